What follows belongs to an exercise in optimizing a design on an open flow for a short achievable clock period and few clock cycles per item; a production flow would make more cautious choices. RTL that was checked went through simulation tests only; none was proved equivalent to the original. Order is by start time. A run may have started before the one above it ended, and the first run may already hold edits. Some runs may be left out. An edit can pass the tests and still lose a function that they never use. Only the layout flow was run in runs 2 to 16, 18 to 24, 27, 30, 37 to 42, 57, 63, 64, 75, 77, 78 and 80 to 82; the RTL was not checked for function there. No activity file was given, so power comes from the tool's default toggle rates.

==> flow/design.v <==
module cpu(clk, rst, imem_addr, imem_rdata, dmem_addr, dmem_rdata, dmem_we, dmem_wdata);
  input clk;
  input rst;
  output [9:0] imem_addr;
  input [31:0] imem_rdata;
  output [9:0] dmem_addr;
  input [31:0] dmem_rdata;
  output dmem_we;
  output [31:0] dmem_wdata;
  parameter nop = 32'd0, lw = 6'd35, sw = 6'd43, RInstruction = 6'd0, beq = 6'd4, bne = 6'd5, j = 6'd2,
            addi = 6'd8, andi = 6'd12, ori = 6'd13;
  reg [9:0] PC, IFID_PC, IDEX_PC;
  reg [31:0] RegisterFile [1:31];
  reg [31:0] IFID_Instruction,
             IDEX_Instruction, IDEX_Rs, IDEX_Rt, IDEX_Constant,
             EXMEM_Instruction, EXMEM_ALUout, EXMEM_Rt,
             MEMWB_Instruction, MEMWB_Value, MEMWB_ALUout;
  function [4:0] dest;
    input [31:0] i;
    begin
      dest = 5'd0;
      if(i[31:26] == RInstruction) begin
        case(i[5:0])
          6'd00, 6'd02, 6'd32, 6'd34, 6'd36, 6'd37, 6'd39: dest = i[15:11];
          default: dest = 5'd0;
        endcase
      end else if(i[31:26] == lw | i[31:26] == addi | i[31:26] == andi | i[31:26] == ori)
        dest = i[20:16];
    end
  endfunction
  wire [4:0] EXMEM_Dest = dest(EXMEM_Instruction);
  wire [4:0] MEMWB_Dest = dest(MEMWB_Instruction);
  wire [31:0] MEMWB_Result = (MEMWB_Instruction[31:26] == lw) ? MEMWB_Value : MEMWB_ALUout;
  wire [4:0] IFID_RsNum = IFID_Instruction[25:21], IFID_RtNum = IFID_Instruction[20:16];
  wire [31:0] ID_Rs = IFID_RsNum == 0 ? 32'd0
                    : MEMWB_Dest == IFID_RsNum ? MEMWB_Result : RegisterFile[IFID_RsNum];
  wire [31:0] ID_Rt = IFID_RtNum == 0 ? 32'd0
                    : MEMWB_Dest == IFID_RtNum ? MEMWB_Result : RegisterFile[IFID_RtNum];
  wire Stall = (IDEX_Instruction[31:26] == lw)
             & (IDEX_Instruction[20:16] == IFID_RsNum | IDEX_Instruction[20:16] == IFID_RtNum);
  wire [4:0] IDEX_RsNum = IDEX_Instruction[25:21], IDEX_RtNum = IDEX_Instruction[20:16];
  wire [31:0] EX_Rs = (EXMEM_Dest != 0 & EXMEM_Dest == IDEX_RsNum) ? EXMEM_ALUout
                    : (MEMWB_Dest != 0 & MEMWB_Dest == IDEX_RsNum) ? MEMWB_Result : IDEX_Rs;
  wire [31:0] EX_Rt = (EXMEM_Dest != 0 & EXMEM_Dest == IDEX_RtNum) ? EXMEM_ALUout
                    : (MEMWB_Dest != 0 & MEMWB_Dest == IDEX_RtNum) ? MEMWB_Result : IDEX_Rt;
  reg [31:0] ALUout;
  always @ * begin
    ALUout = 32'd0;
    if(IDEX_Instruction[31:26] == lw | IDEX_Instruction[31:26] == sw)
      ALUout = EX_Rs + (IDEX_Constant >> 2);
    else if(IDEX_Instruction[31:26] == RInstruction) begin
      case(IDEX_Instruction[5:0])
        6'd00: ALUout = EX_Rt << IDEX_Instruction[10:6];
        6'd02: ALUout = EX_Rt >> IDEX_Instruction[10:6];
        6'd32: ALUout = EX_Rs + EX_Rt;
        6'd34: ALUout = EX_Rs - EX_Rt;
        6'd36: ALUout = EX_Rs & EX_Rt;
        6'd37: ALUout = EX_Rs | EX_Rt;
        6'd39: ALUout = ~(EX_Rs | EX_Rt);
        default: ALUout = 32'd0;
      endcase
    end else if(IDEX_Instruction[31:26] == addi) ALUout = EX_Rs + IDEX_Constant;
    else if(IDEX_Instruction[31:26] == andi) ALUout = EX_Rs & IDEX_Constant;
    else if(IDEX_Instruction[31:26] == ori) ALUout = EX_Rs | IDEX_Constant;
  end
  wire Taken = (IDEX_Instruction[31:26] == beq & EX_Rs == EX_Rt)
             | (IDEX_Instruction[31:26] == bne & EX_Rs != EX_Rt);
  wire Jump = IDEX_Instruction[31:26] == j;
  wire [9:0] Target = Jump ? IDEX_Instruction[9:0] : IDEX_PC + 10'd1 + IDEX_Constant[9:0];
  assign imem_addr = PC;
  assign dmem_addr = EXMEM_ALUout[9:0];
  assign dmem_we = EXMEM_Instruction[31:26] == sw;
  assign dmem_wdata = EXMEM_Rt;
  always @(posedge clk) begin
    if(rst) begin
      PC <= 10'd0;
      IFID_Instruction <= nop;
      IDEX_Instruction <= nop;
      EXMEM_Instruction <= nop;
      MEMWB_Instruction <= nop;
    end else begin
      if(Taken | Jump) begin
        PC <= Target;
        IFID_Instruction <= nop;
        IDEX_Instruction <= nop;
      end else if(Stall) begin
        IDEX_Instruction <= nop;
      end else begin
        PC <= PC + 10'd1;
        IFID_PC <= PC;
        IFID_Instruction <= imem_rdata;
        IDEX_Instruction <= IFID_Instruction;
      end
      EXMEM_Instruction <= IDEX_Instruction;
      MEMWB_Instruction <= EXMEM_Instruction;
    end
    IDEX_PC <= IFID_PC;
    IDEX_Rs <= ID_Rs;
    IDEX_Rt <= ID_Rt;
    IDEX_Constant <= { { 16 { IFID_Instruction[15] } }, IFID_Instruction[15:0]};
    EXMEM_ALUout <= ALUout;
    EXMEM_Rt <= EX_Rt;
    MEMWB_ALUout <= EXMEM_ALUout;
    MEMWB_Value <= dmem_rdata;
    if(MEMWB_Dest != 0) RegisterFile[MEMWB_Dest] <= MEMWB_Result;
  end
endmodule
==> flow/run.sh <==
#!/bin/bash
# synth_recipe.tcl (not shown) runs the flow's synth.tcl, then flattens the netlist and writes it again
# the make line also repeats each setting of config.mk as NAME=value (left out here)
make -C /OpenROAD-flow-scripts/flow DESIGN_CONFIG=/design/flow/config.mk WORK_HOME=/design/flow/orfs CLKGATE_MAP_FILE= SYNTH_SCRIPT=/design/flow/synth_recipe.tcl finish
==> flow/config.mk <==
export PLATFORM = sky130hd
export DESIGN_NAME = cpu
export DESIGN_NICKNAME = cpu
export VERILOG_FILES = /design/flow/design.v
export SDC_FILE = /design/flow/constraint.sdc
export NUM_CORES = 8
export LEC_CHECK = 0
export CAP_MARGIN = 20
export CORE_MARGIN = 2
export CORE_UTILIZATION = 40
export SLEW_MARGIN = 20
==> flow/constraint.sdc <==
create_clock -name core_clock -period 7.5 [get_ports {clk}]
set_input_delay 1.5000 -clock core_clock [delete_from_list [all_inputs] [get_ports {clk}]]
set_output_delay 1.5000 -clock core_clock [all_outputs]
set_load 0.01 [all_outputs]
==> reports/metrics.cfg, run 1 <==
[drt]
firstDrtPassIters = 8
avgViaCountPerCell = 6.46
postRouteAntennaNets = 0
drt-total-wl_mm = 258
drc = 0
wl_per_cell_um = 32.9
drt_iter0_drc = 6681
vias = 50800

[synth]
ys_warn_count = 1
synthArstFlopShare_pct = 0
ys_ff_latch = 1338
yosysUniqueCellTypes = 100
synthCells = 5346
synth_top_flop_cell = edfxtp_1
syn_area_per_cell_um2 = 13.3
synth_edf_count = 1002
yosysSeqAreaShare_pct = 51.6
synth_area_mm2 = 0.0713

[critical_path]
cp.required_ps = 8140
arrival_ps = 7870
r2r-start = MEMWB_Instruction[28]
critPathKind = flop to flop
r2r.worst_path.cells = 24
rrSetupSlack_ps = 270
cp-end-kind = flop
path_max_fanout = 15
reg2reg_to = EXMEM_ALUout[19]
start_kind = flop

[floorplanning]
initial_core_util_pct = 40.4
die_w_um = 426
die-area_mm2 = 0.182
io_pins = 119
die_h_um = 426
coreArea_mm2 = 0.177
rows = 154

[run]
maxCapViolCount = 0

[timing]
max_freq_mhz = 138
finClkSkew_ps = 35.0
final-hold-violation-count = 0
hold_ws_ps = 339
finalSetupViolCount = 0
worst_pin_slew_ps = 1140
setup_tns_ps = 0
slew_viol_final = 0
finalCriticalPeriod_ps = 7230
slew_headroom_pct = 23.5
rsz0062_at_grt = false
fin_crit_sh_pct = 96.4

[min_path]
hold_end = IDEX_PC[5]
min_path_type = flop to flop
worstHoldStart = IFID_PC[5]
hold_depth = 0

[place]
finalWeightedCongestion = 1.04
hpwlAfterDp_mm = 170
portBuffers = 118

[global_route]
grt_max_degree = 98
antenna_found_initial = 7
grt_pass1_wl_mm = 365
grt_pass1_vias = 49300
grt_usage_pct = 28.0
grt_overflow = 0

[clocking]
clock_tree.buffer_depth = 3
worstSkewPairLatency_ps = 800
cts_max_level = 4
holdBufCountCts = 0
cts_inserted_buffers = 145
clock_sinks = 1338
cts_tree = done
root_buffer = clkbuf_16
clk_pin_slew_ps = 60

[cells_and_area]
area_growth_pct = 13.1
layout.nets = 5662
drive_gt1_share_pct = 22.5

[outcome]
status = no timing/DRC/antenna violations

[power_and_ir_drop]
leakagePower_uw = 0.0273
ir_worst_vdd_mv = 0.227
power_density_mw_per_mm2 = 271

through the flow:
step | cells | util (%) | area, um^2 | total power (uW) | setup WS, ps
6_report | 7858 | 45.6 | 80700 | 21900 | 267
5_1_grt | 7855 | 45.6 | 80600 | 22500 | 25.9
4_1_cts | 7855 | 45.6 | 80600 | 21800 | 166
3_5_place_dp | 7591 | 42.9 | 75900 | 14700 | 219
3_3_place_gp | 7588 | 42.9 | 75800 | 14700 | 297
2_1_floorplan | 5346 | - | 71300 | 12400 | 1020
placed cells by master, fill, tap and decap left out, types with 89 or more instances in the layout:
master           instances
nand3_1                 89
mux2i_1                267
buf_4                  184
clkdlybuf4s50_1        117
nor2_1                 335
a21oi_1                377
edfxtp_1              1002
mux4_2                 499
o21ai_0                159
nand2_1                213
dfxtp_1                320
ha_1                   193
mux2_2                 171
clkbuf_16              148
inv_1                  139
critical path, stage by stage (launching register included):
cell and delay [ps]:
dfxtp_1 320, or4_4 540, nor4_4 330, nand3_1 220
and4_1 280, a211o_1 310, a211oi_2 320, o2111ai_4 150
buf_4 250, mux2_2 290, mux2_2 370, ha_1 390
a21o_1 200, a21o_1 200, a21oi_1 290, a21oi_1 180
a221oi_1 370, o21ai_0 290, a21o_1 260, a21oi_1 280
o21ai_0 130, o21bai_1 230, nand3_1 130, o41ai_2 520
o2111ai_1 200
report_power, final:
part | internal [uW] | switching, uW | leakage (uW)
logic | 1960 | 3770 | 0.0130
registers | 8670 | 287 | 0.0120
clock network | 4110 | 3090 | 0.00230
total | 14700 | 7140 | 0.0273
kinds of logic (layout without fill, tap and decap cells):
kind of cell               count (synthesis)  count (layout)  synth area share, %
adders and majority gates                198             198                 3.53
and+or+nand+nor                         1067            1067                 7.27
xor gates and xnor gates                  94              94                 1.15
buffers and inverters                    552             721                 3.05
DFF                                     1338            1338                 51.6
muxes                                    941             941                 22.3
AOI/OAI and AO/OA                       1156            1156                 11.1
other                                      0               3                    0
worst max-delay path by stage:
stage	startpoint	end	slack, ps	cells past startpoint
2_1_floorplan	MEMWB_Instruction[28]	EXMEM_ALUout[31]	1020	25
3_3_place_gp	MEMWB_Instruction[28]	EXMEM_ALUout[28]	300	27
3_5_place_dp	MEMWB_Instruction[28]	EXMEM_ALUout[28]	220	27
4_1_cts	MEMWB_Instruction[28]	EXMEM_ALUout[28]	170	27
5_1_grt	MEMWB_Instruction[28]	EXMEM_ALUout[30]	30	25
6_report	MEMWB_Instruction[28]	EXMEM_ALUout[19]	270	24
sequential cells by signal (all words and copies together), names as in the netlist:
name / flops
EXMEM_ALUout: 32
EXMEM_Instruction: 22
EXMEM_Rt: 32
IDEX_Constant: 16
IDEX_Instruction: 32
IDEX_PC: 10
IDEX_Rs: 32
IDEX_Rt: 32
IFID_Instruction: 32
IFID_PC: 10
MEMWB_ALUout: 32
MEMWB_Instruction: 22
MEMWB_Value: 32
PC: 10
RegisterFile: 992
cell usage after synthesis, types with 23 or more instances:
cell type / n / area (um^2)
a211oi_1: 65 / 488
a21o_1: 44 / 330
a21oi_1: 377 / 1890
a221o_1: 23 / 230
a221oi_1: 85 / 744
a31oi_1: 39 / 244
and2_1: 48 / 300
buf_1: 103 / 387
clkbuf_1: 272 / 1020
dfxtp_1: 336 / 6730
edfxtp_1: 1002 / 30100
ha_1: 193 / 2410
inv_1: 139 / 522
mux2_2: 171 / 1930
mux2i_1: 267 / 2670
mux4_2: 499 / 11200
nand2_1: 216 / 811
nand2b_1: 39 / 244
nand3_1: 89 / 445
nor2_1: 368 / 1380
nor2b_1: 83 / 519
nor3_1: 90 / 450
o21ai_0: 161 / 806
o21bai_1: 25 / 188
o221ai_1: 57 / 499
o22ai_1: 50 / 313
or3_1: 24 / 150
xnor2_1: 55 / 482
xor2_1: 39 / 342
metal layers:
metal	share of wire, %	global-route usage, %	vias up
li1	-	-	21200
met1	39	37.6	26100
met2	46	43.6	2885
met3	9.6	5.83	608
met4	5.2	12.6	4
met5	0.010	0	-
area by class of cell:
cell class                      instances  area, um^2
Timing Repair Buffer                  314        2800
Multi-Input combinational cell       3456       32800
Tap cell                             2340        2930
Fill cell                           15700       96000
Antenna cell                            3        7.51
Clock buffer                          208        4060
Inverter                              143         537
Sequential cell                      1338       36900
Clock inverter                         56         686
what timing repair did:
action,4_1_cts,5_1_grt
resized for setup,0,6
setup buffers,0,0
setup endpoints to repair,0,6
Testbench counts, summed over its fixed seeds: cycles 63,139, instructions 44,290.
==> inputs of run 2 (changes only) <==
==> flow/design.v (replaced) <==
module cpu(clk, rst, imem_addr, imem_rdata, dmem_addr, dmem_rdata, dmem_we, dmem_wdata);
  input clk;
  input rst;
  output [9:0] imem_addr;
  input [31:0] imem_rdata;
  output [9:0] dmem_addr;
  input [31:0] dmem_rdata;
  output dmem_we;
  output [31:0] dmem_wdata;
  reg [9:0] PC;
  wire [31:0] fI = imem_rdata;
  wire fJ = fI[31:26] == 6'd2;
  wire fBr = fI[31:27] == 5'b00010;
  wire fPT = fBr & fI[15];
  wire [9:0] fPC1 = PC + 10'd1;
  wire [9:0] fBT = fPC1 + fI[9:0];
  wire [9:0] fNext = fJ ? fI[9:0] : fPT ? fBT : fPC1;
  wire [9:0] fAlt = fPT ? fPC1 : fBT;
  reg [31:0] dI;
  reg dV, dPT;
  reg [9:0] dAlt;
  reg [31:0] RF [1:31];
  reg [31:0] wRes;
  reg [4:0] wDest;
  wire [5:0] dOp = dI[31:26], dFn = dI[5:0];
  wire [4:0] dRs = dI[25:21], dRt = dI[20:16], dRd = dI[15:11];
  wire dR = dOp == 6'd0;
  wire dSLL = dR & dFn == 6'd0, dSRL = dR & dFn == 6'd2, dADD = dR & dFn == 6'd32,
       dSUB = dR & dFn == 6'd34, dAND = dR & dFn == 6'd36, dOR = dR & dFn == 6'd37,
       dNOR = dR & dFn == 6'd39;
  wire dADDI = dOp == 6'd8, dANDI = dOp == 6'd12, dORI = dOp == 6'd13,
       dLW = dOp == 6'd35, dSW = dOp == 6'd43, dBEQ = dOp == 6'd4, dBNE = dOp == 6'd5;
  wire dRW = dSLL | dSRL | dADD | dSUB | dAND | dOR | dNOR;
  wire dIW = dADDI | dANDI | dORI | dLW;
  wire [4:0] dDest = dRW ? dRd : dIW ? dRt : 5'd0;
  wire dImm = dADDI | dANDI | dORI;
  wire [31:0] dSimm = {{16{dI[15]}}, dI[15:0]};
  wire [31:0] dRsV = dRs == 5'd0 ? 32'd0 : wDest == dRs ? wRes : RF[dRs];
  wire [31:0] dRtV = dRt == 5'd0 ? 32'd0 : wDest == dRt ? wRes : RF[dRt];
  reg [4:0] eDest;
  reg eWe, eBeq, eBne, ePT;
  reg [9:0] eAlt, eAddr;
  reg [31:0] eA, eB, eO2;
  reg eFA, eFB, eF2, eSub;
  reg [4:0] eSh;
  reg sAdd, sAnd, sOr, sNor, sSll, sSrl, sLw;
  wire dStall = dV & (dLW | dSW) & eDest != 5'd0 & eDest == dRs;
  wire [31:0] A = eFA ? wRes : eA;
  wire [31:0] B = eFB ? wRes : eB;
  wire [31:0] O2 = eF2 ? wRes ^ {32{eSub}} : eO2;
  wire [31:0] sum = A + O2 + {31'd0, eSub};
  wire [31:0] res = ({32{sAdd}} & sum) | ({32{sAnd}} & (A & O2)) | ({32{sOr}} & (A | O2))
                  | ({32{sNor}} & ~(A | O2)) | ({32{sSll}} & (B << eSh))
                  | ({32{sSrl}} & (B >> eSh)) | ({32{sLw}} & dmem_rdata);
  wire eEq = A == B;
  wire eMis = (eBeq & (eEq ^ ePT)) | (eBne & (eEq ~^ ePT));
  assign imem_addr = PC;
  assign dmem_addr = eAddr;
  assign dmem_we = eWe;
  assign dmem_wdata = B;
  wire dGo = dV & ~dStall & ~eMis;
  always @(posedge clk) begin
    if(rst) begin
      PC <= 10'd0;
      dV <= 1'b0;
      eDest <= 5'd0;
      eWe <= 1'b0;
      eBeq <= 1'b0;
      eBne <= 1'b0;
      wDest <= 5'd0;
    end else begin
      if(eMis) begin
        PC <= eAlt;
        dV <= 1'b0;
      end else if(~dStall) begin
        PC <= fNext;
        dV <= 1'b1;
      end
      eDest <= dGo ? dDest : 5'd0;
      eWe <= dGo & dSW;
      eBeq <= dGo & dBEQ;
      eBne <= dGo & dBNE;
      wDest <= eDest;
    end
    if(~dStall) begin
      dI <= fI;
      dPT <= fPT;
      dAlt <= fAlt;
    end
    ePT <= dPT;
    eAlt <= dAlt;
    eAddr <= dRsV[9:0] + dI[11:2];
    eA <= dRsV;
    eB <= dRtV;
    eO2 <= dImm ? dSimm : dSUB ? ~dRtV : dRtV;
    eFA <= eDest != 5'd0 & eDest == dRs;
    eFB <= eDest != 5'd0 & eDest == dRt;
    eF2 <= ~dImm & eDest != 5'd0 & eDest == dRt;
    eSub <= dSUB;
    eSh <= dI[10:6];
    sAdd <= dADD | dSUB | dADDI;
    sAnd <= dAND | dANDI;
    sOr <= dOR | dORI;
    sNor <= dNOR;
    sSll <= dSLL;
    sSrl <= dSRL;
    sLw <= dLW;
    wRes <= res;
    if(wDest != 5'd0) RF[wDest] <= wRes;
  end
endmodule
--- a/flow/config.mk
+++ b/flow/config.mk
@@ -5,7 +5,9 @@
 export SDC_FILE = /design/flow/constraint.sdc
 export NUM_CORES = 8
 export LEC_CHECK = 0
+export ABC_CLOCK_PERIOD_IN_PS = 3000
 export CAP_MARGIN = 20
 export CORE_MARGIN = 2
 export CORE_UTILIZATION = 40
+export SETUP_SLACK_MARGIN = 4.5
 export SLEW_MARGIN = 20
==> run 2 against run 1 <==
Effect of this change: via count is 16% lower; flip-flop and latch count is 104 lower; clock-buffer cell count is 46 lower; synthesized cell count is 21% lower; final area is 4.1% lower; global-route usage is 0.62 points lower; synthesized area is 11% lower; register-to-register slack better by 3700 ps; sequential power is 13% lower; cell count is 15% lower; still clean; highest routed layer unchanged; wire length is 12% lower.
==> reports/metrics.cfg, run 2 <==
[outcome]
status = no timing/DRC/antenna violations

[drt]
drt-total-wl_mm = 227  ; -12%
drc = 0  ; unchanged
drt_iter0_drc = 6144  ; -8.0%
met2WireLength_mm = 105  ; -11%
wl_per_cell_um = 34.0  ; +3.2%
vias = 42800  ; -16%
met1Wirelength_mm = 88.0  ; -14%
avgViaCountPerCell = 6.42  ; -0.64%

[global_route]
grt-busiest-layer = met2
grt_use_met3_pct = 5.69  ; -0.14 points
grt_max_degree = 79  ; -19%
grt_util_met2_pct = 42.8  ; -0.82 points

[synth]
synth_compound_area_share_pct = 7.36  ; -3.8 points
synth_commonest_cells = 1035 x edfxtp_1, 574 x mux4_2, 331 x nor2_1, 266 x mux2i_1, 223 x a21oi_1
synthCells = 4226  ; -21%
post-synth-top-area-cell = edfxtp_1
synth.most_common_cell = edfxtp_1
synth_top_family_by_area = multiplexers
synth_fa_ha_area_share_pct = 1.76  ; -1.8 points
synthArstFlopShare_pct = 0  ; unchanged
synth_edf_count = 1035  ; +3.3%

[timing]
final-hold-violation-count = 0  ; unchanged
fin_ws_ps = 3940  ; +3670 ps
max_freq_mhz = 281  ; +100%
finClkSkew_ps = 30.2  ; -4.81 ps
finalCriticalPeriod_ps = 3560  ; -3670 ps

[cells_and_area]
layout.nets = 4644  ; -18%
largest-register = RF
area_growth_pct = 21.9
utilization_pct = 49.0  ; +3.3 points
largest_reg_flops = 992  ; unchanged

[floorplanning]
coreArea_mm2 = 0.158  ; -11%
die_w_um = 402  ; -5.7%

[power_and_ir_drop]
powerComb_uw = 2970  ; -48%
switchingPower_uw = 4680  ; -35%
power.group.top = registers
power_density_mw_per_mm2 = 223  ; -18%

[clocking]
clock_sinks = 1234  ; -7.8%
clk_pin_slew_ps = 60  ; about the same
cts_max_level = 4  ; unchanged

[place]
portBuffers = 118  ; unchanged
hpwlAfterDp_mm = 127  ; -25%
finalWeightedCongestion = 0.936  ; -9.7%

[critical_path]
arrival_ps = 2060  ; -5810 ps
critPathSlowestCell = dfxtp_4
cp.required_ps = 6000  ; -2140 ps
cp-end-kind = output port

[run]
maxCapViolCount = 0  ; unchanged

[run 2: stage by stage]
step | std cells | power, uW | area (um^2)
finish | 6673 | 17200 | 77300
global placement | 6193 | 10200 | 67300
global route | 6673 | 17700 | 77300
CTS | 6603 | 16900 | 75500
detailed placement | 6193 | 10200 | 67300
floorplan | 4226 | 9350 | 64100
[run 2: path summary, 6_finish.rpt]
| path | depth (start not counted) | slack [ps] | to |
|---|---|---|---|
| worst max-delay path | 5 | 3940 | dmem_wdata[25] |
| worst min-delay path | 0 | 340 | eAlt[5] |
| worst max register to register | 20 | 3940 | eAddr[8] |
| worst min register to register | 0 | 340 | eAlt[5] |
[run 2: cell type report]
class                      count  area, um^2
tap                         2072        2590
fill                       13200       80500
inverter                     128         499
antenna                        1        2.50
timing repair buffer         461        5680
clock buffer                 162        3470
sequential                  1234       35200
timing repair inverter         3        22.5
multi-input combinational   2531       29100
clock inverter                81         798
[run 2: repair_timing]
| action | 4_1_cts | 5_1_grt |
|---|---|---|
| pin swaps | 65 | 110 |
| endpoints found under the hold margin | 0 | 0 |
| gates cloned | 27 | 10 |
| setup buffers | 140 | 59 |
| endpoints found under the setup margin | 254 | 148 |
| resized for setup | 583 | 247 |
==> inputs of run 3 (changes only) <==
==> flow/config.mk (replaced) <==
export PLATFORM = sky130hd
export DESIGN_NAME = cpu
export DESIGN_NICKNAME = cpu
export VERILOG_FILES = /design/flow/design.v
export SDC_FILE = /design/flow/constraint.sdc
export NUM_CORES = 8
export LEC_CHECK = 0
export ABC_CLOCK_PERIOD_IN_PS = 2000
export CAP_MARGIN = 20
export CORE_MARGIN = 2
export CORE_UTILIZATION = 40
export SETUP_SLACK_MARGIN = 5
export SLEW_MARGIN = 20
==> run 3 against run 2 <==
Effect of this change: still clean on timing, DRC and antenna; sequential share of layout area down 2.8 points; total power is 5.4% higher; final area up 6.8%; first-iteration DRC count up 6.2%; non-clock buffer count up 250; clock skew increased by 1.9 ps; setup slack worse by 82 ps; combinational power increased by 13%; sequential power about the same; critical endpoint is now eAddr[9].
==> reports/metrics.cfg, run 3 <==
[outcome]
status = no timing/DRC/antenna violations

[timing]
finClkSkew_ps = 32.0  ; +1.85 ps
fin_ws_ps = 3850  ; -81.8 ps
max_freq_mhz = 274  ; -2.2%
finalCriticalPeriod_ps = 3650  ; +81.8 ps
final-hold-violation-count = 0  ; unchanged

[min_path]
hold_end = eAlt[3]
hold_depth = 0  ; unchanged

[synth]
synthArstFlopShare_pct = 0  ; unchanged
synth_edf_count = 1035  ; unchanged
synthCells = 4226  ; unchanged
synth_commonest_cells = 1035 x edfxtp_1, 574 x mux4_2, 331 x nor2_1, 266 x mux2i_1, 223 x a21oi_1
synth_fa_ha_area_share_pct = 1.76  ; unchanged
synth-xor-area-share_pct = 2.49
synth.most_common_cell = edfxtp_1
post-synth-top-area-cell = edfxtp_1
ys_top_cells_by_area = edfxtp_1 49%, mux4_2 20%, dfxtp_1 6.3%
synth_compound_area_share_pct = 7.36  ; unchanged

[critical_path]
r2r.worst_path.cells = 15  ; -25%
critPathSlowestCell = xnor2_2
worstSetupEndpoint = eAddr[9]
reg2reg_to = eAddr[9]
path_depth = 15  ; +10
arrival_ps = 4310  ; +2250 ps
cp-end-kind = flop

[power_and_ir_drop]
power.group.top = registers
ir_worst_vdd_mv = 0.222
powerComb_uw = 3350  ; +13%
switchingPower_uw = 4920  ; +5.1%
power_density_mw_per_mm2 = 220  ; -1.3%

[run]
maxCapViolCount = 0  ; unchanged

[drt]
drt_iter0_drc = 6522  ; +6.2%
met1Wirelength_mm = 88.7  ; +0.88%
met2WireLength_mm = 113  ; +7.9%
vias = 45000  ; +5.0%
avgViaCountPerCell = 6.48  ; +0.95%
drt-total-wl_mm = 248  ; +9.3%

[place]
finalWeightedCongestion = 0.940  ; +0.42%
portBuffers = 118  ; unchanged

[cells_and_area]
largest-register = RF
area_growth_pct = 30.1
utilization_pct = 52.3  ; +3.3 points
layout.nets = 4902  ; +5.6%
largest_reg_flops = 992  ; unchanged

[clocking]
clk_pin_slew_ps = 60  ; about the same
cts_resized = 1007  ; +73%
cts_max_level = 4  ; unchanged

[floorplanning]
die_w_um = 402  ; unchanged
coreArea_mm2 = 0.158  ; unchanged

[run 3: changes by cell type in the layout (fill, tap and decap cells not counted), moves of 30 or more]
| cell | delta |
|---|---|
| dfxtp_4 | +30 |
| a211oi_1 | -61 |
| buf_4 | +95 |
| buf_6 | +71 |
| buf_16 | +56 |
| buf_12 | +40 |
| a211oi_2 | +40 |
[run 3: per-layer routing]
metal / vias to the layer above / global-route usage [%]
met5: - / 0
met4: 6 / 15.9
met3: 721 / 7.59
met2: 3176 / 46.8
met1: 23100 / 39.1
li1: 18000 / -
[run 3: final cells by class]
type / instances / area (um^2)
antenna: 10 / 25.0
clock buffer: 188 / 3810
clock inverter: 63 / 831
fill: 12500 / 75300
inverter: 128 / 497
multi-input combinational: 2536 / 30200
sequential: 1234 / 35300
tap: 2072 / 2590
timing repair buffer: 711 / 9350
[run 3: through the flow]
stage | total power, uW | cell area [um^2] | instances | hold slack (ps)
5_1_grt | 18600 | 82500 | 6937 | 346
2_1_floorplan | 9390 | 64600 | 4226 | 323
4_1_cts | 17900 | 80400 | 6812 | 343
3_3_place_gp | 10200 | 67500 | 6169 | 324
3_5_place_dp | 10200 | 67500 | 6169 | 328
6_report | 18100 | 82500 | 6942 | 340
==> inputs of run 4 (changes only) <==
==> flow/design.v (replaced) <==
module cpu(clk, rst, imem_addr, imem_rdata, dmem_addr, dmem_rdata, dmem_we, dmem_wdata);
  input clk;
  input rst;
  output [9:0] imem_addr;
  input [31:0] imem_rdata;
  output [9:0] dmem_addr;
  input [31:0] dmem_rdata;
  output dmem_we;
  output [31:0] dmem_wdata;
  reg [31:0] RF [1:31];
  reg [31:0] wRes, w2Res;      
  reg [4:0] wDest;             
  reg [9:0] PC;
  wire [31:0] fI = imem_rdata;
  wire fJ = fI[31:26] == 6'd2;
  wire fBr = fI[31:27] == 5'b00010;
  wire fPT = fBr & fI[15];
  wire [9:0] fPC1 = PC + 10'd1;
  wire [10:0] fBTx = {PC, 1'b1} + {fI[9:0], 1'b1};
  wire [9:0] fBT = fBTx[10:1];
  wire [9:0] fNext = fJ ? fI[9:0] : fPT ? fBT : fPC1;
  wire [9:0] fAlt = fPT ? fPC1 : fBT;
  wire [4:0] fRs = fI[25:21], fRt = fI[20:16];
  wire [31:0] fRsV = fRs == 5'd0 ? 32'd0 : RF[fRs];
  wire [31:0] fRtV = fRt == 5'd0 ? 32'd0 : RF[fRt];
  reg [31:0] dI, dA, dB;
  reg dV, dPT, dA2, dA3, dB2, dB3;
  reg [9:0] dAlt;
  wire [5:0] dOp = dI[31:26], dFn = dI[5:0];
  wire [4:0] dRs = dI[25:21], dRt = dI[20:16], dRd = dI[15:11];
  wire dR = dOp == 6'd0;
  wire dSLL = dR & dFn == 6'd0, dSRL = dR & dFn == 6'd2, dADD = dR & dFn == 6'd32,
       dSUB = dR & dFn == 6'd34, dAND = dR & dFn == 6'd36, dOR = dR & dFn == 6'd37,
       dNOR = dR & dFn == 6'd39;
  wire dADDI = dOp == 6'd8, dANDI = dOp == 6'd12, dORI = dOp == 6'd13,
       dLW = dOp == 6'd35, dSW = dOp == 6'd43, dBEQ = dOp == 6'd4, dBNE = dOp == 6'd5;
  wire dRW = dSLL | dSRL | dADD | dSUB | dAND | dOR | dNOR;
  wire dIW = dADDI | dANDI | dORI | dLW;
  wire [4:0] dDest = dRW ? dRd : dIW ? dRt : 5'd0;
  wire dImm = dADDI | dANDI | dORI;
  wire [31:0] dSimm = {{16{dI[15]}}, dI[15:0]};
  wire [31:0] dAv = dA2 ? wRes : dA3 ? w2Res : dA;
  wire [31:0] dBv = dB2 ? wRes : dB3 ? w2Res : dB;
  wire [9:0] dAddr = dAv[9:0] + dI[11:2];
  reg [4:0] eDest;
  reg eSW, eBeq, eBne, ePT;
  reg [9:0] eAlt, eAddr, mAddr;
  reg [31:0] eA, eB, eO2;
  reg eFA, eFB, eF2, eSub;
  reg [4:0] eSh;
  reg sAdd, sAnd, sOr, sNor, sSll, sSrl, sLw;
  reg sWe;
  reg [31:0] sData;
  wire dStall = dV & (((dLW | dSW) & eDest != 5'd0 & eDest == dRs) | (dLW & eSW));
  wire [31:0] A = eFA ? wRes : eA;
  wire [31:0] B = eFB ? wRes : eB;
  wire [31:0] O2 = eF2 ? wRes ^ {32{eSub}} : eO2;
  wire [32:0] sumx = {A, 1'b1} + {O2, eSub};
  wire [31:0] sum = sumx[32:1];
  wire [31:0] res = ({32{sAdd}} & sum) | ({32{sAnd}} & (A & O2)) | ({32{sOr}} & (A | O2))
                  | ({32{sNor}} & ~(A | O2)) | ({32{sSll}} & (B << eSh))
                  | ({32{sSrl}} & (B >> eSh)) | ({32{sLw}} & dmem_rdata);
  wire eqAB = eA == eB, eqRB = wRes == eB, eqAR = eA == wRes;
  wire eEq = eFA ? (eFB | eqRB) : (eFB ? eqAR : eqAB);
  wire eMis = (eBeq & (eEq ^ ePT)) | (eBne & (eEq ~^ ePT));
  assign imem_addr = PC;
  assign dmem_addr = mAddr;
  assign dmem_we = sWe;
  assign dmem_wdata = sData;
  wire dGo = dV & ~dStall & ~eMis;
  always @(posedge clk) begin
    if(rst) begin
      PC <= 10'd0;
      dV <= 1'b0;
      eDest <= 5'd0;
      eSW <= 1'b0;
      eBeq <= 1'b0;
      eBne <= 1'b0;
      wDest <= 5'd0;
      sWe <= 1'b0;
    end else begin
      if(eMis) begin
        PC <= eAlt;
        dV <= 1'b0;
      end else if(~dStall) begin
        PC <= fNext;
        dV <= 1'b1;
      end
      eDest <= dGo ? dDest : 5'd0;
      eSW <= dGo & dSW;
      eBeq <= dGo & dBEQ;
      eBne <= dGo & dBNE;
      wDest <= eDest;
      sWe <= eSW;
    end
    if(~dStall) begin
      dI <= fI;
      dPT <= fPT;
      dAlt <= fAlt;
      dA <= fRsV;
      dB <= fRtV;
      dA2 <= eDest != 5'd0 & eDest == fRs;
      dB2 <= eDest != 5'd0 & eDest == fRt;
      dA3 <= wDest != 5'd0 & wDest == fRs;
      dB3 <= wDest != 5'd0 & wDest == fRt;
    end else begin
      dA <= dAv;
      dB <= dBv;
      dA2 <= eDest != 5'd0 & eDest == dRs;
      dB2 <= eDest != 5'd0 & eDest == dRt;
      dA3 <= 1'b0;
      dB3 <= 1'b0;
    end
    ePT <= dPT;
    eAlt <= dAlt;
    eAddr <= dAddr;
    mAddr <= eSW ? eAddr : dAddr;
    eA <= dAv;
    eB <= dBv;
    eO2 <= dImm ? dSimm : dSUB ? ~dBv : dBv;
    eFA <= eDest != 5'd0 & eDest == dRs;
    eFB <= eDest != 5'd0 & eDest == dRt;
    eF2 <= ~dImm & eDest != 5'd0 & eDest == dRt;
    eSub <= dSUB;
    eSh <= dI[10:6];
    sAdd <= dADD | dSUB | dADDI;
    sAnd <= dAND | dANDI;
    sOr <= dOR | dORI;
    sNor <= dNOR;
    sSll <= dSLL;
    sSrl <= dSRL;
    sLw <= dLW;
    sData <= B;
    wRes <= res;
    w2Res <= wRes;
    if(wDest != 5'd0) RF[wDest] <= wRes;
  end
endmodule
==> flow/config.mk (replaced) <==
export PLATFORM = sky130hd
export DESIGN_NAME = cpu
export DESIGN_NICKNAME = cpu
export VERILOG_FILES = /design/flow/design.v
export SDC_FILE = /design/flow/constraint.sdc
export NUM_CORES = 8
export LEC_CHECK = 0
export ABC_CLOCK_PERIOD_IN_PS = 2500
export CAP_MARGIN = 20
export CORE_MARGIN = 2
export CORE_UTILIZATION = 40
export SETUP_SLACK_MARGIN = 4.8
export SLEW_MARGIN = 20
==> run 4 against run 3 <==
Effect of this change: maximum frequency increased by 12%; sequential share of layout area increased by 3.0 points; non-clock buffer count decreased by 181; via count increased by 1.5%; still clean on timing, DRC and antenna; synthesized cell count increased by 5.7%; critical path depth decreased by 5.
==> reports/metrics.cfg, run 4 <==
[drt]
avgViaCountPerCell = 6.41  ; -1.1%
vias = 45600  ; +1.5%
met1Wirelength_mm = 90.4  ; +1.9%
drt-total-wl_mm = 256  ; +3.5%
met2WireLength_mm = 122  ; +7.6%

[power_and_ir_drop]
powerComb_uw = 3260  ; -3%
power.total_uw = 19100  ; +5.0%
switchingPower_uw = 5090  ; +3.6%
ir_worst_vdd_mv = 0.193  ; -13%
power_density_mw_per_mm2 = 230  ; +4.6%
power.group.top = registers

[global_route]
grt_use_met3_pct = 6.49  ; -1.1 points
grt_util_met2_pct = 46.4  ; -0.34 points
use_met1_pct = 35.6  ; -3.5 points
grt-busiest-layer = met2

[synth]
synth-simple-area-share_pct = 4.43
synth.most_common_cell = edfxtp_1
synth_edf_count = 1035  ; unchanged
synthCells = 4468  ; +5.7%
ys_top_cells_by_area = edfxtp_1 46%, mux4_2 20%, dfxtp_1 9.8%
synthArstFlopShare_pct = 0  ; unchanged
synth_compound_area_share_pct = 5.74  ; -1.6 points
post-synth-top-area-cell = edfxtp_1
synth-xor-area-share_pct = 2.64  ; +0.16 points

[cells_and_area]
multiInputGateArea_mm2 = 0.0302  ; about the same
layout.nets = 4950  ; +0.98%
area_growth_pct = 22.7
largest-register = RF
largest_reg_flops = 992  ; unchanged
fill_cells = 13900  ; +11%

[critical_path]
cp-end-kind = flop
worstSetupEndpoint = PC[9]
arrival_ps = 3960  ; -350 ps
reg2reg_to = PC[9]
r2r.worst_path.cells = 10  ; -5

[clocking]
cts_resized = 705  ; -30%
cts_max_level = 4  ; unchanged
clk_pin_slew_ps = 60  ; about the same

[floorplanning]
coreArea_mm2 = 0.167  ; +6.1%

[timing]
max_freq_mhz = 307  ; +12%
finalCriticalPeriod_ps = 3260  ; -390 ps
fin_ws_ps = 4240  ; +390 ps
finClkSkew_ps = 39.9  ; +7.85 ps
final-hold-violation-count = 0  ; unchanged

[run]
maxCapViolCount = 0  ; unchanged

[min_path]
hold_end = eAlt[0]

[outcome]
status = no timing/DRC/antenna violations

[place]
dp_cells = 6531  ; +5.9%
finalWeightedCongestion = 0.980  ; +4.3%

-- run 4: logic make-up (layout without fill, tap and decap cells) --
| logic type | Yosys count | after routing |
|---|---|---|
| AO/OA/AOI/OAI | 633 | 633 |
| AND/OR/NAND/NOR | 678 | 681 |
| XOR/XNOR | 201 | 201 |
| other | 0 | 2 |
| buffers and inverters | 485 | 933 |
| flip-flops | 1367 | 1367 |
| multiplexers | 1017 | 1017 |
| adder cells (fa/ha/maj) | 87 | 87 |
-- run 4: metrics by stage --
stage | util, % | hold WS [ps]
global route | 49.5 | 345
finish | 49.5 | 339
global placement | 42.6 | 325
detailed placement | 42.6 | 327
floorplan | - | 323
CTS | 48.2 | 340
-- run 4: critical path: stages, from the launching register on --
cell	delay [ps]
dfxtp_4	380
buf_12	160
buf_12	160
mux2_4	350
xnor2_2	140
nand4_1	310
nor4_4	460
a32o_2	350
a21boi_4	370
or2_4	280
mux2i_1	200
-- run 4: layout make-up --
cell class / count / share of cell area, %
diodes: 2 / 0.00604
clock buffers: 213 / 5.07
clock inverters: 55 / 0.646
inverters: 134 / 0.661
multi-input cells: 2619 / 36.4
flip-flops and latches: 1367 / 45.8
well taps: 2204 / 3.33
repair buffers: 530 / 8.12
repair inverters: 1 / 0.0106
==> inputs of run 5 (changes only) <==
==> flow/config.mk (replaced) <==
export PLATFORM = sky130hd
export DESIGN_NAME = cpu
export DESIGN_NICKNAME = cpu
export VERILOG_FILES = /design/flow/design.v
export SDC_FILE = /design/flow/constraint.sdc
export NUM_CORES = 8
export LEC_CHECK = 0
export ABC_CLOCK_PERIOD_IN_PS = 3000
export CAP_MARGIN = 20
export CORE_MARGIN = 2
export CORE_UTILIZATION = 40
export SETUP_SLACK_MARGIN = 4.5
export SLEW_MARGIN = 20
==> run 5 against run 4 <==
Effect of this change: wire length decreased by 7.3%; utilization decreased by 1.8 points; via count decreased by 3.3%; still clean on timing, DRC and antenna; clock-buffer cell count decreased by 20; flip-flop and latch count unchanged.
==> reports/metrics.cfg, run 5 <==
[clocking]
cts_resized = 401  ; -43%
cts_max_level = 4  ; unchanged
cts_tree = done
clk_pin_slew_ps = 60  ; about the same

[cells_and_area]
largest_reg_flops = 992  ; unchanged
design.seq.count = 1367  ; unchanged
clkbuf_count = 193  ; -9.4%
area_share_nonclk_buffers_pct = 5.59  ; -2.5 points
seq_share_pct = 47.4  ; +1.6 points
clock_cell_area_share_pct = 6.08  ; +0.36 points
area_growth_pct = 18.4
largest-register = RF
multi_input_area_share_pct = 36.8  ; +0.43 points
fill_cells = 14200  ; +1.9%
multiInputGateArea_mm2 = 0.0294  ; -2.4%
num-nonclk-inverters = 134  ; -0.74%
insertedDiodeCount = 4  ; +2
utilization_pct = 47.7  ; -1.8 points
n_all_buffers = 385  ; -27%
multi_input_gates = 2617  ; -0.076%
layout.nets = 4802  ; -3.0%

[timing]
hold_ws_ps = 340  ; +0.653 ps
finalCriticalPeriod_ps = 3210  ; -44.3 ps
final-hold-violation-count = 0  ; unchanged
finClkSkew_ps = 32.6  ; -7.28 ps
max_freq_mhz = 311  ; +1.4%
fin_ws_ps = 4290  ; +44.3 ps

[power_and_ir_drop]
power_density_mw_per_mm2 = 235  ; +2.1%
power.total_uw = 18800  ; -1.6%
power.group.top = registers
switchingPower_uw = 4930  ; -3.2%
powerComb_uw = 2850  ; -13%

[run]
maxCapViolCount = 0  ; unchanged

[synth]
synth_edf_count = 1035  ; unchanged
synthCells = 4468  ; unchanged
synth-xor-area-share_pct = 2.64  ; unchanged
synth.most_common_cell = edfxtp_1
synth_compound_area_share_pct = 5.74  ; unchanged
post-synth-top-area-cell = edfxtp_1

[drt]
avgViaCountPerCell = 6.32  ; -1.3%
drt-total-wl_mm = 238  ; -7.3%

[critical_path]
r2r.worst_path.cells = 11  ; +1
arrival_ps = 3920  ; -40 ps
worstSetupEndpoint = eBeq

[floorplanning]
taps = 2204  ; unchanged
coreArea_mm2 = 0.167  ; unchanged

[place]
finalWeightedCongestion = 1.01  ; +2.7%
dp_cells = 6548  ; +0.26%

[outcome]
status = no timing/DRC/antenna violations

-- run 5: cell counts after synthesis --
No cell type changed its count.
-- run 5: critical path: stages (launching register included) --
cell and delay [ps]:
dfxtp_4 360, buf_12 150, buf_8 130, buf_16 140, mux2_4 340, xnor2_2 160
nand4_1 270, nor4_4 380, a32o_2 360, a21oi_4 80, or4_4 490, nor4b_4 260
-- run 5: per-layer routing --
| metal | share of wire [%] | wire length, um | global-route usage (%) | up-vias |
|---|---|---|---|---|
| li1 | - | - | - | 18000 |
| met1 | 37 | 87400 | 33.9 | 22900 |
| met2 | 48 | 115000 | 44.5 | 2541 |
| met3 | 9.0 | 21400 | 5.11 | 645 |
| met4 | 6.0 | 14200 | 14.2 | 2 |
| met5 | 0.0093 | 22 | 0 | - |
-- run 5: worst min-delay path by stage --
stage                       start  endpoint  slack, ps  cells past startpoint
final                     dAlt[5]   eAlt[5]        340                      0
after global routing      dAlt[5]   eAlt[5]        350                      0
after CTS                 dAlt[5]   eAlt[5]        340                      0
after detailed placement  dAlt[7]   eAlt[7]        330                      0
after global placement    dAlt[9]   eAlt[9]        330                      0
after floorplan           dAlt[0]   eAlt[0]        320                      0
==> inputs of run 6 (changes only) <==
--- a/flow/design.v
+++ b/flow/design.v
@@ -10,6 +10,7 @@
   reg [31:0] RF [1:31];
   reg [31:0] wRes, w2Res;      
   reg [4:0] wDest;             
+  reg [31:0] rfData;           
   reg [9:0] PC;
   wire [31:0] fI = imem_rdata;
   wire fJ = fI[31:26] == 6'd2;
@@ -43,7 +44,9 @@
   wire [31:0] dBv = dB2 ? wRes : dB3 ? w2Res : dB;
   wire [9:0] dAddr = dAv[9:0] + dI[11:2];
   reg [4:0] eDest;
-  reg eSW, eBeq, eBne, ePT;
+  reg eSW, eBeq, eBne, ePT, eK;
+  wire [4:0] eDestV = eK ? 5'd0 : eDest;
+  wire eSWV = eSW & ~eK;
   reg [9:0] eAlt, eAddr, mAddr;
   reg [31:0] eA, eB, eO2;
   reg eFA, eFB, eF2, eSub;
@@ -51,7 +54,7 @@
   reg sAdd, sAnd, sOr, sNor, sSll, sSrl, sLw;
   reg sWe;
   reg [31:0] sData;
-  wire dStall = dV & (((dLW | dSW) & eDest != 5'd0 & eDest == dRs) | (dLW & eSW));
+  wire dStall = dV & (((dLW | dSW) & eDestV != 5'd0 & eDestV == dRs) | (dLW & eSWV));
   wire [31:0] A = eFA ? wRes : eA;
   wire [31:0] B = eFB ? wRes : eB;
   wire [31:0] O2 = eF2 ? wRes ^ {32{eSub}} : eO2;
@@ -62,12 +65,12 @@
                   | ({32{sSrl}} & (B >> eSh)) | ({32{sLw}} & dmem_rdata);
   wire eqAB = eA == eB, eqRB = wRes == eB, eqAR = eA == wRes;
   wire eEq = eFA ? (eFB | eqRB) : (eFB ? eqAR : eqAB);
-  wire eMis = (eBeq & (eEq ^ ePT)) | (eBne & (eEq ~^ ePT));
+  wire eMis = ~eK & ((eBeq & (eEq ^ ePT)) | (eBne & (eEq ~^ ePT)));
   assign imem_addr = PC;
   assign dmem_addr = mAddr;
   assign dmem_we = sWe;
   assign dmem_wdata = sData;
-  wire dGo = dV & ~dStall & ~eMis;
+  wire dGo = dV & ~dStall;
   always @(posedge clk) begin
     if(rst) begin
       PC <= 10'd0;
@@ -76,6 +79,7 @@
       eSW <= 1'b0;
       eBeq <= 1'b0;
       eBne <= 1'b0;
+      eK <= 1'b0;
       wDest <= 5'd0;
       sWe <= 1'b0;
     end else begin
@@ -90,8 +94,9 @@
       eSW <= dGo & dSW;
       eBeq <= dGo & dBEQ;
       eBne <= dGo & dBNE;
-      wDest <= eDest;
-      sWe <= eSW;
+      eK <= eMis;
+      wDest <= eDestV;
+      sWe <= eSWV;
     end
     if(~dStall) begin
       dI <= fI;
@@ -99,28 +104,28 @@
       dAlt <= fAlt;
       dA <= fRsV;
       dB <= fRtV;
-      dA2 <= eDest != 5'd0 & eDest == fRs;
-      dB2 <= eDest != 5'd0 & eDest == fRt;
+      dA2 <= eDestV != 5'd0 & eDestV == fRs;
+      dB2 <= eDestV != 5'd0 & eDestV == fRt;
       dA3 <= wDest != 5'd0 & wDest == fRs;
       dB3 <= wDest != 5'd0 & wDest == fRt;
     end else begin
       dA <= dAv;
       dB <= dBv;
-      dA2 <= eDest != 5'd0 & eDest == dRs;
-      dB2 <= eDest != 5'd0 & eDest == dRt;
+      dA2 <= eDestV != 5'd0 & eDestV == dRs;
+      dB2 <= eDestV != 5'd0 & eDestV == dRt;
       dA3 <= 1'b0;
       dB3 <= 1'b0;
     end
     ePT <= dPT;
     eAlt <= dAlt;
     eAddr <= dAddr;
-    mAddr <= eSW ? eAddr : dAddr;
+    mAddr <= eSWV ? eAddr : dAddr;
     eA <= dAv;
     eB <= dBv;
     eO2 <= dImm ? dSimm : dSUB ? ~dBv : dBv;
-    eFA <= eDest != 5'd0 & eDest == dRs;
-    eFB <= eDest != 5'd0 & eDest == dRt;
-    eF2 <= ~dImm & eDest != 5'd0 & eDest == dRt;
+    eFA <= eDestV != 5'd0 & eDestV == dRs;
+    eFB <= eDestV != 5'd0 & eDestV == dRt;
+    eF2 <= ~dImm & eDestV != 5'd0 & eDestV == dRt;
     eSub <= dSUB;
     eSh <= dI[10:6];
     sAdd <= dADD | dSUB | dADDI;
@@ -132,7 +137,8 @@
     sLw <= dLW;
     sData <= B;
     wRes <= res;
-    w2Res <= wRes;
-    if(wDest != 5'd0) RF[wDest] <= wRes;
+    rfData <= eDestV != 5'd0 ? res : 32'd0;
+    w2Res <= rfData;
+    if(wDest != 5'd0) RF[wDest] <= rfData;
   end
 endmodule
==> run 6 against run 5 <==
Effect of this change: worst hold slack hardly changed; setup slack worse by 150 ps; total power is 3.9% lower; largest cell class unchanged; sequential share of layout area is 0.64 points lower; maximum frequency is 4.5% lower; synthesized cell count is 14% higher; still clean.
==> reports/metrics.cfg, run 6 <==
[cells_and_area]
area_growth_pct = 18.5
largest-register = RF
layout.nets = 5381  ; +12%
multiInputGateArea_mm2 = 0.0311  ; +5.8%
fill_cells = 15000  ; +5.8%
largest_reg_flops = 992  ; unchanged

[critical_path]
cpPeakStageDelay_ps = 470  ; -20 ps
crit_family = compound AO/OA/AOI/OAI gates
worstSetupEndpoint = wRes[20]
r2r.worst_path.cells = 13  ; +2
critPathSlowestCell = a221o_1
cp.buffers_inverters = 3  ; unchanged
crit_chain = buf_12 -> buf_16 -> mux2i_4 -> inv_2 -> ha_4 -> nand2_1 -> o211ai_1 -> a221o_1 -> or2_4 -> a31o_2 -> a21oi_4 -> nor3b_1 -> or3_4
arrival_ps = 4040  ; +120 ps

[clocking]
cts_tree = done
cts_resized = 485  ; +21%
holdBufCountCts = 0
post-cts-setup-buffers = 67
cts_max_level = 4  ; unchanged
clk_pin_slew_ps = 60  ; about the same

[timing]
finalCriticalPeriod_ps = 3360  ; +151 ps
finClkSkew_ps = 31.3  ; -1.29 ps
slew_viol_final = 0
final-hold-violation-count = 0  ; unchanged
fin_crit_sh_pct = 44.8
hold_ws_ps = 340  ; -0.249 ps
max_freq_mhz = 297  ; -4.5%

[drt]
avgViaCountPerCell = 6.31  ; -0.28%
drt-total-wl_mm = 251  ; +5.5%

[min_path]
hold_end = eAlt[6]
hold_depth = 0  ; unchanged
worstHoldStart = dAlt[6]

[global_route]
antenna_found_initial = 17
grt_max_degree = 78

[power_and_ir_drop]
power_density_mw_per_mm2 = 219  ; -6.8%
power.total_uw = 18000  ; -3.9%

[synth]
synth_compound_area_share_pct = 9.20  ; +3.5 points
yosysUniqueCellTypes = 83
synth-xor-area-share_pct = 2.38  ; -0.26 points
synthCells = 5104  ; +14%
synth_edf_count = 1035  ; unchanged
synth.most_common_cell = edfxtp_1
post-synth-top-area-cell = edfxtp_1

[place]
portBuffers = 118
dp_cells = 7245  ; +11%
finalWeightedCongestion = 0.969  ; -3.8%

[outcome]
status = no timing/DRC/antenna violations

[run]
maxCapViolCount = 0  ; unchanged

[floorplanning]
die_w_um = 421

## run 6: through the flow
step                      utilization (%)  setup slack (ps)
final                                47.6              4140
after global routing                 47.6              4080
after CTS                            46.7              4140
after detailed placement             42.3              2290
after global placement               42.3              2370
after floorplan                         -              4100
## run 6: layer usage
| metal | global-route usage, % | routed length [um] |
|---|---|---|
| met4 | 11.5 | 12400 |
| met5 | 0 | 36 |
| met3 | 5.26 | 24200 |
| met1 | 36.6 | 96300 |
| met2 | 44.0 | 118000 |
## run 6: layout make-up
| class | count | share of cell area [%] |
|---|---|---|
| multi-input combinational | 3164 | 37.8 |
| timing repair buffer | 384 | 5.55 |
| inverter | 132 | 0.633 |
| sequential | 1400 | 46.7 |
| tap | 2325 | 3.53 |
| antenna | 3 | 0.00911 |
| clock buffer | 196 | 4.90 |
| clock inverter | 75 | 0.879 |
## run 6: power breakdown
group | internal (uW) | total [uW] | leakage (uW) | switching, uW
Combinational | 929 | 2220 | 0.0134 | 1290
Sequential | 8370 | 8530 | 0.0130 | 158
Clock | 4070 | 7270 | 0.00233 | 3200
Total | 13400 | 18000 | 0.0287 | 4650
==> inputs of run 7 (changes only) <==
==> flow/config.mk (replaced) <==
export PLATFORM = sky130hd
export DESIGN_NAME = cpu
export DESIGN_NICKNAME = cpu
export VERILOG_FILES = /design/flow/design.v
export SDC_FILE = /design/flow/constraint.sdc
export NUM_CORES = 8
export LEC_CHECK = 0
export ABC_CLOCK_PERIOD_IN_PS = 2800
export CAP_MARGIN = 20
export CORE_MARGIN = 2
export CORE_UTILIZATION = 55
export SETUP_SLACK_MARGIN = 4.7
export SLEW_MARGIN = 20
==> run 7 against run 6 <==
Effect of this change: still clean; critical path depth is the same; cell count shrank 7.1%; highest routed layer unchanged; maximum frequency shrank 2.2%; clock skew is essentially flat; critical path type unchanged.
==> reports/metrics.cfg, run 7 <==
[global_route]
antenna_found_initial = 14  ; -3
grt_util_met2_pct = 61.4  ; +17 points
grt_max_degree = 74  ; -5.1%
use_met1_pct = 51.0  ; +14 points

[timing]
finClkSkew_ps = 30.9  ; -0.418 ps
slew_viol_final = 0  ; unchanged
max_freq_mhz = 291  ; -2.2%
finalCriticalPeriod_ps = 3440  ; +74.3 ps
fin_crit_sh_pct = 45.8  ; +0.99 points

[floorplanning]
die_w_um = 360  ; -15%

[power_and_ir_drop]
switchingPower_uw = 4690  ; +0.90%
pg_clk_uw = 7630  ; +5.0%
combPwrFrac_pct = 12.7  ; +0.4 points
swShare_pct = 25.4  ; -0.43 points
power.group.top = registers
power_density_mw_per_mm2 = 222  ; +1.3%
p_int_uw = 13800  ; +3.2%
powerComb_uw = 2340  ; +5%

[synth]
yosysUniqueCellTypes = 83  ; unchanged
synth_edf_count = 1035  ; unchanged
synth.most_common_cell = edfxtp_1

[cells_and_area]
seq_share_pct = 46.2  ; -0.58 points
layout.nets = 5507  ; +2.3%
n_all_buffers = 503  ; +31%
largest_reg_flops = 992  ; unchanged
area_growth_pct = 20.1
multiInputGateArea_mm2 = 0.0314  ; +0.90%
multi_input_area_share_pct = 37.6  ; -0.14 points
clkbuf_count = 212  ; +8.2%
top_area_cell_class = sequential cells
num-nonclk-inverters = 134  ; +1.5%
multi_input_gates = 3164  ; unchanged
design.seq.count = 1400  ; unchanged

[run]
maxCapViolCount = 0  ; unchanged

[critical_path]
r2r.worst_path.cells = 13  ; unchanged
critPathSlowestCell = a221o_1
crit_chain = buf_6 -> mux2i_4 -> inv_2 -> ha_4 -> a21oi_2 -> o211ai_1 -> a221o_1 -> o2111ai_2 -> nand3b_1 -> buf_6 -> a221oi_4 -> nor3b_2 -> or3_1
crit_family = compound AO/OA/AOI/OAI gates
cpPeakStageDelay_ps = 460  ; about the same

[min_path]
hold_end = ePT

[drt]
met1Wirelength_mm = 94.3  ; -2.1%
met2WireLength_mm = 119  ; +1.2%
top_layer = met5

[clocking]
cts_tree = done
clk_pin_slew_ps = 60  ; about the same
holdBufCountCts = 0  ; unchanged

[place]
finalWeightedCongestion = 0.999  ; +3.0%
portBuffers = 118  ; unchanged

[outcome]
status = no timing/DRC/antenna violations

## run 7: per-stage QoR
stage          instances  power, uW  hold slack, ps  util [%]  worst slack [ps]
6_report            7132      18500             325      66.5              4060
5_1_grt             7131      19000             326      66.5              4060
4_1_cts             7046      18300             319      65.1              4170
3_5_place_dp        6587      10500             329      58.0              2830
3_3_place_gp        6586      10500             324      57.9              2850
2_1_floorplan       5104       9910             323         -              4100
## run 7: what timing repair did
action	in CTS	in global routing
cloned	33	11
endpoints found under the setup margin	266	175
setup buffers	147	73
pin swaps	67	72
resized for setup	661	209
## run 7: logic make-up (layout without fill, tap and decap cells)
| family | after synthesis | after routing | share of synthesized area [%] |
|---|---|---|---|
| DFF | 1400 | 1400 | 55.2 |
| muxes | 1022 | 1022 | 22.7 |
| AOI/OAI and AO/OA | 989 | 989 | 9.20 |
| and+or+nand+nor | 874 | 877 | 5.73 |
| buffers and inverters | 543 | 916 | 3.22 |
| xor gates and xnor gates | 189 | 189 | 2.38 |
| adders and majority gates | 87 | 87 | 1.60 |
| other | 0 | 2 | 0 |
==> run 8: too many edits to list; what changed since run 7 <==
flow/design.v: 144 -> 253 lines; modules unchanged: 0
  cpu: edited, 144 -> 253 lines, not shown
==> flow/config.mk (replaced) <==
export PLATFORM = sky130hd
export DESIGN_NAME = cpu
export DESIGN_NICKNAME = cpu
export VERILOG_FILES = /design/flow/design.v
export SDC_FILE = /design/flow/constraint.sdc
export NUM_CORES = 8
export LEC_CHECK = 0
export ABC_CLOCK_PERIOD_IN_PS = 3000
export CAP_MARGIN = 20
export CORE_MARGIN = 2
export CORE_UTILIZATION = 40
export SETUP_SLACK_MARGIN = 4.5
export SLEW_MARGIN = 20
==> run 8 against run 7 <==
Effect of this change: setup slack worse by 130 ps; utilization fell by 18 points; global-route usage fell by 8.9 points; combinational power rose to 6.2 times the previous value; critical path depth increased by 2; maximum frequency decreased by 3.7%; synthesized area is 90% higher; die area increased to 2.6 times the previous value; largest cell class unchanged.
==> reports/metrics.cfg, run 8 <==
[outcome]
status = no timing/DRC/antenna violations

[timing]
finalCriticalPeriod_ps = 3570  ; +133 ps
fin_crit_sh_pct = 47.6  ; +1.8 points
slew_viol_final = 0  ; unchanged
finClkSkew_ps = 100  ; +69.2 ps
hold_ws_ps = 269  ; -55.4 ps
max_freq_mhz = 280  ; -3.7%

[global_route]
grt_util_met2_pct = 44.3  ; -17 points

[place]
dp_cells = 14100  ; +110%
finalWeightedCongestion = 0.919  ; -7.9%

[cells_and_area]
fin_cells = 15100  ; +110%
utilization_pct = 48.4  ; -18 points
area_growth_pct = 20.6
layout.nets = 10600  ; +93%

[power_and_ir_drop]
combPwrFrac_pct = 31.2  ; +19 points
power_density_mw_per_mm2 = 291  ; +32%
swShare_pct = 33.2  ; +7.9 points
p_int_uw = 31000  ; +120%
power.total_uw = 46500  ; +150%

[synth]
synth_edf_count = 1936  ; +87%
yosysUniqueCellTypes = 82  ; -1.2%
synth-xor-area-share_pct = 1.58  ; -0.80 points

[clocking]
post-cts-setup-buffers = 226  ; +54%
cts_tree = done
cts_resized = 870  ; +32%
clk_pin_slew_ps = 60  ; about the same
holdBufCountCts = 0  ; unchanged

[drt]
met1Wirelength_mm = 190  ; +100%
top_layer = met5
met2WireLength_mm = 226  ; +90%

[critical_path]
r2r.worst_path.cells = 15  ; +2
cpPeakStageDelay_ps = 420  ; -40 ps
crit_chain = buf_12 -> buf_12 -> buf_8 -> mux2i_4 -> a211oi_2 -> a21oi_2 -> xor2_2 -> nand4_1 -> o41ai_2 -> nand4_1 -> buf_6 -> o2111ai_4 -> nand4_4 -> buf_12 -> mux2_4
critPathSlowestCell = o41ai_2

## run 8: cell types whose count changed after synthesis, moves of 305 or more
cell      before   now
clkbuf_1     251   578
nand2_1      223  1372
edfxtp_1    1035  1936
dfxtp_1      365   670
nand3_1       52   501
mux4_2       433   952
## run 8: cell families (layout without fill, tap and decap cells)
logic type,Yosys count,in the layout
xor gates and xnor gates,239,239
adders and majority gates,91,91
buffers and inverters,1023,1540
AOI/OAI and AO/OA,1631,1631
muxes,1865,1868
DFF,2606,2606
and+or+nand+nor,2748,2751
other,0,17
## run 8: power groups by stage
stage / Clock, uW / Sequential [uW] / Combinational [uW]
finish: 14600 / 17400 / 14500
global route: 15200 / 17400 / 14900
CTS: 14600 / 17400 / 13400
detailed placement: 0 / 17700 / 12300
global placement: 0 / 17700 / 12200
floorplan: 0 / 16900 / 8720
## run 8: layout make-up
type                    instances  area (um^2)  area share, %
diodes                         17         42.5         0.0267
clock buffers                 398         8240           5.17
clock inverters               133         1350          0.847
inverters                     174          769          0.483
multi-input cells            6580        61000           38.2
flip-flops and latches       2606        71700           45.0
well taps                    4366         5460           3.43
repair buffers                829        10900           6.83
repair inverters                6         53.8         0.0337
==> inputs of run 9 (changes only) <==
==> flow/config.mk (replaced) <==
export PLATFORM = sky130hd
export DESIGN_NAME = cpu
export DESIGN_NICKNAME = cpu
export VERILOG_FILES = /design/flow/design.v
export SDC_FILE = /design/flow/constraint.sdc
export NUM_CORES = 8
export LEC_CHECK = 0
export ABC_CLOCK_PERIOD_IN_PS = 2500
export CAP_MARGIN = 20
export CORE_MARGIN = 2
export CORE_UTILIZATION = 40
export SETUP_SLACK_MARGIN = 4.7
export SLEW_MARGIN = 20
==> run 9 against run 8 <==
Effect of this change: combinational power about the same; wire length increased by 0.51%; flip-flop and latch count unchanged; total power decreased by 0.27%; sequential power about the same; synthesized cell count is the same; worst hold slack better by 29 ps; highest routed layer unchanged.
==> reports/metrics.cfg, run 9 <==
[timing]
max_freq_mhz = 274  ; -2.4%
fin_crit_sh_pct = 48.7  ; +1.2 points
finClkSkew_ps = 87.2  ; -12.9 ps
final-hold-violation-count = 0
slew_viol_final = 0  ; unchanged
finalCriticalPeriod_ps = 3660  ; +86.3 ps

[global_route]
grt_usage_pct = 30.1
grt_overflow = 0

[clocking]
cts_max_level = 5
clk_pin_slew_ps = 60  ; about the same
cts_tree = done
holdBufCountCts = 0  ; unchanged

[cells_and_area]
clkbuf_count = 400  ; +0.50%
final_common_cell = edfxtp_1
top_area_cell_class = sequential cells
num-nonclk-inverters = 181  ; +0.56%
seq_share_pct = 44.5  ; -0.48 points
insertedDiodeCount = 23  ; +6
clock_cell_area_share_pct = 5.78  ; -0.23 points
area_share_nonclk_buffers_pct = 7.40  ; +0.57 points
multi_input_gates = 6594  ; +0.21%
multi_input_area_share_pct = 38.4  ; +0.14 points
n_all_buffers = 907  ; +9.4%
largest-register = RF
design.seq.count = 2606  ; unchanged
multiInputGateArea_mm2 = 0.0619  ; +1.5%
area_growth_pct = 21.9
layout.nets = 10700  ; +0.86%

[critical_path]
critPathSlowestCell = a2111o_1
crit_chain = buf_12 -> buf_6 -> mux2i_2 -> a211o_1 -> a2111o_1 -> nor4_2 -> a21oi_2 -> o41ai_4 -> nand4_1 -> buf_4 -> o2111ai_4 -> nand4_4 -> buf_12 -> buf_16 -> mux2_4
cp.required_ps = 8300
cpPeakStageDelay_ps = 470  ; +50 ps
r2r.worst_path.cells = 15  ; unchanged

[synth]
synth_edf_count = 1936  ; unchanged
yosysUniqueCellTypes = 82  ; unchanged
synth_area_mm2 = 0.132

[power_and_ir_drop]
powerComb_uw = 14800  ; about the same
power.group.top = registers
swShare_pct = 33.4  ; +0.13 points
power_density_mw_per_mm2 = 287  ; -1.4%
seq_cell_power_uw = 17300  ; about the same
p_int_uw = 30900  ; -0.47%
pg_clk_uw = 14300  ; about the same

[outcome]
status = no timing/DRC/antenna violations

[place]
finalWeightedCongestion = 0.929  ; +1.1%

[min_path]
hold_depth = 0

[drt]
firstDrtPassIters = 13
drc = 0
drt-total-wl_mm = 529

## run 9: metrics by stage
step / util (%) / hold slack (ps) / std cells / total power [uW]
2_1_floorplan: - / 310 / 10200 / 25700
3_3_place_gp: 42.1 / 311 / 14100 / 29900
6_report: 48.9 / 298 / 15200 / 46300
5_1_grt: 48.9 / 311 / 15200 / 47400
4_1_cts: 47.5 / 303 / 15000 / 45400
3_5_place_dp: 42.1 / 312 / 14100 / 29900
## run 9: logic make-up (layout without fill, tap and decap cells)
family	after synthesis	count (layout)	share of synthesized area [%]
xor gates and xnor gates	239	239	1.58
adders and majority gates	91	91	0.878
AOI/OAI and AO/OA	1631	1633	8.08
muxes	1865	1868	23.4
and+or+nand+nor	2748	2763	8.97
other	0	23	0
buffers and inverters	1023	1611	3.01
DFF	2606	2606	54.1
## run 9: what timing repair did
action / CTS / global route
endpoints found under the setup margin: 1762 / 930
pin swaps: 157 / 272
gates resized for setup: 1109 / 565
endpoints found under the hold margin: 0 / 0
cloned: 91 / 31
buffers inserted: 290 / 185
## run 9: metal layers
metal	wire (um)	GRT usage, %
met5	410	0
met4	38900	18.7
met3	72900	8.18
met2	227000	44.4
met1	190000	39.5
==> inputs of run 10 (changes only) <==
==> flow/design.v: back to that of run 6 <==
==> flow/config.mk (replaced) <==
export PLATFORM = sky130hd
export DESIGN_NAME = cpu
export DESIGN_NICKNAME = cpu
export VERILOG_FILES = /design/flow/design.v
export SDC_FILE = /design/flow/constraint.sdc
export NUM_CORES = 8
export LEC_CHECK = 0
export ABC_CLOCK_PERIOD_IN_PS = 1600
export CAP_MARGIN = 20
export CORE_MARGIN = 2
export CORE_UTILIZATION = 40
export SETUP_SLACK_MARGIN = 4.5
export SLEW_MARGIN = 20
==> run 10 against run 9 <==
Effect of this change: via count fell by 52%; clock-buffer cell count fell by 204; sequential power fell by 51%; synthesized cell count fell by 50%; die area fell by 47%; combinational power fell by 85%; register-to-register slack improved by 290 ps; clock power fell by 49%; final area fell by 49%; first-iteration DRC count fell by 58%; highest routed layer unchanged.
==> reports/metrics.cfg, run 10 <==
[clocking]
clk_pin_slew_ps = 60  ; about the same
cts_max_level = 4  ; -1
post-cts-setup-buffers = 67  ; -77%
cts_tree = done
holdBufCountCts = 0  ; unchanged
worstSkewPairLatency_ps = 820

[synth]
synth_top_family_by_area = multiplexers
synth_compound_area_share_pct = 9.20  ; +1.1 points
synth_commonest_cells = 1035 x edfxtp_1, 499 x mux2i_1, 433 x mux4_2, 374 x nor2_1, 365 x dfxtp_1
synth_area_mm2 = 0.0695  ; -47%
synth_fa_ha_area_share_pct = 1.60  ; +0.72 points
yosysUniqueCellTypes = 83  ; +1.2%
muxShareOfSynthArea_pct = 22.7  ; -0.72 points
synth_edf_count = 1035  ; -47%
synth-xor-area-share_pct = 2.38  ; +0.80 points

[cells_and_area]
multiInputGateArea_mm2 = 0.0311  ; -50%
fin_cells = 7679  ; -49%
area_growth_pct = 18.5
layout.nets = 5381  ; -50%
utilization_pct = 47.6  ; -1.3 points
final_common_cell = edfxtp_1

[timing]
fin_crit_sh_pct = 44.8  ; -3.9 points
finClkSkew_ps = 31.3  ; -56.0 ps
hold_ws_ps = 340  ; +41.3 ps
rsz0062_at_grt = true
finalCriticalPeriod_ps = 3360  ; -293 ps
final-hold-violation-count = 0  ; unchanged
slew_viol_final = 0  ; unchanged

[critical_path]
crit_chain = buf_12 -> buf_16 -> mux2i_4 -> inv_2 -> ha_4 -> nand2_1 -> o211ai_1 -> a221o_1 -> or2_4 -> a31o_2 -> a21oi_4 -> nor3b_1 -> or3_4
arrival_ps = 4040
crit_family = compound AO/OA/AOI/OAI gates
cp.required_ps = 8180  ; -120 ps
critPathSlowestCell = a221o_1
cpPeakStageDelay_ps = 470  ; about the same

[drt]
firstDrtPassIters = 6  ; -7
postRouteAntennaNets = 0
drt-total-wl_mm = 251  ; -53%
wl_per_cell_um = 32.7
drc = 0  ; unchanged

[outcome]
status = no timing/DRC/antenna violations

[power_and_ir_drop]
swShare_pct = 25.8  ; -7.6 points
p_int_uw = 13400  ; -57%
ir_worst_vdd_mv = 0.250

[global_route]
grt_usage_pct = 27.4  ; -2.7 points
grt_overflow = 0  ; unchanged
grt_pass1_wl_mm = 352

[place]
dp_cells = 7245  ; -48%
finalWeightedCongestion = 0.969  ; +4.3%

[run]
maxCapViolCount = 0

run 10: cell type report:
type	count	area share, %
Sequential cell	1400	46.7
Multi-Input combinational cell	3164	37.8
Timing Repair Buffer	384	5.55
Clock buffer	196	4.90
Tap cell	2325	3.53
Clock inverter	75	0.879
Inverter	132	0.633
Antenna cell	3	0.00911
run 10: metal layers:
| layer | part of all wire, % | track usage, % |
|---|---|---|
| met5 | 0.014 | 0 |
| met2 | 47 | 44.0 |
| met3 | 9.7 | 5.26 |
| met1 | 38 | 36.6 |
| met4 | 4.9 | 11.5 |
run 10: power groups by stage:
stage / Clock, uW / Sequential (uW) / Combinational, uW
after floorplan: 0 / 8620 / 1260
after global placement: 0 / 8690 / 1840
after detailed placement: 0 / 8690 / 1830
after CTS: 7350 / 8530 / 2030
after global routing: 7650 / 8540 / 2320
final: 7270 / 8530 / 2220
run 10: worst paths after layout:
kind | from | end | slack, ps
max reg2reg | eFA | wRes[20] | 4140
min reg2reg | dAlt[6] | eAlt[6] | 340
min | dAlt[6] | eAlt[6] | 340
max | eFA | wRes[20] | 4140
==> inputs of run 11 (changes only) <==
--- a/flow/config.mk
+++ b/flow/config.mk
@@ -5,7 +5,7 @@
 export SDC_FILE = /design/flow/constraint.sdc
 export NUM_CORES = 8
 export LEC_CHECK = 0
-export ABC_CLOCK_PERIOD_IN_PS = 1600
+export ABC_CLOCK_PERIOD_IN_PS = 800
 export CAP_MARGIN = 20
 export CORE_MARGIN = 2
 export CORE_UTILIZATION = 40
==> run 11 against run 10 <==
Effect of this change: synthesized cell count unchanged; critical path type unchanged; cell count unchanged; clock-buffer cell count stayed put; critical endpoint unchanged; setup slack unchanged; combinational power about the same; critical path depth unchanged; via count stayed put; still clean; maximum frequency stayed put; final area unchanged.
==> reports/metrics.cfg, run 11 <==
[place]
dp_cells = 7245  ; unchanged
finalWeightedCongestion = 0.969  ; unchanged

[drt]
wl_per_cell_um = 32.7  ; unchanged
drc = 0  ; unchanged
met1Wirelength_mm = 96.3  ; unchanged
met2WireLength_mm = 118  ; unchanged
postRouteAntennaNets = 0  ; unchanged
top_layer = met5
firstDrtPassIters = 6  ; unchanged
wl_met3_mm = 24.2  ; unchanged

[critical_path]
reg2reg_to = wRes[20]
startpoint = eFA
crit_chain = buf_12 -> buf_16 -> mux2i_4 -> inv_2 -> ha_4 -> nand2_1 -> o211ai_1 -> a221o_1 -> or2_4 -> a31o_2 -> a21oi_4 -> nor3b_1 -> or3_4
cpPeakStageDelay_ps = 470  ; about the same
cp.required_ps = 8180  ; about the same

[run]
maxCapViolCount = 0  ; unchanged

[power_and_ir_drop]
powerComb_uw = 2220  ; about the same
seq_cell_power_uw = 8530  ; about the same
p_int_uw = 13400  ; unchanged
power.group.top = registers
pg_clk_uw = 7270  ; about the same
swShare_pct = 25.8  ; unchanged

[synth]
yosysUniqueCellTypes = 83  ; unchanged
synth_area_mm2 = 0.0695  ; unchanged

[outcome]
status = no timing/DRC/antenna violations

[cells_and_area]
multiInputGateArea_mm2 = 0.0311  ; unchanged
fin_cells = 7679  ; unchanged
utilization_pct = 47.6  ; unchanged

[timing]
slew_viol_final = 0  ; unchanged
fin_crit_sh_pct = 44.8  ; unchanged

[global_route]
grt-busiest-layer = met2
use_met1_pct = 36.6  ; unchanged
grt_usage_pct = 27.4  ; unchanged

[clocking]
post-cts-setup-buffers = 67  ; unchanged

==> run 11: cell counts after synthesis <==
Identical to the previous run, type by type.
==> run 11: worst min path at each step <==
stage            start      end  slack [ps]  cells past startpoint
2_1_floorplan  dAlt[0]  eAlt[0]         320                      0
3_3_place_gp   dAlt[5]  eAlt[5]         320                      0
3_5_place_dp   dAlt[1]  eAlt[1]         330                      0
4_1_cts        dAlt[1]  eAlt[1]         340                      0
5_1_grt        dAlt[1]  eAlt[1]         350                      0
6_report       dAlt[6]  eAlt[6]         340                      0
==> run 11: area by class of cell <==
| class | instances | share of cell area [%] |
|---|---|---|
| flip-flops and latches | 1400 | 46.7 |
| multi-input cells | 3164 | 37.8 |
| repair buffers | 384 | 5.55 |
| clock buffers | 196 | 4.90 |
| well taps | 2325 | 3.53 |
| clock inverters | 75 | 0.879 |
| inverters | 132 | 0.633 |
| diodes | 3 | 0.00911 |
==> run 11: cells by family (layout without fill, tap and decap cells) <==
group	count (synthesis)	in the layout	synth area share, %
multiplexers	1022	1022	22.7
adder cells (fa/ha/maj)	87	87	1.60
other	0	3	0
flip-flops	1400	1400	55.2
buffers and inverters	543	787	3.22
AND/OR/NAND/NOR	874	877	5.73
AO/OA/AOI/OAI	989	989	9.20
XOR/XNOR	189	189	2.38
==> inputs of run 12 (changes only) <==
==> flow/design.v (replaced) <==
module cpu(clk, rst, imem_addr, imem_rdata, dmem_addr, dmem_rdata, dmem_we, dmem_wdata);
  input clk;
  input rst;
  output [9:0] imem_addr;
  input [31:0] imem_rdata;
  output [9:0] dmem_addr;
  input [31:0] dmem_rdata;
  output dmem_we;
  output [31:0] dmem_wdata;
  reg [31:0] RF [1:31];
  reg [31:0] wRes, w2Res;      
  reg [4:0] wDest;             
  reg [4:0] eDest;
  reg eSW, eK;
  wire [4:0] eDestV = eK ? 5'd0 : eDest;
  wire eSWV = eSW & ~eK;
  reg [127:0] BHT;             
  reg uV, uInv;
  reg [5:0] uIdx;
  reg [9:0] PC;
  wire [31:0] fI = imem_rdata;
  wire fJ = fI[31:26] == 6'd2;
  wire fBr = fI[31:27] == 5'b00010;
  wire fInv = BHT[{PC[5:0], 1'b1}];
  wire fPT = fBr & (fI[15] ^ fInv);
  wire [9:0] fPC1 = PC + 10'd1;
  wire [10:0] fBTx = {PC, 1'b1} + {fI[9:0], 1'b1};
  wire [9:0] fBT = fBTx[10:1];
  wire [9:0] fNext = fJ ? fI[9:0] : fPT ? fBT : fPC1;
  wire [9:0] fAlt = fPT ? fPC1 : fBT;
  wire [4:0] fRs = fI[25:21], fRt = fI[20:16];
  wire [31:0] fA0 = fRs[2:0] == 3'd0 ? 32'd0 : RF[{2'd0, fRs[2:0]}];
  wire [31:0] fA1 = RF[{2'd1, fRs[2:0]}], fA2 = RF[{2'd2, fRs[2:0]}], fA3 = RF[{2'd3, fRs[2:0]}];
  wire [31:0] fB0 = fRt[2:0] == 3'd0 ? 32'd0 : RF[{2'd0, fRt[2:0]}];
  wire [31:0] fB1 = RF[{2'd1, fRt[2:0]}], fB2 = RF[{2'd2, fRt[2:0]}], fB3 = RF[{2'd3, fRt[2:0]}];
  reg [31:0] dI;
  reg [31:0] dA0, dA1, dA2v, dA3v, dB0, dB1, dB2v, dB3v;
  reg dV, dPT, dA2, dA3, dB2, dB3;
  reg [9:0] dAlt;
  reg [5:0] dIdx;
  wire [5:0] dOp = dI[31:26], dFn = dI[5:0];
  wire [4:0] dRs = dI[25:21], dRt = dI[20:16], dRd = dI[15:11];
  wire dR = dOp == 6'd0;
  wire dSLL = dR & dFn == 6'd0, dSRL = dR & dFn == 6'd2, dADD = dR & dFn == 6'd32,
       dSUB = dR & dFn == 6'd34, dAND = dR & dFn == 6'd36, dOR = dR & dFn == 6'd37,
       dNOR = dR & dFn == 6'd39;
  wire dADDI = dOp == 6'd8, dANDI = dOp == 6'd12, dORI = dOp == 6'd13,
       dLW = dOp == 6'd35, dSW = dOp == 6'd43, dBEQ = dOp == 6'd4, dBNE = dOp == 6'd5;
  wire dRW = dSLL | dSRL | dADD | dSUB | dAND | dOR | dNOR;
  wire dIW = dADDI | dANDI | dORI | dLW;
  wire [4:0] dDest = dRW ? dRd : dIW ? dRt : 5'd0;
  wire dImm = dADDI | dANDI | dORI;
  wire [31:0] dSimm = {{16{dI[15]}}, dI[15:0]};
  wire [31:0] dA = dRs[4:3] == 2'd0 ? dA0 : dRs[4:3] == 2'd1 ? dA1 : dRs[4:3] == 2'd2 ? dA2v : dA3v;
  wire [31:0] dB = dRt[4:3] == 2'd0 ? dB0 : dRt[4:3] == 2'd1 ? dB1 : dRt[4:3] == 2'd2 ? dB2v : dB3v;
  wire [31:0] dAv = dA2 ? wRes : dA3 ? w2Res : dA;
  wire [31:0] dBv = dB2 ? wRes : dB3 ? w2Res : dB;
  wire [9:0] dAddr = dAv[9:0] + dI[11:2];
  wire dMA = eDestV != 5'd0 & eDestV == dRs;
  wire dMB = eDestV != 5'd0 & eDestV == dRt;
  wire dStall = dV & (((dLW | dSW) & dMA) | (dLW & eSWV));
  wire dGo = dV & ~dStall;
  reg eBeq, eBne, ePT, eSt;
  reg [5:0] eIdx;
  reg [9:0] eAlt, eAddr, mAddr;
  reg [31:0] eA, eB, eO2;      
  reg eSub;
  reg [4:0] eSh;
  reg sAdd, sAnd, sOr, sNor, sSll, sSrl, sLw;
  reg sWe;
  reg [31:0] sData;
  wire [32:0] sumx = {eA, 1'b1} + {eO2, eSub};
  wire [31:0] sum = sumx[32:1];
  wire [31:0] res = ({32{sAdd}} & sum) | ({32{sAnd}} & (eA & eO2)) | ({32{sOr}} & (eA | eO2))
                  | ({32{sNor}} & ~(eA | eO2)) | ({32{sSll}} & (eB << eSh))
                  | ({32{sSrl}} & (eB >> eSh)) | ({32{sLw}} & dmem_rdata);
  wire eEq = eA == eB;
  wire eBr = ~eK & (eBeq | eBne);
  wire eTaken = eBeq ? eEq : ~eEq;
  wire eMis = eBr & (eTaken ^ ePT);
  wire [31:0] nA = dMA ? res : dAv;
  wire [31:0] nB = dMB ? res : dBv;
  assign imem_addr = PC;
  assign dmem_addr = mAddr;
  assign dmem_we = sWe;
  assign dmem_wdata = sData;
  always @(posedge clk) begin
    if(rst) begin
      PC <= 10'd0;
      dV <= 1'b0;
      BHT <= 128'd0;
      uV <= 1'b0;
      eDest <= 5'd0;
      eSW <= 1'b0;
      eBeq <= 1'b0;
      eBne <= 1'b0;
      eK <= 1'b0;
      wDest <= 5'd0;
      sWe <= 1'b0;
    end else begin
      if(eMis) begin
        PC <= eAlt;
        dV <= 1'b0;
      end else if(~dStall) begin
        PC <= fNext;
        dV <= 1'b1;
      end
      if(uV) begin
        if(uInv) begin
          if(BHT[{uIdx, 1'b1}] == 1'b0 | BHT[{uIdx, 1'b0}] == 1'b0)
            {BHT[{uIdx, 1'b1}], BHT[{uIdx, 1'b0}]} <= {BHT[{uIdx, 1'b1}], BHT[{uIdx, 1'b0}]} + 2'd1;
        end else begin
          if(BHT[{uIdx, 1'b1}] == 1'b1 | BHT[{uIdx, 1'b0}] == 1'b1)
            {BHT[{uIdx, 1'b1}], BHT[{uIdx, 1'b0}]} <= {BHT[{uIdx, 1'b1}], BHT[{uIdx, 1'b0}]} - 2'd1;
        end
      end
      uV <= eBr;
      eDest <= dGo ? dDest : 5'd0;
      eSW <= dGo & dSW;
      eBeq <= dGo & dBEQ;
      eBne <= dGo & dBNE;
      eK <= eMis;
      wDest <= eDestV;
      sWe <= eSWV;
    end
    uIdx <= eIdx;
    uInv <= eTaken ^ eSt;
    if(~dStall) begin
      dI <= fI;
      dPT <= fPT;
      dAlt <= fAlt;
      dIdx <= PC[5:0];
      dA0 <= fA0; dA1 <= fA1; dA2v <= fA2; dA3v <= fA3;
      dB0 <= fB0; dB1 <= fB1; dB2v <= fB2; dB3v <= fB3;
      dA2 <= eDestV != 5'd0 & eDestV == fRs;
      dB2 <= eDestV != 5'd0 & eDestV == fRt;
      dA3 <= wDest != 5'd0 & wDest == fRs;
      dB3 <= wDest != 5'd0 & wDest == fRt;
    end else begin
      dA0 <= dAv; dA1 <= dAv; dA2v <= dAv; dA3v <= dAv;
      dB0 <= dBv; dB1 <= dBv; dB2v <= dBv; dB3v <= dBv;
      dA2 <= dMA;
      dB2 <= dMB;
      dA3 <= 1'b0;
      dB3 <= 1'b0;
    end
    ePT <= dPT;
    eSt <= dI[15];
    eIdx <= dIdx;
    eAlt <= dAlt;
    eAddr <= dAddr;
    mAddr <= eSWV ? eAddr : dAddr;
    eA <= nA;
    eB <= nB;
    eO2 <= dImm ? dSimm : nB ^ {32{dSUB}};
    eSub <= dSUB;
    eSh <= dI[10:6];
    sAdd <= dADD | dSUB | dADDI;
    sAnd <= dAND | dANDI;
    sOr <= dOR | dORI;
    sNor <= dNOR;
    sSll <= dSLL;
    sSrl <= dSRL;
    sLw <= dLW;
    sData <= eB;
    wRes <= res;
    w2Res <= wRes;
    if(wDest != 5'd0) RF[wDest] <= wRes;
  end
endmodule
--- a/flow/config.mk
+++ b/flow/config.mk
@@ -5,7 +5,6 @@
 export SDC_FILE = /design/flow/constraint.sdc
 export NUM_CORES = 8
 export LEC_CHECK = 0
-export ABC_CLOCK_PERIOD_IN_PS = 800
 export CAP_MARGIN = 20
 export CORE_MARGIN = 2
 export CORE_UTILIZATION = 40
==> run 12 against run 11 <==
Effect of this change: clock-buffer cell count up 44; largest power group unchanged; sequential power up 14%; final area up 3.2%; first-iteration DRC count down 7.2%; global-route usage down 1.5 points; setup slack worse by 10 ps; critical path type unchanged; total power up 14%; utilization down 0.35 points; synthesized area up 4.0%; register-to-register slack about the same.
==> reports/metrics.cfg, run 12 <==
[min_path]
hold_end = eAlt[7]
hold_depth = 0  ; unchanged
worstHoldStart = dAlt[7]

[power_and_ir_drop]
pg_clk_uw = 7900  ; +8.7%
powerComb_uw = 2850  ; +28%
power.group.top = registers
seq_cell_power_uw = 9710  ; +14%
swShare_pct = 26.2  ; +0.36 points
p_int_uw = 15100  ; +13%

[cells_and_area]
multiInputGateArea_mm2 = 0.0305  ; -2.0%
utilization_pct = 47.2  ; -0.35 points
final_cell_mix = 1035 x edfxtp_1, 559 x mux4_2, 431 x dfxtp_1
fin_cells = 7639  ; -0.52%

[critical_path]
cpPeakStageDelay_ps = 490  ; +20 ps
critPathSlowestCell = mux4_2
r2r.worst_path.cells = 18
cp.required_ps = 8190  ; about the same
r2r-start = dI[24]
startpoint = dI[24]
reg2reg_to = mAddr[8]

[synth]
synth_top_family_by_area = multiplexers
yosysUniqueCellTypes = 91  ; +9.6%
muxShareOfSynthArea_pct = 24.3  ; +1.6 points
synth_compound_area_share_pct = 7.87  ; -1.3 points
yosysSeqAreaShare_pct = 57.4
synth_fa_ha_area_share_pct = 1.52  ; -0.079 points
synth-simple-area-share_pct = 4.57  ; -1.2 points
synth_area_mm2 = 0.0723  ; +4.0%
ys_top_cells_by_area = edfxtp_1 43%, mux4_2 17%, dfxtp_1 14%
synth-xor-area-share_pct = 1.47  ; -0.92 points
synth.most_common_cell = edfxtp_1

[timing]
slew_viol_final = 0  ; unchanged
finalCriticalPeriod_ps = 3370
fin_crit_sh_pct = 45.0  ; +0.14 points
finalSetupViolCount = 0

[global_route]
grt_max_degree = 122
grt_usage_pct = 26.0  ; -1.5 points
grt_overflow = 0

[place]
dp_cells = 7150  ; -1.3%
finalWeightedCongestion = 1.03  ; +6.0%

[run]
maxCapViolCount = 0  ; unchanged

[drt]
wl_per_cell_um = 32.2  ; -1.5%
firstDrtPassIters = 6  ; unchanged
drc = 0  ; unchanged

[floorplanning]
die_w_um = 429
io_pins = 119

[clocking]
post-cts-setup-buffers = 106  ; +58%
holdBufCountCts = 0

[outcome]
status = no timing/DRC/antenna violations

==> run 12: cell count changes after synthesis, sizes merged, moves of 31 or more <==
cell / previous run / this run
xnor2: 163 / 63
o21ai: 184 / 94
buf: 160 / 128
o221ai: 89 / 5
nor2: 374 / 305
xor2: 26 / 58
mux4: 433 / 566
mux2i: 499 / 434
a22o: 31 / 0
dfxtp: 365 / 522
nand2: 223 / 129
and2: 30 / 66
mux2: 90 / 40
a21oi: 306 / 437
==> run 12: critical path: cells and delay by family, from the launching register on <==
kind / cells / cell delay (ps)
buffers and inverters: 3 / 300
adders and majority gates: 2 / 370
xor gates and xnor gates: 1 / 80
DFF: 1 / 400
AOI/OAI and AO/OA: 6 / 970
and+or+nand+nor: 3 / 220
muxes: 3 / 890
==> run 12: cell type report <==
class                           instances  area share (%)
Sequential cell                      1557            49.0
Multi-Input combinational cell       2865            35.8
Clock buffer                          240            5.46
Timing Repair Buffer                  402            4.91
Tap cell                             2370            3.49
Inverter                              135           0.650
Clock inverter                         64           0.613
Timing Repair inverter                  2          0.0162
Antenna cell                            4          0.0118
==> run 12: routing by layer <==
layer / global-route usage, % / wire [um]
met3: 4.31 / 20200
met4: 11.9 / 12900
met1: 35.2 / 98900
met2: 41.0 / 114000
met5: 0 / 46
==> inputs of run 13 (changes only) <==
--- a/flow/design.v
+++ b/flow/design.v
@@ -24,8 +24,8 @@
   wire fInv = BHT[{PC[5:0], 1'b1}];
   wire fPT = fBr & (fI[15] ^ fInv);
   wire [9:0] fPC1 = PC + 10'd1;
-  wire [10:0] fBTx = {PC, 1'b1} + {fI[9:0], 1'b1};
-  wire [9:0] fBT = fBTx[10:1];
+  wire [9:0] fBT;
+  add10c u_fbt(.a(PC), .b(fI[9:0]), .ci(1'b1), .s(fBT));
   wire [9:0] fNext = fJ ? fI[9:0] : fPT ? fBT : fPC1;
   wire [9:0] fAlt = fPT ? fPC1 : fBT;
   wire [4:0] fRs = fI[25:21], fRt = fI[20:16];
@@ -55,7 +55,8 @@
   wire [31:0] dB = dRt[4:3] == 2'd0 ? dB0 : dRt[4:3] == 2'd1 ? dB1 : dRt[4:3] == 2'd2 ? dB2v : dB3v;
   wire [31:0] dAv = dA2 ? wRes : dA3 ? w2Res : dA;
   wire [31:0] dBv = dB2 ? wRes : dB3 ? w2Res : dB;
-  wire [9:0] dAddr = dAv[9:0] + dI[11:2];
+  wire [9:0] dAddr;
+  add10c u_addr(.a(dAv[9:0]), .b(dI[11:2]), .ci(1'b0), .s(dAddr));
   wire dMA = eDestV != 5'd0 & eDestV == dRs;
   wire dMB = eDestV != 5'd0 & eDestV == dRt;
   wire dStall = dV & (((dLW | dSW) & dMA) | (dLW & eSWV));
@@ -168,3 +169,10 @@
     if(wDest != 5'd0) RF[wDest] <= wRes;
   end
 endmodule
+module add10c(a, b, ci, s);
+  input [9:0] a, b;
+  input ci;
+  output [9:0] s;
+  wire [10:0] x = {a, 1'b1} + {b, ci};
+  assign s = x[10:1];
+endmodule
--- a/flow/config.mk
+++ b/flow/config.mk
@@ -10,3 +10,4 @@
 export CORE_UTILIZATION = 40
 export SETUP_SLACK_MARGIN = 4.5
 export SLEW_MARGIN = 20
+export SYNTH_HIERARCHICAL = 1
==> run 13 against run 12 <==
Effect of this change: cell count grew 2.4%; total power rose by 2.6%; clock skew increased by 4.8 ps; wire length up 2.0%; via count increased by 2.0%; highest routed layer unchanged; sequential power is 0.4% higher; largest cell class unchanged; largest power group unchanged; critical path type unchanged; synthesized cell count grew 3.1%; clock-buffer cell count grew 4; global-route usage grew 0.38 points; clock power rose by 3.4%.
==> reports/metrics.cfg, run 13 <==
[outcome]
status = no timing/DRC/antenna violations

[timing]
finalCriticalPeriod_ps = 3150  ; -227 ps
fin_crit_sh_pct = 41.9  ; -3.0 points
slew_viol_final = 0  ; unchanged
finalSetupViolCount = 0  ; unchanged

[synth]
synth_area_mm2 = 0.0731  ; +1.1%
synth.most_common_cell = edfxtp_1
ys_top_cells_by_area = edfxtp_1 43%, mux4_2 17%, dfxtp_1 14%
yosysUniqueCellTypes = 95  ; +4.4%

[min_path]
worstHoldStart = dAlt[6]
hold_end = eAlt[6]
hold_depth = 0  ; unchanged

[place]
finalWeightedCongestion = 1.01  ; -1.9%
dp_cells = 7287  ; +1.9%

[critical_path]
cp.required_ps = 8260  ; +70 ps
r2r.worst_path.cells = 13  ; -5
crit_family = compound AO/OA/AOI/OAI gates
critPathSlowestCell = or4b_4
reg2reg_to = eA[30]
startpoint = eA[1]

[global_route]
grt_use_met3_pct = 5.04  ; +0.73 points
grt_overflow = 0  ; unchanged
use_met1_pct = 34.5  ; -0.69 points
grt_util_met2_pct = 42.7  ; +1.7 points

[floorplanning]
die_w_um = 431  ; +0.52%

[cells_and_area]
fin_cells = 7820  ; +2.4%
final_cell_mix = 1035 x edfxtp_1, 547 x mux4_2, 428 x mux2i_1
utilization_pct = 48.0  ; +0.74 points
multiInputGateArea_mm2 = 0.0315  ; +3.3%

[run]
maxCapViolCount = 0  ; unchanged

[drt]
top_layer = met5
drc = 0  ; unchanged
met2WireLength_mm = 119  ; +4.9%
wl_per_cell_um = 32.0  ; -0.40%

[run 13: cell count changes in the layout (fill, tap and decap cells not counted), moves of 18 or more]
cell,before,now
and2_1,65,11
o21ai_1,32,14
buf_4,212,232
o21ai_0,51,75
and3_1,21,63
nand2_1,123,166
nor2_1,263,311
[run 13: cell families (layout without fill, tap and decap cells)]
kind of cell             after synthesis  in the layout  synth area share, %
AO/OA/AOI/OAI                        942            942                 7.95
AND/OR/NAND/NOR                      782            782                 4.92
flip-flops                          1557           1557                 56.8
other                                  2              8               0.0103
multiplexers                        1055           1055                 24.1
adder cells (fa/ha/maj)               86             86                 1.50
buffers and inverters                524            888                 3.10
XOR/XNOR                             132            132                 1.58
[run 13: final cells by class]
cell class / count / area share (%)
clock buffer: 244 / 5.43
tap: 2370 / 3.41
inverter: 136 / 0.645
timing repair buffer: 447 / 5.45
clock inverter: 61 / 0.770
antenna: 4 / 0.0115
sequential: 1557 / 48.0
multi-input combinational: 3001 / 36.3
[run 13: metrics by stage]
step	cell area, um^2	setup WS, ps
finish	86900	4350
global route	86900	4240
CTS	85000	4330
detailed placement	76800	3300
global placement	76800	3190
floorplan	73300	4230
[run 13: power by group]
group	switching, uW	internal, uW
Combinational	1710	1380
Sequential	331	9420
Clock	3530	4640
Total	5570	15400
==> inputs of run 14 (changes only) <==
--- a/flow/design.v
+++ b/flow/design.v
@@ -36,6 +36,8 @@
   reg [31:0] dI;
   reg [31:0] dA0, dA1, dA2v, dA3v, dB0, dB1, dB2v, dB3v;
   reg dV, dPT, dA2, dA3, dB2, dB3;
+  reg [3:0] gA, gB;            
+  reg dStall;                  
   reg [9:0] dAlt;
   reg [5:0] dIdx;
   wire [5:0] dOp = dI[31:26], dFn = dI[5:0];
@@ -51,16 +53,17 @@
   wire [4:0] dDest = dRW ? dRd : dIW ? dRt : 5'd0;
   wire dImm = dADDI | dANDI | dORI;
   wire [31:0] dSimm = {{16{dI[15]}}, dI[15:0]};
-  wire [31:0] dA = dRs[4:3] == 2'd0 ? dA0 : dRs[4:3] == 2'd1 ? dA1 : dRs[4:3] == 2'd2 ? dA2v : dA3v;
-  wire [31:0] dB = dRt[4:3] == 2'd0 ? dB0 : dRt[4:3] == 2'd1 ? dB1 : dRt[4:3] == 2'd2 ? dB2v : dB3v;
+  wire [31:0] dA = ({32{gA[0]}} & dA0) | ({32{gA[1]}} & dA1) | ({32{gA[2]}} & dA2v) | ({32{gA[3]}} & dA3v);
+  wire [31:0] dB = ({32{gB[0]}} & dB0) | ({32{gB[1]}} & dB1) | ({32{gB[2]}} & dB2v) | ({32{gB[3]}} & dB3v);
   wire [31:0] dAv = dA2 ? wRes : dA3 ? w2Res : dA;
   wire [31:0] dBv = dB2 ? wRes : dB3 ? w2Res : dB;
   wire [9:0] dAddr;
   add10c u_addr(.a(dAv[9:0]), .b(dI[11:2]), .ci(1'b0), .s(dAddr));
   wire dMA = eDestV != 5'd0 & eDestV == dRs;
   wire dMB = eDestV != 5'd0 & eDestV == dRt;
-  wire dStall = dV & (((dLW | dSW) & dMA) | (dLW & eSWV));
   wire dGo = dV & ~dStall;
+  wire fLW = fI[31:26] == 6'd35, fMem = fLW | fI[31:26] == 6'd43;
+  wire fStall = (fMem & dGo & dDest != 5'd0 & dDest == fRs) | (fLW & dGo & dSW);
   reg eBeq, eBne, ePT, eSt;
   reg [5:0] eIdx;
   reg [9:0] eAlt, eAddr, mAddr;
@@ -96,6 +99,7 @@
       eBeq <= 1'b0;
       eBne <= 1'b0;
       eK <= 1'b0;
+      dStall <= 1'b0;
       wDest <= 5'd0;
       sWe <= 1'b0;
     end else begin
@@ -121,6 +125,7 @@
       eBeq <= dGo & dBEQ;
       eBne <= dGo & dBNE;
       eK <= eMis;
+      dStall <= ~eMis & ~dStall & fStall;
       wDest <= eDestV;
       sWe <= eSWV;
     end
@@ -131,6 +136,8 @@
       dPT <= fPT;
       dAlt <= fAlt;
       dIdx <= PC[5:0];
+      gA <= 4'd1 << fI[25:24];
+      gB <= 4'd1 << fI[20:19];
       dA0 <= fA0; dA1 <= fA1; dA2v <= fA2; dA3v <= fA3;
       dB0 <= fB0; dB1 <= fB1; dB2v <= fB2; dB3v <= fB3;
       dA2 <= eDestV != 5'd0 & eDestV == fRs;
==> run 14 against run 13 <==
Effect of this change: clock skew is 0.78 ps higher; critical endpoint is now eO2[27]; maximum frequency grew 3.4%; wire length about the same; critical path depth down 5.
==> reports/metrics.cfg, run 14 <==
[outcome]
status = no timing/DRC/antenna violations

[synth]
ys_top_cells_by_area = edfxtp_1 43%, mux4_2 16%, dfxtp_1 14%
muxShareOfSynthArea_pct = 22.0  ; -2.1 points
synth_fa_ha_area_share_pct = 1.50  ; -0.0054 points
synth-simple-area-share_pct = 4.66  ; -0.26 points
synth_area_mm2 = 0.0734  ; +0.36%
post-synth-top-area-cell = edfxtp_1
yosysUniqueCellTypes = 91  ; -4.2%
synth-xor-area-share_pct = 1.56  ; -0.018 points
synth.most_common_cell = edfxtp_1
synth_top_family_by_area = multiplexers

[cells_and_area]
fin_cells = 7819  ; -0.013%
final_cell_mix = 1043 x edfxtp_1, 524 x mux4_2, 435 x dfxtp_1
fin_area_mm2 = 0.0858  ; -1.3%
utilization_pct = 47.0  ; -1.0 points

[critical_path]
r2r.worst_path.cells = 8  ; -5
startpoint = eB[10]
reg2reg_to = eO2[27]
cp.required_ps = 8160  ; -100 ps

[timing]
slew_viol_final = 0  ; unchanged
fin_ws_ps = 4460  ; +103 ps
finalCriticalPeriod_ps = 3040  ; -103 ps
finalSetupViolCount = 0  ; unchanged

[global_route]
grt_util_met2_pct = 41.8  ; -0.85 points
grt_pass1_vias = 48300
grt_use_met3_pct = 5.52  ; +0.49 points
use_met1_pct = 34.8  ; +0.23 points

[place]
dpl_cell_area_mm2 = 0.0772  ; +0.49%
finalWeightedCongestion = 0.962  ; -4.5%
pre_cts_ws_ps = 3330  ; +25.4 ps
dp_cells = 7356  ; +0.95%

[power_and_ir_drop]
combPwrFrac_pct = 13.0  ; -1.7 points
pg_clk_uw = 8200  ; about the same
powerComb_uw = 2670  ; -13%
pwr-share-clk_pct = 39.8  ; +0.9 points
power.group.top = registers
switchingPower_uw = 5270  ; -5.3%
p_int_uw = 15300  ; -0.60%
seqPwrFrac_pct = 47.3  ; +0.9 points
swShare_pct = 25.6  ; -0.94 points
seq_cell_power_uw = 9740  ; about the same

[drt]
wl_per_cell_um = 32.1  ; about the same
met1Wirelength_mm = 98.3
drt-total-wl_mm = 251
drc = 0  ; unchanged
top_layer = met5
met2WireLength_mm = 118  ; -1.1%

[run]
maxCapViolCount = 0  ; unchanged

[clocking]
clock_tree.buffer_depth = 3

[run 14: cell types whose count changed after synthesis, moves of 56 or more]
cell      delta
a21oi_1    -187
a21boi_0   +189
and3_1      -56
a22oi_1    +130
mux2i_1     -75
a311oi_1    +63
[run 14: worst min-delay path by stage]
stage | startpoint | endpoint | slack, ps | cells past startpoint
after floorplan | dAlt[0] | eAlt[0] | 320 | 0
after global placement | dAlt[5] | eAlt[5] | 320 | 0
after detailed placement | dAlt[1] | eAlt[1] | 330 | 0
after CTS | dAlt[4] | eAlt[4] | 340 | 0
after global routing | dAlt[4] | eAlt[4] | 340 | 0
final | dAlt[4] | eAlt[4] | 340 | 0
[run 14: final cells by class]
cell class	count	area, um^2
clock inverters	64	622
well taps	2385	2980
multi-input cells	3033	30900
repair buffers	396	4020
diodes	1	2.50
inverters	133	556
clock buffers	241	4780
fillers	15800	96900
flip-flops and latches	1566	42000
[run 14: worst max-delay path, cell delays in order (launching register included)]
cell and delay (ps):
dfxtp_1 520, mux4_2 560, mux2i_2 280, nor2_1 90
a21oi_1 360, o221ai_1 310, o41a_1 510, xnor2_1 170
a21oi_1 80
==> inputs of run 15 (changes only) <==
--- a/flow/design.v
+++ b/flow/design.v
@@ -29,17 +29,17 @@
   wire [9:0] fNext = fJ ? fI[9:0] : fPT ? fBT : fPC1;
   wire [9:0] fAlt = fPT ? fPC1 : fBT;
   wire [4:0] fRs = fI[25:21], fRt = fI[20:16];
-  wire [31:0] fA0 = fRs[2:0] == 3'd0 ? 32'd0 : RF[{2'd0, fRs[2:0]}];
-  wire [31:0] fA1 = RF[{2'd1, fRs[2:0]}], fA2 = RF[{2'd2, fRs[2:0]}], fA3 = RF[{2'd3, fRs[2:0]}];
-  wire [31:0] fB0 = fRt[2:0] == 3'd0 ? 32'd0 : RF[{2'd0, fRt[2:0]}];
-  wire [31:0] fB1 = RF[{2'd1, fRt[2:0]}], fB2 = RF[{2'd2, fRt[2:0]}], fB3 = RF[{2'd3, fRt[2:0]}];
+  wire [9:0] fA0 = fRs[2] ? (fRs[1] ? (fRs[0] ? RF[7][9:0] : RF[6][9:0]) : (fRs[0] ? RF[5][9:0] : RF[4][9:0]))
+                          : (fRs[1] ? (fRs[0] ? RF[3][9:0] : RF[2][9:0]) : RF[1][9:0]);
+  wire [9:0] fA1 = RF[{2'd1, fRs[2:0]}][9:0], fA2 = RF[{2'd2, fRs[2:0]}][9:0],
+             fA3 = RF[{2'd3, fRs[2:0]}][9:0];
   reg [31:0] dI;
-  reg [31:0] dA0, dA1, dA2v, dA3v, dB0, dB1, dB2v, dB3v;
-  reg dV, dPT, dA2, dA3, dB2, dB3;
-  reg [3:0] gA, gB;            
-  reg dStall;                  
+  reg [9:0] dG0, dG1, dG2, dG3;
+  reg [3:0] gA;                
+  reg dV, dPT, dA2, dA3;       
   reg [9:0] dAlt;
   reg [5:0] dIdx;
+  reg dStall;                  
   wire [5:0] dOp = dI[31:26], dFn = dI[5:0];
   wire [4:0] dRs = dI[25:21], dRt = dI[20:16], dRd = dI[15:11];
   wire dR = dOp == 6'd0;
@@ -53,12 +53,18 @@
   wire [4:0] dDest = dRW ? dRd : dIW ? dRt : 5'd0;
   wire dImm = dADDI | dANDI | dORI;
   wire [31:0] dSimm = {{16{dI[15]}}, dI[15:0]};
-  wire [31:0] dA = ({32{gA[0]}} & dA0) | ({32{gA[1]}} & dA1) | ({32{gA[2]}} & dA2v) | ({32{gA[3]}} & dA3v);
-  wire [31:0] dB = ({32{gB[0]}} & dB0) | ({32{gB[1]}} & dB1) | ({32{gB[2]}} & dB2v) | ({32{gB[3]}} & dB3v);
-  wire [31:0] dAv = dA2 ? wRes : dA3 ? w2Res : dA;
-  wire [31:0] dBv = dB2 ? wRes : dB3 ? w2Res : dB;
-  wire [9:0] dAddr;
-  add10c u_addr(.a(dAv[9:0]), .b(dI[11:2]), .ci(1'b0), .s(dAddr));
+  wire [9:0] dAlo = ({10{gA[0]}} & dG0) | ({10{gA[1]}} & dG1) | ({10{gA[2]}} & dG2) | ({10{gA[3]}} & dG3);
+  wire dWA = wDest != 5'd0 & wDest == dRs;
+  wire dWB = wDest != 5'd0 & wDest == dRt;
+  wire [21:0] dAhi = dWA ? wRes[31:10] : dRs == 5'd0 ? 22'd0 : RF[dRs][31:10];
+  wire [31:0] dAv = {dAhi, dA2 ? wRes[9:0] : dA3 ? w2Res[9:0] : dAlo};
+  wire [31:0] dBv = dWB ? wRes : dRt == 5'd0 ? 32'd0 : RF[dRt];
+  wire [9:0] dOff = dI[11:2];
+  wire [9:0] aW, aW2, aR;
+  add10c u_aw(.a(wRes[9:0]), .b(dOff), .ci(1'b0), .s(aW));
+  add10c u_aw2(.a(w2Res[9:0]), .b(dOff), .ci(1'b0), .s(aW2));
+  add10c u_ar(.a(dAlo), .b(dOff), .ci(1'b0), .s(aR));
+  wire [9:0] dAddr = dA2 ? aW : dA3 ? aW2 : aR;
   wire dMA = eDestV != 5'd0 & eDestV == dRs;
   wire dMB = eDestV != 5'd0 & eDestV == dRt;
   wire dGo = dV & ~dStall;
@@ -73,7 +79,7 @@
   reg sAdd, sAnd, sOr, sNor, sSll, sSrl, sLw;
   reg sWe;
   reg [31:0] sData;
-  wire [32:0] sumx = {eA, 1'b1} + {eO2, eSub};
+  wire [32:0] sumx = {eA, 1'b1} + {eO2 ^ {32{eSub}}, eSub};
   wire [31:0] sum = sumx[32:1];
   wire [31:0] res = ({32{sAdd}} & sum) | ({32{sAnd}} & (eA & eO2)) | ({32{sOr}} & (eA | eO2))
                   | ({32{sNor}} & ~(eA | eO2)) | ({32{sSll}} & (eB << eSh))
@@ -82,8 +88,6 @@
   wire eBr = ~eK & (eBeq | eBne);
   wire eTaken = eBeq ? eEq : ~eEq;
   wire eMis = eBr & (eTaken ^ ePT);
-  wire [31:0] nA = dMA ? res : dAv;
-  wire [31:0] nB = dMB ? res : dBv;
   assign imem_addr = PC;
   assign dmem_addr = mAddr;
   assign dmem_we = sWe;
@@ -136,21 +140,14 @@
       dPT <= fPT;
       dAlt <= fAlt;
       dIdx <= PC[5:0];
-      gA <= 4'd1 << fI[25:24];
-      gB <= 4'd1 << fI[20:19];
-      dA0 <= fA0; dA1 <= fA1; dA2v <= fA2; dA3v <= fA3;
-      dB0 <= fB0; dB1 <= fB1; dB2v <= fB2; dB3v <= fB3;
+      gA <= fRs == 5'd0 ? 4'd0 : 4'd1 << fRs[4:3];
+      dG0 <= fA0; dG1 <= fA1; dG2 <= fA2; dG3 <= fA3;
       dA2 <= eDestV != 5'd0 & eDestV == fRs;
-      dB2 <= eDestV != 5'd0 & eDestV == fRt;
       dA3 <= wDest != 5'd0 & wDest == fRs;
-      dB3 <= wDest != 5'd0 & wDest == fRt;
     end else begin
-      dA0 <= dAv; dA1 <= dAv; dA2v <= dAv; dA3v <= dAv;
-      dB0 <= dBv; dB1 <= dBv; dB2v <= dBv; dB3v <= dBv;
+      dG0 <= dAv[9:0]; dG1 <= dAv[9:0]; dG2 <= dAv[9:0]; dG3 <= dAv[9:0];
       dA2 <= dMA;
-      dB2 <= dMB;
       dA3 <= 1'b0;
-      dB3 <= 1'b0;
     end
     ePT <= dPT;
     eSt <= dI[15];
@@ -158,9 +155,9 @@
     eAlt <= dAlt;
     eAddr <= dAddr;
     mAddr <= eSWV ? eAddr : dAddr;
-    eA <= nA;
-    eB <= nB;
-    eO2 <= dImm ? dSimm : nB ^ {32{dSUB}};
+    eA <= dMA ? res : dAv;
+    eB <= dMB ? res : dBv;
+    eO2 <= dMB & ~dImm ? res : dImm ? dSimm : dBv;
     eSub <= dSUB;
     eSh <= dI[10:6];
     sAdd <= dADD | dSUB | dADDI;
==> run 15 against run 14 <==
Effect of this change: still clean; utilization increased by 0.90 points; die area decreased by 7.0%; sequential power decreased by about 10%; critical endpoint is now eO2[14].
==> reports/metrics.cfg, run 15 <==
[outcome]
status = no timing/DRC/antenna violations

[synth]
synth-simple-area-share_pct = 5.36  ; +0.70 points
synth.most_common_cell = edfxtp_1
synth_fa_ha_area_share_pct = 1.51  ; +0.015 points
post-synth-top-area-cell = edfxtp_1
yosysUniqueCellTypes = 84  ; -7.7%
ys_top_cells_by_area = edfxtp_1 47%, mux4_2 18%, dfxtp_1 8.6%
muxShareOfSynthArea_pct = 23.4  ; +1.4 points
synth-xor-area-share_pct = 2.02  ; +0.45 points
synth_area_mm2 = 0.0682  ; -7.1%
synth_top_family_by_area = multiplexers

[cells_and_area]
seq_share_pct = 47.1  ; -1.8 points
clock_cell_area_share_pct = 5.94  ; -0.36 points
fin_cells = 7182  ; -8.1%
insertedDiodeCount = 0  ; -1
top_area_cell_class = sequential cells
seq_area_mm2 = 0.0382  ; -9.1%
area_share_nonclk_buffers_pct = 5.61  ; +0.93 points
num-nonclk-inverters = 77  ; -42%
n_all_buffers = 415  ; +4.8%
clkbuf_count = 189  ; -22%
design.seq.count = 1364  ; -13%
multi_input_area_share_pct = 37.5  ; +1.6 points
fill_cells = 14400  ; -8.8%
utilization_pct = 47.9  ; +0.90 points

[timing]
finalSetupViolCount = 0  ; unchanged
slew_viol_final = 0  ; unchanged
fin_ws_ps = 4210  ; -248 ps

[drt]
met1Wirelength_mm = 95.2  ; -3.1%
top_layer = met5
drc = 0  ; unchanged
wl_per_cell_um = 34.5  ; +7.4%
drt-total-wl_mm = 247  ; -1.3%

[power_and_ir_drop]
combPwrFrac_pct = 14.9  ; +1.9 points
pwr-share-clk_pct = 38.9  ; -0.9 points
swShare_pct = 26.5  ; +0.97 points
seqPwrFrac_pct = 46.2  ; -1.1 points

[critical_path]
crit_family = compound AO/OA/AOI/OAI gates
cpPeakStageDelay_ps = 520  ; -40 ps
cp.required_ps = 8200  ; +40 ps
cp.buffers_inverters = 3  ; +3

[place]
dp_cells = 6732  ; -8.5%
pre_cts_ws_ps = 3200  ; -124 ps
finalWeightedCongestion = 0.972  ; +1.0%
dpl_cell_area_mm2 = 0.0721  ; -6.6%

[global_route]
grt_pass1_vias = 45200  ; -6.4%
grt_util_met2_pct = 42.8  ; +0.95 points
use_met1_pct = 37.6  ; +2.9 points

[floorplanning]
taps = 2218  ; -7.0%

## run 15: cell types whose count changed in the layout (fill, tap and decap cells not counted), moves of 46 or more
cell / before / now
mux2i_1: 362 / 222
a211oi_1: 77 / 29
a21boi_0: 192 / 0
a21oi_1: 230 / 184
nor2_1: 308 / 204
a311oi_1: 60 / 2
o22ai_1: 72 / 8
mux2_2: 36 / 96
dfxtp_1: 435 / 226
## run 15: power by group through the flow
stage	Sequential, uW	Combinational, uW	Clock, uW
6_report	8730	2820	7360
5_1_grt	8740	2960	7710
4_1_cts	8710	2650	7420
3_5_place_dp	8900	2290	0
3_3_place_gp	8900	2300	0
2_1_floorplan	8670	1620	0
## run 15: modules after synthesis (local to each module, per instance)
| module | cells inside | flip-flops and latches | cell area, um^2 | copies in the design |
|---|---|---|---|---|
| cpu | 4370 | 1364 | 66400 | 1 |
| add10c | 61 | 0 | 440 | 4 |
## run 15: worst paths after layout
check	start	to	slack [ps]	depth (start not counted)
worst max-delay path	flop	eO2[14]	4210	9
worst min-delay path	dAlt[3]	eAlt[3]	340	0
worst max register to register	flop	eO2[14]	4210	9
worst min register to register	dAlt[3]	eAlt[3]	340	0
==> inputs of run 16 (changes only) <==
--- a/flow/design.v
+++ b/flow/design.v
@@ -73,15 +73,15 @@
   reg eBeq, eBne, ePT, eSt;
   reg [5:0] eIdx;
   reg [9:0] eAlt, eAddr, mAddr;
-  reg [31:0] eA, eB, eO2;      
-  reg eSub;
+  reg [31:0] eA, eB, eO2, eO2n;  
   reg [4:0] eSh;
-  reg sAdd, sAnd, sOr, sNor, sSll, sSrl, sLw;
+  reg sAdd, sSub, sAnd, sOr, sNor, sSll, sSrl, sLw;
   reg sWe;
   reg [31:0] sData;
-  wire [32:0] sumx = {eA, 1'b1} + {eO2 ^ {32{eSub}}, eSub};
-  wire [31:0] sum = sumx[32:1];
-  wire [31:0] res = ({32{sAdd}} & sum) | ({32{sAnd}} & (eA & eO2)) | ({32{sOr}} & (eA | eO2))
+  wire [31:0] sum = eA + eO2;
+  wire [32:0] difx = {eA, 1'b1} + {eO2n, 1'b1};
+  wire [31:0] dif = difx[32:1];
+  wire [31:0] res = ({32{sAdd}} & sum) | ({32{sSub}} & dif) | ({32{sAnd}} & (eA & eO2)) | ({32{sOr}} & (eA | eO2))
                   | ({32{sNor}} & ~(eA | eO2)) | ({32{sSll}} & (eB << eSh))
                   | ({32{sSrl}} & (eB >> eSh)) | ({32{sLw}} & dmem_rdata);
   wire eEq = eA == eB;
@@ -158,9 +158,10 @@
     eA <= dMA ? res : dAv;
     eB <= dMB ? res : dBv;
     eO2 <= dMB & ~dImm ? res : dImm ? dSimm : dBv;
-    eSub <= dSUB;
+    eO2n <= ~(dMB ? res : dBv);
     eSh <= dI[10:6];
-    sAdd <= dADD | dSUB | dADDI;
+    sAdd <= dADD | dADDI;
+    sSub <= dSUB;
     sAnd <= dAND | dANDI;
     sOr <= dOR | dORI;
     sNor <= dNOR;
==> run 16 against run 15 <==
Effect of this change: die area is 4.4% higher; global-route usage is 2.0 points lower; still clean; largest cell class unchanged; non-clock buffer count is 43 lower; critical endpoint is now eO2[28].
==> reports/metrics.cfg, run 16 <==
[cells_and_area]
final_common_cell = edfxtp_1
utilization_pct = 47.3  ; -0.54 points
fin_cells = 7454  ; +3.8%
insertedDiodeCount = 0  ; unchanged
layout.nets = 5201

[power_and_ir_drop]
combPwrFrac_pct = 16.1  ; +1.2 points
seqPwrFrac_pct = 44.9  ; -1.3 points
power.total_uw = 19700
pwr-share-clk_pct = 39.0  ; about the same
seq_cell_power_uw = 8830  ; +1%
leakagePower_uw = 0.0291
swShare_pct = 26.3  ; -0.22 points
pg_clk_uw = 7690  ; +4.5%
powerComb_uw = 3180  ; +13%

[place]
dp_cells = 7048  ; +4.7%
finalWeightedCongestion = 0.983  ; +1.1%
pre_cts_ws_ps = 3430  ; +229 ps

[critical_path]
critPathKind = flop to flop
r2r-start = eA[0]
rrSetupSlack_ps = 4370  ; +170 ps
path_max_fanout = 4
cp.buffers_inverters = 4  ; +1
cpPeakStageDelay_ps = 390  ; -130 ps
startpoint = eA[0]
cp.required_ps = 8120  ; -80 ps
crit_family = compound AO/OA/AOI/OAI gates

[drt]
drc = 0  ; unchanged
met1Wirelength_mm = 93.2  ; -2.1%
top_layer = met4
wl_per_cell_um = 31.8  ; -7.6%
drt-total-wl_mm = 237  ; -4.1%
postRouteAntennaNets = 0

[global_route]
grt_util_met2_pct = 41.8  ; -0.98 points
grt_pass1_vias = 45900  ; +1.6%
use_met1_pct = 34.6  ; -3.0 points

[clocking]
holdBufCountCts = 0

[timing]
slew_viol_final = 0  ; unchanged
final-hold-violation-count = 0
fin_ws_ps = 4370  ; +165 ps
setup_tns_ps = 0
finalSetupViolCount = 0  ; unchanged

[synth]
synth.most_common_cell = edfxtp_1
ys_top_cells_by_area = edfxtp_1 45%, mux4_2 20%, dfxtp_1 9.1%
synth_area_mm2 = 0.0712  ; +4.5%
yosysTopAreaCellShare_pct = 45.2
post-synth-top-area-cell = edfxtp_1

[floorplanning]
die_h_um = 426

[outcome]
status = no timing/DRC/antenna violations

[min_path]
worstHoldStart = dAlt[7]

## run 16: kinds of logic (layout without fill, tap and decap cells)
kind of cell,Yosys count,after routing,synth area share (%)
AOI/OAI and AO/OA,846,846,8.03
xor gates and xnor gates,135,135,1.66
adders and majority gates,139,139,2.51
buffers and inverters,529,822,3.23
DFF,1396,1396,54.3
muxes,968,968,25.1
other,2,40,0.0105
and+or+nand+nor,768,768,5.20
## run 16: final cells by class
type,count,area [um^2]
inverters,182,701
clock inverters,63,806
repair buffers,372,3910
fillers,15100,93000
clock buffers,205,4240
multi-input cells,2896,32100
flip-flops and latches,1396,38800
well taps,2340,2930
## run 16: Yosys stat by module, one instance, submodules excluded
| module | cells | times used | area (um^2) |
|---|---|---|---|
| add10c | 61 | 4 | 440 |
| cpu | 4539 | 1 | 69400 |
## run 16: worst paths after layout
path | endpoint | cells after the start
worst min register to register | eAlt[7] | 0
worst max register to register | eO2[28] | 14
worst min-delay path | eAlt[7] | 0
worst max-delay path | eO2[28] | 14
## run 16: stage by stage
stage                     hold WS [ps]  area (um^2)
after global routing               355        83500
after global placement             324        75200
final                              342        83500
after detailed placement           331        75200
after floorplan                    323        71500
after CTS                          343        82100
==> inputs of run 17 (changes only) <==
==> flow/design.v (replaced) <==
module cpu(clk, rst, imem_addr, imem_rdata, dmem_addr, dmem_rdata, dmem_we, dmem_wdata);
  input clk;
  input rst;
  output [9:0] imem_addr;
  input [31:0] imem_rdata;
  output [9:0] dmem_addr;
  input [31:0] dmem_rdata;
  output dmem_we;
  output [31:0] dmem_wdata;
  reg [31:0] RF [1:31];
  reg [31:0] wRes, w2Res;      
  reg [4:0] wDest;             
  reg [4:0] eDest;
  reg eSW, eK;
  wire [4:0] eDestV = eK ? 5'd0 : eDest;
  wire eSWV = eSW & ~eK;
  reg [63:0] bhtH, bhtL;
  integer k;
  reg uV, uInv;
  reg [5:0] uIdx;
  reg [9:0] PC;
  wire [31:0] fI = imem_rdata;
  wire fJ = fI[31:26] == 6'd2;
  wire fBr = fI[31:27] == 5'b00010;
  wire fInv = bhtH[PC[5:0]];
  wire fPT = fBr & (fI[15] ^ fInv);
  wire [9:0] fPC1 = PC + 10'd1;
  wire [9:0] fBT;
  add10c u_fbt(.a(PC), .b(fI[9:0]), .ci(1'b1), .s(fBT));
  wire [9:0] fNext = fJ ? fI[9:0] : fPT ? fBT : fPC1;
  wire [9:0] fAlt = fPT ? fPC1 : fBT;
  wire [4:0] fRs = fI[25:21], fRt = fI[20:16];
  wire [31:0] fA0 = fRs[2:0] == 3'd0 ? 32'd0 : RF[{2'd0, fRs[2:0]}];
  wire [31:0] fA1 = RF[{2'd1, fRs[2:0]}], fA2 = RF[{2'd2, fRs[2:0]}], fA3 = RF[{2'd3, fRs[2:0]}];
  wire [31:0] fB0 = fRt[2:0] == 3'd0 ? 32'd0 : RF[{2'd0, fRt[2:0]}];
  wire [31:0] fB1 = RF[{2'd1, fRt[2:0]}], fB2 = RF[{2'd2, fRt[2:0]}], fB3 = RF[{2'd3, fRt[2:0]}];
  reg [31:0] dI;
  reg [31:0] dA0, dA1, dA2v, dA3v, dB0, dB1, dB2v, dB3v;
  reg dV, dPT, dA2, dA3, dB2, dB3;
  reg [3:0] gA, gB;            
  reg dStall;                  
  reg [9:0] dAlt;
  reg [5:0] dIdx;
  wire [5:0] dOp = dI[31:26], dFn = dI[5:0];
  wire [4:0] dRs = dI[25:21], dRt = dI[20:16], dRd = dI[15:11];
  wire dR = dOp == 6'd0;
  wire dSLL = dR & dFn == 6'd0, dSRL = dR & dFn == 6'd2, dADD = dR & dFn == 6'd32,
       dSUB = dR & dFn == 6'd34, dAND = dR & dFn == 6'd36, dOR = dR & dFn == 6'd37,
       dNOR = dR & dFn == 6'd39;
  wire dADDI = dOp == 6'd8, dANDI = dOp == 6'd12, dORI = dOp == 6'd13,
       dLW = dOp == 6'd35, dSW = dOp == 6'd43, dBEQ = dOp == 6'd4, dBNE = dOp == 6'd5;
  wire dRW = dSLL | dSRL | dADD | dSUB | dAND | dOR | dNOR;
  wire dIW = dADDI | dANDI | dORI | dLW;
  wire [4:0] dDest = dRW ? dRd : dIW ? dRt : 5'd0;
  wire dImm = dADDI | dANDI | dORI;
  wire [31:0] dSimm = {{16{dI[15]}}, dI[15:0]};
  wire [31:0] dA = ({32{gA[0]}} & dA0) | ({32{gA[1]}} & dA1) | ({32{gA[2]}} & dA2v) | ({32{gA[3]}} & dA3v);
  wire [31:0] dB = ({32{gB[0]}} & dB0) | ({32{gB[1]}} & dB1) | ({32{gB[2]}} & dB2v) | ({32{gB[3]}} & dB3v);
  wire [31:0] dAv = dA2 ? wRes : dA3 ? w2Res : dA;
  wire [31:0] dBv = dB2 ? wRes : dB3 ? w2Res : dB;
  wire [9:0] dAddr;
  add10c u_addr(.a(dAv[9:0]), .b(dI[11:2]), .ci(1'b0), .s(dAddr));
  wire dMA = eDestV != 5'd0 & eDestV == dRs;
  wire dMB = eDestV != 5'd0 & eDestV == dRt;
  wire dGo = dV & ~dStall;
  wire fLW = fI[31:26] == 6'd35, fMem = fLW | fI[31:26] == 6'd43;
  wire fStall = (fMem & dGo & dDest != 5'd0 & dDest == fRs) | (fLW & dGo & dSW);
  reg eBeq, eBne, ePT, eSt;
  reg [5:0] eIdx;
  reg [9:0] eAlt, eAddr, mAddr;
  reg [31:0] eA, eB, eO2;      
  reg eSub;
  reg [4:0] eSh;
  reg sAdd, sAnd, sOr, sNor, sSll, sSrl, sLw;
  reg sWe;
  reg [31:0] sData;
  wire [32:0] sumx = {eA, 1'b1} + {eO2, eSub};
  wire [31:0] sum = sumx[32:1];
  wire [31:0] res = ({32{sAdd}} & sum) | ({32{sAnd}} & (eA & eO2)) | ({32{sOr}} & (eA | eO2))
                  | ({32{sNor}} & ~(eA | eO2)) | ({32{sSll}} & (eB << eSh))
                  | ({32{sSrl}} & (eB >> eSh)) | ({32{sLw}} & dmem_rdata);
  wire eEq = eA == eB;
  wire eBr = ~eK & (eBeq | eBne);
  wire eTaken = eBeq ? eEq : ~eEq;
  wire eMis = eBr & (eTaken ^ ePT);
  wire [31:0] nA = dMA ? res : dAv;
  wire [31:0] nB = dMB ? res : dBv;
  assign imem_addr = PC;
  assign dmem_addr = mAddr;
  assign dmem_we = sWe;
  assign dmem_wdata = sData;
  always @(posedge clk) begin
    if(rst) begin
      PC <= 10'd0;
      dV <= 1'b0;
      bhtH <= 64'd0;
      bhtL <= 64'd0;
      uV <= 1'b0;
      eDest <= 5'd0;
      eSW <= 1'b0;
      eBeq <= 1'b0;
      eBne <= 1'b0;
      eK <= 1'b0;
      dStall <= 1'b0;
      wDest <= 5'd0;
      sWe <= 1'b0;
    end else begin
      if(eMis) begin
        PC <= eAlt;
        dV <= 1'b0;
      end else if(~dStall) begin
        PC <= fNext;
        dV <= 1'b1;
      end
      for(k = 0; k < 64; k = k + 1)
        if(uV & uIdx == k) begin
          bhtH[k] <= uInv ? bhtH[k] | bhtL[k] : bhtH[k] & bhtL[k];
          bhtL[k] <= uInv ? ~bhtL[k] | bhtH[k] : ~bhtL[k] & bhtH[k];
        end
      uV <= eBr;
      eDest <= dGo ? dDest : 5'd0;
      eSW <= dGo & dSW;
      eBeq <= dGo & dBEQ;
      eBne <= dGo & dBNE;
      eK <= eMis;
      dStall <= ~eMis & ~dStall & fStall;
      wDest <= eDestV;
      sWe <= eSWV;
    end
    uIdx <= eIdx;
    uInv <= eTaken ^ eSt;
    if(~dStall) begin
      dI <= fI;
      dPT <= fPT;
      dAlt <= fAlt;
      dIdx <= PC[5:0];
      gA <= 4'd1 << fI[25:24];
      gB <= 4'd1 << fI[20:19];
      dA0 <= fA0; dA1 <= fA1; dA2v <= fA2; dA3v <= fA3;
      dB0 <= fB0; dB1 <= fB1; dB2v <= fB2; dB3v <= fB3;
      dA2 <= eDestV != 5'd0 & eDestV == fRs;
      dB2 <= eDestV != 5'd0 & eDestV == fRt;
      dA3 <= wDest != 5'd0 & wDest == fRs;
      dB3 <= wDest != 5'd0 & wDest == fRt;
    end else begin
      dA0 <= dAv; dA1 <= dAv; dA2v <= dAv; dA3v <= dAv;
      dB0 <= dBv; dB1 <= dBv; dB2v <= dBv; dB3v <= dBv;
      dA2 <= dMA;
      dB2 <= dMB;
      dA3 <= 1'b0;
      dB3 <= 1'b0;
    end
    ePT <= dPT;
    eSt <= dI[15];
    eIdx <= dIdx;
    eAlt <= dAlt;
    eAddr <= dAddr;
    mAddr <= eSWV ? eAddr : dAddr;
    eA <= nA;
    eB <= nB;
    eO2 <= dImm ? dSimm : nB ^ {32{dSUB}};
    eSub <= dSUB;
    eSh <= dI[10:6];
    sAdd <= dADD | dSUB | dADDI;
    sAnd <= dAND | dANDI;
    sOr <= dOR | dORI;
    sNor <= dNOR;
    sSll <= dSLL;
    sSrl <= dSRL;
    sLw <= dLW;
    sData <= eB;
    wRes <= res;
    w2Res <= wRes;
    if(wDest != 5'd0) RF[wDest] <= wRes;
  end
endmodule
module add10c(a, b, ci, s);
  input [9:0] a, b;
  input ci;
  output [9:0] s;
  wire [10:0] x = {a, 1'b1} + {b, ci};
  assign s = x[10:1];
endmodule
==> run 17 against run 16 <==
Effect of this change: still clean on timing, DRC and antenna; utilization fell by 0.51 points; critical path type unchanged; flip-flop and latch count rose by 319; combinational power fell by 14%; final area rose by 12%; wire length rose by 12%; clock power rose by 23%; sequential share of layout area rose by 1.7 points; synthesized area rose by 13%; critical path depth fell by 6; highest routed layer is now met5; die area rose by 12%.
==> reports/metrics.cfg, run 17 <==
[timing]
finalSetupViolCount = 0  ; unchanged
setup_tns_ps = 0  ; unchanged
final-hold-violation-count = 0  ; unchanged
hold_ws_ps = 327  ; -15.1 ps
fin_ws_ps = 4450  ; +75.3 ps

[cells_and_area]
drive_gt1_share_pct = 24.6
layout.nets = 6190  ; +19%
fin_area_mm2 = 0.0934  ; +12%
fill_cells = 17400  ; +15%
final_common_cell = edfxtp_1
utilization_pct = 46.8  ; -0.51 points
fin_cells = 8861  ; +19%

[min_path]
hold_depth = 0  ; unchanged
worstHoldStart = eIdx[1]
hold_end = uIdx[1]

[drt]
drc = 0  ; unchanged
postRouteAntennaNets = 0  ; unchanged
drt-total-wl_mm = 266  ; +12%
wl_per_cell_um = 30.0  ; -5.7%

[synth]
ys_top_cells_by_area = edfxtp_1 39%, dfxtp_1 17%, mux4_2 15%
muxShareOfSynthArea_pct = 20.5  ; -4.6 points
synth_area_mm2 = 0.0802  ; +13%
synth_top_family_by_area = multiplexers
yosysTopAreaCellShare_pct = 39.3  ; -5.9 points
synthArstFlopShare_pct = 0
synth.most_common_cell = edfxtp_1
synth-simple-area-share_pct = 6.05  ; +0.85 points
post-synth-top-area-cell = edfxtp_1

[critical_path]
r2r-start = sAdd
path_max_fanout = 33  ; +29
startpoint = sAdd
crit_family = buffers and inverters
worstSetupEndpoint = eB[23]
cpPeakStageDelay_ps = 660  ; +270 ps
path_depth = 8  ; -6
rrSetupSlack_ps = 4450  ; +80 ps
reg2reg_to = eB[23]
critPathKind = flop to flop
cp.required_ps = 8190  ; +70 ps
r2r.worst_path.cells = 8  ; -6

[power_and_ir_drop]
leakagePower_uw = 0.0330  ; +13%

[place]
dpl_cell_area_mm2 = 0.0843  ; +12%
finalWeightedCongestion = 0.971  ; -1.2%
dp_cells = 8373  ; +19%
pre_cts_ws_ps = 3350  ; -82.9 ps

[outcome]
status = no timing/DRC/antenna violations

[clocking]
cts_tree = done

[floorplanning]
die_h_um = 452  ; +6.1%

[global_route]
grt_overflow = 0

run 17: cell types whose count changed in the layout (fill, tap and decap cells not counted), moves of 78 or more:
cell      change
dfxtp_1     +343
a21boi_0    +187
nor2_1      +175
a21oi_1     +140
mux2i_1     +130
a311oi_1    +108
mux4_2       -98
a22oi_1      +95
nand2_1      +78
run 17: what timing repair did:
action,CTS,global route
hold buffers,0,0
setup buffers,70,54
pin swaps,28,39
cloned,9,7
setup endpoints to repair,356,149
gates resized for setup,301,145
run 17: layout make-up:
type	instances	area, um^2	share of cell area [%]
repair inverters	1	8.76	0.00938
diodes	8	20.0	0.0214
inverters	140	568	0.608
well taps	2656	3320	3.56
multi-input cells	3629	34400	36.8
clock buffers	260	5250	5.63
repair buffers	372	3770	4.04
clock inverters	80	1080	1.16
flip-flops and latches	1715	45000	48.2
run 17: metal layers:
layer,global-route usage [%],part of all wire (%),vias up
met5,0,0.0083,-
met4,10.3,4.2,4
met3,4.77,9.5,564
met2,39.9,46,2942
met1,34.2,40,28500
li1,-,-,23500
run 17: where the power goes:
group	internal [uW]	switching, uW
logic	1190	1560
clock network	5500	3950
registers	10300	291
total	17000	5810
run 17: Yosys stat by module, one instance, submodules excluded:
module  cells  copies in the design
add10c     61                     2
cpu      5800                     1
Testbench counts for the RTL of run 17, summed over its fixed seeds: cycles 47,280, instructions 44,290.
==> inputs of run 18 (changes only) <==
--- a/flow/design.v
+++ b/flow/design.v
@@ -30,17 +30,17 @@
   wire [9:0] fNext = fJ ? fI[9:0] : fPT ? fBT : fPC1;
   wire [9:0] fAlt = fPT ? fPC1 : fBT;
   wire [4:0] fRs = fI[25:21], fRt = fI[20:16];
-  wire [31:0] fA0 = fRs[2:0] == 3'd0 ? 32'd0 : RF[{2'd0, fRs[2:0]}];
-  wire [31:0] fA1 = RF[{2'd1, fRs[2:0]}], fA2 = RF[{2'd2, fRs[2:0]}], fA3 = RF[{2'd3, fRs[2:0]}];
-  wire [31:0] fB0 = fRt[2:0] == 3'd0 ? 32'd0 : RF[{2'd0, fRt[2:0]}];
-  wire [31:0] fB1 = RF[{2'd1, fRt[2:0]}], fB2 = RF[{2'd2, fRt[2:0]}], fB3 = RF[{2'd3, fRt[2:0]}];
+  wire [9:0] fA0 = fRs[2] ? (fRs[1] ? (fRs[0] ? RF[7][9:0] : RF[6][9:0]) : (fRs[0] ? RF[5][9:0] : RF[4][9:0]))
+                          : (fRs[1] ? (fRs[0] ? RF[3][9:0] : RF[2][9:0]) : RF[1][9:0]);
+  wire [9:0] fA1 = RF[{2'd1, fRs[2:0]}][9:0], fA2 = RF[{2'd2, fRs[2:0]}][9:0],
+             fA3 = RF[{2'd3, fRs[2:0]}][9:0];
   reg [31:0] dI;
-  reg [31:0] dA0, dA1, dA2v, dA3v, dB0, dB1, dB2v, dB3v;
-  reg dV, dPT, dA2, dA3, dB2, dB3;
-  reg [3:0] gA, gB;            
-  reg dStall;                  
+  reg [9:0] dG0, dG1, dG2, dG3;
+  reg [3:0] gA;                
+  reg dV, dPT, dA2, dA3;       
   reg [9:0] dAlt;
   reg [5:0] dIdx;
+  reg dStall;                  
   wire [5:0] dOp = dI[31:26], dFn = dI[5:0];
   wire [4:0] dRs = dI[25:21], dRt = dI[20:16], dRd = dI[15:11];
   wire dR = dOp == 6'd0;
@@ -54,12 +54,18 @@
   wire [4:0] dDest = dRW ? dRd : dIW ? dRt : 5'd0;
   wire dImm = dADDI | dANDI | dORI;
   wire [31:0] dSimm = {{16{dI[15]}}, dI[15:0]};
-  wire [31:0] dA = ({32{gA[0]}} & dA0) | ({32{gA[1]}} & dA1) | ({32{gA[2]}} & dA2v) | ({32{gA[3]}} & dA3v);
-  wire [31:0] dB = ({32{gB[0]}} & dB0) | ({32{gB[1]}} & dB1) | ({32{gB[2]}} & dB2v) | ({32{gB[3]}} & dB3v);
-  wire [31:0] dAv = dA2 ? wRes : dA3 ? w2Res : dA;
-  wire [31:0] dBv = dB2 ? wRes : dB3 ? w2Res : dB;
-  wire [9:0] dAddr;
-  add10c u_addr(.a(dAv[9:0]), .b(dI[11:2]), .ci(1'b0), .s(dAddr));
+  wire [9:0] dAlo = ({10{gA[0]}} & dG0) | ({10{gA[1]}} & dG1) | ({10{gA[2]}} & dG2) | ({10{gA[3]}} & dG3);
+  wire dWA = wDest != 5'd0 & wDest == dRs;
+  wire dWB = wDest != 5'd0 & wDest == dRt;
+  wire [21:0] dAhi = dWA ? wRes[31:10] : dRs == 5'd0 ? 22'd0 : RF[dRs][31:10];
+  wire [31:0] dAv = {dAhi, dA2 ? wRes[9:0] : dA3 ? w2Res[9:0] : dAlo};
+  wire [31:0] dBv = dWB ? wRes : dRt == 5'd0 ? 32'd0 : RF[dRt];
+  wire [9:0] dOff = dI[11:2];
+  wire [9:0] aW, aW2, aR;
+  add10c u_aw(.a(wRes[9:0]), .b(dOff), .ci(1'b0), .s(aW));
+  add10c u_aw2(.a(w2Res[9:0]), .b(dOff), .ci(1'b0), .s(aW2));
+  add10c u_ar(.a(dAlo), .b(dOff), .ci(1'b0), .s(aR));
+  wire [9:0] dAddr = dA2 ? aW : dA3 ? aW2 : aR;
   wire dMA = eDestV != 5'd0 & eDestV == dRs;
   wire dMB = eDestV != 5'd0 & eDestV == dRt;
   wire dGo = dV & ~dStall;
@@ -68,23 +74,28 @@
   reg eBeq, eBne, ePT, eSt;
   reg [5:0] eIdx;
   reg [9:0] eAlt, eAddr, mAddr;
-  reg [31:0] eA, eB, eO2;      
-  reg eSub;
+  reg [31:0] eA, eB, eO2, eO2n;  
   reg [4:0] eSh;
-  reg sAdd, sAnd, sOr, sNor, sSll, sSrl, sLw;
+  reg sAdd, sSub, sAnd, sOr, sNor, sSll, sSrl, sLw;
   reg sWe;
   reg [31:0] sData;
-  wire [32:0] sumx = {eA, 1'b1} + {eO2, eSub};
-  wire [31:0] sum = sumx[32:1];
-  wire [31:0] res = ({32{sAdd}} & sum) | ({32{sAnd}} & (eA & eO2)) | ({32{sOr}} & (eA | eO2))
+  wire [31:0] sum = eA + eO2;
+  wire [32:0] difx = {eA, 1'b1} + {eO2n, 1'b1};
+  wire [31:0] dif = difx[32:1];
+  wire [31:0] oth = ({32{sAnd}} & (eA & eO2)) | ({32{sOr}} & (eA | eO2))
                   | ({32{sNor}} & ~(eA | eO2)) | ({32{sSll}} & (eB << eSh))
                   | ({32{sSrl}} & (eB >> eSh)) | ({32{sLw}} & dmem_rdata);
+  wire [31:0] res = sAdd ? sum : sSub ? dif : oth;
+  wire fwAs = dMA & sAdd, fwAd = dMA & sSub, fwAo = dMA & ~sAdd & ~sSub;
+  wire fwBs = dMB & sAdd, fwBd = dMB & sSub, fwBo = dMB & ~sAdd & ~sSub;
+  wire [31:0] nA = ({32{fwAs}} & sum) | ({32{fwAd}} & dif) | ({32{fwAo}} & oth) | ({32{~dMA}} & dAv);
+  wire [31:0] nB = ({32{fwBs}} & sum) | ({32{fwBd}} & dif) | ({32{fwBo}} & oth) | ({32{~dMB}} & dBv);
+  wire [31:0] nO2 = ({32{fwBs & ~dImm}} & sum) | ({32{fwBd & ~dImm}} & dif) | ({32{fwBo & ~dImm}} & oth)
+                  | ({32{~dMB | dImm}} & (dImm ? dSimm : dBv));
   wire eEq = eA == eB;
   wire eBr = ~eK & (eBeq | eBne);
   wire eTaken = eBeq ? eEq : ~eEq;
   wire eMis = eBr & (eTaken ^ ePT);
-  wire [31:0] nA = dMA ? res : dAv;
-  wire [31:0] nB = dMB ? res : dBv;
   assign imem_addr = PC;
   assign dmem_addr = mAddr;
   assign dmem_we = sWe;
@@ -134,21 +145,14 @@
       dPT <= fPT;
       dAlt <= fAlt;
       dIdx <= PC[5:0];
-      gA <= 4'd1 << fI[25:24];
-      gB <= 4'd1 << fI[20:19];
-      dA0 <= fA0; dA1 <= fA1; dA2v <= fA2; dA3v <= fA3;
-      dB0 <= fB0; dB1 <= fB1; dB2v <= fB2; dB3v <= fB3;
+      gA <= fRs == 5'd0 ? 4'd0 : 4'd1 << fRs[4:3];
+      dG0 <= fA0; dG1 <= fA1; dG2 <= fA2; dG3 <= fA3;
       dA2 <= eDestV != 5'd0 & eDestV == fRs;
-      dB2 <= eDestV != 5'd0 & eDestV == fRt;
       dA3 <= wDest != 5'd0 & wDest == fRs;
-      dB3 <= wDest != 5'd0 & wDest == fRt;
     end else begin
-      dA0 <= dAv; dA1 <= dAv; dA2v <= dAv; dA3v <= dAv;
-      dB0 <= dBv; dB1 <= dBv; dB2v <= dBv; dB3v <= dBv;
+      dG0 <= dAv[9:0]; dG1 <= dAv[9:0]; dG2 <= dAv[9:0]; dG3 <= dAv[9:0];
       dA2 <= dMA;
-      dB2 <= dMB;
       dA3 <= 1'b0;
-      dB3 <= 1'b0;
     end
     ePT <= dPT;
     eSt <= dI[15];
@@ -158,10 +162,11 @@
     mAddr <= eSWV ? eAddr : dAddr;
     eA <= nA;
     eB <= nB;
-    eO2 <= dImm ? dSimm : nB ^ {32{dSUB}};
-    eSub <= dSUB;
+    eO2 <= nO2;
+    eO2n <= ~nB;
     eSh <= dI[10:6];
-    sAdd <= dADD | dSUB | dADDI;
+    sAdd <= dADD | dADDI;
+    sSub <= dSUB;
     sAnd <= dAND | dANDI;
     sOr <= dOR | dORI;
     sNor <= dNOR;
==> flow/flow/run.sh (new file) <==
#!/bin/bash
# The standard layout (standard.sh), except that Yosys's adders are left to
# ABC instead of being mapped to the library's full/half-adder cells.
set -o pipefail
export ADDER_MAP_FILE=
bash standard.sh 2>&1 | tee standard.log
==> flow/standard.sh (new file) <==
#!/bin/bash
# synth_recipe.tcl (not shown) runs the flow's synth.tcl, then flattens the netlist and writes it again
# the make line also repeats each setting of config.mk as NAME=value (left out here)
make -C /OpenROAD-flow-scripts/flow DESIGN_CONFIG=/design/flow/config.mk WORK_HOME=/design/flow/orfs CLKGATE_MAP_FILE= SYNTH_SCRIPT=/design/flow/synth_recipe.tcl "${@:-finish}"
removed: flow/run.sh
==> run 18 against run 17 <==
Effect of this change: die area is 3.4% lower; synthesized cell count fell by 6.0%; critical path type unchanged; still clean; clock-buffer cell count fell by 39; critical endpoint is now dAlt[8]; worst hold slack worse by 1.4 ps; global-route usage is essentially flat; total power down 6.7%; combinational power up 18%; wire length is 3.6% lower; via count shrank 3.4%.
==> reports/metrics.cfg, run 18 <==
[place]
finalWeightedCongestion = 0.948  ; -2.3%
dp_cells = 7923  ; -5.4%
dpl_cell_area_mm2 = 0.0814  ; -3.4%

[synth]
synth_area_mm2 = 0.0774  ; -3.4%
synth_top_family_by_area = multiplexers
synth-simple-area-share_pct = 6.33  ; +0.28 points
ys_top_cells_by_area = edfxtp_1 42%, mux4_2 20%, dfxtp_1 12%
yosysTopAreaCellShare_pct = 41.8  ; +2.5 points

[floorplanning]
die_h_um = 444  ; -1.7%
taps = 2526  ; -4.9%

[cells_and_area]
multi_input_gates = 3521  ; -3.0%
seq_area_mm2 = 0.0419  ; -6.9%
design.seq.count = 1545  ; -9.9%
final_common_cell = edfxtp_1
layout.nets = 5881  ; -5.0%
multi_input_area_share_pct = 38.4  ; +1.6 points
num-nonclk-inverters = 102  ; -28%
clkbuf_count = 221  ; -15%
insertedDiodeCount = 2  ; -6
fin_area_mm2 = 0.0922  ; -1.2%
fin_cells = 8480  ; -4.3%
multiInputGateArea_mm2 = 0.0354  ; +3.1%
n_all_buffers = 483  ; +30%
top_area_cell_class = sequential cells
seq_share_pct = 45.4  ; -2.7 points
fill_cells = 16300  ; -6.2%

[outcome]
status = no timing/DRC/antenna violations

[critical_path]
reg2reg_to = dAlt[8]
critPathKind = flop to flop
cp.required_ps = 8050  ; -140 ps
crit_family = multiplexers
r2r-start = PC[0]
r2r.worst_path.cells = 10  ; +2
rrSetupSlack_ps = 4050  ; -400 ps
path_max_fanout = 11  ; -67%
cpPeakStageDelay_ps = 550  ; -110 ps

[global_route]
grt_use_met3_pct = 4.74  ; -0.026 points
grt-busiest-layer = met2

[drt]
met2WireLength_mm = 124  ; +0.19%
drt-total-wl_mm = 256  ; -3.6%
postRouteAntennaNets = 0  ; unchanged
wl_met3_mm = 23.6  ; -6.3%
met1Wirelength_mm = 97.9  ; -7.6%
top_layer = met5

[min_path]
hold_end = uIdx[2]
hold_depth = 0  ; unchanged
worstHoldStart = eIdx[2]

[timing]
setup_tns_ps = 0  ; unchanged

[clocking]
cts_tree = done

[run 18: worst max-delay path by stage]
stage,start,to,depth (start not counted)
2_1_floorplan,imem_rdata[27],dAlt[1],5
3_3_place_gp,flop,eO2[30],9
3_5_place_dp,flop,eO2[30],9
4_1_cts,PC[0],PC[3],12
5_1_grt,PC[0],PC[8],12
6_report,PC[0],dAlt[8],10
[run 18: Yosys stat by module (local to each module, per instance)]
module / times used / cells / flops+latches / cell area, um^2
add10c: 4 / 51 / 0 / 385
cpu: 1 / 5363 / 1545 / 75900
[run 18: where the power goes]
group	leakage, uW	internal, uW	switching (uW)	total (uW)
registers	0.0140	9340	472	9810
clock network	0.00261	4650	3530	8180
logic	0.0144	1530	1720	3250
total	0.0310	15500	5720	21200
[run 18: stage by stage]
stage                     worst slack [ps]  util, %
final                                 4050     47.9
after detailed placement              3140     42.3
after global routing                  3990     47.9
after floorplan                       4280        -
after global placement                3150     42.3
after CTS                             4120     46.9
[run 18: timing repair]
action | 4_1_cts | 5_1_grt
resized for setup | 414 | 213
pin swaps | 37 | 68
cloned | 35 | 13
hold endpoints to repair | 0 | 0
setup endpoints to repair | 322 | 220
setup buffers | 115 | 91
==> inputs of run 19 (changes only) <==
--- a/flow/design.v
+++ b/flow/design.v
@@ -30,17 +30,17 @@
   wire [9:0] fNext = fJ ? fI[9:0] : fPT ? fBT : fPC1;
   wire [9:0] fAlt = fPT ? fPC1 : fBT;
   wire [4:0] fRs = fI[25:21], fRt = fI[20:16];
-  wire [9:0] fA0 = fRs[2] ? (fRs[1] ? (fRs[0] ? RF[7][9:0] : RF[6][9:0]) : (fRs[0] ? RF[5][9:0] : RF[4][9:0]))
-                          : (fRs[1] ? (fRs[0] ? RF[3][9:0] : RF[2][9:0]) : RF[1][9:0]);
-  wire [9:0] fA1 = RF[{2'd1, fRs[2:0]}][9:0], fA2 = RF[{2'd2, fRs[2:0]}][9:0],
-             fA3 = RF[{2'd3, fRs[2:0]}][9:0];
+  wire [31:0] fA0 = fRs[2:0] == 3'd0 ? 32'd0 : RF[{2'd0, fRs[2:0]}];
+  wire [31:0] fA1 = RF[{2'd1, fRs[2:0]}], fA2 = RF[{2'd2, fRs[2:0]}], fA3 = RF[{2'd3, fRs[2:0]}];
+  wire [31:0] fB0 = fRt[2:0] == 3'd0 ? 32'd0 : RF[{2'd0, fRt[2:0]}];
+  wire [31:0] fB1 = RF[{2'd1, fRt[2:0]}], fB2 = RF[{2'd2, fRt[2:0]}], fB3 = RF[{2'd3, fRt[2:0]}];
   reg [31:0] dI;
-  reg [9:0] dG0, dG1, dG2, dG3;
-  reg [3:0] gA;                
-  reg dV, dPT, dA2, dA3;       
+  reg [31:0] dA0, dA1, dA2v, dA3v, dB0, dB1, dB2v, dB3v;
+  reg dV, dPT, dA2, dA3, dB2, dB3;
+  reg [3:0] gA, gB;            
+  reg dStall;                  
   reg [9:0] dAlt;
   reg [5:0] dIdx;
-  reg dStall;                  
   wire [5:0] dOp = dI[31:26], dFn = dI[5:0];
   wire [4:0] dRs = dI[25:21], dRt = dI[20:16], dRd = dI[15:11];
   wire dR = dOp == 6'd0;
@@ -54,18 +54,12 @@
   wire [4:0] dDest = dRW ? dRd : dIW ? dRt : 5'd0;
   wire dImm = dADDI | dANDI | dORI;
   wire [31:0] dSimm = {{16{dI[15]}}, dI[15:0]};
-  wire [9:0] dAlo = ({10{gA[0]}} & dG0) | ({10{gA[1]}} & dG1) | ({10{gA[2]}} & dG2) | ({10{gA[3]}} & dG3);
-  wire dWA = wDest != 5'd0 & wDest == dRs;
-  wire dWB = wDest != 5'd0 & wDest == dRt;
-  wire [21:0] dAhi = dWA ? wRes[31:10] : dRs == 5'd0 ? 22'd0 : RF[dRs][31:10];
-  wire [31:0] dAv = {dAhi, dA2 ? wRes[9:0] : dA3 ? w2Res[9:0] : dAlo};
-  wire [31:0] dBv = dWB ? wRes : dRt == 5'd0 ? 32'd0 : RF[dRt];
-  wire [9:0] dOff = dI[11:2];
-  wire [9:0] aW, aW2, aR;
-  add10c u_aw(.a(wRes[9:0]), .b(dOff), .ci(1'b0), .s(aW));
-  add10c u_aw2(.a(w2Res[9:0]), .b(dOff), .ci(1'b0), .s(aW2));
-  add10c u_ar(.a(dAlo), .b(dOff), .ci(1'b0), .s(aR));
-  wire [9:0] dAddr = dA2 ? aW : dA3 ? aW2 : aR;
+  wire [31:0] dA = ({32{gA[0]}} & dA0) | ({32{gA[1]}} & dA1) | ({32{gA[2]}} & dA2v) | ({32{gA[3]}} & dA3v);
+  wire [31:0] dB = ({32{gB[0]}} & dB0) | ({32{gB[1]}} & dB1) | ({32{gB[2]}} & dB2v) | ({32{gB[3]}} & dB3v);
+  wire [31:0] dAv = dA2 ? wRes : dA3 ? w2Res : dA;
+  wire [31:0] dBv = dB2 ? wRes : dB3 ? w2Res : dB;
+  wire [9:0] dAddr;
+  add10c u_addr(.a(dAv[9:0]), .b(dI[11:2]), .ci(1'b0), .s(dAddr));
   wire dMA = eDestV != 5'd0 & eDestV == dRs;
   wire dMB = eDestV != 5'd0 & eDestV == dRt;
   wire dGo = dV & ~dStall;
@@ -82,20 +76,15 @@
   wire [31:0] sum = eA + eO2;
   wire [32:0] difx = {eA, 1'b1} + {eO2n, 1'b1};
   wire [31:0] dif = difx[32:1];
-  wire [31:0] oth = ({32{sAnd}} & (eA & eO2)) | ({32{sOr}} & (eA | eO2))
+  wire [31:0] res = ({32{sAdd}} & sum) | ({32{sSub}} & dif) | ({32{sAnd}} & (eA & eO2)) | ({32{sOr}} & (eA | eO2))
                   | ({32{sNor}} & ~(eA | eO2)) | ({32{sSll}} & (eB << eSh))
                   | ({32{sSrl}} & (eB >> eSh)) | ({32{sLw}} & dmem_rdata);
-  wire [31:0] res = sAdd ? sum : sSub ? dif : oth;
-  wire fwAs = dMA & sAdd, fwAd = dMA & sSub, fwAo = dMA & ~sAdd & ~sSub;
-  wire fwBs = dMB & sAdd, fwBd = dMB & sSub, fwBo = dMB & ~sAdd & ~sSub;
-  wire [31:0] nA = ({32{fwAs}} & sum) | ({32{fwAd}} & dif) | ({32{fwAo}} & oth) | ({32{~dMA}} & dAv);
-  wire [31:0] nB = ({32{fwBs}} & sum) | ({32{fwBd}} & dif) | ({32{fwBo}} & oth) | ({32{~dMB}} & dBv);
-  wire [31:0] nO2 = ({32{fwBs & ~dImm}} & sum) | ({32{fwBd & ~dImm}} & dif) | ({32{fwBo & ~dImm}} & oth)
-                  | ({32{~dMB | dImm}} & (dImm ? dSimm : dBv));
   wire eEq = eA == eB;
   wire eBr = ~eK & (eBeq | eBne);
   wire eTaken = eBeq ? eEq : ~eEq;
   wire eMis = eBr & (eTaken ^ ePT);
+  wire [31:0] nA = dMA ? res : dAv;
+  wire [31:0] nB = dMB ? res : dBv;
   assign imem_addr = PC;
   assign dmem_addr = mAddr;
   assign dmem_we = sWe;
@@ -145,14 +134,21 @@
       dPT <= fPT;
       dAlt <= fAlt;
       dIdx <= PC[5:0];
-      gA <= fRs == 5'd0 ? 4'd0 : 4'd1 << fRs[4:3];
-      dG0 <= fA0; dG1 <= fA1; dG2 <= fA2; dG3 <= fA3;
+      gA <= 4'd1 << fI[25:24];
+      gB <= 4'd1 << fI[20:19];
+      dA0 <= fA0; dA1 <= fA1; dA2v <= fA2; dA3v <= fA3;
+      dB0 <= fB0; dB1 <= fB1; dB2v <= fB2; dB3v <= fB3;
       dA2 <= eDestV != 5'd0 & eDestV == fRs;
+      dB2 <= eDestV != 5'd0 & eDestV == fRt;
       dA3 <= wDest != 5'd0 & wDest == fRs;
+      dB3 <= wDest != 5'd0 & wDest == fRt;
     end else begin
-      dG0 <= dAv[9:0]; dG1 <= dAv[9:0]; dG2 <= dAv[9:0]; dG3 <= dAv[9:0];
+      dA0 <= dAv; dA1 <= dAv; dA2v <= dAv; dA3v <= dAv;
+      dB0 <= dBv; dB1 <= dBv; dB2v <= dBv; dB3v <= dBv;
       dA2 <= dMA;
+      dB2 <= dMB;
       dA3 <= 1'b0;
+      dB3 <= 1'b0;
     end
     ePT <= dPT;
     eSt <= dI[15];
@@ -162,7 +158,7 @@
     mAddr <= eSWV ? eAddr : dAddr;
     eA <= nA;
     eB <= nB;
-    eO2 <= nO2;
+    eO2 <= dImm ? dSimm : nB;
     eO2n <= ~nB;
     eSh <= dI[10:6];
     sAdd <= dADD | dADDI;
==> run 19 against run 18 <==
Effect of this change: still clean; utilization down 0.47 points; final area grew 5.1%; clock skew increased by 13 ps; register-to-register slack hardly changed; wire length is 7.4% higher; critical path type unchanged; highest routed layer unchanged.
==> reports/metrics.cfg, run 19 <==
[power_and_ir_drop]
powerComb_uw = 3210  ; -1%
switchingPower_uw = 6160  ; +7.7%
leakagePower_uw = 0.0340
combPwrFrac_pct = 13.8  ; -1.5 points
seqPwrFrac_pct = 46.7  ; +0.5 points
power.group.top = registers
pg_clk_uw = 9230  ; +13%
p_int_uw = 17200  ; +11%
pwr-share-clk_pct = 39.6  ; +1.1 points
seq_cell_power_uw = 10900  ; +11%

[cells_and_area]
fill_cells = 17700  ; +8.8%
final_common_cell = edfxtp_1
largest_reg_flops = 992
fin_cells = 9307  ; +9.8%
layout.nets = 6523  ; +11%
fin_area_mm2 = 0.0969  ; +5.1%

[clocking]
cts_resized = 379  ; -8.5%
cts_tree = done
post-cts-setup-buffers = 84  ; -27%

[synth]
synth_area_mm2 = 0.0819  ; +5.8%
yosysTopAreaCellShare_pct = 38.4  ; -3.3 points
ys_top_cells_by_area = edfxtp_1 38%, dfxtp_1 17%, mux4_2 14%
syn_area_per_cell_um2 = 13.0
yosysSeqAreaShare_pct = 55.5

[critical_path]
r2r.worst_path.cells = 9  ; -1
cp.required_ps = 8080  ; +30 ps
crit_family = multiplexers
critPathKind = flop to flop
path_depth = 9  ; -1
reg2reg_to = dAlt[5]
startpoint = PC[0]
cpPeakStageDelay_ps = 530  ; -20 ps
path_max_fanout = 6  ; -5
worstSetupEndpoint = dAlt[5]
r2r-start = PC[0]

[min_path]
hold_depth = 0  ; unchanged
hold_end = uIdx[4]
worstHoldStart = eIdx[4]

[floorplanning]
die_h_um = 457  ; +2.8%
die_w_um = 457

[global_route]
grt-busiest-layer = met2
grt_use_met3_pct = 4.77  ; +0.027 points

[place]
finalWeightedCongestion = 0.999  ; +5.4%
dp_cells = 8738  ; +10%
dpl_cell_area_mm2 = 0.0860  ; +5.7%

[drt]
postRouteAntennaNets = 0  ; unchanged
drt-total-wl_mm = 275  ; +7.4%

[outcome]
status = no timing/DRC/antenna violations

[timing]
fin_ws_ps = 4070  ; +12.9 ps

## run 19: changes by cell type after synthesis, sizes merged, moves of 90 or more
| cell | change |
|---|---|
| a22oi | +106 |
| dfxtp | +230 |
| a311oi | +90 |
| mux2i | +192 |
| mux4 | -164 |
| a21boi | +192 |
## run 19: layout make-up
| type | instances | area (um^2) | area share, % |
|---|---|---|---|
| Sequential cell | 1747 | 45700 | 47.1 |
| Inverter | 125 | 529 | 0.546 |
| Clock inverter | 73 | 836 | 0.863 |
| Multi-Input combinational cell | 3932 | 36300 | 37.5 |
| Clock buffer | 267 | 5250 | 5.42 |
| Timing Repair Buffer | 469 | 4930 | 5.09 |
| Tap cell | 2688 | 3360 | 3.47 |
| Antenna cell | 6 | 15.0 | 0.0155 |
## run 19: cells by family after synthesis
| logic type | share of synthesized area, % |
|---|---|
| AND/OR/NAND/NOR | 6.53 |
| buffers and inverters | 2.94 |
| adder cells (fa/ha/maj) | 0.631 |
| XOR/XNOR | 2.42 |
| AO/OA/AOI/OAI | 12.8 |
| flip-flops | 55.5 |
| multiplexers | 19.2 |
| other | 0.00917 |
## run 19: metal layers
layer	wire length, um	part of all wire, %
met3	25200	9.1
met2	129000	47
met5	41	0.015
met1	108000	39
met4	12900	4.7
==> inputs of run 20 (changes only) <==
--- a/flow/design.v
+++ b/flow/design.v
@@ -34,6 +34,19 @@
   wire [31:0] fA1 = RF[{2'd1, fRs[2:0]}], fA2 = RF[{2'd2, fRs[2:0]}], fA3 = RF[{2'd3, fRs[2:0]}];
   wire [31:0] fB0 = fRt[2:0] == 3'd0 ? 32'd0 : RF[{2'd0, fRt[2:0]}];
   wire [31:0] fB1 = RF[{2'd1, fRt[2:0]}], fB2 = RF[{2'd2, fRt[2:0]}], fB3 = RF[{2'd3, fRt[2:0]}];
+  reg [7:0] cV;
+  reg [6:0] cTag [0:7];
+  reg [31:0] cIns [0:7];
+  reg fill;                    
+  reg kV;
+  reg [31:0] kI;
+  reg [9:0] kAlt1;             
+  wire [4:0] kRs = kI[25:21], kRt = kI[20:16];
+  wire [31:0] kA0 = kRs[2:0] == 3'd0 ? 32'd0 : RF[{2'd0, kRs[2:0]}];
+  wire [31:0] kA1 = RF[{2'd1, kRs[2:0]}], kA2 = RF[{2'd2, kRs[2:0]}], kA3 = RF[{2'd3, kRs[2:0]}];
+  wire [31:0] kB0 = kRt[2:0] == 3'd0 ? 32'd0 : RF[{2'd0, kRt[2:0]}];
+  wire [31:0] kB1 = RF[{2'd1, kRt[2:0]}], kB2 = RF[{2'd2, kRt[2:0]}], kB3 = RF[{2'd3, kRt[2:0]}];
+  wire fCtl = fJ | fBr;
   reg [31:0] dI;
   reg [31:0] dA0, dA1, dA2v, dA3v, dB0, dB1, dB2v, dB3v;
   reg dV, dPT, dA2, dA3, dB2, dB3;
@@ -102,16 +115,20 @@
       eBne <= 1'b0;
       eK <= 1'b0;
       dStall <= 1'b0;
+      cV <= 8'd0;
+      fill <= 1'b0;
       wDest <= 5'd0;
       sWe <= 1'b0;
     end else begin
       if(eMis) begin
-        PC <= eAlt;
-        dV <= 1'b0;
+        PC <= kV ? kAlt1 : eAlt;
+        dV <= kV;
       end else if(~dStall) begin
         PC <= fNext;
         dV <= 1'b1;
       end
+      fill <= eMis & ~kV;
+      if(fill & ~fCtl) cV[PC[2:0]] <= 1'b1;
       for(k = 0; k < 64; k = k + 1)
         if(uV & uIdx == k) begin
           bhtH[k] <= uInv ? bhtH[k] | bhtL[k] : bhtH[k] & bhtL[k];
@@ -129,7 +146,25 @@
     end
     uIdx <= eIdx;
     uInv <= eTaken ^ eSt;
-    if(~dStall) begin
+    if(fill & ~fCtl) begin
+      cTag[PC[2:0]] <= PC[9:3];
+      cIns[PC[2:0]] <= fI;
+    end
+    kV <= cV[dAlt[2:0]] & cTag[dAlt[2:0]] == dAlt[9:3];
+    kI <= cIns[dAlt[2:0]];
+    kAlt1 <= dAlt + 10'd1;
+    if(eMis) begin
+      dI <= kI;
+      dPT <= 1'b0;
+      gA <= kRs == 5'd0 ? 4'd0 : 4'd1 << kRs[4:3];
+      gB <= kRt == 5'd0 ? 4'd0 : 4'd1 << kRt[4:3];
+      dA0 <= kA0; dA1 <= kA1; dA2v <= kA2; dA3v <= kA3;
+      dB0 <= kB0; dB1 <= kB1; dB2v <= kB2; dB3v <= kB3;
+      dA2 <= 1'b0;
+      dB2 <= 1'b0;
+      dA3 <= wDest != 5'd0 & wDest == kRs;
+      dB3 <= wDest != 5'd0 & wDest == kRt;
+    end else if(~dStall) begin
       dI <= fI;
       dPT <= fPT;
       dAlt <= fAlt;
==> run 20 against run 19 <==
Effect of this change: still clean; clock power up 28%; first-iteration DRC count up 46%; register-to-register slack got worse by 40 ps; non-clock buffer count is 220 higher; clock-buffer cell count increased by 28; utilization rose by 0.26 points; clock skew is 49 ps higher; die area rose by 37%; setup slack got worse by 41 ps; critical path depth unchanged; highest routed layer unchanged.
==> reports/metrics.cfg, run 20 <==
[outcome]
status = no timing/DRC/antenna violations

[place]
finalWeightedCongestion = 0.950  ; -4.9%
dpl_cell_area_mm2 = 0.118  ; +37%
dp_cells = 11900  ; +37%

[min_path]
hold_end = uIdx[4]
hold_depth = 0  ; unchanged
worstHoldStart = eIdx[4]

[synth]
muxShareOfSynthArea_pct = 27.8  ; +8.6 points
synth_fa_ha_area_share_pct = 0.209  ; -0.42 points
synth_compound_area_share_pct = 11.0  ; -1.8 points
yosysSeqAreaShare_pct = 49.7  ; -5.8 points
yosysTopAreaCellShare_pct = 36.3  ; -2.1 points
synth_top_family_by_area = multiplexers
synth-simple-area-share_pct = 6.24  ; -0.29 points
synth_area_mm2 = 0.112  ; +37%
syn_area_per_cell_um2 = 13.0  ; about the same
synth-xor-area-share_pct = 2.04  ; -0.38 points

[clocking]
cts_max_level = 4
cts_inserted_buffers = 229
clock_sinks = 2114
cts_tree = done
post-cts-setup-buffers = 190  ; +130%
cts_resized = 759  ; +100%

[critical_path]
cp.required_ps = 8300  ; +220 ps
startpoint = PC[0]
r2r-start = PC[0]
path_max_fanout = 6  ; unchanged
cpPeakStageDelay_ps = 530  ; about the same
path_depth = 9  ; unchanged
critPathKind = flop to flop
rrSetupSlack_ps = 4030

[timing]
final-hold-violation-count = 0
fin_ws_ps = 4030  ; -40.9 ps
slew_headroom_pct = 13.1
finClkSkew_ps = 99.0
finalSetupViolCount = 0

[cells_and_area]
layout.nets = 8879  ; +36%
multiInputGateArea_mm2 = 0.0563  ; +55%
final_common_cell = edfxtp_1
fin_cells = 12700  ; +37%
fill_cells = 23900  ; +35%
largest_reg_flops = 992  ; unchanged
seq_area_mm2 = 0.0563  ; +23%
fin_area_mm2 = 0.133  ; +38%

[floorplanning]
die_w_um = 534  ; +17%
die_h_um = 534  ; +17%

[drt]
postRouteAntennaNets = 0  ; unchanged
drt-total-wl_mm = 409  ; +49%

[power_and_ir_drop]
leakagePower_uw = 0.0465  ; +37%

[run 20: changes by cell type after synthesis, moves of 140 or more]
cell	before	now
a21oi_1	398	884
a21boi_0	196	2
nand2_1	336	561
clkbuf_1	348	546
mux2i_1	333	555
mux2_2	42	182
mux4_2	525	1032
nor2_1	483	647
edfxtp_1	1049	1360
[run 20: layer usage]
layer | wire length (um) | global-route usage (%) | vias up
met4 | 24900 | 14.2 | 12
li1 | - | - | 34600
met5 | 76 | 0 | -
met1 | 154000 | 36.7 | 42600
met2 | 184000 | 42.3 | 5460
met3 | 46400 | 5.55 | 1100
[run 20: final cells by class]
cell class                      instances  share of cell area (%)
Clock inverter                        129                    1.15
Multi-Input combinational cell       5663                    42.3
Sequential cell                      2114                    42.2
Antenna cell                            7                  0.0131
Inverter                              116                   0.372
Clock buffer                          295                    4.68
Timing Repair Buffer                  689                    5.82
Tap cell                             3724                    3.50
[run 20: power by group]
part / total (uW) / leakage, uW / internal [uW] / switching (uW)
clock network: 11800 / 0.00378 / 6960 / 4870
registers: 13500 / 0.0189 / 12800 / 702
logic: 8440 / 0.0238 / 3890 / 4560
[run 20: modules after synthesis, one instance, submodules excluded]
module  times used  cells  flip-flops and latches  area, um^2
cpu              1   8534                    2114      112000
add10c           2     51                       0         385
## Run 21: large edit since run 20, in outline
flow/design.v: 219 -> 276 lines; modules unchanged: 1
  cpu: edited, 212 -> 269 lines, shown in part
==> module cpu, changes in run 21, first 10 of 343 lines <==
@@ -10,76 +10,114 @@
   reg [31:0] RF [1:31];
   reg [31:0] wRes, w2Res;      
   reg [4:0] wDest;             
+  function [16:0] dec;
+    input [31:0] i;
+    reg r, sll, srl, add, sub, an, o, nr, addi, andi, ori, lw, sw, beq, bne, rw, iw;
+    begin
+      r = i[31:26] == 6'd0;
+      sll = r & i[5:0] == 6'd0;  srl = r & i[5:0] == 6'd2;  add = r & i[5:0] == 6'd32;
==> flow/flow/run.sh (replaced) <==
#!/bin/bash
# The standard layout (standard.sh) with these changes:
# - synthesis leaves Yosys's adders to ABC instead of mapping them to the
#   library's full/half-adder cells, and ABC maps for delay with its classic
#   mapper (flow/abc.script) instead of ORFS's speed script;
set -o pipefail
export ADDER_MAP_FILE=
export MY_ABC_SCRIPT=$PWD/flow/abc.script
# The standard flow's synthesis script with the ABC script replaced
{ head -n 1 synth_recipe.tcl
  cat <<'EOT'
proc abc {args} {
  set i [lsearch -exact $args -script]
  if {$i >= 0} { set args [lreplace $args $i [expr {$i + 1}] -script $::env(MY_ABC_SCRIPT)] }
  yosys abc {*}$args
}
EOT
  tail -n +2 synth_recipe.tcl; } > flow_synth.tcl
bash standard.sh SYNTH_SCRIPT=$PWD/flow_synth.tcl SETUP_SLACK_MARGIN=5 finish 2>&1 | tee standard.log
==> flow/flow/abc.script (new file) <==
strash
map -D 300
buffer -c
topo
stime -c
upsize -c
dnsize -c
--- a/flow/config.mk
+++ b/flow/config.mk
@@ -8,6 +8,6 @@
 export CAP_MARGIN = 20
 export CORE_MARGIN = 2
 export CORE_UTILIZATION = 40
-export SETUP_SLACK_MARGIN = 4.5
+export SETUP_SLACK_MARGIN = 5
 export SLEW_MARGIN = 20
 export SYNTH_HIERARCHICAL = 1
==> run 21 against run 20 <==
Effect of this change: synthesized area grew 25%; critical path depth decreased by 2; wire length increased by 87%; critical path type unchanged; combinational power grew to 3.5 times the previous value; total power rose by 78%; setup slack worse by 27 ps; still clean; maximum frequency down 0.79%; largest power group is now combinational logic; non-clock buffer count grew 778.
==> reports/metrics.cfg, run 21 <==
[drt]
top_layer = met5
postRouteAntennaNets = 0  ; unchanged
wl_met3_mm = 133  ; +190%
drt-total-wl_mm = 767  ; +87%
met2WireLength_mm = 291  ; +58%
drc = 0
firstDrtPassIters = 14

[clocking]
post-cts-setup-buffers = 476  ; +150%
clock_sinks = 2424  ; +15%
cts_max_level = 5  ; +1
cts_tree = done
cts_inserted_buffers = 280  ; +22%

[power_and_ir_drop]
p_int_uw = 33900  ; +43%
combPwrFrac_pct = 48.9  ; +24 points
power_density_mw_per_mm2 = 322
swShare_pct = 43.7  ; +14 points
seqPwrFrac_pct = 27.4  ; -13 points
leakagePower_uw = 0.0742  ; +60%
pwr-share-clk_pct = 23.7  ; -11 points

[timing]
final-hold-violation-count = 0  ; unchanged
finClkSkew_ps = 100  ; +1.19 ps
finalSetupViolCount = 0  ; unchanged

[cells_and_area]
fin_area_mm2 = 0.187  ; +40%
multiInputGateArea_mm2 = 0.0762  ; +35%
fin_cells = 23000  ; +81%
final_common_cell = nand2_1
seq_area_mm2 = 0.0658  ; +17%
layout.nets = 18200  ; +100%

[global_route]
grt-busiest-layer = met2
use_met1_pct = 47.3  ; +11 points
grt_use_met3_pct = 16.7  ; +11 points

[place]
dp_cells = 21300  ; +78%
finalWeightedCongestion = 1.04  ; +9.8%
dpl_cell_area_mm2 = 0.145  ; +23%

[synth]
yosysSeqAreaShare_pct = 46.6  ; -3.2 points
synth_area_mm2 = 0.140  ; +25%
yosysTopAreaCellShare_pct = 36.0  ; -0.30 points
synth-simple-area-share_pct = 19.0  ; +13 points
muxShareOfSynthArea_pct = 8.85  ; -19 points
synth_top_family_by_area = simple AND/OR/NAND/NOR gates
synth-xor-area-share_pct = 1.30  ; -0.74 points
syn_area_per_cell_um2 = 8.05  ; -38%

[critical_path]
path_max_fanout = 22  ; +16
cp.required_ps = 8410  ; +110 ps
critPathKind = flop to flop

[floorplanning]
die_h_um = 596  ; +12%
die_w_um = 596  ; +12%
initial_core_util_pct = 40.2

[outcome]
status = no timing/DRC/antenna violations

==> run 21: cells by family after synthesis <==
family	count (synthesis)
simple gates	6661
compound gates	4710
flops	2424
buf+inv	2147
mux	1240
xor+xnor	195
fa+ha+maj	59
other cells	2
==> run 21: critical path: stages (launching register included) <==
cell and delay [ps]:
dfxtp_2 890, buf_6 580, nand2_1 150, a41oi_2 860, mux2i_1 430, o21ai_0 280
nand2_1 80, nand2_1 50
==> run 21: layout make-up <==
class	instances	area share (%)
Antenna cell	62	0.0832
Clock buffer	385	4.24
Clock inverter	131	0.710
Inverter	959	2.10
Multi-Input combinational cell	12900	40.8
Sequential cell	2424	35.2
Tap cell	4599	3.08
Timing Repair Buffer	1467	12.9
Timing Repair inverter	77	0.800
==> run 21: power groups by stage <==
stage               clock (uW)  sequential (uW)  combinational (uW)
detailed placement           0            16600               14100
CTS                      14100            16300               23900
global route             14600            16500               29100
floorplan                    0            16000                9080
global placement             0            16600               14100
finish                   14300            16500               29400
==> run 21: path summary, 6_finish.rpt <==
check	startpoint	end	slack (ps)	cells past startpoint
min reg2reg	eIdx[2]	uIdx[2]	330	0
min	eIdx[2]	uIdx[2]	330	0
max reg2reg	xgB[3]	eO2[30]	4000	7
max	xgB[3]	eO2[30]	4000	7
==> inputs of run 22 (changes only) <==
--- a/flow/design.v
+++ b/flow/design.v
@@ -7,7 +7,7 @@
   input [31:0] dmem_rdata;
   output dmem_we;
   output [31:0] dmem_wdata;
-  reg [31:0] RF [1:31];
+  reg [1023:32] RF;            
   reg [31:0] wRes, w2Res;      
   reg [4:0] wDest;             
   function [16:0] dec;
@@ -50,24 +50,25 @@
   wire [9:0] fNext = fInv ? fNext1 : fNext0;
   wire [9:0] fAlt = fInv ^ fI[15] ? fPC1 : fBT;
   wire [4:0] fRs = fI[25:21], fRt = fI[20:16];
-  wire [9:0] fA0 = fRs[2] ? (fRs[1] ? (fRs[0] ? RF[7][9:0] : RF[6][9:0]) : (fRs[0] ? RF[5][9:0] : RF[4][9:0]))
-                          : (fRs[1] ? (fRs[0] ? RF[3][9:0] : RF[2][9:0]) : RF[1][9:0]);
-  wire [9:0] fA1 = RF[{2'd1, fRs[2:0]}][9:0], fA2 = RF[{2'd2, fRs[2:0]}][9:0],
-             fA3 = RF[{2'd3, fRs[2:0]}][9:0];
+  wire [9:0] fA0 = fRs[2] ? (fRs[1] ? (fRs[0] ? RF[32*(7) +: 10] : RF[32*(6) +: 10]) : (fRs[0] ? RF[32*(5) +: 10] : RF[32*(4) +: 10]))
+                          : (fRs[1] ? (fRs[0] ? RF[32*(3) +: 10] : RF[32*(2) +: 10]) : RF[32*(1) +: 10]);
+  wire [9:0] fA1 = RF[32*({2'd1, fRs[2:0]}) +: 10], fA2 = RF[32*({2'd2, fRs[2:0]}) +: 10],
+             fA3 = RF[32*({2'd3, fRs[2:0]}) +: 10];
   reg [7:0] cV;
-  reg [6:0] cTag [0:7];
-  reg [31:0] cIns1 [0:7];
-  reg [31:0] cIns2 [0:7];
+  reg [8*92-1:0] cE;
   reg fill1, fill2;            
   reg fOK;                     
   reg [31:0] fT1;
   reg [9:0] fTA;
   wire [2:0] cI = dAlt[2:0];
-  wire [31:0] cN1 = cIns1[cI];
+  wire [91:0] cR = cE[92*cI +: 92];
+  wire [31:0] cN1 = cR[84:53];
   wire [4:0] cRs = cN1[25:21], cRt = cN1[20:16];
   reg xV;
   reg [31:0] xI, x2I;          
-  reg [9:0] xAlt2;             
+  reg [9:0] xAd1;              
+  reg x2PT;
+  reg [9:0] x2Alt, x2Nxt;
   reg [31:0] xA0, xA1, xA2v, xA3v, xB0, xB1, xB2v, xB3v;
   reg [3:0] xgA, xgB;
   reg xA2, xA3, xB2, xB3;
@@ -81,10 +82,10 @@
   wire [9:0] xAddr;
   add10c u_xaddr(.a(xAv[9:0]), .b(xI[11:2]), .ci(1'b0), .s(xAddr));
   wire [4:0] yRs = x2I[25:21];
-  wire [9:0] yA0 = yRs[2] ? (yRs[1] ? (yRs[0] ? RF[7][9:0] : RF[6][9:0]) : (yRs[0] ? RF[5][9:0] : RF[4][9:0]))
-                          : (yRs[1] ? (yRs[0] ? RF[3][9:0] : RF[2][9:0]) : RF[1][9:0]);
-  wire [9:0] yA1 = RF[{2'd1, yRs[2:0]}][9:0], yA2 = RF[{2'd2, yRs[2:0]}][9:0],
-             yA3 = RF[{2'd3, yRs[2:0]}][9:0];
+  wire [9:0] yA0 = yRs[2] ? (yRs[1] ? (yRs[0] ? RF[32*(7) +: 10] : RF[32*(6) +: 10]) : (yRs[0] ? RF[32*(5) +: 10] : RF[32*(4) +: 10]))
+                          : (yRs[1] ? (yRs[0] ? RF[32*(3) +: 10] : RF[32*(2) +: 10]) : RF[32*(1) +: 10]);
+  wire [9:0] yA1 = RF[32*({2'd1, yRs[2:0]}) +: 10], yA2 = RF[32*({2'd2, yRs[2:0]}) +: 10],
+             yA3 = RF[32*({2'd3, yRs[2:0]}) +: 10];
   wire [16:0] yC = dec(x2I);
   wire yStall = ((yC[3] | yC[2]) & xDest != 5'd0 & xDest == yRs) | (yC[3] & xC[2]);
   reg [31:0] dI;
@@ -102,9 +103,9 @@
   wire [9:0] dAlo = ({10{gA[0]}} & dG0) | ({10{gA[1]}} & dG1) | ({10{gA[2]}} & dG2) | ({10{gA[3]}} & dG3);
   wire dWA = wDest != 5'd0 & wDest == dRs;
   wire dWB = wDest != 5'd0 & wDest == dRt;
-  wire [21:0] dAhi = dWA ? wRes[31:10] : dRs == 5'd0 ? 22'd0 : RF[dRs][31:10];
+  wire [21:0] dAhi = dWA ? wRes[31:10] : dRs == 5'd0 ? 22'd0 : RF[32*(dRs)+10 +: 22];
   wire [31:0] dAv = {dAhi, dA2 ? wRes[9:0] : dA3 ? w2Res[9:0] : dAlo};
-  wire [31:0] dBv = dWB ? wRes : dRt == 5'd0 ? 32'd0 : RF[dRt];
+  wire [31:0] dBv = dWB ? wRes : dRt == 5'd0 ? 32'd0 : RF[32*(dRt) +: 32];
   wire [9:0] dOff = dI[11:2];
   wire [9:0] aW, aW2, aR;
   add10c u_aw(.a(wRes[9:0]), .b(dOff), .ci(1'b0), .s(aW));
@@ -161,7 +162,7 @@
       sWe <= 1'b0;
     end else begin
       if(eMis) begin
-        PC <= xV ? xAlt2 : eAlt;
+        PC <= xV ? x2Nxt : eAlt;
         dV <= xV;
       end else if(~dStall) begin
         PC <= fNext;
@@ -169,7 +170,7 @@
       end
       fill1 <= eMis & ~xV;
       fill2 <= fill1 & ~fCtl;
-      if(fill2 & ~fCtl) cV[fTA[2:0]] <= 1'b1;
+      if(fill2) cV[fTA[2:0]] <= 1'b1;
       for(k = 0; k < 16; k = k + 1)
         if(uV & uIdx == k) begin
           bhtH[k] <= uInv ? bhtH[k] | bhtL[k] : bhtH[k] & bhtL[k];
@@ -198,28 +199,32 @@
       fT1 <= fI;
       fTA <= PC;
     end
-    if(fill2 & ~fCtl) begin
-      cTag[fTA[2:0]] <= fTA[9:3];
-      cIns1[fTA[2:0]] <= fT1;
-      cIns2[fTA[2:0]] <= fI;
-    end
-    xV <= cV[cI] & cTag[cI] == dAlt[9:3];
+    if(fill2) begin
+      for(k = 0; k < 8; k = k + 1)
+        if(fTA[2:0] == k) cE[92*k +: 92] <= {fTA[9:3], fT1, fI, fPT, fAlt, fNext};
+    end
+    xV <= cV[cI] & cR[91:85] == dAlt[9:3];
     xI <= cN1;
-    x2I <= cIns2[cI];
-    xAlt2 <= dAlt + 10'd2;
+    x2I <= cR[52:21];
+    xAd1 <= dAlt + 10'd1;
+    x2PT <= cR[20];
+    x2Alt <= cR[19:10];
+    x2Nxt <= cR[9:0];
     xgA <= cRs == 5'd0 ? 4'd0 : 4'd1 << cRs[4:3];
     xgB <= cRt == 5'd0 ? 4'd0 : 4'd1 << cRt[4:3];
-    xA0 <= cRs[2:0] == 3'd0 ? 32'd0 : RF[{2'd0, cRs[2:0]}];
-    xA1 <= RF[{2'd1, cRs[2:0]}]; xA2v <= RF[{2'd2, cRs[2:0]}]; xA3v <= RF[{2'd3, cRs[2:0]}];
-    xB0 <= cRt[2:0] == 3'd0 ? 32'd0 : RF[{2'd0, cRt[2:0]}];
-    xB1 <= RF[{2'd1, cRt[2:0]}]; xB2v <= RF[{2'd2, cRt[2:0]}]; xB3v <= RF[{2'd3, cRt[2:0]}];
+    xA0 <= cRs[2:0] == 3'd0 ? 32'd0 : RF[32*({2'd0, cRs[2:0]}) +: 32];
+    xA1 <= RF[32*({2'd1, cRs[2:0]}) +: 32]; xA2v <= RF[32*({2'd2, cRs[2:0]}) +: 32]; xA3v <= RF[32*({2'd3, cRs[2:0]}) +: 32];
+    xB0 <= cRt[2:0] == 3'd0 ? 32'd0 : RF[32*({2'd0, cRt[2:0]}) +: 32];
+    xB1 <= RF[32*({2'd1, cRt[2:0]}) +: 32]; xB2v <= RF[32*({2'd2, cRt[2:0]}) +: 32]; xB3v <= RF[32*({2'd3, cRt[2:0]}) +: 32];
     xA2 <= eDestV != 5'd0 & eDestV == cRs;
     xB2 <= eDestV != 5'd0 & eDestV == cRt;
     xA3 <= wDest != 5'd0 & wDest == cRs;
     xB3 <= wDest != 5'd0 & wDest == cRt;
     if(eMis) begin
       dI <= x2I;
-      dPT <= 1'b0;
+      dPT <= x2PT;
+      dAlt <= x2Alt;
+      dIdx <= xAd1[3:0];
       gA <= yRs == 5'd0 ? 4'd0 : 4'd1 << yRs[4:3];
       dG0 <= yA0; dG1 <= yA1; dG2 <= yA2; dG3 <= yA3;
       dA2 <= 1'b0;
@@ -264,7 +269,8 @@
     sData <= eB;
     wRes <= res;
     w2Res <= wRes;
-    if(wDest != 5'd0) RF[wDest] <= wRes;
+    for(k = 1; k < 32; k = k + 1)
+      if(wDest == k) RF[32*k +: 32] <= wRes;
   end
 endmodule
 module add10c(a, b, ci, s);
==> run 22 against run 21 <==
Effect of this change: the run now fails in global routing (5_1_grt); synthesized cell count up 23%; synthesized area up 12%.
==> reports/metrics.cfg, run 22 <==
[outcome]
status = stopped before the end
haltStage = global routing (5_1_grt)
tool.error = [ERROR GRT-0232] Routing congestion too high. Check the congestion heatmap in the GUI.

[global_route]
grt_use_met3_pct = 38.0
grt_overflow = 2
use_met1_pct = 55.0
grt_max_degree = 92
grt_usage_pct = 51.9
grt_util_met2_pct = 63.8
grt-busiest-layer = met2

[synth]
ys_ff_latch = 2563
yosysUniqueCellTypes = 73
synth_edf_count = 1821
yosysSeqAreaShare_pct = 44.2  ; -2.3 points
synthArstFlopShare_pct = 0
ys_warn_count = 7
ys_top_cells_by_area = edfxtp_1 35%, nand2_1 12%, a21oi_1 9.9%
yosysTopAreaCellShare_pct = 34.8  ; -1.2 points
synth_top_flop_cell = edfxtp_1
syn_area_per_cell_um2 = 7.31  ; -9.2%
synthCells = 21500
post-synth-top-area-cell = edfxtp_1
synth.most_common_cell = nand2_1
synth_area_mm2 = 0.157  ; +12%
synth_commonest_cells = 5069 x nand2_1, 3119 x a21oi_1, 2904 x o21ai_0, 2566 x nor2_1, 1821 x edfxtp_1

[clocking]
clock_sinks = 2563  ; +5.7%
cts_inserted_buffers = 300  ; +7.1%
cts_max_level = 5  ; unchanged
clock_tree.buffer_depth = 4
root_buffer = clkbuf_16

[place]
pre_cts_ws_ps = 1900
dpl_cell_area_mm2 = 0.163  ; +12%
portBuffers = 118
hpwlAfterDp_mm = 447
finalWeightedCongestion = 1.05  ; +1.0%

[floorplanning]
io_pins = 119
die_w_um = 631  ; +5.8%
die_h_um = 631  ; +5.8%
rows = 230
initial_core_util_pct = 40.1  ; -0.071 points

## run 22: power groups by stage
stage	sequential (uW)	combinational, uW	clock (uW)
2_1_floorplan	17000	13500	0
3_3_place_gp	17500	21700	0
3_5_place_dp	17500	21700	0
4_1_cts	17200	38300	15400
## run 22: logic make-up after synthesis
kind of cell	synth area share, %
AOI/OAI and AO/OA	22.9
xor gates and xnor gates	1.09
adders and majority gates	0.376
buffers and inverters	7.14
DFF	44.2
muxes	1.92
other	0.00478
and+or+nand+nor	22.4
## run 22: worst min-delay path by stage
| stage | startpoint | end | slack, ps | cells after the start |
|---|---|---|---|---|
| 4_1_cts | eIdx[2] | uIdx[2] | 330 | 0 |
| 3_5_place_dp | eIdx[0] | uIdx[0] | 310 | 0 |
| 3_3_place_gp | eIdx[1] | uIdx[1] | 310 | 0 |
| 2_1_floorplan | eIdx[0] | uIdx[0] | 310 | 0 |
## run 22: timing repair
action	CTS
buffers inserted	849
pin swaps	654
hold buffers	0
gates cloned	434
resized for setup	4211
endpoints found under the setup margin	2404
## run 22: through the flow
step           utilization [%]  instances
2_1_floorplan                -      21500
3_3_place_gp              41.5      25600
3_5_place_dp              41.5      25600
4_1_cts                   52.5      27500
--- run 23: outline of the changes from run 22 ---
flow/design.v: 282 -> 219 lines; modules unchanged: 1
  cpu: edited, 275 -> 212 lines, not shown
==> run 23 against run 22 <==
Effect of this change: now clean on timing, DRC and antenna; synthesized area decreased by 25%; synthesized cell count decreased by 24%.
==> reports/metrics.cfg, run 23 <==
[synth]
synth_area_mm2 = 0.118  ; -25%
ys_top_cells_by_area = edfxtp_1 34%, nand2_1 18%, dfxtp_1 11%
synth-xor-area-share_pct = 1.35  ; +0.26 points
syn_area_per_cell_um2 = 7.26  ; -0.62%
muxShareOfSynthArea_pct = 0.618  ; -1.3 points
synth_edf_count = 1358  ; -25%
ys_ff_latch = 2009  ; -22%
ys_warn_count = 7  ; unchanged
yosysSeqAreaShare_pct = 45.5  ; +1.2 points
yosysUniqueCellTypes = 80  ; +9.6%
synth_commonest_cells = 5545 x nand2_1, 2420 x a21oi_1, 2082 x o21ai_0, 1358 x edfxtp_1, 910 x clkbuf_1
synth_fa_ha_area_share_pct = 0.495  ; +0.12 points
post-synth-top-area-cell = edfxtp_1
yosysTopAreaCellShare_pct = 34.5  ; -0.34 points
synth-simple-area-share_pct = 23.3  ; +0.90 points
synthArstFlopShare_pct = 0  ; unchanged
synth_top_family_by_area = simple AND/OR/NAND/NOR gates
synthCells = 16300  ; -24%
synth_top_flop_cell = edfxtp_1
synth.most_common_cell = nand2_1

[critical_path]
startpoint = eB[20]
r2r-start = eB[20]

[timing]
setup_tns_ps = 0
max_freq_mhz = 320

[global_route]
grt_util_met2_pct = 52.2
grt_usage_pct = 36.2
grt-busiest-layer = met2
use_met1_pct = 47.2
grt_use_met3_pct = 9.18
grt_max_degree = 219

[clocking]
clock_sinks = 2009  ; -22%
root_buffer = clkbuf_16
cts_resized = 1919  ; -54%
clock_tree.buffer_depth = 4  ; unchanged
holdBufCountCts = 0  ; unchanged
clk_pin_slew_ps = 60
cts_max_level = 4  ; -1
post-cts-setup-buffers = 316  ; -63%

[outcome]
status = no timing/DRC/antenna violations

[place]
portBuffers = 118  ; unchanged
hpwlAfterDp_mm = 296  ; -34%
finalWeightedCongestion = 0.990  ; -6.1%

[power_and_ir_drop]
power_density_mw_per_mm2 = 237

[floorplanning]
die_w_um = 548  ; -13%
initial_core_util_pct = 40.3  ; +0.15 points
die_h_um = 548  ; -13%
io_pins = 119  ; unchanged

[drt]
top_layer = met5
vias = 125000

[run 23: kinds of logic (layout without fill, tap and decap cells)]
kind of cell / count (synthesis) / after routing
XOR/XNOR: 165 / 165
buffers and inverters: 1992 / 2225
AO/OA/AOI/OAI: 5056 / 5056
adder cells (fa/ha/maj): 56 / 56
AND/OR/NAND/NOR: 6948 / 6951
flip-flops: 2009 / 2009
multiplexers: 72 / 72
other: 2 / 21
[run 23: worst paths after layout]
kind,slack (ps),depth (start not counted),end
worst max-delay path,4380,14,dI[0]
worst min-delay path,330,0,uIdx[2]
worst max register to register,4380,14,dI[0]
worst min register to register,330,0,uIdx[2]
[run 23: area by class of cell]
type | instances | area [um^2]
diodes | 13 | 32.5
repair buffers | 944 | 12900
flip-flops and latches | 2009 | 54200
clock inverters | 106 | 1030
well taps | 3919 | 4900
inverters | 836 | 3480
clock buffers | 322 | 6570
fillers | 27700 | 147000
multi-input cells | 12300 | 63600
repair inverters | 17 | 262
[run 23: metrics by stage]
stage          instances  area, um^2  total power, uW  worst slack, ps
3_5_place_dp       19500      123000            21300             2670
3_3_place_gp       19500      123000            21300             2720
6_report           20500      147000            34800             4380
5_1_grt            20500      147000            35700             4380
2_1_floorplan      16300      121000            18400             3630
4_1_cts            20300      142000            33700             4400
==> inputs of run 24 (changes only) <==
--- a/flow/design.v
+++ b/flow/design.v
@@ -7,7 +7,7 @@
   input [31:0] dmem_rdata;
   output dmem_we;
   output [31:0] dmem_wdata;
-  reg [31:0] RF [1:31];
+  reg [1023:32] RF;            
   reg [31:0] wRes, w2Res;      
   reg [4:0] wDest;             
   reg [4:0] eDest;
@@ -32,26 +32,26 @@
   wire [9:0] fNext = fInv ? fNext1 : fNext0;
   wire [9:0] fAlt = fInv ^ fI[15] ? fPC1 : fBT;
   wire [4:0] fRs = fI[25:21], fRt = fI[20:16];
-  wire [31:0] fA0 = fRs[2:0] == 3'd0 ? 32'd0 : RF[{2'd0, fRs[2:0]}];
-  wire [31:0] fA1 = RF[{2'd1, fRs[2:0]}], fA2 = RF[{2'd2, fRs[2:0]}], fA3 = RF[{2'd3, fRs[2:0]}];
-  wire [31:0] fB0 = fRt[2:0] == 3'd0 ? 32'd0 : RF[{2'd0, fRt[2:0]}];
-  wire [31:0] fB1 = RF[{2'd1, fRt[2:0]}], fB2 = RF[{2'd2, fRt[2:0]}], fB3 = RF[{2'd3, fRt[2:0]}];
+  wire [9:0] fA0 = fRs[2] ? (fRs[1] ? (fRs[0] ? RF[32*(7) +: 10] : RF[32*(6) +: 10]) : (fRs[0] ? RF[32*(5) +: 10] : RF[32*(4) +: 10]))
+                          : (fRs[1] ? (fRs[0] ? RF[32*(3) +: 10] : RF[32*(2) +: 10]) : RF[32*(1) +: 10]);
+  wire [9:0] fA1 = RF[32*({2'd1, fRs[2:0]}) +: 10], fA2 = RF[32*({2'd2, fRs[2:0]}) +: 10],
+             fA3 = RF[32*({2'd3, fRs[2:0]}) +: 10];
   reg [7:0] cV;
   reg [8*39-1:0] cE;
   reg fill;                    
   reg kV;
   reg [31:0] kI;
   reg [9:0] kAlt1;             
-  wire [4:0] kRs = kI[25:21], kRt = kI[20:16];
-  wire [31:0] kA0 = kRs[2:0] == 3'd0 ? 32'd0 : RF[{2'd0, kRs[2:0]}];
-  wire [31:0] kA1 = RF[{2'd1, kRs[2:0]}], kA2 = RF[{2'd2, kRs[2:0]}], kA3 = RF[{2'd3, kRs[2:0]}];
-  wire [31:0] kB0 = kRt[2:0] == 3'd0 ? 32'd0 : RF[{2'd0, kRt[2:0]}];
-  wire [31:0] kB1 = RF[{2'd1, kRt[2:0]}], kB2 = RF[{2'd2, kRt[2:0]}], kB3 = RF[{2'd3, kRt[2:0]}];
+  wire [4:0] kRs = kI[25:21];
+  wire [9:0] kA0 = kRs[2] ? (kRs[1] ? (kRs[0] ? RF[32*(7) +: 10] : RF[32*(6) +: 10]) : (kRs[0] ? RF[32*(5) +: 10] : RF[32*(4) +: 10]))
+                          : (kRs[1] ? (kRs[0] ? RF[32*(3) +: 10] : RF[32*(2) +: 10]) : RF[32*(1) +: 10]);
+  wire [9:0] kA1 = RF[32*({2'd1, kRs[2:0]}) +: 10], kA2 = RF[32*({2'd2, kRs[2:0]}) +: 10],
+             kA3 = RF[32*({2'd3, kRs[2:0]}) +: 10];
   wire fCtl = fJ | fBr;
   reg [31:0] dI;
-  reg [31:0] dA0, dA1, dA2v, dA3v, dB0, dB1, dB2v, dB3v;
-  reg dV, dPT, dA2, dA3, dB2, dB3;
-  reg [3:0] gA, gB;            
+  reg [9:0] dG0, dG1, dG2, dG3;
+  reg dV, dPT, dA2, dA3;       
+  reg [3:0] gA;                
   reg dStall;                  
   reg [9:0] dAlt;
   reg [3:0] dIdx;
@@ -69,12 +69,18 @@
   wire [4:0] dDest = dRW ? dRd : dIW ? dRt : 5'd0;
   wire dImm = dADDI | dANDI | dORI;
   wire [31:0] dSimm = {{16{dI[15]}}, dI[15:0]};
-  wire [31:0] dA = ({32{gA[0]}} & dA0) | ({32{gA[1]}} & dA1) | ({32{gA[2]}} & dA2v) | ({32{gA[3]}} & dA3v);
-  wire [31:0] dB = ({32{gB[0]}} & dB0) | ({32{gB[1]}} & dB1) | ({32{gB[2]}} & dB2v) | ({32{gB[3]}} & dB3v);
-  wire [31:0] dAv = dA2 ? wRes : dA3 ? w2Res : dA;
-  wire [31:0] dBv = dB2 ? wRes : dB3 ? w2Res : dB;
-  wire [9:0] dAddr;
-  add10c u_addr(.a(dAv[9:0]), .b(dI[11:2]), .ci(1'b0), .s(dAddr));
+  wire [9:0] dAlo = ({10{gA[0]}} & dG0) | ({10{gA[1]}} & dG1) | ({10{gA[2]}} & dG2) | ({10{gA[3]}} & dG3);
+  wire dWA = wDest != 5'd0 & wDest == dRs;
+  wire dWB = wDest != 5'd0 & wDest == dRt;
+  wire [21:0] dAhi = dWA ? wRes[31:10] : dRs == 5'd0 ? 22'd0 : RF[32*(dRs)+10 +: 22];
+  wire [31:0] dAv = {dAhi, dA2 ? wRes[9:0] : dA3 ? w2Res[9:0] : dAlo};
+  wire [31:0] dBv = dWB ? wRes : dRt == 5'd0 ? 32'd0 : RF[32*(dRt) +: 32];
+  wire [9:0] dOff = dI[11:2];
+  wire [9:0] aW, aW2, aR;
+  add10c u_aw(.a(wRes[9:0]), .b(dOff), .ci(1'b0), .s(aW));
+  add10c u_aw2(.a(w2Res[9:0]), .b(dOff), .ci(1'b0), .s(aW2));
+  add10c u_ar(.a(dAlo), .b(dOff), .ci(1'b0), .s(aR));
+  wire [9:0] dAddr = dA2 ? aW : dA3 ? aW2 : aR;
   wire dMA = eDestV != 5'd0 & eDestV == dRs;
   wire dMB = eDestV != 5'd0 & eDestV == dRt;
   wire dGo = dV & ~dStall;
@@ -157,33 +163,22 @@
       dI <= kI;
       dPT <= 1'b0;
       gA <= kRs == 5'd0 ? 4'd0 : 4'd1 << kRs[4:3];
-      gB <= kRt == 5'd0 ? 4'd0 : 4'd1 << kRt[4:3];
-      dA0 <= kA0; dA1 <= kA1; dA2v <= kA2; dA3v <= kA3;
-      dB0 <= kB0; dB1 <= kB1; dB2v <= kB2; dB3v <= kB3;
+      dG0 <= kA0; dG1 <= kA1; dG2 <= kA2; dG3 <= kA3;
       dA2 <= 1'b0;
-      dB2 <= 1'b0;
       dA3 <= wDest != 5'd0 & wDest == kRs;
-      dB3 <= wDest != 5'd0 & wDest == kRt;
     end else if(~dStall) begin
       dI <= fI;
       dPT <= fPT;
       dAlt <= fAlt;
       dIdx <= PC[3:0];
-      gA <= 4'd1 << fI[25:24];
-      gB <= 4'd1 << fI[20:19];
-      dA0 <= fA0; dA1 <= fA1; dA2v <= fA2; dA3v <= fA3;
-      dB0 <= fB0; dB1 <= fB1; dB2v <= fB2; dB3v <= fB3;
+      gA <= fRs == 5'd0 ? 4'd0 : 4'd1 << fRs[4:3];
+      dG0 <= fA0; dG1 <= fA1; dG2 <= fA2; dG3 <= fA3;
       dA2 <= eDestV != 5'd0 & eDestV == fRs;
-      dB2 <= eDestV != 5'd0 & eDestV == fRt;
       dA3 <= wDest != 5'd0 & wDest == fRs;
-      dB3 <= wDest != 5'd0 & wDest == fRt;
     end else begin
-      dA0 <= dAv; dA1 <= dAv; dA2v <= dAv; dA3v <= dAv;
-      dB0 <= dBv; dB1 <= dBv; dB2v <= dBv; dB3v <= dBv;
+      dG0 <= dAv[9:0]; dG1 <= dAv[9:0]; dG2 <= dAv[9:0]; dG3 <= dAv[9:0];
       dA2 <= dMA;
-      dB2 <= dMB;
       dA3 <= 1'b0;
-      dB3 <= 1'b0;
     end
     ePT <= dPT;
     eSt <= dI[15];
@@ -207,7 +202,8 @@
     sData <= eB;
     wRes <= res;
     w2Res <= wRes;
-    if(wDest != 5'd0) RF[wDest] <= wRes;
+    for(k = 1; k < 32; k = k + 1)
+      if(wDest == k) RF[32*k +: 32] <= wRes;
   end
 endmodule
 module add10c(a, b, ci, s);
==> run 24 against run 23 <==
Effect of this change: register-to-register slack worse by 480 ps; total power fell by 12%; die area is 16% lower; non-clock buffer count is 209 higher; still clean; worst hold slack barely moved; clock power decreased by 14%; cell count is 19% lower; global-route usage up 1.8 points; critical path depth is 3 higher; critical path type unchanged; largest power group unchanged; utilization rose by 3.0 points; sequential share of layout area increased by 0.57 points.
==> reports/metrics.cfg, run 24 <==
[synth]
synthCells = 12500  ; -23%
synthArstFlopShare_pct = 0  ; unchanged
yosysTopAreaCellShare_pct = 40.8  ; +6.4 points
synth.most_common_cell = nand2_1
yosysUniqueCellTypes = 75  ; -6.3%
synth_area_mm2 = 0.0995  ; -16%
synth_top_flop_cell = edfxtp_1
post-synth-top-area-cell = edfxtp_1
synth-xor-area-share_pct = 1.64  ; +0.29 points
muxShareOfSynthArea_pct = 1.31  ; +0.69 points
synth_edf_count = 1354  ; -0.29%
synth_fa_ha_area_share_pct = 0.588  ; +0.094 points

[timing]
setup_tns_ps = 0  ; unchanged
fin_ws_ps = 3890  ; -484 ps

[global_route]
grt_util_met2_pct = 54.2  ; +2.0 points
use_met1_pct = 48.5  ; +1.3 points
grt_usage_pct = 38.0  ; +1.8 points
grt_use_met3_pct = 13.7  ; +4.6 points

[outcome]
status = no timing/DRC/antenna violations

[clocking]
clock_tree.buffer_depth = 3  ; -1
root_buffer = clkbuf_16
clock_sinks = 1765  ; -12%
cts_max_level = 4  ; unchanged

[critical_path]
r2r.worst_path.cells = 17  ; +3

[place]
portBuffers = 118  ; unchanged
finalWeightedCongestion = 1.02  ; +3.1%
dpl_cell_area_mm2 = 0.104  ; -15%
pre_cts_ws_ps = 2340  ; -330 ps
dp_cells = 15300  ; -21%

[min_path]
hold_depth = 0  ; unchanged

[floorplanning]
die_w_um = 503  ; -8.2%
die_h_um = 503  ; -8.2%
io_pins = 119  ; unchanged

[power_and_ir_drop]
power_density_mw_per_mm2 = 233  ; -1.5%

run 24: changes by cell type after synthesis, moves of 49 or more:
cell / change
nor2_1: +1034
buf_1: -49
clkbuf_1: -374
nand4_1: +74
inv_1: -127
mux2i_1: +56
o21ai_0: -298
nand2_1: -3464
dfxtp_1: -240
a21oi_1: -428
a22oi_1: -53
o21ai_1: -159
buf_2: +132
run 24: Yosys stat by module, one instance, submodules excluded:
module	cells	cell area [um^2]	flip-flops and latches
cpu	12000	96600	1765
add10c	136	727	0
run 24: what timing repair did:
item | CTS | global route
setup buffers | 533 | 115
pin swaps | 608 | 394
gates resized for setup | 2672 | 640
hold buffers | 0 | 0
gates cloned | 190 | 39
endpoints found under the hold margin | 0 | 0
endpoints found under the setup margin | 1411 | 725
run 24: cell type report:
type                       count  area [um^2]
fill                       21700       116000
multi-input combinational   9193        51600
sequential                  1765        49200
timing repair buffer        1153        16500
clock buffer                 281         5640
tap                         3330         4170
inverter                     687         2940
clock inverter                88          988
timing repair inverter        28          355
antenna                       30         75.1
run 24: final timing paths:
path | start | end | slack, ps
max | dI[17] | eO2[13] | 3890
min reg2reg | eIdx[3] | uIdx[3] | 330
min | eIdx[3] | uIdx[3] | 330
max reg2reg | dI[17] | eO2[13] | 3890
==> inputs of run 25 (changes only) <==
==> flow/design.v: back to that of run 17 <==
==> run 25 against run 24 <==
Effect of this change: largest power group unchanged; non-clock buffer count shrank 423; clock power shrank 6.1%; global-route usage shrank 9.2 points; still clean on timing, DRC and antenna; flip-flop and latch count shrank 50; first-iteration DRC count shrank 54%; maximum frequency grew 22%; sequential power shrank 8%; die area shrank 14%; synthesized area shrank 14%.
==> reports/metrics.cfg, run 25 <==
[clocking]
cts_resized = 1484  ; -44%
clock_sinks = 1715  ; -2.8%
post-cts-setup-buffers = 294  ; -45%
clock_tree.buffer_depth = 3  ; unchanged
holdBufCountCts = 0  ; unchanged
root_buffer = clkbuf_16

[critical_path]
r2r-start = PC[0]
startpoint = PC[2]
r2r.worst_path.cells = 17  ; unchanged
cp.buffers_inverters = 2
worstSetupEndpoint = imem_addr[2]
rrSetupSlack_ps = 4570  ; +680 ps
reg2reg_to = PC[5]

[synth]
post-synth-top-area-cell = edfxtp_1
synth_top_flop_cell = edfxtp_1
synth_edf_count = 1049  ; -23%
synth.most_common_cell = nand2_1
synthArstFlopShare_pct = 0  ; unchanged
yosysUniqueCellTypes = 69  ; -8.0%
synth_area_mm2 = 0.0853  ; -14%
synthCells = 10300  ; -18%
yosysTopAreaCellShare_pct = 36.9  ; -3.9 points

[power_and_ir_drop]
power_density_mw_per_mm2 = 221  ; -5.3%

[global_route]
grt_usage_pct = 28.8  ; -9.2 points

[outcome]
status = no timing/DRC/antenna violations

[cells_and_area]
insertedDiodeCount = 4  ; -87%
seq_share_pct = 42.2  ; +4.8 points
num-nonclk-inverters = 847  ; +18%
clkbuf_count = 277  ; -1.4%
multiInputGateArea_mm2 = 0.0405  ; -22%
n_all_buffers = 730  ; -37%
area_share_nonclk_buffers_pct = 7.58  ; -5.0 points
seq_area_mm2 = 0.0452  ; -8.3%
multi_input_gates = 7073  ; -23%
fill_cells = 19200  ; -12%
top_area_cell_class = sequential cells
multi_input_area_share_pct = 37.8  ; -1.4 points

[timing]
setup_tns_ps = 0  ; unchanged
fin_ws_ps = 4530  ; +643 ps

[place]
finalWeightedCongestion = 0.979  ; -4.1%
portBuffers = 118  ; unchanged
dpl_cell_area_mm2 = 0.0898  ; -14%
dp_cells = 12700  ; -17%

[floorplanning]
io_pins = 119  ; unchanged
die_h_um = 466  ; -7.3%
taps = 2821  ; -15%

[min_path]
hold_depth = 0  ; unchanged
worstHoldStart = eIdx[1]
hold_end = uIdx[1]

[run 25: changes by cell type after synthesis, sizes merged, moves of 122 or more]
cell    before   now
buf        341   144
inv        679   827
nand2     2083  2536
edfxtp    1354  1049
nor2      1818   771
nand4      231   109
dfxtp      411   666
mux2i      119   281
a21oi     2004   931
o21ai     1849  1497
[run 25: Yosys stat by module (local to each module, per instance)]
module  flip-flops and latches  cell area (um^2)
cpu                       1715             83900
add10c                       0               727
[run 25: worst register-to-register path, delay by kind of cell (launching register included)]
kind	cells	cell delay (ps)
and+or+nand+nor	3	220
buffers and inverters	4	630
AOI/OAI and AO/OA	10	1620
DFF	1	360
[run 25: logic make-up after synthesis]
kind of cell / count (synthesis) / share of synthesized area [%]
other cells: 2 / 0.00880
compound gates: 2733 / 17.0
fa+ha+maj: 127 / 1.49
flops: 1715 / 52.5
mux: 281 / 3.30
xor+xnor: 94 / 1.00
buf+inv: 1470 / 6.57
simple gates: 3828 / 18.1
[run 25: routing by layer]
| metal | global-route usage, % | wire, um | share of wire, % |
|---|---|---|---|
| met5 | 0 | 64 | 0.019 |
| met4 | 12.9 | 15800 | 4.8 |
| met3 | 5.98 | 33300 | 10 |
| met2 | 45.0 | 148000 | 45 |
| met1 | 38.6 | 133000 | 40 |
Testbench counts for the RTL of run 25, summed over its fixed seeds: cycles 47,280, instructions 44,290.
==> inputs of run 26 (changes only) <==
--- a/flow/design.v
+++ b/flow/design.v
@@ -14,21 +14,23 @@
   reg eSW, eK;
   wire [4:0] eDestV = eK ? 5'd0 : eDest;
   wire eSWV = eSW & ~eK;
-  reg [63:0] bhtH, bhtL;
+  reg [15:0] bhtH, bhtL;
   integer k;
   reg uV, uInv;
-  reg [5:0] uIdx;
+  reg [3:0] uIdx;
   reg [9:0] PC;
   wire [31:0] fI = imem_rdata;
   wire fJ = fI[31:26] == 6'd2;
   wire fBr = fI[31:27] == 5'b00010;
-  wire fInv = bhtH[PC[5:0]];
+  wire fInv = bhtH[PC[3:0]];
   wire fPT = fBr & (fI[15] ^ fInv);
   wire [9:0] fPC1 = PC + 10'd1;
   wire [9:0] fBT;
   add10c u_fbt(.a(PC), .b(fI[9:0]), .ci(1'b1), .s(fBT));
-  wire [9:0] fNext = fJ ? fI[9:0] : fPT ? fBT : fPC1;
-  wire [9:0] fAlt = fPT ? fPC1 : fBT;
+  wire [9:0] fNext0 = fJ ? fI[9:0] : fBr & fI[15] ? fBT : fPC1;
+  wire [9:0] fNext1 = fJ ? fI[9:0] : fBr & ~fI[15] ? fBT : fPC1;
+  wire [9:0] fNext = fInv ? fNext1 : fNext0;
+  wire [9:0] fAlt = fInv ^ fI[15] ? fPC1 : fBT;
   wire [4:0] fRs = fI[25:21], fRt = fI[20:16];
   wire [31:0] fA0 = fRs[2:0] == 3'd0 ? 32'd0 : RF[{2'd0, fRs[2:0]}];
   wire [31:0] fA1 = RF[{2'd1, fRs[2:0]}], fA2 = RF[{2'd2, fRs[2:0]}], fA3 = RF[{2'd3, fRs[2:0]}];
@@ -40,7 +42,7 @@
   reg [3:0] gA, gB;            
   reg dStall;                  
   reg [9:0] dAlt;
-  reg [5:0] dIdx;
+  reg [3:0] dIdx;
   wire [5:0] dOp = dI[31:26], dFn = dI[5:0];
   wire [4:0] dRs = dI[25:21], dRt = dI[20:16], dRd = dI[15:11];
   wire dR = dOp == 6'd0;
@@ -66,7 +68,7 @@
   wire fLW = fI[31:26] == 6'd35, fMem = fLW | fI[31:26] == 6'd43;
   wire fStall = (fMem & dGo & dDest != 5'd0 & dDest == fRs) | (fLW & dGo & dSW);
   reg eBeq, eBne, ePT, eSt;
-  reg [5:0] eIdx;
+  reg [3:0] eIdx;
   reg [9:0] eAlt, eAddr, mAddr;
   reg [31:0] eA, eB, eO2;      
   reg eSub;
@@ -93,8 +95,8 @@
     if(rst) begin
       PC <= 10'd0;
       dV <= 1'b0;
-      bhtH <= 64'd0;
-      bhtL <= 64'd0;
+      bhtH <= 16'd0;
+      bhtL <= 16'd0;
       uV <= 1'b0;
       eDest <= 5'd0;
       eSW <= 1'b0;
@@ -112,7 +114,7 @@
         PC <= fNext;
         dV <= 1'b1;
       end
-      for(k = 0; k < 64; k = k + 1)
+      for(k = 0; k < 16; k = k + 1)
         if(uV & uIdx == k) begin
           bhtH[k] <= uInv ? bhtH[k] | bhtL[k] : bhtH[k] & bhtL[k];
           bhtL[k] <= uInv ? ~bhtL[k] | bhtH[k] : ~bhtL[k] & bhtH[k];
@@ -133,7 +135,7 @@
       dI <= fI;
       dPT <= fPT;
       dAlt <= fAlt;
-      dIdx <= PC[5:0];
+      dIdx <= PC[3:0];
       gA <= 4'd1 << fI[25:24];
       gB <= 4'd1 << fI[20:19];
       dA0 <= fA0; dA1 <= fA1; dA2v <= fA2; dA3v <= fA3;
==> run 26 against run 25 <==
Effect of this change: setup slack better by 31 ps; worst hold slack hardly changed; synthesized cell count is 6.5% lower; flip-flop and latch count is 102 lower; critical path type unchanged.
==> reports/metrics.cfg, run 26 <==
[clocking]
cts_resized = 1452  ; -2.2%
clock_tree.buffer_depth = 3  ; unchanged
root_buffer = clkbuf_16
post-cts-setup-buffers = 239  ; -19%
clock_sinks = 1613  ; -5.9%

[global_route]
grt-busiest-layer = met2
grt_use_met3_pct = 5.78  ; -0.21 points
grt_util_met2_pct = 46.0  ; +1.0 points
grt_usage_pct = 29.3  ; +0.46 points

[synth]
yosysTopAreaCellShare_pct = 39.0  ; +2.1 points
post-synth-top-area-cell = edfxtp_1
synth_top_family_by_area = simple AND/OR/NAND/NOR gates
synth_fa_ha_area_share_pct = 0.506  ; -0.98 points
yosysUniqueCellTypes = 77  ; +12%
synth_compound_area_share_pct = 17.5  ; +0.45 points
synthCells = 9583  ; -6.5%
synth-simple-area-share_pct = 18.0  ; -0.063 points
synth.most_common_cell = nand2_1
synth-xor-area-share_pct = 1.05  ; +0.053 points
synthArstFlopShare_pct = 0  ; unchanged
synth_area_mm2 = 0.0806  ; -5.6%

[critical_path]
r2r.worst_path.cells = 15  ; -2
reg2reg_to = eO2[18]
r2r-start = eA[12]
rrSetupSlack_ps = 4670  ; +100 ps

[floorplanning]
io_pins = 119  ; unchanged
initial_core_util_pct = 40.3
die_h_um = 453  ; -2.8%

[outcome]
status = no timing/DRC/antenna violations

[drt]
met2WireLength_mm = 142  ; -3.7%
drt_iter0_drc = 8387
wl_met3_mm = 30.8  ; -7.5%
top_layer = met5
met1Wirelength_mm = 129  ; -3.7%

[cells_and_area]
utilization_pct = 50.5
drive_gt1_share_pct = 21.1
multiInputGateArea_mm2 = 0.0382  ; -5.7%

[timing]
setup_tns_ps = 0  ; unchanged
fin_ws_ps = 4570  ; +30.9 ps

[min_path]
hold_depth = 0  ; unchanged
worstHoldStart = eIdx[0]
min_path_type = flop to flop
hold_end = uIdx[0]

[place]
dp_cells = 11900  ; -6.1%
dpl_cell_area_mm2 = 0.0852  ; -5.1%
finalWeightedCongestion = 0.962  ; -1.7%
portBuffers = 118  ; unchanged

[power_and_ir_drop]
seqPwrFrac_pct = 45.0
power_density_mw_per_mm2 = 220  ; -0.27%

## run 26: final cells by class
cell class                      count  area share, %
Tap cell                         2656           3.29
Timing Repair inverter              3         0.0260
Sequential cell                  1613           42.7
Multi-Input combinational cell   6634           37.8
Clock inverter                     62          0.602
Antenna cell                       10         0.0248
Clock buffer                      271           5.14
Inverter                          758           3.00
Timing Repair Buffer              676           7.42
## run 26: worst max-delay path: stages (launching register included)
cell and delay (ps):
dfxtp_4 350, buf_12 120, buf_6 110
## run 26: power groups by stage
stage / Clock [uW] / Combinational, uW / Sequential, uW
floorplan: 0 / 1690 / 10000
global placement: 0 / 2480 / 10100
detailed placement: 0 / 2500 / 10100
CTS: 8830 / 3060 / 9990
global route: 9190 / 3710 / 10000
finish: 8740 / 3480 / 10000
## run 26: how the worst max path moves through the flow
stage / start / endpoint / slack [ps]
floorplan: imem_rdata[6] / PC[9] / 4570
global placement: imem_rdata[16] / dB2v[1] / 3270
detailed placement: imem_rdata[16] / dB2v[0] / 3220
CTS: PC[0] / imem_addr[0] / 4510
global route: PC[1] / imem_addr[1] / 4530
finish: PC[0] / imem_addr[0] / 4570
## run 26: per-module statistics from Yosys, one instance, submodules excluded
module / flip-flops and latches / area (um^2)
add10c: 0 / 727
cpu: 1613 / 79200
Testbench counts for the RTL of run 26, summed over its fixed seeds: cycles 47,280, instructions 44,290.
==> inputs of run 27 (changes only) <==
==> flow/design.v: back to that of run 23 <==
--- a/flow/flow/run.sh
+++ b/flow/flow/run.sh
@@ -3,6 +3,7 @@
 # - synthesis leaves Yosys's adders to ABC instead of mapping them to the
 #   library's full/half-adder cells, and ABC maps for delay with its classic
 #   mapper (flow/abc.script) instead of ORFS's speed script;
+# - timing repair aims at a 5 ns setup margin;
 set -o pipefail
 export ADDER_MAP_FILE=
 export MY_ABC_SCRIPT=$PWD/flow/abc.script
@@ -16,4 +17,4 @@
 }
 EOT
   tail -n +2 synth_recipe.tcl; } > flow_synth.tcl
-bash standard.sh SYNTH_SCRIPT=$PWD/flow_synth.tcl SETUP_SLACK_MARGIN=5 finish 2>&1 | tee standard.log
+bash standard.sh SYNTH_SCRIPT=$PWD/flow_synth.tcl SETUP_SLACK_MARGIN=5 PRE_RESIZE_TCL=$PWD/flow/pre_resize.tcl finish 2>&1 | tee standard.log
==> flow/flow/pre_resize.tcl (new file) <==
# Before the first buffering pass (repair_design): keep fanout low, so that
# high-fanout nets get buffer trees rather than long slow wires.
set_max_fanout 16 [current_design]
==> run 27 against run 26 <==
Effect of this change: die area rose by 46%; maximum frequency is 9.2% lower; total power increased by 65%; highest routed layer unchanged.
==> reports/metrics.cfg, run 27 <==
[timing]
fin_ws_ps = 4270  ; -299 ps

[power_and_ir_drop]
pg_clk_uw = 11800  ; +35%
power_density_mw_per_mm2 = 235  ; +6.7%
seqPwrFrac_pct = 34.5  ; -11 points
power.group.top = registers
powerComb_uw = 12300  ; +250%
seq_cell_power_uw = 12700  ; +27%

[critical_path]
r2r-start = eA[2]
reg2reg_to = eO2[22]
worstSetupEndpoint = eO2[22]
crit_family = simple AND/OR/NAND/NOR gates
path_depth = 12  ; +10
r2r.worst_path.cells = 12  ; -3
cp.buffers_inverters = 0  ; -2
cpPeakStageDelay_ps = 430  ; +80 ps
startpoint = eA[2]
crit_chain = xor2_4 -> nand4_1 -> o211ai_4 -> nand4_1 -> o211ai_1 -> nand2_1 -> nand3_2 -> nand3_2 -> nor3_4 -> nand4_4 -> a21oi_2 -> o21ai_1
rrSetupSlack_ps = 4270  ; -400 ps

[synth]
synth-simple-area-share_pct = 23.3  ; +5.2 points
synth-xor-area-share_pct = 1.35  ; +0.30 points
synthCells = 16300  ; +70%
synth_compound_area_share_pct = 22.3  ; +4.8 points
synth_fa_ha_area_share_pct = 0.495  ; -0.011 points
synth_top_family_by_area = simple AND/OR/NAND/NOR gates
post-synth-top-area-cell = edfxtp_1
synth.most_common_cell = nand2_1
yosysTopAreaCellShare_pct = 34.5  ; -4.5 points

[floorplanning]
io_pins = 119  ; unchanged
die_h_um = 548  ; +21%

[cells_and_area]
utilization_pct = 53.2  ; +2.7 points
drive_gt1_share_pct = 21.1  ; +0.023 points

[min_path]
worstHoldStart = eIdx[2]
min_path_type = flop to flop
hold_end = uIdx[2]

[global_route]
grt_util_met2_pct = 53.7  ; +7.7 points
grt_use_met3_pct = 12.5  ; +6.8 points
grt_usage_pct = 38.1  ; +8.8 points
grt-busiest-layer = met2

[clocking]
cts_resized = 1172  ; -19%
root_buffer = clkbuf_16
clock_tree.buffer_depth = 4  ; +1

[drt]
top_layer = met5
met1Wirelength_mm = 219  ; +70%
drt_iter0_drc = 22300  ; +170%
wl_met3_mm = 97.4  ; +220%

[place]
finalWeightedCongestion = 0.990  ; +2.9%
dpl_cell_area_mm2 = 0.131  ; +54%
portBuffers = 118  ; unchanged

[outcome]
status = no timing/DRC/antenna violations

[run 27: cell types whose count changed after synthesis, moves of 34 or more]
cell	change
dfxtp_1	+85
clkbuf_1	+440
xor2_1	+36
o21ai_0	+592
a21oi_1	+1630
inv_1	+47
nand2_1	+3227
nor3_1	+34
nand4_1	+41
o21ai_1	+174
buf_1	+74
mux2i_1	-222
edfxtp_1	+311
[run 27: final cells by class]
type	count	area (um^2)
timing repair buffer	1984	22300
tap	3919	4900
inverter	836	3430
multi-input combinational	12300	63800
fill	27000	138000
clock buffer	322	6430
sequential	2009	54200
clock inverter	101	1190
antenna	60	150
[run 27: Yosys stat by module (local to each module, per instance)]
module / cell area, um^2 / copies in the design / flip-flops and latches
add10c: 727 / 2 / 0
cpu: 117000 / 1 / 2009
[run 27: metrics by stage]
| stage | cells | TNS (ps) |
|---|---|---|
| after floorplan | 16300 | 0 |
| after global placement | 19500 | 0 |
| after detailed placement | 20300 | -327340 |
| after CTS | 20800 | 0 |
| after global routing | 21500 | 0 |
| final | 21500 | 0 |
[run 27: kinds of logic after synthesis]
logic type	after synthesis
AO/OA/AOI/OAI	5056
adder cells (fa/ha/maj)	56
flip-flops	2009
other	2
AND/OR/NAND/NOR	6948
XOR/XNOR	165
buffers and inverters	1992
multiplexers	72
==> inputs of run 28 (changes only) <==
==> flow/design.v: back to that of run 26 <==
==> run 28 against run 27 <==
Effect of this change: die area shrank 32%; combinational power fell by about 70%; via count decreased by 43%; global-route usage shrank 7.1 points; critical path depth is 10 higher; wire length down 45%; register-to-register slack gained 150 ps; cell count down 39%; non-clock buffer count shrank 778; total power fell by 39%; sequential share of layout area increased by 6.0 points; utilization shrank 0.26 points; largest power group unchanged.
==> reports/metrics.cfg, run 28 <==
[outcome]
status = no timing/DRC/antenna violations

[critical_path]
crit_chain = buf_6 -> buf_12 -> buf_12 -> inv_8 -> buf_12 -> clkbuf_16 -> buf_6 -> nand2_4 -> nand2_4 -> a21oi_2 -> nor2_1 -> nor2_2 -> nor2_2 -> nor2_1 -> nor3_2 -> nor2_2 -> o211ai_4 -> buf_12 -> nand2_2 -> a21oi_1 -> o21ai_2 -> nand2_1
r2r.worst_path.cells = 22  ; +10
r2r-start = eSh[0]
cpPeakStageDelay_ps = 320  ; -110 ps
reg2reg_to = eO2[14]

[global_route]
grt_usage_pct = 31.0  ; -7.1 points
grt_use_met3_pct = 6.69  ; -5.9 points
grt-busiest-layer = met2

[synth]
synth.most_common_cell = nand2_1
synth-simple-area-share_pct = 18.0  ; -5.2 points
synthCells = 9583  ; -41%
synth_compound_area_share_pct = 17.5  ; -4.8 points
post-synth-top-area-cell = edfxtp_1
yosysTopAreaCellShare_pct = 39.0  ; +4.5 points
synth_top_family_by_area = simple AND/OR/NAND/NOR gates

[min_path]
hold_end = uIdx[0]
worstHoldStart = eIdx[0]
min_path_type = flop to flop

[clocking]
clk_pin_slew_ps = 70
clock_tree.buffer_depth = 3  ; -1
root_buffer = clkbuf_16

[drt]
wl_met3_mm = 36.2  ; -63%
top_layer = met5

[cells_and_area]
fin_cells = 13200  ; -39%
utilization_pct = 52.9  ; -0.26 points

[floorplanning]
die_h_um = 453  ; -17%
io_pins = 119  ; unchanged

[timing]
fin_ws_ps = 4420  ; +153 ps
finClkSkew_ps = 56.1

[place]
dp_cells = 12400  ; -39%
portBuffers = 118  ; unchanged
finalWeightedCongestion = 0.962  ; -2.8%

[power_and_ir_drop]
power_density_mw_per_mm2 = 213  ; -9.3%

[run 28: cell type report]
cell class,count,area (um^2)
multi-input cells,6631,37900
well taps,2656,3320
repair buffers,1206,12700
flip-flops and latches,1613,43100
diodes,12,30.0
fillers,17700,94200
clock inverters,70,758
clock buffers,262,5170
inverters,758,2930
[run 28: critical path: cells and delay by family (launching register included)]
family,cells,cell delay (ps)
compound gates,4,590
simple gates,10,1010
flops,1,320
buf+inv,8,1000
[run 28: per-stage QoR]
step | cell area, um^2 | setup TNS [ps]
after CTS | 96300 | 0
after global routing | 106000 | 0
after detailed placement | 89700 | -84460
final | 106000 | 0
after global placement | 85100 | 0
after floorplan | 82600 | 0
[run 28: power groups by stage]
stage	Combinational (uW)	Sequential, uW	Clock [uW]
finish	3640	9990	8930
global route	3860	10000	9320
CTS	2760	9930	8980
detailed placement	2730	10100	0
global placement	2480	10100	0
floorplan	1690	10000	0
[run 28: repair_timing]
item                                    in CTS  in global routing
endpoints found under the setup margin    1725               1791
gates cloned                                 1                 20
gates resized for setup                   1099               3087
buffers inserted                            43                366
pin swaps                                   21                412
[run 28: Yosys stat by module (local to each module, per instance)]
module / area (um^2) / flip-flops and latches
add10c: 727 / 0
cpu: 79200 / 1613
Testbench counts for the RTL of run 28, summed over its fixed seeds: cycles 47,280, instructions 44,290.
==> inputs of run 29 (changes only) <==
--- a/flow/flow/run.sh
+++ b/flow/flow/run.sh
@@ -3,7 +3,6 @@
 # - synthesis leaves Yosys's adders to ABC instead of mapping them to the
 #   library's full/half-adder cells, and ABC maps for delay with its classic
 #   mapper (flow/abc.script) instead of ORFS's speed script;
-# - timing repair aims at a 5 ns setup margin;
 set -o pipefail
 export ADDER_MAP_FILE=
 export MY_ABC_SCRIPT=$PWD/flow/abc.script
@@ -17,4 +16,4 @@
 }
 EOT
   tail -n +2 synth_recipe.tcl; } > flow_synth.tcl
-bash standard.sh SYNTH_SCRIPT=$PWD/flow_synth.tcl SETUP_SLACK_MARGIN=5 PRE_RESIZE_TCL=$PWD/flow/pre_resize.tcl finish 2>&1 | tee standard.log
+bash standard.sh SYNTH_SCRIPT=$PWD/flow_synth.tcl SETUP_SLACK_MARGIN=5 finish 2>&1 | tee standard.log
--- a/flow/config.mk
+++ b/flow/config.mk
@@ -7,7 +7,7 @@
 export LEC_CHECK = 0
 export CAP_MARGIN = 20
 export CORE_MARGIN = 2
-export CORE_UTILIZATION = 40
+export CORE_UTILIZATION = 45
 export SETUP_SLACK_MARGIN = 5
 export SLEW_MARGIN = 20
 export SYNTH_HIERARCHICAL = 1
removed: flow/flow/pre_resize.tcl
==> run 29 against run 28 <==
Effect of this change: synthesized area unchanged; via count decreased by 2.9%; wire length decreased by 3.3%; global-route usage rose by 2.7 points; sequential power barely moved; critical endpoint is now eO2[28]; highest routed layer unchanged.
==> reports/metrics.cfg, run 29 <==
[critical_path]
cp-end-kind = flop
cp.buffers_inverters = 3  ; -5
arrival_ps = 3790
crit_family = compound AO/OA/AOI/OAI gates
crit_chain = clkinvlp_4 -> clkbuf_16 -> buf_8 -> nand2_1 -> a21oi_1 -> o21ai_2 -> a21oi_1 -> o21ai_2 -> nand4_4 -> nand2_2 -> a21oi_2 -> o21ai_1 -> nand2_1
r2r.worst_path.cells = 13  ; -41%
path_depth = 13  ; -41%
cpPeakStageDelay_ps = 430  ; +110 ps
cp.required_ps = 8200

[power_and_ir_drop]
seq_cell_power_uw = 10000  ; about the same
powerComb_uw = 3800  ; +4%
seqPwrFrac_pct = 44.3
power.group.top = registers
pg_clk_uw = 8770  ; -2%

[place]
dpl_cell_area_mm2 = 0.0847  ; -5.7%
dp_cells = 11600  ; -6.5%
finalWeightedCongestion = 0.993  ; +3.2%
portBuffers = 118  ; unchanged

[drt]
top_layer = met5
wl_met3_mm = 36.2  ; +0.17%
met2WireLength_mm = 144

[clocking]
clk_pin_slew_ps = 60  ; about the same
post-cts-setup-buffers = 274  ; +540%
cts_resized = 1385  ; +26%
clock_tree.buffer_depth = 3  ; unchanged
root_buffer = clkbuf_16

[cells_and_area]
multiInputGateArea_mm2 = 0.0384  ; +1.3%
area_growth_pct = 26.3
fin_cells = 12500  ; -5.7%
fill_cells = 15300  ; -14%
fin_area_mm2 = 0.102  ; -3.8%
utilization_pct = 57.1  ; +4.2 points
seq_area_mm2 = 0.0431  ; about the same

[floorplanning]
initial_core_util_pct = 45.2
die_h_um = 427  ; -5.7%
io_pins = 119  ; unchanged

[timing]
fin_ws_ps = 4410  ; -13.9 ps
finalSetupViolCount = 0
finClkSkew_ps = 48.3  ; -7.72 ps
setup_tns_ps = 0  ; unchanged

[min_path]
min_path_type = flop to flop

[synth]
synth.most_common_cell = nand2_1
post-synth-top-area-cell = edfxtp_1
yosysTopAreaCellShare_pct = 39.0  ; unchanged

[global_route]
grt_usage_pct = 33.7  ; +2.7 points
grt_pass1_wl_mm = 452
grt_use_met3_pct = 7.53  ; +0.84 points
grt-busiest-layer = met2

[outcome]
status = no timing/DRC/antenna violations

## run 29: cell types whose count changed in the layout (fill, tap and decap cells not counted), sizes merged, moves of 6 or more
cell           before  now
clkdlybuf4s50      89   43
dlymetal6s2s       71    1
diode              12    6
clkbuf            388  284
clkinv             56   44
buf               916  674
bufbuf              0   16
## run 29: cells by family after synthesis
kind of cell / Yosys count / share of synthesized area (%)
AND/OR/NAND/NOR: 3570 / 18.0
XOR/XNOR: 90 / 1.05
flip-flops: 1613 / 53.1
AO/OA/AOI/OAI: 2636 / 17.5
adder cells (fa/ha/maj): 40 / 0.506
buffers and inverters: 1347 / 6.34
multiplexers: 285 / 3.54
other: 2 / 0.00932
## run 29: worst paths after layout
check | from | end | slack [ps]
min | eIdx[0] | uIdx[0] | 330
min reg2reg | eIdx[0] | uIdx[0] | 330
max | eSh[1] | eO2[28] | 4410
max reg2reg | eSh[1] | eO2[28] | 4410
## run 29: final cells by class
class / instances / area share, %
sequential: 1613 / 42.3
multi-input combinational: 6635 / 37.7
timing repair buffer: 756 / 8.32
clock buffer: 268 / 5.12
inverter: 758 / 2.96
tap: 2355 / 2.89
clock inverter: 57 / 0.584
timing repair inverter: 5 / 0.0541
antenna: 6 / 0.0147
==> inputs of run 30 (changes only) <==
--- a/flow/design.v
+++ b/flow/design.v
@@ -18,18 +18,25 @@
   integer k;
   reg uV, uInv;
   reg [3:0] uIdx;
-  reg [9:0] PC;
+  reg [9:0] PC;                 
+  reg [9:0] PCn;                
   wire [31:0] fI = imem_rdata;
   wire fJ = fI[31:26] == 6'd2;
   wire fBr = fI[31:27] == 5'b00010;
-  wire fInv = bhtH[PC[3:0]];
+  wire fInv = bhtH[PCn[3:0]];   
   wire fPT = fBr & (fI[15] ^ fInv);
-  wire [9:0] fPC1 = PC + 10'd1;
-  wire [9:0] fBT;
-  add10c u_fbt(.a(PC), .b(fI[9:0]), .ci(1'b1), .s(fBT));
+  wire [9:0] fPC1 = PCn;
+  wire [9:0] fBT, fBT1, fPC2, fJT1;
+  add10c u_fbt(.a(PCn), .b(fI[9:0]), .ci(1'b0), .s(fBT));
+  add10c u_fbt1(.a(PCn), .b(fI[9:0]), .ci(1'b1), .s(fBT1));
+  add10c u_pc2(.a(PCn), .b(10'd0), .ci(1'b1), .s(fPC2));
+  add10c u_jt1(.a(fI[9:0]), .b(10'd0), .ci(1'b1), .s(fJT1));
   wire [9:0] fNext0 = fJ ? fI[9:0] : fBr & fI[15] ? fBT : fPC1;
   wire [9:0] fNext1 = fJ ? fI[9:0] : fBr & ~fI[15] ? fBT : fPC1;
   wire [9:0] fNext = fInv ? fNext1 : fNext0;
+  wire [9:0] fNextP0 = fJ ? fJT1 : fBr & fI[15] ? fBT1 : fPC2;
+  wire [9:0] fNextP1 = fJ ? fJT1 : fBr & ~fI[15] ? fBT1 : fPC2;
+  wire [9:0] fNextP = fInv ? fNextP1 : fNextP0;
   wire [9:0] fAlt = fInv ^ fI[15] ? fPC1 : fBT;
   wire [4:0] fRs = fI[25:21], fRt = fI[20:16];
   wire [31:0] fA0 = fRs[2:0] == 3'd0 ? 32'd0 : RF[{2'd0, fRs[2:0]}];
@@ -41,7 +48,7 @@
   reg dV, dPT, dA2, dA3, dB2, dB3;
   reg [3:0] gA, gB;            
   reg dStall;                  
-  reg [9:0] dAlt;
+  reg [9:0] dAlt, dAlt1;       
   reg [3:0] dIdx;
   wire [5:0] dOp = dI[31:26], dFn = dI[5:0];
   wire [4:0] dRs = dI[25:21], dRt = dI[20:16], dRd = dI[15:11];
@@ -69,7 +76,7 @@
   wire fStall = (fMem & dGo & dDest != 5'd0 & dDest == fRs) | (fLW & dGo & dSW);
   reg eBeq, eBne, ePT, eSt;
   reg [3:0] eIdx;
-  reg [9:0] eAlt, eAddr, mAddr;
+  reg [9:0] eAlt, eAlt1, eAddr, mAddr;
   reg [31:0] eA, eB, eO2;      
   reg eSub;
   reg [4:0] eSh;
@@ -94,6 +101,7 @@
   always @(posedge clk) begin
     if(rst) begin
       PC <= 10'd0;
+      PCn <= 10'd1;
       dV <= 1'b0;
       bhtH <= 16'd0;
       bhtL <= 16'd0;
@@ -109,9 +117,11 @@
     end else begin
       if(eMis) begin
         PC <= eAlt;
+        PCn <= eAlt1;
         dV <= 1'b0;
       end else if(~dStall) begin
         PC <= fNext;
+        PCn <= fNextP;
         dV <= 1'b1;
       end
       for(k = 0; k < 16; k = k + 1)
@@ -135,7 +145,8 @@
       dI <= fI;
       dPT <= fPT;
       dAlt <= fAlt;
-      dIdx <= PC[3:0];
+      dAlt1 <= fInv ^ fI[15] ? fPC2 : fBT1;
+      dIdx <= PCn[3:0];
       gA <= 4'd1 << fI[25:24];
       gB <= 4'd1 << fI[20:19];
       dA0 <= fA0; dA1 <= fA1; dA2v <= fA2; dA3v <= fA3;
@@ -156,6 +167,7 @@
     eSt <= dI[15];
     eIdx <= dIdx;
     eAlt <= dAlt;
+    eAlt1 <= dAlt1;
     eAddr <= dAddr;
     mAddr <= eSWV ? eAddr : dAddr;
     eA <= nA;
--- a/flow/config.mk
+++ b/flow/config.mk
@@ -7,7 +7,7 @@
 export LEC_CHECK = 0
 export CAP_MARGIN = 20
 export CORE_MARGIN = 2
-export CORE_UTILIZATION = 45
+export CORE_UTILIZATION = 40
 export SETUP_SLACK_MARGIN = 5
 export SLEW_MARGIN = 20
 export SYNTH_HIERARCHICAL = 1
==> run 30 against run 29 <==
Effect of this change: critical path type unchanged; maximum frequency grew 0.31%; synthesized cell count grew 6.6%; non-clock buffer count shrank 54; still clean; largest cell class unchanged.
==> reports/metrics.cfg, run 30 <==
[outcome]
status = no timing/DRC/antenna violations

[drt]
met2WireLength_mm = 151  ; +4.7%
top_layer = met5

[cells_and_area]
clock_cell_area_share_pct = 5.90  ; +0.20 points
num-nonclk-inverters = 853  ; +12%
multiInputGateArea_mm2 = 0.0408  ; +6.3%
area_share_nonclk_buffers_pct = 7.57  ; -0.75 points
top_area_cell_class = sequential cells
fin_area_mm2 = 0.106  ; +3.9%
multi_input_area_share_pct = 38.6  ; +0.86 points
utilization_pct = 50.5  ; -6.7 points
design.seq.count = 1643  ; +1.9%
seq_area_mm2 = 0.0438  ; +1.6%

[synth]
yosysTopAreaCellShare_pct = 37.6  ; -1.4 points
synth.most_common_cell = nand2_1

[place]
dpl_cell_area_mm2 = 0.0894  ; +5.6%
portBuffers = 118  ; unchanged
finalWeightedCongestion = 0.972  ; -2.1%

[critical_path]
cp-end-kind = flop
crit_family = simple AND/OR/NAND/NOR gates
cp.required_ps = 8220  ; +20 ps

[clocking]
root_buffer = clkbuf_16
cts_resized = 1465  ; +5.8%

[floorplanning]
taps = 2805  ; +19%
die_h_um = 463  ; +8.4%
io_pins = 119  ; unchanged
initial_core_util_pct = 40.2  ; -5.0 points

[power_and_ir_drop]
power.group.top = registers
seqPwrFrac_pct = 43.0  ; -1.3 points
powerComb_uw = 4490  ; +18%

[global_route]
grt-busiest-layer = met2
grt_pass1_wl_mm = 488  ; +7.9%

[timing]
fin_ws_ps = 4410  ; +9.43 ps
finalSetupViolCount = 0  ; unchanged

[run 30: changes by cell type in the layout (fill, tap and decap cells not counted), moves of 17 or more]
cell | before | now
nor2_1 | 640 | 706
inv_1 | 695 | 785
conb_1 | 8 | 92
nand2_1 | 2072 | 2265
buf_4 | 355 | 334
a21oi_1 | 557 | 633
nand3_1 | 118 | 142
nand4_1 | 111 | 128
o21ai_0 | 984 | 1062
o21ai_2 | 70 | 51
o21ai_1 | 464 | 481
a21oi_2 | 205 | 174
a21oi_4 | 33 | 15
dfxtp_2 | 69 | 90
[run 30: cells by family after synthesis]
| kind of cell | after synthesis | share of synthesized area (%) |
|---|---|---|
| and+or+nand+nor | 3869 | 18.8 |
| AOI/OAI and AO/OA | 2810 | 18.0 |
| DFF | 1643 | 51.5 |
| buffers and inverters | 1458 | 6.58 |
| muxes | 282 | 3.35 |
| xor gates and xnor gates | 109 | 1.23 |
| adders and majority gates | 43 | 0.513 |
| other | 2 | 0.00890 |
[run 30: path summary, 6_finish.rpt]
path                            startpoint  slack, ps  endpoint  depth (start not counted)
worst max-delay path                eA[14]       4410    eA[16]                         17
worst min-delay path               eIdx[2]        330   uIdx[2]                          0
worst max register to register      eA[14]       4410    eA[16]                         17
worst min register to register     eIdx[2]        330   uIdx[2]                          0
==> inputs of run 31 (changes only) <==
--- a/flow/design.v
+++ b/flow/design.v
@@ -18,25 +18,18 @@
   integer k;
   reg uV, uInv;
   reg [3:0] uIdx;
-  reg [9:0] PC;                 
-  reg [9:0] PCn;                
+  reg [9:0] PC;
   wire [31:0] fI = imem_rdata;
   wire fJ = fI[31:26] == 6'd2;
   wire fBr = fI[31:27] == 5'b00010;
-  wire fInv = bhtH[PCn[3:0]];   
+  wire fInv = bhtH[PC[3:0]];
   wire fPT = fBr & (fI[15] ^ fInv);
-  wire [9:0] fPC1 = PCn;
-  wire [9:0] fBT, fBT1, fPC2, fJT1;
-  add10c u_fbt(.a(PCn), .b(fI[9:0]), .ci(1'b0), .s(fBT));
-  add10c u_fbt1(.a(PCn), .b(fI[9:0]), .ci(1'b1), .s(fBT1));
-  add10c u_pc2(.a(PCn), .b(10'd0), .ci(1'b1), .s(fPC2));
-  add10c u_jt1(.a(fI[9:0]), .b(10'd0), .ci(1'b1), .s(fJT1));
+  wire [9:0] fPC1 = PC + 10'd1;
+  wire [9:0] fBT;
+  add10c u_fbt(.a(PC), .b(fI[9:0]), .ci(1'b1), .s(fBT));
   wire [9:0] fNext0 = fJ ? fI[9:0] : fBr & fI[15] ? fBT : fPC1;
   wire [9:0] fNext1 = fJ ? fI[9:0] : fBr & ~fI[15] ? fBT : fPC1;
   wire [9:0] fNext = fInv ? fNext1 : fNext0;
-  wire [9:0] fNextP0 = fJ ? fJT1 : fBr & fI[15] ? fBT1 : fPC2;
-  wire [9:0] fNextP1 = fJ ? fJT1 : fBr & ~fI[15] ? fBT1 : fPC2;
-  wire [9:0] fNextP = fInv ? fNextP1 : fNextP0;
   wire [9:0] fAlt = fInv ^ fI[15] ? fPC1 : fBT;
   wire [4:0] fRs = fI[25:21], fRt = fI[20:16];
   wire [31:0] fA0 = fRs[2:0] == 3'd0 ? 32'd0 : RF[{2'd0, fRs[2:0]}];
@@ -48,7 +41,7 @@
   reg dV, dPT, dA2, dA3, dB2, dB3;
   reg [3:0] gA, gB;            
   reg dStall;                  
-  reg [9:0] dAlt, dAlt1;       
+  reg [9:0] dAlt;
   reg [3:0] dIdx;
   wire [5:0] dOp = dI[31:26], dFn = dI[5:0];
   wire [4:0] dRs = dI[25:21], dRt = dI[20:16], dRd = dI[15:11];
@@ -76,11 +69,13 @@
   wire fStall = (fMem & dGo & dDest != 5'd0 & dDest == fRs) | (fLW & dGo & dSW);
   reg eBeq, eBne, ePT, eSt;
   reg [3:0] eIdx;
-  reg [9:0] eAlt, eAlt1, eAddr, mAddr;
+  reg [9:0] eAlt, eAddr, mAddr;
   reg [31:0] eA, eB, eO2;      
   reg eSub;
   reg [4:0] eSh;
   reg sAdd, sAnd, sOr, sNor, sSll, sSrl, sLw;
+  reg eZok, eZsh;              
+  reg [31:0] eZm;              
   reg sWe;
   reg [31:0] sData;
   wire [32:0] sumx = {eA, 1'b1} + {eO2, eSub};
@@ -92,6 +87,13 @@
   wire eBr = ~eK & (eBeq | eBne);
   wire eTaken = eBeq ? eEq : ~eEq;
   wire eMis = eBr & (eTaken ^ ePT);
+  wire [31:0] eZv = eZsh ? eB & eZm : ({32{sAnd}} & (eA & eO2)) | ({32{sOr}} & (eA | eO2))
+                                      | ({32{sNor}} & ~(eA | eO2));
+  wire eZ = eZv == 32'd0;
+  wire [4:0] dX = dRs == 5'd0 ? dRt : dRs;
+  wire dEarly = dV & (dBEQ | dBNE) & ((dRs == 5'd0) ^ (dRt == 5'd0)) & eZok & eDestV == dX;
+  wire dTakenE = dBEQ ? eZ : ~eZ;
+  wire dMisE = dEarly & (dTakenE ^ dPT);
   wire [31:0] nA = dMA ? res : dAv;
   wire [31:0] nB = dMB ? res : dBv;
   assign imem_addr = PC;
@@ -101,7 +103,6 @@
   always @(posedge clk) begin
     if(rst) begin
       PC <= 10'd0;
-      PCn <= 10'd1;
       dV <= 1'b0;
       bhtH <= 16'd0;
       bhtL <= 16'd0;
@@ -117,11 +118,12 @@
     end else begin
       if(eMis) begin
         PC <= eAlt;
-        PCn <= eAlt1;
+        dV <= 1'b0;
+      end else if(dMisE) begin
+        PC <= dAlt;
         dV <= 1'b0;
       end else if(~dStall) begin
         PC <= fNext;
-        PCn <= fNextP;
         dV <= 1'b1;
       end
       for(k = 0; k < 16; k = k + 1)
@@ -145,8 +147,7 @@
       dI <= fI;
       dPT <= fPT;
       dAlt <= fAlt;
-      dAlt1 <= fInv ^ fI[15] ? fPC2 : fBT1;
-      dIdx <= PCn[3:0];
+      dIdx <= PC[3:0];
       gA <= 4'd1 << fI[25:24];
       gB <= 4'd1 << fI[20:19];
       dA0 <= fA0; dA1 <= fA1; dA2v <= fA2; dA3v <= fA3;
@@ -163,11 +164,10 @@
       dA3 <= 1'b0;
       dB3 <= 1'b0;
     end
-    ePT <= dPT;
+    ePT <= dPT ^ dMisE;
     eSt <= dI[15];
     eIdx <= dIdx;
     eAlt <= dAlt;
-    eAlt1 <= dAlt1;
     eAddr <= dAddr;
     mAddr <= eSWV ? eAddr : dAddr;
     eA <= nA;
@@ -182,6 +182,9 @@
     sSll <= dSLL;
     sSrl <= dSRL;
     sLw <= dLW;
+    eZok <= dSLL | dSRL | dAND | dANDI | dOR | dORI | dNOR;
+    eZsh <= dSLL | dSRL;
+    eZm <= dSLL ? 32'hffffffff >> dI[10:6] : 32'hffffffff << dI[10:6];
     sData <= eB;
     wRes <= res;
     w2Res <= wRes;
==> run 31 against run 30 <==
Effect of this change: wire length down 6.3%; sequential power about the same; final area shrank 3.3%; first-iteration DRC count decreased by 14%; non-clock buffer count down 36; flip-flop and latch count increased by 4; total power shrank 6.1%; setup slack gained 61 ps; clock power fell by 2.9%; sequential share of layout area rose by 1.4 points; critical path type unchanged; critical endpoint is now eO2[21]; largest power group unchanged; highest routed layer unchanged.
==> reports/metrics.cfg, run 31 <==
[outcome]
status = no timing/DRC/antenna violations

[synth]
synth_top_family_by_area = simple AND/OR/NAND/NOR gates
yosysTopAreaCellShare_pct = 38.1  ; +0.45 points
synth_fa_ha_area_share_pct = 0.429  ; -0.084 points
synth.most_common_cell = nand2_1
synth-simple-area-share_pct = 18.5  ; -0.36 points
synth-xor-area-share_pct = 1.01  ; -0.22 points
synth_compound_area_share_pct = 17.6  ; -0.41 points

[power_and_ir_drop]
powerComb_uw = 3460  ; -23%
seqPwrFrac_pct = 45.1  ; +2.1 points

[floorplanning]
initial_core_util_pct = 40.3  ; about the same
io_pins = 119  ; unchanged
coreArea_mm2 = 0.205
die_h_um = 458  ; -1.1%

[cells_and_area]
utilization_pct = 49.9  ; -0.57 points
fin_area_mm2 = 0.102  ; -3.3%
multiInputGateArea_mm2 = 0.0384  ; -5.9%
seq_area_mm2 = 0.0438  ; about the same

[place]
portBuffers = 118  ; unchanged
dpl_cell_area_mm2 = 0.0869  ; -2.8%
dp_cells = 12300
finalWeightedCongestion = 0.968  ; -0.45%

[critical_path]
critPathSlowestCell = dfxtp_4
r2r-start = eA[3]
path_depth = 18  ; +1
crit_family = compound AO/OA/AOI/OAI gates
rrSetupSlack_ps = 4480  ; +60 ps
cp.required_ps = 8220  ; about the same
crit_top_cell = buf_6
reg2reg_to = eO2[21]
worstSetupEndpoint = eO2[21]
r2r.worst_path.cells = 18  ; +1
startpoint = eA[3]

[drt]
met2WireLength_mm = 146  ; -3.4%
wl_per_cell_um = 25.0
top_layer = met5
met1Wirelength_mm = 133
vias = 75200
firstDrtPassIters = 9
postRouteAntennaNets = 0

[clocking]
root_buffer = clkbuf_16
cts_resized = 1351  ; -7.8%

[timing]
fin_ws_ps = 4480  ; +60.5 ps
finalSetupViolCount = 0  ; unchanged

[min_path]
hold_depth = 0  ; unchanged
worstHoldStart = eIdx[0]

[global_route]
grt-busiest-layer = met2
grt_pass1_wl_mm = 466  ; -4.6%
grt_use_met3_pct = 5.11

-- run 31: cell types whose count changed in the layout (fill, tap and decap cells not counted), sizes merged, moves of 16 or more --
| cell | previous run | this run |
|---|---|---|
| nor2b | 26 | 6 |
| o21ai | 1620 | 1568 |
| nand3 | 190 | 224 |
| xor2 | 56 | 40 |
| nor3b | 20 | 0 |
| nand2 | 2498 | 2383 |
| clkinv | 76 | 50 |
| inv | 843 | 787 |
| nor2 | 812 | 782 |
| buf | 619 | 579 |
| o21a | 34 | 15 |
| conb | 92 | 8 |
| a21boi | 25 | 6 |
-- run 31: layout make-up --
| class | instances | share of cell area [%] |
|---|---|---|
| repair inverters | 3 | 0.0220 |
| clock buffers | 262 | 5.04 |
| inverters | 792 | 3.12 |
| clock inverters | 70 | 0.784 |
| diodes | 4 | 0.00979 |
| well taps | 2688 | 3.29 |
| repair buffers | 666 | 7.37 |
| multi-input cells | 6881 | 37.5 |
| flip-flops and latches | 1647 | 42.8 |
-- run 31: modules after synthesis (local to each module, per instance) --
module	flip-flops and latches	area, um^2	cells	times used
add10c	0	727	136	2
cpu	1647	81100	9654	1
Testbench counts for the RTL of run 31, summed over its fixed seeds: cycles 46,044, instructions 44,290.
==> inputs of run 32 (changes only) <==
--- a/flow/flow/run.sh
+++ b/flow/flow/run.sh
@@ -16,4 +16,4 @@
 }
 EOT
   tail -n +2 synth_recipe.tcl; } > flow_synth.tcl
-bash standard.sh SYNTH_SCRIPT=$PWD/flow_synth.tcl SETUP_SLACK_MARGIN=5 finish 2>&1 | tee standard.log
+bash standard.sh SYNTH_SCRIPT=$PWD/flow_synth.tcl SETUP_SLACK_MARGIN=4.5 finish 2>&1 | tee standard.log
==> run 32 against run 31 <==
Effect of this change: setup slack lost 75 ps; maximum frequency shrank 2.4%; still clean; largest power group unchanged; first-iteration DRC count shrank 0.88%; flip-flop and latch count is the same; utilization shrank 3.2 points; global-route usage shrank 1.5 points; sequential share of layout area grew 2.7 points.
==> reports/metrics.cfg, run 32 <==
[outcome]
status = no timing/DRC/antenna violations

[cells_and_area]
insertedDiodeCount = 9  ; +5
num-nonclk-inverters = 794  ; -0.13%
clkbuf_count = 268  ; +2.3%
design.seq.count = 1647  ; unchanged
multi_input_area_share_pct = 37.2  ; -0.35 points
seq_share_pct = 45.6  ; +2.7 points
seq_area_mm2 = 0.0437  ; -0.35%
n_all_buffers = 428  ; -36%
top_area_cell_class = sequential cells
utilization_pct = 46.7  ; -3.2 points
fin_area_mm2 = 0.0958  ; -6.3%
multiInputGateArea_mm2 = 0.0356  ; -7.2%
multi_input_gates = 6880  ; -0.015%
area_share_nonclk_buffers_pct = 4.44  ; -2.9 points

[critical_path]
cp.required_ps = 8260  ; +40 ps
critPathSlowestCell = dfxtp_1
path_depth = 12  ; -6
crit_family = compound AO/OA/AOI/OAI gates
r2r.worst_path.cells = 12  ; -6

[timing]
fin_ws_ps = 4400  ; -75.3 ps
finalSetupViolCount = 0  ; unchanged

[power_and_ir_drop]
leakagePower_uw = 0.0381
seqPwrFrac_pct = 46.9  ; +1.8 points
switchingPower_uw = 5910

[floorplanning]
taps = 2688  ; unchanged
coreArea_mm2 = 0.205  ; unchanged
io_pins = 119  ; unchanged
initial_core_util_pct = 40.3  ; unchanged
die_h_um = 458  ; unchanged

[drt]
avgViaCountPerCell = 5.72
met1Wirelength_mm = 127  ; -4.7%
wl_per_cell_um = 24.2  ; -3.1%
met2WireLength_mm = 137  ; -5.9%
vias = 73100  ; -2.9%
top_layer = met4
firstDrtPassIters = 6  ; -3

[place]
dpl_cell_area_mm2 = 0.0864  ; -0.63%
portBuffers = 118  ; unchanged
finalWeightedCongestion = 1.04  ; +7.7%

[clocking]
root_buffer = clkbuf_16

[synth]
synthArstFlopShare_pct = 0
yosysTopAreaCellShare_pct = 38.1  ; unchanged
synth.most_common_cell = nand2_1

[global_route]
grt-busiest-layer = met2
grt_pass1_wl_mm = 444  ; -4.6%
grt_use_met3_pct = 5.27  ; +0.16 points

[min_path]
hold_depth = 0  ; unchanged
min_path_type = flop to flop

run 32: logic make-up after synthesis:
kind of cell | Yosys count | share of synthesized area (%)
multiplexers | 286 | 3.47
AO/OA/AOI/OAI | 2719 | 17.6
AND/OR/NAND/NOR | 3738 | 18.5
buffers and inverters | 1408 | 6.46
XOR/XNOR | 91 | 1.01
adder cells (fa/ha/maj) | 35 | 0.429
other | 2 | 0.00910
flip-flops | 1647 | 52.6
run 32: what timing repair did:
action	CTS	global route
gates resized for setup	429	399
setup endpoints to repair	635	475
pin swaps	51	98
buffers inserted	65	73
hold buffers	0	0
gates cloned	4	10
run 32: power groups by stage:
stage | logic [uW] | clock network, uW | registers [uW]
global route | 3020 | 9230 | 10200
floorplan | 1590 | 0 | 10200
finish | 2790 | 8760 | 10200
CTS | 2570 | 8880 | 10200
global placement | 2440 | 0 | 10300
detailed placement | 2450 | 0 | 10300
run 32: worst paths after layout:
| path | end | slack (ps) | start |
|---|---|---|---|
| worst min register to register | uIdx[1] | 330 | eIdx[1] |
| worst min-delay path | uIdx[1] | 330 | eIdx[1] |
| worst max-delay path | eO2[12] | 4400 | eB[4] |
| worst max register to register | eO2[12] | 4400 | eB[4] |
==> inputs of run 33 (changes only) <==
--- a/flow/flow/run.sh
+++ b/flow/flow/run.sh
@@ -16,4 +16,4 @@
 }
 EOT
   tail -n +2 synth_recipe.tcl; } > flow_synth.tcl
-bash standard.sh SYNTH_SCRIPT=$PWD/flow_synth.tcl SETUP_SLACK_MARGIN=4.5 finish 2>&1 | tee standard.log
+bash standard.sh SYNTH_SCRIPT=$PWD/flow_synth.tcl SETUP_SLACK_MARGIN=5 finish 2>&1 | tee standard.log
--- a/flow/config.mk
+++ b/flow/config.mk
@@ -8,6 +8,7 @@
 export CAP_MARGIN = 20
 export CORE_MARGIN = 2
 export CORE_UTILIZATION = 40
+export PLACE_DENSITY = 0.7
 export SETUP_SLACK_MARGIN = 5
 export SLEW_MARGIN = 20
 export SYNTH_HIERARCHICAL = 1
==> run 33 against run 32 <==
Effect of this change: still clean; cell count increased by 2.2%; wire length increased by 5.5%; first-iteration DRC count increased by 22%; die area unchanged.
==> reports/metrics.cfg, run 33 <==
[critical_path]
cp.required_ps = 6000  ; -2260 ps
worstSetupEndpoint = imem_addr[0]
rrSetupSlack_ps = 4590  ; +190 ps
r2r.worst_path.cells = 13  ; +1
path_depth = 2  ; -10
r2r-start = sNor
reg2reg_to = PC[5]
startpoint = PC[0]
critPathSlowestCell = dfxtp_4
crit_family = flip-flops

[global_route]
grt_use_met3_pct = 6.15  ; +0.89 points
grt_pass1_wl_mm = 459  ; +3.3%
grt-busiest-layer = met2

[drt]
top_layer = met5
met1Wirelength_mm = 122  ; -3.7%
drc = 0
wl_per_cell_um = 25.0  ; +3.3%
met2WireLength_mm = 145  ; +5.1%
vias = 77600  ; +6.1%

[timing]
fin_ws_ps = 4570  ; +170 ps
finalSetupViolCount = 0  ; unchanged

[synth]
synth-simple-area-share_pct = 18.5  ; unchanged
synth_fa_ha_area_share_pct = 0.429  ; unchanged
synth-xor-area-share_pct = 1.01  ; unchanged
synth.most_common_cell = nand2_1
yosysTopAreaCellShare_pct = 38.1  ; unchanged
synth_compound_area_share_pct = 17.6  ; unchanged
ys_ff_latch = 1647
synth_top_flop_cell = edfxtp_1
muxShareOfSynthArea_pct = 3.47  ; unchanged
synthArstFlopShare_pct = 0  ; unchanged
synth_top_family_by_area = simple AND/OR/NAND/NOR gates

[place]
portBuffers = 118  ; unchanged
finalWeightedCongestion = 0.969  ; -7.1%
dp_cells = 12300
dpl_cell_area_mm2 = 0.0869  ; +0.58%

[cells_and_area]
fin_area_mm2 = 0.103  ; +7.3%
multiInputGateArea_mm2 = 0.0384  ; +7.9%
utilization_pct = 50.1  ; +3.4 points
seq_area_mm2 = 0.0438  ; +0.29%

[min_path]
hold_depth = 0  ; unchanged
min_path_type = flop to flop
hold_end = uIdx[1]

[floorplanning]
io_pins = 119  ; unchanged
die_h_um = 458  ; unchanged

[power_and_ir_drop]
power_density_mw_per_mm2 = 220

[clocking]
holdBufCountCts = 0  ; unchanged
root_buffer = clkbuf_16

[outcome]
status = no timing/DRC/antenna violations

[run 33: cell count changes in the layout (fill, tap and decap cells not counted), moves of 116 or more]
cell	previous run	this run
nand2_2	52	168
buf_6	42	171
nand2_1	2315	2148
a21oi_2	24	169
o21ai_0	1455	461
a21oi_1	803	648
o21ai_1	80	1033
[run 33: per-module statistics from Yosys, one instance, submodules excluded]
module	flops+latches	area, um^2	copies in the design	cells
cpu	1647	81100	1	9654
add10c	0	727	2	136
[run 33: power breakdown]
part	internal (uW)	total (uW)	switching, uW	leakage, uW
registers	9900	10200	322	0.0147
logic	1340	3530	2190	0.0237
clock network	5080	8840	3770	0.00285
[run 33: cell type report]
| type | instances | area share [%] |
|---|---|---|
| Sequential cell | 1647 | 42.6 |
| Multi-Input combinational cell | 6883 | 37.4 |
| Timing Repair Buffer | 708 | 7.84 |
| Clock buffer | 248 | 4.86 |
| Tap cell | 2688 | 3.27 |
| Inverter | 792 | 3.12 |
| Clock inverter | 75 | 0.802 |
| Timing Repair inverter | 11 | 0.0864 |
| Antenna cell | 7 | 0.0170 |
[run 33: repair_timing]
item                                     CTS  global route
buffers inserted                         265           130
pin swaps                                259           252
cloned                                    34            26
endpoints found under the setup margin  1186           526
gates resized for setup                 1351           557
==> inputs of run 34 (changes only) <==
--- a/flow/config.mk
+++ b/flow/config.mk
@@ -7,8 +7,7 @@
 export LEC_CHECK = 0
 export CAP_MARGIN = 20
 export CORE_MARGIN = 2
-export CORE_UTILIZATION = 40
-export PLACE_DENSITY = 0.7
+export CORE_UTILIZATION = 50
 export SETUP_SLACK_MARGIN = 5
 export SLEW_MARGIN = 20
 export SYNTH_HIERARCHICAL = 1
==> run 34 against run 33 <==
Effect of this change: wire length up 0.88%; clock skew grew 11 ps; sequential power barely moved; still clean; critical endpoint is now eO2[4]; largest power group unchanged; worst hold slack barely moved; highest routed layer unchanged.
==> reports/metrics.cfg, run 34 <==
[outcome]
status = no timing/DRC/antenna violations

[cells_and_area]
fin_area_mm2 = 0.102  ; -0.63%
utilization_pct = 62.1  ; +12 points
seq_area_mm2 = 0.0438  ; about the same
clock_cell_area_share_pct = 5.51  ; -0.16 points
num-nonclk-inverters = 799  ; -0.50%
seq_share_pct = 42.8  ; +0.24 points
n_all_buffers = 735  ; +3.8%
area_share_nonclk_buffers_pct = 7.86  ; +0.022 points
multi_input_area_share_pct = 37.9  ; +0.49 points
design.seq.count = 1647  ; unchanged
insertedDiodeCount = 2  ; -5
multi_input_gates = 6883  ; unchanged
multiInputGateArea_mm2 = 0.0387  ; +0.68%
clkbuf_count = 257  ; +3.6%

[floorplanning]
taps = 2189  ; -19%
die_h_um = 410  ; -10%
io_pins = 119  ; unchanged

[drt]
met1Wirelength_mm = 130  ; +6.3%
wl_per_cell_um = 26.2  ; +4.7%
met2WireLength_mm = 147  ; +1.9%
vias = 76100  ; -1.9%
drc = 0  ; unchanged

[power_and_ir_drop]
leakagePower_uw = 0.0414
power_density_mw_per_mm2 = 219  ; -0.21%
power.total_uw = 22400

[global_route]
grt_pass1_wl_mm = 467  ; +1.7%

[place]
finalWeightedCongestion = 1.01  ; +3.7%
portBuffers = 118  ; unchanged
dpl_cell_area_mm2 = 0.0864  ; -0.52%

[clocking]
root_buffer = clkbuf_16

[critical_path]
crit_family = simple AND/OR/NAND/NOR gates
critPathSlowestCell = nand4_1
cp.required_ps = 8200  ; +2200 ps

[synth]
synth.most_common_cell = nand2_1
post-synth-top-area-cell = edfxtp_1
ys_ff_latch = 1647  ; unchanged
synthArstFlopShare_pct = 0  ; unchanged
synth-xor-area-share_pct = 1.01  ; unchanged
muxShareOfSynthArea_pct = 3.47  ; unchanged
yosysTopAreaCellShare_pct = 38.1  ; unchanged
synth_top_family_by_area = simple AND/OR/NAND/NOR gates
synth_fa_ha_area_share_pct = 0.429  ; unchanged
synth_top_flop_cell = edfxtp_1
synth_compound_area_share_pct = 17.6  ; unchanged
synth-simple-area-share_pct = 18.5  ; unchanged

[timing]
finalSetupViolCount = 0  ; unchanged
fin_crit_sh_pct = 40.2

[min_path]
min_path_type = flop to flop

==> run 34: cell counts after synthesis <==
Identical to the previous run, type by type.
==> run 34: power breakdown <==
part	internal [uW]	switching (uW)	leakage, uW
clock network	4860	3760	0.00277
registers	9900	330	0.0147
logic	1340	2210	0.0239
total	16100	6300	0.0414
==> run 34: metrics by stage <==
stage,setup WS (ps),std cells,hold WS (ps)
2_1_floorplan,4530,9932,310
3_3_place_gp,2970,11800,312
3_5_place_dp,2930,11800,320
4_1_cts,4550,12500,336
5_1_grt,4520,12600,336
6_report,4490,12600,328
==> run 34: timing repair <==
action                                 in CTS  in global routing
gates resized for setup                  1517                435
endpoints found under the hold margin       0                  0
gates cloned                               34                 13
pin swaps                                 304                228
hold buffers                                0                  0
setup buffers                             317                 92
setup endpoints to repair                1194                694
==> run 34: worst paths after layout <==
check | startpoint | to | slack, ps | cells after the start
min | eIdx[1] | uIdx[1] | 330 | 0
max reg2reg | eB[4] | eO2[4] | 4490 | 14
max | eB[4] | eO2[4] | 4490 | 14
min reg2reg | eIdx[1] | uIdx[1] | 330 | 0
==> run 34: routing by layer <==
layer  vias to the layer above  GRT usage, %
li1                      34600             -
met1                     36500          49.8
met4                        14          20.1
met5                         -             0
met2                      4050          58.4
met3                       897          7.04
==> inputs of run 35 (changes only) <==
--- a/flow/flow/run.sh
+++ b/flow/flow/run.sh
@@ -16,4 +16,4 @@
 }
 EOT
   tail -n +2 synth_recipe.tcl; } > flow_synth.tcl
-bash standard.sh SYNTH_SCRIPT=$PWD/flow_synth.tcl SETUP_SLACK_MARGIN=5 finish 2>&1 | tee standard.log
+bash standard.sh SYNTH_SCRIPT=$PWD/flow_synth.tcl SETUP_SLACK_MARGIN=5.5 finish 2>&1 | tee standard.log
--- a/flow/config.mk
+++ b/flow/config.mk
@@ -7,7 +7,7 @@
 export LEC_CHECK = 0
 export CAP_MARGIN = 20
 export CORE_MARGIN = 2
-export CORE_UTILIZATION = 50
+export CORE_UTILIZATION = 40
 export SETUP_SLACK_MARGIN = 5
 export SLEW_MARGIN = 20
 export SYNTH_HIERARCHICAL = 1
==> run 35 against run 34 <==
Effect of this change: critical path type is now flop to output port; clock power up 4.6%; cell count up 6.7%; combinational power up 24%; global-route usage down 3.8 points; synthesized cell count unchanged; via count up 7.5%; non-clock buffer count up 326; flip-flop and latch count unchanged; wire length up 17%.
==> reports/metrics.cfg, run 35 <==
[critical_path]
critPathSlowestCell = dfxtp_4
crit_family = flip-flops
path_depth = 2  ; -12
r2r.worst_path.cells = 14  ; unchanged
cp.required_ps = 6000  ; -2200 ps

[synth]
post-synth-top-area-cell = edfxtp_1
synth.most_common_cell = nand2_1
synth_top_flop_cell = edfxtp_1
synthArstFlopShare_pct = 0  ; unchanged

[drt]
wl_per_cell_um = 28.8  ; +10%
vias = 81800  ; +7.5%
top_layer = met5
drc = 0  ; unchanged
met2WireLength_mm = 168  ; +14%

[power_and_ir_drop]
pwr-share-clk_pct = 38.2  ; -0.3 points
power.group.top = registers
p_int_uw = 16800  ; +4.5%
pg_clk_uw = 9030  ; +4.6%
swShare_pct = 28.9  ; +0.73 points
power_density_mw_per_mm2 = 207  ; -5.8%
leakagePower_uw = 0.0463  ; +12%
combPwrFrac_pct = 18.6  ; +2.7 points
switchingPower_uw = 6830  ; +8.3%
seqPwrFrac_pct = 43.2  ; -2.4 points
seq_cell_power_uw = 10200  ; about the same
powerComb_uw = 4400  ; +24%
power.total_uw = 23600  ; +5.5%

[cells_and_area]
fin_cells = 13400  ; +6.7%
seq_area_mm2 = 0.0439  ; +0.27%
multiInputGateArea_mm2 = 0.0418  ; +8.1%
fin_area_mm2 = 0.114  ; +12%
utilization_pct = 55.8  ; -6.3 points

[timing]
hold_ws_ps = 326  ; -2.74 ps
finalSetupViolCount = 0  ; unchanged

[place]
dpl_cell_area_mm2 = 0.0877  ; +1.5%
portBuffers = 118  ; unchanged
finalWeightedCongestion = 0.981  ; -2.4%
pre_cts_ws_ps = 2980  ; +55.0 ps

[global_route]
grt_pass1_wl_mm = 520  ; +11%
grt-busiest-layer = met2
grt_util_met2_pct = 51.7  ; -6.7 points
use_met1_pct = 43.1  ; -6.7 points
grt_use_met3_pct = 7.41  ; +0.37 points

[clocking]
root_buffer = clkbuf_16
clock_sinks = 1647
holdBufCountCts = 0  ; unchanged

[floorplanning]
io_pins = 119  ; unchanged
die_h_um = 458  ; +12%

[outcome]
status = no timing/DRC/antenna violations

-- run 35: cell counts after synthesis --
No cell type changed its count.
-- run 35: path summary, 6_finish.rpt --
| check | from | end | slack [ps] |
|---|---|---|---|
| hold / removal | eIdx[0] | uIdx[0] | 330 |
| setup reg to reg | sAnd | PC[1] | 4590 |
| hold reg to reg | eIdx[0] | uIdx[0] | 330 |
| setup / recovery | PC[1] | imem_addr[1] | 4560 |
-- run 35: layout make-up --
cell class	instances	share of cell area (%)
diodes	6	0.0131
clock buffers	265	4.63
clock inverters	71	0.536
inverters	792	2.83
multi-input cells	6882	36.6
flip-flops and latches	1647	38.3
well taps	2688	2.94
repair buffers	1061	14.0
repair inverters	13	0.128
-- run 35: cell families (layout without fill, tap and decap cells) --
group	Yosys count	count (layout)	synth area share, %
other cells	2	14	0.00910
buf+inv	1408	2202	6.46
fa+ha+maj	35	35	0.429
xor+xnor	91	93	1.01
simple gates	3738	3741	18.5
compound gates	2719	2719	17.6
flops	1647	1647	52.6
mux	286	286	3.47
-- run 35: repair_timing --
item,in CTS,in global routing
setup buffers,376,188
gates resized for setup,2022,1005
endpoints found under the hold margin,0,0
endpoints found under the setup margin,1462,706
pin swaps,419,442
gates cloned,174,77
==> inputs of run 36 (changes only) <==
--- a/flow/flow/run.sh
+++ b/flow/flow/run.sh
@@ -16,4 +16,4 @@
 }
 EOT
   tail -n +2 synth_recipe.tcl; } > flow_synth.tcl
-bash standard.sh SYNTH_SCRIPT=$PWD/flow_synth.tcl SETUP_SLACK_MARGIN=5.5 finish 2>&1 | tee standard.log
+bash standard.sh SYNTH_SCRIPT=$PWD/flow_synth.tcl SETUP_SLACK_MARGIN=5 finish 2>&1 | tee standard.log
--- a/flow/config.mk
+++ b/flow/config.mk
@@ -7,7 +7,7 @@
 export LEC_CHECK = 0
 export CAP_MARGIN = 20
 export CORE_MARGIN = 2
-export CORE_UTILIZATION = 40
+export CORE_UTILIZATION = 35
 export SETUP_SLACK_MARGIN = 5
 export SLEW_MARGIN = 20
 export SYNTH_HIERARCHICAL = 1
==> run 36 against run 35 <==
Effect of this change: synthesized cell count is the same; synthesized area stayed put; sequential power is essentially flat; still clean; critical path depth stayed put; final area is 9.5% lower; largest power group unchanged; flip-flop and latch count unchanged.
==> reports/metrics.cfg, run 36 <==
[outcome]
status = no timing/DRC/antenna violations

[place]
dpl_cell_area_mm2 = 0.0876  ; -0.15%

[power_and_ir_drop]
pg_clk_uw = 8910  ; -1%
p_int_uw = 16300  ; -3.1%
swShare_pct = 28.1  ; -0.79 points
seqPwrFrac_pct = 45.0  ; +1.8 points
power.total_uw = 22700  ; -4.2%
powerComb_uw = 3550  ; -19%
pwr-share-clk_pct = 39.3  ; +1.1 points
seq_cell_power_uw = 10200  ; about the same
power_density_mw_per_mm2 = 219  ; +5.9%
combPwrFrac_pct = 15.7  ; -2.9 points
leakagePower_uw = 0.0415  ; -10%
switchingPower_uw = 6360  ; -6.8%

[synth]
synthArstFlopShare_pct = 0  ; unchanged
synth-xor-area-share_pct = 1.01  ; unchanged
synth_top_family_by_area = simple AND/OR/NAND/NOR gates
synth.most_common_cell = nand2_1
muxShareOfSynthArea_pct = 3.47  ; unchanged
synth-simple-area-share_pct = 18.5  ; unchanged
post-synth-top-area-cell = edfxtp_1
synth_fa_ha_area_share_pct = 0.429  ; unchanged
synth_compound_area_share_pct = 17.6  ; unchanged
synth_top_flop_cell = edfxtp_1

[drt]
wl_per_cell_um = 24.3  ; -16%
drc = 0  ; unchanged
met2WireLength_mm = 149  ; -11%
top_layer = met5
postRouteAntennaNets = 0

[critical_path]
arrival_ps = 1430
crit_family = flip-flops
cp.required_ps = 6000  ; about the same
cp.buffers_inverters = 2
crit_chain = buf_12 -> buf_6

[global_route]
use_met1_pct = 34.2  ; -8.9 points
grt_util_met2_pct = 41.5  ; -10 points
grt_use_met3_pct = 4.92  ; -2.5 points
grt_pass1_wl_mm = 468  ; -10%

[cells_and_area]
multiInputGateArea_mm2 = 0.0388  ; -7.3%
seq_area_mm2 = 0.0438  ; -0.20%
utilization_pct = 44.1  ; -12 points
fin_area_mm2 = 0.104  ; -9.5%
fin_cells = 13500  ; +0.76%

[timing]
hold_ws_ps = 321  ; -4.40 ps
finalSetupViolCount = 0  ; unchanged

[clocking]
root_buffer = clkbuf_16
holdBufCountCts = 0  ; unchanged

[floorplanning]
io_pins = 119  ; unchanged
die_h_um = 490  ; +6.8%

[run 36: cell counts after synthesis]
Identical to the previous run, type by type.
[run 36: timing repair]
action                      CTS  global route
buffers inserted            252           143
hold endpoints to repair      0             0
pin swaps                   264           319
resized for setup          1364           603
setup endpoints to repair  1128           530
gates cloned                 39            12
[run 36: cell families after synthesis]
family / count (synthesis)
and+or+nand+nor: 3738
AOI/OAI and AO/OA: 2719
DFF: 1647
buffers and inverters: 1408
muxes: 286
xor gates and xnor gates: 91
adders and majority gates: 35
other: 2
[run 36: layout make-up]
cell class / instances / share of cell area (%)
sequential: 1647 / 42.3
inverter: 792 / 3.07
tap: 3150 / 3.81
timing repair inverter: 5 / 0.0471
multi-input combinational: 6883 / 37.5
timing repair buffer: 715 / 7.68
antenna: 7 / 0.0169
clock inverter: 83 / 0.702
clock buffer: 245 / 4.93
[run 36: worst paths after layout]
path / cells after the start / from / slack, ps / endpoint
worst max-delay path: 2 / PC[0] / 4570 / imem_addr[0]
worst min-delay path: 0 / eIdx[0] / 320 / uIdx[0]
worst max register to register: 17 / eO2[13] / 4590 / eO2[16]
worst min register to register: 0 / eIdx[0] / 320 / uIdx[0]
==> inputs of run 37 (changes only) <==
--- a/flow/design.v
+++ b/flow/design.v
@@ -74,8 +74,9 @@
   reg eSub;
   reg [4:0] eSh;
   reg sAdd, sAnd, sOr, sNor, sSll, sSrl, sLw;
-  reg eZok, eZsh;              
+  reg eZok, eZsh, eZeq;        
   reg [31:0] eZm;              
+  reg [31:0] eZn;              
   reg sWe;
   reg [31:0] sData;
   wire [32:0] sumx = {eA, 1'b1} + {eO2, eSub};
@@ -87,8 +88,8 @@
   wire eBr = ~eK & (eBeq | eBne);
   wire eTaken = eBeq ? eEq : ~eEq;
   wire eMis = eBr & (eTaken ^ ePT);
-  wire [31:0] eZv = eZsh ? eB & eZm : ({32{sAnd}} & (eA & eO2)) | ({32{sOr}} & (eA | eO2))
-                                      | ({32{sNor}} & ~(eA | eO2));
+  wire [31:0] eZv = eZsh ? eB & eZm : eZeq ? eA ^ eZn
+                 : ({32{sAnd}} & (eA & eO2)) | ({32{sOr}} & (eA | eO2)) | ({32{sNor}} & ~(eA | eO2));
   wire eZ = eZv == 32'd0;
   wire [4:0] dX = dRs == 5'd0 ? dRt : dRs;
   wire dEarly = dV & (dBEQ | dBNE) & ((dRs == 5'd0) ^ (dRt == 5'd0)) & eZok & eDestV == dX;
@@ -182,8 +183,10 @@
     sSll <= dSLL;
     sSrl <= dSRL;
     sLw <= dLW;
-    eZok <= dSLL | dSRL | dAND | dANDI | dOR | dORI | dNOR;
+    eZok <= dSLL | dSRL | dAND | dANDI | dOR | dORI | dNOR | dADDI | dSUB;
     eZsh <= dSLL | dSRL;
+    eZeq <= dADDI | dSUB;
+    eZn <= dSUB ? nB : 32'd0 - dSimm;
     eZm <= dSLL ? 32'hffffffff >> dI[10:6] : 32'hffffffff << dI[10:6];
     sData <= eB;
     wRes <= res;
==> run 37 against run 36 <==
Effect of this change: combinational power fell by 1%; clock skew up 10 ps; flip-flop and latch count increased by 33; synthesized area rose by 2.8%; critical path depth increased by 15; clock power is 0.4% higher; register-to-register slack worse by 160 ps; critical path type is now flop to flop; highest routed layer unchanged.
==> reports/metrics.cfg, run 37 <==
[outcome]
status = no timing/DRC/antenna violations

[cells_and_area]
utilization_pct = 43.5  ; -0.56 points
multiInputGateArea_mm2 = 0.0394  ; +1.7%
insertedDiodeCount = 4  ; -3
n_all_buffers = 695  ; -2.8%
clock_cell_area_share_pct = 5.64  ; +0.0083 points
multi_input_area_share_pct = 37.6  ; +0.19 points
top_area_cell_class = sequential cells
area_share_nonclk_buffers_pct = 7.34  ; -0.34 points
seq_area_mm2 = 0.0444  ; +1.4%

[drt]
postRouteAntennaNets = 0  ; unchanged
drc = 0  ; unchanged
top_layer = met5
wl_per_cell_um = 24.3  ; about the same

[critical_path]
arrival_ps = 3810  ; +2380 ps
crit_chain = xor2_4 -> buf_6 -> buf_6 -> nand4_1 -> buf_4 -> nor2_4 -> nand2_2 -> nand3b_1 -> nand2_1 -> nand3_2 -> nand4_1 -> nor3_2 -> nand2_2 -> nand2_2 -> a21oi_1 -> o21ai_1 -> o21ai_1
cp.required_ps = 8250  ; +2250 ps
crit_family = simple AND/OR/NAND/NOR gates
startpoint = eA[9]
cp.buffers_inverters = 3  ; +1

[global_route]
grt_pass1_wl_mm = 475  ; +1.6%
use_met1_pct = 33.4  ; -0.77 points
grt_util_met2_pct = 40.8  ; -0.71 points

[power_and_ir_drop]
swShare_pct = 28.6  ; +0.49 points
power_density_mw_per_mm2 = 218  ; -0.23%
leakagePower_uw = 0.0421  ; +1.4%
combPwrFrac_pct = 15.3  ; -0.4 points
switchingPower_uw = 6530  ; +2.7%

[synth]
synth_top_flop_cell = edfxtp_1

[clocking]
holdBufCountCts = 0  ; unchanged

[min_path]
worstHoldStart = eIdx[1]

[place]
dpl_cell_area_mm2 = 0.0898  ; +2.5%

[timing]
hold_ws_ps = 326  ; +4.69 ps

[floorplanning]
taps = 3185  ; +1.1%

-- run 37: cell count changes after synthesis, moves of 9 or more --
cell	change
nor2_1	+79
o22ai_2	+10
inv_2	+11
nand3_1	+20
inv_1	+31
nand2_2	+9
buf_2	+23
nand2_1	+78
nor3b_1	+10
nand3b_1	-11
dfxtp_1	+33
o21ai_1	+40
xor2_1	+22
a21oi_1	+11
-- run 37: modules after synthesis (local to each module, per instance) --
module | times used | area, um^2 | cells inside | flip-flops and latches
cpu | 1 | 83400 | 10000 | 1680
add10c | 2 | 727 | 136 | 0
-- run 37: cells by family after synthesis --
group	count (synthesis)	synth area share [%]
and+or+nand+nor	3911	18.8
AOI/OAI and AO/OA	2778	17.5
DFF	1680	52.0
buffers and inverters	1476	6.71
muxes	286	3.37
xor gates and xnor gates	119	1.31
adders and majority gates	26	0.307
other	2	0.00885
-- run 37: what timing repair did --
action                     in CTS  in global routing
gates cloned                   22                 19
pin swaps                     215                254
gates resized for setup      1237                496
buffers inserted              272                100
setup endpoints to repair    1333                583
-- run 37: final timing paths --
| check | end | depth (start not counted) |
|---|---|---|
| min | uIdx[1] | 0 |
| max | eO2[11] | 17 |
| max reg2reg | eO2[11] | 17 |
| min reg2reg | uIdx[1] | 0 |
==> inputs of run 38 (changes only) <==
--- a/flow/config.mk
+++ b/flow/config.mk
@@ -7,7 +7,8 @@
 export LEC_CHECK = 0
 export CAP_MARGIN = 20
 export CORE_MARGIN = 2
-export CORE_UTILIZATION = 35
+export CORE_UTILIZATION = 40
+export PLACE_DENSITY = 0.7
 export SETUP_SLACK_MARGIN = 5
 export SLEW_MARGIN = 20
 export SYNTH_HIERARCHICAL = 1
==> run 38 against run 37 <==
Effect of this change: largest power group unchanged; clock skew down 20 ps; critical path depth down 1; combinational power up 2%; via count up 1.6%; largest cell class unchanged.
==> reports/metrics.cfg, run 38 <==
[drt]
postRouteAntennaNets = 0  ; unchanged
avgViaCountPerCell = 5.86
drc = 0  ; unchanged
top_layer = met5
wl_per_cell_um = 25.0  ; +2.9%

[place]
dpl_cell_area_mm2 = 0.0892  ; -0.66%
hpwlAfterDp_mm = 196
portBuffers = 118

[critical_path]
cp.buffers_inverters = 3  ; unchanged
critPathSlowestCell = xor3_4
crit_chain = buf_12 -> clkbuf_16 -> o21ai_4 -> nand2_1 -> o21ai_1 -> nand2_1 -> a21oi_2 -> nand4_1 -> nor2_4 -> nand4_1 -> xor3_4 -> buf_12 -> o22ai_4 -> a21oi_2 -> o22ai_1 -> a21oi_1
crit_family = simple AND/OR/NAND/NOR gates
cp.required_ps = 8190  ; -60 ps
arrival_ps = 3870  ; +60 ps
path_depth = 16  ; -1
r2r.worst_path.cells = 16  ; -1

[cells_and_area]
drive_gt1_share_pct = 19.1
n_all_buffers = 685  ; -1.4%
seq_area_mm2 = 0.0444  ; about the same
multiInputGateArea_mm2 = 0.0400  ; +1.4%
clock_cell_area_share_pct = 5.63  ; -0.012 points
insertedDiodeCount = 5  ; +1
area_share_nonclk_buffers_pct = 7.31  ; -0.030 points
top_area_cell_class = sequential cells
multi_input_area_share_pct = 38.1  ; +0.48 points
num-nonclk-inverters = 837

[power_and_ir_drop]
swShare_pct = 28.1  ; -0.42 points
leakagePower_uw = 0.0422  ; +0.16%
combPwrFrac_pct = 15.6  ; +0.3 points
power_density_mw_per_mm2 = 219  ; +0.21%
switchingPower_uw = 6460  ; -1.2%

[floorplanning]
die-area_mm2 = 0.216
taps = 2821  ; -11%

[synth]
ys_warn_count = 7
synth_top_flop_cell = edfxtp_1

[clocking]
cts_max_level = 4
cts_tree = done
clock_sinks = 1680

[min_path]
min_path_type = flop to flop
hold_depth = 0  ; unchanged

[timing]
final-hold-violation-count = 0
fin_crit_sh_pct = 42.3

[global_route]
grt_usage_pct = 29.3
grt_pass1_wl_mm = 477  ; +0.25%
use_met1_pct = 37.7  ; +4.3 points
grt_use_met3_pct = 6.20
grt_util_met2_pct = 45.8  ; +5.0 points

[outcome]
status = no timing/DRC/antenna violations

[run]
maxCapViolCount = 0

[run 38: cell counts after synthesis]
No cell type changed its count.
[run 38: stage by stage]
stage               power (uW)  setup WS (ps)  std cells  hold slack, ps  utilization (%)
CTS                      22500           4330      13400             332             48.0
finish                   22900           4330      13500             331             49.6
global placement         13100           2730      12700             310             42.2
global route             23600           4260      13500             338             49.6
floorplan                12200           4480      10300             310                -
detailed placement       13100           2660      12700             316             42.2
[run 38: logic make-up after synthesis]
group                      Yosys count  synth area share [%]
AOI/OAI and AO/OA                 2778                  17.5
xor gates and xnor gates           119                  1.31
adders and majority gates           26                 0.307
buffers and inverters             1476                  6.71
DFF                               1680                  52.0
muxes                              286                  3.37
other                                2               0.00885
and+or+nand+nor                   3911                  18.8
[run 38: repair_timing]
item                                     CTS  global route
resized for setup                       1254           613
endpoints found under the setup margin  1335           537
hold buffers                               0             0
cloned                                    33            16
buffers inserted                         251           113
pin swaps                                241           246
hold endpoints to repair                   0             0
[run 38: path summary, 6_finish.rpt]
kind,startpoint,endpoint,slack [ps]
max,sOr,PC[9],4330
min,eIdx[0],uIdx[0],330
max reg2reg,sOr,PC[9],4330
min reg2reg,eIdx[0],uIdx[0],330
==> inputs of run 39 (changes only) <==
--- a/flow/config.mk
+++ b/flow/config.mk
@@ -7,8 +7,7 @@
 export LEC_CHECK = 0
 export CAP_MARGIN = 20
 export CORE_MARGIN = 2
-export CORE_UTILIZATION = 40
-export PLACE_DENSITY = 0.7
+export CORE_UTILIZATION = 30
 export SETUP_SLACK_MARGIN = 5
 export SLEW_MARGIN = 20
 export SYNTH_HIERARCHICAL = 1
==> run 39 against run 38 <==
Effect of this change: total power decreased by 0.83%; register-to-register slack improved by 130 ps; synthesized area is the same.
==> reports/metrics.cfg, run 39 <==
[clocking]
cts_tree = done
holdBufCountCts = 0  ; unchanged
cts_max_level = 4  ; unchanged
clock_sinks = 1680  ; unchanged

[min_path]
hold_depth = 0  ; unchanged
min_path_type = flop to flop
hold_end = uIdx[0]
worstHoldStart = eIdx[0]

[cells_and_area]
fin_cells = 14400  ; +7.1%
utilization_pct = 37.5  ; -12 points
area_share_nonclk_buffers_pct = 7.47  ; +0.16 points
multi_input_area_share_pct = 37.5  ; -0.61 points
insertedDiodeCount = 8  ; +3
multiInputGateArea_mm2 = 0.0397  ; -0.75%
drive_gt1_share_pct = 18.8  ; -0.35 points
seq_area_mm2 = 0.0444  ; about the same
top_area_cell_class = sequential cells
n_all_buffers = 725  ; +5.8%
num-nonclk-inverters = 840  ; +0.36%

[power_and_ir_drop]
switchingPower_uw = 6370  ; -1.4%
power.total_uw = 22800  ; -0.83%
swShare_pct = 28.0  ; -0.15 points
leakagePower_uw = 0.0421  ; about the same

[critical_path]
crit_family = compound AO/OA/AOI/OAI gates
critPathSlowestCell = dfxtp_4
cp.required_ps = 8190  ; about the same
cp.buffers_inverters = 3  ; unchanged
r2r.worst_path.cells = 15  ; -1
reg2reg_to = PC[9]
r2r-start = eA[1]
arrival_ps = 3740  ; -130 ps
startpoint = eA[1]

[run]
maxCapViolCount = 0  ; unchanged

[global_route]
grt_pass1_wl_mm = 462  ; -3.0%
grt_usage_pct = 21.4  ; -7.9 points

[timing]
hold_ws_ps = 326  ; -4.51 ps
fin_ws_ps = 4460  ; +132 ps
final-hold-violation-count = 0  ; unchanged

[drt]
postRouteAntennaNets = 0  ; unchanged
avgViaCountPerCell = 5.29  ; -9.7%

[place]
dpl_cell_area_mm2 = 0.0904  ; +1.3%
hpwlAfterDp_mm = 189  ; -3.7%
portBuffers = 118  ; unchanged

[synth]
muxShareOfSynthArea_pct = 3.37  ; unchanged
synth-xor-area-share_pct = 1.31  ; unchanged
synth_top_family_by_area = simple AND/OR/NAND/NOR gates
synth_compound_area_share_pct = 17.5  ; unchanged

[outcome]
status = no timing/DRC/antenna violations

[floorplanning]
taps = 3743  ; +33%

[run 39: cell counts after synthesis]
No cell type changed its count.
[run 39: power by group through the flow]
stage | Combinational [uW] | Clock (uW) | Sequential (uW)
final | 3580 | 8760 | 10400
after global routing | 3810 | 9190 | 10400
after CTS | 3110 | 8850 | 10400
after detailed placement | 2530 | 0 | 10600
after global placement | 2530 | 0 | 10600
after floorplan | 1780 | 0 | 10400
[run 39: metal layers]
metal  global-route usage [%]  part of all wire, %  vias up
li1                         -                    -    35500
met2                     34.7                   46     3790
met5                        0                0.016        -
met1                     27.4                   39    36200
met3                     3.43                  9.0      962
met4                     11.1                  5.8        8
[run 39: what timing repair did]
item,CTS,global route
gates cloned,29,16
pin swaps,223,259
hold endpoints to repair,0,0
buffers inserted,276,134
setup endpoints to repair,1243,802
resized for setup,1273,561
[run 39: worst max-delay path by stage]
stage	to	cells past startpoint	slack [ps]
2_1_floorplan	PC[7]	13	4480
3_3_place_gp	dB0[5]	6	3090
3_5_place_dp	dB0[18]	6	3040
4_1_cts	imem_addr[2]	2	4500
5_1_grt	PC[8]	15	4390
6_report	PC[9]	15	4460
[run 39: Yosys stat by module, one instance, submodules excluded]
module  cells inside  flops+latches
cpu            10000           1680
add10c           136              0
==> inputs of run 40 (changes only) <==
--- a/flow/config.mk
+++ b/flow/config.mk
@@ -7,7 +7,8 @@
 export LEC_CHECK = 0
 export CAP_MARGIN = 20
 export CORE_MARGIN = 2
-export CORE_UTILIZATION = 30
+export CORE_UTILIZATION = 35
+export PLACE_DENSITY = 0.7
 export SETUP_SLACK_MARGIN = 5
 export SLEW_MARGIN = 20
 export SYNTH_HIERARCHICAL = 1
==> run 40 against run 39 <==
Effect of this change: flip-flop and latch count did not move; clock power rose by 1%; critical path depth decreased by 1; maximum frequency fell by 3.3%; worst hold slack gained 0.67 ps; synthesized cell count did not move; wire length shrank 2.0%; first-iteration DRC count increased by 21%; largest cell class unchanged; cell count decreased by 4.1%; total power increased by 0.21%; highest routed layer unchanged; sequential power hardly changed; via count increased by 2.0%.
==> reports/metrics.cfg, run 40 <==
[outcome]
status = no timing/DRC/antenna violations

[synth]
synth-xor-area-share_pct = 1.31  ; unchanged
synth_compound_area_share_pct = 17.5  ; unchanged
synth_top_family_by_area = simple AND/OR/NAND/NOR gates
muxShareOfSynthArea_pct = 3.37  ; unchanged

[critical_path]
r2r-start = sOr
cp.required_ps = 8190  ; about the same
r2r.worst_path.cells = 14  ; -1
reg2reg_to = PC[0]

[cells_and_area]
utilization_pct = 43.6  ; +6.1 points
seq_area_mm2 = 0.0444  ; about the same
layout.nets = 10600
area_share_nonclk_buffers_pct = 7.42  ; -0.049 points
num-nonclk-inverters = 838  ; -0.24%
multiInputGateArea_mm2 = 0.0395  ; -0.42%
largest_reg_flops = 992
top_area_cell_class = sequential cells
drive_gt1_share_pct = 18.5  ; -0.33 points
n_all_buffers = 694  ; -4.3%
insertedDiodeCount = 9  ; +1

[place]
hpwlAfterDp_mm = 185  ; -1.9%
pre_cts_ws_ps = 3070
dp_cells = 13100
dpl_cell_area_mm2 = 0.0896  ; -0.81%

[min_path]
hold_end = uIdx[0]
hold_depth = 0  ; unchanged

[clocking]
clock_sinks = 1680  ; unchanged
clk_pin_slew_ps = 70
cts_max_level = 4  ; unchanged
cts_tree = done
holdBufCountCts = 0  ; unchanged
post-cts-setup-buffers = 267  ; -3.3%
cts_resized = 1244  ; -2.3%

[power_and_ir_drop]
seq_cell_power_uw = 10400  ; about the same
switchingPower_uw = 6350  ; -0.34%
pg_clk_uw = 8880  ; +1%
leakagePower_uw = 0.0422  ; +0.13%
swShare_pct = 27.8  ; -0.15 points
powerComb_uw = 3510  ; -2%
power.group.top = registers
p_int_uw = 16500
power.total_uw = 22800  ; +0.21%

[drt]
avgViaCountPerCell = 5.63  ; +6.4%

[global_route]
grt_pass1_wl_mm = 450  ; -2.5%
grt_usage_pct = 24.2  ; +2.9 points

[timing]
final-hold-violation-count = 0  ; unchanged
fin_ws_ps = 4350  ; -104 ps

[floorplanning]
taps = 3185  ; -15%
die-area_mm2 = 0.246

-- run 40: cell counts after synthesis --
Identical to the previous run, type by type.
-- run 40: routing by layer --
metal / up-vias / global-route usage (%) / wire length [um]
met2: 4862 / 37.8 / 143000
met5: - / 0 / 63
met4: 8 / 14.6 / 22000
met1: 36500 / 31.0 / 121000
met3: 1125 / 4.85 / 36400
li1: 35400 / - / -
-- run 40: worst max path at each step --
stage / start / to / slack (ps)
2_1_floorplan: imem_rdata[3] / PC[7] / 4480
3_3_place_gp: imem_rdata[27] / PC[7] / 3000
3_5_place_dp: imem_rdata[28] / PC[6] / 3070
4_1_cts: sOr / PC[0] / 4490
5_1_grt: sOr / PC[3] / 4250
6_report: sOr / PC[0] / 4350
-- run 40: modules after synthesis, one instance, submodules excluded --
| module | flops+latches | area (um^2) |
|---|---|---|
| cpu | 1680 | 83400 |
| add10c | 0 | 727 |
-- run 40: worst max-delay path, stage by stage, from the launching register on --
cell	delay, ps
dfxtp_4	440
buf_12	190
o21ai_1	130
a31oi_1	170
o21ai_1	210
nand4_1	190
nor4_2	310
nand4_1	170
buf_6	170
xor3_4	390
buf_12	190
o22ai_4	140
a21oi_2	80
o22ai_2	90
a21oi_1	80
==> inputs of run 41 (changes only) <==
--- a/flow/design.v
+++ b/flow/design.v
@@ -74,7 +74,7 @@
   reg eSub;
   reg [4:0] eSh;
   reg sAdd, sAnd, sOr, sNor, sSll, sSrl, sLw;
-  reg eZok, eZsh, eZeq;        
+  reg eZok, eZsh, eZeq, eZsub;  
   reg [31:0] eZm;              
   reg [31:0] eZn;              
   reg sWe;
@@ -88,7 +88,7 @@
   wire eBr = ~eK & (eBeq | eBne);
   wire eTaken = eBeq ? eEq : ~eEq;
   wire eMis = eBr & (eTaken ^ ePT);
-  wire [31:0] eZv = eZsh ? eB & eZm : eZeq ? eA ^ eZn
+  wire [31:0] eZv = eZsh ? eB & eZm : eZeq ? eA ^ (eZsub ? eB : eZn)
                  : ({32{sAnd}} & (eA & eO2)) | ({32{sOr}} & (eA | eO2)) | ({32{sNor}} & ~(eA | eO2));
   wire eZ = eZv == 32'd0;
   wire [4:0] dX = dRs == 5'd0 ? dRt : dRs;
@@ -186,7 +186,8 @@
     eZok <= dSLL | dSRL | dAND | dANDI | dOR | dORI | dNOR | dADDI | dSUB;
     eZsh <= dSLL | dSRL;
     eZeq <= dADDI | dSUB;
-    eZn <= dSUB ? nB : 32'd0 - dSimm;
+    eZsub <= dSUB;
+    eZn <= 32'd0 - dSimm;
     eZm <= dSLL ? 32'hffffffff >> dI[10:6] : 32'hffffffff << dI[10:6];
     sData <= eB;
     wRes <= res;
--- a/flow/config.mk
+++ b/flow/config.mk
@@ -8,7 +8,6 @@
 export CAP_MARGIN = 20
 export CORE_MARGIN = 2
 export CORE_UTILIZATION = 35
-export PLACE_DENSITY = 0.7
 export SETUP_SLACK_MARGIN = 5
 export SLEW_MARGIN = 20
 export SYNTH_HIERARCHICAL = 1
==> run 41 against run 40 <==
Effect of this change: still clean on timing, DRC and antenna; sequential power is essentially flat; first-iteration DRC count shrank 12%; maximum frequency shrank 2.3%; utilization grew 0.46 points; synthesized cell count shrank 1.6%; flip-flop and latch count shrank 15; via count shrank 0.67%; synthesized area shrank 1.1%; cell count shrank 1.2%; critical path depth shrank 1; critical path type unchanged; largest cell class unchanged; largest power group unchanged; highest routed layer unchanged.
==> reports/metrics.cfg, run 41 <==
[outcome]
status = no timing/DRC/antenna violations

[power_and_ir_drop]
seq_cell_power_uw = 10300  ; about the same
swShare_pct = 28.2  ; +0.34 points
leakagePower_uw = 0.0419  ; -0.64%
powerComb_uw = 3580  ; +2%
p_int_uw = 16500  ; +0.54%
power.total_uw = 23000  ; +1.0%
pg_clk_uw = 9120  ; +2.7%
power.group.top = registers

[clocking]
post-cts-setup-buffers = 279  ; +4.5%
clk_pin_slew_ps = 60  ; about the same
holdBufCountCts = 0  ; unchanged
cts_max_level = 4  ; unchanged
cts_tree = done
clock_sinks = 1665  ; -0.89%

[place]
hpwlAfterDp_mm = 198  ; +6.9%
dpl_cell_area_mm2 = 0.0889  ; -0.83%
pre_cts_ws_ps = 2700  ; -366 ps
dp_cells = 12900  ; -1.3%

[min_path]
hold_depth = 0  ; unchanged

[global_route]
grt_usage_pct = 26.4  ; +2.2 points
grt_util_met2_pct = 41.6  ; +3.8 points
use_met1_pct = 35.0  ; +4.0 points
grt_pass1_wl_mm = 479  ; +6.4%

[critical_path]
cp.buffers_inverters = 3  ; unchanged
critPathSlowestCell = nand4_1
r2r-start = eA[2]
r2r.worst_path.cells = 13  ; -1
cpPeakStageDelay_ps = 420  ; -20 ps
cp.required_ps = 8290  ; +100 ps

[synth]
muxShareOfSynthArea_pct = 3.42  ; +0.049 points
synth_compound_area_share_pct = 18.1  ; +0.54 points

[cells_and_area]
drive_gt1_share_pct = 19.2  ; +0.78 points
largest_reg_flops = 992  ; unchanged

## run 41: per-layer routing
metal,vias to the layer above,share of wire (%),wire length (um)
met2,4168,45,153000
met3,868,9.9,33400
met1,37300,40,135000
met5,-,0.013,43
met4,6,5.1,17200
li1,35100,-,-
## run 41: area by class of cell
cell class / count / area [um^2] / area share (%)
sequential: 1665 / 44100 / 42.1
multi-input combinational: 7007 / 39600 / 37.8
timing repair buffer: 696 / 7750 / 7.39
clock buffer: 252 / 5150 / 4.92
tap: 3167 / 3960 / 3.78
inverter: 813 / 3280 / 3.13
clock inverter: 77 / 870 / 0.829
timing repair inverter: 7 / 65.1 / 0.0621
antenna: 2 / 5.00 / 0.00477
## run 41: how the worst max path moves through the flow
| stage | start | endpoint | slack (ps) | depth (start not counted) |
|---|---|---|---|---|
| 6_report | eA[2] | PC[8] | 4280 | 13 |
| 5_1_grt | eZsub | PC[8] | 4150 | 16 |
| 4_1_cts | eZsub | PC[9] | 4280 | 16 |
| 3_5_place_dp | eZsub | PC[8] | 2700 | 15 |
| 3_3_place_gp | eZsub | PC[3] | 2680 | 15 |
| 2_1_floorplan | imem_rdata[3] | PC[7] | 4470 | 13 |
==> inputs of run 42 (changes only) <==
--- a/flow/design.v
+++ b/flow/design.v
@@ -70,18 +70,18 @@
   reg eBeq, eBne, ePT, eSt;
   reg [3:0] eIdx;
   reg [9:0] eAlt, eAddr, mAddr;
-  reg [31:0] eA, eB, eO2;      
-  reg eSub;
+  reg [31:0] eA, eB, eO2, eO2n;  
   reg [4:0] eSh;
-  reg sAdd, sAnd, sOr, sNor, sSll, sSrl, sLw;
+  reg sAdd, sSub, sAnd, sOr, sNor, sSll, sSrl, sLw;
   reg eZok, eZsh, eZeq, eZsub;  
   reg [31:0] eZm;              
   reg [31:0] eZn;              
   reg sWe;
   reg [31:0] sData;
-  wire [32:0] sumx = {eA, 1'b1} + {eO2, eSub};
-  wire [31:0] sum = sumx[32:1];
-  wire [31:0] res = ({32{sAdd}} & sum) | ({32{sAnd}} & (eA & eO2)) | ({32{sOr}} & (eA | eO2))
+  wire [31:0] sum = eA + eO2;
+  wire [32:0] difx = {eA, 1'b1} + {eO2n, 1'b1};
+  wire [31:0] dif = difx[32:1];
+  wire [31:0] res = ({32{sAdd}} & sum) | ({32{sSub}} & dif) | ({32{sAnd}} & (eA & eO2)) | ({32{sOr}} & (eA | eO2))
                   | ({32{sNor}} & ~(eA | eO2)) | ({32{sSll}} & (eB << eSh))
                   | ({32{sSrl}} & (eB >> eSh)) | ({32{sLw}} & dmem_rdata);
   wire eEq = eA == eB;
@@ -173,10 +173,11 @@
     mAddr <= eSWV ? eAddr : dAddr;
     eA <= nA;
     eB <= nB;
-    eO2 <= dImm ? dSimm : nB ^ {32{dSUB}};
-    eSub <= dSUB;
+    eO2 <= dImm ? dSimm : nB;
+    eO2n <= ~nB;
     eSh <= dI[10:6];
-    sAdd <= dADD | dSUB | dADDI;
+    sAdd <= dADD | dADDI;
+    sSub <= dSUB;
     sAnd <= dAND | dANDI;
     sOr <= dOR | dORI;
     sNor <= dNOR;
==> run 42 against run 41 <==
Effect of this change: still clean; via count increased by 4.6%; cell count increased by 4.5%; register-to-register slack got worse by 60 ps; sequential share of layout area decreased by 1.0 points; combinational power increased by 27%; sequential power about the same; setup slack got worse by 56 ps; global-route usage increased by 1.1 points; final area increased by 4.0%; clock power increased by 3.0%; maximum frequency decreased by 1.7%; largest cell class unchanged; highest routed layer unchanged.
==> reports/metrics.cfg, run 42 <==
[clocking]
cts_tree = done
post-cts-setup-buffers = 325  ; +16%
clock_sinks = 1697  ; +1.9%
clk_pin_slew_ps = 60  ; about the same
holdBufCountCts = 0  ; unchanged
cts_max_level = 4  ; unchanged

[cells_and_area]
layout.nets = 10900
final_cell_mix = 2172 x nand2_1, 1096 x o21ai_0, 1047 x edfxtp_1
seq_area_mm2 = 0.0448  ; +1.5%
fin_area_mm2 = 0.109
multiInputGateArea_mm2 = 0.0421  ; +6.1%
largest_reg_flops = 992  ; unchanged
drive_gt1_share_pct = 19.7  ; +0.44 points

[critical_path]
r2r.worst_path.cells = 15  ; +2
r2r-start = eZeq
crit_family = buffers and inverters
cp.required_ps = 8260  ; -30 ps
critPathSlowestCell = dfxtp_4
cp.buffers_inverters = 6  ; +3
cpPeakStageDelay_ps = 380  ; -40 ps

[power_and_ir_drop]
powerComb_uw = 4560  ; +27%
seq_cell_power_uw = 10600  ; about the same
power.total_uw = 24600  ; +6.6%
leakagePower_uw = 0.0436  ; +3.9%
swShare_pct = 29.5  ; +1.3 points
pg_clk_uw = 9390  ; +3.0%
p_int_uw = 17300  ; +4.7%
power.group.top = registers

[drt]
postRouteAntennaNets = 0
top_layer = met5
wl_met3_mm = 35.4  ; +5.7%
met2WireLength_mm = 161  ; +5.0%
met1Wirelength_mm = 143  ; +5.4%

[min_path]
hold_depth = 0  ; unchanged

[outcome]
status = no timing/DRC/antenna violations

[global_route]
grt-busiest-layer = met2
use_met1_pct = 35.4  ; +0.46 points
grt_util_met2_pct = 42.8  ; +1.1 points
grt_usage_pct = 27.5  ; +1.1 points
grt_pass1_wl_mm = 512  ; +6.9%

[place]
pre_cts_ws_ps = 2900  ; +194 ps
hpwlAfterDp_mm = 217  ; +9.9%
dp_cells = 13500  ; +4.3%
dpl_cell_area_mm2 = 0.0918  ; +3.3%

[synth]
synth.most_common_cell = nand2_1
synth_commonest_cells = 2346 x nand2_1, 1566 x o21ai_0, 1047 x edfxtp_1, 961 x nor2_1, 853 x inv_1
yosysUniqueCellTypes = 79

[floorplanning]
die_w_um = 502
io_pins = 119

## run 42: worst max path at each step
stage                   from    end  slack (ps)  cells after the start
3_3_place_gp            sAnd  PC[1]        2890                     14
2_1_floorplan  imem_rdata[3]  PC[7]        4470                     13
4_1_cts               eA[16]  PC[5]        4100                     16
6_report                eZeq  PC[5]        4220                     15
5_1_grt                  sOr  PC[4]        4140                     16
3_5_place_dp            sAnd  PC[6]        2900                     14
## run 42: cell families (layout without fill, tap and decap cells)
| kind of cell | count (synthesis) | in the layout | share of synthesized area, % |
|---|---|---|---|
| buf+inv | 1534 | 1973 | 6.85 |
| flops | 1697 | 1697 | 51.2 |
| simple gates | 3960 | 3962 | 18.7 |
| fa+ha+maj | 30 | 30 | 0.348 |
| mux | 300 | 300 | 3.46 |
| other cells | 2 | 15 | 0.00866 |
| compound gates | 2838 | 2838 | 17.6 |
| xor+xnor | 176 | 177 | 1.84 |
## run 42: final cells by class
cell class,instances,share of cell area (%)
diodes,7,0.0161
clock buffers,279,4.91
clock inverters,70,0.769
inverters,876,3.22
multi-input cells,7315,38.6
flip-flops and latches,1697,41.1
well taps,3312,3.80
repair buffers,743,7.60
repair inverters,5,0.0447
==> inputs of run 43 (changes only) <==
--- a/flow/design.v
+++ b/flow/design.v
@@ -70,26 +70,25 @@
   reg eBeq, eBne, ePT, eSt;
   reg [3:0] eIdx;
   reg [9:0] eAlt, eAddr, mAddr;
-  reg [31:0] eA, eB, eO2, eO2n;  
+  reg [31:0] eA, eB, eO2;      
+  reg eSub;
   reg [4:0] eSh;
-  reg sAdd, sSub, sAnd, sOr, sNor, sSll, sSrl, sLw;
-  reg eZok, eZsh, eZeq, eZsub;  
+  reg sAdd, sAnd, sOr, sNor, sSll, sSrl, sLw;
+  reg eZok, eZsh;              
   reg [31:0] eZm;              
-  reg [31:0] eZn;              
   reg sWe;
   reg [31:0] sData;
-  wire [31:0] sum = eA + eO2;
-  wire [32:0] difx = {eA, 1'b1} + {eO2n, 1'b1};
-  wire [31:0] dif = difx[32:1];
-  wire [31:0] res = ({32{sAdd}} & sum) | ({32{sSub}} & dif) | ({32{sAnd}} & (eA & eO2)) | ({32{sOr}} & (eA | eO2))
+  wire [32:0] sumx = {eA, 1'b1} + {eO2, eSub};
+  wire [31:0] sum = sumx[32:1];
+  wire [31:0] res = ({32{sAdd}} & sum) | ({32{sAnd}} & (eA & eO2)) | ({32{sOr}} & (eA | eO2))
                   | ({32{sNor}} & ~(eA | eO2)) | ({32{sSll}} & (eB << eSh))
                   | ({32{sSrl}} & (eB >> eSh)) | ({32{sLw}} & dmem_rdata);
   wire eEq = eA == eB;
   wire eBr = ~eK & (eBeq | eBne);
   wire eTaken = eBeq ? eEq : ~eEq;
   wire eMis = eBr & (eTaken ^ ePT);
-  wire [31:0] eZv = eZsh ? eB & eZm : eZeq ? eA ^ (eZsub ? eB : eZn)
-                 : ({32{sAnd}} & (eA & eO2)) | ({32{sOr}} & (eA | eO2)) | ({32{sNor}} & ~(eA | eO2));
+  wire [31:0] eZv = eZsh ? eB & eZm : ({32{sAnd}} & (eA & eO2)) | ({32{sOr}} & (eA | eO2))
+                                      | ({32{sNor}} & ~(eA | eO2));
   wire eZ = eZv == 32'd0;
   wire [4:0] dX = dRs == 5'd0 ? dRt : dRs;
   wire dEarly = dV & (dBEQ | dBNE) & ((dRs == 5'd0) ^ (dRt == 5'd0)) & eZok & eDestV == dX;
@@ -173,22 +172,18 @@
     mAddr <= eSWV ? eAddr : dAddr;
     eA <= nA;
     eB <= nB;
-    eO2 <= dImm ? dSimm : nB;
-    eO2n <= ~nB;
+    eO2 <= dImm ? dSimm : nB ^ {32{dSUB}};
+    eSub <= dSUB;
     eSh <= dI[10:6];
-    sAdd <= dADD | dADDI;
-    sSub <= dSUB;
+    sAdd <= dADD | dSUB | dADDI;
     sAnd <= dAND | dANDI;
     sOr <= dOR | dORI;
     sNor <= dNOR;
     sSll <= dSLL;
     sSrl <= dSRL;
     sLw <= dLW;
-    eZok <= dSLL | dSRL | dAND | dANDI | dOR | dORI | dNOR | dADDI | dSUB;
+    eZok <= dSLL | dSRL | dAND | dANDI | dOR | dORI | dNOR;
     eZsh <= dSLL | dSRL;
-    eZeq <= dADDI | dSUB;
-    eZsub <= dSUB;
-    eZn <= 32'd0 - dSimm;
     eZm <= dSLL ? 32'hffffffff >> dI[10:6] : 32'hffffffff << dI[10:6];
     sData <= eB;
     wRes <= res;
--- a/flow/flow/run.sh
+++ b/flow/flow/run.sh
@@ -1,8 +1,8 @@
 #!/bin/bash
 # The standard layout (standard.sh) with these changes:
 # - synthesis leaves Yosys's adders to ABC instead of mapping them to the
-#   library's full/half-adder cells, and ABC maps for delay with its classic
-#   mapper (flow/abc.script) instead of ORFS's speed script;
+#   library's full/half-adder cells, and ABC maps for delay (structural choices, then its classic
+#   mapper; flow/abc.script) instead of ORFS's speed script;
 set -o pipefail
 export ADDER_MAP_FILE=
 export MY_ABC_SCRIPT=$PWD/flow/abc.script
==> flow/flow/abc.script (replaced) <==
strash
dch
map -D 300
buffer -c
topo
stime -c
upsize -c
dnsize -c
==> run 43 against run 42 <==
Effect of this change: non-clock buffer count fell by 173; synthesized area fell by 9.5%; sequential share of layout area rose by 4.5 points; flip-flop and latch count fell by 50; utilization fell by 1.2 points; die area fell by 9.5%; largest power group unchanged.
==> reports/metrics.cfg, run 43 <==
[critical_path]
cpPeakStageDelay_ps = 330  ; -50 ps
startpoint = PC[0]
critPathSlowestCell = dfxtp_2
r2r-start = sOr
cp.required_ps = 6000  ; -2260 ps

[place]
dpl_cell_area_mm2 = 0.0827  ; -9.9%
pre_cts_ws_ps = 3200  ; +305 ps

[floorplanning]
initial_core_util_pct = 35.3
coreArea_mm2 = 0.223
die_h_um = 478
taps = 2975  ; -10%
io_pins = 119  ; unchanged

[power_and_ir_drop]
pg_clk_uw = 8460  ; -9.9%
swShare_pct = 28.8  ; -0.63 points
power.total_uw = 22400  ; -8.6%
powerComb_uw = 3640  ; -20%
leakagePower_uw = 0.0342  ; -22%
ir_worst_vdd_mv = 0.193
power.group.top = registers

[clocking]
holdBufCountCts = 0  ; unchanged
cts_tree = done
clk_pin_slew_ps = 60  ; about the same
clock_sinks = 1647  ; -2.9%

[cells_and_area]
drive_gt1_share_pct = 19.2  ; -0.51 points
layout.nets = 8708  ; -20%
multi_input_gates = 5819  ; -20%
top_area_cell_class = sequential cells
fin_area_mm2 = 0.0959  ; -12%
n_all_buffers = 570  ; -23%
seq_share_pct = 45.6  ; +4.5 points
insertedDiodeCount = 4  ; -3
area_share_nonclk_buffers_pct = 6.98  ; -0.62 points
seq_area_mm2 = 0.0437  ; -2.4%
largest_reg_flops = 992  ; unchanged
final_cell_mix = 1138 x nor2_1, 1047 x edfxtp_1, 892 x nand2_1
clock_cell_area_share_pct = 5.75  ; +0.064 points
design.seq.count = 1647  ; -2.9%
multiInputGateArea_mm2 = 0.0344  ; -18%

[outcome]
status = no timing/DRC/antenna violations

[timing]
final-hold-violation-count = 0

[global_route]
grt_pass1_wl_mm = 491  ; -4.1%
grt_usage_pct = 29.3  ; +1.8 points

[synth]
synthCells = 8484
yosysUniqueCellTypes = 87  ; +10%
synth.most_common_cell = o21ai_0

[drt]
wl_met3_mm = 44.4  ; +26%
top_layer = met5
met1Wirelength_mm = 131  ; -8.2%
met2WireLength_mm = 157  ; -2.4%

run 43: cell count changes after synthesis, sizes merged, moves of 81 or more:
cell	change
o221ai	+369
inv	-448
xor2	-81
a31o	+95
a22oi	+97
o211ai	+154
o22ai	+103
o21ai	-331
mux2i	-294
nand2	-1339
nor2	+295
a21oi	-437
run 43: cell families (layout without fill, tap and decap cells):
logic type                 count (synthesis)  count (layout)  synth area share (%)
buffers and inverters                   1024            1324                  5.06
and+or+nand+nor                         2775            2781                  14.8
AOI/OAI and AO/OA                       2973            2973                  24.0
DFF                                     1647            1647                  55.4
other                                      2               6               0.00957
muxes                                      6               6                0.0765
xor gates and xnor gates                  52              52                 0.598
adders and majority gates                  5               5                0.0638
run 43: layer usage:
layer	track usage [%]	vias to the layer above
li1	-	31500
met4	18.6	6
met1	37.6	36200
met5	0	-
met2	44.9	5718
met3	6.28	1295
run 43: final timing paths:
path | end | slack (ps) | depth (start not counted)
worst max-delay path | imem_addr[0] | 4610 | 2
worst min-delay path | uIdx[1] | 330 | 0
worst max register to register | PC[8] | 4730 | 13
worst min register to register | uIdx[1] | 330 | 0
run 43: modules after synthesis (local to each module, per instance):
module,area [um^2],times used,flip-flops and latches,cells inside
add10c,647,2,0,105
cpu,77200,1,1647,8274
Testbench counts for the RTL of run 43, summed over its fixed seeds: cycles 46,044, instructions 44,290.
==> inputs of run 44 (changes only) <==
--- a/flow/config.mk
+++ b/flow/config.mk
@@ -7,7 +7,7 @@
 export LEC_CHECK = 0
 export CAP_MARGIN = 20
 export CORE_MARGIN = 2
-export CORE_UTILIZATION = 35
+export CORE_UTILIZATION = 40
 export SETUP_SLACK_MARGIN = 5
 export SLEW_MARGIN = 20
 export SYNTH_HIERARCHICAL = 1
==> run 44 against run 43 <==
Effect of this change: clock skew increased by 7.9 ps; sequential share of layout area rose by 0.26 points; sequential power hardly changed; first-iteration DRC count shrank 5.3%; largest power group unchanged; register-to-register slack lost 260 ps; setup slack worse by 280 ps; utilization rose by 5.8 points; global-route usage grew 4.2 points.
==> reports/metrics.cfg, run 44 <==
[critical_path]
rrSetupSlack_ps = 4470  ; -260 ps
cp.required_ps = 8210  ; +2210 ps
r2r.worst_path.cells = 13  ; unchanged
critPathSlowestCell = a21oi_1
cpPeakStageDelay_ps = 970  ; +640 ps
path_depth = 6  ; +4
r2r-start = eSh[0]
reg2reg_to = eO2[1]

[synth]
ys_top_cells_by_area = edfxtp_1 40%, dfxtp_1 15%, o21ai_0 8.0%
yosysUniqueCellTypes = 87  ; unchanged
synth.most_common_cell = o21ai_0
yosysSeqAreaShare_pct = 55.4
synthCells = 8484  ; unchanged

[cells_and_area]
final_cell_mix = 1140 x nor2_1, 1047 x edfxtp_1, 900 x nand2_1
multiInputGateArea_mm2 = 0.0343  ; -0.27%
final_common_cell = nor2_1
largest_reg_flops = 992  ; unchanged
fin_area_mm2 = 0.0954  ; -0.57%
drive_gt1_share_pct = 19.2  ; +0.062 points

[floorplanning]
io_pins = 119  ; unchanged
initial_core_util_pct = 40.2  ; +5.0 points
coreArea_mm2 = 0.195  ; -12%
die_h_um = 447  ; -6.4%

[drt]
top_layer = met5
avgViaCountPerCell = 6.49
met1Wirelength_mm = 129  ; -1.3%
met2WireLength_mm = 151  ; -3.9%
wl_met3_mm = 46.3  ; +4.3%

[outcome]
status = no timing/DRC/antenna violations

[min_path]
hold_depth = 0  ; unchanged
hold_end = uIdx[2]

[global_route]
grt_util_met2_pct = 50.2  ; +5.3 points
grt_pass1_wl_mm = 488  ; -0.68%
grt-busiest-layer = met2
antenna_found_initial = 16
grt_usage_pct = 33.6  ; +4.2 points

[place]
pre_cts_ws_ps = 3210  ; +10.6 ps
dp_cells = 10800
dpl_cell_area_mm2 = 0.0823  ; -0.53%

[clocking]
worstSkewPairLatency_ps = 870
clock_sinks = 1647  ; unchanged
holdBufCountCts = 0  ; unchanged
cts_tree = done
clk_pin_slew_ps = 60  ; about the same

[timing]
finClkSkew_ps = 39.4
setup_tns_ps = 0

[power_and_ir_drop]
ir_worst_vdd_mv = 0.264  ; +37%
leakagePower_uw = 0.0342  ; about the same
power.total_uw = 22700  ; +1.2%

-- run 44: report_power, final --
group	switching [uW]	internal, uW
clock network	3860	4960
logic	2340	1200
registers	391	9960
-- run 44: worst max path at each step --
stage               slack [ps]           end           start
floorplan                 4570         PC[6]  imem_rdata[27]
global placement          3200       dB0[23]  imem_rdata[16]
detailed placement        3210       dB0[23]  imem_rdata[16]
CTS                       4590  imem_addr[0]           PC[0]
global route              4260       eO2[11]  dmem_rdata[11]
finish                    4330       eO2[11]  dmem_rdata[11]
-- run 44: area by class of cell --
type	count	area share (%)
Antenna cell	2	0.00525
Clock inverter	89	0.869
Timing Repair inverter	8	0.0735
Sequential cell	1647	45.8
Tap cell	2624	3.44
Timing Repair Buffer	558	6.67
Inverter	427	1.92
Clock buffer	247	5.26
Multi-Input combinational cell	5817	35.9
-- run 44: cell families after synthesis --
family / count (synthesis) / synth area share (%)
other: 2 / 0.00957
flip-flops: 1647 / 55.4
AO/OA/AOI/OAI: 2973 / 24.0
buffers and inverters: 1024 / 5.06
XOR/XNOR: 52 / 0.598
multiplexers: 6 / 0.0765
AND/OR/NAND/NOR: 2775 / 14.8
adder cells (fa/ha/maj): 5 / 0.0638
==> inputs of run 45 (changes only) <==
--- a/flow/config.mk
+++ b/flow/config.mk
@@ -8,6 +8,7 @@
 export CAP_MARGIN = 20
 export CORE_MARGIN = 2
 export CORE_UTILIZATION = 40
+export PLACE_DENSITY = 0.7
 export SETUP_SLACK_MARGIN = 5
 export SLEW_MARGIN = 20
 export SYNTH_HIERARCHICAL = 1
==> run 45 against run 44 <==
Effect of this change: still clean; sequential power about the same; flip-flop and latch count did not move; synthesized cell count stayed put; highest routed layer unchanged.
==> reports/metrics.cfg, run 45 <==
[place]
dp_cells = 10800  ; -0.15%
pre_cts_ws_ps = 2740  ; -475 ps
dpl_cell_area_mm2 = 0.0821  ; -0.15%

[power_and_ir_drop]
ir_worst_vdd_mv = 0.206  ; -22%
swShare_pct = 28.6  ; -0.36 points
seqPwrFrac_pct = 45.9  ; +0.3 points
pwr-share-clk_pct = 38.2  ; -0.6 points
powerComb_uw = 3570  ; about the same
pg_clk_uw = 8590  ; -2.5%
switchingPower_uw = 6450  ; -2.1%
leakagePower_uw = 0.0339  ; -0.83%
power.group.top = registers
power.total_uw = 22500  ; -0.88%
combPwrFrac_pct = 15.9  ; +0.3 points
p_int_uw = 16100  ; -0.37%

[clocking]
holdBufCountCts = 0  ; unchanged
worstSkewPairLatency_ps = 850  ; -20 ps
cts_tree = done
clk_pin_slew_ps = 70  ; about the same
clock_sinks = 1647  ; unchanged

[global_route]
grt_pass1_vias = 69200
grt_usage_pct = 31.9  ; -1.7 points
grt_pass1_wl_mm = 469  ; -3.8%
antenna_found_initial = 14  ; -2

[min_path]
hold_depth = 0  ; unchanged

[outcome]
status = no timing/DRC/antenna violations

[floorplanning]
coreArea_mm2 = 0.195  ; unchanged
die_h_um = 447  ; unchanged
io_pins = 119  ; unchanged
initial_core_util_pct = 40.2  ; unchanged

[timing]
fin_ws_ps = 4610
slew_headroom_pct = 21.7
setup_tns_ps = 0  ; unchanged

[synth]
synthCells = 8484  ; unchanged
ys_top_cells_by_area = edfxtp_1 40%, dfxtp_1 15%, o21ai_0 8.0%
yosysSeqAreaShare_pct = 55.4  ; unchanged
yosysUniqueCellTypes = 87  ; unchanged
synth.most_common_cell = o21ai_0

[critical_path]
r2r.worst_path.cells = 13  ; unchanged
cp.required_ps = 8200  ; about the same
path_depth = 13  ; +7
critPathSlowestCell = o211ai_1
cpPeakStageDelay_ps = 830  ; -140 ps

[cells_and_area]
drive_gt1_share_pct = 18.5  ; -0.76 points
final_common_cell = nor2_1
final_cell_mix = 1149 x nor2_1, 1047 x edfxtp_1, 915 x nand2_1
largest_reg_flops = 992  ; unchanged
fin_area_mm2 = 0.0949  ; -0.50%

[drt]
avgViaCountPerCell = 6.59  ; +1.6%

==> run 45: cell counts after synthesis <==
Identical to the previous run, type by type.
==> run 45: path summary, 6_finish.rpt <==
kind	to	start	slack (ps)
worst min register to register	uIdx[2]	eIdx[2]	310
worst max register to register	eO2[24]	eSh[0]	4610
worst min-delay path	uIdx[2]	eIdx[2]	310
worst max-delay path	eO2[24]	eSh[0]	4610
==> run 45: logic make-up after synthesis <==
family          synth area share (%)
compound gates                  24.0
xor+xnor                       0.598
fa+ha+maj                     0.0638
buf+inv                         5.06
flops                           55.4
mux                           0.0765
other cells                  0.00957
simple gates                    14.8
==> run 45: cell type report <==
type	count	area, um^2	share of cell area (%)
clock buffers	244	4850	5.11
multi-input cells	5820	34100	36.0
flip-flops and latches	1647	43700	46.1
well taps	2624	3280	3.46
repair buffers	537	6120	6.45
inverters	427	1870	1.98
clock inverters	76	778	0.820
diodes	4	10.0	0.0105
repair inverters	10	114	0.120
==> run 45: layer usage <==
| metal | track usage [%] | wire (um) | up-vias |
|---|---|---|---|
| met5 | 0 | 135 | - |
| met4 | 21.1 | 27400 | 14 |
| met3 | 9.96 | 51900 | 1634 |
| met2 | 47.8 | 145000 | 6327 |
| met1 | 39.5 | 118000 | 35700 |
| li1 | - | - | 31400 |
==> inputs of run 46 (changes only) <==
--- a/flow/design.v
+++ b/flow/design.v
@@ -18,18 +18,25 @@
   integer k;
   reg uV, uInv;
   reg [3:0] uIdx;
-  reg [9:0] PC;
+  reg [9:0] PC;                 
+  reg [9:0] PCn;                
   wire [31:0] fI = imem_rdata;
   wire fJ = fI[31:26] == 6'd2;
   wire fBr = fI[31:27] == 5'b00010;
-  wire fInv = bhtH[PC[3:0]];
+  wire fInv = bhtH[PCn[3:0]];   
   wire fPT = fBr & (fI[15] ^ fInv);
-  wire [9:0] fPC1 = PC + 10'd1;
-  wire [9:0] fBT;
-  add10c u_fbt(.a(PC), .b(fI[9:0]), .ci(1'b1), .s(fBT));
+  wire [9:0] fPC1 = PCn;
+  wire [9:0] fBT, fBT1, fPC2, fJT1;
+  add10c u_fbt(.a(PCn), .b(fI[9:0]), .ci(1'b0), .s(fBT));
+  add10c u_fbt1(.a(PCn), .b(fI[9:0]), .ci(1'b1), .s(fBT1));
+  add10c u_pc2(.a(PCn), .b(10'd0), .ci(1'b1), .s(fPC2));
+  add10c u_jt1(.a(fI[9:0]), .b(10'd0), .ci(1'b1), .s(fJT1));
   wire [9:0] fNext0 = fJ ? fI[9:0] : fBr & fI[15] ? fBT : fPC1;
   wire [9:0] fNext1 = fJ ? fI[9:0] : fBr & ~fI[15] ? fBT : fPC1;
   wire [9:0] fNext = fInv ? fNext1 : fNext0;
+  wire [9:0] fNextP0 = fJ ? fJT1 : fBr & fI[15] ? fBT1 : fPC2;
+  wire [9:0] fNextP1 = fJ ? fJT1 : fBr & ~fI[15] ? fBT1 : fPC2;
+  wire [9:0] fNextP = fInv ? fNextP1 : fNextP0;
   wire [9:0] fAlt = fInv ^ fI[15] ? fPC1 : fBT;
   wire [4:0] fRs = fI[25:21], fRt = fI[20:16];
   wire [31:0] fA0 = fRs[2:0] == 3'd0 ? 32'd0 : RF[{2'd0, fRs[2:0]}];
@@ -41,7 +48,7 @@
   reg dV, dPT, dA2, dA3, dB2, dB3;
   reg [3:0] gA, gB;            
   reg dStall;                  
-  reg [9:0] dAlt;
+  reg [9:0] dAlt, dAlt1;       
   reg [3:0] dIdx;
   wire [5:0] dOp = dI[31:26], dFn = dI[5:0];
   wire [4:0] dRs = dI[25:21], dRt = dI[20:16], dRd = dI[15:11];
@@ -69,7 +76,7 @@
   wire fStall = (fMem & dGo & dDest != 5'd0 & dDest == fRs) | (fLW & dGo & dSW);
   reg eBeq, eBne, ePT, eSt;
   reg [3:0] eIdx;
-  reg [9:0] eAlt, eAddr, mAddr;
+  reg [9:0] eAlt, eAlt1, eAddr, mAddr;
   reg [31:0] eA, eB, eO2;      
   reg eSub;
   reg [4:0] eSh;
@@ -103,6 +110,7 @@
   always @(posedge clk) begin
     if(rst) begin
       PC <= 10'd0;
+      PCn <= 10'd1;
       dV <= 1'b0;
       bhtH <= 16'd0;
       bhtL <= 16'd0;
@@ -118,12 +126,15 @@
     end else begin
       if(eMis) begin
         PC <= eAlt;
+        PCn <= eAlt1;
         dV <= 1'b0;
       end else if(dMisE) begin
         PC <= dAlt;
+        PCn <= dAlt1;
         dV <= 1'b0;
       end else if(~dStall) begin
         PC <= fNext;
+        PCn <= fNextP;
         dV <= 1'b1;
       end
       for(k = 0; k < 16; k = k + 1)
@@ -147,7 +158,8 @@
       dI <= fI;
       dPT <= fPT;
       dAlt <= fAlt;
-      dIdx <= PC[3:0];
+      dAlt1 <= fInv ^ fI[15] ? fPC2 : fBT1;
+      dIdx <= PCn[3:0];
       gA <= 4'd1 << fI[25:24];
       gB <= 4'd1 << fI[20:19];
       dA0 <= fA0; dA1 <= fA1; dA2v <= fA2; dA3v <= fA3;
@@ -168,6 +180,7 @@
     eSt <= dI[15];
     eIdx <= dIdx;
     eAlt <= dAlt;
+    eAlt1 <= dAlt1;
     eAddr <= dAddr;
     mAddr <= eSWV ? eAddr : dAddr;
     eA <= nA;
--- a/flow/config.mk
+++ b/flow/config.mk
@@ -7,8 +7,7 @@
 export LEC_CHECK = 0
 export CAP_MARGIN = 20
 export CORE_MARGIN = 2
-export CORE_UTILIZATION = 40
-export PLACE_DENSITY = 0.7
+export CORE_UTILIZATION = 35
 export SETUP_SLACK_MARGIN = 5
 export SLEW_MARGIN = 20
 export SYNTH_HIERARCHICAL = 1
==> run 46 against run 45 <==
Effect of this change: still clean; register-to-register slack improved by 130 ps; maximum frequency increased by 0.81%; sequential power increased by 5%; worst hold slack improved by 16 ps; flip-flop and latch count increased by 30; synthesized area increased by 3.9%; final area increased by 5.7%; first-iteration DRC count decreased by 0.93%; cell count increased by 8.9%; critical path type is now flop to output port; critical endpoint is now imem_addr[7]; largest cell class unchanged.
==> reports/metrics.cfg, run 46 <==
[outcome]
status = no timing/DRC/antenna violations

[place]
dp_cells = 11700  ; +8.6%
dpl_cell_area_mm2 = 0.0859  ; +4.6%

[timing]
fin_ws_ps = 4630  ; +23.2 ps

[global_route]
antenna_found_initial = 24  ; +10
use_met1_pct = 38.3  ; -1.2 points
grt_util_met2_pct = 43.6  ; -4.2 points
grt_pass1_vias = 72100  ; +4.1%
grt-busiest-layer = met2
grt_use_met3_pct = 7.14  ; -2.8 points

[power_and_ir_drop]
leakagePower_uw = 0.0365  ; +7.6%
power.total_uw = 25000  ; +11%
ir_worst_vdd_mv = 0.275  ; +34%

[cells_and_area]
multiInputGateArea_mm2 = 0.0370  ; +8.2%
seq_area_mm2 = 0.0444  ; +1.5%
largest_reg_flops = 992  ; unchanged

[critical_path]
worstSetupEndpoint = imem_addr[7]
r2r.worst_path.cells = 14  ; +1
rrSetupSlack_ps = 4740  ; +130 ps
reg2reg_to = PC[2]
cpPeakStageDelay_ps = 390  ; -440 ps

[min_path]
hold_depth = 0  ; unchanged
hold_end = uIdx[3]

[clocking]
clk_pin_slew_ps = 70  ; about the same
clock_sinks = 1677  ; +1.8%

[synth]
yosysUniqueCellTypes = 86  ; -1.1%
yosysSeqAreaShare_pct = 54.1  ; -1.2 points
synthCells = 8949  ; +5.5%
synth-simple-area-share_pct = 15.7  ; +0.91 points

[floorplanning]
die_h_um = 487  ; +8.9%
coreArea_mm2 = 0.232  ; +19%

[drt]
avgViaCountPerCell = 6.32  ; -4.1%
top_layer = met5
wl_met3_mm = 48.4  ; -6.8%

-- run 46: cell types whose count changed after synthesis, sizes merged, moves of 26 or more --
cell / delta
a21oi: -26
a31o: +50
a31oi: +31
inv: +42
nand2: +82
nor2: +144
o221ai: +41
xor2: +34
-- run 46: where the power goes --
group | internal [uW] | switching (uW) | leakage (uW) | total (uW)
sequential | 10300 | 475 | 0.0152 | 10800
combinational | 1810 | 3320 | 0.0184 | 5130
clock | 5120 | 3930 | 0.00290 | 9050
-- run 46: cell type report --
cell class / count / area share, %
inverter: 472 / 2.09
antenna: 12 / 0.0299
timing repair buffer: 610 / 6.90
sequential: 1677 / 44.2
clock inverter: 78 / 0.802
timing repair inverter: 15 / 0.148
tap: 3043 / 3.80
multi-input combinational: 6244 / 36.9
clock buffer: 256 / 5.14
-- run 46: timing repair --
item,CTS,global route
gates cloned,39,28
pin swaps,117,205
buffers inserted,176,133
endpoints found under the hold margin,0,0
hold buffers,0,0
resized for setup,965,584
endpoints found under the setup margin,853,563
-- run 46: per-module statistics from Yosys, one instance, submodules excluded --
module / flops+latches / area [um^2] / times used / cells inside
cpu: 1677 / 78300 / 1 / 8424
add10c: 0 / 647 / 5 / 105
Testbench counts for the RTL of run 46, summed over its fixed seeds: cycles 46,044, instructions 44,290.
==> inputs of run 47 (changes only) <==
--- a/flow/config.mk
+++ b/flow/config.mk
@@ -7,7 +7,7 @@
 export LEC_CHECK = 0
 export CAP_MARGIN = 20
 export CORE_MARGIN = 2
-export CORE_UTILIZATION = 35
+export CORE_UTILIZATION = 30
 export SETUP_SLACK_MARGIN = 5
 export SLEW_MARGIN = 20
 export SYNTH_HIERARCHICAL = 1
==> run 47 against run 46 <==
Effect of this change: register-to-register slack lost 40 ps; setup slack gained 38 ps; synthesized area is the same; sequential share of layout area shrank 0.36 points; non-clock buffer count shrank 9; critical path depth is the same; clock skew grew 28 ps; worst hold slack lost 3.0 ps; global-route usage shrank 4.3 points.
==> reports/metrics.cfg, run 47 <==
[outcome]
status = no timing/DRC/antenna violations

[power_and_ir_drop]
pg_clk_uw = 8950  ; -1%
ir_worst_vdd_mv = 0.188  ; -31%
swShare_pct = 30.9  ; -0.075 points
pwr-share-clk_pct = 35.9  ; -0.4 points
seq_cell_power_uw = 10800  ; about the same
p_int_uw = 17300  ; +0.13%
switchingPower_uw = 7710  ; -0.22%
seqPwrFrac_pct = 43.4  ; +0.2 points
power.total_uw = 25000  ; about the same
power.group.top = registers
leakagePower_uw = 0.0365  ; about the same
combPwrFrac_pct = 20.8  ; +0.3 points

[global_route]
grt_util_met2_pct = 37.2  ; -6.4 points
grt_use_met3_pct = 5.49  ; -1.6 points
use_met1_pct = 32.5  ; -5.8 points
grt-busiest-layer = met2
antenna_found_initial = 26  ; +8.3%
grt_pass1_vias = 72500  ; +0.63%

[critical_path]
cpPeakStageDelay_ps = 360  ; -30 ps
path_max_fanout = 2
arrival_ps = 1330
rrSetupSlack_ps = 4700  ; -40 ps
reg2reg_to = eO2[31]
critPathKind = flop to output port

[min_path]
hold_depth = 0  ; unchanged
hold_end = uIdx[2]

[clocking]
holdBufCountCts = 0  ; unchanged
clock_sinks = 1677  ; unchanged

[cells_and_area]
fill_cells = 26400
largest_reg_flops = 992  ; unchanged
final_cell_mix = 1236 x nor2_1, 1057 x edfxtp_1, 960 x nand2_1
multiInputGateArea_mm2 = 0.0370  ; +0.15%
seq_area_mm2 = 0.0444  ; about the same
final_common_cell = nor2_1

[floorplanning]
coreArea_mm2 = 0.271  ; +17%

[drt]
drt_iter0_drc = 12700
top_layer = met5
avgViaCountPerCell = 6.10  ; -3.5%
drt-total-wl_mm = 374
wl_met3_mm = 46.7  ; -3.4%

[synth]
ys_top_cells_by_area = edfxtp_1 39%, dfxtp_1 15%, o21ai_0 7.9%
synthCells = 8949  ; unchanged
syn_area_per_cell_um2 = 9.12
synth-simple-area-share_pct = 15.7  ; unchanged
yosysUniqueCellTypes = 86  ; unchanged

[place]
dpl_cell_area_mm2 = 0.0866  ; +0.82%

[timing]
fin_ws_ps = 4670  ; +38.5 ps
fin_crit_sh_pct = 37.7

[run 47: cell counts after synthesis]
Identical to the previous run, type by type.
[run 47: how the worst max path moves through the flow]
stage	from	to	slack, ps
finish	PC[0]	imem_addr[0]	4670
global route	PC[3]	imem_addr[3]	4650
CTS	PC[3]	imem_addr[3]	4630
detailed placement	dmem_rdata[12]	eA[12]	3150
global placement	dmem_rdata[12]	eA[12]	3110
floorplan	imem_rdata[28]	PC[5]	4550
[run 47: through the flow]
step / std cells / util, %
CTS: 12800 / 36.0
detailed placement: 12200 / 32.0
global placement: 12200 / 32.0
finish: 12900 / 37.4
global route: 12900 / 37.4
floorplan: 9008 / -
[run 47: modules after synthesis, one instance, submodules excluded]
module	flip-flops and latches	cell area, um^2
add10c	0	647
cpu	1677	78300
[run 47: area by class of cell]
class / instances / area share, %
Tap cell: 3570 / 4.42
Clock inverter: 73 / 0.723
Antenna cell: 13 / 0.0322
Clock buffer: 267 / 5.11
Multi-Input combinational cell: 6241 / 36.6
Sequential cell: 1677 / 43.9
Timing Repair inverter: 14 / 0.124
Inverter: 472 / 2.03
Timing Repair Buffer: 601 / 7.08
==> inputs of run 48 (changes only) <==
--- a/flow/config.mk
+++ b/flow/config.mk
@@ -7,7 +7,7 @@
 export LEC_CHECK = 0
 export CAP_MARGIN = 20
 export CORE_MARGIN = 2
-export CORE_UTILIZATION = 30
+export CORE_UTILIZATION = 40
 export SETUP_SLACK_MARGIN = 5
 export SLEW_MARGIN = 20
 export SYNTH_HIERARCHICAL = 1
==> run 48 against run 47 <==
Effect of this change: wire length decreased by 2.3%; final area fell by 0.34%; largest cell class unchanged; combinational power down 1%; still clean on timing, DRC and antenna; critical endpoint is now imem_addr[1]; flip-flop and latch count is the same; first-iteration DRC count decreased by 4.8%; maximum frequency down 0.94%.
==> reports/metrics.cfg, run 48 <==
[outcome]
status = no timing/DRC/antenna violations

[cells_and_area]
clkbuf_count = 259  ; -3.0%
area_share_nonclk_buffers_pct = 7.27  ; +0.19 points
multi_input_gates = 6247  ; +0.096%
multi_input_area_share_pct = 37.0  ; +0.39 points
final_common_cell = nor2_1
design.seq.count = 1677  ; unchanged
num-nonclk-inverters = 481  ; -1.0%
fill_cells = 18200  ; -31%
seq_area_mm2 = 0.0444  ; unchanged
insertedDiodeCount = 11  ; -2
fin_cells = 12100  ; -6.8%
seq_share_pct = 44.0  ; +0.15 points
clock_cell_area_share_pct = 6.26  ; +0.43 points
largest_reg_flops = 992  ; unchanged

[synth]
ys_top_cells_by_area = edfxtp_1 39%, dfxtp_1 15%, o21ai_0 7.9%
synth-simple-area-share_pct = 15.7  ; unchanged
synthCells = 8949  ; unchanged
yosysUniqueCellTypes = 86  ; unchanged

[critical_path]
arrival_ps = 1360  ; +30 ps
path_max_fanout = 2  ; unchanged
startpoint = PC[1]
worstSetupEndpoint = imem_addr[1]
cpPeakStageDelay_ps = 390  ; +30 ps
critPathKind = flop to output port

[floorplanning]
taps = 2672  ; -25%
coreArea_mm2 = 0.203  ; -25%

[drt]
wl_met3_mm = 47.4  ; +1.6%
avgViaCountPerCell = 6.51  ; +6.8%
drt_iter0_drc = 12100  ; -4.8%
top_layer = met5

[power_and_ir_drop]
p_int_uw = 17700  ; +2.4%
swShare_pct = 30.4  ; -0.50 points
ir_worst_vdd_mv = 0.273  ; +45%
seqPwrFrac_pct = 42.5  ; -0.9 points
combPwrFrac_pct = 20.2  ; -0.6 points
pwr-share-clk_pct = 37.3  ; +1.4 points
leakagePower_uw = 0.0368  ; +0.91%

[global_route]
grt_util_met2_pct = 48.8  ; +12 points
use_met1_pct = 43.3  ; +11 points
grt_pass1_vias = 72900  ; +0.50%
grt-busiest-layer = met2
grt_use_met3_pct = 7.74  ; +2.2 points

[place]
dp_cells = 11300  ; -7.4%
dpl_cell_area_mm2 = 0.0855  ; -1.3%

[clocking]
clock_sinks = 1677  ; unchanged
holdBufCountCts = 0  ; unchanged

[min_path]
hold_depth = 0  ; unchanged

[timing]
fin_crit_sh_pct = 38.1  ; +0.36 points

==> run 48: timing repair <==
item	CTS	global route
endpoints found under the setup margin	943	373
pin swaps	153	299
gates resized for setup	972	677
cloned	45	23
buffers inserted	191	126
==> run 48: modules after synthesis (local to each module, per instance) <==
| module | cells | cell area [um^2] | copies in the design | flip-flops and latches |
|---|---|---|---|---|
| add10c | 105 | 647 | 5 | 0 |
| cpu | 8424 | 78300 | 1 | 1677 |
==> run 48: per-stage QoR <==
stage | hold slack (ps) | setup slack, ps | util, % | total power (uW)
finish | 327 | 4640 | 49.8 | 25400
global route | 342 | 4630 | 49.8 | 26100
CTS | 332 | 4610 | 47.8 | 24700
detailed placement | 319 | 3140 | 42.2 | 14900
global placement | 313 | 3140 | 42.2 | 14800
floorplan | 310 | 4550 | - | 13400
==> run 48: power groups by stage <==
stage | clock, uW | combinational (uW) | sequential [uW]
6_report | 9460 | 5130 | 10800
5_1_grt | 9870 | 5420 | 10800
4_1_cts | 9500 | 4450 | 10700
3_5_place_dp | 0 | 3970 | 10900
3_3_place_gp | 0 | 3940 | 10900
2_1_floorplan | 0 | 2670 | 10700
==> inputs of run 49 (changes only) <==
==> flow/design.v: back to that of run 31 <==
--- a/flow/config.mk
+++ b/flow/config.mk
@@ -7,7 +7,8 @@
 export LEC_CHECK = 0
 export CAP_MARGIN = 20
 export CORE_MARGIN = 2
-export CORE_UTILIZATION = 40
+export CORE_UTILIZATION = 35
+export PLACE_DENSITY = 0.7
 export SETUP_SLACK_MARGIN = 5
 export SLEW_MARGIN = 20
 export SYNTH_HIERARCHICAL = 1
==> run 49 against run 48 <==
Effect of this change: die area increased by 9.9%; sequential power is 5% lower; sequential share of layout area up 1.5 points; non-clock buffer count shrank 87; wire length is 5.6% lower; synthesized cell count fell by 5.2%; clock-buffer cell count fell by 8; first-iteration DRC count rose by 8.4%; via count shrank 3.7%; maximum frequency fell by 0.15%; critical path depth stayed put; flip-flop and latch count decreased by 30; critical path type unchanged.
==> reports/metrics.cfg, run 49 <==
[power_and_ir_drop]
power.total_uw = 22900  ; -9.7%
powerComb_uw = 3530  ; -31%
power.group.top = registers
pwr-share-clk_pct = 39.4  ; +2.1 points
combPwrFrac_pct = 15.4  ; -4.8 points
swShare_pct = 28.7  ; -1.7 points
seqPwrFrac_pct = 45.2  ; +2.7 points
seq_cell_power_uw = 10300  ; -5%
leakagePower_uw = 0.0341  ; -7.4%
ir_worst_vdd_mv = 0.279  ; +2.2%

[cells_and_area]
utilization_pct = 43.1  ; -6.7 points
clkbuf_count = 251  ; -3.1%
clock_cell_area_share_pct = 6.26  ; about the same
multi_input_area_share_pct = 35.7  ; -1.3 points
design.seq.count = 1647  ; -1.8%
fill_cells = 20700  ; +14%
num-nonclk-inverters = 439  ; -8.7%
fin_cells = 11700  ; -2.5%
seq_share_pct = 45.6  ; +1.5 points
seq_area_mm2 = 0.0437  ; -1.5%
final_common_cell = nor2_1
insertedDiodeCount = 7  ; -4
multi_input_gates = 5815  ; -6.9%
area_share_nonclk_buffers_pct = 6.50  ; -0.77 points

[critical_path]
arrival_ps = 1360  ; about the same
cpPeakStageDelay_ps = 380  ; about the same
startpoint = PC[9]
path_max_fanout = 3  ; +1
critPathKind = flop to output port
worstSetupEndpoint = imem_addr[9]

[drt]
avgViaCountPerCell = 6.44  ; -1.2%
drt_iter0_drc = 13100  ; +8.4%

[timing]
hold_ws_ps = 323  ; -3.88 ps
slew_headroom_pct = 18.9
fin_crit_sh_pct = 38.1  ; +0.056 points
fin_ws_ps = 4640  ; -4.22 ps
max_freq_mhz = 350

[global_route]
grt_pass1_vias = 70500  ; -3.2%
antenna_found_initial = 8

[clocking]
worstSkewPairLatency_ps = 880
clock_sinks = 1647  ; -1.8%
clock_tree.buffer_depth = 3

[synth]
synthCells = 8484  ; -5.2%
yosysUniqueCellTypes = 87  ; +1.2%
ys_top_cells_by_area = edfxtp_1 40%, dfxtp_1 15%, o21ai_0 8.0%

[floorplanning]
die_h_um = 478

[min_path]
hold_depth = 0  ; unchanged

[place]
dpl_cell_area_mm2 = 0.0825  ; -3.5%

[outcome]
status = no timing/DRC/antenna violations

==> run 49: modules after synthesis (local to each module, per instance) <==
module	times used	flip-flops and latches	cells
cpu	1	1647	8274
add10c	2	0	105
==> run 49: timing repair <==
action | in CTS | in global routing
resized for setup | 886 | 495
cloned | 34 | 14
setup buffers | 176 | 91
pin swaps | 113 | 168
setup endpoints to repair | 655 | 438
hold buffers | 0 | 0
==> run 49: logic make-up (layout without fill, tap and decap cells) <==
family / count (synthesis) / after routing / synth area share, %
muxes: 6 / 6 / 0.0765
and+or+nand+nor: 2775 / 2777 / 14.8
AOI/OAI and AO/OA: 2973 / 2973 / 24.0
xor gates and xnor gates: 52 / 52 / 0.598
adders and majority gates: 5 / 5 / 0.0638
DFF: 1647 / 1647 / 55.4
other: 2 / 9 / 0.00957
buffers and inverters: 1024 / 1304 / 5.06
==> run 49: layer usage <==
layer / up-vias / track usage [%] / share of wire (%)
li1: 31400 / - / -
met1: 36000 / 35.1 / 35
met2: 6556 / 42.2 / 42
met3: 1634 / 9.07 / 15
met4: 20 / 18.7 / 7.8
met5: - / 0 / 0.18
Testbench counts for the RTL of run 49, summed over its fixed seeds: cycles 46,044, instructions 44,290.
==> inputs of run 50 (changes only) <==
==> flow/design.v: back to that of run 46 <==
--- a/flow/config.mk
+++ b/flow/config.mk
@@ -7,7 +7,7 @@
 export LEC_CHECK = 0
 export CAP_MARGIN = 20
 export CORE_MARGIN = 2
-export CORE_UTILIZATION = 35
+export CORE_UTILIZATION = 40
 export PLACE_DENSITY = 0.7
 export SETUP_SLACK_MARGIN = 5
 export SLEW_MARGIN = 20
==> run 50 against run 49 <==
Effect of this change: via count up 5.8%; sequential share of layout area decreased by 0.78 points; clock skew fell by 25 ps; wire length grew 4.1%; final area rose by 3.3%; non-clock buffer count grew 18; largest power group unchanged.
==> reports/metrics.cfg, run 50 <==
[global_route]
use_met1_pct = 40.2  ; +5.2 points
antenna_found_initial = 22  ; +14
grt_pass1_vias = 74800  ; +6.0%
grt_util_met2_pct = 47.1  ; +4.9 points
grt-busiest-layer = met2
grt_use_met3_pct = 9.44  ; +0.38 points

[power_and_ir_drop]
leakagePower_uw = 0.0361  ; +5.8%
ir_worst_vdd_mv = 0.237  ; -15%
power.total_uw = 24600  ; +7.5%

[critical_path]
critPathKind = flop to output port
path_max_fanout = 2  ; -1
worstSetupEndpoint = imem_addr[0]
startpoint = PC[0]
arrival_ps = 1330  ; -30 ps
cpPeakStageDelay_ps = 390  ; about the same

[cells_and_area]
utilization_pct = 48.9  ; +5.8 points
seq_area_mm2 = 0.0444  ; +1.5%
fill_cells = 17900  ; -14%
final_common_cell = nor2_1
fin_cells = 12000  ; +1.9%

[synth]
synth-simple-area-share_pct = 15.7  ; +0.91 points
muxShareOfSynthArea_pct = 0.0368  ; -0.040 points
synth-xor-area-share_pct = 0.822  ; +0.22 points
synthCells = 8949  ; +5.5%
synth_compound_area_share_pct = 23.9  ; -0.087 points
ys_top_cells_by_area = edfxtp_1 39%, dfxtp_1 15%, o21ai_0 7.9%
synth_top_family_by_area = compound AO/OA/AOI/OAI gates
yosysUniqueCellTypes = 86  ; -1.1%

[timing]
hold_ws_ps = 331  ; +7.64 ps
slew_headroom_pct = 22.9  ; +3.9 points
fin_crit_sh_pct = 37.7  ; -0.40 points
max_freq_mhz = 353  ; +1.1%
slew_viol_final = 0
fin_ws_ps = 4670  ; +30.4 ps

[floorplanning]
coreArea_mm2 = 0.203
die_h_um = 456  ; -4.6%

[drt]
wl_met3_mm = 55.0  ; +5.2%
met2WireLength_mm = 149  ; +2.1%
avgViaCountPerCell = 6.68  ; +3.8%
drt_iter0_drc = 14100  ; +7.1%
met1Wirelength_mm = 123  ; +3.2%
top_layer = met5

[clocking]
holdBufCountCts = 0  ; unchanged
clock_sinks = 1677  ; +1.8%
cts_resized = 966  ; +9.0%
worstSkewPairLatency_ps = 860  ; -20 ps
post-cts-setup-buffers = 161  ; -8.5%

[place]
dpl_cell_area_mm2 = 0.0853  ; +3.4%

[outcome]
status = no timing/DRC/antenna violations

## run 50: changes by cell type in the layout (fill, tap and decap cells not counted), sizes merged, moves of 25 or more
cell	before	now
nor2	1257	1402
nand2	1008	1092
conb	2	61
a31o	98	148
inv	426	467
o221ai	376	417
xor2	20	54
a31oi	90	121
a21oi	410	384
o211ai	190	165
o21ai	1312	1337
## run 50: modules after synthesis (local to each module, per instance)
module | cells | cell area, um^2
add10c | 105 | 647
cpu | 8424 | 78300
## run 50: final cells by class
class                   count  area share [%]
clock inverters            83           0.960
diodes                     10          0.0253
well taps                2672            3.37
multi-input cells        6244            37.0
inverters                 472            2.05
flip-flops and latches   1677            44.8
repair buffers            555            6.81
repair inverters           12          0.0998
clock buffers             244            4.92
## run 50: how the worst min path moves through the flow
stage               endpoint  slack, ps  cells after the start
finish               uIdx[3]        330                      0
global route         uIdx[3]        330                      0
CTS                  uIdx[3]        330                      0
detailed placement   uIdx[0]        310                      0
global placement     uIdx[3]        310                      0
floorplan            uIdx[0]        310                      0
## run 50: power breakdown
group / total (uW) / switching [uW] / internal, uW
logic: 4950 / 3200 / 1750
clock network: 8870 / 3900 / 4970
registers: 10800 / 511 / 10300
total: 24600 / 7610 / 17000
Testbench counts for the RTL of run 50, summed over its fixed seeds: cycles 46,044, instructions 44,290.
==> inputs of run 51 (changes only) <==
==> flow/design.v: back to that of run 31 <==
--- a/flow/flow/run.sh
+++ b/flow/flow/run.sh
@@ -16,4 +16,4 @@
 }
 EOT
   tail -n +2 synth_recipe.tcl; } > flow_synth.tcl
-bash standard.sh SYNTH_SCRIPT=$PWD/flow_synth.tcl SETUP_SLACK_MARGIN=5 finish 2>&1 | tee standard.log
+bash standard.sh SYNTH_SCRIPT=$PWD/flow_synth.tcl SETUP_SLACK_MARGIN=5.5 finish 2>&1 | tee standard.log
--- a/flow/config.mk
+++ b/flow/config.mk
@@ -7,8 +7,7 @@
 export LEC_CHECK = 0
 export CAP_MARGIN = 20
 export CORE_MARGIN = 2
-export CORE_UTILIZATION = 40
-export PLACE_DENSITY = 0.7
+export CORE_UTILIZATION = 35
 export SETUP_SLACK_MARGIN = 5
 export SLEW_MARGIN = 20
 export SYNTH_HIERARCHICAL = 1
==> run 51 against run 50 <==
Effect of this change: die area rose by 9.9%; still clean; synthesized area is 3.8% lower; largest power group unchanged; utilization grew 2.2 points; global-route usage is 2.4 points higher; sequential power fell by 4%; critical path depth unchanged; total power fell by 0.48%; highest routed layer unchanged; critical path type unchanged.
==> reports/metrics.cfg, run 51 <==
[clocking]
holdBufCountCts = 0  ; unchanged
worstSkewPairLatency_ps = 930  ; +70 ps
post-cts-setup-buffers = 402  ; +150%
clock_sinks = 1647  ; -1.8%
cts_resized = 1956  ; +100%

[critical_path]
arrival_ps = 1380  ; +50 ps
worstSetupEndpoint = imem_addr[4]
path_max_fanout = 2  ; unchanged
startpoint = PC[4]
path_depth = 1
critPathKind = flop to output port
cpPeakStageDelay_ps = 400  ; about the same

[timing]
fin_crit_sh_pct = 38.4  ; +0.62 points
slew_viol_final = 0  ; unchanged
slew_headroom_pct = 19.6  ; -3.3 points
hold_ws_ps = 326  ; -4.43 ps

[global_route]
grt_use_met3_pct = 12.3  ; +2.8 points
use_met1_pct = 41.1  ; +0.91 points
grt_pass1_vias = 74600  ; -0.22%
grt_util_met2_pct = 50.0  ; +2.9 points
grt-busiest-layer = met2
antenna_found_initial = 44  ; +100%

[floorplanning]
coreArea_mm2 = 0.223  ; +9.9%
rows = 173
die_h_um = 478  ; +4.8%

[drt]
drt_iter0_drc = 17300  ; +23%
wl_met3_mm = 83.6  ; +52%
avgViaCountPerCell = 6.96  ; +4.2%
met1Wirelength_mm = 149  ; +21%
met2WireLength_mm = 181  ; +21%
top_layer = met5

[synth]
synth-simple-area-share_pct = 14.8  ; -0.91 points
ys_top_cells_by_area = edfxtp_1 40%, dfxtp_1 15%, o21ai_0 8.0%
muxShareOfSynthArea_pct = 0.0765  ; +0.040 points
ys_ff_latch = 1647
yosysUniqueCellTypes = 87  ; +1.2%
synth_top_family_by_area = compound AO/OA/AOI/OAI gates
synth-xor-area-share_pct = 0.598  ; -0.22 points
synth_edf_count = 1047
synth_compound_area_share_pct = 24.0  ; +0.087 points

[cells_and_area]
final_common_cell = edfxtp_1
fill_cells = 18800  ; +5.4%
layout.nets = 9347

[place]
dpl_cell_area_mm2 = 0.0829  ; -2.8%

[run]
maxCapViolCount = 0

[min_path]
hold_depth = 0  ; unchanged
worstHoldStart = eIdx[3]

[outcome]
status = no timing/DRC/antenna violations

[power_and_ir_drop]
leakagePower_uw = 0.0413  ; +14%

[run 51: cell count changes in the layout (fill, tap and decap cells not counted), moves of 142 or more]
cell and change:
nor2_1 -304, o21ai_1 +149, nand2_1 -213, o221ai_1 -145, o21ai_0 -393, o21ai_2 +142
[run 51: cell type report]
class | instances | area (um^2) | area share, %
inverter | 427 | 1970 | 1.73
clock inverter | 78 | 785 | 0.690
sequential | 1647 | 43800 | 38.5
timing repair inverter | 56 | 1020 | 0.900
timing repair buffer | 1162 | 17600 | 15.5
clock buffer | 240 | 4900 | 4.31
multi-input combinational | 5817 | 39800 | 35.0
antenna | 50 | 125 | 0.110
tap | 2975 | 3720 | 3.27
[run 51: where the power goes]
| group | switching (uW) | internal (uW) | total, uW |
|---|---|---|---|
| Combinational | 3260 | 2020 | 5270 |
| Sequential | 399 | 9960 | 10400 |
| Clock | 3910 | 4960 | 8870 |
[run 51: stage by stage]
step	setup slack (ps)	cells	util [%]	power, uW
5_1_grt	4580	12400	51.1	24800
3_5_place_dp	3140	11100	37.3	13300
4_1_cts	4620	12000	46.0	23100
3_3_place_gp	3150	11100	37.3	13300
2_1_floorplan	4570	8484	-	12200
6_report	4620	12500	51.1	24500
Testbench counts for the RTL of run 51, summed over its fixed seeds: cycles 46,044, instructions 44,290.
==> inputs of run 52 (changes only) <==
--- a/flow/flow/run.sh
+++ b/flow/flow/run.sh
@@ -16,4 +16,4 @@
 }
 EOT
   tail -n +2 synth_recipe.tcl; } > flow_synth.tcl
-bash standard.sh SYNTH_SCRIPT=$PWD/flow_synth.tcl SETUP_SLACK_MARGIN=5.5 finish 2>&1 | tee standard.log
+bash standard.sh SYNTH_SCRIPT=$PWD/flow_synth.tcl SETUP_SLACK_MARGIN=5 finish 2>&1 | tee standard.log
--- a/flow/config.mk
+++ b/flow/config.mk
@@ -7,7 +7,7 @@
 export LEC_CHECK = 0
 export CAP_MARGIN = 20
 export CORE_MARGIN = 2
-export CORE_UTILIZATION = 35
+export CORE_UTILIZATION = 30
 export SETUP_SLACK_MARGIN = 5
 export SLEW_MARGIN = 20
 export SYNTH_HIERARCHICAL = 1
==> run 52 against run 51 <==
Effect of this change: utilization down 14 points; synthesized cell count unchanged; highest routed layer unchanged; critical endpoint is now imem_addr[8]; flip-flop and latch count unchanged; total power down 6.0%; register-to-register slack better by 100 ps.
==> reports/metrics.cfg, run 52 <==
[place]
dpl_cell_area_mm2 = 0.0832  ; +0.37%
dp_cells = 11600  ; +4.7%

[timing]
slew_viol_final = 0  ; unchanged
fin_ws_ps = 4650  ; +22.4 ps
slew_headroom_pct = 20.1  ; +0.48 points
fin_crit_sh_pct = 38.1  ; -0.30 points
hold_ws_ps = 309  ; -17.0 ps

[drt]
avgViaCountPerCell = 6.04  ; -13%
met2WireLength_mm = 152  ; -16%
met1Wirelength_mm = 132  ; -12%
drt_iter0_drc = 11100  ; -36%
wl_met3_mm = 42.8  ; -49%
top_layer = met5

[critical_path]
arrival_ps = 1350  ; -30 ps
worstSetupEndpoint = imem_addr[8]
path_depth = 1  ; unchanged
cpPeakStageDelay_ps = 390  ; about the same
startpoint = PC[8]
critPathKind = flop to output port

[outcome]
status = no timing/DRC/antenna violations

[global_route]
grt_util_met2_pct = 37.2  ; -13 points
antenna_found_initial = 14  ; -68%
grt_use_met3_pct = 5.58  ; -6.7 points
grt-busiest-layer = met2
use_met1_pct = 31.6  ; -9.6 points

[power_and_ir_drop]
power.total_uw = 23000  ; -6.0%
leakagePower_uw = 0.0342  ; -17%
swShare_pct = 29.0  ; -1.9 points
seqPwrFrac_pct = 45.0  ; +2.7 points
power.group.top = registers
pwr-share-clk_pct = 39.2  ; +3.0 points
pg_clk_uw = 9040  ; +2%
switchingPower_uw = 6680  ; -12%

[min_path]
hold_depth = 0  ; unchanged
worstHoldStart = eIdx[2]

[cells_and_area]
fin_cells = 12300  ; -1.3%
utilization_pct = 37.3  ; -14 points
layout.nets = 8699  ; -6.9%
final_common_cell = nor2_1

[synth]
ys_ff_latch = 1647  ; unchanged
synth_edf_count = 1047  ; unchanged

[clocking]
worstSkewPairLatency_ps = 890  ; -40 ps
holdBufCountCts = 0  ; unchanged
clock_sinks = 1647  ; unchanged
post-cts-setup-buffers = 135  ; -66%

[floorplanning]
coreArea_mm2 = 0.260  ; +17%
die_h_um = 515  ; +7.9%
rows = 187  ; +8.1%

[run]
maxCapViolCount = 0  ; unchanged

[run 52: cell count changes in the layout (fill, tap and decap cells not counted), moves of 110 or more]
cell / delta
o21ai_2: -136
buf_16: -130
o21ai_1: -132
buf_12: -140
nor2_1: +199
nand2_1: +119
buf_6: -110
o21ai_0: +332
[run 52: cell families (layout without fill, tap and decap cells)]
| kind of cell | Yosys count | count (layout) | synth area share, % |
|---|---|---|---|
| simple gates | 2775 | 2779 | 14.8 |
| flops | 1647 | 1647 | 55.4 |
| other cells | 2 | 10 | 0.00957 |
| fa+ha+maj | 5 | 5 | 0.0638 |
| compound gates | 2973 | 2974 | 24.0 |
| xor+xnor | 52 | 52 | 0.598 |
| buf+inv | 1024 | 1324 | 5.06 |
| mux | 6 | 6 | 0.0765 |
[run 52: area by class of cell]
class | count | area (um^2) | area share, %
flip-flops and latches | 1647 | 43700 | 45.1
multi-input cells | 5818 | 34500 | 35.6
clock buffers | 258 | 5110 | 5.27
repair inverters | 12 | 110 | 0.114
well taps | 3496 | 4370 | 4.51
diodes | 8 | 20.0 | 0.0206
clock inverters | 77 | 988 | 1.02
repair buffers | 550 | 6270 | 6.46
inverters | 427 | 1840 | 1.89
==> inputs of run 53 (changes only) <==
==> flow/design.v: back to that of run 46 <==
--- a/flow/config.mk
+++ b/flow/config.mk
@@ -8,6 +8,7 @@
 export CAP_MARGIN = 20
 export CORE_MARGIN = 2
 export CORE_UTILIZATION = 30
+export PLACE_DENSITY = 0.7
 export SETUP_SLACK_MARGIN = 5
 export SLEW_MARGIN = 20
 export SYNTH_HIERARCHICAL = 1
==> run 53 against run 52 <==
Effect of this change: clock power is 3.4% lower; synthesized area is 3.9% higher; sequential power is 4% higher; setup slack worse by 5.2 ps; flip-flop and latch count is 30 higher; worst hold slack better by 17 ps; critical endpoint is now imem_addr[5]; final area is 2.4% higher; utilization is 0.58 points lower; via count is 5.0% higher; non-clock buffer count is 31 lower.
==> reports/metrics.cfg, run 53 <==
[min_path]
hold_depth = 0  ; unchanged
worstHoldStart = eIdx[2]

[critical_path]
cpPeakStageDelay_ps = 370  ; -20 ps
path_depth = 1  ; unchanged
worstSetupEndpoint = imem_addr[5]

[cells_and_area]
clock_cell_area_share_pct = 5.80  ; -0.49 points
clkbuf_count = 266  ; +3.1%
multi_input_gates = 6243  ; +7.3%
final_common_cell = nor2_1
multiInputGateArea_mm2 = 0.0364  ; +5.3%
multi_input_area_share_pct = 36.6  ; +1.0 points
area_share_nonclk_buffers_pct = 6.23  ; -0.23 points
seq_share_pct = 44.7  ; -0.43 points
num-nonclk-inverters = 483  ; +10%
layout.nets = 9166  ; +5.4%
top_area_cell_class = sequential cells
fin_cells = 12800  ; +4.4%
seq_area_mm2 = 0.0444  ; +1.5%
n_all_buffers = 519  ; -5.6%
design.seq.count = 1677  ; +1.8%
insertedDiodeCount = 12  ; +4

[power_and_ir_drop]
switchingPower_uw = 7470  ; +12%
swShare_pct = 30.7  ; +1.8 points
pwr-share-clk_pct = 35.9  ; -3.3 points
pg_clk_uw = 8730  ; -3.4%
leakagePower_uw = 0.0357  ; +4.4%

[outcome]
status = no timing/DRC/antenna violations

[run]
maxCapViolCount = 0  ; unchanged

[global_route]
antenna_found_initial = 12  ; -2
grt-busiest-layer = met2
use_met1_pct = 29.1  ; -2.5 points
grt_use_met3_pct = 6.21  ; +0.64 points
grt_util_met2_pct = 33.5  ; -3.7 points

[drt]
top_layer = met5
wl_met3_mm = 52.4  ; +23%
drt_iter0_drc = 13600  ; +23%
met1Wirelength_mm = 121  ; -8.3%
avgViaCountPerCell = 6.07  ; +0.56%

[floorplanning]
die_h_um = 525  ; +1.9%
rows = 191  ; +2.1%

[place]
dpl_cell_area_mm2 = 0.0865  ; +3.9%
dp_cells = 12200  ; +4.9%
finalWeightedCongestion = 1.05

[synth]
ys_ff_latch = 1677  ; +1.8%
synth_edf_count = 1057  ; +0.96%

[clocking]
clock_sinks = 1677  ; +1.8%
worstSkewPairLatency_ps = 890  ; about the same
holdBufCountCts = 0  ; unchanged

[timing]
slew_viol_final = 0  ; unchanged

## run 53: changes by cell type in the layout (fill, tap and decap cells not counted), sizes merged, moves of 34 or more
| cell | before | now |
|---|---|---|
| nor2 | 1257 | 1402 |
| nand2 | 1011 | 1094 |
| conb | 2 | 61 |
| xor2 | 20 | 54 |
| a31o | 98 | 148 |
| inv | 421 | 459 |
| o221ai | 376 | 417 |
## run 53: logic make-up (layout without fill, tap and decap cells)
group | count (synthesis) | in the layout | synth area share (%)
and+or+nand+nor | 3045 | 3056 | 15.7
AOI/OAI and AO/OA | 3041 | 3041 | 23.9
DFF | 1677 | 1677 | 54.1
buffers and inverters | 1099 | 1335 | 5.27
xor gates and xnor gates | 75 | 75 | 0.822
adders and majority gates | 7 | 7 | 0.0859
muxes | 3 | 3 | 0.0368
other | 2 | 73 | 0.00921
## run 53: what timing repair did
action                     CTS  global route
resized for setup          810           573
gates cloned                40            25
pin swaps                   80           166
buffers inserted           106           123
setup endpoints to repair  986           457
## run 53: stage by stage
step	worst slack [ps]	utilization, %	power, uW	hold WS (ps)
final	4640	36.7	24300	326
after global routing	4620	36.7	24900	331
after CTS	4600	35.4	23600	327
after detailed placement	3190	32.0	14700	315
after global placement	3170	32.0	14700	313
after floorplan	4550	-	13400	310
Testbench counts for the RTL of run 53, summed over its fixed seeds: cycles 46,044, instructions 44,290.
==> inputs of run 54 (changes only) <==
==> flow/design.v: back to that of run 31 <==
--- a/flow/config.mk
+++ b/flow/config.mk
@@ -7,8 +7,7 @@
 export LEC_CHECK = 0
 export CAP_MARGIN = 20
 export CORE_MARGIN = 2
-export CORE_UTILIZATION = 30
-export PLACE_DENSITY = 0.7
+export CORE_UTILIZATION = 45
 export SETUP_SLACK_MARGIN = 5
 export SLEW_MARGIN = 20
 export SYNTH_HIERARCHICAL = 1
==> run 54 against run 53 <==
Effect of this change: global-route usage up 15 points; clock-buffer cell count down 9; maximum frequency down 2.6%; sequential share of layout area up 0.65 points; combinational power down about 20%.
==> reports/metrics.cfg, run 54 <==
[outcome]
status = no timing/DRC/antenna violations

[place]
pre_cts_ws_ps = 3160  ; -27.7 ps
dp_cells = 10500  ; -14%
finalWeightedCongestion = 1.03  ; -2.5%
dpl_cell_area_mm2 = 0.0820  ; -5.2%

[synth]
synth_fa_ha_area_share_pct = 0.0638  ; -0.022 points
synth_top_family_by_area = compound AO/OA/AOI/OAI gates
synth_edf_count = 1047  ; -0.95%
synth_commonest_cells = 1261 x o21ai_0, 1228 x nor2_1, 1047 x edfxtp_1, 994 x nand2_1, 600 x dfxtp_1
synth-simple-area-share_pct = 14.8  ; -0.91 points
synth-xor-area-share_pct = 0.598  ; -0.22 points
muxShareOfSynthArea_pct = 0.0765  ; +0.040 points
ys_ff_latch = 1647  ; -1.8%
synthCells = 8484

[global_route]
use_met1_pct = 48.9  ; +20 points
antenna_found_initial = 12  ; unchanged
grt_use_met3_pct = 9.81  ; +3.6 points

[clocking]
worstSkewPairLatency_ps = 860  ; -30 ps
clock_sinks = 1647  ; -1.8%
post-cts-setup-buffers = 182  ; +72%
cts_resized = 973  ; +20%
holdBufCountCts = 0  ; unchanged

[cells_and_area]
final_common_cell = nor2_1
drive_gt1_share_pct = 20.5
layout.nets = 8780  ; -4.2%
utilization_pct = 55.6  ; +19 points
fin_cells = 11200  ; -13%

[power_and_ir_drop]
swShare_pct = 28.8  ; -2.0 points
power_density_mw_per_mm2 = 238
pwr-share-clk_pct = 38.4  ; +2.5 points
switchingPower_uw = 6620  ; -11%
pg_clk_uw = 8820  ; +1%
seq_cell_power_uw = 10300
power.total_uw = 23000  ; -5.4%

[min_path]
worstHoldStart = eIdx[2]
hold_depth = 0  ; unchanged

[drt]
avgViaCountPerCell = 6.72  ; +11%
drc = 0

[floorplanning]
die_h_um = 422  ; -20%
rows = 153  ; -20%

[critical_path]
crit_family = flip-flops
worstSetupEndpoint = imem_addr[0]
path_depth = 2  ; +1
cpPeakStageDelay_ps = 360  ; about the same

[timing]
slew_viol_final = 0  ; unchanged
hold_ws_ps = 318  ; -8.00 ps
fin_ws_ps = 4570  ; -75.1 ps
slew_headroom_pct = 24.6

[run]
maxCapViolCount = 0  ; unchanged

## run 54: cell count changes in the layout (fill, tap and decap cells not counted), sizes merged, moves of 41 or more
cell / before / now
a31o: 148 / 98
buf: 440 / 546
conb: 61 / 2
nand2: 1094 / 1010
nor2: 1402 / 1257
o221ai: 417 / 376
## run 54: worst register-to-register path, stage by stage (launching register included)
cell	delay [ps]
dfxtp_4	440
inv_16	170
o22ai_1	110
a21oi_2	250
nand4_1	340
o22ai_2	260
nand4_1	210
nand2_4	160
a21oi_4	70
buf_6	130
buf_12	140
o211ai_1	220
a31oi_2	130
## run 54: cell type report
cell class | instances | area [um^2]
Inverter | 427 | 1870
Clock buffer | 257 | 5010
Timing Repair Buffer | 633 | 7340
Timing Repair inverter | 11 | 110
Fill cell | 15100 | 77100
Sequential cell | 1647 | 43700
Tap cell | 2325 | 2910
Multi-Input combinational cell | 5819 | 34800
Antenna cell | 7 | 17.5
Clock inverter | 74 | 774
## run 54: routing by layer
layer  share of wire (%)  up-vias
li1                    -    31700
met1                  37    36400
met2                  43     5811
met3                  13     1359
met4                 7.3       12
met5               0.067        -
Testbench counts for the RTL of run 54, summed over its fixed seeds: cycles 46,044, instructions 44,290.
==> inputs of run 55 (changes only) <==
==> flow/design.v: back to that of run 46 <==
--- a/flow/config.mk
+++ b/flow/config.mk
@@ -7,7 +7,7 @@
 export LEC_CHECK = 0
 export CAP_MARGIN = 20
 export CORE_MARGIN = 2
-export CORE_UTILIZATION = 45
+export CORE_UTILIZATION = 25
 export SETUP_SLACK_MARGIN = 5
 export SLEW_MARGIN = 20
 export SYNTH_HIERARCHICAL = 1
==> run 55 against run 54 <==
Effect of this change: first-iteration DRC count down 2.8%; total power up 8.6%; register-to-register slack worse by 130 ps; non-clock buffer count down 57; die area up 86%; via count up 2.3%; clock skew up 23 ps.
==> reports/metrics.cfg, run 55 <==
[outcome]
status = no timing/DRC/antenna violations

[run]
maxCapViolCount = 0  ; unchanged

[drt]
met2WireLength_mm = 156  ; +2.0%
drc = 0  ; unchanged
wl_met3_mm = 44.5  ; -5.4%
top_layer = met5
avgViaCountPerCell = 5.64  ; -16%
met1Wirelength_mm = 138  ; +6.0%

[floorplanning]
die_w_um = 575
die-area_mm2 = 0.331
rows = 209  ; +37%
die_h_um = 575  ; +36%

[clocking]
worstSkewPairLatency_ps = 880  ; +20 ps
post-cts-setup-buffers = 113  ; -38%
holdBufCountCts = 0  ; unchanged
clock_sinks = 1677  ; +1.8%
clock_tree.buffer_depth = 3

[critical_path]
cpPeakStageDelay_ps = 890  ; +530 ps
start_kind = flop
path_depth = 9  ; +7
worstSetupEndpoint = dA2v[11]
cp-end-kind = flop
crit_family = compound AO/OA/AOI/OAI gates

[cells_and_area]
drive_gt1_share_pct = 20.7  ; +0.22 points
layout.nets = 9226  ; +5.1%
utilization_pct = 31.5  ; -24 points

[timing]
max_freq_mhz = 347
slew_viol_final = 0  ; unchanged
fin_ws_ps = 4620  ; +53.1 ps
hold_ws_ps = 327  ; +8.89 ps
slew_headroom_pct = 20.1  ; -4.4 points

[place]
finalWeightedCongestion = 1.01  ; -1.8%
dp_cells = 13000  ; +24%
pre_cts_ws_ps = 3140  ; -19.2 ps
dpl_cell_area_mm2 = 0.0876  ; +6.8%

[min_path]
worstHoldStart = eIdx[0]

[synth]
post-synth-top-area-cell = edfxtp_1
synth_commonest_cells = 1347 x nor2_1, 1293 x o21ai_0, 1070 x nand2_1, 1057 x edfxtp_1, 620 x dfxtp_1
synth_edf_count = 1057  ; +0.96%
ys_ff_latch = 1677  ; +1.8%
yosysTopAreaCellShare_pct = 38.9
synthArstFlopShare_pct = 0

[global_route]
use_met1_pct = 26.6  ; -22 points
antenna_found_initial = 17  ; +5
grt_util_met2_pct = 30.8
grt_max_degree = 98
grt_use_met3_pct = 4.46  ; -5.4 points

[power_and_ir_drop]
power_density_mw_per_mm2 = 244  ; +2.5%
power.total_uw = 25000  ; +8.6%

-- run 55: cell types whose count changed in the layout (fill, tap and decap cells not counted), moves of 31 or more --
cell and delta:
nor2_2 +40, buf_6 +51, conb_1 +59, dfxtp_1 +31, nor2_1 +97, buf_4 -83, a31o_2 +50, xor2_1 +33
o221ai_1 +45, inv_1 +37, nand2_1 +52, o21ai_0 +38, nand2_2 +45
-- run 55: cells by family after synthesis --
kind of cell	count (synthesis)	synth area share, %
fa+ha+maj	7	0.0859
compound gates	3041	23.9
other cells	2	0.00921
flops	1677	54.1
simple gates	3045	15.7
buf+inv	1099	5.27
xor+xnor	75	0.822
mux	3	0.0368
-- run 55: Yosys stat by module (local to each module, per instance) --
module | cells inside | area (um^2)
add10c | 105 | 647
cpu | 8424 | 78300
-- run 55: where the power goes --
part	internal (uW)	switching [uW]	total [uW]
clock	5110	3990	9100
combinational	1840	3240	5080
sequential	10300	475	10800
-- run 55: layout make-up --
cell class | instances | area, um^2
repair buffers | 576 | 7050
well taps | 4325 | 5410
inverters | 472 | 2060
multi-input cells | 6242 | 37100
clock inverters | 85 | 955
fillers | 33100 | 222000
repair inverters | 11 | 101
flip-flops and latches | 1677 | 44400
diodes | 7 | 17.5
clock buffers | 252 | 5090
Testbench counts for the RTL of run 55, summed over its fixed seeds: cycles 46,044, instructions 44,290.
==> inputs of run 56 (changes only) <==
--- a/flow/flow/run.sh
+++ b/flow/flow/run.sh
@@ -16,4 +16,4 @@
 }
 EOT
   tail -n +2 synth_recipe.tcl; } > flow_synth.tcl
-bash standard.sh SYNTH_SCRIPT=$PWD/flow_synth.tcl SETUP_SLACK_MARGIN=5 finish 2>&1 | tee standard.log
+bash standard.sh SYNTH_SCRIPT=$PWD/flow_synth.tcl SETUP_SLACK_MARGIN=5.5 finish 2>&1 | tee standard.log
--- a/flow/config.mk
+++ b/flow/config.mk
@@ -7,7 +7,7 @@
 export LEC_CHECK = 0
 export CAP_MARGIN = 20
 export CORE_MARGIN = 2
-export CORE_UTILIZATION = 25
+export CORE_UTILIZATION = 35
 export SETUP_SLACK_MARGIN = 5
 export SLEW_MARGIN = 20
 export SYNTH_HIERARCHICAL = 1
==> run 56 against run 55 <==
Effect of this change: total power rose by 11%; clock skew fell by 8.9 ps; final area grew 19%; register-to-register slack better by 160 ps; clock power rose by 6.2%; flip-flop and latch count unchanged; clock-buffer cell count increased by 22; cell count is 3.6% lower; critical endpoint is now imem_addr[7].
==> reports/metrics.cfg, run 56 <==
[synth]
post-synth-top-area-cell = edfxtp_1
yosysTopAreaCellShare_pct = 38.9  ; unchanged
synth_commonest_cells = 1347 x nor2_1, 1293 x o21ai_0, 1070 x nand2_1, 1057 x edfxtp_1, 620 x dfxtp_1
synth_edf_count = 1057  ; unchanged

[timing]
hold_ws_ps = 323  ; -3.61 ps
fin_ws_ps = 4600  ; -17.3 ps
slew_headroom_pct = 29.5  ; +9.4 points
slew_viol_final = 0  ; unchanged
finalCriticalPeriod_ps = 2900

[critical_path]
cp-end-kind = output port
path_depth = 1  ; -8
cpPeakStageDelay_ps = 400  ; -490 ps
start_kind = flop
crit_chain = buf_6
crit_family = flip-flops

[floorplanning]
die_w_um = 487  ; -15%
die-area_mm2 = 0.237  ; -28%
rows = 177  ; -15%

[min_path]
min_path_type = flop to flop
worstHoldStart = eIdx[0]

[drt]
drc = 0  ; unchanged
met1Wirelength_mm = 163  ; +18%
wl_met3_mm = 93.1  ; +110%
met2WireLength_mm = 191  ; +22%

[clocking]
holdBufCountCts = 0  ; unchanged
clock_tree.buffer_depth = 3  ; unchanged
worstSkewPairLatency_ps = 940  ; +60 ps
clk_pin_slew_ps = 60
cts_tree = done
post-cts-setup-buffers = 510  ; +350%
clock_sinks = 1677  ; unchanged

[global_route]
grt_util_met2_pct = 50.9  ; +20 points
grt_use_met3_pct = 16.4  ; +12 points
grt_max_degree = 113  ; +15%
antenna_found_initial = 56  ; +39

[power_and_ir_drop]
power_density_mw_per_mm2 = 227  ; -7.2%
power.total_uw = 27600  ; +11%

[cells_and_area]
drive_gt1_share_pct = 38.7  ; +18 points
fill_cells = 19000  ; -42%
seq_area_mm2 = 0.0445  ; +0.14%
utilization_pct = 52.6  ; +21 points
fin_cells = 13200
multiInputGateArea_mm2 = 0.0448  ; +21%
layout.nets = 9955  ; +7.9%

[place]
pre_cts_ws_ps = 3020  ; -128 ps
dp_cells = 11700  ; -10%
dpl_cell_area_mm2 = 0.0863  ; -1.4%

[run]
maxCapViolCount = 0  ; unchanged

[outcome]
status = no timing/DRC/antenna violations

-- run 56: cell counts after synthesis --
No cell type changed its count.
-- run 56: modules after synthesis (local to each module, per instance) --
| module | copies in the design | cells | area, um^2 |
|---|---|---|---|
| cpu | 1 | 8424 | 78300 |
| add10c | 5 | 105 | 647 |
-- run 56: area by class of cell --
class	instances	share of cell area, %
Sequential cell	1677	36.4
Multi-Input combinational cell	6250	36.8
Clock inverter	71	0.800
Timing Repair inverter	67	1.05
Antenna cell	63	0.129
Tap cell	3043	3.12
Timing Repair Buffer	1239	15.6
Clock buffer	274	4.35
Inverter	472	1.76
-- run 56: power by group --
group / internal [uW] / switching, uW
Combinational: 2730 / 4420
Sequential: 10300 / 523
Clock: 5440 / 4210
-- run 56: logic make-up after synthesis --
group	Yosys count	synth area share, %
simple gates	3045	15.7
compound gates	3041	23.9
flops	1677	54.1
buf+inv	1099	5.27
xor+xnor	75	0.822
fa+ha+maj	7	0.0859
mux	3	0.0368
other cells	2	0.00921
-- run 56: path summary, 6_finish.rpt --
| path | endpoint | slack (ps) |
|---|---|---|
| worst max register to register | PC[4] | 4780 |
| worst max-delay path | imem_addr[7] | 4600 |
| worst min register to register | uIdx[0] | 320 |
| worst min-delay path | uIdx[0] | 320 |
==> inputs of run 57 (changes only) <==
==> flow/design.v: back to that of run 41 <==
--- a/flow/flow/run.sh
+++ b/flow/flow/run.sh
@@ -16,4 +16,4 @@
 }
 EOT
   tail -n +2 synth_recipe.tcl; } > flow_synth.tcl
-bash standard.sh SYNTH_SCRIPT=$PWD/flow_synth.tcl SETUP_SLACK_MARGIN=5.5 finish 2>&1 | tee standard.log
+bash standard.sh SYNTH_SCRIPT=$PWD/flow_synth.tcl SETUP_SLACK_MARGIN=5 finish 2>&1 | tee standard.log
--- a/flow/config.mk
+++ b/flow/config.mk
@@ -7,7 +7,7 @@
 export LEC_CHECK = 0
 export CAP_MARGIN = 20
 export CORE_MARGIN = 2
-export CORE_UTILIZATION = 35
+export CORE_UTILIZATION = 30
 export SETUP_SLACK_MARGIN = 5
 export SLEW_MARGIN = 20
 export SYNTH_HIERARCHICAL = 1
==> run 57 against run 56 <==
Effect of this change: largest cell class is now sequential cells; via count fell by 18%; worst hold slack improved by 1.6 ps; highest routed layer unchanged; still clean; synthesized area fell by 2.9%; critical path type is now flop to flop; combinational power fell by 41%.
==> reports/metrics.cfg, run 57 <==
[synth]
synth_commonest_cells = 1386 x o21ai_0, 1288 x nor2_1, 1047 x edfxtp_1, 1044 x nand2_1, 618 x dfxtp_1
synth_fa_ha_area_share_pct = 0.0126  ; -0.073 points
synth-simple-area-share_pct = 14.2  ; -1.6 points
synth_edf_count = 1047  ; -0.95%
synth_top_family_by_area = compound AO/OA/AOI/OAI gates
yosysTopAreaCellShare_pct = 39.7  ; +0.80 points
synth_compound_area_share_pct = 24.2  ; +0.31 points

[timing]
fin_ws_ps = 4380  ; -220 ps
slew_viol_final = 0  ; unchanged
hold_ws_ps = 325  ; +1.61 ps
slew_headroom_pct = 23.5  ; -6.1 points

[cells_and_area]
multi_input_area_share_pct = 35.5  ; -1.3 points
clkbuf_count = 245  ; -11%
layout.nets = 8973  ; -9.9%
area_share_nonclk_buffers_pct = 7.81  ; -7.8 points
fin_cells = 12600  ; -4.3%
clock_cell_area_share_pct = 5.79  ; +0.64 points
multi_input_gates = 5907  ; -5.5%
drive_gt1_share_pct = 21.5  ; -17 points
seq_area_mm2 = 0.0441  ; -0.85%
fill_cells = 25500  ; +34%
n_all_buffers = 652  ; -47%

[floorplanning]
rows = 188  ; +6.2%

[power_and_ir_drop]
power_density_mw_per_mm2 = 237  ; +4.7%
seqPwrFrac_pct = 44.6  ; +5.4 points
pwr-share-clk_pct = 37.7  ; +2.8 points
combPwrFrac_pct = 17.7  ; -8.2 points
switchingPower_uw = 6930  ; -24%
power.total_uw = 23600  ; -14%

[critical_path]
worstSetupEndpoint = PC[1]
cpPeakStageDelay_ps = 390  ; about the same
rrSetupSlack_ps = 4380  ; -400 ps
start_kind = flop
cp-end-kind = flop

[clocking]
clock_tree.buffer_depth = 3  ; unchanged
clock_sinks = 1665  ; -0.72%
post-cts-setup-buffers = 228  ; -55%
cts_tree = done
clk_pin_slew_ps = 60  ; about the same

[global_route]
grt_use_met3_pct = 7.46  ; -9.0 points
grt_max_degree = 138  ; +22%
grt_util_met2_pct = 39.0  ; -12 points

[min_path]
min_path_type = flop to flop
worstHoldStart = eIdx[3]

[drt]
wl_met3_mm = 50.1  ; -46%
drc = 0  ; unchanged
met1Wirelength_mm = 134  ; -18%

[outcome]
status = no timing/DRC/antenna violations

[place]
pre_cts_ws_ps = 3080  ; +59.5 ps

## run 57: changes by cell type in the layout (fill, tap and decap cells not counted), sizes merged, moves of 35 or more
cell / previous run / this run
diode: 63 / 17
conb: 61 / 2
o211ai: 165 / 120
o21ai: 1337 / 1407
clkbuf: 328 / 260
nor2: 1402 / 1309
a21oi: 384 / 480
nand2: 1099 / 1052
nand3: 250 / 203
buf: 1104 / 558
nand4: 135 / 62
o221ai: 417 / 382
## run 57: kinds of logic after synthesis
logic type	count (synthesis)
compound gates	3079
simple gates	2754
flops	1665
buf+inv	1114
xor+xnor	51
mux	18
other cells	2
fa+ha+maj	1
## run 57: worst max-delay path, delay by kind of cell, from the launching register on
kind	cells	cell delay, ps
flops	1	390
compound gates	6	1100
simple gates	3	680
buf+inv	5	780
## run 57: power by group through the flow
stage / sequential (uW) / combinational [uW] / clock, uW
floorplan: 10500 / 2050 / 0
CTS: 10500 / 3640 / 8930
global route: 10600 / 4410 / 9290
detailed placement: 10700 / 3090 / 0
finish: 10500 / 4190 / 8900
global placement: 10700 / 3050 / 0
## run 57: Yosys stat by module (local to each module, per instance)
module,times used,area (um^2),cells,flops+latches
add10c,2,647,105,0
cpu,1,77900,8474,1665
==> inputs of run 58 (changes only) <==
==> flow/design.v: back to that of run 46 <==
--- a/flow/config.mk
+++ b/flow/config.mk
@@ -7,7 +7,7 @@
 export LEC_CHECK = 0
 export CAP_MARGIN = 20
 export CORE_MARGIN = 2
-export CORE_UTILIZATION = 30
+export CORE_UTILIZATION = 45
 export SETUP_SLACK_MARGIN = 5
 export SLEW_MARGIN = 20
 export SYNTH_HIERARCHICAL = 1
==> run 58 against run 57 <==
Effect of this change: still clean on timing, DRC and antenna; clock skew up 2.2 ps; wire length is 2.4% higher; setup slack improved by 270 ps; total power is 6.9% higher; final area up 1.4%; utilization increased by 18 points; synthesized area grew 3.0%; worst hold slack better by 2.8 ps.
==> reports/metrics.cfg, run 58 <==
[outcome]
status = no timing/DRC/antenna violations

[min_path]
worstHoldStart = eIdx[2]
min_path_type = flop to flop

[timing]
slew_headroom_pct = 19.1  ; -4.3 points
hold_ws_ps = 328  ; +2.75 ps
slew_viol_final = 0  ; unchanged
fin_ws_ps = 4650  ; +269 ps
setup_tns_ps = 0

[cells_and_area]
fin_cells = 11800  ; -6.3%
layout.nets = 9324  ; +3.9%
fill_cells = 15600  ; -39%
final_cell_mix = 1226 x nor2_1, 1057 x edfxtp_1, 937 x nand2_1
drive_gt1_share_pct = 22.0  ; +0.55 points

[global_route]
grt_util_met2_pct = 55.8  ; +17 points
grt_max_degree = 128  ; -7.2%
grt_use_met3_pct = 9.33  ; +1.9 points

[power_and_ir_drop]
combPwrFrac_pct = 20.9  ; +3.2 points
seq_cell_power_uw = 10800  ; about the same
powerComb_uw = 5280  ; +26%
power.total_uw = 25300  ; +6.9%
pg_clk_uw = 9190  ; +3.3%
seqPwrFrac_pct = 42.7  ; -1.9 points
switchingPower_uw = 7820  ; +13%
power.group.top = registers
power_density_mw_per_mm2 = 250  ; +5.4%
pwr-share-clk_pct = 36.4  ; -1.3 points

[place]
pre_cts_ws_ps = 3020  ; -54.3 ps
hpwlAfterDp_mm = 207

[drt]
wl_met3_mm = 50.5  ; +0.91%
met1Wirelength_mm = 143  ; +7.1%
top_layer = met5

[synth]
synth_top_flop_cell = edfxtp_1
synth_edf_count = 1057  ; +0.96%
synth_commonest_cells = 1347 x nor2_1, 1293 x o21ai_0, 1070 x nand2_1, 1057 x edfxtp_1, 620 x dfxtp_1
synth.most_common_cell = nor2_1
yosysTopAreaCellShare_pct = 38.9  ; -0.80 points

[critical_path]
cp-end-kind = output port
rrSetupSlack_ps = 4770  ; +390 ps
start_kind = flop
cp.buffers_inverters = 1  ; -4
reg2reg_to = eO2[31]
cpPeakStageDelay_ps = 390  ; about the same
worstSetupEndpoint = imem_addr[8]
crit_family = flip-flops

[clocking]
post-cts-setup-buffers = 194  ; -15%
cts_tree = done
clock_sinks = 1677  ; +0.72%
cts_resized = 1156
clock_tree.buffer_depth = 3  ; unchanged

==> run 58: cell count changes in the layout (fill, tap and decap cells not counted), moves of 33 or more <==
cell and delta:
o21ai_1 +198, o21ai_2 -47, inv_1 -39, o211ai_1 +44, nand4_1 +72, nand3_1 +35, nand2_2 +33, nor2_1 +63
conb_1 +59, o21ai_0 -209, a21oi_1 -92, o221ai_1 +33
==> run 58: area by class of cell <==
type / instances / area, um^2 / area share (%)
flip-flops and latches: 1677 / 44400 / 44.0
multi-input cells: 6243 / 37500 / 37.1
repair buffers: 672 / 8000 / 7.91
clock buffers: 249 / 5090 / 5.04
well taps: 2370 / 2970 / 2.93
inverters: 472 / 2040 / 2.02
clock inverters: 91 / 965 / 0.954
repair inverters: 12 / 101 / 0.100
diodes: 11 / 27.5 / 0.0272
==> run 58: kinds of logic after synthesis <==
logic type | synth area share (%)
flops | 54.1
simple gates | 15.7
other cells | 0.00921
xor+xnor | 0.822
fa+ha+maj | 0.0859
mux | 0.0368
compound gates | 23.9
buf+inv | 5.27
==> run 58: per-module statistics from Yosys (local to each module, per instance) <==
| module | cells inside | copies in the design |
|---|---|---|
| cpu | 8424 | 1 |
| add10c | 105 | 5 |
Testbench counts for the RTL of run 58, summed over its fixed seeds: cycles 46,044, instructions 44,290.
==> inputs of run 59 (changes only) <==
--- a/flow/config.mk
+++ b/flow/config.mk
@@ -7,7 +7,7 @@
 export LEC_CHECK = 0
 export CAP_MARGIN = 20
 export CORE_MARGIN = 2
-export CORE_UTILIZATION = 45
+export CORE_UTILIZATION = 50
 export SETUP_SLACK_MARGIN = 5
 export SLEW_MARGIN = 20
 export SYNTH_HIERARCHICAL = 1
==> run 59 against run 58 <==
Effect of this change: still clean on timing, DRC and antenna; total power fell by 0.92%; worst hold slack worse by 2.0 ps; global-route usage up 3.4 points; synthesized cell count is the same; largest cell class unchanged; sequential share of layout area up 0.44 points; setup slack gained 29 ps; clock skew is 8.0 ps higher; flip-flop and latch count unchanged; clock power fell by 0.5%; non-clock buffer count is 67 lower.
==> reports/metrics.cfg, run 59 <==
[cells_and_area]
clkbuf_count = 256  ; +2.8%
drive_gt1_share_pct = 20.3  ; -1.8 points
num-nonclk-inverters = 485  ; +0.21%
insertedDiodeCount = 13  ; +2
seq_area_mm2 = 0.0444  ; -0.13%
layout.nets = 9257  ; -0.72%
design.seq.count = 1677  ; unchanged
final_cell_mix = 1243 x nor2_1, 1057 x edfxtp_1, 959 x nand2_1
fill_cells = 13600  ; -13%
seq_share_pct = 44.4  ; +0.44 points
area_share_nonclk_buffers_pct = 7.46  ; -0.45 points
n_all_buffers = 605  ; -10%
multiInputGateArea_mm2 = 0.0371  ; -0.86%
top_area_cell_class = sequential cells
clock_cell_area_share_pct = 6.05  ; +0.062 points

[critical_path]
cp-end-kind = output port
rrSetupSlack_ps = 4730  ; -40 ps
cpPeakStageDelay_ps = 370  ; -20 ps
start_kind = flop
worstSetupEndpoint = imem_addr[6]
cp.buffers_inverters = 1  ; unchanged

[power_and_ir_drop]
seqPwrFrac_pct = 43.2  ; +0.5 points
pwr-share-clk_pct = 36.5  ; about the same
powerComb_uw = 5090  ; -4%
seq_cell_power_uw = 10800  ; about the same
power.group.top = registers
pg_clk_uw = 9140  ; -0.5%
switchingPower_uw = 7670  ; -1.9%
power.total_uw = 25000  ; -0.92%

[global_route]
grt_max_degree = 133  ; +3.9%

[timing]
hold_ws_ps = 326  ; -1.97 ps
slew_headroom_pct = 23.1  ; +4.0 points
slew_viol_final = 0  ; unchanged
fin_ws_ps = 4680  ; +29.4 ps
setup_tns_ps = 0  ; unchanged

[clocking]
cts_tree = done
clock_tree.buffer_depth = 3  ; unchanged

[synth]
yosysTopAreaCellShare_pct = 38.9  ; unchanged
synth-xor-area-share_pct = 0.822  ; unchanged
synth-simple-area-share_pct = 15.7  ; unchanged
synth_edf_count = 1057  ; unchanged
synth_compound_area_share_pct = 23.9  ; unchanged
synth_fa_ha_area_share_pct = 0.0859  ; unchanged
synth_commonest_cells = 1347 x nor2_1, 1293 x o21ai_0, 1070 x nand2_1, 1057 x edfxtp_1, 620 x dfxtp_1
synth_top_family_by_area = compound AO/OA/AOI/OAI gates
synth.most_common_cell = nor2_1

[floorplanning]
taps = 2175  ; -8.2%

[min_path]
min_path_type = flop to flop

[outcome]
status = no timing/DRC/antenna violations

[run 59: cell counts after synthesis]
No cell type changed its count.
[run 59: worst min path at each step]
stage,slack (ps),endpoint,cells past startpoint,startpoint
4_1_cts,330,uIdx[2],0,eIdx[2]
3_5_place_dp,310,uIdx[0],0,eIdx[0]
3_3_place_gp,310,uIdx[2],0,eIdx[2]
2_1_floorplan,310,uIdx[0],0,eIdx[0]
5_1_grt,340,uIdx[2],0,eIdx[2]
6_report,330,uIdx[2],0,eIdx[2]
[run 59: Yosys stat by module (local to each module, per instance)]
| module | times used | cells inside |
|---|---|---|
| cpu | 1 | 8424 |
| add10c | 5 | 105 |
[run 59: routing by layer]
layer  track usage (%)  vias to the layer above  wire, um
met5                 0                        -       220
met4              28.0                       24     29200
met3              10.2                     1455     50000
met2              60.5                     6347    157000
met1              55.6                    38100    139000
li1                  -                    33200         -
[run 59: what timing repair did]
item | in CTS | in global routing
setup buffers | 184 | 88
pin swaps | 128 | 214
gates resized for setup | 1071 | 534
setup endpoints to repair | 796 | 560
endpoints found under the hold margin | 0 | 0
cloned | 50 | 31
==> inputs of run 60 (changes only) <==
--- a/flow/config.mk
+++ b/flow/config.mk
@@ -7,7 +7,7 @@
 export LEC_CHECK = 0
 export CAP_MARGIN = 20
 export CORE_MARGIN = 2
-export CORE_UTILIZATION = 50
+export CORE_UTILIZATION = 55
 export SETUP_SLACK_MARGIN = 5
 export SLEW_MARGIN = 20
 export SYNTH_HIERARCHICAL = 1
==> run 60 against run 59 <==
Effect of this change: synthesized cell count is the same; maximum frequency is essentially flat; highest routed layer unchanged; combinational power shrank 2%; via count is essentially flat; clock-buffer cell count grew 8; register-to-register slack is essentially flat; sequential power is essentially flat; largest power group unchanged; cell count shrank 2.6%; clock skew grew 28 ps; critical endpoint is now imem_addr[4]; first-iteration DRC count grew 1.8%; critical path type unchanged; setup slack lost 1.5 ps; clock power shrank 1%.
==> reports/metrics.cfg, run 60 <==
[cells_and_area]
multiInputGateArea_mm2 = 0.0373  ; +0.32%
layout.nets = 9204  ; -0.57%
fill_cells = 11400  ; -16%
drive_gt1_share_pct = 20.0  ; -0.28 points
final_cell_mix = 1235 x nor2_1, 1057 x edfxtp_1, 953 x nand2_1
seq_area_mm2 = 0.0444  ; about the same

[clocking]
cts_resized = 1064  ; -0.65%
cts_tree = done
post-cts-setup-buffers = 158  ; -14%
clock_tree.buffer_depth = 3  ; unchanged

[global_route]
use_met1_pct = 58.7  ; +3.1 points
grt_util_met2_pct = 64.0  ; +3.5 points
grt-busiest-layer = met2
grt_use_met3_pct = 12.0  ; +1.8 points
grt_max_degree = 131  ; -1.5%

[drt]
met1Wirelength_mm = 128  ; -7.9%
top_layer = met5
met2WireLength_mm = 149  ; -5.3%

[critical_path]
cp-end-kind = output port
cp.buffers_inverters = 1  ; unchanged
cpPeakStageDelay_ps = 370  ; about the same

[power_and_ir_drop]
power.total_uw = 24800  ; -0.87%

[synth]
synth.most_common_cell = nor2_1
synth_compound_area_share_pct = 23.9  ; unchanged
synth-xor-area-share_pct = 0.822  ; unchanged
synth_commonest_cells = 1347 x nor2_1, 1293 x o21ai_0, 1070 x nand2_1, 1057 x edfxtp_1, 620 x dfxtp_1
synth_fa_ha_area_share_pct = 0.0859  ; unchanged
synth_edf_count = 1057  ; unchanged
yosysTopAreaCellShare_pct = 38.9  ; unchanged

[timing]
slew_headroom_pct = 22.2  ; -0.87 points
slew_viol_final = 0  ; unchanged
setup_tns_ps = 0  ; unchanged

[outcome]
status = no timing/DRC/antenna violations

[min_path]
min_path_type = flop to flop

==> run 60: final timing paths <==
kind	from	endpoint	slack (ps)	depth (start not counted)
worst min-delay path	eIdx[0]	uIdx[0]	330	0
worst min register to register	eIdx[0]	uIdx[0]	330	0
worst max register to register	sNor	PC[3]	4740	13
worst max-delay path	PC[4]	imem_addr[4]	4680	1
==> run 60: report_power, final <==
part           switching, uW  internal (uW)
clock network           3870           5180
registers                499          10300
logic                   3240           1740
total                   7600          17200
==> run 60: final cells by class <==
type	instances	area share (%)
sequential	1677	44.8
multi-input combinational	6245	37.6
timing repair buffer	554	6.82
clock buffer	264	5.19
tap	1930	2.44
inverter	472	2.09
clock inverter	70	0.916
timing repair inverter	12	0.106
antenna	12	0.0303
==> run 60: Yosys stat by module (local to each module, per instance) <==
module / copies in the design / area [um^2] / flops+latches
cpu: 1 / 78300 / 1677
add10c: 5 / 647 / 0
==> run 60: metrics by stage <==
step           hold slack, ps  area [um^2]  setup WS [ps]  cells  utilization, %
6_report                  326        99100           4680  11200            67.2
5_1_grt                   336        99000           4660  11200            67.1
4_1_cts                   330        95500           4660  11100            64.7
3_5_place_dp              317        84500           3170  10600            57.3
3_3_place_gp              313        84500           3170  10600            57.3
2_1_floorplan             310        83200           4550   9008               -
==> inputs of run 61 (changes only) <==
--- a/flow/flow/run.sh
+++ b/flow/flow/run.sh
@@ -1,7 +1,7 @@
 #!/bin/bash
 # The standard layout (standard.sh) with these changes:
 # - synthesis leaves Yosys's adders to ABC instead of mapping them to the
-#   library's full/half-adder cells, and ABC maps for delay (structural choices, then its classic
+#   library's full/half-adder cells, and ABC maps for delay (structural choices (dch -f), then its classic
 #   mapper; flow/abc.script) instead of ORFS's speed script;
 set -o pipefail
 export ADDER_MAP_FILE=
==> flow/flow/abc.script (replaced) <==
strash
dch -f
map -D 300
buffer -c
topo
stime -c
upsize -c
dnsize -c
--- a/flow/config.mk
+++ b/flow/config.mk
@@ -7,7 +7,7 @@
 export LEC_CHECK = 0
 export CAP_MARGIN = 20
 export CORE_MARGIN = 2
-export CORE_UTILIZATION = 55
+export CORE_UTILIZATION = 45
 export SETUP_SLACK_MARGIN = 5
 export SLEW_MARGIN = 20
 export SYNTH_HIERARCHICAL = 1
==> run 61 against run 60 <==
Effect of this change: clock skew is 5.0 ps lower; global-route usage is 6.5 points lower; synthesized area is 0.32% lower; still clean; critical path type is now flop to flop; maximum frequency is 1.7% lower; setup slack worse by 47 ps.
==> reports/metrics.cfg, run 61 <==
[outcome]
status = no timing/DRC/antenna violations

[synth]
yosysTopAreaCellShare_pct = 39.0  ; +0.13 points
synth_commonest_cells = 1599 x o21ai_0, 1388 x nor2_1, 1057 x edfxtp_1, 1013 x nand2_1, 620 x dfxtp_1
synth-xor-area-share_pct = 0.631  ; -0.19 points
synth_fa_ha_area_share_pct = 0  ; -0.086 points
synth_edf_count = 1057  ; unchanged
synth.most_common_cell = o21ai_0
ys_top_cells_by_area = edfxtp_1 39%, dfxtp_1 15%, o21ai_0 9.8%

[clocking]
holdBufCountCts = 0
cts_resized = 1077  ; +1.2%
cts_tree = done
clock_tree.buffer_depth = 3  ; unchanged

[cells_and_area]
design.seq.count = 1677  ; unchanged
drive_gt1_share_pct = 21.2  ; +1.3 points
seq_area_mm2 = 0.0444  ; about the same
final_cell_mix = 1267 x nor2_1, 1221 x o21ai_0, 1057 x edfxtp_1
insertedDiodeCount = 12  ; unchanged
multiInputGateArea_mm2 = 0.0376  ; +0.91%
area_share_nonclk_buffers_pct = 7.77  ; +0.95 points
top_area_cell_class = sequential cells
layout.nets = 9396  ; +2.1%
clkbuf_count = 264  ; unchanged
seq_share_pct = 43.9  ; -0.89 points
n_all_buffers = 648  ; +17%
multi_input_area_share_pct = 37.2  ; -0.44 points
multi_input_gates = 6349  ; +1.7%
utilization_pct = 56.1  ; -11 points
num-nonclk-inverters = 471  ; -2.7%

[power_and_ir_drop]
combPwrFrac_pct = 21.7  ; +1.6 points
swShare_pct = 31.3  ; +0.63 points
switchingPower_uw = 8000  ; +5.2%
p_int_uw = 17600  ; +2.2%
seqPwrFrac_pct = 42.3  ; -1.2 points
pwr-share-clk_pct = 36.0  ; -0.4 points

[timing]
setup_tns_ps = 0  ; unchanged
finalCriticalPeriod_ps = 2870
slew_headroom_pct = 23.6  ; +1.4 points

[critical_path]
path_depth = 13  ; +12
startpoint = eB[19]
cp-end-kind = flop
reg2reg_to = PC[8]
r2r.worst_path.cells = 13  ; unchanged
worstSetupEndpoint = PC[8]
cp.buffers_inverters = 4  ; +3
r2r-start = eB[19]
cpPeakStageDelay_ps = 470  ; +100 ps

[global_route]
grt_max_degree = 156  ; +19%

[min_path]
min_path_type = flop to flop

[floorplanning]
taps = 2370  ; +23%

run 61: power groups by stage:
stage	combinational, uW	sequential [uW]	clock (uW)
final	5560	10800	9220
after CTS	4870	10800	9250
after global routing	5890	10900	9620
after detailed placement	4280	10900	0
after floorplan	2880	10800	0
after global placement	4260	10900	0
run 61: how the worst min path moves through the flow:
stage	from	endpoint	slack, ps	cells after the start
after floorplan	eIdx[0]	uIdx[0]	310	0
after global placement	eIdx[3]	uIdx[3]	310	0
after detailed placement	eIdx[2]	uIdx[2]	310	0
after CTS	eIdx[2]	uIdx[2]	330	0
after global routing	eIdx[2]	uIdx[2]	330	0
final	eIdx[2]	uIdx[2]	320	0
run 61: stage by stage:
stage          area [um^2]  hold WS, ps  total power, uW  std cells  setup slack (ps)
2_1_floorplan        82900          310            13600       9085              4620
3_3_place_gp         85200          313            15200      11100              2930
3_5_place_dp         85200          313            15200      11100              2940
4_1_cts              96600          327            24900      11700              4640
5_1_grt             101000          329            26400      11900              4580
6_report            101000          322            25600      11900              4630
run 61: per-layer routing:
| metal | track usage, % | part of all wire, % |
|---|---|---|
| met4 | 20.2 | 6.5 |
| met1 | 51.3 | 38 |
| met2 | 55.1 | 42 |
| met5 | 0 | 0.046 |
| met3 | 9.59 | 13 |
==> inputs of run 62 (changes only) <==
--- a/flow/config.mk
+++ b/flow/config.mk
@@ -7,7 +7,7 @@
 export LEC_CHECK = 0
 export CAP_MARGIN = 20
 export CORE_MARGIN = 2
-export CORE_UTILIZATION = 45
+export CORE_UTILIZATION = 40
 export SETUP_SLACK_MARGIN = 5
 export SLEW_MARGIN = 20
 export SYNTH_HIERARCHICAL = 1
==> run 62 against run 61 <==
Effect of this change: still clean on timing, DRC and antenna; die area increased by 12%; combinational power increased by 2%; maximum frequency decreased by 2.0%; worst hold slack about the same; sequential power about the same; highest routed layer unchanged; clock skew decreased by 3.9 ps.
==> reports/metrics.cfg, run 62 <==
[outcome]
status = no timing/DRC/antenna violations

[critical_path]
r2r.worst_path.cells = 12  ; -1
path_depth = 12  ; -1
cpPeakStageDelay_ps = 430  ; -40 ps
worstSetupEndpoint = eO2[12]
cp.buffers_inverters = 3  ; -1
reg2reg_to = eO2[12]
cp-end-kind = flop
startpoint = eSh[0]

[floorplanning]
coreArea_mm2 = 0.202
taps = 2672  ; +13%

[timing]
setup_tns_ps = 0  ; unchanged

[clocking]
cts_resized = 1165  ; +8.2%
cts_tree = done

[cells_and_area]
drive_gt1_share_pct = 20.2  ; -1.0 points
n_all_buffers = 634  ; -2.2%
seq_share_pct = 44.1  ; +0.16 points
multi_input_area_share_pct = 37.0  ; -0.21 points
design.seq.count = 1677  ; unchanged
layout.nets = 9375  ; -0.22%
seq_area_mm2 = 0.0444  ; about the same
clkbuf_count = 276  ; +4.5%
fin_area_mm2 = 0.101  ; -0.32%
insertedDiodeCount = 16  ; +4
multi_input_gates = 6348  ; -0.016%
final_cell_mix = 1266 x nor2_1, 1220 x o21ai_0, 1057 x edfxtp_1
top_area_cell_class = sequential cells
num-nonclk-inverters = 465  ; -1.3%
area_share_nonclk_buffers_pct = 7.59  ; -0.18 points

[place]
dpl_cell_area_mm2 = 0.0856  ; +0.51%
dp_cells = 11400  ; +2.7%
hpwlAfterDp_mm = 216

[global_route]
grt_max_degree = 146  ; -6.4%

[synth]
synth_fa_ha_area_share_pct = 0  ; unchanged
synth-xor-area-share_pct = 0.631  ; unchanged
synth_edf_count = 1057  ; unchanged
yosysTopAreaCellShare_pct = 39.0  ; unchanged
synth.most_common_cell = o21ai_0

[min_path]
hold_depth = 0  ; unchanged
worstHoldStart = eIdx[3]
hold_end = uIdx[3]
min_path_type = flop to flop

[power_and_ir_drop]
power_density_mw_per_mm2 = 254
pwr-share-clk_pct = 35.6  ; -0.4 points
swShare_pct = 31.5  ; +0.30 points
seqPwrFrac_pct = 42.3  ; about the same
combPwrFrac_pct = 22.1  ; +0.4 points
switchingPower_uw = 8090  ; +1.1%
p_int_uw = 17600  ; -0.25%

## run 62: changes by cell type in the layout (fill, tap and decap cells not counted), moves of 15 or more
cell	previous run	this run
dfxtp_2	110	83
nand2_1	854	877
a21oi_1	225	242
buf_6	127	112
## run 62: per-layer routing
metal  up-vias  part of all wire, %  GRT usage (%)
li1      33500                    -              -
met1     38700                   38           47.1
met2      6189                   42           52.1
met3      1467                   13           8.73
met4        12                  7.2           21.6
met5         -                0.022              0
## run 62: per-module statistics from Yosys (local to each module, per instance)
module	flops+latches	area (um^2)	cells inside	times used
cpu	1677	78100	8475	1
add10c	0	641	109	5
## run 62: through the flow
stage	power, uW	hold WS [ps]	setup WS [ps]	utilization (%)
after floorplan	13600	310	4620	-
after detailed placement	15300	315	3150	42.4
after CTS	25000	323	4630	48.1
after global placement	15300	311	3060	42.3
final	25600	322	4570	49.9
after global routing	26400	328	4530	49.9
## run 62: power groups by stage
stage                     logic (uW)  clock network (uW)  registers (uW)
after global placement          4360                   0           11000
after floorplan                 2880                   0           10800
final                           5670                9120           10900
after detailed placement        4350                   0           11000
after CTS                       5090                9120           10800
after global routing            5980                9500           10900
==> inputs of run 63 (changes only) <==
--- a/flow/design.v
+++ b/flow/design.v
@@ -49,6 +49,7 @@
   reg [3:0] gA, gB;            
   reg dStall;                  
   reg [9:0] dAlt, dAlt1;       
+  reg [9:0] dPCn, dPCn1;       
   reg [3:0] dIdx;
   wire [5:0] dOp = dI[31:26], dFn = dI[5:0];
   wire [4:0] dRs = dI[25:21], dRt = dI[20:16], dRd = dI[15:11];
@@ -136,6 +137,9 @@
         PC <= fNext;
         PCn <= fNextP;
         dV <= 1'b1;
+      end else begin
+        PC <= dPCn;
+        PCn <= dPCn1;
       end
       for(k = 0; k < 16; k = k + 1)
         if(uV & uIdx == k) begin
@@ -159,6 +163,8 @@
       dPT <= fPT;
       dAlt <= fAlt;
       dAlt1 <= fInv ^ fI[15] ? fPC2 : fBT1;
+      dPCn <= PCn;
+      dPCn1 <= fPC2;
       dIdx <= PCn[3:0];
       gA <= 4'd1 << fI[25:24];
       gB <= 4'd1 << fI[20:19];
--- a/flow/flow/run.sh
+++ b/flow/flow/run.sh
@@ -1,7 +1,7 @@
 #!/bin/bash
 # The standard layout (standard.sh) with these changes:
 # - synthesis leaves Yosys's adders to ABC instead of mapping them to the
-#   library's full/half-adder cells, and ABC maps for delay (structural choices (dch -f), then its classic
+#   library's full/half-adder cells, and ABC maps for delay (structural choices, then its classic
 #   mapper; flow/abc.script) instead of ORFS's speed script;
 set -o pipefail
 export ADDER_MAP_FILE=
==> flow/flow/abc.script (replaced) <==
strash
dch
map -D 300
buffer -c
topo
stime -c
upsize -c
dnsize -c
--- a/flow/config.mk
+++ b/flow/config.mk
@@ -7,7 +7,7 @@
 export LEC_CHECK = 0
 export CAP_MARGIN = 20
 export CORE_MARGIN = 2
-export CORE_UTILIZATION = 40
+export CORE_UTILIZATION = 45
 export SETUP_SLACK_MARGIN = 5
 export SLEW_MARGIN = 20
 export SYNTH_HIERARCHICAL = 1
==> run 63 against run 62 <==
Effect of this change: flip-flop and latch count increased by 16; die area fell by 10%; maximum frequency up 0.17%; synthesized cell count is 0.47% lower; register-to-register slack about the same; critical path type unchanged; worst hold slack got worse by 12 ps; via count decreased by 2.2%; clock-buffer cell count shrank 10; utilization up 5.1 points; non-clock buffer count decreased by 59; critical endpoint is now PC[1]; wire length down 5.8%.
==> reports/metrics.cfg, run 63 <==
[outcome]
status = no timing/DRC/antenna violations

[power_and_ir_drop]
seqPwrFrac_pct = 43.5  ; +1.2 points
powerComb_uw = 5120  ; -9.7%
p_int_uw = 17700  ; +0.60%
pg_clk_uw = 9250  ; +1%
leakagePower_uw = 0.0367
power.total_uw = 25400  ; -0.89%
seq_cell_power_uw = 11000  ; about the same
power.group.top = registers
combPwrFrac_pct = 20.2  ; -1.9 points
swShare_pct = 30.5  ; -1.0 points
switchingPower_uw = 7750  ; -4.1%
power_density_mw_per_mm2 = 256  ; +0.54%

[synth]
synth_compound_area_share_pct = 23.6
synth_commonest_cells = 1309 x nor2_1, 1277 x o21ai_0, 1147 x nand2_1, 1073 x edfxtp_1, 620 x dfxtp_1
synth_fa_ha_area_share_pct = 0.0367  ; +0.037 points
syn_area_per_cell_um2 = 9.12
synth-xor-area-share_pct = 0.758  ; +0.13 points
yosysUniqueCellTypes = 80
muxShareOfSynthArea_pct = 0.0978
yosysTopAreaCellShare_pct = 39.4  ; +0.33 points
synth_area_mm2 = 0.0819
synth_edf_count = 1073  ; +1.5%
synth.most_common_cell = nor2_1

[cells_and_area]
drive_gt1_share_pct = 19.1  ; -1.1 points
layout.nets = 9249  ; -1.3%

[min_path]
min_path_type = flop to flop

[critical_path]
cpPeakStageDelay_ps = 410  ; -20 ps
crit_top_cell = buf_12
cp.buffers_inverters = 7  ; +4

[clocking]
clock_sinks = 1693
cts_tree = done
cts_inserted_buffers = 181
clock_tree.buffer_depth = 3

[global_route]
grt_util_met2_pct = 54.7  ; +2.6 points
grt-busiest-layer = met2
grt_max_degree = 106  ; -27%
grt_usage_pct = 37.5
use_met1_pct = 50.4  ; +3.3 points

[timing]
setup_tns_ps = 0  ; unchanged
rsz0062_at_grt = true
slew_viol_final = 0

[floorplanning]
rows = 156
coreArea_mm2 = 0.181  ; -11%

[drt]
top_layer = met5
drt-total-wl_mm = 368
met1Wirelength_mm = 140  ; -4.2%

[place]
hpwlAfterDp_mm = 201  ; -7.0%

[run]
maxCapViolCount = 0

[run 63: final cells by class]
type | instances | area (um^2)
fillers | 15800 | 81400
repair buffers | 575 | 6980
repair inverters | 13 | 115
multi-input cells | 6257 | 36300
well taps | 2370 | 2970
inverters | 462 | 2010
flip-flops and latches | 1693 | 44900
clock buffers | 266 | 5230
clock inverters | 76 | 871
diodes | 3 | 7.51
[run 63: worst paths after layout]
| path | start | to | slack, ps | cells after the start |
|---|---|---|---|---|
| worst max-delay path | eB[25] | PC[1] | 4580 | 17 |
| worst min-delay path | eIdx[1] | uIdx[1] | 310 | 0 |
| worst max register to register | eB[25] | PC[1] | 4580 | 17 |
| worst min register to register | eIdx[1] | uIdx[1] | 310 | 0 |
[run 63: stage by stage]
| step | std cells | hold WS [ps] | worst slack (ps) | utilization [%] | area [um^2] |
|---|---|---|---|---|---|
| final | 11700 | 310 | 4580 | 55.0 | 99400 |
| after global routing | 11700 | 314 | 4510 | 55.0 | 99400 |
| after CTS | 11600 | 312 | 4590 | 53.1 | 96000 |
| after detailed placement | 11100 | 315 | 3060 | 47.3 | 85500 |
| after global placement | 11100 | 312 | 3080 | 47.3 | 85400 |
| after floorplan | 9037 | 310 | 4680 | - | 83600 |
==> inputs of run 64 (changes only) <==
--- a/flow/config.mk
+++ b/flow/config.mk
@@ -7,7 +7,7 @@
 export LEC_CHECK = 0
 export CAP_MARGIN = 20
 export CORE_MARGIN = 2
-export CORE_UTILIZATION = 45
+export CORE_UTILIZATION = 50
 export SETUP_SLACK_MARGIN = 5
 export SLEW_MARGIN = 20
 export SYNTH_HIERARCHICAL = 1
==> run 64 against run 63 <==
Effect of this change: non-clock buffer count is 43 lower; synthesized cell count stayed put; cell count is 2.0% lower; synthesized area stayed put; global-route usage is 3.9 points higher; die area is 9.9% lower; critical endpoint is now PCn[8].
==> reports/metrics.cfg, run 64 <==
[timing]
setup_tns_ps = 0  ; unchanged
rsz0062_at_grt = true
hold_ws_ps = 328  ; +18.8 ps
slew_viol_final = 0  ; unchanged
fin_ws_ps = 4550  ; -28.0 ps

[place]
hpwlAfterDp_mm = 198  ; -1.8%
dp_cells = 10900  ; -1.8%
pre_cts_ws_ps = 3180  ; +116 ps

[synth]
synth_fa_ha_area_share_pct = 0.0367  ; unchanged
muxShareOfSynthArea_pct = 0.0978  ; unchanged
synth_compound_area_share_pct = 23.6  ; unchanged
yosysUniqueCellTypes = 80  ; unchanged
synth.most_common_cell = nor2_1
synth-xor-area-share_pct = 0.758  ; unchanged
yosysTopAreaCellShare_pct = 39.4  ; unchanged
synth_area_mm2 = 0.0819  ; unchanged
synth_edf_count = 1073  ; unchanged

[floorplanning]
rows = 148  ; -5.1%

[outcome]
status = no timing/DRC/antenna violations

[cells_and_area]
fin_area_mm2 = 0.0986  ; -0.79%
layout.nets = 9204  ; -0.49%
drive_gt1_share_pct = 18.7  ; -0.46 points
utilization_pct = 60.6  ; +5.7 points
fin_cells = 11500  ; -2.0%

[critical_path]
worstSetupEndpoint = PCn[8]
startpoint = eB[23]
rrSetupSlack_ps = 4550  ; -30 ps
r2r.worst_path.cells = 14  ; -3

[power_and_ir_drop]
pg_clk_uw = 8900  ; -3.8%
p_int_uw = 17300  ; -2.1%
switchingPower_uw = 7730  ; -0.31%
swShare_pct = 30.9  ; +0.39 points
power.total_uw = 25000  ; -1.6%
leakagePower_uw = 0.0363  ; -1.2%
power.group.top = registers
power_density_mw_per_mm2 = 254  ; -0.77%
seq_cell_power_uw = 11000  ; about the same
combPwrFrac_pct = 20.5  ; +0.3 points
powerComb_uw = 5130  ; about the same

[clocking]
clock_tree.buffer_depth = 3  ; unchanged
cts_tree = done
clock_sinks = 1693  ; unchanged

[drt]
top_layer = met5
drt-total-wl_mm = 368  ; about the same
met1Wirelength_mm = 139  ; -0.76%

[global_route]
grt_util_met2_pct = 60.1  ; +5.4 points
grt_usage_pct = 41.4  ; +3.9 points
use_met1_pct = 55.7  ; +5.3 points
grt-busiest-layer = met2

run 64: cell counts after synthesis:
No cell type changed its count.
run 64: worst max-delay path, cell delays in order (launching register included):
cell and delay, ps:
dfxtp_4 450, inv_1 180, nand2_1 100, nand4_1 180, nor3_2 280, nand4_1 130, buf_4 200, or3_4 400
nand2_4 90, nand2_4 60, a31oi_4 220, buf_8 190, buf_12 160, o2111ai_1 140, nand3_1 90
run 64: modules after synthesis (local to each module, per instance):
module  area (um^2)  flip-flops and latches  times used  cells inside
add10c          647                       0           5           105
cpu           78600                    1693           1          8453
run 64: how the worst min path moves through the flow:
stage | start | endpoint | slack [ps] | cells after the start
2_1_floorplan | eIdx[0] | uIdx[0] | 310 | 0
3_3_place_gp | eIdx[1] | uIdx[1] | 320 | 0
3_5_place_dp | eIdx[1] | uIdx[1] | 320 | 0
4_1_cts | eIdx[1] | uIdx[1] | 330 | 0
5_1_grt | eIdx[1] | uIdx[1] | 350 | 0
6_report | eIdx[1] | uIdx[1] | 330 | 0
run 64: layout make-up:
class                   count  area, um^2
fillers                 13800       64000
inverters                 462        2010
clock buffers             267        5090
multi-input cells        6259       36500
repair buffers            532        6500
repair inverters           10        87.6
diodes                      8        20.0
well taps                2175        2720
flip-flops and latches   1693       44900
clock inverters            74         782
==> inputs of run 65 (changes only) <==
--- a/flow/design.v
+++ b/flow/design.v
@@ -49,7 +49,6 @@
   reg [3:0] gA, gB;            
   reg dStall;                  
   reg [9:0] dAlt, dAlt1;       
-  reg [9:0] dPCn, dPCn1;       
   reg [3:0] dIdx;
   wire [5:0] dOp = dI[31:26], dFn = dI[5:0];
   wire [4:0] dRs = dI[25:21], dRt = dI[20:16], dRd = dI[15:11];
@@ -137,9 +136,6 @@
         PC <= fNext;
         PCn <= fNextP;
         dV <= 1'b1;
-      end else begin
-        PC <= dPCn;
-        PCn <= dPCn1;
       end
       for(k = 0; k < 16; k = k + 1)
         if(uV & uIdx == k) begin
@@ -163,8 +159,6 @@
       dPT <= fPT;
       dAlt <= fAlt;
       dAlt1 <= fInv ^ fI[15] ? fPC2 : fBT1;
-      dPCn <= PCn;
-      dPCn1 <= fPC2;
       dIdx <= PCn[3:0];
       gA <= 4'd1 << fI[25:24];
       gB <= 4'd1 << fI[20:19];
--- a/flow/config.mk
+++ b/flow/config.mk
@@ -7,7 +7,8 @@
 export LEC_CHECK = 0
 export CAP_MARGIN = 20
 export CORE_MARGIN = 2
-export CORE_UTILIZATION = 50
+export CORE_UTILIZATION = 45
+export PLACE_DENSITY = 0.7
 export SETUP_SLACK_MARGIN = 5
 export SLEW_MARGIN = 20
 export SYNTH_HIERARCHICAL = 1
==> run 65 against run 64 <==
Effect of this change: die area grew 11%; via count grew 2.4%; total power decreased by 1.7%; critical endpoint is now imem_addr[0]; sequential share of layout area down 0.64 points.
==> reports/metrics.cfg, run 65 <==
[outcome]
status = no timing/DRC/antenna violations

[clocking]
cts_tree = done
clock_tree.buffer_depth = 3  ; unchanged
holdBufCountCts = 0
clock_sinks = 1677  ; -0.95%

[critical_path]
cp.buffers_inverters = 1  ; -3
path_depth = 1  ; -13
crit_chain = buf_6
rrSetupSlack_ps = 4780  ; +230 ps
startpoint = PC[0]
crit_family = flip-flops
worstSetupEndpoint = imem_addr[0]

[power_and_ir_drop]
swShare_pct = 30.8  ; -0.11 points
switchingPower_uw = 7570  ; -2.0%
power_density_mw_per_mm2 = 248  ; -2.1%
power.total_uw = 24600  ; -1.7%
combPwrFrac_pct = 20.3  ; -0.2 points
leakagePower_uw = 0.0362  ; -0.10%
p_int_uw = 17000  ; -1.5%

[drt]
wl_per_cell_um = 30.3
met1Wirelength_mm = 122  ; -12%
drt-total-wl_mm = 354  ; -3.7%

[cells_and_area]
fin_cells = 11700  ; +1.9%
drive_gt1_share_pct = 19.8  ; +1.1 points
layout.nets = 9227  ; +0.25%
utilization_pct = 54.9  ; -5.8 points
fill_cells = 15200  ; +11%
largest-register = RF

[min_path]
worstHoldStart = eIdx[1]
hold_end = uIdx[1]
hold_depth = 0  ; unchanged

[place]
dp_cells = 11000  ; +1.4%
hpwlAfterDp_mm = 192  ; -2.9%

[synth]
synth_fa_ha_area_share_pct = 0.0859  ; +0.049 points
yosysUniqueCellTypes = 86  ; +7.5%
synth_compound_area_share_pct = 23.9  ; +0.29 points
yosysTopAreaCellShare_pct = 38.9  ; -0.45 points
synth_area_mm2 = 0.0816  ; -0.35%
synth.most_common_cell = nor2_1
muxShareOfSynthArea_pct = 0.0368  ; -0.061 points
synth-xor-area-share_pct = 0.822  ; +0.064 points
synth_edf_count = 1057  ; -1.5%

[timing]
worst_pin_slew_ps = 1160
rsz0062_at_grt = true
setup_tns_ps = 0  ; unchanged
hold_ws_ps = 327  ; -1.80 ps
slew_viol_final = 0  ; unchanged

[floorplanning]
rows = 156  ; +5.4%

[global_route]
grt_usage_pct = 35.5  ; -5.9 points

## run 65: changes by cell type after synthesis, sizes merged, moves of 28 or more
cell / delta
nand2: -77
o211ai: -55
nand3: -42
nor2: +38
a31oi: +28
nand4: +28
## run 65: per-layer routing
layer,vias to the layer above,GRT usage [%]
met2,7007,51.9
li1,33200,-
met3,1827,10.8
met4,18,23.7
met1,37900,45.4
met5,-,0
## run 65: through the flow
stage,setup slack [ps],cell area [um^2]
floorplan,4550,83200
global placement,3130,85000
detailed placement,3090,85000
CTS,4660,94900
global route,4640,99000
finish,4670,99000
## run 65: layout make-up
class	count	area [um^2]	share of cell area [%]
flip-flops and latches	1677	44400	44.9
inverters	472	2070	2.09
diodes	12	30.0	0.0303
clock inverters	76	856	0.865
repair buffers	570	6500	6.56
repair inverters	18	159	0.161
clock buffers	251	4920	4.97
multi-input cells	6248	37100	37.5
well taps	2370	2970	3.00
## run 65: power groups by stage
stage / clock network [uW] / registers, uW / logic [uW]
after floorplan: 0 / 10700 / 2670
after global placement: 0 / 10900 / 3830
after detailed placement: 0 / 10900 / 3870
after CTS: 8800 / 10700 / 4280
after global routing: 9180 / 10800 / 5240
final: 8830 / 10800 / 5000
Testbench counts for the RTL of run 65, summed over its fixed seeds: cycles 46,044, instructions 44,290.
==> inputs of run 66 (changes only) <==
--- a/flow/design.v
+++ b/flow/design.v
@@ -49,6 +49,7 @@
   reg [3:0] gA, gB;            
   reg dStall;                  
   reg [9:0] dAlt, dAlt1;       
+  reg [9:0] dPCn, dPCn1;       
   reg [3:0] dIdx;
   wire [5:0] dOp = dI[31:26], dFn = dI[5:0];
   wire [4:0] dRs = dI[25:21], dRt = dI[20:16], dRd = dI[15:11];
@@ -77,17 +78,17 @@
   reg eBeq, eBne, ePT, eSt;
   reg [3:0] eIdx;
   reg [9:0] eAlt, eAlt1, eAddr, mAddr;
-  reg [31:0] eA, eB, eO2;      
-  reg eSub;
+  reg [31:0] eA, eB, eO2, eO2n;  
   reg [4:0] eSh;
-  reg sAdd, sAnd, sOr, sNor, sSll, sSrl, sLw;
+  reg sAdd, sSub, sAnd, sOr, sNor, sSll, sSrl, sLw;
   reg eZok, eZsh;              
   reg [31:0] eZm;              
   reg sWe;
   reg [31:0] sData;
-  wire [32:0] sumx = {eA, 1'b1} + {eO2, eSub};
-  wire [31:0] sum = sumx[32:1];
-  wire [31:0] res = ({32{sAdd}} & sum) | ({32{sAnd}} & (eA & eO2)) | ({32{sOr}} & (eA | eO2))
+  wire [31:0] sum = eA + eO2;
+  wire [32:0] difx = {eA, 1'b1} + {eO2n, 1'b1};
+  wire [31:0] dif = difx[32:1];
+  wire [31:0] res = ({32{sAdd}} & sum) | ({32{sSub}} & dif) | ({32{sAnd}} & (eA & eO2)) | ({32{sOr}} & (eA | eO2))
                   | ({32{sNor}} & ~(eA | eO2)) | ({32{sSll}} & (eB << eSh))
                   | ({32{sSrl}} & (eB >> eSh)) | ({32{sLw}} & dmem_rdata);
   wire eEq = eA == eB;
@@ -136,6 +137,9 @@
         PC <= fNext;
         PCn <= fNextP;
         dV <= 1'b1;
+      end else begin
+        PC <= dPCn;
+        PCn <= dPCn1;
       end
       for(k = 0; k < 16; k = k + 1)
         if(uV & uIdx == k) begin
@@ -159,6 +163,8 @@
       dPT <= fPT;
       dAlt <= fAlt;
       dAlt1 <= fInv ^ fI[15] ? fPC2 : fBT1;
+      dPCn <= PCn;
+      dPCn1 <= fPC2;
       dIdx <= PCn[3:0];
       gA <= 4'd1 << fI[25:24];
       gB <= 4'd1 << fI[20:19];
@@ -185,10 +191,11 @@
     mAddr <= eSWV ? eAddr : dAddr;
     eA <= nA;
     eB <= nB;
-    eO2 <= dImm ? dSimm : nB ^ {32{dSUB}};
-    eSub <= dSUB;
+    eO2 <= dImm ? dSimm : nB;
+    eO2n <= ~nB;
     eSh <= dI[10:6];
-    sAdd <= dADD | dSUB | dADDI;
+    sAdd <= dADD | dADDI;
+    sSub <= dSUB;
     sAnd <= dAND | dANDI;
     sOr <= dOR | dORI;
     sNor <= dNOR;
--- a/flow/config.mk
+++ b/flow/config.mk
@@ -8,7 +8,6 @@
 export CAP_MARGIN = 20
 export CORE_MARGIN = 2
 export CORE_UTILIZATION = 45
-export PLACE_DENSITY = 0.7
 export SETUP_SLACK_MARGIN = 5
 export SLEW_MARGIN = 20
 export SYNTH_HIERARCHICAL = 1
==> run 66 against run 65 <==
Effect of this change: clock-buffer cell count unchanged; largest cell class unchanged; combinational power up 22%; wire length up 12%; setup slack better by 19 ps; die area up 4.8%; critical path type unchanged.
==> reports/metrics.cfg, run 66 <==
[cells_and_area]
design.seq.count = 1725  ; +2.9%
fin_area_mm2 = 0.104  ; +5.1%
clkbuf_count = 251  ; unchanged
area_share_nonclk_buffers_pct = 6.61  ; +0.045 points
multi_input_area_share_pct = 38.4  ; +0.92 points
seq_area_mm2 = 0.0456  ; +2.7%
multi_input_gates = 6779  ; +8.5%
insertedDiodeCount = 7  ; -5
multiInputGateArea_mm2 = 0.0399  ; +7.7%
top_area_cell_class = sequential cells
n_all_buffers = 578  ; +1.4%
largest-register = RF
clock_cell_area_share_pct = 6.01  ; +0.18 points
fill_cells = 16600  ; +8.7%

[clocking]
clock_tree.buffer_depth = 3  ; unchanged
cts_tree = done
holdBufCountCts = 0  ; unchanged
clock_sinks = 1725  ; +2.9%

[drt]
drt-total-wl_mm = 395  ; +12%

[global_route]
grt-busiest-layer = met2
grt_usage_pct = 38.0  ; +2.5 points

[floorplanning]
rows = 159  ; +1.9%
taps = 2495  ; +5.3%

[timing]
fin_ws_ps = 4690  ; +18.9 ps
rsz0062_at_grt = true
setup_tns_ps = 0  ; unchanged
hold_ws_ps = 327  ; +0.0710 ps
worst_pin_slew_ps = 1160  ; -1.84 ps
slew_viol_final = 0  ; unchanged

[critical_path]
rrSetupSlack_ps = 4870  ; +90 ps
r2r.worst_path.cells = 13
crit_chain = buf_6
cp.buffers_inverters = 1  ; unchanged
path_depth = 1  ; unchanged
crit_family = flip-flops
worstSetupEndpoint = imem_addr[7]
startpoint = PC[7]

[synth]
yosysUniqueCellTypes = 90  ; +4.7%
yosysTopAreaCellShare_pct = 37.7  ; -1.2 points
synth_edf_count = 1073  ; +1.5%
synth.most_common_cell = nor2_1

[place]
dpl_cell_area_mm2 = 0.0891  ; +4.7%
pre_cts_ws_ps = 2850  ; -246 ps

[power_and_ir_drop]
combPwrFrac_pct = 22.8  ; +2.5 points
power.group.top = registers
power_density_mw_per_mm2 = 258  ; +3.9%
powerComb_uw = 6120  ; +22%

[outcome]
status = no timing/DRC/antenna violations

[min_path]
hold_depth = 0  ; unchanged

==> run 66: cell types whose count changed after synthesis, moves of 48 or more <==
cell	before	now
o22ai_1	118	175
nor2_1	1347	1555
nand4_1	134	227
o211ai_1	159	226
nand3_1	243	344
nand2_1	1070	1118
==> run 66: layer usage <==
metal | up-vias | wire length (um)
met4 | 14 | 24400
met2 | 6182 | 167000
met1 | 40300 | 152000
li1 | 35400 | -
met5 | - | 128
met3 | 1259 | 51900
==> run 66: what timing repair did <==
item                       CTS  global route
setup endpoints to repair  810           505
resized for setup          960           704
pin swaps                   69           292
cloned                      30            33
buffers inserted           113           157
==> run 66: worst min path at each step <==
stage	endpoint	slack, ps
floorplan	uIdx[0]	310
global placement	uIdx[2]	310
detailed placement	uIdx[1]	310
CTS	uIdx[3]	330
global route	uIdx[1]	330
finish	uIdx[3]	330
==> run 66: logic make-up after synthesis <==
group	synth area share, %
simple gates	17.6
compound gates	23.4
flops	52.9
buf+inv	5.26
xor+xnor	0.817
other cells	0.00878
fa+ha+maj	0.0117
mux	0.0117
==> run 66: stage by stage <==
step	instances	util, %	total power [uW]
floorplan	9652	-	14400
global placement	11800	47.3	16100
detailed placement	11800	47.3	16100
CTS	12300	52.8	26000
global route	12400	55.3	27700
finish	12500	55.3	26900
Testbench counts for the RTL of run 66, summed over its fixed seeds: cycles 46,044, instructions 44,290.
==> inputs of run 67 (changes only) <==
--- a/flow/config.mk
+++ b/flow/config.mk
@@ -7,7 +7,7 @@
 export LEC_CHECK = 0
 export CAP_MARGIN = 20
 export CORE_MARGIN = 2
-export CORE_UTILIZATION = 45
+export CORE_UTILIZATION = 50
 export SETUP_SLACK_MARGIN = 5
 export SLEW_MARGIN = 20
 export SYNTH_HIERARCHICAL = 1
==> run 67 against run 66 <==
Effect of this change: clock power increased by 0.6%; non-clock buffer count is 32 lower; maximum frequency down 0.36%; global-route usage rose by 3.9 points; final area decreased by 1.1%; synthesized cell count unchanged; clock-buffer cell count rose by 18; clock skew rose by 28 ps; highest routed layer unchanged; flip-flop and latch count did not move; synthesized area is the same; worst hold slack better by 12 ps; critical endpoint is now imem_addr[5]; total power fell by 0.95%.
==> reports/metrics.cfg, run 67 <==
[timing]
worst_pin_slew_ps = 1170  ; +11.8 ps
rsz0062_at_grt = true
slew_viol_final = 0  ; unchanged
setup_tns_ps = 0  ; unchanged

[drt]
drt-total-wl_mm = 389  ; -1.6%
top_layer = met5
wl_met3_mm = 54.5  ; +5.1%
met1Wirelength_mm = 148  ; -2.5%

[power_and_ir_drop]
power.group.top = registers
combPwrFrac_pct = 21.8  ; -1.0 points
power_density_mw_per_mm2 = 259  ; +0.19%
powerComb_uw = 5790  ; -5.4%

[synth]
synthCells = 9593
synth-simple-area-share_pct = 17.6  ; unchanged
synth_edf_count = 1073  ; unchanged
synth_fa_ha_area_share_pct = 0.0117  ; unchanged
syn_area_per_cell_um2 = 8.91
yosysUniqueCellTypes = 90  ; unchanged
synth_compound_area_share_pct = 23.4  ; unchanged
muxShareOfSynthArea_pct = 0.0117  ; unchanged
yosysTopAreaCellShare_pct = 37.7  ; unchanged
synth_top_family_by_area = compound AO/OA/AOI/OAI gates
synth-xor-area-share_pct = 0.817  ; unchanged
ys_top_cells_by_area = edfxtp_1 38%, dfxtp_1 15%, o21ai_0 7.7%
synth.most_common_cell = nor2_1

[cells_and_area]
fin_cells = 12100  ; -2.5%
fill_cells = 14400  ; -13%
largest-register = RF
fin_area_mm2 = 0.103  ; -1.1%

[floorplanning]
rows = 151  ; -5.0%

[min_path]
hold_depth = 0  ; unchanged

[critical_path]
r2r.worst_path.cells = 13  ; unchanged
path_depth = 1  ; unchanged
crit_chain = buf_6
startpoint = PC[5]
crit_family = flip-flops
cp.buffers_inverters = 1  ; unchanged
worstSetupEndpoint = imem_addr[5]
rrSetupSlack_ps = 4790  ; -80 ps
critPathSlowestCell = dfxtp_4

[clocking]
cts_resized = 908  ; -5.4%
cts_inserted_buffers = 185
clock_tree.buffer_depth = 3  ; unchanged
post-cts-setup-buffers = 128  ; +13%
cts_tree = done

[global_route]
grt_usage_pct = 41.9  ; +3.9 points
grt-busiest-layer = met2

[outcome]
status = no timing/DRC/antenna violations

[place]
dp_cells = 11500  ; -2.4%

run 67: cell counts after synthesis:
Identical to the previous run, type by type.
run 67: through the flow:
stage | util [%] | setup WS, ps | hold WS, ps | total power, uW
after floorplan | - | 4660 | 310 | 14400
after global placement | 52.3 | 3270 | 315 | 16000
after detailed placement | 52.3 | 3220 | 316 | 16000
after CTS | 58.2 | 4620 | 337 | 25700
after global routing | 60.6 | 4640 | 342 | 27400
final | 60.6 | 4680 | 339 | 26600
run 67: worst min path at each step:
stage	startpoint	endpoint	slack (ps)
2_1_floorplan	eIdx[0]	uIdx[0]	310
3_3_place_gp	eIdx[0]	uIdx[0]	310
3_5_place_dp	eIdx[3]	uIdx[3]	320
4_1_cts	eIdx[0]	uIdx[0]	340
5_1_grt	eIdx[0]	uIdx[0]	340
6_report	eIdx[0]	uIdx[0]	340
run 67: final cells by class:
type                            instances  area [um^2]  area share, %
Tap cell                             2218         2780           2.70
Timing Repair inverter                 10         91.3         0.0888
Timing Repair Buffer                  546         6310           6.13
Inverter                              510         2120           2.06
Multi-Input combinational cell       6775        39600           38.5
Sequential cell                      1725        45600           44.3
Clock buffer                          269         5390           5.24
Antenna cell                            7         17.5         0.0170
Clock inverter                         82          930          0.904
==> inputs of run 68 (changes only) <==
--- a/flow/config.mk
+++ b/flow/config.mk
@@ -7,7 +7,8 @@
 export LEC_CHECK = 0
 export CAP_MARGIN = 20
 export CORE_MARGIN = 2
-export CORE_UTILIZATION = 50
+export CORE_UTILIZATION = 45
+export PLACE_DENSITY = 0.7
 export SETUP_SLACK_MARGIN = 5
 export SLEW_MARGIN = 20
 export SYNTH_HIERARCHICAL = 1
==> run 68 against run 67 <==
Effect of this change: global-route usage decreased by 4.8 points; non-clock buffer count increased by 30; worst hold slack got worse by 11 ps; critical path depth increased by 12; critical endpoint is now PC[8].
==> reports/metrics.cfg, run 68 <==
[timing]
finalCriticalPeriod_ps = 2860
worst_pin_slew_ps = 1150  ; -13.2 ps
rsz0062_at_grt = true
hold_ws_ps = 328  ; -10.8 ps
slew_viol_final = 0  ; unchanged

[power_and_ir_drop]
power.total_uw = 26600  ; -0.13%
power_density_mw_per_mm2 = 257  ; -0.49%

[global_route]
grt_usage_pct = 37.2  ; -4.8 points
grt-busiest-layer = met2

[critical_path]
critPathSlowestCell = dfxtp_4
rrSetupSlack_ps = 4640  ; -150 ps
startpoint = eB[27]
r2r.worst_path.cells = 13  ; unchanged
cp.buffers_inverters = 4  ; +3
crit_family = simple AND/OR/NAND/NOR gates
crit_chain = clkinvlp_4 -> nand2_2 -> nand4_1 -> nor2_2 -> nand4_4 -> o21a_1 -> o21bai_4 -> buf_6 -> buf_6 -> a31oi_4 -> buf_6 -> nand3_2 -> nand3_1
path_depth = 13  ; +12
worstSetupEndpoint = PC[8]
crit_top_cell = buf_6

[synth]
synthCells = 9593  ; unchanged
synth-xor-area-share_pct = 0.817  ; unchanged
yosysTopAreaCellShare_pct = 37.7  ; unchanged
synth_commonest_cells = 1555 x nor2_1, 1317 x o21ai_0, 1118 x nand2_1, 1073 x edfxtp_1, 652 x dfxtp_1
synth-simple-area-share_pct = 17.6  ; unchanged
syn_area_per_cell_um2 = 8.91  ; unchanged
synth_top_family_by_area = compound AO/OA/AOI/OAI gates
synth_compound_area_share_pct = 23.4  ; unchanged
synth.most_common_cell = nor2_1
synth_edf_count = 1073  ; unchanged

[outcome]
status = no timing/DRC/antenna violations

[cells_and_area]
fill_cells = 16400  ; +14%
seq_area_mm2 = 0.0455  ; -0.13%
multiInputGateArea_mm2 = 0.0396  ; -0.13%
largest-register = RF

[drt]
met1Wirelength_mm = 136  ; -8.0%
wl_met3_mm = 57.3  ; +5.1%
top_layer = met5
drt-total-wl_mm = 385  ; -0.92%

[clocking]
cts_max_level = 4
clock_tree.buffer_depth = 3  ; unchanged
root_buffer = clkbuf_16
cts_tree = done
cts_inserted_buffers = 184  ; -0.54%

[min_path]
hold_end = uIdx[0]
hold_depth = 0  ; unchanged
worstHoldStart = eIdx[0]

[floorplanning]
rows = 159  ; +5.3%

[run]
maxCapViolCount = 0

[place]
finalWeightedCongestion = 1.03

==> run 68: metrics by stage <==
step	util [%]	instances	setup slack, ps	area, um^2
final	54.8	12500	4640	103000
after global routing	54.8	12400	4660	103000
after CTS	52.8	12300	4630	99300
after detailed placement	47.3	11800	3350	89100
after global placement	47.3	11800	3330	89100
after floorplan	-	9652	4660	86900
==> run 68: cells by family after synthesis <==
group           after synthesis
compound gates             3119
fa+ha+maj                     1
mux                           1
xor+xnor                     78
buf+inv                    1155
other cells                   2
simple gates               3512
flops                      1725
==> run 68: cell type report <==
cell class	instances	share of cell area (%)
Clock buffer	256	5.12
Sequential cell	1725	44.1
Timing Repair Buffer	576	6.31
Tap cell	2495	3.02
Clock inverter	91	0.877
Multi-Input combinational cell	6775	38.3
Inverter	510	2.09
Antenna cell	16	0.0388
Timing Repair inverter	9	0.0897
==> run 68: timing repair <==
item | in CTS | in global routing
buffers inserted | 153 | 130
gates cloned | 22 | 23
resized for setup | 878 | 616
pin swaps | 127 | 225
endpoints found under the setup margin | 1116 | 550
==> run 68: power by group <==
part	internal, uW	switching (uW)	leakage (uW)
combinational	2080	3840	0.0192
sequential	10700	601	0.0156
clock	5330	4060	0.00304
==> inputs of run 69 (changes only) <==
--- a/flow/config.mk
+++ b/flow/config.mk
@@ -7,8 +7,7 @@
 export LEC_CHECK = 0
 export CAP_MARGIN = 20
 export CORE_MARGIN = 2
-export CORE_UTILIZATION = 45
-export PLACE_DENSITY = 0.7
+export CORE_UTILIZATION = 55
 export SETUP_SLACK_MARGIN = 5
 export SLEW_MARGIN = 20
 export SYNTH_HIERARCHICAL = 1
==> run 69 against run 68 <==
Effect of this change: maximum frequency up 2.3%; flip-flop and latch count is the same; worst hold slack improved by 3.0 ps; register-to-register slack improved by 170 ps; critical path depth fell by 12; clock skew up 34 ps; cell count is 3.8% lower; setup slack gained 63 ps; total power grew 0.83%; sequential power about the same; combinational power up 3%.
==> reports/metrics.cfg, run 69 <==
[cells_and_area]
fin_area_mm2 = 0.103  ; about the same

[global_route]
grt-busiest-layer = met2
grt_usage_pct = 46.1  ; +8.9 points

[power_and_ir_drop]
switchingPower_uw = 8570  ; +0.83%
power_density_mw_per_mm2 = 260  ; +0.93%
powerComb_uw = 6110  ; +3%
p_int_uw = 18200  ; +0.83%
seq_cell_power_uw = 11300  ; about the same
seqPwrFrac_pct = 42.0  ; -0.4 points
pg_clk_uw = 9440  ; +0.4%
pwr-share-clk_pct = 35.2  ; -0.2 points
swShare_pct = 32.0  ; about the same
power.group.top = registers
combPwrFrac_pct = 22.8  ; +0.5 points

[timing]
rsz0062_at_grt = true
hold_ws_ps = 331  ; +2.95 ps
slew_viol_final = 0  ; unchanged
finalCriticalPeriod_ps = 2800  ; -63.1 ps

[min_path]
hold_end = uIdx[2]
hold_depth = 0  ; unchanged
worstHoldStart = eIdx[2]

[critical_path]
cp.buffers_inverters = 1  ; -3
crit_family = flip-flops
startpoint = PC[0]
path_depth = 1  ; -12
rrSetupSlack_ps = 4810  ; +170 ps
r2r.worst_path.cells = 13  ; unchanged

[synth]
synthCells = 9593  ; unchanged
synth-simple-area-share_pct = 17.6  ; unchanged
syn_area_per_cell_um2 = 8.91  ; unchanged
synth_compound_area_share_pct = 23.4  ; unchanged
synth_commonest_cells = 1555 x nor2_1, 1317 x o21ai_0, 1118 x nand2_1, 1073 x edfxtp_1, 652 x dfxtp_1
synth-xor-area-share_pct = 0.817  ; unchanged
synth_top_family_by_area = compound AO/OA/AOI/OAI gates
synth.most_common_cell = nor2_1

[clocking]
cts_tree = done
post-cts-setup-buffers = 104  ; -32%
clock_tree.buffer_depth = 3  ; unchanged
cts_inserted_buffers = 176  ; -4.3%
cts_max_level = 4  ; unchanged

[place]
finalWeightedCongestion = 1.05  ; +1.8%
dpl_cell_area_mm2 = 0.0884  ; -0.76%

[drt]
met1Wirelength_mm = 136  ; +0.26%
wl_met3_mm = 64.4  ; +12%
drt-total-wl_mm = 391  ; +1.5%
top_layer = met5

[floorplanning]
rows = 144  ; -9.4%

[run]
maxCapViolCount = 0  ; unchanged

[outcome]
status = no timing/DRC/antenna violations

run 69: cell count changes in the layout (fill, tap and decap cells not counted), sizes merged, moves of 8 or more:
cell / change
buf: -12
bufinv: +10
clkinv: -10
clkdlybuf4s50: -8
diode: +8
run 69: cell families (layout without fill, tap and decap cells):
| family | Yosys count | count (layout) |
|---|---|---|
| mux | 1 | 1 |
| compound gates | 3119 | 3120 |
| simple gates | 3512 | 3515 |
| xor+xnor | 78 | 78 |
| fa+ha+maj | 1 | 1 |
| flops | 1725 | 1725 |
| buf+inv | 1155 | 1417 |
| other cells | 2 | 85 |
run 69: area by class of cell:
class	instances	area (um^2)
Multi-Input combinational cell	6776	39800
Inverter	510	2140
Sequential cell	1725	45600
Tap cell	2044	2560
Timing Repair inverter	10	90.1
Timing Repair Buffer	565	6700
Fill cell	12100	51100
Clock buffer	244	4990
Clock inverter	88	1230
Antenna cell	24	60.1
run 69: through the flow:
stage | cells | utilization [%] | setup WS, ps
after detailed placement | 11300 | 57.3 | 2940
after floorplan | 9652 | - | 4660
final | 12000 | 66.8 | 4700
after global placement | 11300 | 57.3 | 2900
after global routing | 12000 | 66.8 | 4680
after CTS | 11800 | 63.9 | 4670
==> inputs of run 70 (changes only) <==
--- a/flow/config.mk
+++ b/flow/config.mk
@@ -7,7 +7,8 @@
 export LEC_CHECK = 0
 export CAP_MARGIN = 20
 export CORE_MARGIN = 2
-export CORE_UTILIZATION = 55
+export CORE_UTILIZATION = 40
+export PLACE_DENSITY = 0.7
 export SETUP_SLACK_MARGIN = 5
 export SLEW_MARGIN = 20
 export SYNTH_HIERARCHICAL = 1
==> run 70 against run 69 <==
Effect of this change: still clean; worst hold slack got worse by 8.5 ps; final area rose by 0.15%; first-iteration DRC count fell by 6.0%; clock skew fell by 28 ps; utilization fell by 18 points; sequential share of layout area fell by 0.092 points; clock power barely moved; flip-flop and latch count did not move; maximum frequency fell by 0.90%; synthesized area did not move; setup slack got worse by 25 ps; critical endpoint is now imem_addr[7]; largest power group unchanged.
==> reports/metrics.cfg, run 70 <==
[timing]
hold_ws_ps = 322  ; -8.51 ps
rsz0062_at_grt = true
finalCriticalPeriod_ps = 2820  ; +25.3 ps
slew_viol_final = 0  ; unchanged
setup_tns_ps = 0
fin_ws_ps = 4680  ; -25.3 ps

[critical_path]
cp.buffers_inverters = 1  ; unchanged
path_depth = 1  ; unchanged
critPathSlowestCell = dfxtp_1
crit_family = flip-flops
rrSetupSlack_ps = 4860  ; +50 ps
r2r.worst_path.cells = 11  ; -2

[place]
dp_cells = 12100  ; +6.8%
dpl_cell_area_mm2 = 0.0893  ; +1.0%

[clocking]
cts_max_level = 4  ; unchanged
clock_tree.buffer_depth = 3  ; unchanged
post-cts-setup-buffers = 103  ; -0.96%
cts_tree = done

[floorplanning]
rows = 169  ; +17%
die-area_mm2 = 0.217

[synth]
synthCells = 9593  ; unchanged
syn_area_per_cell_um2 = 8.91  ; unchanged
synth-simple-area-share_pct = 17.6  ; unchanged
synth_top_flop_cell = edfxtp_1
synth_top_family_by_area = compound AO/OA/AOI/OAI gates
synth-xor-area-share_pct = 0.817  ; unchanged
synth.most_common_cell = nor2_1

[power_and_ir_drop]
p_int_uw = 18100  ; -0.86%
pwr-share-clk_pct = 35.4  ; +0.2 points
power_density_mw_per_mm2 = 257  ; -1.0%
combPwrFrac_pct = 22.2  ; -0.6 points
seqPwrFrac_pct = 42.4  ; +0.4 points
switchingPower_uw = 8490  ; -0.88%

[cells_and_area]
largest_reg_flops = 992
fin_cells = 12700  ; +6.2%
fill_cells = 19100  ; +59%
fin_area_mm2 = 0.103  ; +0.15%
multiInputGateArea_mm2 = 0.0395  ; -0.63%
utilization_pct = 48.6  ; -18 points

[drt]
wl_per_cell_um = 29.9
top_layer = met5
drt-total-wl_mm = 381  ; -2.6%
wl_met3_mm = 57.6  ; -11%

[outcome]
status = no timing/DRC/antenna violations

[min_path]
worstHoldStart = eIdx[3]
hold_end = uIdx[3]

[global_route]
grt-busiest-layer = met2
grt_usage_pct = 32.6  ; -14 points

[run]
maxCapViolCount = 0  ; unchanged

[run 70: cell counts after synthesis]
No cell type changed its count.
[run 70: power groups by stage]
| stage | clock, uW | sequential (uW) | combinational [uW] |
|---|---|---|---|
| 2_1_floorplan | 0 | 11100 | 3240 |
| 3_3_place_gp | 0 | 11300 | 4550 |
| 3_5_place_dp | 0 | 11400 | 4600 |
| 4_1_cts | 9410 | 11200 | 4990 |
| 5_1_grt | 9790 | 11300 | 6250 |
| 6_report | 9410 | 11200 | 5900 |
[run 70: cell type report]
type	count	share of cell area, %
Sequential cell	1725	44.1
Inverter	510	2.08
Timing Repair Buffer	524	5.97
Timing Repair inverter	11	0.105
Clock inverter	98	1.08
Multi-Input combinational cell	6775	38.3
Antenna cell	18	0.0436
Clock buffer	245	4.93
Tap cell	2821	3.42
[run 70: worst max-delay path by stage]
stage | startpoint | end | slack [ps]
finish | PC[7] | imem_addr[7] | 4680
global route | PC[7] | imem_addr[7] | 4640
detailed placement | imem_rdata[21] | dA3v[29] | 2880
CTS | sData[17] | dmem_wdata[17] | 4650
global placement | imem_rdata[21] | dA0[10] | 3000
floorplan | imem_rdata[2] | PC[5] | 4660
==> inputs of run 71 (changes only) <==
--- a/flow/config.mk
+++ b/flow/config.mk
@@ -7,8 +7,9 @@
 export LEC_CHECK = 0
 export CAP_MARGIN = 20
 export CORE_MARGIN = 2
-export CORE_UTILIZATION = 40
-export PLACE_DENSITY = 0.7
+export CORE_UTILIZATION = 55
+export CTS_CLUSTER_DIAMETER = 100
+export CTS_CLUSTER_SIZE = 20
 export SETUP_SLACK_MARGIN = 5
 export SLEW_MARGIN = 20
 export SYNTH_HIERARCHICAL = 1
==> run 71 against run 70 <==
Effect of this change: global-route usage is 13 points higher; setup slack improved by 70 ps; sequential share of layout area increased by 1.7 points; highest routed layer unchanged; largest power group unchanged; via count is 0.75% higher.
==> reports/metrics.cfg, run 71 <==
[outcome]
status = no timing/DRC/antenna violations

[timing]
rsz0062_at_grt = true
fin_ws_ps = 4750  ; +69.7 ps
finalCriticalPeriod_ps = 2750  ; -69.7 ps
slew_viol_final = 0  ; unchanged
slew_headroom_pct = 18.5
worst_pin_slew_ps = 1220
hold_ws_ps = 311  ; -11.5 ps
setup_tns_ps = 0  ; unchanged

[cells_and_area]
fin_cells = 11800  ; -7.3%
largest-register = RF
fin_area_mm2 = 0.0995  ; -3.6%
drive_gt1_share_pct = 17.8
utilization_pct = 64.5  ; +16 points
layout.nets = 9718
final_cell_mix = 1422 x nor2_1, 1115 x o21ai_0, 1073 x edfxtp_1
largest_reg_flops = 992  ; unchanged

[clocking]
clock_tree.buffer_depth = 3  ; unchanged
cts_max_level = 3  ; -1
cts_tree = done

[drt]
top_layer = met5
drt-total-wl_mm = 389  ; +2.0%
wl_per_cell_um = 33.0  ; +10%
met1Wirelength_mm = 135
wl_met3_mm = 64.7  ; +12%

[synth]
ys_ff_latch = 1725
synth-simple-area-share_pct = 17.6  ; unchanged
synth_top_flop_cell = edfxtp_1
synth_top_family_by_area = compound AO/OA/AOI/OAI gates
synth.most_common_cell = nor2_1
synth_area_mm2 = 0.0855
synthCells = 9593  ; unchanged
yosysTopAreaCellShare_pct = 37.7
synth-xor-area-share_pct = 0.817  ; unchanged
syn_area_per_cell_um2 = 8.91  ; unchanged

[place]
dpl_cell_area_mm2 = 0.0884  ; -1.0%
dp_cells = 11300  ; -6.4%

[floorplanning]
rows = 144  ; -15%
initial_core_util_pct = 55.4
die-area_mm2 = 0.159  ; -27%
coreArea_mm2 = 0.154

[global_route]
grt_usage_pct = 45.9  ; +13 points
grt-busiest-layer = met2

[critical_path]
rrSetupSlack_ps = 4750  ; -110 ps
crit_chain = clkinvlp_4 -> buf_12 -> nand2_4 -> o21a_1 -> nand2_2 -> nand2_4 -> nor2_4 -> o211ai_1 -> o2111a_2 -> nand4_1 -> nand2_1 -> inv_1
critPathSlowestCell = dfxtp_4

[run]
maxCapViolCount = 0  ; unchanged

[power_and_ir_drop]
power.total_uw = 23300
power_density_mw_per_mm2 = 234  ; -8.9%

run 71: cell counts after synthesis:
No cell type changed its count.
run 71: critical path: cells and delay by family, from the launching register on:
kind                   cells  cell delay [ps]
AO/OA/AOI/OAI              3             1060
buffers and inverters      3              450
AND/OR/NAND/NOR            6              570
flip-flops                 1              510
run 71: layout make-up:
class	instances	area, um^2
Timing Repair inverter	9	78.8
Clock buffer	173	2790
Multi-Input combinational cell	6775	39600
Tap cell	2044	2560
Timing Repair Buffer	531	6540
Sequential cell	1725	45600
Fill cell	12500	54700
Antenna cell	11	27.5
Clock inverter	14	253
Inverter	510	2130
run 71: path summary, 6_finish.rpt:
kind | from | to | cells past startpoint
min reg2reg | dAlt1[0] | eAlt1[0] | 0
min | dAlt1[0] | eAlt1[0] | 0
max reg2reg | eSh[0] | eB[27] | 12
max | eSh[0] | eB[27] | 12
run 71: what timing repair did:
action	in CTS	in global routing
cloned	31	28
pin swaps	87	237
setup endpoints to repair	811	440
resized for setup	927	693
buffers inserted	107	125
hold buffers	0	0
run 71: report_power, final:
group	switching, uW	leakage, uW	internal (uW)
registers	607	0.0157	10600
logic	3940	0.0192	2150
clock network	3380	0.00143	2590
==> inputs of run 72 (changes only) <==
--- a/flow/config.mk
+++ b/flow/config.mk
@@ -7,7 +7,7 @@
 export LEC_CHECK = 0
 export CAP_MARGIN = 20
 export CORE_MARGIN = 2
-export CORE_UTILIZATION = 55
+export CORE_UTILIZATION = 50
 export CTS_CLUSTER_DIAMETER = 100
 export CTS_CLUSTER_SIZE = 20
 export SETUP_SLACK_MARGIN = 5
==> run 72 against run 71 <==
Effect of this change: via count shrank 1.5%; die area grew 9.9%; flip-flop and latch count is the same; maximum frequency shrank 0.76%; worst hold slack is essentially flat; sequential share of layout area shrank 0.42 points; global-route usage shrank 3.8 points; synthesized area is the same; combinational power shrank 3%; largest cell class unchanged.
==> reports/metrics.cfg, run 72 <==
[outcome]
status = no timing/DRC/antenna violations

[critical_path]
r2r-start = eSh[0]
crit_family = flip-flops
startpoint = PC[5]
rrSetupSlack_ps = 4770  ; +20 ps
reg2reg_to = eO2[29]
critPathSlowestCell = dfxtp_4
cp.buffers_inverters = 1  ; -2

[floorplanning]
coreArea_mm2 = 0.170  ; +10%
initial_core_util_pct = 50.4  ; -5.0 points

[cells_and_area]
seq_share_pct = 45.4  ; -0.42 points
utilization_pct = 59.2  ; -5.3 points
largest-register = RF
area_share_nonclk_buffers_pct = 6.86  ; +0.29 points
n_all_buffers = 592  ; +11%
clock_cell_area_share_pct = 3.02  ; -0.039 points
insertedDiodeCount = 4  ; -7
multi_input_gates = 6775  ; unchanged
design.seq.count = 1725  ; unchanged
fin_cells = 12000  ; +1.9%
clkbuf_count = 174  ; +0.58%
drive_gt1_share_pct = 18.9  ; +1.1 points
top_area_cell_class = sequential cells

[power_and_ir_drop]
power.group.top = registers
power.total_uw = 23200  ; -0.49%
seqPwrFrac_pct = 48.6  ; +0.3 points
seq_cell_power_uw = 11300  ; about the same
combPwrFrac_pct = 25.6  ; -0.5 points
swShare_pct = 33.8  ; -0.15 points
pg_clk_uw = 6000  ; about the same
p_int_uw = 15300  ; -0.27%
powerComb_uw = 5940  ; -3%

[min_path]
hold_end = uIdx[0]
hold_depth = 0  ; unchanged

[global_route]
grt_usage_pct = 42.1  ; -3.8 points

[place]
dp_cells = 11500  ; +1.6%

[synth]
yosysTopAreaCellShare_pct = 37.7  ; unchanged
synth_area_mm2 = 0.0855  ; unchanged
syn_area_per_cell_um2 = 8.91  ; unchanged
synth.most_common_cell = nor2_1

[timing]
rsz0062_at_grt = true
finalCriticalPeriod_ps = 2770  ; +21.0 ps
setup_tns_ps = 0  ; unchanged
worst_pin_slew_ps = 1140  ; -84.7 ps

[drt]
met1Wirelength_mm = 148  ; +9.6%
wl_per_cell_um = 32.6  ; -1.2%
drt-total-wl_mm = 391  ; +0.68%

[clocking]
holdBufCountCts = 0  ; unchanged
clock_tree.buffer_depth = 3  ; unchanged

==> run 72: worst max-delay path by stage <==
stage	to	cells after the start
floorplan	PC[5]	11
global placement	dB0[31]	6
detailed placement	dB0[31]	6
CTS	imem_addr[5]	1
global route	imem_addr[5]	1
finish	imem_addr[5]	1
==> run 72: metrics by stage <==
step / hold slack, ps / area, um^2
floorplan: 310 / 86900
global placement: 315 / 88700
detailed placement: 316 / 88700
CTS: 329 / 95800
global route: 331 / 100000
finish: 311 / 100000
==> run 72: per-module statistics from Yosys (local to each module, per instance) <==
module | area, um^2 | flip-flops and latches | cells | copies in the design
add10c | 647 | 0 | 105 | 5
cpu | 82300 | 1725 | 9068 | 1
==> run 72: per-layer routing <==
metal  global-route usage, %  up-vias
met2                    60.0     6475
met1                    58.0    40300
met3                    11.4     1216
met5                       0        -
met4                    23.1       16
li1                        -    35100
==> run 72: cell families after synthesis <==
logic type | after synthesis | share of synthesized area (%)
compound gates | 3119 | 23.4
mux | 1 | 0.0117
buf+inv | 1155 | 5.26
other cells | 2 | 0.00878
flops | 1725 | 52.9
simple gates | 3512 | 17.6
xor+xnor | 78 | 0.817
fa+ha+maj | 1 | 0.0117
==> inputs of run 73 (changes only) <==
--- a/flow/config.mk
+++ b/flow/config.mk
@@ -7,7 +7,7 @@
 export LEC_CHECK = 0
 export CAP_MARGIN = 20
 export CORE_MARGIN = 2
-export CORE_UTILIZATION = 50
+export CORE_UTILIZATION = 45
 export CTS_CLUSTER_DIAMETER = 100
 export CTS_CLUSTER_SIZE = 20
 export SETUP_SLACK_MARGIN = 5
==> run 73 against run 72 <==
Effect of this change: still clean on timing, DRC and antenna; synthesized area is the same; wire length rose by 1.1%; cell count is 2.4% higher; register-to-register slack better by 20 ps; global-route usage is 3.9 points lower; sequential power hardly changed; utilization fell by 5.4 points; synthesized cell count did not move; non-clock buffer count decreased by 1; final area rose by 0.88%; total power increased by 1.1%.
==> reports/metrics.cfg, run 73 <==
[critical_path]
worstSetupEndpoint = imem_addr[7]
cp.buffers_inverters = 1  ; unchanged
critPathSlowestCell = dfxtp_2
reg2reg_to = wRes[21]
startpoint = PC[7]
crit_family = flip-flops
rrSetupSlack_ps = 4790  ; +20 ps
path_depth = 1  ; unchanged

[outcome]
status = no timing/DRC/antenna violations

[cells_and_area]
final_common_cell = nor2_1
drive_gt1_share_pct = 18.8  ; -0.11 points
largest-register = RF
utilization_pct = 53.9  ; -5.4 points
fin_cells = 12300  ; +2.4%
fin_area_mm2 = 0.101  ; +0.88%

[synth]
synthCells = 9593
yosysUniqueCellTypes = 90
synth_area_mm2 = 0.0855  ; unchanged
synth.most_common_cell = nor2_1
post-synth-top-area-cell = edfxtp_1
ys_top_cells_by_area = edfxtp_1 38%, dfxtp_1 15%, o21ai_0 7.7%
yosysTopAreaCellShare_pct = 37.7  ; unchanged

[timing]
hold_ws_ps = 334  ; +23.4 ps
rsz0062_at_grt = true
worst_pin_slew_ps = 1140  ; +7.37 ps
finalCriticalPeriod_ps = 2770  ; -3.68 ps
finalSetupViolCount = 0
setup_tns_ps = 0  ; unchanged

[clocking]
clock_tree.buffer_depth = 3  ; unchanged
holdBufCountCts = 0  ; unchanged
cts_inserted_buffers = 100

[global_route]
grt-busiest-layer = met2
grt_usage_pct = 38.2  ; -3.9 points
use_met1_pct = 52.2  ; -5.8 points
grt_use_met3_pct = 8.83  ; -2.6 points
grt_util_met2_pct = 56.4  ; -3.6 points
grt_overflow = 0
grt_max_degree = 173

[drt]
wl_per_cell_um = 32.2  ; -1.2%
wl_met3_mm = 51.6
drt-total-wl_mm = 396  ; +1.1%

[power_and_ir_drop]
power.total_uw = 23400  ; +1.1%

[place]
dp_cells = 11800  ; +2.4%
dpl_cell_area_mm2 = 0.0891  ; +0.39%

[min_path]
hold_end = uIdx[0]
hold_depth = 0  ; unchanged

[floorplanning]
rows = 159
initial_core_util_pct = 45.4  ; -5.0 points
coreArea_mm2 = 0.188  ; +11%

run 73: cells by family (layout without fill, tap and decap cells):
| kind of cell | count (synthesis) | after routing | share of synthesized area [%] |
|---|---|---|---|
| and+or+nand+nor | 3512 | 3515 | 17.6 |
| AOI/OAI and AO/OA | 3119 | 3120 | 23.4 |
| DFF | 1725 | 1725 | 52.9 |
| buffers and inverters | 1155 | 1295 | 5.26 |
| xor gates and xnor gates | 78 | 81 | 0.817 |
| other | 2 | 71 | 0.00878 |
| adders and majority gates | 1 | 1 | 0.0117 |
| muxes | 1 | 1 | 0.0117 |
run 73: cell type report:
| cell class | count | area [um^2] | share of cell area [%] |
|---|---|---|---|
| clock buffers | 171 | 2830 | 2.79 |
| well taps | 2495 | 3120 | 3.08 |
| multi-input cells | 6779 | 40100 | 39.6 |
| repair buffers | 591 | 7150 | 7.05 |
| flip-flops and latches | 1725 | 45600 | 45.0 |
| clock inverters | 13 | 218 | 0.215 |
| diodes | 10 | 25.0 | 0.0247 |
| repair inverters | 10 | 95.1 | 0.0938 |
| inverters | 510 | 2170 | 2.14 |
run 73: report_power, final:
group,switching (uW),internal (uW)
sequential,600,10600
combinational,4030,2200
clock,3350,2630
total,7980,15500
==> inputs of run 74 (changes only) <==
--- a/flow/config.mk
+++ b/flow/config.mk
@@ -7,8 +7,8 @@
 export LEC_CHECK = 0
 export CAP_MARGIN = 20
 export CORE_MARGIN = 2
-export CORE_UTILIZATION = 45
-export CTS_CLUSTER_DIAMETER = 100
+export CORE_UTILIZATION = 50
+export CTS_CLUSTER_DIAMETER = 60
 export CTS_CLUSTER_SIZE = 20
 export SETUP_SLACK_MARGIN = 5
 export SLEW_MARGIN = 20
==> run 74 against run 73 <==
Effect of this change: critical path type unchanged; still clean; clock-buffer cell count up 1; setup slack worse by 61 ps; sequential power about the same; largest power group unchanged; register-to-register slack about the same.
==> reports/metrics.cfg, run 74 <==
[cells_and_area]
design.seq.count = 1725  ; unchanged
n_all_buffers = 580  ; -1.9%
fin_area_mm2 = 0.102  ; +0.56%
num-nonclk-inverters = 520  ; unchanged
drive_gt1_share_pct = 19.4  ; +0.68 points
seq_area_mm2 = 0.0456  ; about the same
multi_input_area_share_pct = 39.0  ; -0.61 points
seq_share_pct = 44.7  ; -0.27 points
insertedDiodeCount = 5  ; -5
area_share_nonclk_buffers_pct = 6.59  ; -0.46 points
clkbuf_count = 172  ; +0.58%
largest-register = RF
top_area_cell_class = sequential cells
final_common_cell = nor2_1
multiInputGateArea_mm2 = 0.0398  ; -0.99%
multi_input_gates = 6775  ; -0.059%

[critical_path]
crit_family = flip-flops
critPathSlowestCell = dfxtp_4
startpoint = PC[5]

[synth]
synthCells = 9593  ; unchanged
muxShareOfSynthArea_pct = 0.0117  ; unchanged
yosysTopAreaCellShare_pct = 37.7  ; unchanged
yosysUniqueCellTypes = 90  ; unchanged
synth_compound_area_share_pct = 23.4  ; unchanged
post-synth-top-area-cell = edfxtp_1
ys_top_cells_by_area = edfxtp_1 38%, dfxtp_1 15%, o21ai_0 7.7%
synth_top_family_by_area = compound AO/OA/AOI/OAI gates
synth_area_mm2 = 0.0855  ; unchanged
synth-xor-area-share_pct = 0.817  ; unchanged

[floorplanning]
rows = 151  ; -5.0%
initial_core_util_pct = 50.4  ; +5.0 points
coreArea_mm2 = 0.170  ; -9.9%
taps = 2218  ; -11%

[power_and_ir_drop]
p_int_uw = 16800  ; +8.8%
swShare_pct = 33.0  ; -0.98 points
combPwrFrac_pct = 23.3  ; -3.2 points
pwr-share-clk_pct = 31.9  ; +6.4 points
switchingPower_uw = 8310  ; +4.1%
seqPwrFrac_pct = 44.8  ; -3.2 points

[clocking]
cts_inserted_buffers = 139  ; +39%
clock_tree.buffer_depth = 3  ; unchanged

[drt]
wl_per_cell_um = 32.3  ; +0.33%
drt-total-wl_mm = 390  ; -1.5%

[global_route]
grt_overflow = 0  ; unchanged

[outcome]
status = no timing/DRC/antenna violations

[timing]
rsz0062_at_grt = true
worst_pin_slew_ps = 1130  ; -11.2 ps
hold_ws_ps = 305  ; -29.0 ps
setup_tns_ps = 0  ; unchanged

run 74: cell types whose count changed in the layout (fill, tap and decap cells not counted), sizes merged, moves of 3 or more:
cell	delta
bufbuf	-9
clkinvlp	+9
inv	+37
diode	-5
clkinv	+15
dlymetal6s2s	+5
buf	-5
bufinv	+10
xor2	-3
run 74: per-stage QoR:
stage                     util [%]  setup slack (ps)  power [uW]  std cells
after floorplan                  -              4660       14400       9652
after global placement        52.3              3270       16000      11500
after detailed placement      52.3              3220       16000      11500
after CTS                     57.5              4630       24200      11900
after global routing          60.1              4640       25900      12100
final                         60.1              4670       25100      12100
run 74: power by group through the flow:
stage	combinational (uW)	sequential, uW	clock, uW
CTS	4970	11200	8050
finish	5860	11300	8010
floorplan	3240	11100	0
global placement	4590	11400	0
detailed placement	4610	11400	0
global route	6210	11300	8380
run 74: worst paths after layout:
path                                endpoint  slack [ps]
worst min register to register       uIdx[0]         300
worst max register to register         PC[0]        4780
worst max-delay path            imem_addr[5]        4670
worst min-delay path                 uIdx[0]         300
run 74: layer usage:
metal / share of wire (%) / up-vias / global-route usage [%]
li1: - / 35300 / -
met2: 41 / 6392 / 59.3
met1: 38 / 40300 / 57.6
met4: 6.6 / 20 / 23.3
met5: 0.035 / - / 0
met3: 14 / 1214 / 11.7
==> inputs of run 75 (changes only) <==
--- a/flow/design.v
+++ b/flow/design.v
@@ -79,18 +79,28 @@
   reg [3:0] eIdx;
   reg [9:0] eAlt, eAlt1, eAddr, mAddr;
   reg [31:0] eA, eB, eO2, eO2n;  
-  reg [4:0] eSh;
-  reg sAdd, sSub, sAnd, sOr, sNor, sSll, sSrl, sLw;
+  reg [3:0] eL1, eL2, eR1, eR2;
+  reg eL3, eR3;
+  reg sAdd, sSub, sAnd, sOr, sNor, sLw;
   reg eZok, eZsh;              
   reg [31:0] eZm;              
   reg sWe;
   reg [31:0] sData;
+  wire [31:0] shl1 = ({32{eL1[0]}} & eB) | ({32{eL1[1]}} & {eB[30:0], 1'b0})
+                   | ({32{eL1[2]}} & {eB[29:0], 2'b0}) | ({32{eL1[3]}} & {eB[28:0], 3'b0});
+  wire [31:0] shl2 = ({32{eL2[0]}} & shl1) | ({32{eL2[1]}} & {shl1[27:0], 4'b0})
+                   | ({32{eL2[2]}} & {shl1[23:0], 8'b0}) | ({32{eL2[3]}} & {shl1[19:0], 12'b0});
+  wire [31:0] shl = eL3 ? {shl2[15:0], 16'b0} : shl2;
+  wire [31:0] shr1 = ({32{eR1[0]}} & eB) | ({32{eR1[1]}} & {1'b0, eB[31:1]})
+                   | ({32{eR1[2]}} & {2'b0, eB[31:2]}) | ({32{eR1[3]}} & {3'b0, eB[31:3]});
+  wire [31:0] shr2 = ({32{eR2[0]}} & shr1) | ({32{eR2[1]}} & {4'b0, shr1[31:4]})
+                   | ({32{eR2[2]}} & {8'b0, shr1[31:8]}) | ({32{eR2[3]}} & {12'b0, shr1[31:12]});
+  wire [31:0] shr = eR3 ? {16'b0, shr2[31:16]} : shr2;
   wire [31:0] sum = eA + eO2;
   wire [32:0] difx = {eA, 1'b1} + {eO2n, 1'b1};
   wire [31:0] dif = difx[32:1];
   wire [31:0] res = ({32{sAdd}} & sum) | ({32{sSub}} & dif) | ({32{sAnd}} & (eA & eO2)) | ({32{sOr}} & (eA | eO2))
-                  | ({32{sNor}} & ~(eA | eO2)) | ({32{sSll}} & (eB << eSh))
-                  | ({32{sSrl}} & (eB >> eSh)) | ({32{sLw}} & dmem_rdata);
+                  | ({32{sNor}} & ~(eA | eO2)) | shl | shr | ({32{sLw}} & dmem_rdata);
   wire eEq = eA == eB;
   wire eBr = ~eK & (eBeq | eBne);
   wire eTaken = eBeq ? eEq : ~eEq;
@@ -193,14 +203,17 @@
     eB <= nB;
     eO2 <= dImm ? dSimm : nB;
     eO2n <= ~nB;
-    eSh <= dI[10:6];
+    eL1 <= {4{dSLL}} & (4'd1 << dI[7:6]);
+    eL2 <= {4{dSLL}} & (4'd1 << dI[9:8]);
+    eL3 <= dSLL & dI[10];
+    eR1 <= {4{dSRL}} & (4'd1 << dI[7:6]);
+    eR2 <= {4{dSRL}} & (4'd1 << dI[9:8]);
+    eR3 <= dSRL & dI[10];
     sAdd <= dADD | dADDI;
     sSub <= dSUB;
     sAnd <= dAND | dANDI;
     sOr <= dOR | dORI;
     sNor <= dNOR;
-    sSll <= dSLL;
-    sSrl <= dSRL;
     sLw <= dLW;
     eZok <= dSLL | dSRL | dAND | dANDI | dOR | dORI | dNOR;
     eZsh <= dSLL | dSRL;
--- a/flow/config.mk
+++ b/flow/config.mk
@@ -8,7 +8,7 @@
 export CAP_MARGIN = 20
 export CORE_MARGIN = 2
 export CORE_UTILIZATION = 50
-export CTS_CLUSTER_DIAMETER = 60
+export CTS_CLUSTER_DIAMETER = 100
 export CTS_CLUSTER_SIZE = 20
 export SETUP_SLACK_MARGIN = 5
 export SLEW_MARGIN = 20
==> run 75 against run 74 <==
Effect of this change: still clean; combinational power is essentially flat; synthesized cell count down 1.3%; global-route usage up 0.16 points; critical path type unchanged; critical endpoint is now imem_addr[0]; largest power group unchanged.
==> reports/metrics.cfg, run 75 <==
[outcome]
status = no timing/DRC/antenna violations

[cells_and_area]
layout.nets = 9735
utilization_pct = 59.8  ; -0.24 points
drive_gt1_share_pct = 19.8  ; +0.38 points
largest-register = RF
final_common_cell = nor2_1

[critical_path]
rrSetupSlack_ps = 4790  ; about the same
crit_chain = buf_6
start_kind = flop
startpoint = PC[0]
worstSetupEndpoint = imem_addr[0]
crit_family = flip-flops
critPathSlowestCell = dfxtp_4
reg2reg_to = PCn[7]

[drt]
wl_met3_mm = 54.1  ; -1.1%
drt-total-wl_mm = 391  ; +0.31%
met2WireLength_mm = 166  ; +3.1%
met1Wirelength_mm = 145  ; -2.0%
wl_per_cell_um = 32.6  ; +1.2%
top_layer = met5

[run]
maxCapViolCount = 0

[clocking]
clock_tree.buffer_depth = 3  ; unchanged
cts_inserted_buffers = 100  ; -28%
root_buffer = clkbuf_16

[synth]
yosysSeqAreaShare_pct = 53.2
ys_top_cells_by_area = edfxtp_1 38%, dfxtp_1 16%, o21ai_0 7.2%
post-synth-top-area-cell = edfxtp_1
yosysTopAreaCellShare_pct = 37.7  ; about the same
synth_area_mm2 = 0.0855  ; about the same
synthCells = 9471  ; -1.3%
yosysUniqueCellTypes = 89  ; -1.1%

[global_route]
use_met1_pct = 57.1  ; -0.47 points
grt-busiest-layer = met2
grt_max_degree = 160
grt_util_met2_pct = 62.2  ; +2.9 points
grt_use_met3_pct = 9.85  ; -1.9 points
grt_overflow = 0  ; unchanged

[floorplanning]
coreArea_mm2 = 0.170  ; unchanged
rows = 151  ; unchanged
io_pins = 119
initial_core_util_pct = 50.4  ; about the same

[timing]
rsz0062_at_grt = true
fin_ws_ps = 4710  ; +38.4 ps
worst_pin_slew_ps = 1200  ; +70.8 ps
hold_ws_ps = 329  ; +23.9 ps
finalSetupViolCount = 0
setup_tns_ps = 0  ; unchanged

[min_path]
hold_end = uIdx[1]

[place]
pre_cts_ws_ps = 2960  ; -266 ps

run 75: area by class of cell:
cell class	count	area (um^2)
antenna	6	15.0
clock buffer	171	2780
clock inverter	16	268
fill	14400	68100
inverter	544	2280
multi-input combinational	6626	40000
sequential	1736	45800
tap	2218	2780
timing repair buffer	650	7570
timing repair inverter	11	97.6
run 75: modules after synthesis (local to each module, per instance):
module	flops+latches	cells	area, um^2
add10c	0	105	647
cpu	1736	8946	82200
run 75: through the flow:
| stage | power [uW] | std cells | cell area [um^2] |
|---|---|---|---|
| floorplan | 14400 | 9530 | 87500 |
| global placement | 16000 | 11400 | 88800 |
| detailed placement | 16000 | 11400 | 88800 |
| CTS | 22300 | 11800 | 97000 |
| global route | 23800 | 12000 | 101000 |
| finish | 23200 | 12000 | 102000 |
run 75: kinds of logic (layout without fill, tap and decap cells):
logic type	count (synthesis)	in the layout	share of synthesized area, %
other cells	2	67	0.00879
mux	4	4	0.0483
xor+xnor	71	71	0.745
simple gates	3351	3360	16.6
flops	1736	1736	53.2
compound gates	3129	3130	24.0
buf+inv	1178	1392	5.38
run 75: power by group:
part	leakage (uW)	switching (uW)	internal (uW)
Sequential	0.0158	570	10700
Clock	0.00144	3400	2620
Combinational	0.0196	3820	2060
Total	0.0369	7790	15400
==> inputs of run 76 (changes only) <==
--- a/flow/design.v
+++ b/flow/design.v
@@ -79,28 +79,18 @@
   reg [3:0] eIdx;
   reg [9:0] eAlt, eAlt1, eAddr, mAddr;
   reg [31:0] eA, eB, eO2, eO2n;  
-  reg [3:0] eL1, eL2, eR1, eR2;
-  reg eL3, eR3;
-  reg sAdd, sSub, sAnd, sOr, sNor, sLw;
+  reg [4:0] eSh;
+  reg sAdd, sSub, sAnd, sOr, sNor, sSll, sSrl, sLw;
   reg eZok, eZsh;              
   reg [31:0] eZm;              
   reg sWe;
   reg [31:0] sData;
-  wire [31:0] shl1 = ({32{eL1[0]}} & eB) | ({32{eL1[1]}} & {eB[30:0], 1'b0})
-                   | ({32{eL1[2]}} & {eB[29:0], 2'b0}) | ({32{eL1[3]}} & {eB[28:0], 3'b0});
-  wire [31:0] shl2 = ({32{eL2[0]}} & shl1) | ({32{eL2[1]}} & {shl1[27:0], 4'b0})
-                   | ({32{eL2[2]}} & {shl1[23:0], 8'b0}) | ({32{eL2[3]}} & {shl1[19:0], 12'b0});
-  wire [31:0] shl = eL3 ? {shl2[15:0], 16'b0} : shl2;
-  wire [31:0] shr1 = ({32{eR1[0]}} & eB) | ({32{eR1[1]}} & {1'b0, eB[31:1]})
-                   | ({32{eR1[2]}} & {2'b0, eB[31:2]}) | ({32{eR1[3]}} & {3'b0, eB[31:3]});
-  wire [31:0] shr2 = ({32{eR2[0]}} & shr1) | ({32{eR2[1]}} & {4'b0, shr1[31:4]})
-                   | ({32{eR2[2]}} & {8'b0, shr1[31:8]}) | ({32{eR2[3]}} & {12'b0, shr1[31:12]});
-  wire [31:0] shr = eR3 ? {16'b0, shr2[31:16]} : shr2;
   wire [31:0] sum = eA + eO2;
   wire [32:0] difx = {eA, 1'b1} + {eO2n, 1'b1};
   wire [31:0] dif = difx[32:1];
   wire [31:0] res = ({32{sAdd}} & sum) | ({32{sSub}} & dif) | ({32{sAnd}} & (eA & eO2)) | ({32{sOr}} & (eA | eO2))
-                  | ({32{sNor}} & ~(eA | eO2)) | shl | shr | ({32{sLw}} & dmem_rdata);
+                  | ({32{sNor}} & ~(eA | eO2)) | ({32{sSll}} & (eB << eSh))
+                  | ({32{sSrl}} & (eB >> eSh)) | ({32{sLw}} & dmem_rdata);
   wire eEq = eA == eB;
   wire eBr = ~eK & (eBeq | eBne);
   wire eTaken = eBeq ? eEq : ~eEq;
@@ -203,17 +193,14 @@
     eB <= nB;
     eO2 <= dImm ? dSimm : nB;
     eO2n <= ~nB;
-    eL1 <= {4{dSLL}} & (4'd1 << dI[7:6]);
-    eL2 <= {4{dSLL}} & (4'd1 << dI[9:8]);
-    eL3 <= dSLL & dI[10];
-    eR1 <= {4{dSRL}} & (4'd1 << dI[7:6]);
-    eR2 <= {4{dSRL}} & (4'd1 << dI[9:8]);
-    eR3 <= dSRL & dI[10];
+    eSh <= dI[10:6];
     sAdd <= dADD | dADDI;
     sSub <= dSUB;
     sAnd <= dAND | dANDI;
     sOr <= dOR | dORI;
     sNor <= dNOR;
+    sSll <= dSLL;
+    sSrl <= dSRL;
     sLw <= dLW;
     eZok <= dSLL | dSRL | dAND | dANDI | dOR | dORI | dNOR;
     eZsh <= dSLL | dSRL;
--- a/flow/config.mk
+++ b/flow/config.mk
@@ -9,7 +9,7 @@
 export CORE_MARGIN = 2
 export CORE_UTILIZATION = 50
 export CTS_CLUSTER_DIAMETER = 100
-export CTS_CLUSTER_SIZE = 20
+export CTS_CLUSTER_SIZE = 15
 export SETUP_SLACK_MARGIN = 5
 export SLEW_MARGIN = 20
 export SYNTH_HIERARCHICAL = 1
==> run 76 against run 75 <==
Effect of this change: still clean on timing, DRC and antenna; non-clock buffer count down 57; maximum frequency down 0.61%; setup slack lost 17 ps; clock skew down 25 ps; die area hardly changed; via count increased by 0.39%; first-iteration DRC count increased by 1.1%; flip-flop and latch count down 11; critical path type unchanged.
==> reports/metrics.cfg, run 76 <==
[min_path]
hold_end = uIdx[2]

[global_route]
grt-busiest-layer = met2
grt_util_met2_pct = 60.2  ; -2.1 points
use_met1_pct = 58.2  ; +1.0 points
grt_use_met3_pct = 12.2  ; +2.4 points
grt_max_degree = 138  ; -14%

[cells_and_area]
layout.nets = 9818  ; +0.85%
final_common_cell = nor2_1
fill_cells = 14700  ; +2.0%
drive_gt1_share_pct = 19.1  ; -0.75 points
largest-register = RF

[clocking]
root_buffer = clkbuf_16
clock_tree.buffer_depth = 3  ; unchanged
cts_inserted_buffers = 136  ; +36%

[critical_path]
start_kind = flop
rrSetupSlack_ps = 4790  ; about the same
worstSetupEndpoint = imem_addr[0]
reg2reg_to = PC[4]
cp.required_ps = 6000
crit_chain = buf_6

[floorplanning]
io_pins = 119  ; unchanged
initial_core_util_pct = 50.4  ; about the same
coreArea_mm2 = 0.170  ; unchanged
rows = 151  ; unchanged

[synth]
synth_fa_ha_area_share_pct = 0.0117  ; +0.012 points
synthCells = 9593  ; +1.3%
synth-xor-area-share_pct = 0.817  ; +0.071 points
synth_compound_area_share_pct = 23.4  ; -0.57 points
yosysSeqAreaShare_pct = 52.9  ; -0.28 points
ys_top_cells_by_area = edfxtp_1 38%, dfxtp_1 15%, o21ai_0 7.7%
synth_top_family_by_area = compound AO/OA/AOI/OAI gates
muxShareOfSynthArea_pct = 0.0117  ; -0.037 points
post-synth-top-area-cell = edfxtp_1
synth_area_mm2 = 0.0855  ; about the same

[outcome]
status = no timing/DRC/antenna violations

[timing]
slew_headroom_pct = 20.3
fin_ws_ps = 4690  ; -17.2 ps
rsz0062_at_grt = true
finalSetupViolCount = 0  ; unchanged
worst_pin_slew_ps = 1190  ; -8.31 ps
setup_tns_ps = 0  ; unchanged

[drt]
top_layer = met5
wl_per_cell_um = 32.4  ; -0.64%
wl_met3_mm = 56.6  ; +4.5%
drt-total-wl_mm = 392  ; +0.24%
met1Wirelength_mm = 149  ; +2.7%

[power_and_ir_drop]
power.total_uw = 24300  ; +4.8%

[run]
maxCapViolCount = 0  ; unchanged

[place]
pre_cts_ws_ps = 3220  ; +266 ps

==> run 76: changes by cell type in the layout (fill, tap and decap cells not counted), sizes merged, moves of 28 or more <==
cell and change:
o211ai +127, o21ai +100, a22oi -93, o221ai -64, nand3 +59, clkbuf +56
buf -44, nor2 +37, o22ai -28
==> run 76: through the flow <==
step                      hold WS, ps  instances  area, um^2  util (%)
final                             338      12100      101000      59.8
after global routing              351      12100      101000      59.8
after CTS                         341      11900       97100      57.2
after detailed placement          316      11500       88700      52.3
after global placement            315      11500       88700      52.3
after floorplan                   310       9652       86900         -
==> run 76: cell type report <==
type | instances | share of cell area, %
timing repair buffer | 593 | 6.80
inverter | 510 | 2.11
antenna | 4 | 0.00986
tap | 2218 | 2.73
sequential | 1725 | 44.9
multi-input combinational | 6775 | 39.3
timing repair inverter | 11 | 0.101
clock buffer | 233 | 3.84
clock inverter | 15 | 0.174
==> run 76: power by group <==
| group | switching, uW | internal, uW |
|---|---|---|
| combinational | 3790 | 2050 |
| clock | 3600 | 3570 |
| sequential | 616 | 10700 |
==> run 76: kinds of logic after synthesis <==
family          Yosys count
simple gates           3512
fa+ha+maj                 1
buf+inv                1155
other cells               2
flops                  1725
mux                       1
compound gates         3119
xor+xnor                 78
Testbench counts for the RTL of run 76, summed over its fixed seeds: cycles 46,044, instructions 44,290.
==> inputs of run 77 (changes only) <==
--- a/flow/design.v
+++ b/flow/design.v
@@ -79,18 +79,28 @@
   reg [3:0] eIdx;
   reg [9:0] eAlt, eAlt1, eAddr, mAddr;
   reg [31:0] eA, eB, eO2, eO2n;  
-  reg [4:0] eSh;
-  reg sAdd, sSub, sAnd, sOr, sNor, sSll, sSrl, sLw;
+  reg [3:0] eL1, eL2, eR1, eR2;
+  reg eL3, eR3;
+  reg sAdd, sSub, sAnd, sOr, sNor, sLw;
   reg eZok, eZsh;              
   reg [31:0] eZm;              
   reg sWe;
   reg [31:0] sData;
+  wire [31:0] shl1 = ({32{eL1[0]}} & eB) | ({32{eL1[1]}} & {eB[30:0], 1'b0})
+                   | ({32{eL1[2]}} & {eB[29:0], 2'b0}) | ({32{eL1[3]}} & {eB[28:0], 3'b0});
+  wire [31:0] shl2 = ({32{eL2[0]}} & shl1) | ({32{eL2[1]}} & {shl1[27:0], 4'b0})
+                   | ({32{eL2[2]}} & {shl1[23:0], 8'b0}) | ({32{eL2[3]}} & {shl1[19:0], 12'b0});
+  wire [31:0] shl = eL3 ? {shl2[15:0], 16'b0} : shl2;
+  wire [31:0] shr1 = ({32{eR1[0]}} & eB) | ({32{eR1[1]}} & {1'b0, eB[31:1]})
+                   | ({32{eR1[2]}} & {2'b0, eB[31:2]}) | ({32{eR1[3]}} & {3'b0, eB[31:3]});
+  wire [31:0] shr2 = ({32{eR2[0]}} & shr1) | ({32{eR2[1]}} & {4'b0, shr1[31:4]})
+                   | ({32{eR2[2]}} & {8'b0, shr1[31:8]}) | ({32{eR2[3]}} & {12'b0, shr1[31:12]});
+  wire [31:0] shr = eR3 ? {16'b0, shr2[31:16]} : shr2;
   wire [31:0] sum = eA + eO2;
   wire [32:0] difx = {eA, 1'b1} + {eO2n, 1'b1};
   wire [31:0] dif = difx[32:1];
   wire [31:0] res = ({32{sAdd}} & sum) | ({32{sSub}} & dif) | ({32{sAnd}} & (eA & eO2)) | ({32{sOr}} & (eA | eO2))
-                  | ({32{sNor}} & ~(eA | eO2)) | ({32{sSll}} & (eB << eSh))
-                  | ({32{sSrl}} & (eB >> eSh)) | ({32{sLw}} & dmem_rdata);
+                  | ({32{sNor}} & ~(eA | eO2)) | shl | shr | ({32{sLw}} & dmem_rdata);
   wire eEq = eA == eB;
   wire eBr = ~eK & (eBeq | eBne);
   wire eTaken = eBeq ? eEq : ~eEq;
@@ -193,14 +203,17 @@
     eB <= nB;
     eO2 <= dImm ? dSimm : nB;
     eO2n <= ~nB;
-    eSh <= dI[10:6];
+    eL1 <= {4{dSLL}} & (4'd1 << dI[7:6]);
+    eL2 <= {4{dSLL}} & (4'd1 << dI[9:8]);
+    eL3 <= dSLL & dI[10];
+    eR1 <= {4{dSRL}} & (4'd1 << dI[7:6]);
+    eR2 <= {4{dSRL}} & (4'd1 << dI[9:8]);
+    eR3 <= dSRL & dI[10];
     sAdd <= dADD | dADDI;
     sSub <= dSUB;
     sAnd <= dAND | dANDI;
     sOr <= dOR | dORI;
     sNor <= dNOR;
-    sSll <= dSLL;
-    sSrl <= dSRL;
     sLw <= dLW;
     eZok <= dSLL | dSRL | dAND | dANDI | dOR | dORI | dNOR;
     eZsh <= dSLL | dSRL;
--- a/flow/config.mk
+++ b/flow/config.mk
@@ -7,9 +7,9 @@
 export LEC_CHECK = 0
 export CAP_MARGIN = 20
 export CORE_MARGIN = 2
-export CORE_UTILIZATION = 50
+export CORE_UTILIZATION = 55
 export CTS_CLUSTER_DIAMETER = 100
-export CTS_CLUSTER_SIZE = 15
+export CTS_CLUSTER_SIZE = 20
 export SETUP_SLACK_MARGIN = 5
 export SLEW_MARGIN = 20
 export SYNTH_HIERARCHICAL = 1
==> run 77 against run 76 <==
Effect of this change: flip-flop and latch count rose by 11; clock power down 16%; final area shrank 0.72%; combinational power down 0.7%.
==> reports/metrics.cfg, run 77 <==
[timing]
fin_ws_ps = 4740  ; +52.0 ps
slew_headroom_pct = 22.0  ; +1.7 points
hold_ws_ps = 331  ; -6.47 ps
worst_pin_slew_ps = 1170  ; -25.2 ps
finalSetupViolCount = 0  ; unchanged
rsz0062_at_grt = true
setup_tns_ps = 0  ; unchanged

[power_and_ir_drop]
power.total_uw = 23100  ; -4.8%
combPwrFrac_pct = 25.1  ; +1.0 points
powerComb_uw = 5800  ; -0.7%
pg_clk_uw = 6040  ; -16%
pwr-share-clk_pct = 26.1  ; -3.4 points
seq_cell_power_uw = 11300  ; about the same
seqPwrFrac_pct = 48.8  ; +2.4 points
p_int_uw = 15300  ; -5.7%
switchingPower_uw = 7780  ; -2.8%

[place]
pre_cts_ws_ps = 3010  ; -212 ps
dpl_cell_area_mm2 = 0.0885  ; -0.24%
dp_cells = 11200  ; -2.5%

[synth]
synthCells = 9471  ; -1.3%
yosysSeqAreaShare_pct = 53.2  ; +0.28 points
post-synth-top-area-cell = edfxtp_1
synth_area_mm2 = 0.0855  ; about the same

[global_route]
use_met1_pct = 60.3  ; +2.1 points
grt_util_met2_pct = 64.4  ; +4.3 points
grt_max_degree = 149  ; +8.0%

[cells_and_area]
fin_area_mm2 = 0.101  ; -0.72%
largest-register = RF
drive_gt1_share_pct = 19.6  ; +0.55 points
final_common_cell = nor2_1
utilization_pct = 65.3  ; +5.5 points
fin_cells = 11800  ; -2.4%
layout.nets = 9721  ; -0.99%

[drt]
wl_per_cell_um = 32.2  ; -0.85%
met1Wirelength_mm = 136  ; -9.0%
top_layer = met5

[floorplanning]
io_pins = 119  ; unchanged
rows = 144  ; -4.6%

[run]
maxCapViolCount = 0  ; unchanged

[clocking]
root_buffer = clkbuf_16
cts_inserted_buffers = 101  ; -26%
clock_tree.buffer_depth = 3  ; unchanged

[critical_path]
crit_chain = buf_8 -> o21ai_2 -> o2111a_1 -> nand4_1 -> o22ai_4 -> nand4_1 -> nand2_4 -> buf_12 -> nand2_8 -> nand2_8 -> nand4_1 -> nand3_1
rrSetupSlack_ps = 4740  ; -50 ps
cp.required_ps = 8200  ; +2200 ps
reg2reg_to = PC[8]
start_kind = flop

[min_path]
hold_end = uIdx[0]

[outcome]
status = no timing/DRC/antenna violations

==> run 77: changes by cell type after synthesis, sizes merged, moves of 23 or more <==
| cell | previous run | this run |
|---|---|---|
| a31o | 126 | 149 |
| o211ai | 232 | 105 |
| a22oi | 130 | 223 |
| inv | 502 | 536 |
| nand2 | 1136 | 1109 |
| o22ai | 178 | 206 |
| o21ai | 1373 | 1273 |
| nor2 | 1612 | 1574 |
| o221ai | 398 | 462 |
| nand3 | 352 | 294 |
==> run 77: layout make-up <==
cell class,instances,share of cell area [%]
Clock inverter,15,0.283
Sequential cell,1736,45.5
Antenna cell,7,0.0174
Inverter,544,2.29
Timing Repair Buffer,637,6.95
Clock buffer,171,2.79
Multi-Input combinational cell,6625,39.6
Timing Repair inverter,10,0.106
Tap cell,2044,2.54
==> run 77: kinds of logic (layout without fill, tap and decap cells) <==
logic type / Yosys count / in the layout / share of synthesized area [%]
and+or+nand+nor: 3351 / 3359 / 16.6
AOI/OAI and AO/OA: 3129 / 3130 / 24.0
DFF: 1736 / 1736 / 53.2
buffers and inverters: 1178 / 1377 / 5.38
xor gates and xnor gates: 71 / 71 / 0.745
muxes: 4 / 4 / 0.0483
other: 2 / 68 / 0.00879
==> inputs of run 78 (changes only) <==
--- a/flow/config.mk
+++ b/flow/config.mk
@@ -7,7 +7,7 @@
 export LEC_CHECK = 0
 export CAP_MARGIN = 20
 export CORE_MARGIN = 2
-export CORE_UTILIZATION = 55
+export CORE_UTILIZATION = 45
 export CTS_CLUSTER_DIAMETER = 100
 export CTS_CLUSTER_SIZE = 20
 export SETUP_SLACK_MARGIN = 5
==> run 78 against run 77 <==
Effect of this change: synthesized area did not move; clock-buffer cell count did not move; largest power group unchanged; still clean on timing, DRC and antenna; setup slack worse by 23 ps; critical path type is now flop to output port; die area grew 22%; critical path depth is 11 lower; worst hold slack improved by 7.9 ps; non-clock buffer count up 14; clock power down 0.7%.
==> reports/metrics.cfg, run 78 <==
[critical_path]
rrSetupSlack_ps = 4800  ; +60 ps
path_depth = 1
reg2reg_to = PCn[0]
start_kind = flop
r2r.worst_path.cells = 10
crit_chain = buf_6
cp.required_ps = 6000  ; -2200 ps

[cells_and_area]
largest-register = RF
layout.nets = 9734  ; +0.13%
largest_reg_flops = 992
fin_area_mm2 = 0.102  ; +1.3%
drive_gt1_share_pct = 20.6  ; +1.0 points
utilization_pct = 54.2  ; -11 points
fin_cells = 12300  ; +3.9%

[timing]
hold_ws_ps = 339  ; +7.94 ps
rsz0062_at_grt = true
slew_viol_final = 0
slew_headroom_pct = 22.4  ; +0.35 points
setup_tns_ps = 0  ; unchanged
finalSetupViolCount = 0  ; unchanged
worst_pin_slew_ps = 1160  ; -8.03 ps
fin_ws_ps = 4720  ; -23.4 ps

[synth]
post-synth-top-area-cell = edfxtp_1
synthCells = 9471  ; unchanged
synth_top_family_by_area = compound AO/OA/AOI/OAI gates
muxShareOfSynthArea_pct = 0.0483  ; unchanged
synth_compound_area_share_pct = 24.0  ; unchanged
synth_area_mm2 = 0.0855  ; unchanged
synth-simple-area-share_pct = 16.6  ; unchanged
synth-xor-area-share_pct = 0.745  ; unchanged
synth_fa_ha_area_share_pct = 0  ; unchanged

[floorplanning]
rows = 159  ; +10%
io_pins = 119  ; unchanged

[min_path]
hold_end = uIdx[1]

[place]
hpwlAfterDp_mm = 220
dpl_cell_area_mm2 = 0.0891  ; +0.70%
pre_cts_ws_ps = 2930  ; -84.8 ps

[drt]
avgViaCountPerCell = 6.76
top_layer = met5
met1Wirelength_mm = 150  ; +10%

[global_route]
use_met1_pct = 51.7  ; -8.6 points
grt_max_degree = 145  ; -2.7%
grt_util_met2_pct = 56.3  ; -8.1 points

[outcome]
status = no timing/DRC/antenna violations

[clocking]
clock_tree.buffer_depth = 3  ; unchanged
root_buffer = clkbuf_16
cts_inserted_buffers = 100  ; -0.99%

[run]
maxCapViolCount = 0  ; unchanged

[power_and_ir_drop]
power.total_uw = 23400  ; +1.0%

-- run 78: changes by cell type in the layout (fill, tap and decap cells not counted), moves of 12 or more --
cell	change
dfxtp_1	-24
dfxtp_2	+20
nand3_1	-32
buf_6	+28
nand3_2	+25
nand2_1	-13
buf_2	-16
nand2_2	+12
-- run 78: layout make-up --
| class | count | area share, % |
|---|---|---|
| repair buffers | 651 | 7.17 |
| multi-input cells | 6625 | 39.5 |
| diodes | 7 | 0.0172 |
| inverters | 544 | 2.28 |
| flip-flops and latches | 1736 | 44.9 |
| repair inverters | 10 | 0.0932 |
| well taps | 2495 | 3.06 |
| clock buffers | 171 | 2.77 |
| clock inverters | 13 | 0.181 |
-- run 78: Yosys stat by module, one instance, submodules excluded --
module / times used / flip-flops and latches
add10c: 5 / 0
cpu: 1 / 1736
-- run 78: report_power, final --
group / switching, uW / internal (uW) / total (uW) / leakage, uW
logic: 3940 / 2160 / 6100 / 0.0196
registers: 569 / 10700 / 11300 / 0.0158
clock network: 3380 / 2620 / 6000 / 0.00143
total: 7890 / 15500 / 23400 / 0.0369
-- run 78: timing repair --
item	4_1_cts	5_1_grt
pin swaps	119	266
setup endpoints to repair	1053	414
resized for setup	1027	683
gates cloned	36	24
buffers inserted	156	195
==> inputs of run 79 (changes only) <==
--- a/flow/design.v
+++ b/flow/design.v
@@ -79,28 +79,18 @@
   reg [3:0] eIdx;
   reg [9:0] eAlt, eAlt1, eAddr, mAddr;
   reg [31:0] eA, eB, eO2, eO2n;  
-  reg [3:0] eL1, eL2, eR1, eR2;
-  reg eL3, eR3;
-  reg sAdd, sSub, sAnd, sOr, sNor, sLw;
+  reg [4:0] eSh;
+  reg sAdd, sSub, sAnd, sOr, sNor, sSll, sSrl, sLw;
   reg eZok, eZsh;              
   reg [31:0] eZm;              
   reg sWe;
   reg [31:0] sData;
-  wire [31:0] shl1 = ({32{eL1[0]}} & eB) | ({32{eL1[1]}} & {eB[30:0], 1'b0})
-                   | ({32{eL1[2]}} & {eB[29:0], 2'b0}) | ({32{eL1[3]}} & {eB[28:0], 3'b0});
-  wire [31:0] shl2 = ({32{eL2[0]}} & shl1) | ({32{eL2[1]}} & {shl1[27:0], 4'b0})
-                   | ({32{eL2[2]}} & {shl1[23:0], 8'b0}) | ({32{eL2[3]}} & {shl1[19:0], 12'b0});
-  wire [31:0] shl = eL3 ? {shl2[15:0], 16'b0} : shl2;
-  wire [31:0] shr1 = ({32{eR1[0]}} & eB) | ({32{eR1[1]}} & {1'b0, eB[31:1]})
-                   | ({32{eR1[2]}} & {2'b0, eB[31:2]}) | ({32{eR1[3]}} & {3'b0, eB[31:3]});
-  wire [31:0] shr2 = ({32{eR2[0]}} & shr1) | ({32{eR2[1]}} & {4'b0, shr1[31:4]})
-                   | ({32{eR2[2]}} & {8'b0, shr1[31:8]}) | ({32{eR2[3]}} & {12'b0, shr1[31:12]});
-  wire [31:0] shr = eR3 ? {16'b0, shr2[31:16]} : shr2;
   wire [31:0] sum = eA + eO2;
   wire [32:0] difx = {eA, 1'b1} + {eO2n, 1'b1};
   wire [31:0] dif = difx[32:1];
   wire [31:0] res = ({32{sAdd}} & sum) | ({32{sSub}} & dif) | ({32{sAnd}} & (eA & eO2)) | ({32{sOr}} & (eA | eO2))
-                  | ({32{sNor}} & ~(eA | eO2)) | shl | shr | ({32{sLw}} & dmem_rdata);
+                  | ({32{sNor}} & ~(eA | eO2)) | ({32{sSll}} & (eB << eSh))
+                  | ({32{sSrl}} & (eB >> eSh)) | ({32{sLw}} & dmem_rdata);
   wire eEq = eA == eB;
   wire eBr = ~eK & (eBeq | eBne);
   wire eTaken = eBeq ? eEq : ~eEq;
@@ -203,17 +193,14 @@
     eB <= nB;
     eO2 <= dImm ? dSimm : nB;
     eO2n <= ~nB;
-    eL1 <= {4{dSLL}} & (4'd1 << dI[7:6]);
-    eL2 <= {4{dSLL}} & (4'd1 << dI[9:8]);
-    eL3 <= dSLL & dI[10];
-    eR1 <= {4{dSRL}} & (4'd1 << dI[7:6]);
-    eR2 <= {4{dSRL}} & (4'd1 << dI[9:8]);
-    eR3 <= dSRL & dI[10];
+    eSh <= dI[10:6];
     sAdd <= dADD | dADDI;
     sSub <= dSUB;
     sAnd <= dAND | dANDI;
     sOr <= dOR | dORI;
     sNor <= dNOR;
+    sSll <= dSLL;
+    sSrl <= dSRL;
     sLw <= dLW;
     eZok <= dSLL | dSRL | dAND | dANDI | dOR | dORI | dNOR;
     eZsh <= dSLL | dSRL;
--- a/flow/config.mk
+++ b/flow/config.mk
@@ -7,9 +7,9 @@
 export LEC_CHECK = 0
 export CAP_MARGIN = 20
 export CORE_MARGIN = 2
-export CORE_UTILIZATION = 45
-export CTS_CLUSTER_DIAMETER = 100
-export CTS_CLUSTER_SIZE = 20
+export CORE_UTILIZATION = 55
+export CTS_CLUSTER_DIAMETER = 120
+export CTS_CLUSTER_SIZE = 25
 export SETUP_SLACK_MARGIN = 5
 export SLEW_MARGIN = 20
 export SYNTH_HIERARCHICAL = 1
==> run 79 against run 78 <==
Effect of this change: still clean on timing, DRC and antenna; non-clock buffer count is 87 lower; final area is 2.5% lower; critical path depth unchanged; combinational power fell by 1%; wire length fell by 1.6%; register-to-register slack about the same; global-route usage is 7.5 points higher; synthesized area barely moved; critical path type unchanged.
==> reports/metrics.cfg, run 79 <==
[outcome]
status = no timing/DRC/antenna violations

[power_and_ir_drop]
power.total_uw = 22800  ; -2.4%
seq_cell_power_uw = 11300  ; about the same
power.group.top = registers
pwr-share-clk_pct = 24.2  ; -1.5 points
p_int_uw = 15000  ; -3.3%
switchingPower_uw = 7830  ; -0.78%
seqPwrFrac_pct = 49.4  ; +1.2 points
combPwrFrac_pct = 26.5  ; +0.4 points

[drt]
avgViaCountPerCell = 7.15  ; +5.7%

[floorplanning]
rows = 144  ; -9.4%
io_pins = 119  ; unchanged

[clocking]
clock_tree.buffer_depth = 3  ; unchanged
root_buffer = clkbuf_16
cts_resized = 912  ; -11%
post-cts-setup-buffers = 96  ; -38%
cts_inserted_buffers = 83  ; -17%

[critical_path]
cp.required_ps = 6000  ; about the same
r2r.worst_path.cells = 13  ; +3
path_depth = 1  ; unchanged
crit_chain = buf_6
rrSetupSlack_ps = 4810  ; about the same

[cells_and_area]
largest_reg_flops = 992  ; unchanged
fin_cells = 11800  ; -3.7%
drive_gt1_share_pct = 18.0  ; -2.6 points
utilization_pct = 64.5  ; +10 points
largest-register = RF
fill_cells = 12500
fin_area_mm2 = 0.0994  ; -2.5%

[global_route]
grt_overflow = 0

[synth]
muxShareOfSynthArea_pct = 0.0117  ; -0.037 points
synth-xor-area-share_pct = 0.817  ; +0.071 points
synth_compound_area_share_pct = 23.4  ; -0.57 points
post-synth-top-area-cell = edfxtp_1
synthCells = 9593  ; +1.3%
synth-simple-area-share_pct = 17.6  ; +0.93 points
synth_edf_count = 1073
synth_area_mm2 = 0.0855  ; about the same
synth_fa_ha_area_share_pct = 0.0117  ; +0.012 points

[timing]
worst_pin_slew_ps = 1350  ; +184 ps
slew_headroom_pct = 10.3  ; -12 points
hold_ws_ps = 337  ; -2.01 ps
rsz0062_at_grt = true
slew_viol_final = 0  ; unchanged
fin_ws_ps = 4740  ; +25.7 ps

[place]
hpwlAfterDp_mm = 217  ; -1.5%
dpl_cell_area_mm2 = 0.0884  ; -0.82%
pre_cts_ws_ps = 2940  ; +10.3 ps

[run]
maxCapViolCount = 0  ; unchanged

==> run 79: layout make-up <==
type	count	area (um^2)	share of cell area, %
inverters	510	2140	2.15
clock inverters	16	350	0.352
repair inverters	13	113	0.113
clock buffers	137	2280	2.29
well taps	2044	2560	2.57
flip-flops and latches	1725	45600	45.8
repair buffers	564	6670	6.70
diodes	13	32.5	0.0327
multi-input cells	6777	39700	40.0
==> run 79: how the worst min path moves through the flow <==
stage / from / endpoint / slack, ps / depth (start not counted)
final: eIdx[1] / uIdx[1] / 340 / 0
after global routing: eIdx[3] / uIdx[3] / 350 / 0
after CTS: eIdx[1] / uIdx[1] / 340 / 0
after detailed placement: eIdx[3] / uIdx[3] / 320 / 0
after global placement: eIdx[1] / uIdx[1] / 320 / 0
after floorplan: eIdx[0] / uIdx[0] / 310 / 0
==> run 79: routing by layer <==
metal  GRT usage (%)  vias to the layer above  routed length, um
met5               0                        -                248
met4            27.9                       28              31400
met3            14.9                     1799              64100
met2            65.3                     7698             157000
met1            60.4                    39800             135000
li1                -                    35000                  -
==> run 79: per-module statistics from Yosys (local to each module, per instance) <==
module,cell area (um^2),cells inside,flip-flops and latches,copies in the design
add10c,647,105,0,5
cpu,82300,9068,1725,1
Testbench counts for the RTL of run 79, summed over its fixed seeds: cycles 46,044, instructions 44,290.
==> inputs of run 80 (changes only) <==
--- a/flow/design.v
+++ b/flow/design.v
@@ -14,30 +14,22 @@
   reg eSW, eK;
   wire [4:0] eDestV = eK ? 5'd0 : eDest;
   wire eSWV = eSW & ~eK;
-  reg [15:0] bhtH, bhtL;
   integer k;
-  reg uV, uInv;
-  reg [3:0] uIdx;
   reg [9:0] PC;                 
   reg [9:0] PCn;                
   wire [31:0] fI = imem_rdata;
   wire fJ = fI[31:26] == 6'd2;
   wire fBr = fI[31:27] == 5'b00010;
-  wire fInv = bhtH[PCn[3:0]];   
-  wire fPT = fBr & (fI[15] ^ fInv);
+  wire fPT = fBr & fI[15];
   wire [9:0] fPC1 = PCn;
   wire [9:0] fBT, fBT1, fPC2, fJT1;
   add10c u_fbt(.a(PCn), .b(fI[9:0]), .ci(1'b0), .s(fBT));
   add10c u_fbt1(.a(PCn), .b(fI[9:0]), .ci(1'b1), .s(fBT1));
   add10c u_pc2(.a(PCn), .b(10'd0), .ci(1'b1), .s(fPC2));
   add10c u_jt1(.a(fI[9:0]), .b(10'd0), .ci(1'b1), .s(fJT1));
-  wire [9:0] fNext0 = fJ ? fI[9:0] : fBr & fI[15] ? fBT : fPC1;
-  wire [9:0] fNext1 = fJ ? fI[9:0] : fBr & ~fI[15] ? fBT : fPC1;
-  wire [9:0] fNext = fInv ? fNext1 : fNext0;
-  wire [9:0] fNextP0 = fJ ? fJT1 : fBr & fI[15] ? fBT1 : fPC2;
-  wire [9:0] fNextP1 = fJ ? fJT1 : fBr & ~fI[15] ? fBT1 : fPC2;
-  wire [9:0] fNextP = fInv ? fNextP1 : fNextP0;
-  wire [9:0] fAlt = fInv ^ fI[15] ? fPC1 : fBT;
+  wire [9:0] fNext = fJ ? fI[9:0] : fPT ? fBT : fPC1;
+  wire [9:0] fNextP = fJ ? fJT1 : fPT ? fBT1 : fPC2;
+  wire [9:0] fAlt = fI[15] ? fPC1 : fBT;
   wire [4:0] fRs = fI[25:21], fRt = fI[20:16];
   wire [31:0] fA0 = fRs[2:0] == 3'd0 ? 32'd0 : RF[{2'd0, fRs[2:0]}];
   wire [31:0] fA1 = RF[{2'd1, fRs[2:0]}], fA2 = RF[{2'd2, fRs[2:0]}], fA3 = RF[{2'd3, fRs[2:0]}];
@@ -50,7 +42,6 @@
   reg dStall;                  
   reg [9:0] dAlt, dAlt1;       
   reg [9:0] dPCn, dPCn1;       
-  reg [3:0] dIdx;
   wire [5:0] dOp = dI[31:26], dFn = dI[5:0];
   wire [4:0] dRs = dI[25:21], dRt = dI[20:16], dRd = dI[15:11];
   wire dR = dOp == 6'd0;
@@ -75,22 +66,31 @@
   wire dGo = dV & ~dStall;
   wire fLW = fI[31:26] == 6'd35, fMem = fLW | fI[31:26] == 6'd43;
   wire fStall = (fMem & dGo & dDest != 5'd0 & dDest == fRs) | (fLW & dGo & dSW);
-  reg eBeq, eBne, ePT, eSt;
-  reg [3:0] eIdx;
+  reg eBeq, eBne, ePT;
   reg [9:0] eAlt, eAlt1, eAddr, mAddr;
   reg [31:0] eA, eB, eO2, eO2n;  
-  reg [4:0] eSh;
-  reg sAdd, sSub, sAnd, sOr, sNor, sSll, sSrl, sLw;
+  reg [3:0] eL1, eL2, eR1, eR2;
+  reg eL3, eR3;
+  reg sAdd, sSub, sAnd, sOr, sNor, sLw;
   reg eZok, eZsh;              
   reg [31:0] eZm;              
   reg sWe;
   reg [31:0] sData;
+  wire [31:0] shl1 = ({32{eL1[0]}} & eB) | ({32{eL1[1]}} & {eB[30:0], 1'b0})
+                   | ({32{eL1[2]}} & {eB[29:0], 2'b0}) | ({32{eL1[3]}} & {eB[28:0], 3'b0});
+  wire [31:0] shl2 = ({32{eL2[0]}} & shl1) | ({32{eL2[1]}} & {shl1[27:0], 4'b0})
+                   | ({32{eL2[2]}} & {shl1[23:0], 8'b0}) | ({32{eL2[3]}} & {shl1[19:0], 12'b0});
+  wire [31:0] shl = eL3 ? {shl2[15:0], 16'b0} : shl2;
+  wire [31:0] shr1 = ({32{eR1[0]}} & eB) | ({32{eR1[1]}} & {1'b0, eB[31:1]})
+                   | ({32{eR1[2]}} & {2'b0, eB[31:2]}) | ({32{eR1[3]}} & {3'b0, eB[31:3]});
+  wire [31:0] shr2 = ({32{eR2[0]}} & shr1) | ({32{eR2[1]}} & {4'b0, shr1[31:4]})
+                   | ({32{eR2[2]}} & {8'b0, shr1[31:8]}) | ({32{eR2[3]}} & {12'b0, shr1[31:12]});
+  wire [31:0] shr = eR3 ? {16'b0, shr2[31:16]} : shr2;
   wire [31:0] sum = eA + eO2;
   wire [32:0] difx = {eA, 1'b1} + {eO2n, 1'b1};
   wire [31:0] dif = difx[32:1];
   wire [31:0] res = ({32{sAdd}} & sum) | ({32{sSub}} & dif) | ({32{sAnd}} & (eA & eO2)) | ({32{sOr}} & (eA | eO2))
-                  | ({32{sNor}} & ~(eA | eO2)) | ({32{sSll}} & (eB << eSh))
-                  | ({32{sSrl}} & (eB >> eSh)) | ({32{sLw}} & dmem_rdata);
+                  | ({32{sNor}} & ~(eA | eO2)) | shl | shr | ({32{sLw}} & dmem_rdata);
   wire eEq = eA == eB;
   wire eBr = ~eK & (eBeq | eBne);
   wire eTaken = eBeq ? eEq : ~eEq;
@@ -113,9 +113,6 @@
       PC <= 10'd0;
       PCn <= 10'd1;
       dV <= 1'b0;
-      bhtH <= 16'd0;
-      bhtL <= 16'd0;
-      uV <= 1'b0;
       eDest <= 5'd0;
       eSW <= 1'b0;
       eBeq <= 1'b0;
@@ -141,12 +138,6 @@
         PC <= dPCn;
         PCn <= dPCn1;
       end
-      for(k = 0; k < 16; k = k + 1)
-        if(uV & uIdx == k) begin
-          bhtH[k] <= uInv ? bhtH[k] | bhtL[k] : bhtH[k] & bhtL[k];
-          bhtL[k] <= uInv ? ~bhtL[k] | bhtH[k] : ~bhtL[k] & bhtH[k];
-        end
-      uV <= eBr;
       eDest <= dGo ? dDest : 5'd0;
       eSW <= dGo & dSW;
       eBeq <= dGo & dBEQ;
@@ -156,16 +147,13 @@
       wDest <= eDestV;
       sWe <= eSWV;
     end
-    uIdx <= eIdx;
-    uInv <= eTaken ^ eSt;
     if(~dStall) begin
       dI <= fI;
       dPT <= fPT;
       dAlt <= fAlt;
-      dAlt1 <= fInv ^ fI[15] ? fPC2 : fBT1;
+      dAlt1 <= fI[15] ? fPC2 : fBT1;
       dPCn <= PCn;
       dPCn1 <= fPC2;
-      dIdx <= PCn[3:0];
       gA <= 4'd1 << fI[25:24];
       gB <= 4'd1 << fI[20:19];
       dA0 <= fA0; dA1 <= fA1; dA2v <= fA2; dA3v <= fA3;
@@ -183,8 +171,6 @@
       dB3 <= 1'b0;
     end
     ePT <= dPT ^ dMisE;
-    eSt <= dI[15];
-    eIdx <= dIdx;
     eAlt <= dAlt;
     eAlt1 <= dAlt1;
     eAddr <= dAddr;
@@ -193,14 +179,17 @@
     eB <= nB;
     eO2 <= dImm ? dSimm : nB;
     eO2n <= ~nB;
-    eSh <= dI[10:6];
+    eL1 <= {4{dSLL}} & (4'd1 << dI[7:6]);
+    eL2 <= {4{dSLL}} & (4'd1 << dI[9:8]);
+    eL3 <= dSLL & dI[10];
+    eR1 <= {4{dSRL}} & (4'd1 << dI[7:6]);
+    eR2 <= {4{dSRL}} & (4'd1 << dI[9:8]);
+    eR3 <= dSRL & dI[10];
     sAdd <= dADD | dADDI;
     sSub <= dSUB;
     sAnd <= dAND | dANDI;
     sOr <= dOR | dORI;
     sNor <= dNOR;
-    sSll <= dSLL;
-    sSrl <= dSRL;
     sLw <= dLW;
     eZok <= dSLL | dSRL | dAND | dANDI | dOR | dORI | dNOR;
     eZsh <= dSLL | dSRL;
==> run 80 against run 79 <==
Effect of this change: wire length fell by 1.6%; critical path depth did not move; synthesized area fell by 2.4%; critical endpoint is now imem_addr[0]; clock skew fell by 33 ps; critical path type unchanged; still clean on timing, DRC and antenna; setup slack improved by 9.9 ps; total power fell by 8.3%; global-route usage fell by 0.13 points.
==> reports/metrics.cfg, run 80 <==
[drt]
avgViaCountPerCell = 7.21  ; +0.85%
wl_met3_mm = 61.4  ; -4.2%
met2WireLength_mm = 156  ; -1.0%
top_layer = met5
met1Wirelength_mm = 132  ; -2.0%

[outcome]
status = no timing/DRC/antenna violations

[floorplanning]
rows = 142  ; -1.4%
taps = 2016  ; -1.4%
io_pins = 119  ; unchanged

[cells_and_area]
utilization_pct = 65.1  ; +0.61 points
fin_area_mm2 = 0.0978  ; -1.6%
seq_area_mm2 = 0.0449  ; -1.5%
largest-register = RF
fin_cells = 11400  ; -3.3%
insertedDiodeCount = 14  ; +1
drive_gt1_share_pct = 19.4  ; +1.4 points
fill_cells = 12200  ; -3.0%
num-nonclk-inverters = 514  ; -1.7%
multi_input_gates = 6424  ; -5.2%
top_area_cell_class = sequential cells
area_share_nonclk_buffers_pct = 7.21  ; +0.51 points
multiInputGateArea_mm2 = 0.0386  ; -2.9%

[critical_path]
path_depth = 1  ; unchanged
crit_chain = buf_6
rrSetupSlack_ps = 4780  ; -30 ps
r2r.worst_path.cells = 12  ; -1

[power_and_ir_drop]
combPwrFrac_pct = 22.9  ; -3.6 points
pwr-share-clk_pct = 25.0  ; +0.8 points
switchingPower_uw = 6820  ; -13%
power.group.top = registers
seq_cell_power_uw = 10900  ; -4%
seqPwrFrac_pct = 52.1  ; +2.7 points
power.total_uw = 20900  ; -8.3%

[synth]
synthCells = 9183  ; -4.3%
post-synth-top-area-cell = edfxtp_1
synth_edf_count = 1073  ; unchanged

[global_route]
use_met1_pct = 60.0  ; -0.48 points
grt_overflow = 0  ; unchanged
grt_use_met3_pct = 14.1  ; -0.76 points

[place]
pre_cts_ws_ps = 2900  ; -37.7 ps
hpwlAfterDp_mm = 211  ; -2.8%

[clocking]
clock_tree.buffer_depth = 3  ; unchanged

[min_path]
hold_depth = 0  ; unchanged
hold_end = eAlt1[2]
worstHoldStart = dAlt1[2]

[timing]
slew_headroom_pct = 21.8  ; +11 points
fin_ws_ps = 4750  ; +9.95 ps
hold_ws_ps = 377  ; +39.6 ps

[run]
maxCapViolCount = 0  ; unchanged

run 80: cell types whose count changed after synthesis, moves of 21 or more:
| cell | change |
|---|---|
| o221ai_1 | +45 |
| o211ai_1 | -143 |
| a22oi_1 | +123 |
| nand2_1 | -85 |
| dfxtp_1 | -32 |
| nand3_1 | -96 |
| a31o_2 | +34 |
| a21oi_1 | -74 |
| o21ai_0 | -132 |
| or2_2 | -25 |
| o22ai_1 | +32 |
| nand4_1 | -24 |
| o2111a_1 | -21 |
run 80: cell families (layout without fill, tap and decap cells):
logic type / count (synthesis) / in the layout / synth area share (%)
other: 2 / 75 / 0.00900
xor gates and xnor gates: 73 / 73 / 0.811
buffers and inverters: 1128 / 1265 / 5.29
and+or+nand+nor: 3276 / 3277 / 16.5
AOI/OAI and AO/OA: 3010 / 3012 / 23.9
muxes: 1 / 1 / 0.0120
DFF: 1693 / 1693 / 53.5
run 80: Yosys stat by module, one instance, submodules excluded:
| module | copies in the design | cells inside | flip-flops and latches |
|---|---|---|---|
| cpu | 1 | 8658 | 1693 |
| add10c | 5 | 105 | 0 |
run 80: timing repair:
item	4_1_cts	5_1_grt
endpoints found under the setup margin	1016	543
buffers inserted	143	164
gates cloned	32	23
endpoints found under the hold margin	0	0
pin swaps	95	225
resized for setup	941	607
==> inputs of run 81 (changes only) <==
--- a/flow/config.mk
+++ b/flow/config.mk
@@ -7,7 +7,7 @@
 export LEC_CHECK = 0
 export CAP_MARGIN = 20
 export CORE_MARGIN = 2
-export CORE_UTILIZATION = 55
+export CORE_UTILIZATION = 50
 export CTS_CLUSTER_DIAMETER = 120
 export CTS_CLUSTER_SIZE = 25
 export SETUP_SLACK_MARGIN = 5
==> run 81 against run 80 <==
Effect of this change: utilization fell by 5.7 points; die area rose by 9.9%; flip-flop and latch count did not move; still clean on timing, DRC and antenna; largest cell class unchanged; via count fell by 0.84%; register-to-register slack got worse by 100 ps; clock skew fell by 15 ps; non-clock buffer count rose by 35.
==> reports/metrics.cfg, run 81 <==
[outcome]
status = no timing/DRC/antenna violations

[global_route]
use_met1_pct = 58.8  ; -1.2 points
grt_overflow = 0  ; unchanged
grt_use_met3_pct = 11.8  ; -2.4 points

[place]
hpwlAfterDp_mm = 217  ; +3.1%
pre_cts_ws_ps = 3220  ; +323 ps

[synth]
synth-simple-area-share_pct = 16.5  ; unchanged
synthCells = 9183  ; unchanged
post-synth-top-area-cell = edfxtp_1
synth_fa_ha_area_share_pct = 0  ; unchanged
synth_top_family_by_area = compound AO/OA/AOI/OAI gates
muxShareOfSynthArea_pct = 0.0120  ; unchanged
synth_edf_count = 1073  ; unchanged
synth_compound_area_share_pct = 23.9  ; unchanged
synth-xor-area-share_pct = 0.811  ; unchanged
ys_warn_count = 7

[cells_and_area]
fin_area_mm2 = 0.0983  ; +0.44%
area_share_nonclk_buffers_pct = 7.47  ; +0.25 points
fill_cells = 14100  ; +16%
area_growth_pct = 17.7
largest-register = RF
drive_gt1_share_pct = 19.6  ; +0.13 points
top_area_cell_class = sequential cells
fin_cells = 11600  ; +1.8%
seq_area_mm2 = 0.0449  ; about the same
multi_input_gates = 6421  ; -0.047%
insertedDiodeCount = 14  ; unchanged
clkbuf_count = 136
multiInputGateArea_mm2 = 0.0385  ; -0.36%

[timing]
finClkSkew_ps = 51.6
fin_ws_ps = 4680  ; -73.9 ps
hold_ws_ps = 377  ; -0.489 ps
setup_tns_ps = 0

[clocking]
clock_tree.buffer_depth = 3  ; unchanged

[floorplanning]
io_pins = 119  ; unchanged
rows = 149  ; +4.9%

[run]
maxCapViolCount = 0  ; unchanged

[min_path]
hold_depth = 0  ; unchanged
worstHoldStart = dAlt1[8]
hold_end = eAlt1[8]

[drt]
avgViaCountPerCell = 7.02  ; -2.6%

[power_and_ir_drop]
switchingPower_uw = 6930  ; +1.6%
combPwrFrac_pct = 22.8  ; about the same
power.total_uw = 21100  ; +0.86%
pwr-share-clk_pct = 25.5  ; +0.5 points

[critical_path]
start_kind = flop
rrSetupSlack_ps = 4680  ; -100 ps
crit_chain = buf_6 -> inv_1 -> nand2_1 -> nand4_1 -> nor3_1 -> nand4_1 -> o21ai_4 -> a31oi_4 -> a21oi_4 -> buf_6 -> buf_16 -> o21ai_1 -> o22ai_1
r2r.worst_path.cells = 13  ; +1

-- run 81: power by group through the flow --
stage	registers [uW]	logic, uW	clock network [uW]
after floorplan	10800	2530	0
after global placement	11000	3710	0
after detailed placement	11000	3720	0
after CTS	10900	4160	5360
after global routing	10900	5030	5650
final	10900	4810	5370
-- run 81: how the worst max path moves through the flow --
| stage | from | end | slack, ps | depth (start not counted) |
|---|---|---|---|---|
| floorplan | imem_rdata[2] | PC[9] | 4740 | 12 |
| global placement | imem_rdata[16] | dB0[2] | 3230 | 7 |
| detailed placement | imem_rdata[16] | dB0[2] | 3220 | 7 |
| CTS | PC[0] | imem_addr[0] | 4720 | 1 |
| global route | PC[1] | imem_addr[1] | 4730 | 1 |
| finish | eA[21] | PC[0] | 4680 | 13 |
-- run 81: what timing repair did --
action,4_1_cts,5_1_grt
hold endpoints to repair,0,0
resized for setup,978,564
setup endpoints to repair,1155,574
hold buffers,0,0
cloned,34,19
pin swaps,125,216
setup buffers,158,161
-- run 81: metal layers --
layer	wire length [um]	vias to the layer above
met5	137	-
met4	29000	20
met3	56300	1497
met2	161000	6688
met1	145000	39500
li1	-	33900
==> inputs of run 82 (changes only) <==
==> flow/design.v: back to that of run 75 <==
--- a/flow/config.mk
+++ b/flow/config.mk
@@ -7,7 +7,7 @@
 export LEC_CHECK = 0
 export CAP_MARGIN = 20
 export CORE_MARGIN = 2
-export CORE_UTILIZATION = 50
+export CORE_UTILIZATION = 55
 export CTS_CLUSTER_DIAMETER = 120
 export CTS_CLUSTER_SIZE = 25
 export SETUP_SLACK_MARGIN = 5
==> run 82 against run 81 <==
Effect of this change: utilization rose by 5.1 points; via count rose by 2.4%; sequential power rose by 4%; still clean on timing, DRC and antenna; die area fell by 6.8%.
==> reports/metrics.cfg, run 82 <==
[synth]
synth_top_family_by_area = compound AO/OA/AOI/OAI gates
muxShareOfSynthArea_pct = 0.0483  ; +0.036 points
synthCells = 9471  ; +3.1%
post-synth-top-area-cell = edfxtp_1
synth-simple-area-share_pct = 16.6  ; +0.11 points
synth_commonest_cells = 1522 x nor2_1, 1228 x o21ai_0, 1086 x nand2_1, 1073 x edfxtp_1, 663 x dfxtp_1
synth_fa_ha_area_share_pct = 0  ; unchanged
synth_edf_count = 1073  ; unchanged

[cells_and_area]
multi_input_gates = 6622  ; +3.1%
drive_gt1_share_pct = 18.7  ; -0.88 points
area_share_nonclk_buffers_pct = 6.77  ; -0.70 points
largest-register = RF
area_growth_pct = 16.4
fill_cells = 12600  ; -11%
multiInputGateArea_mm2 = 0.0394  ; +2.5%
n_all_buffers = 616
fin_cells = 11700  ; +1.0%
layout.nets = 9680
seq_area_mm2 = 0.0458  ; +2.0%
insertedDiodeCount = 10  ; -4
clkbuf_count = 138  ; +1.5%

[critical_path]
cpPeakStageDelay_ps = 380
rrSetupSlack_ps = 4780  ; +100 ps
crit_chain = buf_6
cp.buffers_inverters = 1
start_kind = flop

[floorplanning]
rows = 144  ; -3.4%
io_pins = 119  ; unchanged

[drt]
top_layer = met5
wl_met3_mm = 57.8  ; +2.7%
met1Wirelength_mm = 135  ; -6.8%
firstDrtPassIters = 8
avgViaCountPerCell = 7.12  ; +1.4%
met2WireLength_mm = 158  ; -2.3%

[place]
portBuffers = 118

[clocking]
clock_tree.buffer_depth = 3  ; unchanged
cts_max_level = 3
root_buffer = clkbuf_16
cts_resized = 965  ; -1.3%
holdBufCountCts = 0  ; unchanged
post-cts-setup-buffers = 156  ; -1.3%

[global_route]
grt_use_met3_pct = 12.2  ; +0.45 points
grt_overflow = 0  ; unchanged

[outcome]
status = no timing/DRC/antenna violations

[timing]
setup_tns_ps = 0  ; unchanged
hold_ws_ps = 311  ; -65.9 ps

[power_and_ir_drop]
power.total_uw = 22500  ; +6.9%
leakagePower_uw = 0.0361

[run]
maxCapViolCount = 0  ; unchanged

## run 82: Yosys stat by module (local to each module, per instance)
module	times used	area, um^2
cpu	1	82200
add10c	5	647
## run 82: cell families (layout without fill, tap and decap cells)
logic type / count (synthesis) / in the layout
XOR/XNOR: 71 / 71
buffers and inverters: 1178 / 1324
AO/OA/AOI/OAI: 3129 / 3130
AND/OR/NAND/NOR: 3351 / 3356
multiplexers: 4 / 4
other: 2 / 71
flip-flops: 1736 / 1736
## run 82: final timing paths
kind	from	to	depth (start not counted)
min	eIdx[0]	uIdx[0]	0
max	PC[0]	imem_addr[0]	1
min reg2reg	eIdx[0]	uIdx[0]	0
max reg2reg	sOr	PCn[0]	11
## run 82: metrics by stage
stage               cell area (um^2)  setup WS [ps]
CTS                            95700           4700
global route                   99500           4710
floorplan                      87500           4670
detailed placement             88500           3010
finish                         99500           4730
global placement               88500           3110
## run 82: where the power goes
part | total, uW | internal (uW) | switching [uW]
combinational | 5760 | 2000 | 3760
sequential | 11300 | 10700 | 595
clock | 5510 | 2210 | 3300
total | 22500 | 14900 | 7650
==> inputs of run 83 (changes only) <==
--- a/flow/design.v
+++ b/flow/design.v
@@ -79,28 +79,18 @@
   reg [3:0] eIdx;
   reg [9:0] eAlt, eAlt1, eAddr, mAddr;
   reg [31:0] eA, eB, eO2, eO2n;  
-  reg [3:0] eL1, eL2, eR1, eR2;
-  reg eL3, eR3;
-  reg sAdd, sSub, sAnd, sOr, sNor, sLw;
+  reg [4:0] eSh;
+  reg sAdd, sSub, sAnd, sOr, sNor, sSll, sSrl, sLw;
   reg eZok, eZsh;              
   reg [31:0] eZm;              
   reg sWe;
   reg [31:0] sData;
-  wire [31:0] shl1 = ({32{eL1[0]}} & eB) | ({32{eL1[1]}} & {eB[30:0], 1'b0})
-                   | ({32{eL1[2]}} & {eB[29:0], 2'b0}) | ({32{eL1[3]}} & {eB[28:0], 3'b0});
-  wire [31:0] shl2 = ({32{eL2[0]}} & shl1) | ({32{eL2[1]}} & {shl1[27:0], 4'b0})
-                   | ({32{eL2[2]}} & {shl1[23:0], 8'b0}) | ({32{eL2[3]}} & {shl1[19:0], 12'b0});
-  wire [31:0] shl = eL3 ? {shl2[15:0], 16'b0} : shl2;
-  wire [31:0] shr1 = ({32{eR1[0]}} & eB) | ({32{eR1[1]}} & {1'b0, eB[31:1]})
-                   | ({32{eR1[2]}} & {2'b0, eB[31:2]}) | ({32{eR1[3]}} & {3'b0, eB[31:3]});
-  wire [31:0] shr2 = ({32{eR2[0]}} & shr1) | ({32{eR2[1]}} & {4'b0, shr1[31:4]})
-                   | ({32{eR2[2]}} & {8'b0, shr1[31:8]}) | ({32{eR2[3]}} & {12'b0, shr1[31:12]});
-  wire [31:0] shr = eR3 ? {16'b0, shr2[31:16]} : shr2;
   wire [31:0] sum = eA + eO2;
   wire [32:0] difx = {eA, 1'b1} + {eO2n, 1'b1};
   wire [31:0] dif = difx[32:1];
   wire [31:0] res = ({32{sAdd}} & sum) | ({32{sSub}} & dif) | ({32{sAnd}} & (eA & eO2)) | ({32{sOr}} & (eA | eO2))
-                  | ({32{sNor}} & ~(eA | eO2)) | shl | shr | ({32{sLw}} & dmem_rdata);
+                  | ({32{sNor}} & ~(eA | eO2)) | ({32{sSll}} & (eB << eSh))
+                  | ({32{sSrl}} & (eB >> eSh)) | ({32{sLw}} & dmem_rdata);
   wire eEq = eA == eB;
   wire eBr = ~eK & (eBeq | eBne);
   wire eTaken = eBeq ? eEq : ~eEq;
@@ -203,17 +193,14 @@
     eB <= nB;
     eO2 <= dImm ? dSimm : nB;
     eO2n <= ~nB;
-    eL1 <= {4{dSLL}} & (4'd1 << dI[7:6]);
-    eL2 <= {4{dSLL}} & (4'd1 << dI[9:8]);
-    eL3 <= dSLL & dI[10];
-    eR1 <= {4{dSRL}} & (4'd1 << dI[7:6]);
-    eR2 <= {4{dSRL}} & (4'd1 << dI[9:8]);
-    eR3 <= dSRL & dI[10];
+    eSh <= dI[10:6];
     sAdd <= dADD | dADDI;
     sSub <= dSUB;
     sAnd <= dAND | dANDI;
     sOr <= dOR | dORI;
     sNor <= dNOR;
+    sSll <= dSLL;
+    sSrl <= dSRL;
     sLw <= dLW;
     eZok <= dSLL | dSRL | dAND | dANDI | dOR | dORI | dNOR;
     eZsh <= dSLL | dSRL;
--- a/flow/config.mk
+++ b/flow/config.mk
@@ -7,7 +7,7 @@
 export LEC_CHECK = 0
 export CAP_MARGIN = 20
 export CORE_MARGIN = 2
-export CORE_UTILIZATION = 55
+export CORE_UTILIZATION = 50
 export CTS_CLUSTER_DIAMETER = 120
 export CTS_CLUSTER_SIZE = 25
 export SETUP_SLACK_MARGIN = 5
==> run 83 against run 82 <==
Effect of this change: utilization fell by 5.5 points; critical path depth rose by 12; final area rose by 0.66%; via count fell by 0.47%; non-clock buffer count fell by 17.
==> reports/metrics.cfg, run 83 <==
[power_and_ir_drop]
p_int_uw = 15000  ; +0.41%
combPwrFrac_pct = 26.4  ; +0.9 points
power.total_uw = 22700  ; +0.46%
seqPwrFrac_pct = 49.8  ; -0.3 points
seq_cell_power_uw = 11300  ; about the same
leakagePower_uw = 0.0364  ; +0.91%
pwr-share-clk_pct = 23.8  ; -0.6 points
switchingPower_uw = 7690  ; +0.57%
swShare_pct = 34.0  ; +0.036 points
powerComb_uw = 5990  ; +4.0%
power.group.top = registers
pg_clk_uw = 5390  ; -2%

[drt]
avgViaCountPerCell = 6.93  ; -2.7%
firstDrtPassIters = 7  ; -1

[place]
pre_cts_ws_ps = 3220  ; +212 ps
portBuffers = 118  ; unchanged

[synth]
muxShareOfSynthArea_pct = 0.0117  ; -0.037 points
synth-simple-area-share_pct = 17.6  ; +0.93 points
synthCells = 9593  ; +1.3%
synth_edf_count = 1073  ; unchanged
synth_fa_ha_area_share_pct = 0.0117  ; +0.012 points
synth_top_family_by_area = compound AO/OA/AOI/OAI gates
post-synth-top-area-cell = edfxtp_1
synth_commonest_cells = 1555 x nor2_1, 1317 x o21ai_0, 1118 x nand2_1, 1073 x edfxtp_1, 652 x dfxtp_1
syn_area_per_cell_um2 = 8.91

[timing]
setup_tns_ps = 0  ; unchanged
hold_ws_ps = 341  ; +30.1 ps

[clocking]
holdBufCountCts = 0  ; unchanged
root_buffer = clkbuf_16
clock_tree.buffer_depth = 3  ; unchanged
cts_max_level = 3  ; unchanged
post-cts-setup-buffers = 127  ; -19%
cts_resized = 936  ; -3.0%

[global_route]
grt_overflow = 0  ; unchanged

[critical_path]
worstSetupEndpoint = PC[0]
reg2reg_to = PC[0]
startpoint = sOr
rrSetupSlack_ps = 4700  ; -80 ps

[cells_and_area]
largest-register = RF
fin_area_mm2 = 0.100  ; +0.66%
drive_gt1_share_pct = 18.9  ; +0.28 points
fill_cells = 14700  ; +17%
fin_cells = 12000  ; +2.3%
largest_reg_flops = 992
area_growth_pct = 17.2

[outcome]
status = no timing/DRC/antenna violations

[min_path]
hold_end = uIdx[0]
worstHoldStart = eIdx[0]

[run]
maxCapViolCount = 0  ; unchanged

## run 83: cell count changes after synthesis, sizes merged, moves of 38 or more
cell    before   now
o211ai     105   232
o21ai     1273  1373
a22oi      223   130
o221ai     462   398
nand3      294   352
nor2      1574  1612
## run 83: layout make-up
class | count | area (um^2) | area share, %
multi-input cells | 6775 | 40100 | 40.0
diodes | 16 | 40.0 | 0.0400
clock buffers | 137 | 2280 | 2.28
inverters | 510 | 2130 | 2.12
clock inverters | 12 | 191 | 0.191
well taps | 2218 | 2780 | 2.77
repair inverters | 10 | 96.3 | 0.0962
repair buffers | 599 | 7020 | 7.00
flip-flops and latches | 1725 | 45600 | 45.5
## run 83: per-layer routing
metal  vias up  wire, um  track usage (%)
li1      35100         -                -
met1     40400    149000             58.1
met2      6469    162000             60.2
met3      1211     54000             10.6
met4        22     25300             21.8
met5         -       154                0
## run 83: worst max-delay path, cell delays in order, from the launching register on
cell and delay, ps:
dfxtp_4 460, buf_12 200, o21ai_4 70, nand3_4 100, nor3_4 230, nand4_1 410
o21ai_2 220, nand4_4 160, nand2_4 170, buf_12 130, buf_12 90, and3_4 280
nand3_1 90, nand3_1 100
## run 83: modules after synthesis (local to each module, per instance)
module | cells | area [um^2]
cpu | 9068 | 82300
add10c | 105 | 647
Testbench counts for the RTL of run 83, summed over its fixed seeds: cycles 46,044, instructions 44,290.
==> inputs of run 84 (changes only) <==
--- a/flow/config.mk
+++ b/flow/config.mk
@@ -7,7 +7,7 @@
 export LEC_CHECK = 0
 export CAP_MARGIN = 20
 export CORE_MARGIN = 2
-export CORE_UTILIZATION = 50
+export CORE_UTILIZATION = 60
 export CTS_CLUSTER_DIAMETER = 120
 export CTS_CLUSTER_SIZE = 25
 export SETUP_SLACK_MARGIN = 5
==> run 84 against run 83 <==
Effect of this change: final area decreased by 2.0%; total power is 0.51% higher; non-clock buffer count shrank 63; sequential share of layout area rose by 0.86 points; flip-flop and latch count unchanged; clock skew grew 3.0 ps; register-to-register slack better by 80 ps; combinational power grew 1%; largest power group unchanged; critical endpoint is now imem_addr[5]; still clean on timing, DRC and antenna; first-iteration DRC count increased by 23%.
==> reports/metrics.cfg, run 84 <==
[synth]
synth_commonest_cells = 1555 x nor2_1, 1317 x o21ai_0, 1118 x nand2_1, 1073 x edfxtp_1, 652 x dfxtp_1
post-synth-top-area-cell = edfxtp_1
yosysSeqAreaShare_pct = 52.9
synth_edf_count = 1073  ; unchanged
synthCells = 9593  ; unchanged
syn_area_per_cell_um2 = 8.91  ; unchanged

[power_and_ir_drop]
switchingPower_uw = 7840  ; +2.0%
pwr-share-clk_pct = 23.8  ; about the same
pg_clk_uw = 5410  ; about the same
p_int_uw = 14900  ; -0.23%
seq_cell_power_uw = 11300  ; about the same
swShare_pct = 34.4  ; +0.49 points
power.group.top = registers
power.total_uw = 22800  ; +0.51%
combPwrFrac_pct = 26.6  ; +0.2 points
leakagePower_uw = 0.0358  ; -1.8%

[cells_and_area]
drive_gt1_share_pct = 17.3  ; -1.7 points
fin_area_mm2 = 0.0982  ; -2.0%
largest_reg_flops = 992  ; unchanged
area_growth_pct = 14.9
fin_cells = 11600  ; -3.3%
largest-register = RF

[critical_path]
rrSetupSlack_ps = 4780  ; +80 ps
reg2reg_to = eB[24]
worstSetupEndpoint = imem_addr[5]
cpPeakStageDelay_ps = 430  ; -30 ps
crit_family = flip-flops
critPathSlowestCell = dfxtp_2
startpoint = PC[5]
path_depth = 1  ; -12
cp.buffers_inverters = 1  ; -2

[min_path]
hold_end = uIdx[1]
worstHoldStart = eIdx[1]

[timing]
hold_ws_ps = 348  ; +7.08 ps
setup_tns_ps = 0  ; unchanged
slew_viol_final = 0

[drt]
avgViaCountPerCell = 7.32  ; +5.6%
firstDrtPassIters = 21  ; +14
drt_iter0_drc = 16700

[clocking]
holdBufCountCts = 0  ; unchanged
clk_pin_slew_ps = 120
clock_tree.buffer_depth = 3  ; unchanged
post-cts-setup-buffers = 109  ; -14%
root_buffer = clkbuf_16

[run]
maxCapViolCount = 0  ; unchanged

[floorplanning]
die-area_mm2 = 0.146

[outcome]
status = no timing/DRC/antenna violations

[place]
portBuffers = 118  ; unchanged
pre_cts_ws_ps = 2840  ; -382 ps

==> run 84: cell counts after synthesis <==
Identical to the previous run, type by type.
==> run 84: cell type report <==
| class | count | area (um^2) |
|---|---|---|
| tap | 1890 | 2360 |
| fill | 10600 | 43400 |
| timing repair inverter | 12 | 108 |
| clock inverter | 12 | 233 |
| antenna | 9 | 22.5 |
| sequential | 1725 | 45500 |
| clock buffer | 139 | 2280 |
| inverter | 510 | 2110 |
| timing repair buffer | 536 | 6150 |
| multi-input combinational | 6776 | 39400 |
==> run 84: logic make-up (layout without fill, tap and decap cells) <==
family	count (synthesis)	after routing	share of synthesized area, %
AO/OA/AOI/OAI	3119	3120	23.4
multiplexers	1	1	0.0117
AND/OR/NAND/NOR	3512	3515	17.6
other	2	70	0.00878
XOR/XNOR	78	78	0.817
flip-flops	1725	1725	52.9
buffers and inverters	1155	1209	5.26
adder cells (fa/ha/maj)	1	1	0.0117
==> run 84: per-layer routing <==
layer  vias to the layer above  GRT usage [%]  routed length (um)  share of wire (%)
met5                         -              0                 184              0.049
met4                        28           31.1               31500                8.4
met3                      2020           16.6               65600                 17
met2                      8273           69.3              154000                 41
met1                     39700           62.3              125000                 33
li1                      35000              -                   -                  -
==> inputs of run 85 (changes only) <==
--- a/flow/config.mk
+++ b/flow/config.mk
@@ -7,8 +7,8 @@
 export LEC_CHECK = 0
 export CAP_MARGIN = 20
 export CORE_MARGIN = 2
-export CORE_UTILIZATION = 60
-export CTS_CLUSTER_DIAMETER = 120
+export CORE_UTILIZATION = 55
+export CTS_CLUSTER_DIAMETER = 80
 export CTS_CLUSTER_SIZE = 25
 export SETUP_SLACK_MARGIN = 5
 export SLEW_MARGIN = 20
==> run 85 against run 84 <==
Effect of this change: still clean; flip-flop and latch count is the same; non-clock buffer count up 45; clock-buffer cell count did not move; maximum frequency up 4.0%; sequential share of layout area down 1.1 points; largest cell class unchanged.
==> reports/metrics.cfg, run 85 <==
[outcome]
status = no timing/DRC/antenna violations

[critical_path]
critPathSlowestCell = dfxtp_2
worstSetupEndpoint = imem_addr[1]
path_depth = 1  ; unchanged
startpoint = PC[1]
rrSetupSlack_ps = 4810  ; +30 ps
crit_family = flip-flops
reg2reg_to = eA[27]

[clocking]
root_buffer = clkbuf_16
post-cts-setup-buffers = 101  ; -7.3%
clk_pin_slew_ps = 100  ; -20 ps
holdBufCountCts = 0  ; unchanged
clock_tree.buffer_depth = 3  ; unchanged

[power_and_ir_drop]
power.total_uw = 23700  ; +3.9%
switchingPower_uw = 8070  ; +2.9%
combPwrFrac_pct = 26.0  ; -0.6 points
power.group.top = registers
leakagePower_uw = 0.0368  ; +3.0%
swShare_pct = 34.1  ; -0.35 points
seq_cell_power_uw = 11200  ; about the same

[cells_and_area]
fill_cells = 12400  ; +17%
fin_area_mm2 = 0.101  ; +2.6%
drive_gt1_share_pct = 18.9  ; +1.7 points
seq_area_mm2 = 0.0456  ; about the same
largest-register = RF
multiInputGateArea_mm2 = 0.0399  ; +1.4%
area_growth_pct = 17.8

[drt]
firstDrtPassIters = 10  ; -52%
drt_iter0_drc = 15700  ; -6.1%
met1Wirelength_mm = 136  ; +8.8%
wl_met3_mm = 65.0  ; -0.88%

[synth]
syn_area_per_cell_um2 = 8.91  ; unchanged
post-synth-top-area-cell = edfxtp_1
ys_warn_count = 7
synth_edf_count = 1073  ; unchanged
synthCells = 9593  ; unchanged
yosysSeqAreaShare_pct = 52.9  ; unchanged

[global_route]
use_met1_pct = 61.1  ; -1.2 points
grt_util_met2_pct = 64.7  ; -4.6 points
grt-busiest-layer = met2

[floorplanning]
die-area_mm2 = 0.159  ; +9.0%

[timing]
slew_viol_final = 0  ; unchanged
hold_ws_ps = 340  ; -8.20 ps
setup_tns_ps = 0  ; unchanged

[min_path]
worstHoldStart = eIdx[1]
hold_end = uIdx[1]

[place]
pre_cts_ws_ps = 2940  ; +94.9 ps
portBuffers = 118  ; unchanged

[run]
maxCapViolCount = 0  ; unchanged

==> run 85: cell count changes in the layout (fill, tap and decap cells not counted), sizes merged, moves of 5 or more <==
cell / change
buf: +31
bufinv: +6
clkbuf: +14
clkdlybuf4s50: -5
clkinv: +8
dlymetal6s2s: +5
inv: +14
==> run 85: logic make-up (layout without fill, tap and decap cells) <==
logic type | Yosys count | after routing | synth area share, %
AOI/OAI and AO/OA | 3119 | 3120 | 23.4
xor gates and xnor gates | 78 | 78 | 0.817
adders and majority gates | 1 | 1 | 0.0117
buffers and inverters | 1155 | 1282 | 5.26
DFF | 1725 | 1725 | 52.9
muxes | 1 | 1 | 0.0117
other | 2 | 71 | 0.00878
and+or+nand+nor | 3512 | 3515 | 17.6
==> run 85: per-module statistics from Yosys, one instance, submodules excluded <==
module | copies in the design | flops+latches | area, um^2 | cells
add10c | 5 | 0 | 647 | 105
cpu | 1 | 1725 | 82300 | 9068
==> run 85: area by class of cell <==
cell class	count	share of cell area [%]
flip-flops and latches	1725	45.2
multi-input cells	6776	39.6
repair buffers	581	7.06
clock buffers	139	2.62
well taps	2044	2.54
inverters	510	2.11
clock inverters	40	0.662
repair inverters	12	0.107
diodes	10	0.0248
==> inputs of run 86 (changes only) <==
--- a/flow/config.mk
+++ b/flow/config.mk
@@ -8,7 +8,7 @@
 export CAP_MARGIN = 20
 export CORE_MARGIN = 2
 export CORE_UTILIZATION = 55
-export CTS_CLUSTER_DIAMETER = 80
+export CTS_CLUSTER_DIAMETER = 60
 export CTS_CLUSTER_SIZE = 25
 export SETUP_SLACK_MARGIN = 5
 export SLEW_MARGIN = 20
==> run 86 against run 85 <==
Effect of this change: still clean; sequential power about the same; sequential share of layout area decreased by 0.26 points; flip-flop and latch count unchanged; cell count is 0.34% higher; clock-buffer cell count down 11; register-to-register slack worse by 90 ps; critical path depth rose by 11; non-clock buffer count decreased by 16; global-route usage fell by 0.36 points; clock power up 15%; synthesized cell count unchanged; largest power group unchanged.
==> reports/metrics.cfg, run 86 <==
[outcome]
status = no timing/DRC/antenna violations

[cells_and_area]
multi_input_gates = 6776  ; unchanged
drive_gt1_share_pct = 19.4  ; +0.43 points
seq_area_mm2 = 0.0456  ; about the same
num-nonclk-inverters = 519  ; -0.57%
fill_cells = 12300  ; -0.71%
clkbuf_count = 128  ; -7.9%
n_all_buffers = 565  ; -2.8%
seq_share_pct = 45.0  ; -0.26 points
multi_input_area_share_pct = 39.5  ; -0.16 points
multiInputGateArea_mm2 = 0.0400  ; +0.15%
largest-register = RF
insertedDiodeCount = 23  ; +13
design.seq.count = 1725  ; unchanged
area_growth_pct = 18.5
area_share_nonclk_buffers_pct = 6.59  ; -0.47 points
top_area_cell_class = sequential cells

[clocking]
root_buffer = clkbuf_16
clock_tree.buffer_depth = 3  ; unchanged
holdBufCountCts = 0  ; unchanged
clk_pin_slew_ps = 90  ; about the same

[drt]
firstDrtPassIters = 9  ; -1
drt_iter0_drc = 15700  ; -0.064%

[timing]
finClkSkew_ps = 77.6
setup_tns_ps = 0  ; unchanged
hold_ws_ps = 340  ; -0.0310 ps
slew_viol_final = 0  ; unchanged

[synth]
synth_top_flop_cell = edfxtp_1
synth_edf_count = 1073  ; unchanged
syn_area_per_cell_um2 = 8.91  ; unchanged
synthCells = 9593  ; unchanged
ys_warn_count = 7  ; unchanged

[floorplanning]
die-area_mm2 = 0.159  ; unchanged
coreArea_mm2 = 0.154
taps = 2044  ; unchanged

[power_and_ir_drop]
leakagePower_uw = 0.0370  ; +0.48%
seq_cell_power_uw = 11300  ; about the same
switchingPower_uw = 8440  ; +4.6%
power.group.top = registers
swShare_pct = 34.4  ; +0.32 points
power.total_uw = 24500  ; +3.7%

[place]
portBuffers = 118  ; unchanged
pre_cts_ws_ps = 2940  ; unchanged

[run]
maxCapViolCount = 0  ; unchanged

[critical_path]
crit_family = compound AO/OA/AOI/OAI gates
arrival_ps = 3450
reg2reg_to = eO2[9]
rrSetupSlack_ps = 4720  ; -90 ps

[min_path]
hold_end = uIdx[2]

run 86: worst max-delay path by stage:
stage                               from      endpoint  slack, ps  cells after the start
after floorplan            imem_rdata[2]         PC[5]       4660                     11
after global placement    imem_rdata[29]        PCn[9]       2900                      8
after detailed placement  imem_rdata[29]        PCn[7]       2940                      8
after CTS                          PC[5]  imem_addr[5]       4730                      1
after global routing               PC[1]  imem_addr[1]       4720                      1
final                             eSh[0]        eO2[9]       4720                     12
run 86: per-layer routing:
layer / vias up / wire length [um] / GRT usage [%]
met3: 1794 / 62300 / 15.2
li1: 35200 / - / -
met5: - / 284 / 0
met1: 40300 / 136000 / 60.2
met2: 7778 / 157000 / 65.0
met4: 18 / 29700 / 26.8
run 86: cell families (layout without fill, tap and decap cells):
| logic type | count (synthesis) | count (layout) | synth area share (%) |
|---|---|---|---|
| adder cells (fa/ha/maj) | 1 | 1 | 0.0117 |
| AND/OR/NAND/NOR | 3512 | 3515 | 17.6 |
| AO/OA/AOI/OAI | 3119 | 3120 | 23.4 |
| flip-flops | 1725 | 1725 | 52.9 |
| XOR/XNOR | 78 | 78 | 0.817 |
| other | 2 | 84 | 0.00878 |
| buffers and inverters | 1155 | 1309 | 5.26 |
| multiplexers | 1 | 1 | 0.0117 |

[afterwards: timing with drivers on the ports]
Ports are ideal in the flow. The routed layouts listed here were re-timed in OpenROAD. Step 1: set_driving_cell puts a clkbuf_16 on clk and a buf_2 on each other input, an assumption about the parent block. Step 2 adds t to the input delays and takes it off the output delays; t is the mean of the earliest and latest rising clock arrival at the registers after step 1. Input paths then give back, and output paths get back, about the clock's delay inside the block. Three values: ideal, step 1, step 2; two values: the first two.
run	shift t [ns]	slack for setup (ns)	worst hold slack (ns)
run 1	0.869	0.267 / 0.267 / 0.267	0.339 / 0.339 / 0.339
run 2	0.872	3.936 / 3.843 / 3.531	0.340 / 0.340 / 0.340
run 3	0.871	3.854 / 3.816 / 3.748	0.340 / 0.340 / 0.340
run 4	0.872	4.244 / 4.244 / 3.668	0.339 / 0.339 / 0.339
run 5	0.874	4.288 / 4.288 / 3.589	0.340 / 0.340 / 0.340
run 6	0.881	4.138 / 4.138 / 3.381	0.340 / 0.340 / 0.340
run 7	0.867	4.063 / 4.063 / 3.511	0.325 / 0.325 / 0.325
run 8	0.991	3.931 / 3.931 / 3.132	0.269 / 0.269 / 0.269
run 9	0.998	3.844 / 3.844 / 3.198	0.298 / 0.298 / 0.298
run 10	0.881	4.138 / 4.138 / 3.381	0.340 / 0.340 / 0.340
run 11	0.881	4.138 / 4.138 / 3.381	0.340 / 0.340 / 0.340
run 12	0.898	4.127 / 4.127 / 3.604	0.343 / 0.343 / 0.343
run 13	0.917	4.354 / 4.354 / 3.737	0.342 / 0.342 / 0.342
run 14	0.897	4.457 / 4.455 / 3.624	0.339 / 0.339 / 0.339
run 15	0.884	4.209 / 4.209 / 3.633	0.339 / 0.339 / 0.339
run 16	0.877	4.375 / 4.375 / 3.652	0.342 / 0.342 / 0.342
run 17	0.905	4.450 / 4.450 / 3.579	0.327 / 0.327 / 0.327
run 18	0.911	4.055 / 4.055 / 3.339	0.326 / 0.326 / 0.326
run 19	0.927	4.067 / 4.046 / 3.474	0.322 / 0.322 / 0.322
run 20	0.993	4.026 / 4.026 / 3.299	0.320 / 0.320 / 0.320
run 21	1.055	3.999 / 3.999 / 3.489	0.328 / 0.328 / 0.328
run 23	1.034	4.375 / 4.336 / 3.500	0.327 / 0.327 / 0.327
run 24	0.992	3.892 / 3.892 / 3.513	0.327 / 0.327 / 0.327
run 25	0.941	4.534 / 4.444 / 3.814	0.329 / 0.329 / 0.329
run 26	0.927	4.565 / 4.477 / 3.914	0.329 / 0.329 / 0.329
run 27	1.050	4.266 / 4.248 / 3.502	0.327 / 0.327 / 0.327
run 28	0.926	4.419 / 4.343 / 3.903	0.328 / 0.328 / 0.328
run 29	0.928	4.405 / 4.405 / 3.797	0.331 / 0.331 / 0.331
run 30	0.952	4.415 / 4.415 / 3.785	0.327 / 0.327 / 0.327
run 31	0.938	4.475 / 4.475 / 3.695	0.326 / 0.326 / 0.326
run 32	0.909	4.400 / 4.400 / 3.568	0.330 / 0.330 / 0.330
run 33	0.933	4.570 / 4.470 / 3.757	0.328 / 0.328 / 0.328
run 34	0.929	4.489 / 4.489 / 3.806	0.328 / 0.328 / 0.328
run 35	0.922	4.558 / 4.471 / 3.781	0.326 / 0.326 / 0.326
run 36	0.946	4.567 / 4.465 / 3.877	0.321 / 0.321 / 0.321
run 37	0.944	4.431 / 4.431 / 3.672	0.326 / 0.326 / 0.326
run 38	0.932	4.325 / 4.325 / 3.470	0.331 / 0.331 / 0.331
run 39	0.942	4.457 / 4.456 / 3.681	0.326 / 0.326 / 0.326
run 40	0.947	4.354 / 4.354 / 3.566	0.327 / 0.327 / 0.327
run 41	0.943	4.280 / 4.280 / 3.540	0.322 / 0.322 / 0.322
run 42	0.939	4.224 / 4.224 / 3.482	0.337 / 0.337 / 0.337
run 43	0.923	4.605 / 4.512 / 3.955	0.326 / 0.326 / 0.326
run 44	0.937	4.329 / 4.391 / 3.454	0.327 / 0.327 / 0.327
run 45	0.940	4.609 / 4.547 / 3.884	0.313 / 0.313 / 0.313
run 46	0.955	4.632 / 4.530 / 3.710	0.329 / 0.329 / 0.329
run 47	0.926	4.671 / 4.588 / 3.805	0.326 / 0.326 / 0.326
run 48	0.940	4.644 / 4.556 / 3.810	0.327 / 0.327 / 0.327
run 49	0.925	4.640 / 4.556 / 3.847	0.323 / 0.323 / 0.323
run 50	0.931	4.670 / 4.572 / 3.710	0.331 / 0.331 / 0.331
run 51	1.002	4.624 / 4.518 / 3.772	0.326 / 0.326 / 0.326
run 52	0.952	4.646 / 4.543 / 3.839	0.309 / 0.309 / 0.309
run 53	0.949	4.641 / 4.542 / 3.809	0.326 / 0.326 / 0.326
run 54	0.917	4.566 / 4.478 / 3.859	0.318 / 0.318 / 0.318
run 55	0.911	4.619 / 4.590 / 3.928	0.327 / 0.327 / 0.327
run 56	0.999	4.602 / 4.507 / 3.770	0.323 / 0.323 / 0.323
run 57	0.947	4.382 / 4.382 / 3.721	0.325 / 0.325 / 0.325
run 58	0.936	4.651 / 4.566 / 3.877	0.328 / 0.328 / 0.328
run 59	0.932	4.680 / 4.588 / 3.908	0.326 / 0.326 / 0.326
run 60	0.901	4.679 / 4.596 / 3.869	0.326 / 0.326 / 0.326
run 61	0.906	4.631 / 4.602 / 3.758	0.322 / 0.322 / 0.322
run 62	0.941	4.573 / 4.562 / 3.845	0.322 / 0.322 / 0.322
run 63	0.949	4.578 / 4.544 / 3.799	0.310 / 0.310 / 0.310
run 64	0.938	4.550 / 4.550 / 3.854	0.328 / 0.328 / 0.328
run 65	0.940	4.668 / 4.588 / 3.788	0.327 / 0.327 / 0.327
run 66	0.932	4.687 / 4.603 / 3.926	0.327 / 0.327 / 0.327
run 67	0.932	4.677 / 4.588 / 3.873	0.339 / 0.339 / 0.339
run 68	0.931	4.639 / 4.583 / 3.853	0.328 / 0.328 / 0.328
run 69	0.904	4.702 / 4.617 / 3.826	0.331 / 0.331 / 0.331
run 70	0.944	4.676 / 4.584 / 3.804	0.322 / 0.322 / 0.322
run 71	0.854	4.746 / 4.674 / 3.905	0.311 / 0.311 / 0.311
run 72	0.859	4.725 / 4.639 / 3.870	0.311 / 0.311 / 0.311
run 73	0.885	4.729 / 4.629 / 3.815	0.334 / 0.334 / 0.334
run 74	0.914	4.668 / 4.579 / 3.914	0.305 / 0.305 / 0.305
run 75	0.876	4.706 / 4.621 / 3.979	0.329 / 0.329 / 0.329
run 76	0.901	4.689 / 4.601 / 3.904	0.338 / 0.338 / 0.338
run 77	0.847	4.741 / 4.665 / 3.933	0.331 / 0.331 / 0.331
run 78	0.880	4.717 / 4.625 / 3.793	0.339 / 0.339 / 0.339
run 79	0.857	4.743 / 4.663 / 3.857	0.337 / 0.337 / 0.337
run 80	0.837	4.753 / 4.664 / 3.902	0.377 / 0.377 / 0.377
run 81	0.835	4.679 / 4.675 / 3.955	0.377 / 0.377 / 0.377
run 82	0.847	4.727 / 4.641 / 3.940	0.311 / 0.311 / 0.311
run 83	0.836	4.703 / 4.663 / 3.863	0.341 / 0.341 / 0.341
run 84	0.875	4.655 / 4.566 / 3.811	0.348 / 0.348 / 0.348
run 85	0.845	4.765 / 4.679 / 3.890	0.340 / 0.340 / 0.340
run 86	0.893	4.723 / 4.641 / 3.809	0.340 / 0.340 / 0.340
After both steps setup and hold are still met in every run listed. For run 50, which loses most, drivers alone change the setup slack by -0.098 ns; drivers and shift together by -0.960 ns.
